This design comes from an exercise in tuning for small area on the open sky130 flow, not from production work.
Where RTL was checked, it was by simulation tests only, not by an equivalence proof against the original.
The runs stand in the order in which they began. Some may have run side by side, so a run need not build on the results above it, and the first need not be the original design.
Some runs may be left out. An edit can pass the tests and still lose a function that they never use.
No functional check of the RTL was part of runs 2 to 6.

**flow/run.sh**
```bash
#!/bin/bash
# synth_recipe.tcl (not shown) runs the flow's synth.tcl, then flattens the netlist and writes it again
# the make line also repeats each setting of config.mk as NAME=value (left out here)
make -C /OpenROAD-flow-scripts/flow DESIGN_CONFIG=/design/flow/config.mk WORK_HOME=/design/flow/orfs CLKGATE_MAP_FILE= SYNTH_SCRIPT=/design/flow/synth_recipe.tcl finish
```
**flow/config.mk**
```make
export PLATFORM = sky130hd
export DESIGN_NAME = fp_adder_tree
export DESIGN_NICKNAME = fp_adder_tree
export VERILOG_FILES = /design/flow/design.v
export SDC_FILE = /design/flow/constraint.sdc
export NUM_CORES = 4
export LEC_CHECK = 0
export CAP_MARGIN = 20
export CORE_MARGIN = 2
export CORE_UTILIZATION = 40
export SLEW_MARGIN = 20
```
**flow/constraint.sdc**
```tcl
create_clock -name core_clock -period 8.5 [get_ports {clk}]
set_input_delay 1.7000 -clock core_clock [delete_from_list [all_inputs] [get_ports {clk}]]
set_output_delay 1.7000 -clock core_clock [all_outputs]
set_load 0.01 [all_outputs]
```
**flow/design.v**
```verilog
module first_set_bit64(
  input logic [63:0] x,
  output logic [5:0] q,
  output logic aOut
);
logic [4:0] z0,z1;
logic [1:0] a;
first_set_bit32 lzc0(x[31:0],z0,a[0]);
first_set_bit32 lzc1(x[63:32],z1,a[1]);
assign aOut = a[1] && a[0];
assign q = (a[1]) ? {1'b0,z0} : {1'b1,z1};
endmodule
module first_set_bit32(
  input logic [31:0] x,
  output logic [4:0] q,
  output logic aOut
);
logic [3:0] z0,z1;
logic [1:0] a;
first_set_bit16 lzc0(x[15:0],z0,a[0]);
first_set_bit16 lzc1(x[31:16],z1,a[1]);
assign aOut = a[1] && a[0];
assign q = (a[1]) ? {1'b0,z0} : {1'b1,z1};
endmodule
module first_set_bit16(
  input logic [15:0] x,
  output logic [3:0] q,
  output logic aOut
);
logic [2:0] z0,z1;
logic [1:0] a;
first_set_bit8 lzc0(x[7:0],z0,a[0]);
first_set_bit8 lzc1(x[15:8],z1,a[1]);
assign aOut = a[1] && a[0];
assign q = (a[1]) ? {1'b0,z0} : {1'b1,z1};
endmodule
module first_set_bit8(
  input logic [7:0] x,
  output logic [2:0] q,
  output logic aOut
);
logic [1:0] z0,z1;
logic [1:0] a;
first_set_bit4 lzc0(x[3:0],z0,a[0]);
first_set_bit4 lzc1(x[7:4],z1,a[1]);
assign aOut = a[1] && a[0];
assign q = (a[1]) ? {1'b0,z0} : {1'b1,z1};
endmodule
module first_set_bit4(
  input logic [3:0] x,
  output logic [1:0] q,
  output logic a
);
assign a = ~x[3] && ~x[2] && ~x[1] && ~x[0]; 
assign q = 2'b11 - {~(x[3] || x[2]),(~x[3] && x[2]) || (~x[3] && ~x[1])};
endmodule
module fp32_converter #(
    parameter int unsigned DATA_WIDTH = 51,        
    parameter int unsigned FIXED_POINT = 46        
) (
    input [DATA_WIDTH-1:0] in_fixed,
    input [7:0]            exp,
    output [31:0]          fp32
);
logic sign;
logic [DATA_WIDTH-1:0] abs_fixed;
logic [63:0] abs_fixed_64;
logic [5:0] first_set_bit;
logic [7:0] exp_out;
logic [DATA_WIDTH-1:0] shifted_fixed;
logic [5:0] shamt;
logic [22:0] mantissa;
assign sign = in_fixed[DATA_WIDTH-1];
assign abs_fixed = sign ? (~in_fixed)+1: in_fixed;
assign abs_fixed_64 = abs_fixed;
first_set_bit64 first_set_bit64_inst(
    .x (abs_fixed_64), 
    .q (first_set_bit),
    .aOut ()
);
assign exp_out = exp + first_set_bit - FIXED_POINT + 8'b01111111;
assign shamt = first_set_bit - 23;
assign shifted_fixed = abs_fixed >> shamt;
assign mantissa = shifted_fixed[22:0]; 
assign fp32 = {sign, exp_out, mantissa};
endmodule
module max_8 #(
  parameter int unsigned DATA_WIDTH=9
)(
    input clk,
    input [7:0][DATA_WIDTH-1:0] in,
    output logic signed [DATA_WIDTH-1:0] out
);
logic signed [DATA_WIDTH-1:0] max1;
logic signed [DATA_WIDTH-1:0] max2;
logic signed [DATA_WIDTH-1:0] max;
max_4 #(DATA_WIDTH) mx1(.in(in[3:0]), .out(max1));
max_4 #(DATA_WIDTH) mx2(.in(in[7:4]), .out(max2));
assign max = max1 > max2 ? max1 : max2;
always_ff @(posedge clk) begin
    out <= max;
end
endmodule
module max_4 #(
  parameter int unsigned DATA_WIDTH=9
)(
    input [3:0][DATA_WIDTH-1:0] in,
    output signed [DATA_WIDTH-1:0] out
);
logic signed [DATA_WIDTH-1:0] max;
always_comb begin
    max = $signed(in[0]);
    if ($signed(in[1]) > max)begin
        max = $signed(in[1]);
    end
    if ($signed(in[2]) > max)begin
        max = $signed(in[2]);
    end
    if ($signed(in[3]) > max)begin
        max = $signed(in[3]);
    end
end
assign out = max;
endmodule
module fixed_adder_arr #(
  parameter int unsigned ARRAY_IN_WIDTH=64,
  parameter int unsigned ARRAY_OUT_WIDTH=ARRAY_IN_WIDTH/2,
  parameter int unsigned DATA_WIDTH=32
)(
    input clk,
    input [ARRAY_IN_WIDTH-1:0][DATA_WIDTH-1:0] in,
    output logic [ARRAY_OUT_WIDTH-1:0][DATA_WIDTH:0] out
);
int i;
always_ff @(posedge clk) begin
    for (i=0; i<ARRAY_OUT_WIDTH; i=i+1) begin: add_arr
        out[i] <= $signed(in[2*i]) + $signed(in[2*i+1]);
    end
end
endmodule
module fixed_adder_arr_out_1d #(
  parameter int unsigned DATA_WIDTH=32
)(
    input clk,
    input [1:0][DATA_WIDTH-1:0] in,
    output logic signed [DATA_WIDTH:0] out
);
always_ff @(posedge clk) begin
    out <= $signed(in[0]) + $signed(in[1]);
end
endmodule
module normalizer #(
    parameter N = 8,
    parameter EXP_W = 8,
    parameter MANT_W = 23
) (
    input clk,
    input [N-1:0][EXP_W-1:0] exp_in,
    input [N-1:0][EXP_W-1:0] exp,
    input [N-1:0][MANT_W:0] mant,
    output logic signed [EXP_W-1:0] exp_max,
    output logic [N-1:0][2*MANT_W:0] out
);
logic unsigned [EXP_W-1:0] exp_diff[0:N-1];
max_8 #(.DATA_WIDTH (EXP_W)) max_inst (
    .clk (clk),
    .in (exp_in),
    .out (exp_max)
);
int j;
always_comb begin
    for(j=0;j<N;j=j+1) begin
        exp_diff[j] = exp_max - exp[j];
    end
end
int k;
always_comb begin
    for(k=0;k<N;k=k+1) begin
        out[k] = {mant[k], {MANT_W{1'b0}}} >>> exp_diff[k];
    end
end
endmodule
module fp_adder_tree #(
    parameter int unsigned N = 8
) (
    input clk,
    input rst_n,
    input            in_valid,
    input [32*N-1:0] fp_in,
    output           out_valid,
    output [31:0]    out
);
localparam EXP_W = 8;
localparam EXP_BIAS = 127;
localparam MANT_W = 23;
logic [N-1:0] in_sign;
logic [N-1:0][EXP_W-1:0] in_exp;
logic [N-1:0][MANT_W:0] in_mant_all;
logic [N-1:0] is_normal;
logic [N-1:0] in_sign_r;
logic [N-1:0][EXP_W-1:0] in_exp_r;
logic [N-1:0][MANT_W:0] in_mant_all_r;
logic signed [EXP_W-1:0] exp_max;
logic [N-1:0][2*MANT_W:0] mant_shift;
logic [N-1:0][2*MANT_W+1:0] mant_shift_sign;
logic [3:0][2*MANT_W+2:0] reduction_4;
logic [1:0][2*MANT_W+3:0] reduction_2;
logic signed [2*MANT_W+4:0] fixed_adder_out;
logic [EXP_W-1:0] exp_max_d2, exp_max_d3, exp_max_d4;
logic [31:0] fp32;
logic [31:0] out_r;
logic [4:0] valid_pipe;
int i;
always_comb begin
    for(i=0;i<N;i=i+1) begin
        in_sign[i] = fp_in[32*i+EXP_W+MANT_W];
        is_normal[i] = fp_in[32*i+MANT_W +: EXP_W] != {EXP_W{1'b0}};
        in_exp[i] = is_normal[i] ? {1'b0, fp_in[32*i+MANT_W +: EXP_W]}-EXP_BIAS: -EXP_BIAS+1;
        in_mant_all[i] = {is_normal[i], fp_in[32*i +: MANT_W]};  
    end
end
always_ff @(posedge clk) begin
    in_sign_r <= in_sign;
    in_exp_r <= in_exp;
    in_mant_all_r <= in_mant_all;
end
normalizer #(.N(N), .EXP_W(EXP_W), .MANT_W(MANT_W)) normalizer_inst (
    .clk (clk),
    .exp_in (in_exp),
    .exp (in_exp_r),
    .mant (in_mant_all_r),
    .exp_max (exp_max),
    .out (mant_shift)
);
int j;
always_comb begin
    for(j=0;j<N;j=j+1) begin
        if (in_sign_r[j]) begin
            mant_shift_sign[j] = ~{1'b0, mant_shift[j]}+1;
        end else begin
            mant_shift_sign[j] = {1'b0, mant_shift[j]};
        end
    end
end
fixed_adder_arr #(.ARRAY_IN_WIDTH(8), .DATA_WIDTH(2*MANT_W+2)) l1(
    clk, mant_shift_sign, reduction_4
);
fixed_adder_arr #(.ARRAY_IN_WIDTH(4), .DATA_WIDTH(2*MANT_W+3)) l2(
    clk, reduction_4, reduction_2
);
fixed_adder_arr_out_1d #(.DATA_WIDTH(2*MANT_W+4)) l3(
    clk, reduction_2, fixed_adder_out
);
always_ff @(posedge clk) begin
    exp_max_d2 <= exp_max;
    exp_max_d3 <= exp_max_d2;
    exp_max_d4 <= exp_max_d3;
end
fp32_converter #(
    .DATA_WIDTH (2*MANT_W+5),
    .FIXED_POINT (2*MANT_W)
) fp32_converter_inst (
    .in_fixed (fixed_adder_out),
    .exp (exp_max_d4),
    .fp32 (fp32)
);
always_ff @(posedge clk) begin
    out_r <= fp32;
end
always_ff @(posedge clk) begin
    if (!rst_n) begin
        valid_pipe <= '0;
    end else begin
        valid_pipe <= {valid_pipe[3:0], in_valid};
    end
end
assign out = out_r;
assign out_valid = valid_pipe[4];
endmodule
```
==> impl_metrics.toml, run 1 <==
[grt]
grt_pass1_vias = 64500
grt_pass1_wl_mm = 381
grt_max_degree = 61
grt-ovfl-total = 0
grt_antenna_before_repair = 11
grt_use_total = 0.288

[worst_setup_path]
critical_path_class = "input port to flip-flop"
critPathMaxStageDelay_ns = 0.35
cp_common_cell = "a21oi_2"
end_kind = "flip-flop"
crit_required_ns = 9.04
start_kind = "input port"
path_buf_inv = 8
critPathTopFamily = "compound AO/OA/AOI/OAI gates"
slowest_stage = "ha_1"
cp_max_fo = 10
arrival_ns = 8.82

[run]
maxCapViolations = 0

[logic_synthesis]
synth-seq-area-share = 0.209
synthArstFlopShare = 0
postSynthCellCount = 8517
synth_edf_count = 0
synth-main-ff-cell = "dfxtp_1"
syn_area_um2 = 65300
synthTopCellsByArea = "dfxtp_1 21%, ha_1 9.1%, xnor2_1 7.1%, a21oi_1 5.5%, mux2i_1 5.3%"
synth_seq_cells = 680
synth_cell_type_count = 126
avgSynthCellArea_um2 = 7.66
synth_top_area_share = 0.209
ys_warn_count = 8
yosysTopAreaCell = "dfxtp_1"

[final_layout]
ff_latch_area_um2 = 13600
fin_cells = 11800
final_net_count = 10300
multi_input_area_um2 = 50200
drive_gt1_frac = 0.167
syn_to_final_growth_pct = 25.1
n_fill_cell = 15900

[clock_network]
tritoncts = "built"
clk_pin_slew_ns = 0.06
numCtsBuffers = 81
cts_max_path_buffers = 3
clkSinkCount = 680
ctsHtreeMaxLevel = 3
insertion_delay_ns = 0.73
clockRootBuffer = "clkbuf_16"

[timing]
maxSlewHeadroom = 0.177
setup_tns_ns = 0
finalSetupViolCount = 0
whs_ns = 0.320
hold_violations = 0
finalClockSkew_ns = 0.0533
fin_crit_ns = 8.29
tightestPinTransition_ns = 1.22
slew_viol_final = 0
rsz0062_at_grt = "true"
fmax_ghz = 0.121
setup_slack_ns = 0.215
fin_crit_sh = 0.975

[route]
wire_per_inst_um = 21.4
drc = 0
routed-wl-met2_mm = 111
ant_nets = 0
wl_met1_mm = 115
vias = 68400
met3WireLength_mm = 16.4
first_pass_iters = 7
top_layer = "met4"
drtIter0Drc = 6699
wirelength_mm = 252
vias_per_cell = 5.80

[die]
dieArea_um2 = 166000
initial_core_util = 0.402
core_area_um2 = 162000
pin_count = 292
die-height_um = 408
rows = 148
die_w_um = 408

[placed_design]
place_ws_ns = -1.21
portBuffers = 291
hpwlAfterDp_mm = 208
dp_cells = 11600
place_congestion = 0.997

[hold_path]
hold_path.class = "flip-flop to flip-flop"

[run_status]
status = "timing/DRC/antenna clean"
metrics by stage:
step | util | area (µm²)
after floorplan | - | 65500
after global placement | 0.477 | 77500
after detailed placement | 0.477 | 77500
after CTS | 0.496 | 80600
after global routing | 0.503 | 81600
final | 0.503 | 81600
final timing paths:
path | slack (ns) | cells past startpoint | from | endpoint
max | 0.21 | 43 | fp_in[24] | normalizer_inst.max_inst.out[7]
min reg2reg | 0.32 | 0 | exp_max_d2[2] | exp_max_d3[2]
max reg2reg | 0.33 | 35 | normalizer_inst.max_inst.out[0] | l1.out[194]
min | 0.32 | 0 | exp_max_d2[2] | exp_max_d3[2]
synth_stat cells, types with 82 or more instances:
| cell | number |
|---|---|
| a21o_1 | 218 |
| xnor2_1 | 529 |
| a211oi_1 | 89 |
| xor2_1 | 280 |
| o21ai_0 | 623 |
| mux2_2 | 96 |
| clkbuf_1 | 254 |
| nand2_1 | 834 |
| o21a_1 | 123 |
| mux2i_1 | 345 |
| ha_1 | 474 |
| a21oi_1 | 721 |
| nand2b_1 | 115 |
| nand4_1 | 98 |
| o31ai_1 | 82 |
| nor3_1 | 176 |
| nor2b_1 | 90 |
| o22ai_1 | 83 |
| dfxtp_1 | 680 |
| nand3_1 | 204 |
| nor2_1 | 698 |
| a31oi_1 | 102 |
| inv_1 | 332 |
layout make-up:
class,count,share of cell area
antenna,3,0.0000920
clock buffer,99,0.0270
clock inverter,46,0.00861
inverter,336,0.0157
multi-input combinational,7156,0.615
sequential,680,0.167
tap,2175,0.0333
timing repair buffer,1295,0.133
timing repair inverter,1,0.0000613
worst reg2reg max path: cells and delay by family (launching register included):
| kind | cells | cell delay (ns) |
|---|---|---|
| buf+inv | 7 | 1.00 |
| compound gates | 14 | 2.63 |
| xor+xnor | 2 | 0.41 |
| flops | 1 | 0.34 |
| fa+ha+maj | 4 | 1.31 |
| mux | 2 | 0.68 |
| simple gates | 6 | 1.72 |
per-layer routing:
metal,vias to the layer above,track usage
li1,33300,-
met1,32300,0.398
met2,2393,0.461
met3,381,0.0346
met4,0,0.101
met5,-,0
registers in the layout, summed over array words and instances (netlist names):
register,cells
l1.out,196
in_mant_all_r,192
l2.out,100
in_exp_r,64
l3.out,51
out_r,32
exp_max_d2,8
exp_max_d3,8
exp_max_d4,8
in_sign_r,8
normalizer_inst.max_inst.out,8
valid_pipe,5
logic make-up (layout without fill, tap and decap cells):
logic type / after synthesis / in the layout / share of synthesized area
AOI/OAI and AO/OA: 2682 / 2684 / 0.264
and+or+nand+nor: 2681 / 2681 / 0.198
other: 0 / 3 / 0
xor gates and xnor gates: 814 / 814 / 0.110
buffers and inverters: 683 / 1777 / 0.0403
adders and majority gates: 496 / 496 / 0.0967
muxes: 481 / 481 / 0.0833
DFF: 680 / 680 / 0.209
cells in the final DEF (no fill, tap or decap), drive strengths merged, types with 73 or more instances in the layout:
cell / count
mux2i: 345
clkdlybuf4s50: 259
a21oi: 722
a21o: 219
xor2: 282
o211ai: 76
buf: 1006
mux2: 96
nor3: 177
nand2b: 116
o22ai: 84
a31oi: 103
o21ai: 652
xnor2: 532
nor2b: 90
dfxtp: 680
clkbuf: 101
nor2: 700
nor4: 76
o31ai: 88
and3: 73
nand2: 835
inv: 340
nand3: 205
a211oi: 91
o21a: 123
nand4: 100
ha: 474
repair_timing:
action / CTS / global route
hold buffers: 0 / 0
gates cloned: 1 / 2
endpoints found under the setup margin: 8 / 45
resized for setup: 34 / 190
buffers inserted: 7 / 22
pin swaps: 14 / 68
Power of run 1 is left out: the tool's default activity adds up to more than one toggle a clock period on the data nets, which glitch-free logic cannot reach.
==> inputs of run 2 (changes only) <==
==> flow/design.v (replaced) <==
module leading_zero_cnt (input [63:0] x, output logic [5:0] lz, output logic zero);
logic [15:0] z4; logic [15:0][1:0] c4;
logic [7:0] z8; logic [7:0][2:0] c8;
logic [3:0] z16; logic [3:0][3:0] c16;
logic [1:0] z32; logic [1:0][4:0] c32;
always_comb begin
    for (int i = 0; i < 16; i++) begin
        logic [3:0] n; n = x[4*i +: 4];
        z4[i] = ~|n;
        c4[i] = n[3] ? 2'd0 : n[2] ? 2'd1 : n[1] ? 2'd2 : 2'd3;
    end
    for (int i = 0; i < 8; i++) begin
        z8[i] = z4[2*i+1] & z4[2*i];
        c8[i] = z4[2*i+1] ? {1'b1, c4[2*i]} : {1'b0, c4[2*i+1]};
    end
    for (int i = 0; i < 4; i++) begin
        z16[i] = z8[2*i+1] & z8[2*i];
        c16[i] = z8[2*i+1] ? {1'b1, c8[2*i]} : {1'b0, c8[2*i+1]};
    end
    for (int i = 0; i < 2; i++) begin
        z32[i] = z16[2*i+1] & z16[2*i];
        c32[i] = z16[2*i+1] ? {1'b1, c16[2*i]} : {1'b0, c16[2*i+1]};
    end
    zero = z32[1] & z32[0];
    lz = z32[1] ? {1'b1, c32[0]} : {1'b0, c32[1]};
end
endmodule
module fp32_converter (
    input  [50:0] t,
    input  [7:0]  xmax,
    output [31:0] fp32
);
logic        sign;
logic [49:0] a;
logic [5:0]  lz;
logic        zero;
logic [48:0] norm;
logic [7:0]  exp_out;
logic [22:0] frac;
assign sign = ~t[50];
assign a    = sign ? -t[49:0] : t[49:0];
leading_zero_cnt lzc_inst (.x({a, 14'b0}), .lz(lz), .zero(zero));
assign norm    = a[48:0] << lz[4:0];
assign frac    = (lz > 6'd26) ? 23'd0 : norm[48:26];
assign exp_out = zero ? xmax - 8'd46 : xmax + 8'd3 - {2'b00, lz};
assign fp32 = {sign, exp_out, frac};
endmodule
module ge9 (
    input  [8:0] a,
    input  [8:0] b,
    output       ge
);
logic [8:0] g, p, c;
always_comb begin
    g = a & ~b;
    p = a | ~b;
    c[0] = p[0];
    for (int i = 1; i < 9; i++) c[i] = g[i] | (p[i] & c[i-1]);
end
assign ge = c[8];
endmodule
module exp_max (
    input  [7:0][7:0]   ex,
    output logic [7:0]  xmax
);
logic [7:0][8:0] k;
logic [3:0][8:0] q;
logic [3:0]      l1;
logic            ge01, ge02, ge03, ge12, ge13, ge23;
logic [3:0]      win;
always_comb
    for (int i = 0; i < 8; i++) k[i] = {~&ex[i], ex[i]};
for (genvar i = 0; i < 4; i++) begin : g_pair
    ge9 c (.a(k[2*i]), .b(k[2*i+1]), .ge(l1[i]));
    assign q[i] = l1[i] ? k[2*i] : k[2*i+1];
end
ge9 c01 (.a(q[0]), .b(q[1]), .ge(ge01));
ge9 c02 (.a(q[0]), .b(q[2]), .ge(ge02));
ge9 c03 (.a(q[0]), .b(q[3]), .ge(ge03));
ge9 c12 (.a(q[1]), .b(q[2]), .ge(ge12));
ge9 c13 (.a(q[1]), .b(q[3]), .ge(ge13));
ge9 c23 (.a(q[2]), .b(q[3]), .ge(ge23));
assign win[0] =  ge01 &  ge02 &  ge03;
assign win[1] = ~ge01 &  ge12 &  ge13;
assign win[2] = ~ge02 & ~ge12 &  ge23;
assign win[3] = ~ge03 & ~ge13 & ~ge23;
always_comb begin
    xmax = '0;
    for (int i = 0; i < 4; i++) xmax |= q[i][7:0] & {8{win[i]}};
end
endmodule
module csa_row #(
    parameter int unsigned W = 51
) (
    input  [W-1:0] a,
    input  [W-1:0] b,
    input  [W-1:0] c,
    output [W-1:0] sm,
    output [W-1:0] cy
);
logic [W-1:0] maj;
assign sm  = a ^ b ^ c;
assign maj = (a & b) | (a & c) | (b & c);
assign cy  = {maj[W-2:0], 1'b0};
endmodule
module align (
    input               s,
    input        [23:0] m,
    input        [5:0]  d,
    output logic [47:0] u
);
logic [46:0] v [0:6];
always_comb begin
    v[0] = {m, 23'b0};
    for (int k = 0; k < 6; k++) begin
        for (int j = 0; j < 47; j++)
            v[k+1][j] = d[k] ? ((j + (1 << k) < 47) ? v[k][j + (1 << k)] : 1'b0) : v[k][j];
    end
    u[46:0] = v[6] ^ {47{s}};
    u[47]   = ~s;
end
endmodule
module fp_adder_tree #(
    parameter int unsigned N = 8
) (
    input clk,
    input rst_n,
    input            in_valid,
    input [32*N-1:0] fp_in,
    output           out_valid,
    output [31:0]    out
);
localparam int W = 51;    
logic [N-1:0][7:0]  ex;      
logic [N-1:0][7:0]  d;       
logic [N-1:0]       s;
logic [N-1:0][23:0] m;
logic [7:0]         xmax;    
always_comb begin
    for (int i = 0; i < N; i++) begin
        s[i]  = fp_in[32*i+31];
        ex[i] = (fp_in[32*i+23 +: 8] == 8'd0) ? 8'd1 : fp_in[32*i+23 +: 8];
        m[i]  = {fp_in[32*i+23 +: 8] != 8'd0, fp_in[32*i +: 23]};
    end
end
exp_max exp_max_inst (.ex(ex), .xmax(xmax));
always_comb
    for (int i = 0; i < N; i++) d[i] = xmax - ex[i];
logic [N-1:0][23:0] m_r;
logic [N-1:0][5:0]  d_r;
logic [N-1:0]       s_r;
logic [7:0]         xmax_r;
logic               valid_r;
always_ff @(posedge clk) begin
    for (int i = 0; i < N; i++) begin
        m_r[i] <= (d[i] >= 8'd48) ? 24'd0 : m[i];
        d_r[i] <= d[i][5:0];
    end
    s_r    <= s;
    xmax_r <= xmax;
end
logic [N-1:0][47:0] u;       
logic [3:0]         nneg;    
for (genvar i = 0; i < N; i++) begin : g_align
    align align_inst (.s(s_r[i]), .m(m_r[i]), .d(d_r[i]), .u(u[i]));
end
always_comb begin
    nneg = '0;
    for (int i = 0; i < N; i++) nneg = nneg + s_r[i];
end
logic [8:0][W-1:0] r0;
logic [5:0][W-1:0] r1;
logic [3:0][W-1:0] r2;
logic [2:0][W-1:0] r3;
logic [1:0][W-1:0] r4;
always_comb begin
    for (int i = 0; i < N; i++) r0[i] = W'(u[i]);
    r0[8] = W'(nneg);
end
csa_row #(W) c10 (r0[0], r0[1], r0[2], r1[0], r1[1]);
csa_row #(W) c11 (r0[3], r0[4], r0[5], r1[2], r1[3]);
csa_row #(W) c12 (r0[6], r0[7], r0[8], r1[4], r1[5]);
csa_row #(W) c20 (r1[0], r1[1], r1[2], r2[0], r2[1]);
csa_row #(W) c21 (r1[3], r1[4], r1[5], r2[2], r2[3]);
csa_row #(W) c30 (r2[0], r2[1], r2[2], r3[0], r3[1]);
assign r3[2] = r2[3];
csa_row #(W) c40 (r3[0], r3[1], r3[2], r4[0], r4[1]);
logic [W-1:0] t_r;
logic [7:0]   xmax_r2;
logic         valid_r2;
always_ff @(posedge clk) begin
    t_r     <= r4[0] + r4[1];
    xmax_r2 <= xmax_r;
end
always_ff @(posedge clk) begin
    if (!rst_n) begin
        valid_r  <= 1'b0;
        valid_r2 <= 1'b0;
    end else begin
        valid_r  <= in_valid;
        valid_r2 <= valid_r;
    end
end
fp32_converter conv_inst (
    .t     (t_r),
    .xmax  (xmax_r2),
    .fp32  (out)
);
assign out_valid = valid_r2;
endmodule
==> run 2 against run 1 <==
Against the previous run:
- now fails the layout checks on negative setup slack
- first-iteration DRC count decreased by 40%
- critical path depth shrank 7
- largest cell class unchanged
- via count shrank 38%
- global-route usage increased by 0.45 points
- count of clock-buffer cells in the layout is 54 lower
- non-clock buffer count shrank 640
- sequential share of layout area down 4.8 points
- synthesized cell count is 32% lower
- critical path type is now flip-flop to flip-flop
- setup slack worse by 0.23 ns
==> impl_metrics.toml, run 2 <==
[route]
wire_per_inst_um = 23.0
vias = 42500
ant_nets = 0
first_pass_iters = 6
wirelength_mm = 175
drtIter0Drc = 4010
drc = 0
vias_per_cell = 5.56

[clock_network]
numCtsBuffers = 38
insertion_delay_ns = 0.61
clockRootBuffer = "clkbuf_16"
cts_hold_buf = 0
tritoncts = "built"
cts_max_path_buffers = 3
clkSinkCount = 317
ctsHtreeMaxLevel = 2
clk_pin_slew_ns = 0.06

[final_layout]
final_common_cell = "inv_1"
drive_gt1_frac = 0.135
largest_register = "m_r"
stdcell_area_um2 = 53500
layout_common_cells = "660 x inv_1, 567 x nor2_1, 455 x xnor2_1"
final_net_count = 6833
syn_to_final_growth_pct = 18.0
largest_register_ffs = 192
n_fill_cell = 11200
largestRegisters = "m_r: 192 flops, t_r: 51 flops, d_r: 48 flops"

[grt]
grt-ovfl-total = 0
grt_pass1_vias = 41100
grt_use_total = 0.293
grt_antenna_before_repair = 13
grt_pass1_wl_mm = 258
grt_max_degree = 52

[placed_design]
place_congestion = 1.03
hpwlAfterDp_mm = 150
place_area_um2 = 51700
portBuffers = 291

[timing]
maxSlewHeadroom = 0.382
finalClockSkew_ns = 0.0355
slew_viol_final = 0
finalSetupViolCount = 2
fmax_ghz = 0.117
fin_crit_ns = 8.52
fin_crit_sh = 1.00
setup_slack_ns = -0.0192
hold_violations = 0
tightestPinTransition_ns = 0.925
rsz0062_at_grt = "true"

[die]
pin_count = 292
initial_core_util = 0.403
rows = 123
core_area_um2 = 112000
die_w_um = 341
dieArea_um2 = 116000
die-height_um = 341

[logic_synthesis]
synth.top_cells.by_count = "666 x inv_1, 568 x nor2_1, 461 x xnor2_1"
synth_seq_cells = 317
ys_warn_count = 6
synth-main-ff-cell = "dfxtp_1"
synth_cell_type_count = 111
avgSynthCellArea_um2 = 7.89
synth_top_area_share = 0.140
syn_area_um2 = 45400
synthArstFlopShare = 0
synthTopCellsByArea = "dfxtp_1 14%, fa_1 13%, xnor2_1 8.9%, mux2i_1 6.8%, inv_1 5.5%"
synth_edf_count = 0
postSynthCellCount = 5756
yosysTopAreaCell = "dfxtp_1"
synth.most_common_cell = "inv_1"
synth-seq-area-share = 0.140

[worst_setup_path]
end_kind = "flip-flop"
slowest_stage = "fa_1"
arrival_ns = 8.98
start_kind = "flip-flop"
critical_path_class = "flip-flop to flip-flop"
cp_max_fo = 3
crit_required_ns = 8.96
cp_common_cell = "fa_1"
critPathMaxStageDelay_ns = 0.57

[hold_path]
hold_path.class = "flip-flop to flip-flop"

[run_status]
status = "finished with violations"
so.violations = "negative setup slack"

[run]
maxCapViolations = 0
## run 2: changes by cell type after synthesis, moves of 304 or more
cell	before	now
a21oi_1	721	329
dfxtp_1	680	317
ha_1	474	170
inv_1	332	666
nand2_1	834	428
o21ai_0	623	250
## run 2: logic make-up (layout without fill, tap and decap cells)
kind of cell	count (synthesis)	after routing	synth area share
AO/OA/AOI/OAI	1207	1207	0.173
XOR/XNOR	520	520	0.100
adder cells (fa/ha/maj)	470	470	0.179
buffers and inverters	1029	1406	0.0873
flip-flops	317	317	0.140
multiplexers	521	521	0.141
other	0	1	0
AND/OR/NAND/NOR	1692	1692	0.180
## run 2: layer usage
metal  vias up  global-route usage  routed length, µm
met5         -                   0                 94
met4        14               0.121               8170
met3       277              0.0485              11700
met2      1477               0.483              81300
met1     20400               0.379              74100
li1      20300                   -                  -
## run 2: worst paths after layout
kind         startpoint    endpoint  cells after the start  slack, ns
max              s_r[3]     t_r[50]                     36      -0.02
min           xmax_r[0]  xmax_r2[0]                      0       0.33
max reg2reg      s_r[3]     t_r[50]                     36      -0.02
min reg2reg   xmax_r[0]  xmax_r2[0]                      0       0.33
## run 2: repair_timing
| action | 4_1_cts | 5_1_grt |
|---|---|---|
| setup buffers | 27 | 15 |
| pin swaps | 12 | 41 |
| endpoints found under the setup margin | 13 | 41 |
| gates resized for setup | 19 | 61 |
## run 2: final cells by class
class / instances / area, µm² / share of cell area
timing repair buffer: 655 / 6040 / 0.113
multi-input combinational: 4410 / 35400 / 0.662
antenna: 1 / 2.50 / 0.0000467
tap: 1500 / 1880 / 0.0351
clock buffer: 45 / 1020 / 0.0190
clock inverter: 21 / 264 / 0.00493
inverter: 685 / 2570 / 0.0480
sequential: 317 / 6350 / 0.119
## run 2: critical path, delay by kind of cell, from the launching register on
family | cells | cell delay, ns
AO/OA/AOI/OAI | 14 | 2.33
buffers and inverters | 7 | 0.43
adder cells (fa/ha/maj) | 11 | 4.67
XOR/XNOR | 2 | 0.27
flip-flops | 1 | 0.33
AND/OR/NAND/NOR | 2 | 0.33
## run 2: per-stage QoR
stage | instances | TNS, ns | hold slack [ns] | setup slack (ns) | util
floorplan | 5756 | 0 | 0.310 | 0.0647 | -
global placement | 7530 | -0.591 | 0.317 | -0.177 | 0.460
detailed placement | 7530 | -1.77 | 0.321 | -0.293 | 0.460
CTS | 7623 | 0 | 0.334 | 0.00966 | 0.473
global route | 7633 | -1.62 | 0.338 | -0.241 | 0.476
finish | 7634 | -0.0352 | 0.329 | -0.0192 | 0.476
Power of run 2 is left out for the same reason.
==> inputs of run 3 (changes only) <==
--- a/flow/config.mk
+++ b/flow/config.mk
@@ -10,2 +10,3 @@
 export CORE_UTILIZATION = 40
+export GPL_TIMING_DRIVEN = 0
 export SLEW_MARGIN = 20
==> run 3 against run 2 <==
Against the previous run:
- via count up 2.0%
- highest routed layer is now met4
- routed wire length up 3.1%
- cell count up 0.30%
- largest cell class unchanged
- synthesized cell count unchanged
- fmax down 0.97%
- area after synthesis unchanged
- final area down 1.3%
- first-iteration DRC count up 1.2%
- the layout still fails its checks (negative setup slack)
- count of clock-buffer cells in the layout up 8
==> impl_metrics.toml, run 3 <==
[route]
first_pass_iters = 6
drtIter0Drc = 4060
vias = 43300
vias_per_cell = 5.66
wire_per_inst_um = 23.6
ant_nets = 0
wirelength_mm = 181
drc = 0

[final_layout]
largestRegisters = "m_r: 192 flops, t_r: 51 flops, d_r: 48 flops"
n_fill_cell = 11300
final_common_cell = "inv_1"
largest_register = "m_r"
largest_register_ffs = 192
final_net_count = 6856
syn_to_final_growth_pct = 16.4
drive_gt1_frac = 0.111
layout_common_cells = "661 x inv_1, 567 x nor2_1, 444 x xnor2_1"

[timing]
maxSlewHeadroom = 0.347
setup_slack_ns = -0.103
fmax_ghz = 0.116
finalClockSkew_ns = 0.0192
fin_crit_ns = 8.60
hold_violations = 0
finalSetupViolCount = 5
fin_crit_sh = 1.01
slew_viol_final = 0
tightestPinTransition_ns = 0.952
setup_tns_ns = -0.310
rsz0062_at_grt = "true"

[worst_setup_path]
critPathTopFamily = "adder cells"
end_kind = "flip-flop"
cp_max_fo = 3
arrival_ns = 9.10
start_kind = "flip-flop"
critPathMaxStageDelay_ns = 0.64
path_buf_inv = 6
timing.critical_path.from = "s_r[0]"
cp_common_cell = "fa_1"
worstReg2RegStart = "s_r[0]"
crit_required_ns = 9.00
slowest_stage = "fa_2"
critical_path_class = "flip-flop to flip-flop"

[logic_synthesis]
synth-seq-area-share = 0.140
synthArstFlopShare = 0
synthAdderAreaFrac = 0.179
synth-simple-area-share = 0.180
syn_area_um2 = 45400
synth-xor-area-share = 0.100
synth_mux_area_frac = 0.141
synth-main-ff-cell = "dfxtp_1"
avgSynthCellArea_um2 = 7.89
synthTopCellsByArea = "dfxtp_1 14%, fa_1 13%, xnor2_1 8.9%, mux2i_1 6.8%, inv_1 5.5%"
synth_seq_cells = 317
synth_cell_type_count = 111
yosysTopAreaCell = "dfxtp_1"
synth_edf_count = 0
synth-compound-area-share = 0.173
synth_top_area_share = 0.140
synth.most_common_cell = "inv_1"
postSynthCellCount = 5756
synth_top_family_by_area = "simple AND/OR/NAND/NOR gates"
ys_warn_count = 6
synth.top_cells.by_count = "666 x inv_1, 568 x nor2_1, 461 x xnor2_1"

[clock_network]
cts_max_path_buffers = 3
clockRootBuffer = "clkbuf_16"
clkSinkCount = 317
tritoncts = "built"
clk_pin_slew_ns = 0.06
insertion_delay_ns = 0.59
numCtsBuffers = 37
ctsHtreeMaxLevel = 2
cts_hold_buf = 0

[run_status]
so.violations = "negative setup slack"
status = "finished with violations"

[hold_path]
min-delay-start = "xmax_r[0]"
hold_path.class = "flip-flop to flip-flop"

[grt]
grt_use_total = 0.301
grt_pass1_vias = 41900
grt_antenna_before_repair = 6
grt_max_degree = 15
grt_pass1_wl_mm = 266
grt-ovfl-total = 0

[placed_design]
portBuffers = 285
place_congestion = 1.07
hpwlAfterDp_mm = 155

[die]
die-height_um = 341
core_area_um2 = 112000
dieArea_um2 = 116000
die_w_um = 341
pin_count = 292
initial_core_util = 0.403
rows = 123

[run]
maxCapViolations = 0
-- run 3: cell counts after synthesis --
Identical to the previous run, type by type.
-- run 3: stage by stage --
stage	hold WS [ns]	setup slack, ns	util	area (µm²)	instances
2_1_floorplan	0.310	0.0647	-	45400	5756
3_3_place_gp	0.317	-3.38	0.446	50100	7541
3_5_place_dp	0.318	-2.08	0.446	50200	7546
4_1_cts	0.331	-0.232	0.465	52300	7630
5_1_grt	0.343	-0.414	0.470	52900	7656
6_report	0.331	-0.103	0.470	52900	7657
-- run 3: final cells by class --
cell class	count	area (µm²)	area share
Multi-Input combinational cell	4410	36000	0.681
Buffer	320	1440	0.0272
Timing Repair Buffer	359	3440	0.0651
Clock inverter	11	119	0.00225
Antenna cell	2	5.00	0.0000947
Clock buffer	53	1070	0.0202
Sequential cell	317	6370	0.120
Inverter	685	2570	0.0486
Tap cell	1500	1880	0.0355
-- run 3: routing by layer --
| metal | global-route usage | part of all wire | wire [µm] | vias up |
|---|---|---|---|---|
| met1 | 0.396 | 0.43 | 77100 | 20800 |
| met2 | 0.486 | 0.45 | 81300 | 1803 |
| met3 | 0.0429 | 0.069 | 12400 | 354 |
| li1 | - | - | - | 20400 |
| met4 | 0.143 | 0.055 | 10000 | 0 |
| met5 | 0 | 0 | 0 | - |
-- run 3: repair_timing --
item,CTS,global route
buffers inserted,37,33
pin swaps,46,48
resized for setup,188,105
setup endpoints to repair,247,238
-- run 3: worst reg2reg max path: cells and delay by family, from the launching register on --
family / cells / cell delay [ns]
flops: 1 / 0.39
fa+ha+maj: 11 / 4.80
buf+inv: 6 / 0.30
compound gates: 14 / 2.42
xor+xnor: 2 / 0.34
simple gates: 2 / 0.28
-- run 3: path summary, 6_finish.rpt --
| kind | end | slack (ns) | cells after the start |
|---|---|---|---|
| max reg2reg | t_r[50] | -0.10 | 35 |
| min reg2reg | xmax_r2[0] | 0.33 | 0 |
| min | xmax_r2[0] | 0.33 | 0 |
| max | t_r[50] | -0.10 | 35 |
-- run 3: cells by family (layout without fill, tap and decap cells) --
| group | after synthesis | in the layout |
|---|---|---|
| XOR/XNOR | 520 | 520 |
| AO/OA/AOI/OAI | 1207 | 1207 |
| other | 0 | 2 |
| buffers and inverters | 1029 | 1428 |
| flip-flops | 317 | 317 |
| AND/OR/NAND/NOR | 1692 | 1692 |
| adder cells (fa/ha/maj) | 470 | 470 |
| multiplexers | 521 | 521 |
Power of run 3 is left out for the same reason.
==> inputs of run 4 (changes only) <==
==> flow/design.v (replaced) <==
module c_o22ai (input a1, input a2, input b1, input b2, output y);
assign y = ~((a1 | a2) & (b1 | b2));
endmodule
module c_a22oi (input a1, input a2, input b1, input b2, output y);
assign y = ~((a1 & a2) | (b1 & b2));
endmodule
module c_a222oi (input a1, input a2, input b1, input b2, input c1, input c2, output y);
assign y = ~((a1 & a2) | (b1 & b2) | (c1 & c2));
endmodule
module c_nand2 (input a, input b, output y);
assign y = ~(a & b);
endmodule
module c_nor2 (input a, input b, output y);
assign y = ~(a | b);
endmodule
module c_inv (input a, output y);
assign y = ~a;
endmodule
module c_xor2 (input a, input b, output y);
assign y = a ^ b;
endmodule
module c_xnor2 (input a, input b, output y);
assign y = ~(a ^ b);
endmodule
module c_fa (input a, input b, input ci, output s, output co);
assign s  = a ^ b ^ ci;
assign co = (a & b) | (a & ci) | (b & ci);
endmodule
module c_ha (input a, input b, output s, output co);
assign s  = a ^ b;
assign co = a & b;
endmodule
module leading_zero_cnt (
    input  [63:0]      x,
    output logic [5:0] lz,
    output logic       zero
);
logic [15:0]      z4;
logic [15:0][1:0] c4;
logic [7:0]       z8;
logic [7:0][2:0]  c8;
logic [3:0]       z16;
logic [3:0][3:0]  c16;
logic [1:0]       z32;
logic [1:0][4:0]  c32;
always_comb begin
    for (int i = 0; i < 16; i++) begin
        logic [3:0] n;
        n = x[4*i +: 4];
        z4[i] = ~|n;
        c4[i] = n[3] ? 2'd0 : n[2] ? 2'd1 : n[1] ? 2'd2 : 2'd3;
    end
    for (int i = 0; i < 8; i++) begin
        z8[i] = z4[2*i+1] & z4[2*i];
        c8[i] = z4[2*i+1] ? {1'b1, c4[2*i]} : {1'b0, c4[2*i+1]};
    end
    for (int i = 0; i < 4; i++) begin
        z16[i] = z8[2*i+1] & z8[2*i];
        c16[i] = z8[2*i+1] ? {1'b1, c8[2*i]} : {1'b0, c8[2*i+1]};
    end
    for (int i = 0; i < 2; i++) begin
        z32[i] = z16[2*i+1] & z16[2*i];
        c32[i] = z16[2*i+1] ? {1'b1, c16[2*i]} : {1'b0, c16[2*i+1]};
    end
    zero = z32[1] & z32[0];
    lz   = z32[1] ? {1'b1, c32[0]} : {1'b0, c32[1]};
end
endmodule
module fp32_converter (
    input  [50:0] t,
    input  [7:0]  xmax,
    output [31:0] fp32
);
logic        sign;
logic [49:0] nz;      
logic [49:0] a;       
logic [5:0]  lz;
logic        zero;
logic        big;
logic [7:0]  exp_out;
logic [22:0] frac;
assign sign = ~t[50];
logic [48:0] po;
always_comb begin
    po = t[48:0];
    for (int st = 1; st < 49; st = st * 2)
        for (int i = 2*st - 1; i < 49; i += 2*st) po[i] = po[i] | po[i-st];
    for (int st = 16; st >= 1; st = st / 2)
        for (int i = 3*st - 1; i < 49; i += 2*st) po[i] = po[i] | po[i-st];
    nz = {po, 1'b0};
end
assign a = t[49:0] ^ ({50{sign}} & nz);
leading_zero_cnt lzc_inst (.x({a, 14'b0}), .lz(lz), .zero(zero));
assign big = lz[5] | (lz[4] & lz[3] & (lz[2] | (lz[1] & lz[0])));
norm_shift norm_inst (.a(a[48:0]), .lz(lz[4:0]), .big(big), .f(frac));
assign exp_out = zero ? xmax - 8'd46 : xmax + 8'd3 - {2'b00, lz};
assign fp32 = {sign, exp_out, frac};
endmodule
module norm_shift (
    input  [48:0] a,
    input  [4:0]  lz,
    input         big,
    output [22:0] f
);
wire lzn0, lzn1, lzn2, lzn3, lzn4, n0_11, n0_12, n0_13, n0_14, n0_15, n0_16, n0_17, n0_18, n0_19, n0_20, n0_21, n0_22, n0_23, n0_24, n0_25, n0_26, n0_27, n0_28, n0_29, n0_30, n0_31, n0_32, n0_33, n0_34, n0_35, n0_36, n0_37, n0_38, n0_39, n0_40, n0_41, n0_42, n0_43, n0_44, n0_45, n0_46, n0_47, n0_48, n1_19, n1_20, n1_21, n1_22, n1_23, n1_24, n1_25, n1_26, n1_27, n1_28, n1_29, n1_30, n1_31, n1_32, n1_33, n1_34, n1_35, n1_36, n1_37, n1_38, n1_39, n1_40, n1_41, n1_42, n1_43, n1_44, n1_45, n1_46, n1_47, n1_48, n2_23, n2_24, n2_25, n2_26, n2_27, n2_28, n2_29, n2_30, n2_31, n2_32, n2_33, n2_34, n2_35, n2_36, n2_37, n2_38, n2_39, n2_40, n2_41, n2_42, n2_43, n2_44, n2_45, n2_46, n2_47, n2_48, n3_25, n3_26, n3_27, n3_28, n3_29, n3_30, n3_31, n3_32, n3_33, n3_34, n3_35, n3_36, n3_37, n3_38, n3_39, n3_40, n3_41, n3_42, n3_43, n3_44, n3_45, n3_46, n3_47, n3_48, n4_26, n4_27, n4_28, n4_29, n4_30, n4_31, n4_32, n4_33, n4_34, n4_35, n4_36, n4_37, n4_38, n4_39, n4_40, n4_41, n4_42, n4_43, n4_44, n4_45, n4_46, n4_47, n4_48;
c_inv i_lzn4 (.a(lz[4]), .y(lzn4));
c_nand2 u0_11 (.a(a[11]), .b(lzn4), .y(n0_11));
c_nand2 u0_12 (.a(a[12]), .b(lzn4), .y(n0_12));
c_nand2 u0_13 (.a(a[13]), .b(lzn4), .y(n0_13));
c_nand2 u0_14 (.a(a[14]), .b(lzn4), .y(n0_14));
c_nand2 u0_15 (.a(a[15]), .b(lzn4), .y(n0_15));
c_o22ai u0_16 (.a1(a[16]), .a2(lz[4]), .b1(a[0]), .b2(lzn4), .y(n0_16));
c_o22ai u0_17 (.a1(a[17]), .a2(lz[4]), .b1(a[1]), .b2(lzn4), .y(n0_17));
c_o22ai u0_18 (.a1(a[18]), .a2(lz[4]), .b1(a[2]), .b2(lzn4), .y(n0_18));
c_o22ai u0_19 (.a1(a[19]), .a2(lz[4]), .b1(a[3]), .b2(lzn4), .y(n0_19));
c_o22ai u0_20 (.a1(a[20]), .a2(lz[4]), .b1(a[4]), .b2(lzn4), .y(n0_20));
c_o22ai u0_21 (.a1(a[21]), .a2(lz[4]), .b1(a[5]), .b2(lzn4), .y(n0_21));
c_o22ai u0_22 (.a1(a[22]), .a2(lz[4]), .b1(a[6]), .b2(lzn4), .y(n0_22));
c_o22ai u0_23 (.a1(a[23]), .a2(lz[4]), .b1(a[7]), .b2(lzn4), .y(n0_23));
c_o22ai u0_24 (.a1(a[24]), .a2(lz[4]), .b1(a[8]), .b2(lzn4), .y(n0_24));
c_o22ai u0_25 (.a1(a[25]), .a2(lz[4]), .b1(a[9]), .b2(lzn4), .y(n0_25));
c_o22ai u0_26 (.a1(a[26]), .a2(lz[4]), .b1(a[10]), .b2(lzn4), .y(n0_26));
c_o22ai u0_27 (.a1(a[27]), .a2(lz[4]), .b1(a[11]), .b2(lzn4), .y(n0_27));
c_o22ai u0_28 (.a1(a[28]), .a2(lz[4]), .b1(a[12]), .b2(lzn4), .y(n0_28));
c_o22ai u0_29 (.a1(a[29]), .a2(lz[4]), .b1(a[13]), .b2(lzn4), .y(n0_29));
c_o22ai u0_30 (.a1(a[30]), .a2(lz[4]), .b1(a[14]), .b2(lzn4), .y(n0_30));
c_o22ai u0_31 (.a1(a[31]), .a2(lz[4]), .b1(a[15]), .b2(lzn4), .y(n0_31));
c_o22ai u0_32 (.a1(a[32]), .a2(lz[4]), .b1(a[16]), .b2(lzn4), .y(n0_32));
c_o22ai u0_33 (.a1(a[33]), .a2(lz[4]), .b1(a[17]), .b2(lzn4), .y(n0_33));
c_o22ai u0_34 (.a1(a[34]), .a2(lz[4]), .b1(a[18]), .b2(lzn4), .y(n0_34));
c_o22ai u0_35 (.a1(a[35]), .a2(lz[4]), .b1(a[19]), .b2(lzn4), .y(n0_35));
c_o22ai u0_36 (.a1(a[36]), .a2(lz[4]), .b1(a[20]), .b2(lzn4), .y(n0_36));
c_o22ai u0_37 (.a1(a[37]), .a2(lz[4]), .b1(a[21]), .b2(lzn4), .y(n0_37));
c_o22ai u0_38 (.a1(a[38]), .a2(lz[4]), .b1(a[22]), .b2(lzn4), .y(n0_38));
c_o22ai u0_39 (.a1(a[39]), .a2(lz[4]), .b1(a[23]), .b2(lzn4), .y(n0_39));
c_o22ai u0_40 (.a1(a[40]), .a2(lz[4]), .b1(a[24]), .b2(lzn4), .y(n0_40));
c_o22ai u0_41 (.a1(a[41]), .a2(lz[4]), .b1(a[25]), .b2(lzn4), .y(n0_41));
c_o22ai u0_42 (.a1(a[42]), .a2(lz[4]), .b1(a[26]), .b2(lzn4), .y(n0_42));
c_o22ai u0_43 (.a1(a[43]), .a2(lz[4]), .b1(a[27]), .b2(lzn4), .y(n0_43));
c_o22ai u0_44 (.a1(a[44]), .a2(lz[4]), .b1(a[28]), .b2(lzn4), .y(n0_44));
c_o22ai u0_45 (.a1(a[45]), .a2(lz[4]), .b1(a[29]), .b2(lzn4), .y(n0_45));
c_o22ai u0_46 (.a1(a[46]), .a2(lz[4]), .b1(a[30]), .b2(lzn4), .y(n0_46));
c_o22ai u0_47 (.a1(a[47]), .a2(lz[4]), .b1(a[31]), .b2(lzn4), .y(n0_47));
c_o22ai u0_48 (.a1(a[48]), .a2(lz[4]), .b1(a[32]), .b2(lzn4), .y(n0_48));
c_inv i_lzn3 (.a(lz[3]), .y(lzn3));
c_o22ai u1_19 (.a1(n0_19), .a2(lz[3]), .b1(n0_11), .b2(lzn3), .y(n1_19));
c_o22ai u1_20 (.a1(n0_20), .a2(lz[3]), .b1(n0_12), .b2(lzn3), .y(n1_20));
c_o22ai u1_21 (.a1(n0_21), .a2(lz[3]), .b1(n0_13), .b2(lzn3), .y(n1_21));
c_o22ai u1_22 (.a1(n0_22), .a2(lz[3]), .b1(n0_14), .b2(lzn3), .y(n1_22));
c_o22ai u1_23 (.a1(n0_23), .a2(lz[3]), .b1(n0_15), .b2(lzn3), .y(n1_23));
c_o22ai u1_24 (.a1(n0_24), .a2(lz[3]), .b1(n0_16), .b2(lzn3), .y(n1_24));
c_o22ai u1_25 (.a1(n0_25), .a2(lz[3]), .b1(n0_17), .b2(lzn3), .y(n1_25));
c_o22ai u1_26 (.a1(n0_26), .a2(lz[3]), .b1(n0_18), .b2(lzn3), .y(n1_26));
c_o22ai u1_27 (.a1(n0_27), .a2(lz[3]), .b1(n0_19), .b2(lzn3), .y(n1_27));
c_o22ai u1_28 (.a1(n0_28), .a2(lz[3]), .b1(n0_20), .b2(lzn3), .y(n1_28));
c_o22ai u1_29 (.a1(n0_29), .a2(lz[3]), .b1(n0_21), .b2(lzn3), .y(n1_29));
c_o22ai u1_30 (.a1(n0_30), .a2(lz[3]), .b1(n0_22), .b2(lzn3), .y(n1_30));
c_o22ai u1_31 (.a1(n0_31), .a2(lz[3]), .b1(n0_23), .b2(lzn3), .y(n1_31));
c_o22ai u1_32 (.a1(n0_32), .a2(lz[3]), .b1(n0_24), .b2(lzn3), .y(n1_32));
c_o22ai u1_33 (.a1(n0_33), .a2(lz[3]), .b1(n0_25), .b2(lzn3), .y(n1_33));
c_o22ai u1_34 (.a1(n0_34), .a2(lz[3]), .b1(n0_26), .b2(lzn3), .y(n1_34));
c_o22ai u1_35 (.a1(n0_35), .a2(lz[3]), .b1(n0_27), .b2(lzn3), .y(n1_35));
c_o22ai u1_36 (.a1(n0_36), .a2(lz[3]), .b1(n0_28), .b2(lzn3), .y(n1_36));
c_o22ai u1_37 (.a1(n0_37), .a2(lz[3]), .b1(n0_29), .b2(lzn3), .y(n1_37));
c_o22ai u1_38 (.a1(n0_38), .a2(lz[3]), .b1(n0_30), .b2(lzn3), .y(n1_38));
c_o22ai u1_39 (.a1(n0_39), .a2(lz[3]), .b1(n0_31), .b2(lzn3), .y(n1_39));
c_o22ai u1_40 (.a1(n0_40), .a2(lz[3]), .b1(n0_32), .b2(lzn3), .y(n1_40));
c_o22ai u1_41 (.a1(n0_41), .a2(lz[3]), .b1(n0_33), .b2(lzn3), .y(n1_41));
c_o22ai u1_42 (.a1(n0_42), .a2(lz[3]), .b1(n0_34), .b2(lzn3), .y(n1_42));
c_o22ai u1_43 (.a1(n0_43), .a2(lz[3]), .b1(n0_35), .b2(lzn3), .y(n1_43));
c_o22ai u1_44 (.a1(n0_44), .a2(lz[3]), .b1(n0_36), .b2(lzn3), .y(n1_44));
c_o22ai u1_45 (.a1(n0_45), .a2(lz[3]), .b1(n0_37), .b2(lzn3), .y(n1_45));
c_o22ai u1_46 (.a1(n0_46), .a2(lz[3]), .b1(n0_38), .b2(lzn3), .y(n1_46));
c_o22ai u1_47 (.a1(n0_47), .a2(lz[3]), .b1(n0_39), .b2(lzn3), .y(n1_47));
c_o22ai u1_48 (.a1(n0_48), .a2(lz[3]), .b1(n0_40), .b2(lzn3), .y(n1_48));
c_inv i_lzn2 (.a(lz[2]), .y(lzn2));
c_o22ai u2_23 (.a1(n1_23), .a2(lz[2]), .b1(n1_19), .b2(lzn2), .y(n2_23));
c_o22ai u2_24 (.a1(n1_24), .a2(lz[2]), .b1(n1_20), .b2(lzn2), .y(n2_24));
c_o22ai u2_25 (.a1(n1_25), .a2(lz[2]), .b1(n1_21), .b2(lzn2), .y(n2_25));
c_o22ai u2_26 (.a1(n1_26), .a2(lz[2]), .b1(n1_22), .b2(lzn2), .y(n2_26));
c_o22ai u2_27 (.a1(n1_27), .a2(lz[2]), .b1(n1_23), .b2(lzn2), .y(n2_27));
c_o22ai u2_28 (.a1(n1_28), .a2(lz[2]), .b1(n1_24), .b2(lzn2), .y(n2_28));
c_o22ai u2_29 (.a1(n1_29), .a2(lz[2]), .b1(n1_25), .b2(lzn2), .y(n2_29));
c_o22ai u2_30 (.a1(n1_30), .a2(lz[2]), .b1(n1_26), .b2(lzn2), .y(n2_30));
c_o22ai u2_31 (.a1(n1_31), .a2(lz[2]), .b1(n1_27), .b2(lzn2), .y(n2_31));
c_o22ai u2_32 (.a1(n1_32), .a2(lz[2]), .b1(n1_28), .b2(lzn2), .y(n2_32));
c_o22ai u2_33 (.a1(n1_33), .a2(lz[2]), .b1(n1_29), .b2(lzn2), .y(n2_33));
c_o22ai u2_34 (.a1(n1_34), .a2(lz[2]), .b1(n1_30), .b2(lzn2), .y(n2_34));
c_o22ai u2_35 (.a1(n1_35), .a2(lz[2]), .b1(n1_31), .b2(lzn2), .y(n2_35));
c_o22ai u2_36 (.a1(n1_36), .a2(lz[2]), .b1(n1_32), .b2(lzn2), .y(n2_36));
c_o22ai u2_37 (.a1(n1_37), .a2(lz[2]), .b1(n1_33), .b2(lzn2), .y(n2_37));
c_o22ai u2_38 (.a1(n1_38), .a2(lz[2]), .b1(n1_34), .b2(lzn2), .y(n2_38));
c_o22ai u2_39 (.a1(n1_39), .a2(lz[2]), .b1(n1_35), .b2(lzn2), .y(n2_39));
c_o22ai u2_40 (.a1(n1_40), .a2(lz[2]), .b1(n1_36), .b2(lzn2), .y(n2_40));
c_o22ai u2_41 (.a1(n1_41), .a2(lz[2]), .b1(n1_37), .b2(lzn2), .y(n2_41));
c_o22ai u2_42 (.a1(n1_42), .a2(lz[2]), .b1(n1_38), .b2(lzn2), .y(n2_42));
c_o22ai u2_43 (.a1(n1_43), .a2(lz[2]), .b1(n1_39), .b2(lzn2), .y(n2_43));
c_o22ai u2_44 (.a1(n1_44), .a2(lz[2]), .b1(n1_40), .b2(lzn2), .y(n2_44));
c_o22ai u2_45 (.a1(n1_45), .a2(lz[2]), .b1(n1_41), .b2(lzn2), .y(n2_45));
c_o22ai u2_46 (.a1(n1_46), .a2(lz[2]), .b1(n1_42), .b2(lzn2), .y(n2_46));
c_o22ai u2_47 (.a1(n1_47), .a2(lz[2]), .b1(n1_43), .b2(lzn2), .y(n2_47));
c_o22ai u2_48 (.a1(n1_48), .a2(lz[2]), .b1(n1_44), .b2(lzn2), .y(n2_48));
c_inv i_lzn1 (.a(lz[1]), .y(lzn1));
c_o22ai u3_25 (.a1(n2_25), .a2(lz[1]), .b1(n2_23), .b2(lzn1), .y(n3_25));
c_o22ai u3_26 (.a1(n2_26), .a2(lz[1]), .b1(n2_24), .b2(lzn1), .y(n3_26));
c_o22ai u3_27 (.a1(n2_27), .a2(lz[1]), .b1(n2_25), .b2(lzn1), .y(n3_27));
c_o22ai u3_28 (.a1(n2_28), .a2(lz[1]), .b1(n2_26), .b2(lzn1), .y(n3_28));
c_o22ai u3_29 (.a1(n2_29), .a2(lz[1]), .b1(n2_27), .b2(lzn1), .y(n3_29));
c_o22ai u3_30 (.a1(n2_30), .a2(lz[1]), .b1(n2_28), .b2(lzn1), .y(n3_30));
c_o22ai u3_31 (.a1(n2_31), .a2(lz[1]), .b1(n2_29), .b2(lzn1), .y(n3_31));
c_o22ai u3_32 (.a1(n2_32), .a2(lz[1]), .b1(n2_30), .b2(lzn1), .y(n3_32));
c_o22ai u3_33 (.a1(n2_33), .a2(lz[1]), .b1(n2_31), .b2(lzn1), .y(n3_33));
c_o22ai u3_34 (.a1(n2_34), .a2(lz[1]), .b1(n2_32), .b2(lzn1), .y(n3_34));
c_o22ai u3_35 (.a1(n2_35), .a2(lz[1]), .b1(n2_33), .b2(lzn1), .y(n3_35));
c_o22ai u3_36 (.a1(n2_36), .a2(lz[1]), .b1(n2_34), .b2(lzn1), .y(n3_36));
c_o22ai u3_37 (.a1(n2_37), .a2(lz[1]), .b1(n2_35), .b2(lzn1), .y(n3_37));
c_o22ai u3_38 (.a1(n2_38), .a2(lz[1]), .b1(n2_36), .b2(lzn1), .y(n3_38));
c_o22ai u3_39 (.a1(n2_39), .a2(lz[1]), .b1(n2_37), .b2(lzn1), .y(n3_39));
c_o22ai u3_40 (.a1(n2_40), .a2(lz[1]), .b1(n2_38), .b2(lzn1), .y(n3_40));
c_o22ai u3_41 (.a1(n2_41), .a2(lz[1]), .b1(n2_39), .b2(lzn1), .y(n3_41));
c_o22ai u3_42 (.a1(n2_42), .a2(lz[1]), .b1(n2_40), .b2(lzn1), .y(n3_42));
c_o22ai u3_43 (.a1(n2_43), .a2(lz[1]), .b1(n2_41), .b2(lzn1), .y(n3_43));
c_o22ai u3_44 (.a1(n2_44), .a2(lz[1]), .b1(n2_42), .b2(lzn1), .y(n3_44));
c_o22ai u3_45 (.a1(n2_45), .a2(lz[1]), .b1(n2_43), .b2(lzn1), .y(n3_45));
c_o22ai u3_46 (.a1(n2_46), .a2(lz[1]), .b1(n2_44), .b2(lzn1), .y(n3_46));
c_o22ai u3_47 (.a1(n2_47), .a2(lz[1]), .b1(n2_45), .b2(lzn1), .y(n3_47));
c_o22ai u3_48 (.a1(n2_48), .a2(lz[1]), .b1(n2_46), .b2(lzn1), .y(n3_48));
c_inv i_lzn0 (.a(lz[0]), .y(lzn0));
c_o22ai u4_26 (.a1(n3_26), .a2(lz[0]), .b1(n3_25), .b2(lzn0), .y(n4_26));
c_o22ai u4_27 (.a1(n3_27), .a2(lz[0]), .b1(n3_26), .b2(lzn0), .y(n4_27));
c_o22ai u4_28 (.a1(n3_28), .a2(lz[0]), .b1(n3_27), .b2(lzn0), .y(n4_28));
c_o22ai u4_29 (.a1(n3_29), .a2(lz[0]), .b1(n3_28), .b2(lzn0), .y(n4_29));
c_o22ai u4_30 (.a1(n3_30), .a2(lz[0]), .b1(n3_29), .b2(lzn0), .y(n4_30));
c_o22ai u4_31 (.a1(n3_31), .a2(lz[0]), .b1(n3_30), .b2(lzn0), .y(n4_31));
c_o22ai u4_32 (.a1(n3_32), .a2(lz[0]), .b1(n3_31), .b2(lzn0), .y(n4_32));
c_o22ai u4_33 (.a1(n3_33), .a2(lz[0]), .b1(n3_32), .b2(lzn0), .y(n4_33));
c_o22ai u4_34 (.a1(n3_34), .a2(lz[0]), .b1(n3_33), .b2(lzn0), .y(n4_34));
c_o22ai u4_35 (.a1(n3_35), .a2(lz[0]), .b1(n3_34), .b2(lzn0), .y(n4_35));
c_o22ai u4_36 (.a1(n3_36), .a2(lz[0]), .b1(n3_35), .b2(lzn0), .y(n4_36));
c_o22ai u4_37 (.a1(n3_37), .a2(lz[0]), .b1(n3_36), .b2(lzn0), .y(n4_37));
c_o22ai u4_38 (.a1(n3_38), .a2(lz[0]), .b1(n3_37), .b2(lzn0), .y(n4_38));
c_o22ai u4_39 (.a1(n3_39), .a2(lz[0]), .b1(n3_38), .b2(lzn0), .y(n4_39));
c_o22ai u4_40 (.a1(n3_40), .a2(lz[0]), .b1(n3_39), .b2(lzn0), .y(n4_40));
c_o22ai u4_41 (.a1(n3_41), .a2(lz[0]), .b1(n3_40), .b2(lzn0), .y(n4_41));
c_o22ai u4_42 (.a1(n3_42), .a2(lz[0]), .b1(n3_41), .b2(lzn0), .y(n4_42));
c_o22ai u4_43 (.a1(n3_43), .a2(lz[0]), .b1(n3_42), .b2(lzn0), .y(n4_43));
c_o22ai u4_44 (.a1(n3_44), .a2(lz[0]), .b1(n3_43), .b2(lzn0), .y(n4_44));
c_o22ai u4_45 (.a1(n3_45), .a2(lz[0]), .b1(n3_44), .b2(lzn0), .y(n4_45));
c_o22ai u4_46 (.a1(n3_46), .a2(lz[0]), .b1(n3_45), .b2(lzn0), .y(n4_46));
c_o22ai u4_47 (.a1(n3_47), .a2(lz[0]), .b1(n3_46), .b2(lzn0), .y(n4_47));
c_o22ai u4_48 (.a1(n3_48), .a2(lz[0]), .b1(n3_47), .b2(lzn0), .y(n4_48));
c_nor2 uf_26 (.a(n4_26), .b(big), .y(f[0]));
c_nor2 uf_27 (.a(n4_27), .b(big), .y(f[1]));
c_nor2 uf_28 (.a(n4_28), .b(big), .y(f[2]));
c_nor2 uf_29 (.a(n4_29), .b(big), .y(f[3]));
c_nor2 uf_30 (.a(n4_30), .b(big), .y(f[4]));
c_nor2 uf_31 (.a(n4_31), .b(big), .y(f[5]));
c_nor2 uf_32 (.a(n4_32), .b(big), .y(f[6]));
c_nor2 uf_33 (.a(n4_33), .b(big), .y(f[7]));
c_nor2 uf_34 (.a(n4_34), .b(big), .y(f[8]));
c_nor2 uf_35 (.a(n4_35), .b(big), .y(f[9]));
c_nor2 uf_36 (.a(n4_36), .b(big), .y(f[10]));
c_nor2 uf_37 (.a(n4_37), .b(big), .y(f[11]));
c_nor2 uf_38 (.a(n4_38), .b(big), .y(f[12]));
c_nor2 uf_39 (.a(n4_39), .b(big), .y(f[13]));
c_nor2 uf_40 (.a(n4_40), .b(big), .y(f[14]));
c_nor2 uf_41 (.a(n4_41), .b(big), .y(f[15]));
c_nor2 uf_42 (.a(n4_42), .b(big), .y(f[16]));
c_nor2 uf_43 (.a(n4_43), .b(big), .y(f[17]));
c_nor2 uf_44 (.a(n4_44), .b(big), .y(f[18]));
c_nor2 uf_45 (.a(n4_45), .b(big), .y(f[19]));
c_nor2 uf_46 (.a(n4_46), .b(big), .y(f[20]));
c_nor2 uf_47 (.a(n4_47), .b(big), .y(f[21]));
c_nor2 uf_48 (.a(n4_48), .b(big), .y(f[22]));
endmodule
module ge9 (
    input  [8:0] a,
    input  [8:0] b,
    output       ge
);
logic [8:0] g, e;
logic [2:0] gg, ee;
always_comb begin
    g = a & ~b;
    e = ~(a ^ b);
    for (int k = 0; k < 3; k++) begin
        gg[k] = g[3*k+2] | (e[3*k+2] & g[3*k+1]) | (e[3*k+2] & e[3*k+1] & g[3*k]);
        ee[k] = e[3*k+2] & e[3*k+1] & e[3*k];
    end
end
assign ge = gg[2] | (ee[2] & gg[1]) | (ee[2] & ee[1] & (gg[0] | ee[0]));
endmodule
module max9 (
    input  [8:0] a,
    input  [8:0] b,
    output [8:0] y
);
logic ge;
ge9 cmp (.a(a), .b(b), .ge(ge));
assign y = ge ? a : b;
endmodule
module shift_dist (
    input  [7:0] x,
    input  [7:0] y,
    output [5:0] dsat
);
logic [7:0] d;
logic [8:0] c;
always_comb begin
    c[0] = 1'b1;
    for (int i = 0; i < 8; i++) begin
        d[i]   = x[i] ^ ~y[i] ^ c[i];
        c[i+1] = (x[i] & ~y[i]) | (x[i] & c[i]) | (~y[i] & c[i]);
    end
end
assign dsat = d[5:0] | {6{d[7] | d[6] | (d[5] & d[4])}};
endmodule
module exp_max (
    input  [7:0][7:0]  e,
    output [7:0]       xmax,
    output [7:0][5:0]  dsat
);
logic [7:0][7:0] ex;
logic [8:0]      q [0:14];
always_comb begin
    for (int i = 0; i < 8; i++) begin
        ex[i] = {e[i][7:1], e[i][0] | ~|e[i][7:1]};
        q[i]  = {~&e[i], e[i]};
    end
end
for (genvar i = 0; i < 7; i++) begin : g_tree
    max9 m (.a(q[2*i]), .b(q[2*i+1]), .y(q[8+i]));
end
assign xmax = {q[14][7:1], q[14][0] | ~|q[14][7:1]};
for (genvar i = 0; i < 8; i++) begin : g_dist
    shift_dist dd (.x(xmax), .y(ex[i]), .dsat(dsat[i]));
end
endmodule
module csa_tree (
    input  [7:0][47:0] u,
    input  [3:0]       pc,
    output [50:0]      x,
    output [50:0]      y
);
wire w1, w2, w3, w4, w5, w6, w7, w8, w9, w10, w11, w12, w13, w14, w15, w16, w17, w18, w19, w20, w21, w22, w23, w24, w25, w26, w27, w28, w29, w30, w31, w32, w33, w34, w35, w36, w37, w38, w39, w40, w41, w42, w43, w44, w45, w46, w47, w48, w49, w50, w51, w52, w53, w54, w55, w56, w57, w58, w59, w60, w61, w62, w63, w64, w65, w66, w67, w68, w69, w70, w71, w72, w73, w74, w75, w76, w77, w78, w79, w80, w81, w82, w83, w84, w85, w86, w87, w88, w89, w90, w91, w92, w93, w94, w95, w96, w97, w98, w99, w100, w101, w102, w103, w104, w105, w106, w107, w108, w109, w110, w111, w112, w113, w114, w115, w116, w117, w118, w119, w120, w121, w122, w123, w124, w125, w126, w127, w128, w129, w130, w131, w132, w133, w134, w135, w136, w137, w138, w139, w140, w141, w142, w143, w144, w145, w146, w147, w148, w149, w150, w151, w152, w153, w154, w155, w156, w157, w158, w159, w160, w161, w162, w163, w164, w165, w166, w167, w168, w169, w170, w171, w172, w173, w174, w175, w176, w177, w178, w179, w180, w181, w182, w183, w184, w185, w186, w187, w188, w189, w190, w191, w192, w193, w194, w195, w196, w197, w198, w199, w200, w201, w202, w203, w204, w205, w206, w207, w208, w209, w210, w211, w212, w213, w214, w215, w216, w217, w218, w219, w220, w221, w222, w223, w224, w225, w226, w227, w228, w229, w230, w231, w232, w233, w234, w235, w236, w237, w238, w239, w240, w241, w242, w243, w244, w245, w246, w247, w248, w249, w250, w251, w252, w253, w254, w255, w256, w257, w258, w259, w260, w261, w262, w263, w264, w265, w266, w267, w268, w269, w270, w271, w272, w273, w274, w275, w276, w277, w278, w279, w280, w281, w282, w283, w284, w285, w286, w287, w288, w289, w290, w291, w292, w293, w294, w295, w296, w297, w298, w299, w300, w301, w302, w303, w304, w305, w306, w307, w308, w309, w310, w311, w312, w313, w314, w315, w316, w317, w318, w319, w320, w321, w322, w323, w324, w325, w326, w327, w328, w329, w330, w331, w332, w333, w334, w335, w336, w337, w338, w339, w340, w341, w342, w343, w344, w345, w346, w347, w348, w349, w350, w351, w352, w353, w354, w355, w356, w357, w358, w359, w360, w361, w362, w363, w364, w365, w366, w367, w368, w369, w370, w371, w372, w373, w374, w375, w376, w377, w378, w379, w380, w381, w382, w383, w384, w385, w386, w387, w388, w389, w390, w391, w392, w393, w394, w395, w396, w397, w398, w399, w400, w401, w402, w403, w404, w405, w406, w407, w408, w409, w410, w411, w412, w413, w414, w415, w416, w417, w418, w419, w420, w421, w422, w423, w424, w425, w426, w427, w428, w429, w430, w431, w432, w433, w434, w435, w436, w437, w438, w439, w440, w441, w442, w443, w444, w445, w446, w447, w448, w449, w450, w451, w452, w453, w454, w455, w456, w457, w458, w459, w460, w461, w462, w463, w464, w465, w466, w467, w468, w469, w470, w471, w472, w473, w474, w475, w476, w477, w478, w480, w481, w482, w483, w484, w485, w486, w487, w488, w489, w490, w491, w492, w493, w494, w495, w496, w497, w498, w499, w500, w501, w502, w503, w504, w505, w506, w507, w508, w509, w510, w511, w512, w513, w514, w515, w516, w517, w518, w519, w520, w521, w522, w523, w524, w525, w526, w527, w528, w529, w530, w531, w532, w533, w534, w535, w536, w537, w538, w539, w540, w541, w542, w543, w544, w545, w546, w547, w548, w549, w550, w551, w552, w553, w554, w555, w556, w557, w558, w559, w560, w561, w562, w563, w564, w565, w566, w567, w568, w569, w570, w571, w572, w573, w574, w575, w576;
c_fa f_w1 (.a(u[0][0]), .b(u[1][0]), .ci(u[2][0]), .s(w1), .co(w2));
c_ha h_w3 (.a(u[3][0]), .b(u[4][0]), .s(w3), .co(w4));
c_fa f_w5 (.a(u[0][1]), .b(u[1][1]), .ci(u[2][1]), .s(w5), .co(w6));
c_fa f_w7 (.a(u[3][1]), .b(u[4][1]), .ci(u[5][1]), .s(w7), .co(w8));
c_ha h_w9 (.a(u[6][1]), .b(u[7][1]), .s(w9), .co(w10));
c_fa f_w11 (.a(u[0][2]), .b(u[1][2]), .ci(u[2][2]), .s(w11), .co(w12));
c_fa f_w13 (.a(u[3][2]), .b(u[4][2]), .ci(u[5][2]), .s(w13), .co(w14));
c_fa f_w15 (.a(u[6][2]), .b(u[7][2]), .ci(pc[2]), .s(w15), .co(w16));
c_fa f_w17 (.a(u[0][3]), .b(u[1][3]), .ci(u[2][3]), .s(w17), .co(w18));
c_fa f_w19 (.a(u[3][3]), .b(u[4][3]), .ci(u[5][3]), .s(w19), .co(w20));
c_fa f_w21 (.a(u[6][3]), .b(u[7][3]), .ci(pc[3]), .s(w21), .co(w22));
c_fa f_w23 (.a(u[0][4]), .b(u[1][4]), .ci(u[2][4]), .s(w23), .co(w24));
c_fa f_w25 (.a(u[3][4]), .b(u[4][4]), .ci(u[5][4]), .s(w25), .co(w26));
c_ha h_w27 (.a(u[6][4]), .b(u[7][4]), .s(w27), .co(w28));
c_fa f_w29 (.a(u[0][5]), .b(u[1][5]), .ci(u[2][5]), .s(w29), .co(w30));
c_fa f_w31 (.a(u[3][5]), .b(u[4][5]), .ci(u[5][5]), .s(w31), .co(w32));
c_ha h_w33 (.a(u[6][5]), .b(u[7][5]), .s(w33), .co(w34));
c_fa f_w35 (.a(u[0][6]), .b(u[1][6]), .ci(u[2][6]), .s(w35), .co(w36));
c_fa f_w37 (.a(u[3][6]), .b(u[4][6]), .ci(u[5][6]), .s(w37), .co(w38));
c_ha h_w39 (.a(u[6][6]), .b(u[7][6]), .s(w39), .co(w40));
c_fa f_w41 (.a(u[0][7]), .b(u[1][7]), .ci(u[2][7]), .s(w41), .co(w42));
c_fa f_w43 (.a(u[3][7]), .b(u[4][7]), .ci(u[5][7]), .s(w43), .co(w44));
c_ha h_w45 (.a(u[6][7]), .b(u[7][7]), .s(w45), .co(w46));
c_fa f_w47 (.a(u[0][8]), .b(u[1][8]), .ci(u[2][8]), .s(w47), .co(w48));
c_fa f_w49 (.a(u[3][8]), .b(u[4][8]), .ci(u[5][8]), .s(w49), .co(w50));
c_ha h_w51 (.a(u[6][8]), .b(u[7][8]), .s(w51), .co(w52));
c_fa f_w53 (.a(u[0][9]), .b(u[1][9]), .ci(u[2][9]), .s(w53), .co(w54));
c_fa f_w55 (.a(u[3][9]), .b(u[4][9]), .ci(u[5][9]), .s(w55), .co(w56));
c_ha h_w57 (.a(u[6][9]), .b(u[7][9]), .s(w57), .co(w58));
c_fa f_w59 (.a(u[0][10]), .b(u[1][10]), .ci(u[2][10]), .s(w59), .co(w60));
c_fa f_w61 (.a(u[3][10]), .b(u[4][10]), .ci(u[5][10]), .s(w61), .co(w62));
c_ha h_w63 (.a(u[6][10]), .b(u[7][10]), .s(w63), .co(w64));
c_fa f_w65 (.a(u[0][11]), .b(u[1][11]), .ci(u[2][11]), .s(w65), .co(w66));
c_fa f_w67 (.a(u[3][11]), .b(u[4][11]), .ci(u[5][11]), .s(w67), .co(w68));
c_ha h_w69 (.a(u[6][11]), .b(u[7][11]), .s(w69), .co(w70));
c_fa f_w71 (.a(u[0][12]), .b(u[1][12]), .ci(u[2][12]), .s(w71), .co(w72));
c_fa f_w73 (.a(u[3][12]), .b(u[4][12]), .ci(u[5][12]), .s(w73), .co(w74));
c_ha h_w75 (.a(u[6][12]), .b(u[7][12]), .s(w75), .co(w76));
c_fa f_w77 (.a(u[0][13]), .b(u[1][13]), .ci(u[2][13]), .s(w77), .co(w78));
c_fa f_w79 (.a(u[3][13]), .b(u[4][13]), .ci(u[5][13]), .s(w79), .co(w80));
c_ha h_w81 (.a(u[6][13]), .b(u[7][13]), .s(w81), .co(w82));
c_fa f_w83 (.a(u[0][14]), .b(u[1][14]), .ci(u[2][14]), .s(w83), .co(w84));
c_fa f_w85 (.a(u[3][14]), .b(u[4][14]), .ci(u[5][14]), .s(w85), .co(w86));
c_ha h_w87 (.a(u[6][14]), .b(u[7][14]), .s(w87), .co(w88));
c_fa f_w89 (.a(u[0][15]), .b(u[1][15]), .ci(u[2][15]), .s(w89), .co(w90));
c_fa f_w91 (.a(u[3][15]), .b(u[4][15]), .ci(u[5][15]), .s(w91), .co(w92));
c_ha h_w93 (.a(u[6][15]), .b(u[7][15]), .s(w93), .co(w94));
c_fa f_w95 (.a(u[0][16]), .b(u[1][16]), .ci(u[2][16]), .s(w95), .co(w96));
c_fa f_w97 (.a(u[3][16]), .b(u[4][16]), .ci(u[5][16]), .s(w97), .co(w98));
c_ha h_w99 (.a(u[6][16]), .b(u[7][16]), .s(w99), .co(w100));
c_fa f_w101 (.a(u[0][17]), .b(u[1][17]), .ci(u[2][17]), .s(w101), .co(w102));
c_fa f_w103 (.a(u[3][17]), .b(u[4][17]), .ci(u[5][17]), .s(w103), .co(w104));
c_ha h_w105 (.a(u[6][17]), .b(u[7][17]), .s(w105), .co(w106));
c_fa f_w107 (.a(u[0][18]), .b(u[1][18]), .ci(u[2][18]), .s(w107), .co(w108));
c_fa f_w109 (.a(u[3][18]), .b(u[4][18]), .ci(u[5][18]), .s(w109), .co(w110));
c_ha h_w111 (.a(u[6][18]), .b(u[7][18]), .s(w111), .co(w112));
c_fa f_w113 (.a(u[0][19]), .b(u[1][19]), .ci(u[2][19]), .s(w113), .co(w114));
c_fa f_w115 (.a(u[3][19]), .b(u[4][19]), .ci(u[5][19]), .s(w115), .co(w116));
c_ha h_w117 (.a(u[6][19]), .b(u[7][19]), .s(w117), .co(w118));
c_fa f_w119 (.a(u[0][20]), .b(u[1][20]), .ci(u[2][20]), .s(w119), .co(w120));
c_fa f_w121 (.a(u[3][20]), .b(u[4][20]), .ci(u[5][20]), .s(w121), .co(w122));
c_ha h_w123 (.a(u[6][20]), .b(u[7][20]), .s(w123), .co(w124));
c_fa f_w125 (.a(u[0][21]), .b(u[1][21]), .ci(u[2][21]), .s(w125), .co(w126));
c_fa f_w127 (.a(u[3][21]), .b(u[4][21]), .ci(u[5][21]), .s(w127), .co(w128));
c_ha h_w129 (.a(u[6][21]), .b(u[7][21]), .s(w129), .co(w130));
c_fa f_w131 (.a(u[0][22]), .b(u[1][22]), .ci(u[2][22]), .s(w131), .co(w132));
c_fa f_w133 (.a(u[3][22]), .b(u[4][22]), .ci(u[5][22]), .s(w133), .co(w134));
c_ha h_w135 (.a(u[6][22]), .b(u[7][22]), .s(w135), .co(w136));
c_fa f_w137 (.a(u[0][23]), .b(u[1][23]), .ci(u[2][23]), .s(w137), .co(w138));
c_fa f_w139 (.a(u[3][23]), .b(u[4][23]), .ci(u[5][23]), .s(w139), .co(w140));
c_ha h_w141 (.a(u[6][23]), .b(u[7][23]), .s(w141), .co(w142));
c_fa f_w143 (.a(u[0][24]), .b(u[1][24]), .ci(u[2][24]), .s(w143), .co(w144));
c_fa f_w145 (.a(u[3][24]), .b(u[4][24]), .ci(u[5][24]), .s(w145), .co(w146));
c_ha h_w147 (.a(u[6][24]), .b(u[7][24]), .s(w147), .co(w148));
c_fa f_w149 (.a(u[0][25]), .b(u[1][25]), .ci(u[2][25]), .s(w149), .co(w150));
c_fa f_w151 (.a(u[3][25]), .b(u[4][25]), .ci(u[5][25]), .s(w151), .co(w152));
c_ha h_w153 (.a(u[6][25]), .b(u[7][25]), .s(w153), .co(w154));
c_fa f_w155 (.a(u[0][26]), .b(u[1][26]), .ci(u[2][26]), .s(w155), .co(w156));
c_fa f_w157 (.a(u[3][26]), .b(u[4][26]), .ci(u[5][26]), .s(w157), .co(w158));
c_ha h_w159 (.a(u[6][26]), .b(u[7][26]), .s(w159), .co(w160));
c_fa f_w161 (.a(u[0][27]), .b(u[1][27]), .ci(u[2][27]), .s(w161), .co(w162));
c_fa f_w163 (.a(u[3][27]), .b(u[4][27]), .ci(u[5][27]), .s(w163), .co(w164));
c_ha h_w165 (.a(u[6][27]), .b(u[7][27]), .s(w165), .co(w166));
c_fa f_w167 (.a(u[0][28]), .b(u[1][28]), .ci(u[2][28]), .s(w167), .co(w168));
c_fa f_w169 (.a(u[3][28]), .b(u[4][28]), .ci(u[5][28]), .s(w169), .co(w170));
c_ha h_w171 (.a(u[6][28]), .b(u[7][28]), .s(w171), .co(w172));
c_fa f_w173 (.a(u[0][29]), .b(u[1][29]), .ci(u[2][29]), .s(w173), .co(w174));
c_fa f_w175 (.a(u[3][29]), .b(u[4][29]), .ci(u[5][29]), .s(w175), .co(w176));
c_ha h_w177 (.a(u[6][29]), .b(u[7][29]), .s(w177), .co(w178));
c_fa f_w179 (.a(u[0][30]), .b(u[1][30]), .ci(u[2][30]), .s(w179), .co(w180));
c_fa f_w181 (.a(u[3][30]), .b(u[4][30]), .ci(u[5][30]), .s(w181), .co(w182));
c_ha h_w183 (.a(u[6][30]), .b(u[7][30]), .s(w183), .co(w184));
c_fa f_w185 (.a(u[0][31]), .b(u[1][31]), .ci(u[2][31]), .s(w185), .co(w186));
c_fa f_w187 (.a(u[3][31]), .b(u[4][31]), .ci(u[5][31]), .s(w187), .co(w188));
c_ha h_w189 (.a(u[6][31]), .b(u[7][31]), .s(w189), .co(w190));
c_fa f_w191 (.a(u[0][32]), .b(u[1][32]), .ci(u[2][32]), .s(w191), .co(w192));
c_fa f_w193 (.a(u[3][32]), .b(u[4][32]), .ci(u[5][32]), .s(w193), .co(w194));
c_ha h_w195 (.a(u[6][32]), .b(u[7][32]), .s(w195), .co(w196));
c_fa f_w197 (.a(u[0][33]), .b(u[1][33]), .ci(u[2][33]), .s(w197), .co(w198));
c_fa f_w199 (.a(u[3][33]), .b(u[4][33]), .ci(u[5][33]), .s(w199), .co(w200));
c_ha h_w201 (.a(u[6][33]), .b(u[7][33]), .s(w201), .co(w202));
c_fa f_w203 (.a(u[0][34]), .b(u[1][34]), .ci(u[2][34]), .s(w203), .co(w204));
c_fa f_w205 (.a(u[3][34]), .b(u[4][34]), .ci(u[5][34]), .s(w205), .co(w206));
c_ha h_w207 (.a(u[6][34]), .b(u[7][34]), .s(w207), .co(w208));
c_fa f_w209 (.a(u[0][35]), .b(u[1][35]), .ci(u[2][35]), .s(w209), .co(w210));
c_fa f_w211 (.a(u[3][35]), .b(u[4][35]), .ci(u[5][35]), .s(w211), .co(w212));
c_ha h_w213 (.a(u[6][35]), .b(u[7][35]), .s(w213), .co(w214));
c_fa f_w215 (.a(u[0][36]), .b(u[1][36]), .ci(u[2][36]), .s(w215), .co(w216));
c_fa f_w217 (.a(u[3][36]), .b(u[4][36]), .ci(u[5][36]), .s(w217), .co(w218));
c_ha h_w219 (.a(u[6][36]), .b(u[7][36]), .s(w219), .co(w220));
c_fa f_w221 (.a(u[0][37]), .b(u[1][37]), .ci(u[2][37]), .s(w221), .co(w222));
c_fa f_w223 (.a(u[3][37]), .b(u[4][37]), .ci(u[5][37]), .s(w223), .co(w224));
c_ha h_w225 (.a(u[6][37]), .b(u[7][37]), .s(w225), .co(w226));
c_fa f_w227 (.a(u[0][38]), .b(u[1][38]), .ci(u[2][38]), .s(w227), .co(w228));
c_fa f_w229 (.a(u[3][38]), .b(u[4][38]), .ci(u[5][38]), .s(w229), .co(w230));
c_ha h_w231 (.a(u[6][38]), .b(u[7][38]), .s(w231), .co(w232));
c_fa f_w233 (.a(u[0][39]), .b(u[1][39]), .ci(u[2][39]), .s(w233), .co(w234));
c_fa f_w235 (.a(u[3][39]), .b(u[4][39]), .ci(u[5][39]), .s(w235), .co(w236));
c_ha h_w237 (.a(u[6][39]), .b(u[7][39]), .s(w237), .co(w238));
c_fa f_w239 (.a(u[0][40]), .b(u[1][40]), .ci(u[2][40]), .s(w239), .co(w240));
c_fa f_w241 (.a(u[3][40]), .b(u[4][40]), .ci(u[5][40]), .s(w241), .co(w242));
c_ha h_w243 (.a(u[6][40]), .b(u[7][40]), .s(w243), .co(w244));
c_fa f_w245 (.a(u[0][41]), .b(u[1][41]), .ci(u[2][41]), .s(w245), .co(w246));
c_fa f_w247 (.a(u[3][41]), .b(u[4][41]), .ci(u[5][41]), .s(w247), .co(w248));
c_ha h_w249 (.a(u[6][41]), .b(u[7][41]), .s(w249), .co(w250));
c_fa f_w251 (.a(u[0][42]), .b(u[1][42]), .ci(u[2][42]), .s(w251), .co(w252));
c_fa f_w253 (.a(u[3][42]), .b(u[4][42]), .ci(u[5][42]), .s(w253), .co(w254));
c_ha h_w255 (.a(u[6][42]), .b(u[7][42]), .s(w255), .co(w256));
c_fa f_w257 (.a(u[0][43]), .b(u[1][43]), .ci(u[2][43]), .s(w257), .co(w258));
c_fa f_w259 (.a(u[3][43]), .b(u[4][43]), .ci(u[5][43]), .s(w259), .co(w260));
c_ha h_w261 (.a(u[6][43]), .b(u[7][43]), .s(w261), .co(w262));
c_fa f_w263 (.a(u[0][44]), .b(u[1][44]), .ci(u[2][44]), .s(w263), .co(w264));
c_fa f_w265 (.a(u[3][44]), .b(u[4][44]), .ci(u[5][44]), .s(w265), .co(w266));
c_ha h_w267 (.a(u[6][44]), .b(u[7][44]), .s(w267), .co(w268));
c_fa f_w269 (.a(u[0][45]), .b(u[1][45]), .ci(u[2][45]), .s(w269), .co(w270));
c_fa f_w271 (.a(u[3][45]), .b(u[4][45]), .ci(u[5][45]), .s(w271), .co(w272));
c_ha h_w273 (.a(u[6][45]), .b(u[7][45]), .s(w273), .co(w274));
c_fa f_w275 (.a(u[0][46]), .b(u[1][46]), .ci(u[2][46]), .s(w275), .co(w276));
c_fa f_w277 (.a(u[3][46]), .b(u[4][46]), .ci(u[5][46]), .s(w277), .co(w278));
c_ha h_w279 (.a(u[6][46]), .b(u[7][46]), .s(w279), .co(w280));
c_fa f_w281 (.a(u[0][47]), .b(u[1][47]), .ci(u[2][47]), .s(w281), .co(w282));
c_fa f_w283 (.a(u[3][47]), .b(u[4][47]), .ci(u[5][47]), .s(w283), .co(w284));
c_ha h_w285 (.a(u[6][47]), .b(u[7][47]), .s(w285), .co(w286));
c_fa f_w287 (.a(u[5][0]), .b(u[6][0]), .ci(u[7][0]), .s(w287), .co(w288));
c_fa f_w289 (.a(pc[1]), .b(w2), .ci(w4), .s(w289), .co(w290));
c_ha h_w291 (.a(w5), .b(w7), .s(w291), .co(w292));
c_fa f_w293 (.a(w6), .b(w8), .ci(w10), .s(w293), .co(w294));
c_fa f_w295 (.a(w11), .b(w13), .ci(w15), .s(w295), .co(w296));
c_fa f_w297 (.a(w12), .b(w14), .ci(w16), .s(w297), .co(w298));
c_fa f_w299 (.a(w17), .b(w19), .ci(w21), .s(w299), .co(w300));
c_fa f_w301 (.a(w18), .b(w20), .ci(w22), .s(w301), .co(w302));
c_fa f_w303 (.a(w23), .b(w25), .ci(w27), .s(w303), .co(w304));
c_fa f_w305 (.a(w24), .b(w26), .ci(w28), .s(w305), .co(w306));
c_fa f_w307 (.a(w29), .b(w31), .ci(w33), .s(w307), .co(w308));
c_fa f_w309 (.a(w30), .b(w32), .ci(w34), .s(w309), .co(w310));
c_fa f_w311 (.a(w35), .b(w37), .ci(w39), .s(w311), .co(w312));
c_fa f_w313 (.a(w36), .b(w38), .ci(w40), .s(w313), .co(w314));
c_fa f_w315 (.a(w41), .b(w43), .ci(w45), .s(w315), .co(w316));
c_fa f_w317 (.a(w42), .b(w44), .ci(w46), .s(w317), .co(w318));
c_fa f_w319 (.a(w47), .b(w49), .ci(w51), .s(w319), .co(w320));
c_fa f_w321 (.a(w48), .b(w50), .ci(w52), .s(w321), .co(w322));
c_fa f_w323 (.a(w53), .b(w55), .ci(w57), .s(w323), .co(w324));
c_fa f_w325 (.a(w54), .b(w56), .ci(w58), .s(w325), .co(w326));
c_fa f_w327 (.a(w59), .b(w61), .ci(w63), .s(w327), .co(w328));
c_fa f_w329 (.a(w60), .b(w62), .ci(w64), .s(w329), .co(w330));
c_fa f_w331 (.a(w65), .b(w67), .ci(w69), .s(w331), .co(w332));
c_fa f_w333 (.a(w66), .b(w68), .ci(w70), .s(w333), .co(w334));
c_fa f_w335 (.a(w71), .b(w73), .ci(w75), .s(w335), .co(w336));
c_fa f_w337 (.a(w72), .b(w74), .ci(w76), .s(w337), .co(w338));
c_fa f_w339 (.a(w77), .b(w79), .ci(w81), .s(w339), .co(w340));
c_fa f_w341 (.a(w78), .b(w80), .ci(w82), .s(w341), .co(w342));
c_fa f_w343 (.a(w83), .b(w85), .ci(w87), .s(w343), .co(w344));
c_fa f_w345 (.a(w84), .b(w86), .ci(w88), .s(w345), .co(w346));
c_fa f_w347 (.a(w89), .b(w91), .ci(w93), .s(w347), .co(w348));
c_fa f_w349 (.a(w90), .b(w92), .ci(w94), .s(w349), .co(w350));
c_fa f_w351 (.a(w95), .b(w97), .ci(w99), .s(w351), .co(w352));
c_fa f_w353 (.a(w96), .b(w98), .ci(w100), .s(w353), .co(w354));
c_fa f_w355 (.a(w101), .b(w103), .ci(w105), .s(w355), .co(w356));
c_fa f_w357 (.a(w102), .b(w104), .ci(w106), .s(w357), .co(w358));
c_fa f_w359 (.a(w107), .b(w109), .ci(w111), .s(w359), .co(w360));
c_fa f_w361 (.a(w108), .b(w110), .ci(w112), .s(w361), .co(w362));
c_fa f_w363 (.a(w113), .b(w115), .ci(w117), .s(w363), .co(w364));
c_fa f_w365 (.a(w114), .b(w116), .ci(w118), .s(w365), .co(w366));
c_fa f_w367 (.a(w119), .b(w121), .ci(w123), .s(w367), .co(w368));
c_fa f_w369 (.a(w120), .b(w122), .ci(w124), .s(w369), .co(w370));
c_fa f_w371 (.a(w125), .b(w127), .ci(w129), .s(w371), .co(w372));
c_fa f_w373 (.a(w126), .b(w128), .ci(w130), .s(w373), .co(w374));
c_fa f_w375 (.a(w131), .b(w133), .ci(w135), .s(w375), .co(w376));
c_fa f_w377 (.a(w132), .b(w134), .ci(w136), .s(w377), .co(w378));
c_fa f_w379 (.a(w137), .b(w139), .ci(w141), .s(w379), .co(w380));
c_fa f_w381 (.a(w138), .b(w140), .ci(w142), .s(w381), .co(w382));
c_fa f_w383 (.a(w143), .b(w145), .ci(w147), .s(w383), .co(w384));
c_fa f_w385 (.a(w144), .b(w146), .ci(w148), .s(w385), .co(w386));
c_fa f_w387 (.a(w149), .b(w151), .ci(w153), .s(w387), .co(w388));
c_fa f_w389 (.a(w150), .b(w152), .ci(w154), .s(w389), .co(w390));
c_fa f_w391 (.a(w155), .b(w157), .ci(w159), .s(w391), .co(w392));
c_fa f_w393 (.a(w156), .b(w158), .ci(w160), .s(w393), .co(w394));
c_fa f_w395 (.a(w161), .b(w163), .ci(w165), .s(w395), .co(w396));
c_fa f_w397 (.a(w162), .b(w164), .ci(w166), .s(w397), .co(w398));
c_fa f_w399 (.a(w167), .b(w169), .ci(w171), .s(w399), .co(w400));
c_fa f_w401 (.a(w168), .b(w170), .ci(w172), .s(w401), .co(w402));
c_fa f_w403 (.a(w173), .b(w175), .ci(w177), .s(w403), .co(w404));
c_fa f_w405 (.a(w174), .b(w176), .ci(w178), .s(w405), .co(w406));
c_fa f_w407 (.a(w179), .b(w181), .ci(w183), .s(w407), .co(w408));
c_fa f_w409 (.a(w180), .b(w182), .ci(w184), .s(w409), .co(w410));
c_fa f_w411 (.a(w185), .b(w187), .ci(w189), .s(w411), .co(w412));
c_fa f_w413 (.a(w186), .b(w188), .ci(w190), .s(w413), .co(w414));
c_fa f_w415 (.a(w191), .b(w193), .ci(w195), .s(w415), .co(w416));
c_fa f_w417 (.a(w192), .b(w194), .ci(w196), .s(w417), .co(w418));
c_fa f_w419 (.a(w197), .b(w199), .ci(w201), .s(w419), .co(w420));
c_fa f_w421 (.a(w198), .b(w200), .ci(w202), .s(w421), .co(w422));
c_fa f_w423 (.a(w203), .b(w205), .ci(w207), .s(w423), .co(w424));
c_fa f_w425 (.a(w204), .b(w206), .ci(w208), .s(w425), .co(w426));
c_fa f_w427 (.a(w209), .b(w211), .ci(w213), .s(w427), .co(w428));
c_fa f_w429 (.a(w210), .b(w212), .ci(w214), .s(w429), .co(w430));
c_fa f_w431 (.a(w215), .b(w217), .ci(w219), .s(w431), .co(w432));
c_fa f_w433 (.a(w216), .b(w218), .ci(w220), .s(w433), .co(w434));
c_fa f_w435 (.a(w221), .b(w223), .ci(w225), .s(w435), .co(w436));
c_fa f_w437 (.a(w222), .b(w224), .ci(w226), .s(w437), .co(w438));
c_fa f_w439 (.a(w227), .b(w229), .ci(w231), .s(w439), .co(w440));
c_fa f_w441 (.a(w228), .b(w230), .ci(w232), .s(w441), .co(w442));
c_fa f_w443 (.a(w233), .b(w235), .ci(w237), .s(w443), .co(w444));
c_fa f_w445 (.a(w234), .b(w236), .ci(w238), .s(w445), .co(w446));
c_fa f_w447 (.a(w239), .b(w241), .ci(w243), .s(w447), .co(w448));
c_fa f_w449 (.a(w240), .b(w242), .ci(w244), .s(w449), .co(w450));
c_fa f_w451 (.a(w245), .b(w247), .ci(w249), .s(w451), .co(w452));
c_fa f_w453 (.a(w246), .b(w248), .ci(w250), .s(w453), .co(w454));
c_fa f_w455 (.a(w251), .b(w253), .ci(w255), .s(w455), .co(w456));
c_fa f_w457 (.a(w252), .b(w254), .ci(w256), .s(w457), .co(w458));
c_fa f_w459 (.a(w257), .b(w259), .ci(w261), .s(w459), .co(w460));
c_fa f_w461 (.a(w258), .b(w260), .ci(w262), .s(w461), .co(w462));
c_fa f_w463 (.a(w263), .b(w265), .ci(w267), .s(w463), .co(w464));
c_fa f_w465 (.a(w264), .b(w266), .ci(w268), .s(w465), .co(w466));
c_fa f_w467 (.a(w269), .b(w271), .ci(w273), .s(w467), .co(w468));
c_fa f_w469 (.a(w270), .b(w272), .ci(w274), .s(w469), .co(w470));
c_fa f_w471 (.a(w275), .b(w277), .ci(w279), .s(w471), .co(w472));
c_fa f_w473 (.a(w276), .b(w278), .ci(w280), .s(w473), .co(w474));
c_fa f_w475 (.a(w281), .b(w283), .ci(w285), .s(w475), .co(w476));
c_ha h_w477 (.a(w282), .b(w284), .s(w477), .co(w478));
c_ha h_w479 (.a(pc[0]), .b(w1), .s(x[0]), .co(w480));
c_fa f_w481 (.a(w9), .b(w288), .ci(w289), .s(w481), .co(w482));
c_fa f_w483 (.a(w290), .b(w292), .ci(w293), .s(w483), .co(w484));
c_fa f_w485 (.a(w294), .b(w296), .ci(w297), .s(w485), .co(w486));
c_fa f_w487 (.a(w298), .b(w300), .ci(w301), .s(w487), .co(w488));
c_fa f_w489 (.a(w302), .b(w304), .ci(w305), .s(w489), .co(w490));
c_fa f_w491 (.a(w306), .b(w308), .ci(w309), .s(w491), .co(w492));
c_fa f_w493 (.a(w310), .b(w312), .ci(w313), .s(w493), .co(w494));
c_fa f_w495 (.a(w314), .b(w316), .ci(w317), .s(w495), .co(w496));
c_fa f_w497 (.a(w318), .b(w320), .ci(w321), .s(w497), .co(w498));
c_fa f_w499 (.a(w322), .b(w324), .ci(w325), .s(w499), .co(w500));
c_fa f_w501 (.a(w326), .b(w328), .ci(w329), .s(w501), .co(w502));
c_fa f_w503 (.a(w330), .b(w332), .ci(w333), .s(w503), .co(w504));
c_fa f_w505 (.a(w334), .b(w336), .ci(w337), .s(w505), .co(w506));
c_fa f_w507 (.a(w338), .b(w340), .ci(w341), .s(w507), .co(w508));
c_fa f_w509 (.a(w342), .b(w344), .ci(w345), .s(w509), .co(w510));
c_fa f_w511 (.a(w346), .b(w348), .ci(w349), .s(w511), .co(w512));
c_fa f_w513 (.a(w350), .b(w352), .ci(w353), .s(w513), .co(w514));
c_fa f_w515 (.a(w354), .b(w356), .ci(w357), .s(w515), .co(w516));
c_fa f_w517 (.a(w358), .b(w360), .ci(w361), .s(w517), .co(w518));
c_fa f_w519 (.a(w362), .b(w364), .ci(w365), .s(w519), .co(w520));
c_fa f_w521 (.a(w366), .b(w368), .ci(w369), .s(w521), .co(w522));
c_fa f_w523 (.a(w370), .b(w372), .ci(w373), .s(w523), .co(w524));
c_fa f_w525 (.a(w374), .b(w376), .ci(w377), .s(w525), .co(w526));
c_fa f_w527 (.a(w378), .b(w380), .ci(w381), .s(w527), .co(w528));
c_fa f_w529 (.a(w382), .b(w384), .ci(w385), .s(w529), .co(w530));
c_fa f_w531 (.a(w386), .b(w388), .ci(w389), .s(w531), .co(w532));
c_fa f_w533 (.a(w390), .b(w392), .ci(w393), .s(w533), .co(w534));
c_fa f_w535 (.a(w394), .b(w396), .ci(w397), .s(w535), .co(w536));
c_fa f_w537 (.a(w398), .b(w400), .ci(w401), .s(w537), .co(w538));
c_fa f_w539 (.a(w402), .b(w404), .ci(w405), .s(w539), .co(w540));
c_fa f_w541 (.a(w406), .b(w408), .ci(w409), .s(w541), .co(w542));
c_fa f_w543 (.a(w410), .b(w412), .ci(w413), .s(w543), .co(w544));
c_fa f_w545 (.a(w414), .b(w416), .ci(w417), .s(w545), .co(w546));
c_fa f_w547 (.a(w418), .b(w420), .ci(w421), .s(w547), .co(w548));
c_fa f_w549 (.a(w422), .b(w424), .ci(w425), .s(w549), .co(w550));
c_fa f_w551 (.a(w426), .b(w428), .ci(w429), .s(w551), .co(w552));
c_fa f_w553 (.a(w430), .b(w432), .ci(w433), .s(w553), .co(w554));
c_fa f_w555 (.a(w434), .b(w436), .ci(w437), .s(w555), .co(w556));
c_fa f_w557 (.a(w438), .b(w440), .ci(w441), .s(w557), .co(w558));
c_fa f_w559 (.a(w442), .b(w444), .ci(w445), .s(w559), .co(w560));
c_fa f_w561 (.a(w446), .b(w448), .ci(w449), .s(w561), .co(w562));
c_fa f_w563 (.a(w450), .b(w452), .ci(w453), .s(w563), .co(w564));
c_fa f_w565 (.a(w454), .b(w456), .ci(w457), .s(w565), .co(w566));
c_fa f_w567 (.a(w458), .b(w460), .ci(w461), .s(w567), .co(w568));
c_fa f_w569 (.a(w462), .b(w464), .ci(w465), .s(w569), .co(w570));
c_fa f_w571 (.a(w466), .b(w468), .ci(w469), .s(w571), .co(w572));
c_fa f_w573 (.a(w470), .b(w472), .ci(w473), .s(w573), .co(w574));
c_fa f_w575 (.a(w286), .b(w474), .ci(w476), .s(w575), .co(w576));
c_ha h_w577 (.a(w3), .b(w287), .s(y[0]), .co(x[1]));
c_fa f_w579 (.a(w291), .b(w480), .ci(w481), .s(y[1]), .co(x[2]));
c_fa f_w581 (.a(w295), .b(w482), .ci(w483), .s(y[2]), .co(x[3]));
c_fa f_w583 (.a(w299), .b(w484), .ci(w485), .s(y[3]), .co(x[4]));
c_fa f_w585 (.a(w303), .b(w486), .ci(w487), .s(y[4]), .co(x[5]));
c_fa f_w587 (.a(w307), .b(w488), .ci(w489), .s(y[5]), .co(x[6]));
c_fa f_w589 (.a(w311), .b(w490), .ci(w491), .s(y[6]), .co(x[7]));
c_fa f_w591 (.a(w315), .b(w492), .ci(w493), .s(y[7]), .co(x[8]));
c_fa f_w593 (.a(w319), .b(w494), .ci(w495), .s(y[8]), .co(x[9]));
c_fa f_w595 (.a(w323), .b(w496), .ci(w497), .s(y[9]), .co(x[10]));
c_fa f_w597 (.a(w327), .b(w498), .ci(w499), .s(y[10]), .co(x[11]));
c_fa f_w599 (.a(w331), .b(w500), .ci(w501), .s(y[11]), .co(x[12]));
c_fa f_w601 (.a(w335), .b(w502), .ci(w503), .s(y[12]), .co(x[13]));
c_fa f_w603 (.a(w339), .b(w504), .ci(w505), .s(y[13]), .co(x[14]));
c_fa f_w605 (.a(w343), .b(w506), .ci(w507), .s(y[14]), .co(x[15]));
c_fa f_w607 (.a(w347), .b(w508), .ci(w509), .s(y[15]), .co(x[16]));
c_fa f_w609 (.a(w351), .b(w510), .ci(w511), .s(y[16]), .co(x[17]));
c_fa f_w611 (.a(w355), .b(w512), .ci(w513), .s(y[17]), .co(x[18]));
c_fa f_w613 (.a(w359), .b(w514), .ci(w515), .s(y[18]), .co(x[19]));
c_fa f_w615 (.a(w363), .b(w516), .ci(w517), .s(y[19]), .co(x[20]));
c_fa f_w617 (.a(w367), .b(w518), .ci(w519), .s(y[20]), .co(x[21]));
c_fa f_w619 (.a(w371), .b(w520), .ci(w521), .s(y[21]), .co(x[22]));
c_fa f_w621 (.a(w375), .b(w522), .ci(w523), .s(y[22]), .co(x[23]));
c_fa f_w623 (.a(w379), .b(w524), .ci(w525), .s(y[23]), .co(x[24]));
c_fa f_w625 (.a(w383), .b(w526), .ci(w527), .s(y[24]), .co(x[25]));
c_fa f_w627 (.a(w387), .b(w528), .ci(w529), .s(y[25]), .co(x[26]));
c_fa f_w629 (.a(w391), .b(w530), .ci(w531), .s(y[26]), .co(x[27]));
c_fa f_w631 (.a(w395), .b(w532), .ci(w533), .s(y[27]), .co(x[28]));
c_fa f_w633 (.a(w399), .b(w534), .ci(w535), .s(y[28]), .co(x[29]));
c_fa f_w635 (.a(w403), .b(w536), .ci(w537), .s(y[29]), .co(x[30]));
c_fa f_w637 (.a(w407), .b(w538), .ci(w539), .s(y[30]), .co(x[31]));
c_fa f_w639 (.a(w411), .b(w540), .ci(w541), .s(y[31]), .co(x[32]));
c_fa f_w641 (.a(w415), .b(w542), .ci(w543), .s(y[32]), .co(x[33]));
c_fa f_w643 (.a(w419), .b(w544), .ci(w545), .s(y[33]), .co(x[34]));
c_fa f_w645 (.a(w423), .b(w546), .ci(w547), .s(y[34]), .co(x[35]));
c_fa f_w647 (.a(w427), .b(w548), .ci(w549), .s(y[35]), .co(x[36]));
c_fa f_w649 (.a(w431), .b(w550), .ci(w551), .s(y[36]), .co(x[37]));
c_fa f_w651 (.a(w435), .b(w552), .ci(w553), .s(y[37]), .co(x[38]));
c_fa f_w653 (.a(w439), .b(w554), .ci(w555), .s(y[38]), .co(x[39]));
c_fa f_w655 (.a(w443), .b(w556), .ci(w557), .s(y[39]), .co(x[40]));
c_fa f_w657 (.a(w447), .b(w558), .ci(w559), .s(y[40]), .co(x[41]));
c_fa f_w659 (.a(w451), .b(w560), .ci(w561), .s(y[41]), .co(x[42]));
c_fa f_w661 (.a(w455), .b(w562), .ci(w563), .s(y[42]), .co(x[43]));
c_fa f_w663 (.a(w459), .b(w564), .ci(w565), .s(y[43]), .co(x[44]));
c_fa f_w665 (.a(w463), .b(w566), .ci(w567), .s(y[44]), .co(x[45]));
c_fa f_w667 (.a(w467), .b(w568), .ci(w569), .s(y[45]), .co(x[46]));
c_fa f_w669 (.a(w471), .b(w570), .ci(w571), .s(y[46]), .co(x[47]));
c_fa f_w671 (.a(w475), .b(w572), .ci(w573), .s(y[47]), .co(x[48]));
c_fa f_w673 (.a(w477), .b(w574), .ci(w575), .s(y[48]), .co(x[49]));
c_ha h_w675 (.a(w478), .b(w576), .s(y[49]), .co(x[50]));
assign y[50] = 1'b0;
endmodule
module popcount8 (
    input  [7:0] s,
    output [3:0] pc
);
wire a0, a1, b0, b1, c0, c1, k, q1, q2, r2;
c_fa f0 (.a(s[0]), .b(s[1]), .ci(s[2]), .s(a0), .co(a1));
c_fa f1 (.a(s[3]), .b(s[4]), .ci(s[5]), .s(b0), .co(b1));
c_ha h0 (.a(s[6]), .b(s[7]), .s(c0), .co(c1));
c_fa f2 (.a(a0), .b(b0), .ci(c0), .s(pc[0]), .co(k));
c_fa f3 (.a(a1), .b(b1), .ci(c1), .s(q1), .co(q2));
c_ha h1 (.a(q1), .b(k), .s(pc[1]), .co(r2));
c_ha h2 (.a(q2), .b(r2), .s(pc[2]), .co(pc[3]));
endmodule
module cpa51 (
    input  [50:0]       a,
    input  [50:0]       b,
    output logic [50:0] s
);
localparam int W = 51;
logic [W-1:0] g, p, gg, pp;
always_comb begin
    g  = a & b;
    p  = a ^ b;
    gg = g;
    pp = p;
    for (int st = 1; st < W; st = st * 2)
        for (int i = 2*st - 1; i < W; i += 2*st) begin
            gg[i] = gg[i] | (pp[i] & gg[i-st]);
            pp[i] = pp[i] & pp[i-st];
        end
    for (int st = 16; st >= 1; st = st / 2)
        for (int i = 3*st - 1; i < W; i += 2*st) begin
            gg[i] = gg[i] | (pp[i] & gg[i-st]);
            pp[i] = pp[i] & pp[i-st];
        end
    s[0] = p[0];
    for (int i = 1; i < W; i++) s[i] = p[i] ^ gg[i-1];
end
endmodule
module align (
    input         s,
    input  [23:0] m,
    input  [5:0]  d,
    output [47:0] u
);
wire dn0, dn1, dn2, dn3, dn4, dn5, l0_22, l0_23, l0_24, l0_25, l0_26, l0_27, l0_28, l0_29, l0_30, l0_31, l0_32, l0_33, l0_34, l0_35, l0_36, l0_37, l0_38, l0_39, l0_40, l0_41, l0_42, l0_43, l0_44, l0_45, l0_46, l1_20, l1_21, l1_22, l1_23, l1_24, l1_25, l1_26, l1_27, l1_28, l1_29, l1_30, l1_31, l1_32, l1_33, l1_34, l1_35, l1_36, l1_37, l1_38, l1_39, l1_40, l1_41, l1_42, l1_43, l1_44, l1_45, l1_46, l2_16, l2_17, l2_18, l2_19, l2_20, l2_21, l2_22, l2_23, l2_24, l2_25, l2_26, l2_27, l2_28, l2_29, l2_30, l2_31, l2_32, l2_33, l2_34, l2_35, l2_36, l2_37, l2_38, l2_39, l2_40, l2_41, l2_42, l2_43, l2_44, l2_45, l2_46, l3_10, l3_11, l3_12, l3_13, l3_14, l3_15, l3_16, l3_17, l3_18, l3_19, l3_20, l3_21, l3_22, l3_23, l3_24, l3_25, l3_26, l3_27, l3_28, l3_29, l3_30, l3_31, l3_32, l3_33, l3_34, l3_35, l3_36, l3_37, l3_38, l3_39, l3_40, l3_41, l3_42, l3_43, l3_44, l3_45, l3_46, l3_8, l3_9, l4_0, l4_1, l4_10, l4_11, l4_12, l4_13, l4_14, l4_15, l4_16, l4_17, l4_18, l4_19, l4_2, l4_20, l4_21, l4_22, l4_23, l4_24, l4_25, l4_26, l4_27, l4_28, l4_29, l4_3, l4_30, l4_31, l4_32, l4_33, l4_34, l4_35, l4_36, l4_37, l4_38, l4_39, l4_4, l4_40, l4_41, l4_42, l4_43, l4_44, l4_45, l4_46, l4_5, l4_6, l4_7, l4_8, l4_9, l5_0, l5_1, l5_10, l5_11, l5_12, l5_13, l5_14, l5_15, l5_16, l5_17, l5_18, l5_19, l5_2, l5_20, l5_21, l5_22, l5_23, l5_24, l5_25, l5_26, l5_27, l5_28, l5_29, l5_3, l5_30, l5_31, l5_32, l5_33, l5_34, l5_35, l5_36, l5_37, l5_38, l5_39, l5_4, l5_40, l5_41, l5_42, l5_43, l5_44, l5_45, l5_46, l5_5, l5_6, l5_7, l5_8, l5_9;
c_inv i_dn0 (.a(d[0]), .y(dn0));
c_nand2 u0_22 (.a(m[0]), .b(d[0]), .y(l0_22));
c_o22ai u0_23 (.a1(m[0]), .a2(d[0]), .b1(m[1]), .b2(dn0), .y(l0_23));
c_o22ai u0_24 (.a1(m[1]), .a2(d[0]), .b1(m[2]), .b2(dn0), .y(l0_24));
c_o22ai u0_25 (.a1(m[2]), .a2(d[0]), .b1(m[3]), .b2(dn0), .y(l0_25));
c_o22ai u0_26 (.a1(m[3]), .a2(d[0]), .b1(m[4]), .b2(dn0), .y(l0_26));
c_o22ai u0_27 (.a1(m[4]), .a2(d[0]), .b1(m[5]), .b2(dn0), .y(l0_27));
c_o22ai u0_28 (.a1(m[5]), .a2(d[0]), .b1(m[6]), .b2(dn0), .y(l0_28));
c_o22ai u0_29 (.a1(m[6]), .a2(d[0]), .b1(m[7]), .b2(dn0), .y(l0_29));
c_o22ai u0_30 (.a1(m[7]), .a2(d[0]), .b1(m[8]), .b2(dn0), .y(l0_30));
c_o22ai u0_31 (.a1(m[8]), .a2(d[0]), .b1(m[9]), .b2(dn0), .y(l0_31));
c_o22ai u0_32 (.a1(m[9]), .a2(d[0]), .b1(m[10]), .b2(dn0), .y(l0_32));
c_o22ai u0_33 (.a1(m[10]), .a2(d[0]), .b1(m[11]), .b2(dn0), .y(l0_33));
c_o22ai u0_34 (.a1(m[11]), .a2(d[0]), .b1(m[12]), .b2(dn0), .y(l0_34));
c_o22ai u0_35 (.a1(m[12]), .a2(d[0]), .b1(m[13]), .b2(dn0), .y(l0_35));
c_o22ai u0_36 (.a1(m[13]), .a2(d[0]), .b1(m[14]), .b2(dn0), .y(l0_36));
c_o22ai u0_37 (.a1(m[14]), .a2(d[0]), .b1(m[15]), .b2(dn0), .y(l0_37));
c_o22ai u0_38 (.a1(m[15]), .a2(d[0]), .b1(m[16]), .b2(dn0), .y(l0_38));
c_o22ai u0_39 (.a1(m[16]), .a2(d[0]), .b1(m[17]), .b2(dn0), .y(l0_39));
c_o22ai u0_40 (.a1(m[17]), .a2(d[0]), .b1(m[18]), .b2(dn0), .y(l0_40));
c_o22ai u0_41 (.a1(m[18]), .a2(d[0]), .b1(m[19]), .b2(dn0), .y(l0_41));
c_o22ai u0_42 (.a1(m[19]), .a2(d[0]), .b1(m[20]), .b2(dn0), .y(l0_42));
c_o22ai u0_43 (.a1(m[20]), .a2(d[0]), .b1(m[21]), .b2(dn0), .y(l0_43));
c_o22ai u0_44 (.a1(m[21]), .a2(d[0]), .b1(m[22]), .b2(dn0), .y(l0_44));
c_o22ai u0_45 (.a1(m[22]), .a2(d[0]), .b1(m[23]), .b2(dn0), .y(l0_45));
c_nand2 u0_46 (.a(m[23]), .b(dn0), .y(l0_46));
c_inv i_dn1 (.a(d[1]), .y(dn1));
c_nor2 u1_20 (.a(l0_22), .b(dn1), .y(l1_20));
c_nor2 u1_21 (.a(l0_23), .b(dn1), .y(l1_21));
c_o22ai u1_22 (.a1(l0_22), .a2(d[1]), .b1(l0_24), .b2(dn1), .y(l1_22));
c_o22ai u1_23 (.a1(l0_23), .a2(d[1]), .b1(l0_25), .b2(dn1), .y(l1_23));
c_o22ai u1_24 (.a1(l0_24), .a2(d[1]), .b1(l0_26), .b2(dn1), .y(l1_24));
c_o22ai u1_25 (.a1(l0_25), .a2(d[1]), .b1(l0_27), .b2(dn1), .y(l1_25));
c_o22ai u1_26 (.a1(l0_26), .a2(d[1]), .b1(l0_28), .b2(dn1), .y(l1_26));
c_o22ai u1_27 (.a1(l0_27), .a2(d[1]), .b1(l0_29), .b2(dn1), .y(l1_27));
c_o22ai u1_28 (.a1(l0_28), .a2(d[1]), .b1(l0_30), .b2(dn1), .y(l1_28));
c_o22ai u1_29 (.a1(l0_29), .a2(d[1]), .b1(l0_31), .b2(dn1), .y(l1_29));
c_o22ai u1_30 (.a1(l0_30), .a2(d[1]), .b1(l0_32), .b2(dn1), .y(l1_30));
c_o22ai u1_31 (.a1(l0_31), .a2(d[1]), .b1(l0_33), .b2(dn1), .y(l1_31));
c_o22ai u1_32 (.a1(l0_32), .a2(d[1]), .b1(l0_34), .b2(dn1), .y(l1_32));
c_o22ai u1_33 (.a1(l0_33), .a2(d[1]), .b1(l0_35), .b2(dn1), .y(l1_33));
c_o22ai u1_34 (.a1(l0_34), .a2(d[1]), .b1(l0_36), .b2(dn1), .y(l1_34));
c_o22ai u1_35 (.a1(l0_35), .a2(d[1]), .b1(l0_37), .b2(dn1), .y(l1_35));
c_o22ai u1_36 (.a1(l0_36), .a2(d[1]), .b1(l0_38), .b2(dn1), .y(l1_36));
c_o22ai u1_37 (.a1(l0_37), .a2(d[1]), .b1(l0_39), .b2(dn1), .y(l1_37));
c_o22ai u1_38 (.a1(l0_38), .a2(d[1]), .b1(l0_40), .b2(dn1), .y(l1_38));
c_o22ai u1_39 (.a1(l0_39), .a2(d[1]), .b1(l0_41), .b2(dn1), .y(l1_39));
c_o22ai u1_40 (.a1(l0_40), .a2(d[1]), .b1(l0_42), .b2(dn1), .y(l1_40));
c_o22ai u1_41 (.a1(l0_41), .a2(d[1]), .b1(l0_43), .b2(dn1), .y(l1_41));
c_o22ai u1_42 (.a1(l0_42), .a2(d[1]), .b1(l0_44), .b2(dn1), .y(l1_42));
c_o22ai u1_43 (.a1(l0_43), .a2(d[1]), .b1(l0_45), .b2(dn1), .y(l1_43));
c_o22ai u1_44 (.a1(l0_44), .a2(d[1]), .b1(l0_46), .b2(dn1), .y(l1_44));
c_nor2 u1_45 (.a(l0_45), .b(d[1]), .y(l1_45));
c_nor2 u1_46 (.a(l0_46), .b(d[1]), .y(l1_46));
c_inv i_dn2 (.a(d[2]), .y(dn2));
c_nand2 u2_16 (.a(l1_20), .b(d[2]), .y(l2_16));
c_nand2 u2_17 (.a(l1_21), .b(d[2]), .y(l2_17));
c_nand2 u2_18 (.a(l1_22), .b(d[2]), .y(l2_18));
c_nand2 u2_19 (.a(l1_23), .b(d[2]), .y(l2_19));
c_o22ai u2_20 (.a1(l1_20), .a2(d[2]), .b1(l1_24), .b2(dn2), .y(l2_20));
c_o22ai u2_21 (.a1(l1_21), .a2(d[2]), .b1(l1_25), .b2(dn2), .y(l2_21));
c_o22ai u2_22 (.a1(l1_22), .a2(d[2]), .b1(l1_26), .b2(dn2), .y(l2_22));
c_o22ai u2_23 (.a1(l1_23), .a2(d[2]), .b1(l1_27), .b2(dn2), .y(l2_23));
c_o22ai u2_24 (.a1(l1_24), .a2(d[2]), .b1(l1_28), .b2(dn2), .y(l2_24));
c_o22ai u2_25 (.a1(l1_25), .a2(d[2]), .b1(l1_29), .b2(dn2), .y(l2_25));
c_o22ai u2_26 (.a1(l1_26), .a2(d[2]), .b1(l1_30), .b2(dn2), .y(l2_26));
c_o22ai u2_27 (.a1(l1_27), .a2(d[2]), .b1(l1_31), .b2(dn2), .y(l2_27));
c_o22ai u2_28 (.a1(l1_28), .a2(d[2]), .b1(l1_32), .b2(dn2), .y(l2_28));
c_o22ai u2_29 (.a1(l1_29), .a2(d[2]), .b1(l1_33), .b2(dn2), .y(l2_29));
c_o22ai u2_30 (.a1(l1_30), .a2(d[2]), .b1(l1_34), .b2(dn2), .y(l2_30));
c_o22ai u2_31 (.a1(l1_31), .a2(d[2]), .b1(l1_35), .b2(dn2), .y(l2_31));
c_o22ai u2_32 (.a1(l1_32), .a2(d[2]), .b1(l1_36), .b2(dn2), .y(l2_32));
c_o22ai u2_33 (.a1(l1_33), .a2(d[2]), .b1(l1_37), .b2(dn2), .y(l2_33));
c_o22ai u2_34 (.a1(l1_34), .a2(d[2]), .b1(l1_38), .b2(dn2), .y(l2_34));
c_o22ai u2_35 (.a1(l1_35), .a2(d[2]), .b1(l1_39), .b2(dn2), .y(l2_35));
c_o22ai u2_36 (.a1(l1_36), .a2(d[2]), .b1(l1_40), .b2(dn2), .y(l2_36));
c_o22ai u2_37 (.a1(l1_37), .a2(d[2]), .b1(l1_41), .b2(dn2), .y(l2_37));
c_o22ai u2_38 (.a1(l1_38), .a2(d[2]), .b1(l1_42), .b2(dn2), .y(l2_38));
c_o22ai u2_39 (.a1(l1_39), .a2(d[2]), .b1(l1_43), .b2(dn2), .y(l2_39));
c_o22ai u2_40 (.a1(l1_40), .a2(d[2]), .b1(l1_44), .b2(dn2), .y(l2_40));
c_o22ai u2_41 (.a1(l1_41), .a2(d[2]), .b1(l1_45), .b2(dn2), .y(l2_41));
c_o22ai u2_42 (.a1(l1_42), .a2(d[2]), .b1(l1_46), .b2(dn2), .y(l2_42));
c_nand2 u2_43 (.a(l1_43), .b(dn2), .y(l2_43));
c_nand2 u2_44 (.a(l1_44), .b(dn2), .y(l2_44));
c_nand2 u2_45 (.a(l1_45), .b(dn2), .y(l2_45));
c_nand2 u2_46 (.a(l1_46), .b(dn2), .y(l2_46));
c_inv i_dn3 (.a(d[3]), .y(dn3));
c_nor2 u3_8 (.a(l2_16), .b(dn3), .y(l3_8));
c_nor2 u3_9 (.a(l2_17), .b(dn3), .y(l3_9));
c_nor2 u3_10 (.a(l2_18), .b(dn3), .y(l3_10));
c_nor2 u3_11 (.a(l2_19), .b(dn3), .y(l3_11));
c_nor2 u3_12 (.a(l2_20), .b(dn3), .y(l3_12));
c_nor2 u3_13 (.a(l2_21), .b(dn3), .y(l3_13));
c_nor2 u3_14 (.a(l2_22), .b(dn3), .y(l3_14));
c_nor2 u3_15 (.a(l2_23), .b(dn3), .y(l3_15));
c_o22ai u3_16 (.a1(l2_16), .a2(d[3]), .b1(l2_24), .b2(dn3), .y(l3_16));
c_o22ai u3_17 (.a1(l2_17), .a2(d[3]), .b1(l2_25), .b2(dn3), .y(l3_17));
c_o22ai u3_18 (.a1(l2_18), .a2(d[3]), .b1(l2_26), .b2(dn3), .y(l3_18));
c_o22ai u3_19 (.a1(l2_19), .a2(d[3]), .b1(l2_27), .b2(dn3), .y(l3_19));
c_o22ai u3_20 (.a1(l2_20), .a2(d[3]), .b1(l2_28), .b2(dn3), .y(l3_20));
c_o22ai u3_21 (.a1(l2_21), .a2(d[3]), .b1(l2_29), .b2(dn3), .y(l3_21));
c_o22ai u3_22 (.a1(l2_22), .a2(d[3]), .b1(l2_30), .b2(dn3), .y(l3_22));
c_o22ai u3_23 (.a1(l2_23), .a2(d[3]), .b1(l2_31), .b2(dn3), .y(l3_23));
c_o22ai u3_24 (.a1(l2_24), .a2(d[3]), .b1(l2_32), .b2(dn3), .y(l3_24));
c_o22ai u3_25 (.a1(l2_25), .a2(d[3]), .b1(l2_33), .b2(dn3), .y(l3_25));
c_o22ai u3_26 (.a1(l2_26), .a2(d[3]), .b1(l2_34), .b2(dn3), .y(l3_26));
c_o22ai u3_27 (.a1(l2_27), .a2(d[3]), .b1(l2_35), .b2(dn3), .y(l3_27));
c_o22ai u3_28 (.a1(l2_28), .a2(d[3]), .b1(l2_36), .b2(dn3), .y(l3_28));
c_o22ai u3_29 (.a1(l2_29), .a2(d[3]), .b1(l2_37), .b2(dn3), .y(l3_29));
c_o22ai u3_30 (.a1(l2_30), .a2(d[3]), .b1(l2_38), .b2(dn3), .y(l3_30));
c_o22ai u3_31 (.a1(l2_31), .a2(d[3]), .b1(l2_39), .b2(dn3), .y(l3_31));
c_o22ai u3_32 (.a1(l2_32), .a2(d[3]), .b1(l2_40), .b2(dn3), .y(l3_32));
c_o22ai u3_33 (.a1(l2_33), .a2(d[3]), .b1(l2_41), .b2(dn3), .y(l3_33));
c_o22ai u3_34 (.a1(l2_34), .a2(d[3]), .b1(l2_42), .b2(dn3), .y(l3_34));
c_o22ai u3_35 (.a1(l2_35), .a2(d[3]), .b1(l2_43), .b2(dn3), .y(l3_35));
c_o22ai u3_36 (.a1(l2_36), .a2(d[3]), .b1(l2_44), .b2(dn3), .y(l3_36));
c_o22ai u3_37 (.a1(l2_37), .a2(d[3]), .b1(l2_45), .b2(dn3), .y(l3_37));
c_o22ai u3_38 (.a1(l2_38), .a2(d[3]), .b1(l2_46), .b2(dn3), .y(l3_38));
c_nor2 u3_39 (.a(l2_39), .b(d[3]), .y(l3_39));
c_nor2 u3_40 (.a(l2_40), .b(d[3]), .y(l3_40));
c_nor2 u3_41 (.a(l2_41), .b(d[3]), .y(l3_41));
c_nor2 u3_42 (.a(l2_42), .b(d[3]), .y(l3_42));
c_nor2 u3_43 (.a(l2_43), .b(d[3]), .y(l3_43));
c_nor2 u3_44 (.a(l2_44), .b(d[3]), .y(l3_44));
c_nor2 u3_45 (.a(l2_45), .b(d[3]), .y(l3_45));
c_nor2 u3_46 (.a(l2_46), .b(d[3]), .y(l3_46));
c_inv i_dn4 (.a(d[4]), .y(dn4));
c_nand2 u4_0 (.a(l3_16), .b(d[4]), .y(l4_0));
c_nand2 u4_1 (.a(l3_17), .b(d[4]), .y(l4_1));
c_nand2 u4_2 (.a(l3_18), .b(d[4]), .y(l4_2));
c_nand2 u4_3 (.a(l3_19), .b(d[4]), .y(l4_3));
c_nand2 u4_4 (.a(l3_20), .b(d[4]), .y(l4_4));
c_nand2 u4_5 (.a(l3_21), .b(d[4]), .y(l4_5));
c_nand2 u4_6 (.a(l3_22), .b(d[4]), .y(l4_6));
c_nand2 u4_7 (.a(l3_23), .b(d[4]), .y(l4_7));
c_o22ai u4_8 (.a1(l3_8), .a2(d[4]), .b1(l3_24), .b2(dn4), .y(l4_8));
c_o22ai u4_9 (.a1(l3_9), .a2(d[4]), .b1(l3_25), .b2(dn4), .y(l4_9));
c_o22ai u4_10 (.a1(l3_10), .a2(d[4]), .b1(l3_26), .b2(dn4), .y(l4_10));
c_o22ai u4_11 (.a1(l3_11), .a2(d[4]), .b1(l3_27), .b2(dn4), .y(l4_11));
c_o22ai u4_12 (.a1(l3_12), .a2(d[4]), .b1(l3_28), .b2(dn4), .y(l4_12));
c_o22ai u4_13 (.a1(l3_13), .a2(d[4]), .b1(l3_29), .b2(dn4), .y(l4_13));
c_o22ai u4_14 (.a1(l3_14), .a2(d[4]), .b1(l3_30), .b2(dn4), .y(l4_14));
c_o22ai u4_15 (.a1(l3_15), .a2(d[4]), .b1(l3_31), .b2(dn4), .y(l4_15));
c_o22ai u4_16 (.a1(l3_16), .a2(d[4]), .b1(l3_32), .b2(dn4), .y(l4_16));
c_o22ai u4_17 (.a1(l3_17), .a2(d[4]), .b1(l3_33), .b2(dn4), .y(l4_17));
c_o22ai u4_18 (.a1(l3_18), .a2(d[4]), .b1(l3_34), .b2(dn4), .y(l4_18));
c_o22ai u4_19 (.a1(l3_19), .a2(d[4]), .b1(l3_35), .b2(dn4), .y(l4_19));
c_o22ai u4_20 (.a1(l3_20), .a2(d[4]), .b1(l3_36), .b2(dn4), .y(l4_20));
c_o22ai u4_21 (.a1(l3_21), .a2(d[4]), .b1(l3_37), .b2(dn4), .y(l4_21));
c_o22ai u4_22 (.a1(l3_22), .a2(d[4]), .b1(l3_38), .b2(dn4), .y(l4_22));
c_o22ai u4_23 (.a1(l3_23), .a2(d[4]), .b1(l3_39), .b2(dn4), .y(l4_23));
c_o22ai u4_24 (.a1(l3_24), .a2(d[4]), .b1(l3_40), .b2(dn4), .y(l4_24));
c_o22ai u4_25 (.a1(l3_25), .a2(d[4]), .b1(l3_41), .b2(dn4), .y(l4_25));
c_o22ai u4_26 (.a1(l3_26), .a2(d[4]), .b1(l3_42), .b2(dn4), .y(l4_26));
c_o22ai u4_27 (.a1(l3_27), .a2(d[4]), .b1(l3_43), .b2(dn4), .y(l4_27));
c_o22ai u4_28 (.a1(l3_28), .a2(d[4]), .b1(l3_44), .b2(dn4), .y(l4_28));
c_o22ai u4_29 (.a1(l3_29), .a2(d[4]), .b1(l3_45), .b2(dn4), .y(l4_29));
c_o22ai u4_30 (.a1(l3_30), .a2(d[4]), .b1(l3_46), .b2(dn4), .y(l4_30));
c_nand2 u4_31 (.a(l3_31), .b(dn4), .y(l4_31));
c_nand2 u4_32 (.a(l3_32), .b(dn4), .y(l4_32));
c_nand2 u4_33 (.a(l3_33), .b(dn4), .y(l4_33));
c_nand2 u4_34 (.a(l3_34), .b(dn4), .y(l4_34));
c_nand2 u4_35 (.a(l3_35), .b(dn4), .y(l4_35));
c_nand2 u4_36 (.a(l3_36), .b(dn4), .y(l4_36));
c_nand2 u4_37 (.a(l3_37), .b(dn4), .y(l4_37));
c_nand2 u4_38 (.a(l3_38), .b(dn4), .y(l4_38));
c_nand2 u4_39 (.a(l3_39), .b(dn4), .y(l4_39));
c_nand2 u4_40 (.a(l3_40), .b(dn4), .y(l4_40));
c_nand2 u4_41 (.a(l3_41), .b(dn4), .y(l4_41));
c_nand2 u4_42 (.a(l3_42), .b(dn4), .y(l4_42));
c_nand2 u4_43 (.a(l3_43), .b(dn4), .y(l4_43));
c_nand2 u4_44 (.a(l3_44), .b(dn4), .y(l4_44));
c_nand2 u4_45 (.a(l3_45), .b(dn4), .y(l4_45));
c_nand2 u4_46 (.a(l3_46), .b(dn4), .y(l4_46));
c_inv i_dn5 (.a(d[5]), .y(dn5));
c_o22ai u5_0 (.a1(l4_0), .a2(d[5]), .b1(l4_32), .b2(dn5), .y(l5_0));
c_o22ai u5_1 (.a1(l4_1), .a2(d[5]), .b1(l4_33), .b2(dn5), .y(l5_1));
c_o22ai u5_2 (.a1(l4_2), .a2(d[5]), .b1(l4_34), .b2(dn5), .y(l5_2));
c_o22ai u5_3 (.a1(l4_3), .a2(d[5]), .b1(l4_35), .b2(dn5), .y(l5_3));
c_o22ai u5_4 (.a1(l4_4), .a2(d[5]), .b1(l4_36), .b2(dn5), .y(l5_4));
c_o22ai u5_5 (.a1(l4_5), .a2(d[5]), .b1(l4_37), .b2(dn5), .y(l5_5));
c_o22ai u5_6 (.a1(l4_6), .a2(d[5]), .b1(l4_38), .b2(dn5), .y(l5_6));
c_o22ai u5_7 (.a1(l4_7), .a2(d[5]), .b1(l4_39), .b2(dn5), .y(l5_7));
c_o22ai u5_8 (.a1(l4_8), .a2(d[5]), .b1(l4_40), .b2(dn5), .y(l5_8));
c_o22ai u5_9 (.a1(l4_9), .a2(d[5]), .b1(l4_41), .b2(dn5), .y(l5_9));
c_o22ai u5_10 (.a1(l4_10), .a2(d[5]), .b1(l4_42), .b2(dn5), .y(l5_10));
c_o22ai u5_11 (.a1(l4_11), .a2(d[5]), .b1(l4_43), .b2(dn5), .y(l5_11));
c_o22ai u5_12 (.a1(l4_12), .a2(d[5]), .b1(l4_44), .b2(dn5), .y(l5_12));
c_o22ai u5_13 (.a1(l4_13), .a2(d[5]), .b1(l4_45), .b2(dn5), .y(l5_13));
c_o22ai u5_14 (.a1(l4_14), .a2(d[5]), .b1(l4_46), .b2(dn5), .y(l5_14));
c_nor2 u5_15 (.a(l4_15), .b(d[5]), .y(l5_15));
c_nor2 u5_16 (.a(l4_16), .b(d[5]), .y(l5_16));
c_nor2 u5_17 (.a(l4_17), .b(d[5]), .y(l5_17));
c_nor2 u5_18 (.a(l4_18), .b(d[5]), .y(l5_18));
c_nor2 u5_19 (.a(l4_19), .b(d[5]), .y(l5_19));
c_nor2 u5_20 (.a(l4_20), .b(d[5]), .y(l5_20));
c_nor2 u5_21 (.a(l4_21), .b(d[5]), .y(l5_21));
c_nor2 u5_22 (.a(l4_22), .b(d[5]), .y(l5_22));
c_nor2 u5_23 (.a(l4_23), .b(d[5]), .y(l5_23));
c_nor2 u5_24 (.a(l4_24), .b(d[5]), .y(l5_24));
c_nor2 u5_25 (.a(l4_25), .b(d[5]), .y(l5_25));
c_nor2 u5_26 (.a(l4_26), .b(d[5]), .y(l5_26));
c_nor2 u5_27 (.a(l4_27), .b(d[5]), .y(l5_27));
c_nor2 u5_28 (.a(l4_28), .b(d[5]), .y(l5_28));
c_nor2 u5_29 (.a(l4_29), .b(d[5]), .y(l5_29));
c_nor2 u5_30 (.a(l4_30), .b(d[5]), .y(l5_30));
c_nor2 u5_31 (.a(l4_31), .b(d[5]), .y(l5_31));
c_nor2 u5_32 (.a(l4_32), .b(d[5]), .y(l5_32));
c_nor2 u5_33 (.a(l4_33), .b(d[5]), .y(l5_33));
c_nor2 u5_34 (.a(l4_34), .b(d[5]), .y(l5_34));
c_nor2 u5_35 (.a(l4_35), .b(d[5]), .y(l5_35));
c_nor2 u5_36 (.a(l4_36), .b(d[5]), .y(l5_36));
c_nor2 u5_37 (.a(l4_37), .b(d[5]), .y(l5_37));
c_nor2 u5_38 (.a(l4_38), .b(d[5]), .y(l5_38));
c_nor2 u5_39 (.a(l4_39), .b(d[5]), .y(l5_39));
c_nor2 u5_40 (.a(l4_40), .b(d[5]), .y(l5_40));
c_nor2 u5_41 (.a(l4_41), .b(d[5]), .y(l5_41));
c_nor2 u5_42 (.a(l4_42), .b(d[5]), .y(l5_42));
c_nor2 u5_43 (.a(l4_43), .b(d[5]), .y(l5_43));
c_nor2 u5_44 (.a(l4_44), .b(d[5]), .y(l5_44));
c_nor2 u5_45 (.a(l4_45), .b(d[5]), .y(l5_45));
c_nor2 u5_46 (.a(l4_46), .b(d[5]), .y(l5_46));
c_xor2 ux_0 (.a(l5_0), .b(s), .y(u[0]));
c_xor2 ux_1 (.a(l5_1), .b(s), .y(u[1]));
c_xor2 ux_2 (.a(l5_2), .b(s), .y(u[2]));
c_xor2 ux_3 (.a(l5_3), .b(s), .y(u[3]));
c_xor2 ux_4 (.a(l5_4), .b(s), .y(u[4]));
c_xor2 ux_5 (.a(l5_5), .b(s), .y(u[5]));
c_xor2 ux_6 (.a(l5_6), .b(s), .y(u[6]));
c_xor2 ux_7 (.a(l5_7), .b(s), .y(u[7]));
c_xor2 ux_8 (.a(l5_8), .b(s), .y(u[8]));
c_xor2 ux_9 (.a(l5_9), .b(s), .y(u[9]));
c_xor2 ux_10 (.a(l5_10), .b(s), .y(u[10]));
c_xor2 ux_11 (.a(l5_11), .b(s), .y(u[11]));
c_xor2 ux_12 (.a(l5_12), .b(s), .y(u[12]));
c_xor2 ux_13 (.a(l5_13), .b(s), .y(u[13]));
c_xor2 ux_14 (.a(l5_14), .b(s), .y(u[14]));
c_xor2 ux_15 (.a(l5_15), .b(s), .y(u[15]));
c_xor2 ux_16 (.a(l5_16), .b(s), .y(u[16]));
c_xor2 ux_17 (.a(l5_17), .b(s), .y(u[17]));
c_xor2 ux_18 (.a(l5_18), .b(s), .y(u[18]));
c_xor2 ux_19 (.a(l5_19), .b(s), .y(u[19]));
c_xor2 ux_20 (.a(l5_20), .b(s), .y(u[20]));
c_xor2 ux_21 (.a(l5_21), .b(s), .y(u[21]));
c_xor2 ux_22 (.a(l5_22), .b(s), .y(u[22]));
c_xor2 ux_23 (.a(l5_23), .b(s), .y(u[23]));
c_xor2 ux_24 (.a(l5_24), .b(s), .y(u[24]));
c_xor2 ux_25 (.a(l5_25), .b(s), .y(u[25]));
c_xor2 ux_26 (.a(l5_26), .b(s), .y(u[26]));
c_xor2 ux_27 (.a(l5_27), .b(s), .y(u[27]));
c_xor2 ux_28 (.a(l5_28), .b(s), .y(u[28]));
c_xor2 ux_29 (.a(l5_29), .b(s), .y(u[29]));
c_xor2 ux_30 (.a(l5_30), .b(s), .y(u[30]));
c_xor2 ux_31 (.a(l5_31), .b(s), .y(u[31]));
c_xor2 ux_32 (.a(l5_32), .b(s), .y(u[32]));
c_xor2 ux_33 (.a(l5_33), .b(s), .y(u[33]));
c_xor2 ux_34 (.a(l5_34), .b(s), .y(u[34]));
c_xor2 ux_35 (.a(l5_35), .b(s), .y(u[35]));
c_xor2 ux_36 (.a(l5_36), .b(s), .y(u[36]));
c_xor2 ux_37 (.a(l5_37), .b(s), .y(u[37]));
c_xor2 ux_38 (.a(l5_38), .b(s), .y(u[38]));
c_xor2 ux_39 (.a(l5_39), .b(s), .y(u[39]));
c_xor2 ux_40 (.a(l5_40), .b(s), .y(u[40]));
c_xor2 ux_41 (.a(l5_41), .b(s), .y(u[41]));
c_xor2 ux_42 (.a(l5_42), .b(s), .y(u[42]));
c_xor2 ux_43 (.a(l5_43), .b(s), .y(u[43]));
c_xor2 ux_44 (.a(l5_44), .b(s), .y(u[44]));
c_xor2 ux_45 (.a(l5_45), .b(s), .y(u[45]));
c_xor2 ux_46 (.a(l5_46), .b(s), .y(u[46]));
c_inv u_sgn (.a(s), .y(u[47]));
endmodule
module fp_adder_tree #(
    parameter int unsigned N = 8
) (
    input clk,
    input rst_n,
    input            in_valid,
    input [32*N-1:0] fp_in,
    output           out_valid,
    output [31:0]    out
);
logic [N-1:0][7:0]  e;
logic [N-1:0][5:0]  dsat;
logic [7:0]         xmax;
always_comb
    for (int i = 0; i < N; i++) e[i] = fp_in[32*i+23 +: 8];
exp_max exp_max_inst (.e(e), .xmax(xmax), .dsat(dsat));
logic [N-1:0][23:0] m_r;
logic [N-1:0][5:0]  d_r;
logic [N-1:0]       s_r;
logic [7:0]         xmax_r;
logic               valid_r;
always_ff @(posedge clk) begin
    for (int i = 0; i < N; i++) begin
        m_r[i] <= {e[i] != 8'd0, fp_in[32*i +: 23]};
        s_r[i] <= fp_in[32*i+31];
    end
    d_r    <= dsat;
    xmax_r <= xmax;
end
logic [N-1:0][47:0] u;
logic [3:0]         pc;
logic [50:0]        sum_x, sum_y, t;
for (genvar i = 0; i < N; i++) begin : g_align
    align align_inst (.s(s_r[i]), .m(m_r[i]), .d(d_r[i]), .u(u[i]));
end
popcount8 pc_inst (.s(s_r), .pc(pc));
csa_tree  csa_inst (.u(u), .pc(pc), .x(sum_x), .y(sum_y));
cpa51     cpa_inst (.a(sum_x), .b(sum_y), .s(t));
logic [50:0] t_r;
logic [7:0]  xmax_r2;
logic        valid_r2;
always_ff @(posedge clk) begin
    t_r     <= t;
    xmax_r2 <= xmax_r;
end
always_ff @(posedge clk) begin
    if (!rst_n) begin
        valid_r  <= 1'b0;
        valid_r2 <= 1'b0;
    end else begin
        valid_r  <= in_valid;
        valid_r2 <= valid_r;
    end
end
fp32_converter conv_inst (
    .t    (t_r),
    .xmax (xmax_r2),
    .fp32 (out)
);
assign out_valid = valid_r2;
endmodule
--- a/flow/config.mk
+++ b/flow/config.mk
@@ -10,3 +10,3 @@
 export CORE_UTILIZATION = 40
-export GPL_TIMING_DRIVEN = 0
 export SLEW_MARGIN = 20
+export SYNTH_HIERARCHICAL = 1
==> run 4 against run 3 <==
Against the previous run:
- the layout still fails its checks (negative setup slack)
- area after synthesis is 21% lower
- fmax shrank 0.12%
- routed wire length down 23%
- setup slack got worse by 0.010 ns
- non-clock buffer count fell by 145
- synthesized cell count shrank 28%
- utilization increased by 2.8 points
- final area down 16%
- critical endpoint is now d_r[1]
- register-to-register slack better by 1.0 ns
- via count down 19%
- sequential share of layout area rose by 2.3 points
==> impl_metrics.toml, run 4 <==
[run_status]
status = "finished with violations"
so.violations = "negative setup slack"

[timing]
fin_crit_ns = 8.61
rsz0062_at_grt = "true"
setup_slack_ns = -0.113
finalClockSkew_ns = 0.0393
finalSetupViolCount = 42
hold_violations = 0
fmax_ghz = 0.116
fin_crit_sh = 1.01
slew_viol_final = 0
maxSlewHeadroom = 0.417
tightestPinTransition_ns = 0.874

[die]
pin_count = 292
initial_core_util = 0.405
core_area_um2 = 88600
die-height_um = 304
dieArea_um2 = 92200
rows = 109
die_w_um = 304

[final_layout]
largestRegisters = "m_r: 192 flops, t_r: 51 flops, d_r: 48 flops"
final_common_cell = "o22ai_1"
largest_register_ffs = 192
drive_gt1_frac = 0.136
antenna_cells = 0
layout_common_cells = "1179 x o22ai_1, 495 x nor2_1, 420 x xor2_1"
syn_to_final_growth_pct = 23.0
largest_register = "m_r"
n_fill_cell = 8643
stdcell_area_um2 = 44200
final_net_count = 5537

[clock_network]
clkSinkCount = 317
cts_max_path_buffers = 3
clk_pin_slew_ns = 0.06
ctsHtreeMaxLevel = 2
cts_hold_buf = 0
tritoncts = "built"
insertion_delay_ns = 0.59
numCtsBuffers = 35
clockRootBuffer = "clkbuf_16"

[logic_synthesis]
syn_area_um2 = 35900
avgSynthCellArea_um2 = 8.68
postSynthCellCount = 4136
ys_warn_count = 22

[route]
first_pass_iters = 7
ant_nets = 0
drtIter0Drc = 3675
wirelength_mm = 140
vias = 35000
drc = 0
vias_per_cell = 5.92
wire_per_inst_um = 23.7

[worst_setup_path]
end_kind = "flip-flop"
critical_path_class = "input port to flip-flop"
critPathMaxStageDelay_ns = 0.35
crit_required_ns = 8.92
start_kind = "input port"
cp_max_fo = 6
cp_common_cell = "fa_2"
arrival_ns = 9.03
slowest_stage = "mux2_4"

[grt]
grt-ovfl-total = 0
grt_pass1_wl_mm = 205
grt_pass1_vias = 32800
grt_use_total = 0.297
grt_max_degree = 49
grt_antenna_before_repair = 1

[placed_design]
place_congestion = 1.07
hpwlAfterDp_mm = 117
place_area_um2 = 42200
portBuffers = 291

[run]
maxCapViolations = 0

[hold_path]
hold_path.class = "flip-flop to flip-flop"
## run 4: metal layers
metal,GRT usage,routed length [µm]
met5,0,0
met4,0.153,8230
met3,0.0388,9870
met2,0.469,62900
met1,0.399,59100
## run 4: what timing repair did
action / 4_1_cts / 5_1_grt
endpoints found under the setup margin: 49 / 72
resized for setup: 243 / 112
pin swaps: 48 / 40
cloned: 5 / 2
setup buffers: 15 / 13
## run 4: metrics by stage
stage	hold slack [ns]	setup slack, ns	std cells	TNS [ns]	utilization
global route	0.326	-0.379	5916	-15.03	0.498
CTS	0.325	-0.134	5902	-2.71	0.496
floorplan	0.310	-0.0810	4172	-3.43	-
detailed placement	0.314	-1.18	5820	-53.70	0.476
global placement	0.314	-1.04	5820	-48.57	0.476
finish	0.325	-0.113	5916	-2.30	0.498
## run 4: worst max-delay path, delay by kind of cell
family	cells	cell delay (ns)
AO/OA/AOI/OAI	9	1.55
XOR/XNOR	1	0.28
adder cells (fa/ha/maj)	10	2.68
buffers and inverters	9	1.02
multiplexers	3	0.99
AND/OR/NAND/NOR	4	0.79
## run 4: worst paths after layout
path	cells after the start	startpoint	slack (ns)	endpoint
setup / recovery	36	fp_in[91]	-0.11	d_r[1]
hold / removal	0	xmax_r[7]	0.32	xmax_r2[7]
hold reg to reg	0	xmax_r[7]	0.32	xmax_r2[7]
setup reg to reg	22	d_r[30]	0.90	t_r[48]
## run 4: final cells by class
cell class / instances / area [µm²] / share of cell area
sequential: 317 / 6360 / 0.144
timing repair inverter: 1 / 7.51 / 0.000170
tap: 1165 / 1460 / 0.0330
timing repair buffer: 534 / 4750 / 0.108
multi-input combinational: 3579 / 29500 / 0.667
inverter: 258 / 1000 / 0.0227
clock buffer: 48 / 965 / 0.0218
clock inverter: 14 / 171 / 0.00388
Power of run 4 is not shown: the default activity estimate is doubtful for this run.
==> inputs of run 5 (changes only) <==
--- a/flow/config.mk
+++ b/flow/config.mk
@@ -9,3 +9,3 @@
 export CORE_MARGIN = 2
-export CORE_UTILIZATION = 40
+export CORE_UTILIZATION = 60
 export SLEW_MARGIN = 20
==> run 5 against run 4 <==
Against the previous run:
- the layout still fails its checks (negative setup slack)
- final area is 1.1% lower
- cell count is 6.8% lower
- area after synthesis stayed put
- register-to-register slack worse by 0.28 ns
- setup slack worse by 0.25 ns
- via count is 6.0% higher
- utilization is 24 points higher
- critical endpoint unchanged
==> impl_metrics.toml, run 5 <==
[run_status]
status = "finished with violations"
so.violations = "negative setup slack"

[placed_design]
place_congestion = 1.18
portBuffers = 291
place_ws_ns = -1.21
hpwlAfterDp_mm = 113

[clock_network]
clk_pin_slew_ns = 0.07
clkSinkCount = 317
clockRootBuffer = "clkbuf_16"
insertion_delay_ns = 0.58
cts_max_path_buffers = 3
ctsHtreeMaxLevel = 2
tritoncts = "built"
numCtsBuffers = 34

[die]
core_area_um2 = 59100
dieArea_um2 = 61800
die-height_um = 249
rows = 89
initial_core_util = 0.607
die_w_um = 249
pin_count = 292

[logic_synthesis]
avgSynthCellArea_um2 = 8.68
ys_warn_count = 22
postSynthCellCount = 4136
syn_area_um2 = 35900

[worst_setup_path]
start_kind = "input port"
end_kind = "flip-flop"
crit_required_ns = 8.94
critPathMaxStageDelay_ns = 0.37
arrival_ns = 9.31
critical_path_class = "input port to flip-flop"
cp_common_cell = "fa_2"
cp_max_fo = 8
slowest_stage = "fa_2"

[final_layout]
largest_register = "m_r"
largest_register_ffs = 192
ff_latch_area_um2 = 6360
syn_to_final_growth_pct = 21.7
drive_gt1_frac = 0.135
n_fill_cell = 4382
multi_input_area_um2 = 29500
layout_common_cells = "1179 x o22ai_1, 495 x nor2_1, 423 x xor2_1"
final_net_count = 5524
largestRegisters = "m_r: 192 flops, t_r: 51 flops, d_r: 48 flops"
final_common_cell = "o22ai_1"

[route]
vias = 37100
drtIter0Drc = 5484
vias_per_cell = 6.73
ant_nets = 0
wire_per_inst_um = 25.7
drc = 0
wirelength_mm = 142
first_pass_iters = 9

[grt]
grt_use_total = 0.442
grt_pass1_vias = 34800
grt-ovfl-total = 0
grt_pass1_wl_mm = 208
grt_antenna_before_repair = 6
grt_max_degree = 49

[timing]
rsz0062_at_grt = "true"
fin_crit_ns = 8.87
fin_crit_sh = 1.04
finalSetupViolCount = 48
setup_slack_ns = -0.365
fmax_ghz = 0.113
tightestPinTransition_ns = 1.01
hold_violations = 0
slew_viol_final = 0
finalClockSkew_ns = 0.0243
maxSlewHeadroom = 0.324

[hold_path]
hold_path.class = "flip-flop to flip-flop"

[run]
maxCapViolations = 0
run 5: changes by cell type in the layout (fill, tap and decap cells not counted), moves of 4 or more:
cell / before / now
a21oi_2: 9 / 13
buf_16: 5 / 0
buf_2: 15 / 11
buf_4: 216 / 198
clkbuf_1: 9 / 1
dlygate4sd2_1: 2 / 13
ha_4: 32 / 36
inv_6: 6 / 2
run 5: stage by stage:
step | cells | hold slack, ns | setup TNS, ns | instance area [µm²] | utilization
after floorplan | 4172 | 0.310 | -3.43 | 36300 | -
after global placement | 5411 | 0.415 | -46.56 | 41600 | 0.703
after detailed placement | 5411 | 0.415 | -54.84 | 41600 | 0.703
after CTS | 5499 | 0.435 | -6.80 | 43500 | 0.735
after global routing | 5512 | 0.442 | -23.26 | 43700 | 0.739
final | 5514 | 0.438 | -13.33 | 43700 | 0.739
run 5: repair_timing:
action	4_1_cts	5_1_grt
gates resized for setup	245	91
cloned	2	1
setup endpoints to repair	49	67
pin swaps	50	42
hold buffers	0	0
buffers inserted	25	15
run 5: routing by layer:
| metal | GRT usage | vias up | part of all wire |
|---|---|---|---|
| li1 | - | 16700 | - |
| met3 | 0.0968 | 520 | 0.11 |
| met4 | 0.318 | 6 | 0.088 |
| met5 | 0 | - | 0.00026 |
| met1 | 0.558 | 17400 | 0.37 |
| met2 | 0.672 | 2431 | 0.43 |
run 5: path summary, 6_finish.rpt:
path,slack [ns],from,to,depth (start not counted)
setup reg to reg,0.62,d_r[37],t_r[48],21
setup / recovery,-0.37,fp_in[124],d_r[1],36
hold reg to reg,0.44,valid_r,valid_r2,1
hold / removal,0.44,valid_r,valid_r2,1
run 5: area by class of cell:
cell class | instances | area share
diodes | 2 | 0.000115
clock buffers | 41 | 0.0217
clock inverters | 21 | 0.00604
inverters | 258 | 0.0227
multi-input cells | 3579 | 0.675
flip-flops and latches | 317 | 0.146
well taps | 773 | 0.0221
repair buffers | 522 | 0.107
repair inverters | 1 | 0.000172
run 5: worst max-delay path: cells and delay by family:
kind	cells	cell delay, ns
fa+ha+maj	10	2.81
compound gates	9	1.78
buf+inv	10	1.17
mux	3	0.99
simple gates	3	0.50
xor+xnor	1	0.30
Power of run 5 is not shown: the default activity estimate is doubtful for this run.
==> inputs of run 6 (changes only) <==
--- a/flow/design.v
+++ b/flow/design.v
@@ -327,3 +327,3 @@
         ex[i] = {e[i][7:1], e[i][0] | ~|e[i][7:1]};
-        q[i]  = {~&e[i], e[i]};
+        q[i]  = {~&e[i], ex[i]};
     end
@@ -333,3 +333,3 @@
 end
-assign xmax = {q[14][7:1], q[14][0] | ~|q[14][7:1]};
+assign xmax = q[14][7:0];
 for (genvar i = 0; i < 8; i++) begin : g_dist
==> run 6 against run 5 <==
Against the previous run:
- the layout still fails its checks (negative setup slack)
- clock skew down 0.0079 ns
- critical path depth up 1
- first-iteration DRC count up 0.62%
- die area about the same
==> impl_metrics.toml, run 6 <==
[final_layout]
syn_to_final_growth_pct = 21.4
layout_common_cells = "1179 x o22ai_1, 494 x nor2_1, 422 x xor2_1"
largest_register_ffs = 192
final_common_cell = "o22ai_1"
fin_cells = 5519
n_fill_cell = 4366
largest_register = "m_r"
largestRegisters = "m_r: 192 flops, t_r: 51 flops, d_r: 48 flops"
final_net_count = 5527
drive_gt1_frac = 0.121
fin_util = 0.737
stdcell_area_um2 = 43600

[timing]
setup_slack_ns = -0.145
slew_viol_final = 0
maxSlewHeadroom = 0.365
fmax_ghz = 0.116
finalClockSkew_ns = 0.0165
fin_crit_ns = 8.64
fin_crit_sh = 1.02
hold_violations = 0
tightestPinTransition_ns = 0.945
finalSetupViolCount = 12
rsz0062_at_grt = "true"

[route]
vias_per_cell = 6.75
wirelength_mm = 143
vias = 37300
wire_per_inst_um = 25.9
ant_nets = 0
drtIter0Drc = 5518
drc = 0
first_pass_iters = 22

[worst_setup_path]
r2r_end = "t_r[48]"
start_kind = "input port"
cp_common_cell = "fa_2"
rr_worst_depth = 23
arrival_ns = 9.07
slowest_stage = "fa_2"
crit_required_ns = 8.92
critical_path_class = "input port to flip-flop"
end_kind = "flip-flop"
critPathMaxStageDelay_ns = 0.40
worstReg2RegStart = "d_r[6]"
reg2reg_slack_ns = 0.44
cp_max_fo = 6

[grt]
grt_use_total = 0.442
grt_antenna_before_repair = 6
grt_max_degree = 49
grt_pass1_vias = 34800
grt_pass1_wl_mm = 208
grt-ovfl-total = 0

[hold_path]
min-delay-start = "xmax_r[2]"
hold_path.class = "flip-flop to flip-flop"
holdPathStages = 0
worstHoldEndpoint = "xmax_r2[2]"

[clock_network]
cts_hold_buf = 0
ctsHtreeMaxLevel = 2
clk_pin_slew_ns = 0.06
cts_max_path_buffers = 3
clkSinkCount = 317
insertion_delay_ns = 0.58
clockRootBuffer = "clkbuf_16"
tritoncts = "built"
numCtsBuffers = 35

[run]
maxCapViolations = 0

[logic_synthesis]
avgSynthCellArea_um2 = 8.69
syn_area_um2 = 35900
postSynthCellCount = 4132
ys_warn_count = 22

[die]
die-height_um = 249
pin_count = 292
initial_core_util = 0.607
rows = 89
die_w_um = 249
core_area_um2 = 59100
dieArea_um2 = 61800

[placed_design]
dp_cells = 5408
portBuffers = 291
hpwlAfterDp_mm = 113
place_congestion = 1.15
place_area_um2 = 41300

[run_status]
status = "finished with violations"
so.violations = "negative setup slack"
[run 6: worst max-delay path, delay by kind of cell]
kind                     cells  cell delay (ns)
buffers and inverters       11             1.34
multiplexers                 3             0.72
adder cells (fa/ha/maj)     10             3.04
XOR/XNOR                     1             0.32
AND/OR/NAND/NOR              6             0.90
AO/OA/AOI/OAI                6             1.04
[run 6: how the worst max path moves through the flow]
stage | start | endpoint | slack, ns | cells after the start
after floorplan | fp_in[60] | d_r[0] | 0.02 | 33
after global placement | fp_in[188] | d_r[15] | -0.66 | 34
after detailed placement | fp_in[29] | d_r[12] | -0.91 | 32
after CTS | fp_in[183] | d_r[24] | 0.003 | 36
after global routing | fp_in[126] | d_r[13] | -0.32 | 37
final | fp_in[126] | d_r[13] | -0.14 | 37
[run 6: cell type report]
class                           instances  area, µm²  area share
Timing Repair Buffer                  527       4790       0.110
Antenna cell                            3       7.51    0.000172
Clock inverter                         18        270     0.00620
Tap cell                              773        967      0.0222
Sequential cell                       317       6360       0.146
Clock buffer                           46        977      0.0224
Inverter                              259        978      0.0225
Timing Repair inverter                  1       7.51    0.000172
Multi-Input combinational cell       3575      29200       0.671
[run 6: repair_timing]
item,in CTS,in global routing
endpoints found under the setup margin,49,68
cloned,4,1
resized for setup,88,186
setup buffers,18,23
pin swaps,34,68
[run 6: per-layer routing]
layer,track usage,vias to the layer above,part of all wire
met5,0,-,0.00019
met4,0.301,4,0.087
met3,0.0907,595,0.11
met2,0.675,2526,0.43
met1,0.566,17400,0.37
li1,-,16700,-
[run 6: per-stage QoR]
step           hold WS (ns)  TNS [ns]  worst slack (ns)
5_1_grt               0.344     -7.40            -0.316
3_5_place_dp          0.312    -41.11            -0.914
3_3_place_gp          0.313    -30.70            -0.661
2_1_floorplan         0.310         0            0.0227
6_report              0.326    -0.723            -0.145
4_1_cts               0.326         0           0.00264
Power of run 6 is not shown: the default activity estimate is doubtful for this run.
==> inputs of run 7 (changes only) <==
--- a/flow/design.v
+++ b/flow/design.v
@@ -292,26 +292,39 @@
 endmodule
-module max9 (
+module max9n (
     input  [8:0] a,
     input  [8:0] b,
+    input        ge,
     output [8:0] y
 );
-logic ge;
-ge9 cmp (.a(a), .b(b), .ge(ge));
-assign y = ge ? a : b;
+wire gen;
+c_inv i_gen (.a(ge), .y(gen));
+for (genvar i = 0; i < 9; i++) begin : g_mux
+    c_o22ai u (.a1(b[i]), .a2(ge), .b1(a[i]), .b2(gen), .y(y[i]));
+end
 endmodule
-module shift_dist (
-    input  [7:0] x,
-    input  [7:0] y,
-    output [5:0] dsat
+module dist_lo (
+    input  [5:0] nx,
+    input  [5:0] y,
+    output [5:0] r,
+    output       co
 );
-logic [7:0] d;
-logic [8:0] c;
-always_comb begin
-    c[0] = 1'b1;
-    for (int i = 0; i < 8; i++) begin
-        d[i]   = x[i] ^ ~y[i] ^ c[i];
-        c[i+1] = (x[i] & ~y[i]) | (x[i] & c[i]) | (~y[i] & c[i]);
-    end
+wire [5:0] c;
+c_ha h0 (.a(nx[0]), .b(y[0]), .s(r[0]), .co(c[0]));
+for (genvar i = 1; i < 6; i++) begin : g_fa
+    c_fa f (.a(nx[i]), .b(y[i]), .ci(c[i-1]), .s(r[i]), .co(c[i]));
 end
-assign dsat = d[5:0] | {6{d[7] | d[6] | (d[5] & d[4])}};
+assign co = c[5];
+endmodule
+module dist_sat (
+    input  [1:0] nx,
+    input  [1:0] y,
+    input        ci,
+    input  [1:0] r54,
+    output       keep
+);
+wire [1:0] r;       
+wire       c6, c7;
+c_fa f6 (.a(nx[0]), .b(y[0]), .ci(ci), .s(r[0]), .co(c6));
+c_fa f7 (.a(nx[1]), .b(y[1]), .ci(c6), .s(r[1]), .co(c7));
+assign keep = r[1] & r[0] & (r54[1] | r54[0]);
 endmodule
@@ -319,7 +332,14 @@
     input  [7:0][7:0]  e,
-    output [7:0]       xmax,
-    output [7:0][5:0]  dsat
+    output [7:0]       xn,
+    output [7:0][5:0]  rl,
+    output [7:0]       cl
 );
 logic [7:0][7:0] ex;
-logic [8:0]      q [0:14];
+logic [7:0][8:0] q;
+wire  [3:0][8:0] w1n;      
+wire  [1:0][8:0] w2;       
+wire  [8:0]      kn;       
+wire  [3:0]      ge1;
+wire  [1:0]      ge2;
+wire             ge3;
 always_comb begin
@@ -330,8 +350,15 @@
 end
-for (genvar i = 0; i < 7; i++) begin : g_tree
-    max9 m (.a(q[2*i]), .b(q[2*i+1]), .y(q[8+i]));
+for (genvar i = 0; i < 4; i++) begin : g_r1
+    ge9   c (.a(q[2*i]), .b(q[2*i+1]), .ge(ge1[i]));
+    max9n m (.a(q[2*i]), .b(q[2*i+1]), .ge(ge1[i]), .y(w1n[i]));
+end
+for (genvar i = 0; i < 2; i++) begin : g_r2
+    ge9   c (.a(w1n[2*i+1]), .b(w1n[2*i]), .ge(ge2[i]));
+    max9n m (.a(w1n[2*i]), .b(w1n[2*i+1]), .ge(ge2[i]), .y(w2[i]));
 end
-assign xmax = q[14][7:0];
+ge9   c3 (.a(w2[0]), .b(w2[1]), .ge(ge3));
+max9n m3 (.a(w2[0]), .b(w2[1]), .ge(ge3), .y(kn));
+assign xn = kn[7:0];
 for (genvar i = 0; i < 8; i++) begin : g_dist
-    shift_dist dd (.x(xmax), .y(ex[i]), .dsat(dsat[i]));
+    dist_lo dd (.nx(kn[5:0]), .y(ex[i][5:0]), .r(rl[i]), .co(cl[i]));
 end
@@ -727,228 +754,231 @@
     input  [23:0] m,
-    input  [5:0]  d,
+    input  [5:0]  rl,      
+    input         keep,    
     output [47:0] u
 );
-wire dn0, dn1, dn2, dn3, dn4, dn5, l0_22, l0_23, l0_24, l0_25, l0_26, l0_27, l0_28, l0_29, l0_30, l0_31, l0_32, l0_33, l0_34, l0_35, l0_36, l0_37, l0_38, l0_39, l0_40, l0_41, l0_42, l0_43, l0_44, l0_45, l0_46, l1_20, l1_21, l1_22, l1_23, l1_24, l1_25, l1_26, l1_27, l1_28, l1_29, l1_30, l1_31, l1_32, l1_33, l1_34, l1_35, l1_36, l1_37, l1_38, l1_39, l1_40, l1_41, l1_42, l1_43, l1_44, l1_45, l1_46, l2_16, l2_17, l2_18, l2_19, l2_20, l2_21, l2_22, l2_23, l2_24, l2_25, l2_26, l2_27, l2_28, l2_29, l2_30, l2_31, l2_32, l2_33, l2_34, l2_35, l2_36, l2_37, l2_38, l2_39, l2_40, l2_41, l2_42, l2_43, l2_44, l2_45, l2_46, l3_10, l3_11, l3_12, l3_13, l3_14, l3_15, l3_16, l3_17, l3_18, l3_19, l3_20, l3_21, l3_22, l3_23, l3_24, l3_25, l3_26, l3_27, l3_28, l3_29, l3_30, l3_31, l3_32, l3_33, l3_34, l3_35, l3_36, l3_37, l3_38, l3_39, l3_40, l3_41, l3_42, l3_43, l3_44, l3_45, l3_46, l3_8, l3_9, l4_0, l4_1, l4_10, l4_11, l4_12, l4_13, l4_14, l4_15, l4_16, l4_17, l4_18, l4_19, l4_2, l4_20, l4_21, l4_22, l4_23, l4_24, l4_25, l4_26, l4_27, l4_28, l4_29, l4_3, l4_30, l4_31, l4_32, l4_33, l4_34, l4_35, l4_36, l4_37, l4_38, l4_39, l4_4, l4_40, l4_41, l4_42, l4_43, l4_44, l4_45, l4_46, l4_5, l4_6, l4_7, l4_8, l4_9, l5_0, l5_1, l5_10, l5_11, l5_12, l5_13, l5_14, l5_15, l5_16, l5_17, l5_18, l5_19, l5_2, l5_20, l5_21, l5_22, l5_23, l5_24, l5_25, l5_26, l5_27, l5_28, l5_29, l5_3, l5_30, l5_31, l5_32, l5_33, l5_34, l5_35, l5_36, l5_37, l5_38, l5_39, l5_4, l5_40, l5_41, l5_42, l5_43, l5_44, l5_45, l5_46, l5_5, l5_6, l5_7, l5_8, l5_9;
-c_inv i_dn0 (.a(d[0]), .y(dn0));
-c_nand2 u0_22 (.a(m[0]), .b(d[0]), .y(l0_22));
-c_o22ai u0_23 (.a1(m[0]), .a2(d[0]), .b1(m[1]), .b2(dn0), .y(l0_23));
-c_o22ai u0_24 (.a1(m[1]), .a2(d[0]), .b1(m[2]), .b2(dn0), .y(l0_24));
-c_o22ai u0_25 (.a1(m[2]), .a2(d[0]), .b1(m[3]), .b2(dn0), .y(l0_25));
-c_o22ai u0_26 (.a1(m[3]), .a2(d[0]), .b1(m[4]), .b2(dn0), .y(l0_26));
-c_o22ai u0_27 (.a1(m[4]), .a2(d[0]), .b1(m[5]), .b2(dn0), .y(l0_27));
-c_o22ai u0_28 (.a1(m[5]), .a2(d[0]), .b1(m[6]), .b2(dn0), .y(l0_28));
-c_o22ai u0_29 (.a1(m[6]), .a2(d[0]), .b1(m[7]), .b2(dn0), .y(l0_29));
-c_o22ai u0_30 (.a1(m[7]), .a2(d[0]), .b1(m[8]), .b2(dn0), .y(l0_30));
-c_o22ai u0_31 (.a1(m[8]), .a2(d[0]), .b1(m[9]), .b2(dn0), .y(l0_31));
-c_o22ai u0_32 (.a1(m[9]), .a2(d[0]), .b1(m[10]), .b2(dn0), .y(l0_32));
-c_o22ai u0_33 (.a1(m[10]), .a2(d[0]), .b1(m[11]), .b2(dn0), .y(l0_33));
-c_o22ai u0_34 (.a1(m[11]), .a2(d[0]), .b1(m[12]), .b2(dn0), .y(l0_34));
-c_o22ai u0_35 (.a1(m[12]), .a2(d[0]), .b1(m[13]), .b2(dn0), .y(l0_35));
-c_o22ai u0_36 (.a1(m[13]), .a2(d[0]), .b1(m[14]), .b2(dn0), .y(l0_36));
-c_o22ai u0_37 (.a1(m[14]), .a2(d[0]), .b1(m[15]), .b2(dn0), .y(l0_37));
-c_o22ai u0_38 (.a1(m[15]), .a2(d[0]), .b1(m[16]), .b2(dn0), .y(l0_38));
-c_o22ai u0_39 (.a1(m[16]), .a2(d[0]), .b1(m[17]), .b2(dn0), .y(l0_39));
-c_o22ai u0_40 (.a1(m[17]), .a2(d[0]), .b1(m[18]), .b2(dn0), .y(l0_40));
-c_o22ai u0_41 (.a1(m[18]), .a2(d[0]), .b1(m[19]), .b2(dn0), .y(l0_41));
-c_o22ai u0_42 (.a1(m[19]), .a2(d[0]), .b1(m[20]), .b2(dn0), .y(l0_42));
-c_o22ai u0_43 (.a1(m[20]), .a2(d[0]), .b1(m[21]), .b2(dn0), .y(l0_43));
-c_o22ai u0_44 (.a1(m[21]), .a2(d[0]), .b1(m[22]), .b2(dn0), .y(l0_44));
-c_o22ai u0_45 (.a1(m[22]), .a2(d[0]), .b1(m[23]), .b2(dn0), .y(l0_45));
-c_nand2 u0_46 (.a(m[23]), .b(dn0), .y(l0_46));
-c_inv i_dn1 (.a(d[1]), .y(dn1));
-c_nor2 u1_20 (.a(l0_22), .b(dn1), .y(l1_20));
-c_nor2 u1_21 (.a(l0_23), .b(dn1), .y(l1_21));
-c_o22ai u1_22 (.a1(l0_22), .a2(d[1]), .b1(l0_24), .b2(dn1), .y(l1_22));
-c_o22ai u1_23 (.a1(l0_23), .a2(d[1]), .b1(l0_25), .b2(dn1), .y(l1_23));
-c_o22ai u1_24 (.a1(l0_24), .a2(d[1]), .b1(l0_26), .b2(dn1), .y(l1_24));
-c_o22ai u1_25 (.a1(l0_25), .a2(d[1]), .b1(l0_27), .b2(dn1), .y(l1_25));
-c_o22ai u1_26 (.a1(l0_26), .a2(d[1]), .b1(l0_28), .b2(dn1), .y(l1_26));
-c_o22ai u1_27 (.a1(l0_27), .a2(d[1]), .b1(l0_29), .b2(dn1), .y(l1_27));
-c_o22ai u1_28 (.a1(l0_28), .a2(d[1]), .b1(l0_30), .b2(dn1), .y(l1_28));
-c_o22ai u1_29 (.a1(l0_29), .a2(d[1]), .b1(l0_31), .b2(dn1), .y(l1_29));
-c_o22ai u1_30 (.a1(l0_30), .a2(d[1]), .b1(l0_32), .b2(dn1), .y(l1_30));
-c_o22ai u1_31 (.a1(l0_31), .a2(d[1]), .b1(l0_33), .b2(dn1), .y(l1_31));
-c_o22ai u1_32 (.a1(l0_32), .a2(d[1]), .b1(l0_34), .b2(dn1), .y(l1_32));
-c_o22ai u1_33 (.a1(l0_33), .a2(d[1]), .b1(l0_35), .b2(dn1), .y(l1_33));
-c_o22ai u1_34 (.a1(l0_34), .a2(d[1]), .b1(l0_36), .b2(dn1), .y(l1_34));
-c_o22ai u1_35 (.a1(l0_35), .a2(d[1]), .b1(l0_37), .b2(dn1), .y(l1_35));
-c_o22ai u1_36 (.a1(l0_36), .a2(d[1]), .b1(l0_38), .b2(dn1), .y(l1_36));
-c_o22ai u1_37 (.a1(l0_37), .a2(d[1]), .b1(l0_39), .b2(dn1), .y(l1_37));
-c_o22ai u1_38 (.a1(l0_38), .a2(d[1]), .b1(l0_40), .b2(dn1), .y(l1_38));
-c_o22ai u1_39 (.a1(l0_39), .a2(d[1]), .b1(l0_41), .b2(dn1), .y(l1_39));
-c_o22ai u1_40 (.a1(l0_40), .a2(d[1]), .b1(l0_42), .b2(dn1), .y(l1_40));
-c_o22ai u1_41 (.a1(l0_41), .a2(d[1]), .b1(l0_43), .b2(dn1), .y(l1_41));
-c_o22ai u1_42 (.a1(l0_42), .a2(d[1]), .b1(l0_44), .b2(dn1), .y(l1_42));
-c_o22ai u1_43 (.a1(l0_43), .a2(d[1]), .b1(l0_45), .b2(dn1), .y(l1_43));
-c_o22ai u1_44 (.a1(l0_44), .a2(d[1]), .b1(l0_46), .b2(dn1), .y(l1_44));
-c_nor2 u1_45 (.a(l0_45), .b(d[1]), .y(l1_45));
-c_nor2 u1_46 (.a(l0_46), .b(d[1]), .y(l1_46));
-c_inv i_dn2 (.a(d[2]), .y(dn2));
-c_nand2 u2_16 (.a(l1_20), .b(d[2]), .y(l2_16));
-c_nand2 u2_17 (.a(l1_21), .b(d[2]), .y(l2_17));
-c_nand2 u2_18 (.a(l1_22), .b(d[2]), .y(l2_18));
-c_nand2 u2_19 (.a(l1_23), .b(d[2]), .y(l2_19));
-c_o22ai u2_20 (.a1(l1_20), .a2(d[2]), .b1(l1_24), .b2(dn2), .y(l2_20));
-c_o22ai u2_21 (.a1(l1_21), .a2(d[2]), .b1(l1_25), .b2(dn2), .y(l2_21));
-c_o22ai u2_22 (.a1(l1_22), .a2(d[2]), .b1(l1_26), .b2(dn2), .y(l2_22));
-c_o22ai u2_23 (.a1(l1_23), .a2(d[2]), .b1(l1_27), .b2(dn2), .y(l2_23));
-c_o22ai u2_24 (.a1(l1_24), .a2(d[2]), .b1(l1_28), .b2(dn2), .y(l2_24));
-c_o22ai u2_25 (.a1(l1_25), .a2(d[2]), .b1(l1_29), .b2(dn2), .y(l2_25));
-c_o22ai u2_26 (.a1(l1_26), .a2(d[2]), .b1(l1_30), .b2(dn2), .y(l2_26));
-c_o22ai u2_27 (.a1(l1_27), .a2(d[2]), .b1(l1_31), .b2(dn2), .y(l2_27));
-c_o22ai u2_28 (.a1(l1_28), .a2(d[2]), .b1(l1_32), .b2(dn2), .y(l2_28));
-c_o22ai u2_29 (.a1(l1_29), .a2(d[2]), .b1(l1_33), .b2(dn2), .y(l2_29));
-c_o22ai u2_30 (.a1(l1_30), .a2(d[2]), .b1(l1_34), .b2(dn2), .y(l2_30));
-c_o22ai u2_31 (.a1(l1_31), .a2(d[2]), .b1(l1_35), .b2(dn2), .y(l2_31));
-c_o22ai u2_32 (.a1(l1_32), .a2(d[2]), .b1(l1_36), .b2(dn2), .y(l2_32));
-c_o22ai u2_33 (.a1(l1_33), .a2(d[2]), .b1(l1_37), .b2(dn2), .y(l2_33));
-c_o22ai u2_34 (.a1(l1_34), .a2(d[2]), .b1(l1_38), .b2(dn2), .y(l2_34));
-c_o22ai u2_35 (.a1(l1_35), .a2(d[2]), .b1(l1_39), .b2(dn2), .y(l2_35));
-c_o22ai u2_36 (.a1(l1_36), .a2(d[2]), .b1(l1_40), .b2(dn2), .y(l2_36));
-c_o22ai u2_37 (.a1(l1_37), .a2(d[2]), .b1(l1_41), .b2(dn2), .y(l2_37));
-c_o22ai u2_38 (.a1(l1_38), .a2(d[2]), .b1(l1_42), .b2(dn2), .y(l2_38));
-c_o22ai u2_39 (.a1(l1_39), .a2(d[2]), .b1(l1_43), .b2(dn2), .y(l2_39));
-c_o22ai u2_40 (.a1(l1_40), .a2(d[2]), .b1(l1_44), .b2(dn2), .y(l2_40));
-c_o22ai u2_41 (.a1(l1_41), .a2(d[2]), .b1(l1_45), .b2(dn2), .y(l2_41));
-c_o22ai u2_42 (.a1(l1_42), .a2(d[2]), .b1(l1_46), .b2(dn2), .y(l2_42));
-c_nand2 u2_43 (.a(l1_43), .b(dn2), .y(l2_43));
-c_nand2 u2_44 (.a(l1_44), .b(dn2), .y(l2_44));
-c_nand2 u2_45 (.a(l1_45), .b(dn2), .y(l2_45));
-c_nand2 u2_46 (.a(l1_46), .b(dn2), .y(l2_46));
-c_inv i_dn3 (.a(d[3]), .y(dn3));
-c_nor2 u3_8 (.a(l2_16), .b(dn3), .y(l3_8));
-c_nor2 u3_9 (.a(l2_17), .b(dn3), .y(l3_9));
-c_nor2 u3_10 (.a(l2_18), .b(dn3), .y(l3_10));
-c_nor2 u3_11 (.a(l2_19), .b(dn3), .y(l3_11));
-c_nor2 u3_12 (.a(l2_20), .b(dn3), .y(l3_12));
-c_nor2 u3_13 (.a(l2_21), .b(dn3), .y(l3_13));
-c_nor2 u3_14 (.a(l2_22), .b(dn3), .y(l3_14));
-c_nor2 u3_15 (.a(l2_23), .b(dn3), .y(l3_15));
-c_o22ai u3_16 (.a1(l2_16), .a2(d[3]), .b1(l2_24), .b2(dn3), .y(l3_16));
-c_o22ai u3_17 (.a1(l2_17), .a2(d[3]), .b1(l2_25), .b2(dn3), .y(l3_17));
-c_o22ai u3_18 (.a1(l2_18), .a2(d[3]), .b1(l2_26), .b2(dn3), .y(l3_18));
-c_o22ai u3_19 (.a1(l2_19), .a2(d[3]), .b1(l2_27), .b2(dn3), .y(l3_19));
-c_o22ai u3_20 (.a1(l2_20), .a2(d[3]), .b1(l2_28), .b2(dn3), .y(l3_20));
-c_o22ai u3_21 (.a1(l2_21), .a2(d[3]), .b1(l2_29), .b2(dn3), .y(l3_21));
-c_o22ai u3_22 (.a1(l2_22), .a2(d[3]), .b1(l2_30), .b2(dn3), .y(l3_22));
-c_o22ai u3_23 (.a1(l2_23), .a2(d[3]), .b1(l2_31), .b2(dn3), .y(l3_23));
-c_o22ai u3_24 (.a1(l2_24), .a2(d[3]), .b1(l2_32), .b2(dn3), .y(l3_24));
-c_o22ai u3_25 (.a1(l2_25), .a2(d[3]), .b1(l2_33), .b2(dn3), .y(l3_25));
-c_o22ai u3_26 (.a1(l2_26), .a2(d[3]), .b1(l2_34), .b2(dn3), .y(l3_26));
-c_o22ai u3_27 (.a1(l2_27), .a2(d[3]), .b1(l2_35), .b2(dn3), .y(l3_27));
-c_o22ai u3_28 (.a1(l2_28), .a2(d[3]), .b1(l2_36), .b2(dn3), .y(l3_28));
-c_o22ai u3_29 (.a1(l2_29), .a2(d[3]), .b1(l2_37), .b2(dn3), .y(l3_29));
-c_o22ai u3_30 (.a1(l2_30), .a2(d[3]), .b1(l2_38), .b2(dn3), .y(l3_30));
-c_o22ai u3_31 (.a1(l2_31), .a2(d[3]), .b1(l2_39), .b2(dn3), .y(l3_31));
-c_o22ai u3_32 (.a1(l2_32), .a2(d[3]), .b1(l2_40), .b2(dn3), .y(l3_32));
-c_o22ai u3_33 (.a1(l2_33), .a2(d[3]), .b1(l2_41), .b2(dn3), .y(l3_33));
-c_o22ai u3_34 (.a1(l2_34), .a2(d[3]), .b1(l2_42), .b2(dn3), .y(l3_34));
-c_o22ai u3_35 (.a1(l2_35), .a2(d[3]), .b1(l2_43), .b2(dn3), .y(l3_35));
-c_o22ai u3_36 (.a1(l2_36), .a2(d[3]), .b1(l2_44), .b2(dn3), .y(l3_36));
-c_o22ai u3_37 (.a1(l2_37), .a2(d[3]), .b1(l2_45), .b2(dn3), .y(l3_37));
-c_o22ai u3_38 (.a1(l2_38), .a2(d[3]), .b1(l2_46), .b2(dn3), .y(l3_38));
-c_nor2 u3_39 (.a(l2_39), .b(d[3]), .y(l3_39));
-c_nor2 u3_40 (.a(l2_40), .b(d[3]), .y(l3_40));
-c_nor2 u3_41 (.a(l2_41), .b(d[3]), .y(l3_41));
-c_nor2 u3_42 (.a(l2_42), .b(d[3]), .y(l3_42));
-c_nor2 u3_43 (.a(l2_43), .b(d[3]), .y(l3_43));
-c_nor2 u3_44 (.a(l2_44), .b(d[3]), .y(l3_44));
-c_nor2 u3_45 (.a(l2_45), .b(d[3]), .y(l3_45));
-c_nor2 u3_46 (.a(l2_46), .b(d[3]), .y(l3_46));
-c_inv i_dn4 (.a(d[4]), .y(dn4));
-c_nand2 u4_0 (.a(l3_16), .b(d[4]), .y(l4_0));
-c_nand2 u4_1 (.a(l3_17), .b(d[4]), .y(l4_1));
-c_nand2 u4_2 (.a(l3_18), .b(d[4]), .y(l4_2));
-c_nand2 u4_3 (.a(l3_19), .b(d[4]), .y(l4_3));
-c_nand2 u4_4 (.a(l3_20), .b(d[4]), .y(l4_4));
-c_nand2 u4_5 (.a(l3_21), .b(d[4]), .y(l4_5));
-c_nand2 u4_6 (.a(l3_22), .b(d[4]), .y(l4_6));
-c_nand2 u4_7 (.a(l3_23), .b(d[4]), .y(l4_7));
-c_o22ai u4_8 (.a1(l3_8), .a2(d[4]), .b1(l3_24), .b2(dn4), .y(l4_8));
-c_o22ai u4_9 (.a1(l3_9), .a2(d[4]), .b1(l3_25), .b2(dn4), .y(l4_9));
-c_o22ai u4_10 (.a1(l3_10), .a2(d[4]), .b1(l3_26), .b2(dn4), .y(l4_10));
-c_o22ai u4_11 (.a1(l3_11), .a2(d[4]), .b1(l3_27), .b2(dn4), .y(l4_11));
-c_o22ai u4_12 (.a1(l3_12), .a2(d[4]), .b1(l3_28), .b2(dn4), .y(l4_12));
-c_o22ai u4_13 (.a1(l3_13), .a2(d[4]), .b1(l3_29), .b2(dn4), .y(l4_13));
-c_o22ai u4_14 (.a1(l3_14), .a2(d[4]), .b1(l3_30), .b2(dn4), .y(l4_14));
-c_o22ai u4_15 (.a1(l3_15), .a2(d[4]), .b1(l3_31), .b2(dn4), .y(l4_15));
-c_o22ai u4_16 (.a1(l3_16), .a2(d[4]), .b1(l3_32), .b2(dn4), .y(l4_16));
-c_o22ai u4_17 (.a1(l3_17), .a2(d[4]), .b1(l3_33), .b2(dn4), .y(l4_17));
-c_o22ai u4_18 (.a1(l3_18), .a2(d[4]), .b1(l3_34), .b2(dn4), .y(l4_18));
-c_o22ai u4_19 (.a1(l3_19), .a2(d[4]), .b1(l3_35), .b2(dn4), .y(l4_19));
-c_o22ai u4_20 (.a1(l3_20), .a2(d[4]), .b1(l3_36), .b2(dn4), .y(l4_20));
-c_o22ai u4_21 (.a1(l3_21), .a2(d[4]), .b1(l3_37), .b2(dn4), .y(l4_21));
-c_o22ai u4_22 (.a1(l3_22), .a2(d[4]), .b1(l3_38), .b2(dn4), .y(l4_22));
-c_o22ai u4_23 (.a1(l3_23), .a2(d[4]), .b1(l3_39), .b2(dn4), .y(l4_23));
-c_o22ai u4_24 (.a1(l3_24), .a2(d[4]), .b1(l3_40), .b2(dn4), .y(l4_24));
-c_o22ai u4_25 (.a1(l3_25), .a2(d[4]), .b1(l3_41), .b2(dn4), .y(l4_25));
-c_o22ai u4_26 (.a1(l3_26), .a2(d[4]), .b1(l3_42), .b2(dn4), .y(l4_26));
-c_o22ai u4_27 (.a1(l3_27), .a2(d[4]), .b1(l3_43), .b2(dn4), .y(l4_27));
-c_o22ai u4_28 (.a1(l3_28), .a2(d[4]), .b1(l3_44), .b2(dn4), .y(l4_28));
-c_o22ai u4_29 (.a1(l3_29), .a2(d[4]), .b1(l3_45), .b2(dn4), .y(l4_29));
-c_o22ai u4_30 (.a1(l3_30), .a2(d[4]), .b1(l3_46), .b2(dn4), .y(l4_30));
-c_nand2 u4_31 (.a(l3_31), .b(dn4), .y(l4_31));
-c_nand2 u4_32 (.a(l3_32), .b(dn4), .y(l4_32));
-c_nand2 u4_33 (.a(l3_33), .b(dn4), .y(l4_33));
-c_nand2 u4_34 (.a(l3_34), .b(dn4), .y(l4_34));
-c_nand2 u4_35 (.a(l3_35), .b(dn4), .y(l4_35));
-c_nand2 u4_36 (.a(l3_36), .b(dn4), .y(l4_36));
-c_nand2 u4_37 (.a(l3_37), .b(dn4), .y(l4_37));
-c_nand2 u4_38 (.a(l3_38), .b(dn4), .y(l4_38));
-c_nand2 u4_39 (.a(l3_39), .b(dn4), .y(l4_39));
-c_nand2 u4_40 (.a(l3_40), .b(dn4), .y(l4_40));
-c_nand2 u4_41 (.a(l3_41), .b(dn4), .y(l4_41));
-c_nand2 u4_42 (.a(l3_42), .b(dn4), .y(l4_42));
-c_nand2 u4_43 (.a(l3_43), .b(dn4), .y(l4_43));
-c_nand2 u4_44 (.a(l3_44), .b(dn4), .y(l4_44));
-c_nand2 u4_45 (.a(l3_45), .b(dn4), .y(l4_45));
-c_nand2 u4_46 (.a(l3_46), .b(dn4), .y(l4_46));
-c_inv i_dn5 (.a(d[5]), .y(dn5));
-c_o22ai u5_0 (.a1(l4_0), .a2(d[5]), .b1(l4_32), .b2(dn5), .y(l5_0));
-c_o22ai u5_1 (.a1(l4_1), .a2(d[5]), .b1(l4_33), .b2(dn5), .y(l5_1));
-c_o22ai u5_2 (.a1(l4_2), .a2(d[5]), .b1(l4_34), .b2(dn5), .y(l5_2));
-c_o22ai u5_3 (.a1(l4_3), .a2(d[5]), .b1(l4_35), .b2(dn5), .y(l5_3));
-c_o22ai u5_4 (.a1(l4_4), .a2(d[5]), .b1(l4_36), .b2(dn5), .y(l5_4));
-c_o22ai u5_5 (.a1(l4_5), .a2(d[5]), .b1(l4_37), .b2(dn5), .y(l5_5));
-c_o22ai u5_6 (.a1(l4_6), .a2(d[5]), .b1(l4_38), .b2(dn5), .y(l5_6));
-c_o22ai u5_7 (.a1(l4_7), .a2(d[5]), .b1(l4_39), .b2(dn5), .y(l5_7));
-c_o22ai u5_8 (.a1(l4_8), .a2(d[5]), .b1(l4_40), .b2(dn5), .y(l5_8));
-c_o22ai u5_9 (.a1(l4_9), .a2(d[5]), .b1(l4_41), .b2(dn5), .y(l5_9));
-c_o22ai u5_10 (.a1(l4_10), .a2(d[5]), .b1(l4_42), .b2(dn5), .y(l5_10));
-c_o22ai u5_11 (.a1(l4_11), .a2(d[5]), .b1(l4_43), .b2(dn5), .y(l5_11));
-c_o22ai u5_12 (.a1(l4_12), .a2(d[5]), .b1(l4_44), .b2(dn5), .y(l5_12));
-c_o22ai u5_13 (.a1(l4_13), .a2(d[5]), .b1(l4_45), .b2(dn5), .y(l5_13));
-c_o22ai u5_14 (.a1(l4_14), .a2(d[5]), .b1(l4_46), .b2(dn5), .y(l5_14));
-c_nor2 u5_15 (.a(l4_15), .b(d[5]), .y(l5_15));
-c_nor2 u5_16 (.a(l4_16), .b(d[5]), .y(l5_16));
-c_nor2 u5_17 (.a(l4_17), .b(d[5]), .y(l5_17));
-c_nor2 u5_18 (.a(l4_18), .b(d[5]), .y(l5_18));
-c_nor2 u5_19 (.a(l4_19), .b(d[5]), .y(l5_19));
-c_nor2 u5_20 (.a(l4_20), .b(d[5]), .y(l5_20));
-c_nor2 u5_21 (.a(l4_21), .b(d[5]), .y(l5_21));
-c_nor2 u5_22 (.a(l4_22), .b(d[5]), .y(l5_22));
-c_nor2 u5_23 (.a(l4_23), .b(d[5]), .y(l5_23));
-c_nor2 u5_24 (.a(l4_24), .b(d[5]), .y(l5_24));
-c_nor2 u5_25 (.a(l4_25), .b(d[5]), .y(l5_25));
-c_nor2 u5_26 (.a(l4_26), .b(d[5]), .y(l5_26));
-c_nor2 u5_27 (.a(l4_27), .b(d[5]), .y(l5_27));
-c_nor2 u5_28 (.a(l4_28), .b(d[5]), .y(l5_28));
-c_nor2 u5_29 (.a(l4_29), .b(d[5]), .y(l5_29));
-c_nor2 u5_30 (.a(l4_30), .b(d[5]), .y(l5_30));
-c_nor2 u5_31 (.a(l4_31), .b(d[5]), .y(l5_31));
-c_nor2 u5_32 (.a(l4_32), .b(d[5]), .y(l5_32));
-c_nor2 u5_33 (.a(l4_33), .b(d[5]), .y(l5_33));
-c_nor2 u5_34 (.a(l4_34), .b(d[5]), .y(l5_34));
-c_nor2 u5_35 (.a(l4_35), .b(d[5]), .y(l5_35));
-c_nor2 u5_36 (.a(l4_36), .b(d[5]), .y(l5_36));
-c_nor2 u5_37 (.a(l4_37), .b(d[5]), .y(l5_37));
-c_nor2 u5_38 (.a(l4_38), .b(d[5]), .y(l5_38));
-c_nor2 u5_39 (.a(l4_39), .b(d[5]), .y(l5_39));
-c_nor2 u5_40 (.a(l4_40), .b(d[5]), .y(l5_40));
-c_nor2 u5_41 (.a(l4_41), .b(d[5]), .y(l5_41));
-c_nor2 u5_42 (.a(l4_42), .b(d[5]), .y(l5_42));
-c_nor2 u5_43 (.a(l4_43), .b(d[5]), .y(l5_43));
-c_nor2 u5_44 (.a(l4_44), .b(d[5]), .y(l5_44));
-c_nor2 u5_45 (.a(l4_45), .b(d[5]), .y(l5_45));
-c_nor2 u5_46 (.a(l4_46), .b(d[5]), .y(l5_46));
+wire dh4, dh5, dhn4, dhn5, dl0, dl1, dl2, dl3, l0_22, l0_23, l0_24, l0_25, l0_26, l0_27, l0_28, l0_29, l0_30, l0_31, l0_32, l0_33, l0_34, l0_35, l0_36, l0_37, l0_38, l0_39, l0_40, l0_41, l0_42, l0_43, l0_44, l0_45, l0_46, l1_20, l1_21, l1_22, l1_23, l1_24, l1_25, l1_26, l1_27, l1_28, l1_29, l1_30, l1_31, l1_32, l1_33, l1_34, l1_35, l1_36, l1_37, l1_38, l1_39, l1_40, l1_41, l1_42, l1_43, l1_44, l1_45, l1_46, l2_16, l2_17, l2_18, l2_19, l2_20, l2_21, l2_22, l2_23, l2_24, l2_25, l2_26, l2_27, l2_28, l2_29, l2_30, l2_31, l2_32, l2_33, l2_34, l2_35, l2_36, l2_37, l2_38, l2_39, l2_40, l2_41, l2_42, l2_43, l2_44, l2_45, l2_46, l3_10, l3_11, l3_12, l3_13, l3_14, l3_15, l3_16, l3_17, l3_18, l3_19, l3_20, l3_21, l3_22, l3_23, l3_24, l3_25, l3_26, l3_27, l3_28, l3_29, l3_30, l3_31, l3_32, l3_33, l3_34, l3_35, l3_36, l3_37, l3_38, l3_39, l3_40, l3_41, l3_42, l3_43, l3_44, l3_45, l3_46, l3_8, l3_9, l4_0, l4_1, l4_10, l4_11, l4_12, l4_13, l4_14, l4_15, l4_16, l4_17, l4_18, l4_19, l4_2, l4_20, l4_21, l4_22, l4_23, l4_24, l4_25, l4_26, l4_27, l4_28, l4_29, l4_3, l4_30, l4_31, l4_32, l4_33, l4_34, l4_35, l4_36, l4_37, l4_38, l4_39, l4_4, l4_40, l4_41, l4_42, l4_43, l4_44, l4_45, l4_46, l4_5, l4_6, l4_7, l4_8, l4_9, l5_0, l5_1, l5_10, l5_11, l5_12, l5_13, l5_14, l5_15, l5_16, l5_17, l5_18, l5_19, l5_2, l5_20, l5_21, l5_22, l5_23, l5_24, l5_25, l5_26, l5_27, l5_28, l5_29, l5_3, l5_30, l5_31, l5_32, l5_33, l5_34, l5_35, l5_36, l5_37, l5_38, l5_39, l5_4, l5_40, l5_41, l5_42, l5_43, l5_44, l5_45, l5_46, l5_5, l5_6, l5_7, l5_8, l5_9;
+c_inv i_dl0 (.a(rl[0]), .y(dl0));
+c_nand2 u0_22 (.a(m[0]), .b(dl0), .y(l0_22));
+c_o22ai u0_23 (.a1(m[0]), .a2(dl0), .b1(m[1]), .b2(rl[0]), .y(l0_23));
+c_o22ai u0_24 (.a1(m[1]), .a2(dl0), .b1(m[2]), .b2(rl[0]), .y(l0_24));
+c_o22ai u0_25 (.a1(m[2]), .a2(dl0), .b1(m[3]), .b2(rl[0]), .y(l0_25));
+c_o22ai u0_26 (.a1(m[3]), .a2(dl0), .b1(m[4]), .b2(rl[0]), .y(l0_26));
+c_o22ai u0_27 (.a1(m[4]), .a2(dl0), .b1(m[5]), .b2(rl[0]), .y(l0_27));
+c_o22ai u0_28 (.a1(m[5]), .a2(dl0), .b1(m[6]), .b2(rl[0]), .y(l0_28));
+c_o22ai u0_29 (.a1(m[6]), .a2(dl0), .b1(m[7]), .b2(rl[0]), .y(l0_29));
+c_o22ai u0_30 (.a1(m[7]), .a2(dl0), .b1(m[8]), .b2(rl[0]), .y(l0_30));
+c_o22ai u0_31 (.a1(m[8]), .a2(dl0), .b1(m[9]), .b2(rl[0]), .y(l0_31));
+c_o22ai u0_32 (.a1(m[9]), .a2(dl0), .b1(m[10]), .b2(rl[0]), .y(l0_32));
+c_o22ai u0_33 (.a1(m[10]), .a2(dl0), .b1(m[11]), .b2(rl[0]), .y(l0_33));
+c_o22ai u0_34 (.a1(m[11]), .a2(dl0), .b1(m[12]), .b2(rl[0]), .y(l0_34));
+c_o22ai u0_35 (.a1(m[12]), .a2(dl0), .b1(m[13]), .b2(rl[0]), .y(l0_35));
+c_o22ai u0_36 (.a1(m[13]), .a2(dl0), .b1(m[14]), .b2(rl[0]), .y(l0_36));
+c_o22ai u0_37 (.a1(m[14]), .a2(dl0), .b1(m[15]), .b2(rl[0]), .y(l0_37));
+c_o22ai u0_38 (.a1(m[15]), .a2(dl0), .b1(m[16]), .b2(rl[0]), .y(l0_38));
+c_o22ai u0_39 (.a1(m[16]), .a2(dl0), .b1(m[17]), .b2(rl[0]), .y(l0_39));
+c_o22ai u0_40 (.a1(m[17]), .a2(dl0), .b1(m[18]), .b2(rl[0]), .y(l0_40));
+c_o22ai u0_41 (.a1(m[18]), .a2(dl0), .b1(m[19]), .b2(rl[0]), .y(l0_41));
+c_o22ai u0_42 (.a1(m[19]), .a2(dl0), .b1(m[20]), .b2(rl[0]), .y(l0_42));
+c_o22ai u0_43 (.a1(m[20]), .a2(dl0), .b1(m[21]), .b2(rl[0]), .y(l0_43));
+c_o22ai u0_44 (.a1(m[21]), .a2(dl0), .b1(m[22]), .b2(rl[0]), .y(l0_44));
+c_o22ai u0_45 (.a1(m[22]), .a2(dl0), .b1(m[23]), .b2(rl[0]), .y(l0_45));
+c_nand2 u0_46 (.a(m[23]), .b(rl[0]), .y(l0_46));
+c_inv i_dl1 (.a(rl[1]), .y(dl1));
+c_nor2 u1_20 (.a(l0_22), .b(rl[1]), .y(l1_20));
+c_nor2 u1_21 (.a(l0_23), .b(rl[1]), .y(l1_21));
+c_o22ai u1_22 (.a1(l0_22), .a2(dl1), .b1(l0_24), .b2(rl[1]), .y(l1_22));
+c_o22ai u1_23 (.a1(l0_23), .a2(dl1), .b1(l0_25), .b2(rl[1]), .y(l1_23));
+c_o22ai u1_24 (.a1(l0_24), .a2(dl1), .b1(l0_26), .b2(rl[1]), .y(l1_24));
+c_o22ai u1_25 (.a1(l0_25), .a2(dl1), .b1(l0_27), .b2(rl[1]), .y(l1_25));
+c_o22ai u1_26 (.a1(l0_26), .a2(dl1), .b1(l0_28), .b2(rl[1]), .y(l1_26));
+c_o22ai u1_27 (.a1(l0_27), .a2(dl1), .b1(l0_29), .b2(rl[1]), .y(l1_27));
+c_o22ai u1_28 (.a1(l0_28), .a2(dl1), .b1(l0_30), .b2(rl[1]), .y(l1_28));
+c_o22ai u1_29 (.a1(l0_29), .a2(dl1), .b1(l0_31), .b2(rl[1]), .y(l1_29));
+c_o22ai u1_30 (.a1(l0_30), .a2(dl1), .b1(l0_32), .b2(rl[1]), .y(l1_30));
+c_o22ai u1_31 (.a1(l0_31), .a2(dl1), .b1(l0_33), .b2(rl[1]), .y(l1_31));
+c_o22ai u1_32 (.a1(l0_32), .a2(dl1), .b1(l0_34), .b2(rl[1]), .y(l1_32));
+c_o22ai u1_33 (.a1(l0_33), .a2(dl1), .b1(l0_35), .b2(rl[1]), .y(l1_33));
+c_o22ai u1_34 (.a1(l0_34), .a2(dl1), .b1(l0_36), .b2(rl[1]), .y(l1_34));
+c_o22ai u1_35 (.a1(l0_35), .a2(dl1), .b1(l0_37), .b2(rl[1]), .y(l1_35));
+c_o22ai u1_36 (.a1(l0_36), .a2(dl1), .b1(l0_38), .b2(rl[1]), .y(l1_36));
+c_o22ai u1_37 (.a1(l0_37), .a2(dl1), .b1(l0_39), .b2(rl[1]), .y(l1_37));
+c_o22ai u1_38 (.a1(l0_38), .a2(dl1), .b1(l0_40), .b2(rl[1]), .y(l1_38));
+c_o22ai u1_39 (.a1(l0_39), .a2(dl1), .b1(l0_41), .b2(rl[1]), .y(l1_39));
+c_o22ai u1_40 (.a1(l0_40), .a2(dl1), .b1(l0_42), .b2(rl[1]), .y(l1_40));
+c_o22ai u1_41 (.a1(l0_41), .a2(dl1), .b1(l0_43), .b2(rl[1]), .y(l1_41));
+c_o22ai u1_42 (.a1(l0_42), .a2(dl1), .b1(l0_44), .b2(rl[1]), .y(l1_42));
+c_o22ai u1_43 (.a1(l0_43), .a2(dl1), .b1(l0_45), .b2(rl[1]), .y(l1_43));
+c_o22ai u1_44 (.a1(l0_44), .a2(dl1), .b1(l0_46), .b2(rl[1]), .y(l1_44));
+c_nor2 u1_45 (.a(l0_45), .b(dl1), .y(l1_45));
+c_nor2 u1_46 (.a(l0_46), .b(dl1), .y(l1_46));
+c_inv i_dl2 (.a(rl[2]), .y(dl2));
+c_nand2 u2_16 (.a(l1_20), .b(dl2), .y(l2_16));
+c_nand2 u2_17 (.a(l1_21), .b(dl2), .y(l2_17));
+c_nand2 u2_18 (.a(l1_22), .b(dl2), .y(l2_18));
+c_nand2 u2_19 (.a(l1_23), .b(dl2), .y(l2_19));
+c_o22ai u2_20 (.a1(l1_20), .a2(dl2), .b1(l1_24), .b2(rl[2]), .y(l2_20));
+c_o22ai u2_21 (.a1(l1_21), .a2(dl2), .b1(l1_25), .b2(rl[2]), .y(l2_21));
+c_o22ai u2_22 (.a1(l1_22), .a2(dl2), .b1(l1_26), .b2(rl[2]), .y(l2_22));
+c_o22ai u2_23 (.a1(l1_23), .a2(dl2), .b1(l1_27), .b2(rl[2]), .y(l2_23));
+c_o22ai u2_24 (.a1(l1_24), .a2(dl2), .b1(l1_28), .b2(rl[2]), .y(l2_24));
+c_o22ai u2_25 (.a1(l1_25), .a2(dl2), .b1(l1_29), .b2(rl[2]), .y(l2_25));
+c_o22ai u2_26 (.a1(l1_26), .a2(dl2), .b1(l1_30), .b2(rl[2]), .y(l2_26));
+c_o22ai u2_27 (.a1(l1_27), .a2(dl2), .b1(l1_31), .b2(rl[2]), .y(l2_27));
+c_o22ai u2_28 (.a1(l1_28), .a2(dl2), .b1(l1_32), .b2(rl[2]), .y(l2_28));
+c_o22ai u2_29 (.a1(l1_29), .a2(dl2), .b1(l1_33), .b2(rl[2]), .y(l2_29));
+c_o22ai u2_30 (.a1(l1_30), .a2(dl2), .b1(l1_34), .b2(rl[2]), .y(l2_30));
+c_o22ai u2_31 (.a1(l1_31), .a2(dl2), .b1(l1_35), .b2(rl[2]), .y(l2_31));
+c_o22ai u2_32 (.a1(l1_32), .a2(dl2), .b1(l1_36), .b2(rl[2]), .y(l2_32));
+c_o22ai u2_33 (.a1(l1_33), .a2(dl2), .b1(l1_37), .b2(rl[2]), .y(l2_33));
+c_o22ai u2_34 (.a1(l1_34), .a2(dl2), .b1(l1_38), .b2(rl[2]), .y(l2_34));
+c_o22ai u2_35 (.a1(l1_35), .a2(dl2), .b1(l1_39), .b2(rl[2]), .y(l2_35));
+c_o22ai u2_36 (.a1(l1_36), .a2(dl2), .b1(l1_40), .b2(rl[2]), .y(l2_36));
+c_o22ai u2_37 (.a1(l1_37), .a2(dl2), .b1(l1_41), .b2(rl[2]), .y(l2_37));
+c_o22ai u2_38 (.a1(l1_38), .a2(dl2), .b1(l1_42), .b2(rl[2]), .y(l2_38));
+c_o22ai u2_39 (.a1(l1_39), .a2(dl2), .b1(l1_43), .b2(rl[2]), .y(l2_39));
+c_o22ai u2_40 (.a1(l1_40), .a2(dl2), .b1(l1_44), .b2(rl[2]), .y(l2_40));
+c_o22ai u2_41 (.a1(l1_41), .a2(dl2), .b1(l1_45), .b2(rl[2]), .y(l2_41));
+c_o22ai u2_42 (.a1(l1_42), .a2(dl2), .b1(l1_46), .b2(rl[2]), .y(l2_42));
+c_nand2 u2_43 (.a(l1_43), .b(rl[2]), .y(l2_43));
+c_nand2 u2_44 (.a(l1_44), .b(rl[2]), .y(l2_44));
+c_nand2 u2_45 (.a(l1_45), .b(rl[2]), .y(l2_45));
+c_nand2 u2_46 (.a(l1_46), .b(rl[2]), .y(l2_46));
+c_inv i_dl3 (.a(rl[3]), .y(dl3));
+c_nor2 u3_8 (.a(l2_16), .b(rl[3]), .y(l3_8));
+c_nor2 u3_9 (.a(l2_17), .b(rl[3]), .y(l3_9));
+c_nor2 u3_10 (.a(l2_18), .b(rl[3]), .y(l3_10));
+c_nor2 u3_11 (.a(l2_19), .b(rl[3]), .y(l3_11));
+c_nor2 u3_12 (.a(l2_20), .b(rl[3]), .y(l3_12));
+c_nor2 u3_13 (.a(l2_21), .b(rl[3]), .y(l3_13));
+c_nor2 u3_14 (.a(l2_22), .b(rl[3]), .y(l3_14));
+c_nor2 u3_15 (.a(l2_23), .b(rl[3]), .y(l3_15));
+c_o22ai u3_16 (.a1(l2_16), .a2(dl3), .b1(l2_24), .b2(rl[3]), .y(l3_16));
+c_o22ai u3_17 (.a1(l2_17), .a2(dl3), .b1(l2_25), .b2(rl[3]), .y(l3_17));
+c_o22ai u3_18 (.a1(l2_18), .a2(dl3), .b1(l2_26), .b2(rl[3]), .y(l3_18));
+c_o22ai u3_19 (.a1(l2_19), .a2(dl3), .b1(l2_27), .b2(rl[3]), .y(l3_19));
+c_o22ai u3_20 (.a1(l2_20), .a2(dl3), .b1(l2_28), .b2(rl[3]), .y(l3_20));
+c_o22ai u3_21 (.a1(l2_21), .a2(dl3), .b1(l2_29), .b2(rl[3]), .y(l3_21));
+c_o22ai u3_22 (.a1(l2_22), .a2(dl3), .b1(l2_30), .b2(rl[3]), .y(l3_22));
+c_o22ai u3_23 (.a1(l2_23), .a2(dl3), .b1(l2_31), .b2(rl[3]), .y(l3_23));
+c_o22ai u3_24 (.a1(l2_24), .a2(dl3), .b1(l2_32), .b2(rl[3]), .y(l3_24));
+c_o22ai u3_25 (.a1(l2_25), .a2(dl3), .b1(l2_33), .b2(rl[3]), .y(l3_25));
+c_o22ai u3_26 (.a1(l2_26), .a2(dl3), .b1(l2_34), .b2(rl[3]), .y(l3_26));
+c_o22ai u3_27 (.a1(l2_27), .a2(dl3), .b1(l2_35), .b2(rl[3]), .y(l3_27));
+c_o22ai u3_28 (.a1(l2_28), .a2(dl3), .b1(l2_36), .b2(rl[3]), .y(l3_28));
+c_o22ai u3_29 (.a1(l2_29), .a2(dl3), .b1(l2_37), .b2(rl[3]), .y(l3_29));
+c_o22ai u3_30 (.a1(l2_30), .a2(dl3), .b1(l2_38), .b2(rl[3]), .y(l3_30));
+c_o22ai u3_31 (.a1(l2_31), .a2(dl3), .b1(l2_39), .b2(rl[3]), .y(l3_31));
+c_o22ai u3_32 (.a1(l2_32), .a2(dl3), .b1(l2_40), .b2(rl[3]), .y(l3_32));
+c_o22ai u3_33 (.a1(l2_33), .a2(dl3), .b1(l2_41), .b2(rl[3]), .y(l3_33));
+c_o22ai u3_34 (.a1(l2_34), .a2(dl3), .b1(l2_42), .b2(rl[3]), .y(l3_34));
+c_o22ai u3_35 (.a1(l2_35), .a2(dl3), .b1(l2_43), .b2(rl[3]), .y(l3_35));
+c_o22ai u3_36 (.a1(l2_36), .a2(dl3), .b1(l2_44), .b2(rl[3]), .y(l3_36));
+c_o22ai u3_37 (.a1(l2_37), .a2(dl3), .b1(l2_45), .b2(rl[3]), .y(l3_37));
+c_o22ai u3_38 (.a1(l2_38), .a2(dl3), .b1(l2_46), .b2(rl[3]), .y(l3_38));
+c_nor2 u3_39 (.a(l2_39), .b(dl3), .y(l3_39));
+c_nor2 u3_40 (.a(l2_40), .b(dl3), .y(l3_40));
+c_nor2 u3_41 (.a(l2_41), .b(dl3), .y(l3_41));
+c_nor2 u3_42 (.a(l2_42), .b(dl3), .y(l3_42));
+c_nor2 u3_43 (.a(l2_43), .b(dl3), .y(l3_43));
+c_nor2 u3_44 (.a(l2_44), .b(dl3), .y(l3_44));
+c_nor2 u3_45 (.a(l2_45), .b(dl3), .y(l3_45));
+c_nor2 u3_46 (.a(l2_46), .b(dl3), .y(l3_46));
+c_nand2 i_dh4 (.a(rl[4]), .b(keep), .y(dh4));
+c_inv i_dhn4 (.a(dh4), .y(dhn4));
+c_nand2 u4_0 (.a(l3_16), .b(dh4), .y(l4_0));
+c_nand2 u4_1 (.a(l3_17), .b(dh4), .y(l4_1));
+c_nand2 u4_2 (.a(l3_18), .b(dh4), .y(l4_2));
+c_nand2 u4_3 (.a(l3_19), .b(dh4), .y(l4_3));
+c_nand2 u4_4 (.a(l3_20), .b(dh4), .y(l4_4));
+c_nand2 u4_5 (.a(l3_21), .b(dh4), .y(l4_5));
+c_nand2 u4_6 (.a(l3_22), .b(dh4), .y(l4_6));
+c_nand2 u4_7 (.a(l3_23), .b(dh4), .y(l4_7));
+c_o22ai u4_8 (.a1(l3_8), .a2(dh4), .b1(l3_24), .b2(dhn4), .y(l4_8));
+c_o22ai u4_9 (.a1(l3_9), .a2(dh4), .b1(l3_25), .b2(dhn4), .y(l4_9));
+c_o22ai u4_10 (.a1(l3_10), .a2(dh4), .b1(l3_26), .b2(dhn4), .y(l4_10));
+c_o22ai u4_11 (.a1(l3_11), .a2(dh4), .b1(l3_27), .b2(dhn4), .y(l4_11));
+c_o22ai u4_12 (.a1(l3_12), .a2(dh4), .b1(l3_28), .b2(dhn4), .y(l4_12));
+c_o22ai u4_13 (.a1(l3_13), .a2(dh4), .b1(l3_29), .b2(dhn4), .y(l4_13));
+c_o22ai u4_14 (.a1(l3_14), .a2(dh4), .b1(l3_30), .b2(dhn4), .y(l4_14));
+c_o22ai u4_15 (.a1(l3_15), .a2(dh4), .b1(l3_31), .b2(dhn4), .y(l4_15));
+c_o22ai u4_16 (.a1(l3_16), .a2(dh4), .b1(l3_32), .b2(dhn4), .y(l4_16));
+c_o22ai u4_17 (.a1(l3_17), .a2(dh4), .b1(l3_33), .b2(dhn4), .y(l4_17));
+c_o22ai u4_18 (.a1(l3_18), .a2(dh4), .b1(l3_34), .b2(dhn4), .y(l4_18));
+c_o22ai u4_19 (.a1(l3_19), .a2(dh4), .b1(l3_35), .b2(dhn4), .y(l4_19));
+c_o22ai u4_20 (.a1(l3_20), .a2(dh4), .b1(l3_36), .b2(dhn4), .y(l4_20));
+c_o22ai u4_21 (.a1(l3_21), .a2(dh4), .b1(l3_37), .b2(dhn4), .y(l4_21));
+c_o22ai u4_22 (.a1(l3_22), .a2(dh4), .b1(l3_38), .b2(dhn4), .y(l4_22));
+c_o22ai u4_23 (.a1(l3_23), .a2(dh4), .b1(l3_39), .b2(dhn4), .y(l4_23));
+c_o22ai u4_24 (.a1(l3_24), .a2(dh4), .b1(l3_40), .b2(dhn4), .y(l4_24));
+c_o22ai u4_25 (.a1(l3_25), .a2(dh4), .b1(l3_41), .b2(dhn4), .y(l4_25));
+c_o22ai u4_26 (.a1(l3_26), .a2(dh4), .b1(l3_42), .b2(dhn4), .y(l4_26));
+c_o22ai u4_27 (.a1(l3_27), .a2(dh4), .b1(l3_43), .b2(dhn4), .y(l4_27));
+c_o22ai u4_28 (.a1(l3_28), .a2(dh4), .b1(l3_44), .b2(dhn4), .y(l4_28));
+c_o22ai u4_29 (.a1(l3_29), .a2(dh4), .b1(l3_45), .b2(dhn4), .y(l4_29));
+c_o22ai u4_30 (.a1(l3_30), .a2(dh4), .b1(l3_46), .b2(dhn4), .y(l4_30));
+c_nand2 u4_31 (.a(l3_31), .b(dhn4), .y(l4_31));
+c_nand2 u4_32 (.a(l3_32), .b(dhn4), .y(l4_32));
+c_nand2 u4_33 (.a(l3_33), .b(dhn4), .y(l4_33));
+c_nand2 u4_34 (.a(l3_34), .b(dhn4), .y(l4_34));
+c_nand2 u4_35 (.a(l3_35), .b(dhn4), .y(l4_35));
+c_nand2 u4_36 (.a(l3_36), .b(dhn4), .y(l4_36));
+c_nand2 u4_37 (.a(l3_37), .b(dhn4), .y(l4_37));
+c_nand2 u4_38 (.a(l3_38), .b(dhn4), .y(l4_38));
+c_nand2 u4_39 (.a(l3_39), .b(dhn4), .y(l4_39));
+c_nand2 u4_40 (.a(l3_40), .b(dhn4), .y(l4_40));
+c_nand2 u4_41 (.a(l3_41), .b(dhn4), .y(l4_41));
+c_nand2 u4_42 (.a(l3_42), .b(dhn4), .y(l4_42));
+c_nand2 u4_43 (.a(l3_43), .b(dhn4), .y(l4_43));
+c_nand2 u4_44 (.a(l3_44), .b(dhn4), .y(l4_44));
+c_nand2 u4_45 (.a(l3_45), .b(dhn4), .y(l4_45));
+c_nand2 u4_46 (.a(l3_46), .b(dhn4), .y(l4_46));
+c_nand2 i_dh5 (.a(rl[5]), .b(keep), .y(dh5));
+c_inv i_dhn5 (.a(dh5), .y(dhn5));
+c_o22ai u5_0 (.a1(l4_0), .a2(dh5), .b1(l4_32), .b2(dhn5), .y(l5_0));
+c_o22ai u5_1 (.a1(l4_1), .a2(dh5), .b1(l4_33), .b2(dhn5), .y(l5_1));
+c_o22ai u5_2 (.a1(l4_2), .a2(dh5), .b1(l4_34), .b2(dhn5), .y(l5_2));
+c_o22ai u5_3 (.a1(l4_3), .a2(dh5), .b1(l4_35), .b2(dhn5), .y(l5_3));
+c_o22ai u5_4 (.a1(l4_4), .a2(dh5), .b1(l4_36), .b2(dhn5), .y(l5_4));
+c_o22ai u5_5 (.a1(l4_5), .a2(dh5), .b1(l4_37), .b2(dhn5), .y(l5_5));
+c_o22ai u5_6 (.a1(l4_6), .a2(dh5), .b1(l4_38), .b2(dhn5), .y(l5_6));
+c_o22ai u5_7 (.a1(l4_7), .a2(dh5), .b1(l4_39), .b2(dhn5), .y(l5_7));
+c_o22ai u5_8 (.a1(l4_8), .a2(dh5), .b1(l4_40), .b2(dhn5), .y(l5_8));
+c_o22ai u5_9 (.a1(l4_9), .a2(dh5), .b1(l4_41), .b2(dhn5), .y(l5_9));
+c_o22ai u5_10 (.a1(l4_10), .a2(dh5), .b1(l4_42), .b2(dhn5), .y(l5_10));
+c_o22ai u5_11 (.a1(l4_11), .a2(dh5), .b1(l4_43), .b2(dhn5), .y(l5_11));
+c_o22ai u5_12 (.a1(l4_12), .a2(dh5), .b1(l4_44), .b2(dhn5), .y(l5_12));
+c_o22ai u5_13 (.a1(l4_13), .a2(dh5), .b1(l4_45), .b2(dhn5), .y(l5_13));
+c_o22ai u5_14 (.a1(l4_14), .a2(dh5), .b1(l4_46), .b2(dhn5), .y(l5_14));
+c_nor2 u5_15 (.a(l4_15), .b(dh5), .y(l5_15));
+c_nor2 u5_16 (.a(l4_16), .b(dh5), .y(l5_16));
+c_nor2 u5_17 (.a(l4_17), .b(dh5), .y(l5_17));
+c_nor2 u5_18 (.a(l4_18), .b(dh5), .y(l5_18));
+c_nor2 u5_19 (.a(l4_19), .b(dh5), .y(l5_19));
+c_nor2 u5_20 (.a(l4_20), .b(dh5), .y(l5_20));
+c_nor2 u5_21 (.a(l4_21), .b(dh5), .y(l5_21));
+c_nor2 u5_22 (.a(l4_22), .b(dh5), .y(l5_22));
+c_nor2 u5_23 (.a(l4_23), .b(dh5), .y(l5_23));
+c_nor2 u5_24 (.a(l4_24), .b(dh5), .y(l5_24));
+c_nor2 u5_25 (.a(l4_25), .b(dh5), .y(l5_25));
+c_nor2 u5_26 (.a(l4_26), .b(dh5), .y(l5_26));
+c_nor2 u5_27 (.a(l4_27), .b(dh5), .y(l5_27));
+c_nor2 u5_28 (.a(l4_28), .b(dh5), .y(l5_28));
+c_nor2 u5_29 (.a(l4_29), .b(dh5), .y(l5_29));
+c_nor2 u5_30 (.a(l4_30), .b(dh5), .y(l5_30));
+c_nor2 u5_31 (.a(l4_31), .b(dh5), .y(l5_31));
+c_nor2 u5_32 (.a(l4_32), .b(dh5), .y(l5_32));
+c_nor2 u5_33 (.a(l4_33), .b(dh5), .y(l5_33));
+c_nor2 u5_34 (.a(l4_34), .b(dh5), .y(l5_34));
+c_nor2 u5_35 (.a(l4_35), .b(dh5), .y(l5_35));
+c_nor2 u5_36 (.a(l4_36), .b(dh5), .y(l5_36));
+c_nor2 u5_37 (.a(l4_37), .b(dh5), .y(l5_37));
+c_nor2 u5_38 (.a(l4_38), .b(dh5), .y(l5_38));
+c_nor2 u5_39 (.a(l4_39), .b(dh5), .y(l5_39));
+c_nor2 u5_40 (.a(l4_40), .b(dh5), .y(l5_40));
+c_nor2 u5_41 (.a(l4_41), .b(dh5), .y(l5_41));
+c_nor2 u5_42 (.a(l4_42), .b(dh5), .y(l5_42));
+c_nor2 u5_43 (.a(l4_43), .b(dh5), .y(l5_43));
+c_nor2 u5_44 (.a(l4_44), .b(dh5), .y(l5_44));
+c_nor2 u5_45 (.a(l4_45), .b(dh5), .y(l5_45));
+c_nor2 u5_46 (.a(l4_46), .b(dh5), .y(l5_46));
 c_xor2 ux_0 (.a(l5_0), .b(s), .y(u[0]));
@@ -1013,11 +1043,14 @@
 logic [N-1:0][7:0]  e;
-logic [N-1:0][5:0]  dsat;
-logic [7:0]         xmax;
+logic [N-1:0][5:0]  rl;
+logic [N-1:0]       cl;
+logic [7:0]         xn;
 always_comb
     for (int i = 0; i < N; i++) e[i] = fp_in[32*i+23 +: 8];
-exp_max exp_max_inst (.e(e), .xmax(xmax), .dsat(dsat));
+exp_max exp_max_inst (.e(e), .xn(xn), .rl(rl), .cl(cl));
 logic [N-1:0][23:0] m_r;
-logic [N-1:0][5:0]  d_r;
 logic [N-1:0]       s_r;
-logic [7:0]         xmax_r;
+logic [N-1:0][5:0]  rl_r;
+logic [N-1:0]       cl_r;
+logic [N-1:0][1:0]  eh_r;
+logic [7:0]         xn_r;
 logic               valid_r;
@@ -1025,8 +1058,11 @@
     for (int i = 0; i < N; i++) begin
-        m_r[i] <= {e[i] != 8'd0, fp_in[32*i +: 23]};
-        s_r[i] <= fp_in[32*i+31];
+        m_r[i]  <= {e[i] != 8'd0, fp_in[32*i +: 23]};
+        s_r[i]  <= fp_in[32*i+31];
+        eh_r[i] <= e[i][7:6];
     end
-    d_r    <= dsat;
-    xmax_r <= xmax;
+    rl_r <= rl;
+    cl_r <= cl;
+    xn_r <= xn;
 end
+logic [N-1:0]       keep;
 logic [N-1:0][47:0] u;
@@ -1035,3 +1071,4 @@
 for (genvar i = 0; i < N; i++) begin : g_align
-    align align_inst (.s(s_r[i]), .m(m_r[i]), .d(d_r[i]), .u(u[i]));
+    dist_sat dist_inst (.nx(xn_r[7:6]), .y(eh_r[i]), .ci(cl_r[i]), .r54(rl_r[i][5:4]), .keep(keep[i]));
+    align align_inst (.s(s_r[i]), .m(m_r[i]), .rl(rl_r[i]), .keep(keep[i]), .u(u[i]));
 end
@@ -1045,3 +1082,3 @@
     t_r     <= t;
-    xmax_r2 <= xmax_r;
+    xmax_r2 <= ~xn_r;
 end
==> flow/flow/run.sh (new file) <==
#!/bin/bash
# Standard layout, with two changes: the port buffers are buf_1 cells, and
# after global routing the cells on paths with slack are downsized
# (ORFS's power recovery step), which also takes back area.
set -euo pipefail
export BUFFER_PORTS_ARGS="-buffer_cell sky130_fd_sc_hd__buf_1"
export RECOVER_POWER=100
bash standard.sh > standard.log 2>&1
==> flow/standard.sh (new file) <==
#!/bin/bash
# synth_recipe.tcl (not shown) runs the flow's synth.tcl, then flattens the netlist and writes it again
# the make line also repeats each setting of config.mk as NAME=value (left out here)
make -C /OpenROAD-flow-scripts/flow DESIGN_CONFIG=/design/flow/config.mk WORK_HOME=/design/flow/orfs CLKGATE_MAP_FILE= SYNTH_SCRIPT=/design/flow/synth_recipe.tcl "${@:-finish}"
--- a/flow/config.mk
+++ b/flow/config.mk
@@ -9,3 +9,3 @@
 export CORE_MARGIN = 2
-export CORE_UTILIZATION = 60
+export CORE_UTILIZATION = 40
 export SLEW_MARGIN = 20
removed: flow/run.sh
==> run 7 against run 6 <==
Against the previous run:
- the layout fails its checks (max-capacitance violations, max-slew violations)
- via count decreased by 8.8%
- routed wire length decreased by 4.5%
- flip-flop and latch count increased by 24
- synthesized cell count decreased by 1.8%
- register-to-register slack improved by 0.08 ns
- critical path type is now flip-flop to output pin
- largest cell class unchanged
==> impl_metrics.toml, run 7 <==
[route]
vias_per_cell = 5.90
wire_per_inst_um = 23.8
drtIter0Drc = 3366
wirelength_mm = 137
first_pass_iters = 6
ant_nets = 0
drc = 0
vias = 34000

[final_layout]
largestRegisters = "m_r: 192 flops, t_r: 51 flops, rl_r: 48 flops"
layout_common_cells = "1240 x o22ai_1, 498 x nor2_1, 429 x xor2_1"
n_fill_cell = 8891
syn_to_final_growth_pct = 14.2
final_common_cell = "o22ai_1"
final_net_count = 5392
drive_gt1_frac = 0.0565
ff_latch_area_um2 = 6840
largest_register_ffs = 192
largest_register = "m_r"
multi_input_area_um2 = 27800

[placed_design]
place_congestion = 1.03
place_ws_ns = -0.0426
portBuffers = 291
hpwlAfterDp_mm = 116

[grt]
grt-ovfl-total = 0
grt_antenna_before_repair = 5
grt_max_degree = 49
grt_pass1_vias = 31700
grt_pass1_wl_mm = 200
grt_use_total = 0.295

[clock_network]
cts_hold_buf = 0
numCtsBuffers = 37
clkSinkCount = 341
ctsHtreeMaxLevel = 2
tritoncts = "built"
insertion_delay_ns = 0.59
clk_pin_slew_ns = 0.06
cts_max_path_buffers = 3
clockRootBuffer = "clkbuf_16"

[worst_setup_path]
crit_cells = 21
end_kind = "output pin"
crit_required_ns = 6.80
path_buf_inv = 3
slowest_stage = "or4_4"
arrival_ns = 6.42
cp_max_fo = 14
start_kind = "flip-flop"
rr_worst_depth = 24
critical_path_class = "flip-flop to output pin"
critPathMaxStageDelay_ns = 0.56
cp_cell_sequence = "or4_4 -> or4_4 -> nor3_4 -> buf_12 -> a31oi_1 -> xor2_1 -> nor4_4 -> nand2_1 -> nor2_1 -> o2111ai_1 -> a22oi_1 -> inv_1 -> ha_1 -> ha_1 -> fa_1 -> a211oi_1 -> o21bai_1 -> a31o_2 -> o22ai_1 -> xor2_1 -> buf_1"
critPathTopFamily = "simple AND/OR/NAND/NOR gates"

[die]
initial_core_util = 0.405
dieArea_um2 = 90700
rows = 108
pin_count = 292
die_w_um = 301
die-height_um = 301
core_area_um2 = 87200

[logic_synthesis]
syn_area_um2 = 35300
avgSynthCellArea_um2 = 8.70
ys_warn_count = 12
postSynthCellCount = 4059

[timing]
tightestPinTransition_ns = 1.86
setup_slack_ns = 0.378
slew_viol_final = 20
hold_violations = 0
fmax_ghz = 0.123
fin_crit_ns = 8.12
finalClockSkew_ns = 0.0273
maxSlewHeadroom = -0.237
finalSetupViolCount = 0
rsz0062_at_grt = "false"
fin_crit_sh = 0.956

[run_status]
so.violations = "max-capacitance violations, max-slew violations"
status = "finished with violations"

[hold_path]
holdPathStages = 1
hold_path.class = "flip-flop to flip-flop"

[run]
maxCapViolations = 2
==> run 7: timing repair <==
action	in CTS	in global routing
resized for setup	0	1
setup endpoints to repair	0	2
setup buffers	0	5
==> run 7: worst paths after layout <==
check                from  slack, ns        to
setup / recovery  t_r[14]       0.38   out[30]
setup reg to reg  xn_r[6]       0.52   t_r[49]
hold reg to reg   valid_r       0.43  valid_r2
hold / removal    valid_r       0.43  valid_r2
==> run 7: per-layer routing <==
metal / track usage / up-vias / wire (µm) / part of all wire
met2: 0.459 / 1285 / 60500 / 0.44
met5: 0 / - / 13 / 0.000095
met4: 0.142 / 2 / 7450 / 0.054
met3: 0.0371 / 218 / 8900 / 0.065
li1: - / 16400 / - / -
met1: 0.406 / 16100 / 59900 / 0.44
==> run 7: worst reg2reg max path: stages (launching register included) <==
cell and delay (ns):
dfxtp_1 0.57, fa_1 0.55, fa_1 0.49, o211a_1 0.16, nand2_1 0.21, inv_1 0.45, buf_4 0.35, o22ai_1 0.14
o22ai_1 0.19, xor2_1 0.52, ha_1 0.37, fa_1 0.41, fa_1 0.56, fa_1 0.49, ha_1 0.33, nand4_1 0.12
nor2_1 0.07, o211a_1 0.14, o311ai_4 0.31, o211a_4 0.26, o21ai_4 0.08, a2111oi_2 0.35, nor2_1 0.15, fa_1 0.39
xor2_1 0.17
==> run 7: layout make-up <==
type / count / share of cell area
Multi-Input combinational cell: 3544 / 0.689
Sequential cell: 341 / 0.169
Timing Repair Buffer: 450 / 0.0556
Tap cell: 1155 / 0.0358
Clock buffer: 48 / 0.0252
Inverter: 199 / 0.0185
Clock inverter: 19 / 0.00586
Antenna cell: 2 / 0.000124
==> run 7: per-stage QoR <==
| stage | area, µm² | instances | utilization | hold WS (ns) | TNS [ns] |
|---|---|---|---|---|---|
| final | 40300 | 5758 | 0.463 | 0.431 | 0 |
| after global routing | 40300 | 5758 | 0.463 | 0.463 | 0 |
| after detailed placement | 39200 | 5684 | 0.449 | 0.419 | -0.136 |
| after global placement | 39200 | 5684 | 0.449 | 0.414 | -0.00754 |
| after floorplan | 35400 | 4095 | - | 0.338 | 0 |
| after CTS | 40400 | 5751 | 0.464 | 0.437 | 0 |
Power of run 7 is not shown: default switching activity piles up to over one toggle a cycle in this logic, so the estimate is an artifact.
==> inputs of run 8 (changes only) <==
==> flow/run.sh (new file) <==
#!/bin/bash
# synth_recipe.tcl (not shown) runs the flow's synth.tcl, then flattens the netlist and writes it again
# the make line also repeats each setting of config.mk as NAME=value (left out here)
make -C /OpenROAD-flow-scripts/flow DESIGN_CONFIG=/design/flow/config.mk WORK_HOME=/design/flow/orfs CLKGATE_MAP_FILE= SYNTH_SCRIPT=/design/flow/synth_recipe.tcl finish
removed: flow/flow/run.sh
removed: flow/standard.sh
==> run 8 against run 7 <==
Against the previous run:
- now clean on timing, DRC and antenna
- cell count grew 0.54%
- count of clock-buffer cells in the layout grew 5
- critical path depth grew 1
- clock skew shrank 0.013 ns
- first-iteration DRC count grew 6.0%
==> impl_metrics.toml, run 8 <==
[worst_setup_path]
crit_required_ns = 6.80
rr_worst_depth = 24
critPathMaxStageDelay_ns = 0.58
start_kind = "flip-flop"
end_kind = "output pin"
reg2reg_slack_ns = 0.62
cp_cell_sequence = "or4_4 -> or4_4 -> nor3_4 -> buf_12 -> a31oi_1 -> xor2_2 -> nor4_4 -> buf_4 -> nand4_2 -> o311ai_1 -> buf_4 -> a22oi_2 -> inv_1 -> ha_1 -> ha_1 -> fa_1 -> a211oi_2 -> o21bai_1 -> a31o_2 -> o22ai_1 -> xor2_1 -> clkdlybuf4s50_1"
arrival_ns = 6.53
slowest_stage = "clkdlybuf4s50_1"
worstReg2RegStart = "xn_r[6]"
r2r_end = "t_r[49]"
cp_max_fo = 14
timing.critical_path.from = "t_r[14]"
critical_path_class = "flip-flop to output pin"

[timing]
tightestPinTransition_ns = 0.863
setup_slack_ns = 0.268
finalSetupViolCount = 0
fmax_ghz = 0.121
maxSlewHeadroom = 0.424
finalClockSkew_ns = 0.0145
fin_crit_sh = 0.969
fin_crit_ns = 8.23
hold_violations = 0
slew_viol_final = 0
setup_tns_ns = 0

[grt]
grt_antenna_before_repair = 5
grt_use_total = 0.289
grt-ovfl-total = 0
grt_max_degree = 49
grt_pass1_vias = 32200
grt_pass1_wl_mm = 198

[final_layout]
stdcell_area_um2 = 42600
largestRegisters = "m_r: 192 flops, t_r: 51 flops, rl_r: 48 flops"
final_common_cell = "o22ai_1"
n_fill_cell = 8567
drive_gt1_frac = 0.0730
syn_to_final_growth_pct = 20.8
final_net_count = 5422
layout_common_cells = "1236 x o22ai_1, 496 x nor2_1, 424 x xor2_1"
largest_register_ffs = 192
largest_register = "m_r"
multi_input_area_um2 = 27900
ff_latch_area_um2 = 6840

[clock_network]
clkSinkCount = 341
insertion_delay_ns = 0.58
cts_max_path_buffers = 3
clk_pin_slew_ns = 0.06
ctsHtreeMaxLevel = 2
clockRootBuffer = "clkbuf_16"
cts_hold_buf = 0
numCtsBuffers = 38
tritoncts = "built"

[placed_design]
place_congestion = 1.08
hpwlAfterDp_mm = 114
place_area_um2 = 41200
place_ws_ns = -0.109
portBuffers = 291

[die]
rows = 108
die-height_um = 301
pin_count = 292
initial_core_util = 0.405
core_area_um2 = 87200
dieArea_um2 = 90700
die_w_um = 301

[hold_path]
min-delay-start = "valid_r"
hold_path.class = "flip-flop to flip-flop"
holdPathStages = 1
worstHoldEndpoint = "valid_r2"

[route]
drc = 0
wire_per_inst_um = 23.4
first_pass_iters = 6
ant_nets = 0
vias = 34500
vias_per_cell = 5.97
wirelength_mm = 135
drtIter0Drc = 3569

[logic_synthesis]
avgSynthCellArea_um2 = 8.70
syn_area_um2 = 35300
postSynthCellCount = 4059
ys_warn_count = 12

[run]
maxCapViolations = 0

[run_status]
status = "timing/DRC/antenna clean"
==> run 8: cell type report <==
cell class / instances / area share
inverters: 199 / 0.0175
repair buffers: 479 / 0.102
flip-flops and latches: 341 / 0.160
multi-input cells: 3544 / 0.655
well taps: 1155 / 0.0339
clock buffers: 53 / 0.0262
clock inverters: 16 / 0.00411
diodes: 2 / 0.000117
==> run 8: through the flow <==
step,hold WS [ns],cells,util
4_1_cts,0.448,5784,0.488
3_5_place_dp,0.431,5710,0.472
6_report,0.442,5789,0.489
3_3_place_gp,0.416,5710,0.472
2_1_floorplan,0.338,4095,-
5_1_grt,0.463,5787,0.489
==> run 8: critical path, delay by kind of cell, from the launching register on <==
kind,cells,cell delay [ns]
compound gates,7,1.17
xor+xnor,2,0.40
fa+ha+maj,3,0.94
buf+inv,5,1.19
flops,1,0.34
simple gates,5,1.91
==> run 8: how the worst max path moves through the flow <==
stage                     endpoint  slack [ns]  depth (start not counted)
after floorplan           rl_r[11]        0.29                         28
after global placement    rl_r[29]         0.1                         29
after detailed placement  rl_r[23]       -0.11                         29
after CTS                  out[30]       0.008                         21
after global routing       out[30]       -0.01                         22
final                      out[30]        0.27                         22
==> run 8: routing by layer <==
layer | up-vias | global-route usage | wire length (µm)
li1 | 16400 | - | -
met1 | 16500 | 0.388 | 57300
met5 | - | 0 | 13
met3 | 234 | 0.0454 | 10300
met2 | 1403 | 0.450 | 59400
met4 | 2 | 0.153 | 8410
==> run 8: timing repair <==
action | CTS | global route
pin swaps | 2 | 2
setup buffers | 5 | 2
resized for setup | 1 | 15
endpoints found under the setup margin | 1 | 3
Power of run 8 is left out for the same reason.
==> inputs of run 9 (changes only) <==
--- a/flow/config.mk
+++ b/flow/config.mk
@@ -10,2 +10,3 @@
 export CORE_UTILIZATION = 40
+export GPL_TIMING_DRIVEN = 0
 export SLEW_MARGIN = 20
==> run 9 against run 8 <==
Against the previous run:
- still clean on timing, DRC and antenna
- first-iteration DRC count increased by 0.78%
- via count is 1.3% lower
- setup slack lost 0.096 ns
- critical path depth is 6 higher
- sequential share of layout area hardly changed
- final area increased by 0.32%
- utilization increased by 0.16 points
- synthesized cell count did not move
- non-clock buffer count decreased by 109
- global-route usage grew 0.17 points
- register-to-register slack worse by 0.19 ns
- critical path type is now input port to flip-flop
==> impl_metrics.toml, run 9 <==
[timing]
finalSetupViolCount = 0
fmax_ghz = 0.120
slew_viol_final = 0
finalClockSkew_ns = 0.0322
fin_crit_ns = 8.33
fin_crit_sh = 0.980
setup_slack_ns = 0.172
hold_violations = 0
maxSlewHeadroom = 0.308
tightestPinTransition_ns = 1.04

[worst_setup_path]
end_kind = "flip-flop"
critPathMaxStageDelay_ns = 0.61
start_kind = "input port"
path_buf_inv = 5
critical_path_class = "input port to flip-flop"
crit_required_ns = 8.95
slowest_stage = "clkdlybuf4s50_1"
cp_max_fo = 9
arrival_ns = 8.77
cp_common_cell = "fa_1"
critPathTopFamily = "adder cells"

[grt]
grt_antenna_before_repair = 6
grt_max_degree = 50
grt_pass1_wl_mm = 198
grt-ovfl-total = 0
grt_pass1_vias = 31700
grt_use_total = 0.291

[final_layout]
drive_gt1_frac = 0.0675
largest_register = "m_r"
syn_to_final_growth_pct = 21.2
final_common_cell = "o22ai_1"
layout_common_cells = "1213 x o22ai_1, 496 x nor2_1, 426 x xor2_1"
largest_register_ffs = 192
final_net_count = 5326
largestRegisters = "m_r: 192 flops, t_r: 51 flops, rl_r: 48 flops"

[clock_network]
numCtsBuffers = 38
cts_hold_buf = 0
clkSinkCount = 341
clk_pin_slew_ns = 0.06
ctsHtreeMaxLevel = 2
insertion_delay_ns = 0.60
cts_max_path_buffers = 3
clockRootBuffer = "clkbuf_16"
tritoncts = "built"

[die]
core_area_um2 = 87200
die_w_um = 301
pin_count = 292
rows = 108
initial_core_util = 0.405
dieArea_um2 = 90700
die-height_um = 301

[logic_synthesis]
syn_area_um2 = 35300
avgSynthCellArea_um2 = 8.70
postSynthCellCount = 4059
ys_warn_count = 12

[hold_path]
hold_path.class = "flip-flop to flip-flop"

[placed_design]
place_ws_ns = -1.54
portBuffers = 291
place_congestion = 1.08
hpwlAfterDp_mm = 111

[run]
maxCapViolations = 0

[route]
drtIter0Drc = 3597
first_pass_iters = 6
wire_per_inst_um = 23.8
vias_per_cell = 5.98
wirelength_mm = 135
ant_nets = 0
drc = 0
vias = 34100

[run_status]
status = "timing/DRC/antenna clean"
run 9: repair_timing:
action	4_1_cts	5_1_grt
gates cloned	10	3
endpoints found under the setup margin	68	65
pin swaps	17	15
setup buffers	27	18
gates resized for setup	77	81
run 9: cell type report:
| class | instances | area (µm²) |
|---|---|---|
| fillers | 8479 | 44400 |
| multi-input cells | 3546 | 28400 |
| flip-flops and latches | 341 | 6860 |
| repair buffers | 359 | 3790 |
| well taps | 1155 | 1450 |
| clock buffers | 49 | 1050 |
| inverters | 199 | 797 |
| clock inverters | 19 | 294 |
| repair inverters | 11 | 80.1 |
| plain buffers | 11 | 67.6 |
| diodes | 5 | 12.5 |
run 9: metrics by stage:
stage	setup TNS, ns	util	instances	instance area, µm²	hold WS, ns
after floorplan	0	-	4095	35400	0.338
after global placement	-95.22	0.457	5541	39800	0.415
after detailed placement	-56.19	0.464	5564	40400	0.427
after CTS	0	0.486	5669	42400	0.441
after global routing	-0.0601	0.491	5695	42800	0.465
final	0	0.491	5695	42800	0.437
run 9: layer usage:
layer  vias up  share of wire  global-route usage
li1      16300              -                   -
met1     16200           0.43               0.396
met2      1398           0.44               0.450
met3       241          0.071              0.0376
met4         2          0.062               0.155
met5         -       0.000089                   0
run 9: worst paths after layout:
path	startpoint	endpoint	slack [ns]	depth (start not counted)
setup / recovery	fp_in[122]	rl_r[23]	0.17	28
hold / removal	valid_r	valid_r2	0.44	1
setup reg to reg	xn_r[6]	t_r[38]	0.43	21
hold reg to reg	valid_r	valid_r2	0.44	1
run 9: worst reg2reg max path: stages, from the launching register on:
cell	delay (ns)
dfxtp_2	0.45
fa_1	0.48
fa_1	0.45
o211a_1	0.16
nand2_2	0.32
buf_8	0.24
clkinvlp_4	0.52
o22ai_1	0.32
nor2_1	0.08
xor2_1	0.44
fa_1	0.59
fa_1	0.49
fa_1	0.60
fa_1	0.49
ha_1	0.32
nand4_1	0.13
or4_1	0.54
o211a_4	0.31
o21ai_0	0.30
a21o_1	0.17
a21o_1	0.12
fa_1	0.43
Power of run 9 is left out for the same reason.
==> inputs of run 10 (changes only) <==
==> flow/flow/run.sh (new file) <==
#!/bin/bash
# Standard layout, with one change: the port buffers that the standard flow
# puts on every input and output are buf_1 cells instead of the default.
set -euo pipefail
export BUFFER_PORTS_ARGS="-buffer_cell sky130_fd_sc_hd__buf_1"
bash standard.sh > standard.log 2>&1
==> flow/standard.sh (new file) <==
#!/bin/bash
# synth_recipe.tcl (not shown) runs the flow's synth.tcl, then flattens the netlist and writes it again
# the make line also repeats each setting of config.mk as NAME=value (left out here)
make -C /OpenROAD-flow-scripts/flow DESIGN_CONFIG=/design/flow/config.mk WORK_HOME=/design/flow/orfs CLKGATE_MAP_FILE= SYNTH_SCRIPT=/design/flow/synth_recipe.tcl "${@:-finish}"
--- a/flow/config.mk
+++ b/flow/config.mk
@@ -10,3 +10,2 @@
 export CORE_UTILIZATION = 40
-export GPL_TIMING_DRIVEN = 0
 export SLEW_MARGIN = 20
removed: flow/run.sh
==> run 10 against run 9 <==
Against the previous run:
- utilization fell by 2.6 points
- clock skew is 0.0039 ns lower
- synthesized cell count unchanged
- sequential share of layout area rose by 0.85 points
- final area decreased by 5.4%
- first-iteration DRC count down 8.2%
- critical endpoint is now out[30]
- area after synthesis stayed put
- setup slack gained 0.17 ns
- count of clock-buffer cells in the layout fell by 1
==> impl_metrics.toml, run 10 <==
[run_status]
status = "timing/DRC/antenna clean"

[timing]
finalClockSkew_ns = 0.0283
fin_crit_sh = 0.960
maxSlewHeadroom = 0.276
setup_slack_ns = 0.342
whs_ns = 0.429
slew_viol_final = 0
fin_crit_ns = 8.16
fmax_ghz = 0.123
finalSetupViolCount = 0
tightestPinTransition_ns = 1.08
rsz0062_at_grt = "false"
hold_violations = 0

[placed_design]
dp_cells = 5684
portBuffers = 291
place_congestion = 1.03
hpwlAfterDp_mm = 116
place_ws_ns = -0.0426

[die]
core_area_um2 = 87200
initial_core_util = 0.405
die_w_um = 301
dieArea_um2 = 90700
pin_count = 292
rows = 108
die-height_um = 301

[route]
drtIter0Drc = 3301
wirelength_mm = 137
wire_per_inst_um = 23.8
vias = 34000
vias_per_cell = 5.90
first_pass_iters = 6
drc = 0
ant_nets = 0

[worst_setup_path]
cp_max_fo = 14
start_kind = "flip-flop"
rr_worst_depth = 24
crit_required_ns = 6.80
arrival_ns = 6.46
r2r_end = "t_r[49]"
end_kind = "output pin"
critical_path_class = "flip-flop to output pin"
timing.critical_path.from = "t_r[14]"
reg2reg_slack_ns = 0.55
worstReg2RegStart = "xn_r[6]"
crit_end = "out[30]"

[logic_synthesis]
postSynthCellCount = 4059
ys_warn_count = 12
syn_area_um2 = 35300
avgSynthCellArea_um2 = 8.70

[grt]
grt-busiest-layer = "met2"
grt-ovfl-total = 0
grt_antenna_before_repair = 5
gr-usage-met3 = 0.0371
grt_use_total = 0.295
grt_pass1_wl_mm = 200
grt.met2_usage = 0.459
grt_pass1_vias = 31700
grt_max_degree = 49
grt_use_met1 = 0.406

[clock_network]
cts_max_path_buffers = 3
clockRootBuffer = "clkbuf_16"
ctsHtreeMaxLevel = 2
numCtsBuffers = 37
tritoncts = "built"
clk_pin_slew_ns = 0.06
insertion_delay_ns = 0.59
clkSinkCount = 341

[final_layout]
layout_common_cells = "1236 x o22ai_1, 497 x nor2_1, 429 x xor2_1"
final_common_cell = "o22ai_1"
fin_cells = 5758
largestRegisters = "m_r: 192 flops, t_r: 51 flops, rl_r: 48 flops"
largest_register_ffs = 192
final_net_count = 5392
largest_register = "m_r"
drive_gt1_frac = 0.0635
syn_to_final_growth_pct = 14.7

[hold_path]
hold_path.class = "flip-flop to flip-flop"
min-delay-start = "valid_r"

[run]
maxCapViolations = 0
[run 10: worst min path at each step]
stage / end / slack [ns] / cells after the start
after floorplan: xmax_r2[0] / 0.34 / 1
after global placement: valid_r2 / 0.41 / 1
after detailed placement: valid_r2 / 0.42 / 1
after CTS: valid_r2 / 0.44 / 1
after global routing: valid_r2 / 0.46 / 1
final: valid_r2 / 0.43 / 1
[run 10: worst max-delay path, stage by stage (launching register included)]
cell and delay, ns:
dfxtp_1 0.34, or4_4 0.54, or4_4 0.57, nor3_4 0.25
buf_12 0.16, a31oi_1 0.09, xor2_1 0.25, nor4_4 0.37
nand2_1 0.17, nor2_1 0.23, o2111ai_1 0.22, a22oi_1 0.35
inv_1 0.08, ha_1 0.28, ha_1 0.21, fa_1 0.47
a211oi_1 0.31, o21bai_1 0.15, a31o_2 0.26, o22ai_1 0.18
xor2_1 0.20, buf_1 0.17
[run 10: final cells by class]
cell class	instances	area [µm²]
clock buffers	48	1020
fillers	8849	46700
inverters	199	747
well taps	1155	1450
repair buffers	450	2320
diodes	2	5.00
flip-flops and latches	341	6840
clock inverters	19	236
multi-input cells	3544	27900
[run 10: what timing repair did]
action	4_1_cts	5_1_grt
setup endpoints to repair	0	2
buffers inserted	0	5
gates resized for setup	0	1
hold buffers	0	0
endpoints found under the hold margin	0	0
[run 10: through the flow]
stage	cell area (µm²)	TNS [ns]	util
3_3_place_gp	39200	-0.00754	0.449
4_1_cts	40400	0	0.464
5_1_grt	40500	0	0.464
3_5_place_dp	39200	-0.136	0.449
6_report	40500	0	0.464
2_1_floorplan	35400	0	-
[run 10: routing by layer]
layer | vias to the layer above | part of all wire
li1 | 16400 | -
met1 | 16100 | 0.43
met2 | 1293 | 0.44
met3 | 214 | 0.068
met4 | 2 | 0.055
met5 | - | 0.000095
Power of run 10 is left out for the same reason.
==> inputs of run 11 (changes only) <==
--- a/flow/design.v
+++ b/flow/design.v
@@ -33,3 +33,3 @@
 module leading_zero_cnt (
-    input  [63:0]      x,
+    input  [49:0]      x,
     output logic [5:0] lz,
@@ -37,2 +37,3 @@
 );
+logic [63:0]      xp;
 logic [15:0]      z4;
@@ -46,5 +47,6 @@
 always_comb begin
+    xp = {x, 14'b0};
     for (int i = 0; i < 16; i++) begin
         logic [3:0] n;
-        n = x[4*i +: 4];
+        n = xp[4*i +: 4];
         z4[i] = ~|n;
@@ -70,3 +72,3 @@
     input  [50:0] t,
-    input  [7:0]  xmax,
+    input  [7:0]  xn,
     output [31:0] fp32
@@ -92,6 +94,6 @@
 assign a = t[49:0] ^ ({50{sign}} & nz);
-leading_zero_cnt lzc_inst (.x({a, 14'b0}), .lz(lz), .zero(zero));
+leading_zero_cnt lzc_inst (.x(a), .lz(lz), .zero(zero));
 assign big = lz[5] | (lz[4] & lz[3] & (lz[2] | (lz[1] & lz[0])));
 norm_shift norm_inst (.a(a[48:0]), .lz(lz[4:0]), .big(big), .f(frac));
-assign exp_out = zero ? xmax - 8'd46 : xmax + 8'd3 - {2'b00, lz};
+assign exp_out = zero ? ~xn - 8'd46 : ~xn + 8'd3 - {2'b00, lz};
 assign fp32 = {sign, exp_out, frac};
@@ -334,3 +336,4 @@
     output [7:0][5:0]  rl,
-    output [7:0]       cl
+    output [7:0]       cl,
+    output logic [7:0] hid      
 );
@@ -346,3 +349,4 @@
     for (int i = 0; i < 8; i++) begin
-        ex[i] = {e[i][7:1], e[i][0] | ~|e[i][7:1]};
+        ex[i]  = {e[i][7:1], e[i][0] | ~|e[i][7:1]};
+        hid[i] = e[i][0] | |e[i][7:1];
         q[i]  = {~&e[i], ex[i]};
@@ -727,3 +731,3 @@
     input  [50:0]       a,
-    input  [50:0]       b,
+    input  [49:0]       b,
     output logic [50:0] s
@@ -733,4 +737,4 @@
 always_comb begin
-    g  = a & b;
-    p  = a ^ b;
+    g  = a & {1'b0, b};
+    p  = a ^ {1'b0, b};
     gg = g;
@@ -1048,3 +1052,4 @@
     for (int i = 0; i < N; i++) e[i] = fp_in[32*i+23 +: 8];
-exp_max exp_max_inst (.e(e), .xn(xn), .rl(rl), .cl(cl));
+logic [N-1:0]       hid;
+exp_max exp_max_inst (.e(e), .xn(xn), .rl(rl), .cl(cl), .hid(hid));
 logic [N-1:0][23:0] m_r;
@@ -1058,3 +1063,3 @@
     for (int i = 0; i < N; i++) begin
-        m_r[i]  <= {e[i] != 8'd0, fp_in[32*i +: 23]};
+        m_r[i]  <= {hid[i], fp_in[32*i +: 23]};
         s_r[i]  <= fp_in[32*i+31];
@@ -1076,5 +1081,5 @@
 csa_tree  csa_inst (.u(u), .pc(pc), .x(sum_x), .y(sum_y));
-cpa51     cpa_inst (.a(sum_x), .b(sum_y), .s(t));
+cpa51     cpa_inst (.a(sum_x), .b(sum_y[49:0]), .s(t));
 logic [50:0] t_r;
-logic [7:0]  xmax_r2;
+logic [7:0]  xn_r2;
 logic        valid_r2;
@@ -1082,3 +1087,3 @@
     t_r     <= t;
-    xmax_r2 <= ~xn_r;
+    xn_r2   <= xn_r;
 end
@@ -1095,3 +1100,3 @@
     .t    (t_r),
-    .xmax (xmax_r2),
+    .xn   (xn_r2),
     .fp32 (out)
--- a/flow/config.mk
+++ b/flow/config.mk
@@ -10,2 +10,3 @@
 export CORE_UTILIZATION = 40
+export CTS_BUF_LIST = sky130_fd_sc_hd__clkbuf_4 sky130_fd_sc_hd__clkbuf_8
 export SLEW_MARGIN = 20
==> run 11 against run 10 <==
Against the previous run:
- final area barely moved
- setup slack better by 0.074 ns
- synthesized cell count is 1.0% lower
- via count is 0.29% higher
- non-clock buffer count increased by 10
- fmax is 0.91% higher
- clock skew is 0.0068 ns higher
- global-route usage grew 0.53 points
- count of clock-buffer cells in the layout rose by 38
- die area decreased by 0.69%
- largest cell class unchanged
==> impl_metrics.toml, run 11 <==
[run_status]
status = "timing/DRC/antenna clean"

[grt]
grt_pass1_vias = 32000
grt-ovfl-total = 0
grt_pass1_wl_mm = 203
grt_max_degree = 49
grt_use_total = 0.300
grt_antenna_before_repair = 10

[route]
ant_nets = 0
vias_per_cell = 5.94
wire_per_inst_um = 24.2
first_pass_iters = 6
wirelength_mm = 139
vias = 34100
drtIter0Drc = 3358
drc = 0

[clock_network]
cts_hold_buf = 0
clk_pin_slew_ns = 0.07
insertion_delay_ns = 0.73
tritoncts = "built"
ctsHtreeMaxLevel = 2
cts_max_path_buffers = 3
clockRootBuffer = "clkbuf_8"
clkSinkCount = 341
numCtsBuffers = 59

[placed_design]
place_ws_ns = 0.00175
place_congestion = 1.04
dp_cells = 5620
place_area_um2 = 38900
portBuffers = 291
hpwlAfterDp_mm = 117

[logic_synthesis]
syn_area_um2 = 35100
postSynthCellCount = 4017
ys_warn_count = 12
avgSynthCellArea_um2 = 8.73

[hold_path]
hold_path.class = "flip-flop to flip-flop"
holdPathStages = 1
worstHoldEndpoint = "valid_r2"
min-delay-start = "valid_r"

[worst_setup_path]
cp_max_fo = 11
arrival_ns = 6.38
end_kind = "output pin"
start_kind = "flip-flop"
worstReg2RegStart = "xn_r[6]"
critical_path_class = "flip-flop to output pin"
r2r_end = "t_r[31]"
crit_required_ns = 6.80
rr_worst_depth = 26
reg2reg_slack_ns = 0.47
timing.critical_path.from = "t_r[16]"

[timing]
setup_tns_ns = 0
hold_violations = 0
fin_crit_ns = 8.08
fin_crit_sh = 0.951
tightestPinTransition_ns = 1.06
slew_viol_final = 0
fmax_ghz = 0.124
finalSetupViolCount = 0
finalClockSkew_ns = 0.0350
maxSlewHeadroom = 0.294
setup_slack_ns = 0.416

[final_layout]
largest_register_ffs = 192
layout_common_cells = "1233 x o22ai_1, 491 x nor2_1, 421 x xor2_1"
drive_gt1_frac = 0.0824
final_common_cell = "o22ai_1"
fin_cells = 5737
final_net_count = 5346
largestRegisters = "m_r: 192 flops, t_r: 51 flops, rl_r: 48 flops"
largest_register = "m_r"
syn_to_final_growth_pct = 15.5
stdcell_area_um2 = 40500

[run]
maxCapViolations = 0

[die]
initial_core_util = 0.404
pin_count = 292
rows = 108
dieArea_um2 = 90000
die_w_um = 300
core_area_um2 = 86800
die-height_um = 300
-- run 11: routing by layer --
metal,up-vias,share of wire,track usage
met2,1254,0.46,0.484
li1,16300,-,-
met5,-,0.000094,0
met4,2,0.040,0.113
met1,16400,0.44,0.409
met3,188,0.065,0.0412
-- run 11: layout make-up --
class                           instances  area (µm²)
Antenna cell                            4        10.0
Clock buffer                           86        1110
Clock inverter                         26         330
Fill cell                            8756       46200
Inverter                              198         743
Multi-Input combinational cell       3467       27600
Sequential cell                       341        6840
Tap cell                             1155        1450
Timing Repair Buffer                  460        2410
-- run 11: repair_timing --
| item | in CTS | in global routing |
|---|---|---|
| gates resized for setup | 0 | 21 |
| buffers inserted | 0 | 1 |
| setup endpoints to repair | 0 | 1 |
-- run 11: worst max-delay path, cell delays in order (launching register included) --
cell and delay [ns]:
dfxtp_1 0.34, nor4_2 0.35, nand3_2 0.21, nor4_1 0.64, a21oi_1 0.18, xor2_1 0.57, inv_1 0.09, a21oi_1 0.15
a21oi_1 0.10, a2111oi_2 0.46, a2bb2oi_2 0.17, buf_4 0.18, inv_1 0.06, ha_1 0.18, ha_1 0.23, fa_1 0.48
a211oi_1 0.23, nor2_1 0.10, o31ai_1 0.23, mux2_2 0.37, xnor2_1 0.16, buf_1 0.18
-- run 11: worst max path at each step --
stage | to | slack (ns) | depth (start not counted)
floorplan | rl_r[11] | 0.24 | 28
global placement | rl_r[23] | 0.06 | 28
detailed placement | rl_r[47] | 0.002 | 28
CTS | out[30] | 0.09 | 21
global route | out[30] | -0.009 | 21
finish | out[30] | 0.42 | 21
-- run 11: stage by stage --
step | util | hold slack [ns]
after floorplan | - | 0.310
after global routing | 0.467 | 0.458
after detailed placement | 0.449 | 0.422
after global placement | 0.449 | 0.414
final | 0.467 | 0.434
after CTS | 0.465 | 0.438
Power of run 11 is left out for the same reason.
==> inputs of run 12 (changes only) <==
--- a/flow/config.mk
+++ b/flow/config.mk
@@ -10,3 +10,2 @@
 export CORE_UTILIZATION = 40
-export CTS_BUF_LIST = sky130_fd_sc_hd__clkbuf_4 sky130_fd_sc_hd__clkbuf_8
 export SLEW_MARGIN = 20
==> run 12 against run 11 <==
Against the previous run:
- critical path depth is the same
- hold slack lost 0.0016 ns
- synthesized cell count is the same
- routed wire length is essentially flat
- register-to-register slack gained 0.03 ns
- critical path type unchanged
- largest cell class unchanged
==> impl_metrics.toml, run 12 <==
[run_status]
status = "timing/DRC/antenna clean"

[timing]
finalSetupViolCount = 0
tightestPinTransition_ns = 1.06
fin_crit_ns = 8.19
fin_crit_sh = 0.963
slew_viol_final = 0
fmax_ghz = 0.122
maxSlewHeadroom = 0.293
setup_tns_ns = 0
hold_violations = 0
finalClockSkew_ns = 0.0310
rsz0062_at_grt = "false"

[die]
core_area_um2 = 86800
die_w_um = 300
rows = 108
die-height_um = 300
dieArea_um2 = 90000
pin_count = 292
initial_core_util = 0.404

[route]
vias = 33900
drtIter0Drc = 3232
drc = 0
ant_nets = 0
first_pass_iters = 6
wirelength_mm = 138
wire_per_inst_um = 24.3
vias_per_cell = 5.95

[worst_setup_path]
start_kind = "flip-flop"
r2r_end = "t_r[39]"
crit_required_ns = 6.80
reg2reg_slack_ns = 0.50
rr_worst_depth = 23
end_kind = "output pin"
cp_max_fo = 22
slowest_stage = "nor4_2"
worstReg2RegStart = "xn_r[6]"
cp_cell_sequence = "nor4_2 -> nand2_4 -> nor4_4 -> buf_4 -> a21oi_1 -> xor2_1 -> nor4_1 -> nand2_1 -> nor4_1 -> o311ai_0 -> a31oi_2 -> inv_1 -> ha_1 -> ha_1 -> fa_1 -> a211oi_1 -> nor2_1 -> o31ai_1 -> mux2_2 -> xnor2_1 -> buf_1"
timing.critical_path.from = "t_r[6]"
critical_path_class = "flip-flop to output pin"
critPathMaxStageDelay_ns = 0.49
arrival_ns = 6.49

[grt]
grt_antenna_before_repair = 8
grt_use_total = 0.299
grt_pass1_vias = 32000
grt_max_degree = 49
grt-ovfl-total = 0
grt_pass1_wl_mm = 202

[final_layout]
drive_gt1_frac = 0.0713
final_net_count = 5328
largestRegisters = "m_r: 192 flops, t_r: 51 flops, rl_r: 48 flops"
final_common_cell = "o22ai_1"
largest_register_ffs = 192
n_fill_cell = 8755
largest_register = "m_r"
syn_to_final_growth_pct = 15.1
layout_common_cells = "1233 x o22ai_1, 491 x nor2_1, 430 x xor2_1"

[logic_synthesis]
postSynthCellCount = 4017
avgSynthCellArea_um2 = 8.73
ys_warn_count = 12
syn_area_um2 = 35100

[clock_network]
tritoncts = "built"
cts_max_path_buffers = 3
clockRootBuffer = "clkbuf_16"
clkSinkCount = 341
insertion_delay_ns = 0.61
cts_hold_buf = 0
clk_pin_slew_ns = 0.06
numCtsBuffers = 41
ctsHtreeMaxLevel = 2

[placed_design]
hpwlAfterDp_mm = 117
place_congestion = 1.04
portBuffers = 291

[hold_path]
worstHoldEndpoint = "valid_r2"
holdPathStages = 1
hold_path.class = "flip-flop to flip-flop"
min-delay-start = "valid_r"

[run]
maxCapViolations = 0
run 12: routing by layer:
metal / track usage / routed length [µm] / up-vias
li1: - / - / 16200
met1: 0.405 / 60500 / 16200
met2: 0.481 / 62800 / 1246
met3: 0.0425 / 9150 / 192
met4: 0.117 / 6020 / 2
met5: 0 / 13 / -
run 12: worst max-delay path, delay by kind of cell (launching register included):
kind | cells | cell delay, ns
AOI/OAI and AO/OA | 5 | 1.25
xor gates and xnor gates | 2 | 0.41
adders and majority gates | 3 | 0.98
buffers and inverters | 3 | 0.56
DFF | 1 | 0.33
muxes | 1 | 0.37
and+or+nand+nor | 7 | 2.00
run 12: worst max path at each step:
stage,end,slack (ns),cells past startpoint
floorplan,rl_r[11],0.24,28
CTS,out[30],0.26,21
global placement,rl_r[23],0.06,28
finish,out[30],0.31,21
detailed placement,rl_r[47],0.002,28
global route,out[30],0.01,21
run 12: cell type report:
class | instances | area, µm² | area share
clock inverters | 25 | 248 | 0.00614
flip-flops and latches | 341 | 6840 | 0.169
inverters | 198 | 743 | 0.0184
repair buffers | 460 | 2410 | 0.0598
well taps | 1155 | 1450 | 0.0358
clock buffers | 51 | 1140 | 0.0284
multi-input cells | 3467 | 27500 | 0.682
diodes | 1 | 2.50 | 0.0000620
run 12: timing repair:
action / CTS / global route
setup buffers: 0 / 1
endpoints found under the setup margin: 0 / 1
resized for setup: 0 / 4
run 12: metrics by stage:
| step | worst slack [ns] | cell area, µm² | cells | utilization | hold WS, ns |
|---|---|---|---|---|---|
| after detailed placement | 0.00175 | 38900 | 5620 | 0.449 | 0.422 |
| after global placement | 0.0582 | 38900 | 5620 | 0.449 | 0.414 |
| after global routing | 0.00956 | 40300 | 5697 | 0.465 | 0.457 |
| after CTS | 0.257 | 40300 | 5696 | 0.465 | 0.436 |
| final | 0.311 | 40300 | 5698 | 0.465 | 0.433 |
| after floorplan | 0.242 | 35100 | 4017 | - | 0.310 |
Power of run 12 is left out for the same reason.
==> inputs of run 13 (changes only) <==
--- a/flow/config.mk
+++ b/flow/config.mk
@@ -10,2 +10,4 @@
 export CORE_UTILIZATION = 40
+export CTS_CLUSTER_DIAMETER = 100
+export CTS_CLUSTER_SIZE = 30
 export SLEW_MARGIN = 20
==> run 13 against run 12 <==
Against the previous run:
- synthesized cell count is the same
- first-iteration DRC count shrank 1.1%
- setup slack gained 0.15 ns
- critical endpoint is now t_r[31]
==> impl_metrics.toml, run 13 <==
[timing]
fin_crit_sh = 0.946
fin_crit_ns = 8.04
finalClockSkew_ns = 0.0252
setup_slack_ns = 0.458
tightestPinTransition_ns = 1.07
slew_viol_final = 0
maxSlewHeadroom = 0.286
fmax_ghz = 0.124
finalSetupViolCount = 0
hold_violations = 0

[placed_design]
portBuffers = 291
hpwlAfterDp_mm = 117
place_ws_ns = 0.00175
place_congestion = 1.04

[route]
ant_nets = 0
vias = 33700
wirelength_mm = 138
drc = 0
first_pass_iters = 6
vias_per_cell = 5.96
wire_per_inst_um = 24.4
drtIter0Drc = 3198

[die]
core_area_um2 = 86800
die_w_um = 300
die-height_um = 300
initial_core_util = 0.404
dieArea_um2 = 90000
rows = 108
pin_count = 292

[worst_setup_path]
crit_required_ns = 8.98
slowest_stage = "fa_1"
arrival_ns = 8.52
reg2reg_slack_ns = 0.46
crit_end = "t_r[31]"
critical_path_class = "flip-flop to flip-flop"
timing.critical_path.from = "xn_r[6]"
r2r_end = "t_r[31]"
critPathMaxStageDelay_ns = 0.57
start_kind = "flip-flop"
cp_max_fo = 19
end_kind = "flip-flop"
cp_common_cell = "fa_1"
rr_worst_depth = 26
worstReg2RegStart = "xn_r[6]"

[final_layout]
drive_gt1_frac = 0.0644
syn_to_final_growth_pct = 13.4
layout_common_cells = "1233 x o22ai_1, 491 x nor2_1, 429 x xor2_1"
largest_register = "m_r"
largest_register_ffs = 192
largestRegisters = "m_r: 192 flops, t_r: 51 flops, rl_r: 48 flops"
final_common_cell = "o22ai_1"
final_net_count = 5308
fin_util = 0.458

[clock_network]
ctsHtreeMaxLevel = 1
cts_max_path_buffers = 3
insertion_delay_ns = 0.62
clkSinkCount = 341
clk_pin_slew_ns = 0.11
tritoncts = "built"
numCtsBuffers = 21
clockRootBuffer = "clkbuf_16"
cts_hold_buf = 0

[run_status]
status = "timing/DRC/antenna clean"

[logic_synthesis]
ys_warn_count = 12
postSynthCellCount = 4017
avgSynthCellArea_um2 = 8.73
syn_area_um2 = 35100

[grt]
grt_antenna_before_repair = 7
grt_pass1_vias = 31600
grt_use_total = 0.297
grt_pass1_wl_mm = 201
grt_max_degree = 49
grt-ovfl-total = 0

[run]
maxCapViolations = 0

[hold_path]
hold_path.class = "flip-flop to flip-flop"
-- run 13: cell count changes in the layout (fill, tap and decap cells not counted), sizes merged --
cell      previous run  this run
clkinvlp             4         1
bufinv               2         0
clkinv              12         6
clkbuf              51        21
-- run 13: worst min path at each step --
stage | from | endpoint | slack, ns | depth (start not counted)
after detailed placement | valid_r | valid_r2 | 0.42 | 1
after floorplan | xn_r[0] | xn_r2[0] | 0.31 | 0
after global routing | valid_r | valid_r2 | 0.47 | 1
final | valid_r | valid_r2 | 0.44 | 1
after CTS | valid_r | valid_r2 | 0.45 | 1
after global placement | valid_r | valid_r2 | 0.41 | 1
-- run 13: layout make-up --
type	count	area (µm²)
clock buffer	21	526
timing repair buffer	460	2410
sequential	341	6840
inverter	198	743
fill	8797	47000
multi-input combinational	3467	27500
tap	1155	1450
clock inverter	14	255
antenna	1	2.50
-- run 13: critical path: cells and delay by family, from the launching register on --
family,cells,cell delay [ns]
AND/OR/NAND/NOR,3,0.44
AO/OA/AOI/OAI,10,1.70
flip-flops,1,0.53
adder cells (fa/ha/maj),8,3.80
buffers and inverters,3,0.69
XOR/XNOR,2,0.72
-- run 13: layer usage --
metal  wire length (µm)  up-vias  track usage
li1                   -    16100            -
met5                 13        -            0
met4               5210        2        0.100
met2              63100     1274        0.483
met3               9370      145       0.0346
met1              60000    16200        0.408
-- run 13: timing repair --
action,4_1_cts,5_1_grt
setup endpoints to repair,0,1
resized for setup,0,10
setup buffers,0,1
hold endpoints to repair,0,0
-- run 13: per-stage QoR --
step	hold slack [ns]	cell area [µm²]	instances	setup TNS, ns
3_5_place_dp	0.422	38900	5620	0
5_1_grt	0.470	39800	5656	-0.0281
6_report	0.444	39800	5657	0
3_3_place_gp	0.414	38900	5620	0
4_1_cts	0.448	39700	5655	0
2_1_floorplan	0.310	35100	4017	0
Power of run 13 is left out for the same reason.
==> inputs of run 14 (changes only) <==
--- a/flow/config.mk
+++ b/flow/config.mk
@@ -10,4 +10,3 @@
 export CORE_UTILIZATION = 40
-export CTS_CLUSTER_DIAMETER = 100
-export CTS_CLUSTER_SIZE = 30
+export CTS_BUF_LIST = sky130_fd_sc_hd__clkbuf_4
 export SLEW_MARGIN = 20
==> run 14 against run 13 <==
Against the previous run:
- clock skew up 0.025 ns
- synthesized cell count unchanged
- critical path depth down 4
- via count up 1.5%
- utilization up 0.61 points
- cell count up 2.3%
- non-clock buffer count up 6
- global-route usage up 0.37 points
- hold slack worse by 0.011 ns
- count of clock-buffer cells in the layout up 95
- flip-flop and latch count unchanged
- still clean on timing, DRC and antenna
- critical path type is now flip-flop to output pin
==> impl_metrics.toml, run 14 <==
[route]
vias_per_cell = 5.91
first_pass_iters = 8
wirelength_mm = 139
vias = 34200
drtIter0Drc = 3268
ant_nets = 0
drc = 0
wire_per_inst_um = 24.0

[worst_setup_path]
cp_max_fo = 22
crit_end = "out[30]"
timing.critical_path.from = "t_r[2]"
crit_required_ns = 6.80
critical_path_class = "flip-flop to output pin"
start_kind = "flip-flop"
r2r_end = "t_r[31]"
reg2reg_slack_ns = 0.56
end_kind = "output pin"
worstReg2RegStart = "xn_r[6]"
rr_worst_depth = 26
arrival_ns = 6.49

[clock_network]
clockRootBuffer = "clkbuf_4"
clkSinkCount = 341
clk_pin_slew_ns = 0.06
numCtsBuffers = 90
ctsHtreeMaxLevel = 3
insertion_delay_ns = 0.91
cts_hold_buf = 0
tritoncts = "built"
cts_max_path_buffers = 3

[timing]
setup_tns_ns = 0
hold_violations = 0
fmax_ghz = 0.122
fin_crit_sh = 0.963
setup_slack_ns = 0.314
finalSetupViolCount = 0
slew_viol_final = 0
fin_crit_ns = 8.19
finalClockSkew_ns = 0.0505
tightestPinTransition_ns = 1.06
maxSlewHeadroom = 0.289

[placed_design]
portBuffers = 291
place_ws_ns = 0.00175
place_congestion = 1.04
hpwlAfterDp_mm = 117

[logic_synthesis]
postSynthCellCount = 4017
syn_area_um2 = 35100
ys_warn_count = 12
avgSynthCellArea_um2 = 8.73

[final_layout]
n_fill_cell = 8813
fin_util = 0.464
largestRegisters = "m_r: 192 flops, t_r: 51 flops, rl_r: 48 flops"
syn_to_final_growth_pct = 14.9
layout_common_cells = "1233 x o22ai_1, 491 x nor2_1, 418 x xor2_1"
largest_register = "m_r"
final_common_cell = "o22ai_1"
final_net_count = 5383
drive_gt1_frac = 0.0886
largest_register_ffs = 192

[run_status]
status = "timing/DRC/antenna clean"

[run]
maxCapViolations = 0

[die]
initial_core_util = 0.404
dieArea_um2 = 90000
die-height_um = 300
die_w_um = 300
rows = 108
pin_count = 292
core_area_um2 = 86800

[hold_path]
hold_path.class = "flip-flop to flip-flop"

[grt]
grt_pass1_vias = 32300
grt_max_degree = 49
grt_use_total = 0.300
grt_antenna_before_repair = 12
grt_pass1_wl_mm = 203
grt-ovfl-total = 0
run 14: how the worst min path moves through the flow:
stage | start | endpoint | depth (start not counted)
4_1_cts | valid_r | valid_r2 | 1
3_3_place_gp | valid_r | valid_r2 | 1
6_report | valid_r | valid_r2 | 1
3_5_place_dp | valid_r | valid_r2 | 1
5_1_grt | valid_r | valid_r2 | 1
2_1_floorplan | xn_r[0] | xn_r2[0] | 0
run 14: critical path: stages, from the launching register on:
cell and delay, ns:
dfxtp_1 0.35, nor4_4 0.28, buf_4 0.19, nand2_4 0.10, nor4_4 0.29, buf_6 0.24
a21oi_1 0.10, xor2_1 0.25, nor4_2 0.39, nand2_1 0.16, nor4_1 0.31, o311ai_1 0.25
a31oi_2 0.28, inv_1 0.09, ha_1 0.28, ha_1 0.22, fa_1 0.48, a211oi_1 0.23
nor2_1 0.10, o31ai_1 0.24, mux2_2 0.38, xnor2_1 0.16, buf_1 0.18
run 14: repair_timing:
item	4_1_cts	5_1_grt
endpoints found under the setup margin	1	25
resized for setup	3	30
setup buffers	0	7
pin swaps	0	8
run 14: stage by stage:
step	instances	cell area [µm²]	hold slack, ns
after floorplan	4017	35100	0.310
after global placement	5620	38900	0.414
after detailed placement	5620	38900	0.422
after CTS	5773	40000	0.436
after global routing	5785	40300	0.457
final	5788	40300	0.434
run 14: area by class of cell:
cell class | count | area, µm² | share of cell area
multi-input cells | 3467 | 27700 | 0.687
flip-flops and latches | 341 | 6840 | 0.170
well taps | 1155 | 1450 | 0.0359
diodes | 8 | 20.0 | 0.000497
clock inverters | 37 | 220 | 0.00546
repair buffers | 466 | 2460 | 0.0610
clock buffers | 116 | 871 | 0.0216
inverters | 198 | 743 | 0.0184
run 14: routing by layer:
metal  share of wire  vias to the layer above  global-route usage
met5        0.000094                        -                   0
met3           0.068                      193              0.0463
met1            0.43                    16400               0.405
met4           0.044                        2               0.125
met2            0.46                     1301               0.480
li1                -                    16400                   -
Power of run 14 is left out for the same reason.
==> inputs of run 15 (changes only) <==
--- a/flow/config.mk
+++ b/flow/config.mk
@@ -7,7 +7,8 @@
 export LEC_CHECK = 0
-export CAP_MARGIN = 20
+export CAP_MARGIN = 5
 export CORE_MARGIN = 2
 export CORE_UTILIZATION = 40
-export CTS_BUF_LIST = sky130_fd_sc_hd__clkbuf_4
-export SLEW_MARGIN = 20
+export CTS_CLUSTER_DIAMETER = 100
+export CTS_CLUSTER_SIZE = 30
+export SLEW_MARGIN = 5
 export SYNTH_HIERARCHICAL = 1
==> run 15 against run 14 <==
Against the previous run:
- final area decreased by 1.3%
- global-route usage down 0.37 points
- setup slack improved by 0.14 ns
- area after synthesis is the same
- flip-flop and latch count unchanged
==> impl_metrics.toml, run 15 <==
[worst_setup_path]
cp_common_cell = "fa_1"
critPathTopFamily = "adder cells"
path_buf_inv = 3
critPathMaxStageDelay_ns = 0.57
arrival_ns = 8.52
critical_path_class = "flip-flop to flip-flop"
slowest_stage = "fa_1"
crit_required_ns = 8.98
cp_max_fo = 19
end_kind = "flip-flop"
start_kind = "flip-flop"

[final_layout]
drive_gt1_frac = 0.0644
layout_common_cells = "1233 x o22ai_1, 491 x nor2_1, 429 x xor2_1"
largest_register_ffs = 192
fin_cells = 5657
final_common_cell = "o22ai_1"
largestRegisters = "m_r: 192 flops, t_r: 51 flops, rl_r: 48 flops"
largest_register = "m_r"
final_net_count = 5308
n_fill_cell = 8797
syn_to_final_growth_pct = 13.4

[placed_design]
portBuffers = 291
dp_cells = 5620
place_ws_ns = 0.00175
hpwlAfterDp_mm = 117
place_congestion = 1.04

[die]
pin_count = 292
dieArea_um2 = 90000
initial_core_util = 0.404
core_area_um2 = 86800
rows = 108
die-height_um = 300
die_w_um = 300

[clock_network]
ctsHtreeMaxLevel = 1
clk_pin_slew_ns = 0.11
insertion_delay_ns = 0.62
numCtsBuffers = 21
tritoncts = "built"
cts_hold_buf = 0
cts_max_path_buffers = 3
clockRootBuffer = "clkbuf_16"
clkSinkCount = 341

[route]
wire_per_inst_um = 24.4
wirelength_mm = 138
vias = 33700
ant_nets = 0
drc = 0
drtIter0Drc = 3198
vias_per_cell = 5.96
first_pass_iters = 6

[logic_synthesis]
ys_warn_count = 12
avgSynthCellArea_um2 = 8.73
postSynthCellCount = 4017
syn_area_um2 = 35100

[run]
maxCapViolations = 0

[timing]
fmax_ghz = 0.124
whs_ns = 0.444
setup_slack_ns = 0.458
hold_violations = 0
tightestPinTransition_ns = 1.07
slew_viol_final = 0
fin_crit_sh = 0.946
fin_crit_ns = 8.04
finalClockSkew_ns = 0.0252
finalSetupViolCount = 0
maxSlewHeadroom = 0.286

[grt]
grt_max_degree = 49
grt_pass1_wl_mm = 201
grt_antenna_before_repair = 7
grt-ovfl-total = 0
grt_use_total = 0.297
grt_pass1_vias = 31600

[hold_path]
hold_path.class = "flip-flop to flip-flop"

[run_status]
status = "timing/DRC/antenna clean"
run 15: path summary, 6_finish.rpt:
kind | start | to | slack (ns) | depth (start not counted)
setup reg to reg | xn_r[6] | t_r[31] | 0.46 | 26
hold reg to reg | valid_r | valid_r2 | 0.44 | 1
hold / removal | valid_r | valid_r2 | 0.44 | 1
setup / recovery | xn_r[6] | t_r[31] | 0.46 | 26
run 15: per-stage QoR:
stage	TNS [ns]	utilization	instance area, µm²
5_1_grt	-0.0281	0.458	39800
2_1_floorplan	0	-	35100
4_1_cts	0	0.458	39700
6_report	0	0.458	39800
3_3_place_gp	0	0.449	38900
3_5_place_dp	0	0.449	38900
run 15: timing repair:
item                       CTS  global route
resized for setup            0            10
buffers inserted             0             1
setup endpoints to repair    0             1
run 15: layout make-up:
type	instances	area, µm²	area share
well taps	1155	1450	0.0363
repair buffers	460	2410	0.0606
clock buffers	21	526	0.0132
multi-input cells	3467	27500	0.693
flip-flops and latches	341	6840	0.172
diodes	1	2.50	0.0000629
inverters	198	743	0.0187
clock inverters	14	255	0.00642
run 15: routing by layer:
layer  GRT usage  vias to the layer above  wire length (µm)
li1            -                    16100                 -
met1       0.408                    16200             60000
met2       0.483                     1274             63100
met3      0.0346                      145              9370
met4       0.100                        2              5210
met5           0                        -                13
Power of run 15 is left out for the same reason.
==> inputs of run 16 (changes only) <==
--- a/flow/design.v
+++ b/flow/design.v
@@ -306,9 +306,11 @@
 endmodule
-module dist_lo (
-    input  [5:0] nx,
-    input  [5:0] y,
+module shift_dist (
+    input  [7:0] nx,
+    input  [7:0] y,
     output [5:0] r,
-    output       co
+    output       keep
 );
 wire [5:0] c;
+wire [1:0] p;       
+wire       hi_ones;
 c_ha h0 (.a(nx[0]), .b(y[0]), .s(r[0]), .co(c[0]));
@@ -317,16 +319,5 @@
 end
-assign co = c[5];
-endmodule
-module dist_sat (
-    input  [1:0] nx,
-    input  [1:0] y,
-    input        ci,
-    input  [1:0] r54,
-    output       keep
-);
-wire [1:0] r;       
-wire       c6, c7;
-c_fa f6 (.a(nx[0]), .b(y[0]), .ci(ci), .s(r[0]), .co(c6));
-c_fa f7 (.a(nx[1]), .b(y[1]), .ci(c6), .s(r[1]), .co(c7));
-assign keep = r[1] & r[0] & (r54[1] | r54[0]);
+assign p       = nx[7:6] + y[7:6];
+assign hi_ones = c[5] ? (p == 2'd2) : (p == 2'd3);
+assign keep    = hi_ones & (r[5] | r[4]);
 endmodule
@@ -336,3 +327,3 @@
     output [7:0][5:0]  rl,
-    output [7:0]       cl,
+    output [7:0]       keep,
     output logic [7:0] hid      
@@ -366,3 +357,3 @@
 for (genvar i = 0; i < 8; i++) begin : g_dist
-    dist_lo dd (.nx(kn[5:0]), .y(ex[i][5:0]), .r(rl[i]), .co(cl[i]));
+    shift_dist dd (.nx(kn[7:0]), .y(ex[i]), .r(rl[i]), .keep(keep[i]));
 end
@@ -1048,3 +1039,3 @@
 logic [N-1:0][5:0]  rl;
-logic [N-1:0]       cl;
+logic [N-1:0]       keep;
 logic [7:0]         xn;
@@ -1053,3 +1044,3 @@
 logic [N-1:0]       hid;
-exp_max exp_max_inst (.e(e), .xn(xn), .rl(rl), .cl(cl), .hid(hid));
+exp_max exp_max_inst (.e(e), .xn(xn), .rl(rl), .keep(keep), .hid(hid));
 logic [N-1:0][23:0] m_r;
@@ -1057,4 +1048,3 @@
 logic [N-1:0][5:0]  rl_r;
-logic [N-1:0]       cl_r;
-logic [N-1:0][1:0]  eh_r;
+logic [N-1:0]       keep_r;
 logic [7:0]         xn_r;
@@ -1065,9 +1055,7 @@
         s_r[i]  <= fp_in[32*i+31];
-        eh_r[i] <= e[i][7:6];
     end
     rl_r <= rl;
-    cl_r <= cl;
+    keep_r <= keep;
     xn_r <= xn;
 end
-logic [N-1:0]       keep;
 logic [N-1:0][47:0] u;
@@ -1076,4 +1064,3 @@
 for (genvar i = 0; i < N; i++) begin : g_align
-    dist_sat dist_inst (.nx(xn_r[7:6]), .y(eh_r[i]), .ci(cl_r[i]), .r54(rl_r[i][5:4]), .keep(keep[i]));
-    align align_inst (.s(s_r[i]), .m(m_r[i]), .rl(rl_r[i]), .keep(keep[i]), .u(u[i]));
+    align align_inst (.s(s_r[i]), .m(m_r[i]), .rl(rl_r[i]), .keep(keep_r[i]), .u(u[i]));
 end
--- a/flow/config.mk
+++ b/flow/config.mk
@@ -7,3 +7,3 @@
 export LEC_CHECK = 0
-export CAP_MARGIN = 5
+export CAP_MARGIN = 20
 export CORE_MARGIN = 2
@@ -12,3 +12,3 @@
 export CTS_CLUSTER_SIZE = 30
-export SLEW_MARGIN = 5
+export SLEW_MARGIN = 20
 export SYNTH_HIERARCHICAL = 1
==> run 16 against run 15 <==
Against the previous run:
- still clean
- highest routed layer is now met4
- via count is 0.26% lower
- area after synthesis is 0.82% lower
- flip-flop and latch count shrank 16
- utilization down 0.25 points
- final area shrank 0.85%
==> impl_metrics.toml, run 16 <==
[die]
dieArea_um2 = 89300
core_area_um2 = 86500
initial_core_util = 0.402
die-height_um = 299
rows = 108
pin_count = 292
die_w_um = 299

[final_layout]
final_common_cell = "o22ai_1"
syn_to_final_growth_pct = 13.4
layout_common_cells = "1233 x o22ai_1, 493 x nor2_1, 430 x xor2_1"
largest_register = "m_r"
largestRegisters = "m_r: 192 flops, t_r: 51 flops, rl_r: 48 flops"
largest_register_ffs = 192
n_fill_cell = 8782
antenna_cells = 0
final_net_count = 5310
drive_gt1_frac = 0.0688

[worst_setup_path]
critical_path_class = "input port to flip-flop"
reg2reg_slack_ns = 0.95
crit_end = "keep_r[7]"
worstReg2RegStart = "rl_r[0]"
critPathMaxStageDelay_ns = 0.50
arrival_ns = 8.54
start_kind = "input port"
rr_worst_depth = 22
cp_max_fo = 9
timing.critical_path.from = "fp_in[124]"
slowest_stage = "fa_1"
cp_common_cell = "fa_1"
crit_required_ns = 9.02
r2r_end = "t_r[48]"
end_kind = "flip-flop"

[clock_network]
cts_max_path_buffers = 3
insertion_delay_ns = 0.60
ctsHtreeMaxLevel = 1
clk_pin_slew_ns = 0.10
numCtsBuffers = 18
tritoncts = "built"
cts_hold_buf = 0
clockRootBuffer = "clkbuf_16"
clkSinkCount = 325

[timing]
tightestPinTransition_ns = 1.07
slew_viol_final = 0
finalSetupViolCount = 0
maxSlewHeadroom = 0.284
fmax_ghz = 0.125
hold_violations = 0
fin_crit_sh = 0.943
whs_ns = 0.348
finalClockSkew_ns = 0.0201
fin_crit_ns = 8.02
rsz0062_at_grt = "false"

[route]
drtIter0Drc = 3448
vias_per_cell = 5.94
ant_nets = 0
first_pass_iters = 6
wire_per_inst_um = 23.6
wirelength_mm = 134
vias = 33600
drc = 0

[placed_design]
place_congestion = 1.05
portBuffers = 291
hpwlAfterDp_mm = 113

[grt]
grt_use_total = 0.290
grt_antenna_before_repair = 2
grt_max_degree = 49
grt_pass1_wl_mm = 197
grt_pass1_vias = 31500
grt-ovfl-total = 0

[hold_path]
hold_path.class = "flip-flop to flip-flop"

[logic_synthesis]
syn_area_um2 = 34800
avgSynthCellArea_um2 = 8.68
postSynthCellCount = 4007
ys_warn_count = 12

[run_status]
status = "timing/DRC/antenna clean"

[run]
maxCapViolations = 0
-- run 16: worst min path at each step --
| stage | start | end | slack (ns) | cells past startpoint |
|---|---|---|---|---|
| after floorplan | xn_r[0] | xn_r2[0] | 0.31 | 0 |
| after global placement | xn_r[2] | xn_r2[2] | 0.31 | 0 |
| after detailed placement | xn_r[2] | xn_r2[2] | 0.33 | 0 |
| after CTS | xn_r[2] | xn_r2[2] | 0.35 | 0 |
| after global routing | xn_r[2] | xn_r2[2] | 0.36 | 0 |
| final | xn_r[2] | xn_r2[2] | 0.35 | 0 |
-- run 16: cell type report --
class | instances | area (µm²) | share of cell area
tap | 1155 | 1450 | 0.0367
timing repair buffer | 483 | 2550 | 0.0646
sequential | 325 | 6520 | 0.165
multi-input combinational | 3474 | 27600 | 0.699
inverter | 197 | 739 | 0.0188
clock buffer | 19 | 454 | 0.0115
clock inverter | 10 | 163 | 0.00413
-- run 16: worst max-delay path, delay by kind of cell --
kind | cells | cell delay [ns]
simple gates | 3 | 0.67
compound gates | 13 | 2.11
buf+inv | 6 | 0.88
fa+ha+maj | 9 | 3.18
-- run 16: what timing repair did --
action	in CTS	in global routing
setup buffers	0	3
endpoints found under the setup margin	0	19
resized for setup	0	7
-- run 16: per-layer routing --
metal / routed length [µm] / part of all wire / up-vias / global-route usage
li1: - / - / 16200 / -
met1: 56300 / 0.42 / 15900 / 0.387
met2: 58500 / 0.44 / 1326 / 0.448
met3: 10300 / 0.077 / 234 / 0.0467
met4: 8670 / 0.065 / 0 / 0.163
met5: 0 / 0 / - / 0
-- run 16: metrics by stage --
step,instance area (µm²),setup slack [ns],util,instances,setup TNS (ns)
3_3_place_gp,38800,0.0394,0.448,5631,0
2_1_floorplan,34800,0.0320,-,4007,0
3_5_place_dp,38800,-0.142,0.448,5631,-0.848
5_1_grt,39400,0.0608,0.456,5663,0
4_1_cts,39400,0.312,0.455,5660,0
6_report,39400,0.483,0.456,5663,0
Power of run 16 is left out for the same reason.
==> run 17: too many edits to list; what changed since run 16 <==
flow/design.v: 1092 -> 1053 lines; modules unchanged: 17
  fp32_converter: edited, 30 -> 31 lines
  csa_tree: edited, 347 -> 297 lines
  popcount7: new, 13 lines
  cpa51: edited, 26 -> 29 lines
  fp_adder_tree: edited, 65 -> 72 lines
  removed: popcount8
==> module fp32_converter, changes in run 17 <==
@@ -3,2 +3,3 @@
     input  [7:0]  xn,
+    input         allneg,
     output [31:0] fp32
@@ -28,3 +29,3 @@
 assign exp_out = zero ? ~xn - 8'd46 : ~xn + 8'd3 - {2'b00, lz};
-assign fp32 = {sign, exp_out, frac};
+assign fp32 = {allneg ? ~zero : sign, exp_out, frac};
 endmodule
==> module csa_tree as of run 17 <==
module csa_tree (
    input  [7:0][47:0] u,
    input  [2:0]       pc,
    output [50:0]      x,
    output [50:0]      y
);
wire w1, w2, w3, w4, w5, w6, w7, w8, w9, w10, w11, w12, w13, w14, w15, w16, w17, w18, w19, w20, w21, w22, w23, w24, w25, w26, w27, w28, w29, w30, w31, w32, w33, w34, w35, w36, w37, w38, w39, w40, w41, w42, w43, w44, w45, w46, w47, w48, w49, w50, w51, w52, w53, w54, w55, w56, w57, w58, w59, w60, w61, w62, w63, w64, w65, w66, w67, w68, w69, w70, w71, w72, w73, w74, w75, w76, w77, w78, w79, w80, w81, w82, w83, w84, w85, w86, w87, w88, w89, w90, w91, w92, w93, w94, w95, w96, w97, w98, w99, w100, w101, w102, w103, w104, w105, w106, w107, w108, w109, w110, w111, w112, w113, w114, w115, w116, w117, w118, w119, w120, w121, w122, w123, w124, w125, w126, w127, w128, w129, w130, w131, w132, w133, w134, w135, w136, w137, w138, w139, w140, w141, w142, w143, w144, w145, w146, w147, w148, w149, w150, w151, w152, w153, w154, w155, w156, w157, w158, w159, w160, w161, w162, w163, w164, w165, w166, w167, w168, w169, w170, w171, w172, w173, w174, w175, w176, w177, w178, w179, w180, w181, w182, w183, w184, w185, w186, w187, w188, w189, w190, w192, w193, w194, w195, w196, w197, w198, w199, w200, w201, w202, w203, w204, w205, w206, w207, w208, w209, w210, w211, w212, w213, w214, w215, w216, w217, w218, w219, w220, w221, w222, w223, w224, w225, w226, w227, w228, w229, w230, w231, w232, w233, w234, w235, w236, w237, w238, w239, w240, w241, w242, w243, w244, w245, w246, w247, w248, w249, w250, w251, w252, w253, w254, w255, w256, w257, w258, w259, w260, w261, w262, w263, w264, w265, w266, w267, w268, w269, w270, w271, w272, w273, w274, w275, w276, w277, w278, w279, w280, w281, w282, w283, w284, w285, w286, w287, w288, w289, w290, w291, w292, w293, w294, w295, w296, w297, w298, w299, w300, w301, w302, w303, w304, w305, w306, w307, w308, w309, w310, w311, w312, w313, w314, w315, w316, w317, w318, w319, w320, w321, w322, w323, w324, w325, w326, w327, w328, w329, w330, w331, w332, w333, w334, w335, w336, w337, w338, w339, w340, w341, w342, w343, w344, w345, w346, w347, w348, w349, w350, w351, w352, w353, w354, w355, w356, w357, w358, w359, w360, w361, w362, w363, w364, w365, w366, w367, w368, w369, w370, w371, w372, w373, w374, w375, w376, w377, w378, w379, w380, w384, w385, w386, w387, w388, w389, w390, w391, w392, w393, w394, w395, w396, w397, w398, w399, w400, w401, w402, w403, w404, w405, w406, w407, w408, w409, w410, w411, w412, w413, w414, w415, w416, w417, w418, w419, w420, w421, w422, w423, w424, w425, w426, w427, w428, w429, w430, w431, w432, w433, w434, w435, w436, w437, w438, w439, w440, w441, w442, w443, w444, w445, w446, w447, w448, w449, w450, w451, w452, w453, w454, w455, w456, w457, w458, w459, w460, w461, w462, w463, w464, w465, w466, w467, w468, w469, w470, w471, w472, w473, w474, w475, w476, w477;
c_fa f_w1 (.a(u[0][0]), .b(u[1][0]), .ci(u[2][0]), .s(w1), .co(w2));
c_fa f_w3 (.a(u[0][1]), .b(u[1][1]), .ci(u[2][1]), .s(w3), .co(w4));
c_fa f_w5 (.a(u[3][1]), .b(u[4][1]), .ci(u[5][1]), .s(w5), .co(w6));
c_fa f_w7 (.a(u[0][2]), .b(u[1][2]), .ci(u[2][2]), .s(w7), .co(w8));
c_fa f_w9 (.a(u[3][2]), .b(u[4][2]), .ci(u[5][2]), .s(w9), .co(w10));
c_fa f_w11 (.a(u[0][3]), .b(u[1][3]), .ci(u[2][3]), .s(w11), .co(w12));
c_fa f_w13 (.a(u[3][3]), .b(u[4][3]), .ci(u[5][3]), .s(w13), .co(w14));
c_fa f_w15 (.a(u[0][4]), .b(u[1][4]), .ci(u[2][4]), .s(w15), .co(w16));
c_fa f_w17 (.a(u[3][4]), .b(u[4][4]), .ci(u[5][4]), .s(w17), .co(w18));
c_fa f_w19 (.a(u[0][5]), .b(u[1][5]), .ci(u[2][5]), .s(w19), .co(w20));
c_fa f_w21 (.a(u[3][5]), .b(u[4][5]), .ci(u[5][5]), .s(w21), .co(w22));
c_fa f_w23 (.a(u[0][6]), .b(u[1][6]), .ci(u[2][6]), .s(w23), .co(w24));
c_fa f_w25 (.a(u[3][6]), .b(u[4][6]), .ci(u[5][6]), .s(w25), .co(w26));
c_fa f_w27 (.a(u[0][7]), .b(u[1][7]), .ci(u[2][7]), .s(w27), .co(w28));
c_fa f_w29 (.a(u[3][7]), .b(u[4][7]), .ci(u[5][7]), .s(w29), .co(w30));
c_fa f_w31 (.a(u[0][8]), .b(u[1][8]), .ci(u[2][8]), .s(w31), .co(w32));
c_fa f_w33 (.a(u[3][8]), .b(u[4][8]), .ci(u[5][8]), .s(w33), .co(w34));
c_fa f_w35 (.a(u[0][9]), .b(u[1][9]), .ci(u[2][9]), .s(w35), .co(w36));
c_fa f_w37 (.a(u[3][9]), .b(u[4][9]), .ci(u[5][9]), .s(w37), .co(w38));
c_fa f_w39 (.a(u[0][10]), .b(u[1][10]), .ci(u[2][10]), .s(w39), .co(w40));
c_fa f_w41 (.a(u[3][10]), .b(u[4][10]), .ci(u[5][10]), .s(w41), .co(w42));
c_fa f_w43 (.a(u[0][11]), .b(u[1][11]), .ci(u[2][11]), .s(w43), .co(w44));
c_fa f_w45 (.a(u[3][11]), .b(u[4][11]), .ci(u[5][11]), .s(w45), .co(w46));
c_fa f_w47 (.a(u[0][12]), .b(u[1][12]), .ci(u[2][12]), .s(w47), .co(w48));
c_fa f_w49 (.a(u[3][12]), .b(u[4][12]), .ci(u[5][12]), .s(w49), .co(w50));
c_fa f_w51 (.a(u[0][13]), .b(u[1][13]), .ci(u[2][13]), .s(w51), .co(w52));
c_fa f_w53 (.a(u[3][13]), .b(u[4][13]), .ci(u[5][13]), .s(w53), .co(w54));
c_fa f_w55 (.a(u[0][14]), .b(u[1][14]), .ci(u[2][14]), .s(w55), .co(w56));
c_fa f_w57 (.a(u[3][14]), .b(u[4][14]), .ci(u[5][14]), .s(w57), .co(w58));
c_fa f_w59 (.a(u[0][15]), .b(u[1][15]), .ci(u[2][15]), .s(w59), .co(w60));
c_fa f_w61 (.a(u[3][15]), .b(u[4][15]), .ci(u[5][15]), .s(w61), .co(w62));
c_fa f_w63 (.a(u[0][16]), .b(u[1][16]), .ci(u[2][16]), .s(w63), .co(w64));
c_fa f_w65 (.a(u[3][16]), .b(u[4][16]), .ci(u[5][16]), .s(w65), .co(w66));
c_fa f_w67 (.a(u[0][17]), .b(u[1][17]), .ci(u[2][17]), .s(w67), .co(w68));
c_fa f_w69 (.a(u[3][17]), .b(u[4][17]), .ci(u[5][17]), .s(w69), .co(w70));
c_fa f_w71 (.a(u[0][18]), .b(u[1][18]), .ci(u[2][18]), .s(w71), .co(w72));
c_fa f_w73 (.a(u[3][18]), .b(u[4][18]), .ci(u[5][18]), .s(w73), .co(w74));
c_fa f_w75 (.a(u[0][19]), .b(u[1][19]), .ci(u[2][19]), .s(w75), .co(w76));
c_fa f_w77 (.a(u[3][19]), .b(u[4][19]), .ci(u[5][19]), .s(w77), .co(w78));
c_fa f_w79 (.a(u[0][20]), .b(u[1][20]), .ci(u[2][20]), .s(w79), .co(w80));
c_fa f_w81 (.a(u[3][20]), .b(u[4][20]), .ci(u[5][20]), .s(w81), .co(w82));
c_fa f_w83 (.a(u[0][21]), .b(u[1][21]), .ci(u[2][21]), .s(w83), .co(w84));
c_fa f_w85 (.a(u[3][21]), .b(u[4][21]), .ci(u[5][21]), .s(w85), .co(w86));
c_fa f_w87 (.a(u[0][22]), .b(u[1][22]), .ci(u[2][22]), .s(w87), .co(w88));
c_fa f_w89 (.a(u[3][22]), .b(u[4][22]), .ci(u[5][22]), .s(w89), .co(w90));
c_fa f_w91 (.a(u[0][23]), .b(u[1][23]), .ci(u[2][23]), .s(w91), .co(w92));
c_fa f_w93 (.a(u[3][23]), .b(u[4][23]), .ci(u[5][23]), .s(w93), .co(w94));
c_fa f_w95 (.a(u[0][24]), .b(u[1][24]), .ci(u[2][24]), .s(w95), .co(w96));
c_fa f_w97 (.a(u[3][24]), .b(u[4][24]), .ci(u[5][24]), .s(w97), .co(w98));
c_fa f_w99 (.a(u[0][25]), .b(u[1][25]), .ci(u[2][25]), .s(w99), .co(w100));
c_fa f_w101 (.a(u[3][25]), .b(u[4][25]), .ci(u[5][25]), .s(w101), .co(w102));
c_fa f_w103 (.a(u[0][26]), .b(u[1][26]), .ci(u[2][26]), .s(w103), .co(w104));
c_fa f_w105 (.a(u[3][26]), .b(u[4][26]), .ci(u[5][26]), .s(w105), .co(w106));
c_fa f_w107 (.a(u[0][27]), .b(u[1][27]), .ci(u[2][27]), .s(w107), .co(w108));
c_fa f_w109 (.a(u[3][27]), .b(u[4][27]), .ci(u[5][27]), .s(w109), .co(w110));
c_fa f_w111 (.a(u[0][28]), .b(u[1][28]), .ci(u[2][28]), .s(w111), .co(w112));
c_fa f_w113 (.a(u[3][28]), .b(u[4][28]), .ci(u[5][28]), .s(w113), .co(w114));
c_fa f_w115 (.a(u[0][29]), .b(u[1][29]), .ci(u[2][29]), .s(w115), .co(w116));
c_fa f_w117 (.a(u[3][29]), .b(u[4][29]), .ci(u[5][29]), .s(w117), .co(w118));
c_fa f_w119 (.a(u[0][30]), .b(u[1][30]), .ci(u[2][30]), .s(w119), .co(w120));
c_fa f_w121 (.a(u[3][30]), .b(u[4][30]), .ci(u[5][30]), .s(w121), .co(w122));
c_fa f_w123 (.a(u[0][31]), .b(u[1][31]), .ci(u[2][31]), .s(w123), .co(w124));
c_fa f_w125 (.a(u[3][31]), .b(u[4][31]), .ci(u[5][31]), .s(w125), .co(w126));
c_fa f_w127 (.a(u[0][32]), .b(u[1][32]), .ci(u[2][32]), .s(w127), .co(w128));
c_fa f_w129 (.a(u[3][32]), .b(u[4][32]), .ci(u[5][32]), .s(w129), .co(w130));
c_fa f_w131 (.a(u[0][33]), .b(u[1][33]), .ci(u[2][33]), .s(w131), .co(w132));
c_fa f_w133 (.a(u[3][33]), .b(u[4][33]), .ci(u[5][33]), .s(w133), .co(w134));
c_fa f_w135 (.a(u[0][34]), .b(u[1][34]), .ci(u[2][34]), .s(w135), .co(w136));
c_fa f_w137 (.a(u[3][34]), .b(u[4][34]), .ci(u[5][34]), .s(w137), .co(w138));
c_fa f_w139 (.a(u[0][35]), .b(u[1][35]), .ci(u[2][35]), .s(w139), .co(w140));
c_fa f_w141 (.a(u[3][35]), .b(u[4][35]), .ci(u[5][35]), .s(w141), .co(w142));
c_fa f_w143 (.a(u[0][36]), .b(u[1][36]), .ci(u[2][36]), .s(w143), .co(w144));
c_fa f_w145 (.a(u[3][36]), .b(u[4][36]), .ci(u[5][36]), .s(w145), .co(w146));
c_fa f_w147 (.a(u[0][37]), .b(u[1][37]), .ci(u[2][37]), .s(w147), .co(w148));
c_fa f_w149 (.a(u[3][37]), .b(u[4][37]), .ci(u[5][37]), .s(w149), .co(w150));
c_fa f_w151 (.a(u[0][38]), .b(u[1][38]), .ci(u[2][38]), .s(w151), .co(w152));
c_fa f_w153 (.a(u[3][38]), .b(u[4][38]), .ci(u[5][38]), .s(w153), .co(w154));
c_fa f_w155 (.a(u[0][39]), .b(u[1][39]), .ci(u[2][39]), .s(w155), .co(w156));
c_fa f_w157 (.a(u[3][39]), .b(u[4][39]), .ci(u[5][39]), .s(w157), .co(w158));
c_fa f_w159 (.a(u[0][40]), .b(u[1][40]), .ci(u[2][40]), .s(w159), .co(w160));
c_fa f_w161 (.a(u[3][40]), .b(u[4][40]), .ci(u[5][40]), .s(w161), .co(w162));
c_fa f_w163 (.a(u[0][41]), .b(u[1][41]), .ci(u[2][41]), .s(w163), .co(w164));
c_fa f_w165 (.a(u[3][41]), .b(u[4][41]), .ci(u[5][41]), .s(w165), .co(w166));
c_fa f_w167 (.a(u[0][42]), .b(u[1][42]), .ci(u[2][42]), .s(w167), .co(w168));
c_fa f_w169 (.a(u[3][42]), .b(u[4][42]), .ci(u[5][42]), .s(w169), .co(w170));
c_fa f_w171 (.a(u[0][43]), .b(u[1][43]), .ci(u[2][43]), .s(w171), .co(w172));
c_fa f_w173 (.a(u[3][43]), .b(u[4][43]), .ci(u[5][43]), .s(w173), .co(w174));
c_fa f_w175 (.a(u[0][44]), .b(u[1][44]), .ci(u[2][44]), .s(w175), .co(w176));
c_fa f_w177 (.a(u[3][44]), .b(u[4][44]), .ci(u[5][44]), .s(w177), .co(w178));
c_fa f_w179 (.a(u[0][45]), .b(u[1][45]), .ci(u[2][45]), .s(w179), .co(w180));
c_fa f_w181 (.a(u[3][45]), .b(u[4][45]), .ci(u[5][45]), .s(w181), .co(w182));
c_fa f_w183 (.a(u[0][46]), .b(u[1][46]), .ci(u[2][46]), .s(w183), .co(w184));
c_fa f_w185 (.a(u[3][46]), .b(u[4][46]), .ci(u[5][46]), .s(w185), .co(w186));
c_fa f_w187 (.a(u[0][47]), .b(u[1][47]), .ci(u[2][47]), .s(w187), .co(w188));
c_fa f_w189 (.a(u[3][47]), .b(u[4][47]), .ci(u[5][47]), .s(w189), .co(w190));
c_fa f_w191 (.a(u[3][0]), .b(u[4][0]), .ci(u[5][0]), .s(x[0]), .co(w192));
c_fa f_w193 (.a(u[6][1]), .b(u[7][1]), .ci(pc[1]), .s(w193), .co(w194));
c_fa f_w195 (.a(w2), .b(w3), .ci(w5), .s(w195), .co(w196));
c_fa f_w197 (.a(u[6][2]), .b(u[7][2]), .ci(w4), .s(w197), .co(w198));
c_fa f_w199 (.a(w6), .b(w7), .ci(w9), .s(w199), .co(w200));
c_fa f_w201 (.a(u[6][3]), .b(u[7][3]), .ci(w8), .s(w201), .co(w202));
c_fa f_w203 (.a(w10), .b(w11), .ci(w13), .s(w203), .co(w204));
c_fa f_w205 (.a(u[6][4]), .b(u[7][4]), .ci(w12), .s(w205), .co(w206));
c_fa f_w207 (.a(w14), .b(w15), .ci(w17), .s(w207), .co(w208));
c_fa f_w209 (.a(u[6][5]), .b(u[7][5]), .ci(w16), .s(w209), .co(w210));
c_fa f_w211 (.a(w18), .b(w19), .ci(w21), .s(w211), .co(w212));
c_fa f_w213 (.a(u[6][6]), .b(u[7][6]), .ci(w20), .s(w213), .co(w214));
c_fa f_w215 (.a(w22), .b(w23), .ci(w25), .s(w215), .co(w216));
c_fa f_w217 (.a(u[6][7]), .b(u[7][7]), .ci(w24), .s(w217), .co(w218));
c_fa f_w219 (.a(w26), .b(w27), .ci(w29), .s(w219), .co(w220));
c_fa f_w221 (.a(u[6][8]), .b(u[7][8]), .ci(w28), .s(w221), .co(w222));
c_fa f_w223 (.a(w30), .b(w31), .ci(w33), .s(w223), .co(w224));
c_fa f_w225 (.a(u[6][9]), .b(u[7][9]), .ci(w32), .s(w225), .co(w226));
c_fa f_w227 (.a(w34), .b(w35), .ci(w37), .s(w227), .co(w228));
c_fa f_w229 (.a(u[6][10]), .b(u[7][10]), .ci(w36), .s(w229), .co(w230));
c_fa f_w231 (.a(w38), .b(w39), .ci(w41), .s(w231), .co(w232));
c_fa f_w233 (.a(u[6][11]), .b(u[7][11]), .ci(w40), .s(w233), .co(w234));
c_fa f_w235 (.a(w42), .b(w43), .ci(w45), .s(w235), .co(w236));
c_fa f_w237 (.a(u[6][12]), .b(u[7][12]), .ci(w44), .s(w237), .co(w238));
c_fa f_w239 (.a(w46), .b(w47), .ci(w49), .s(w239), .co(w240));
c_fa f_w241 (.a(u[6][13]), .b(u[7][13]), .ci(w48), .s(w241), .co(w242));
c_fa f_w243 (.a(w50), .b(w51), .ci(w53), .s(w243), .co(w244));
c_fa f_w245 (.a(u[6][14]), .b(u[7][14]), .ci(w52), .s(w245), .co(w246));
c_fa f_w247 (.a(w54), .b(w55), .ci(w57), .s(w247), .co(w248));
c_fa f_w249 (.a(u[6][15]), .b(u[7][15]), .ci(w56), .s(w249), .co(w250));
c_fa f_w251 (.a(w58), .b(w59), .ci(w61), .s(w251), .co(w252));
c_fa f_w253 (.a(u[6][16]), .b(u[7][16]), .ci(w60), .s(w253), .co(w254));
c_fa f_w255 (.a(w62), .b(w63), .ci(w65), .s(w255), .co(w256));
c_fa f_w257 (.a(u[6][17]), .b(u[7][17]), .ci(w64), .s(w257), .co(w258));
c_fa f_w259 (.a(w66), .b(w67), .ci(w69), .s(w259), .co(w260));
c_fa f_w261 (.a(u[6][18]), .b(u[7][18]), .ci(w68), .s(w261), .co(w262));
c_fa f_w263 (.a(w70), .b(w71), .ci(w73), .s(w263), .co(w264));
c_fa f_w265 (.a(u[6][19]), .b(u[7][19]), .ci(w72), .s(w265), .co(w266));
c_fa f_w267 (.a(w74), .b(w75), .ci(w77), .s(w267), .co(w268));
c_fa f_w269 (.a(u[6][20]), .b(u[7][20]), .ci(w76), .s(w269), .co(w270));
c_fa f_w271 (.a(w78), .b(w79), .ci(w81), .s(w271), .co(w272));
c_fa f_w273 (.a(u[6][21]), .b(u[7][21]), .ci(w80), .s(w273), .co(w274));
c_fa f_w275 (.a(w82), .b(w83), .ci(w85), .s(w275), .co(w276));
c_fa f_w277 (.a(u[6][22]), .b(u[7][22]), .ci(w84), .s(w277), .co(w278));
c_fa f_w279 (.a(w86), .b(w87), .ci(w89), .s(w279), .co(w280));
c_fa f_w281 (.a(u[6][23]), .b(u[7][23]), .ci(w88), .s(w281), .co(w282));
c_fa f_w283 (.a(w90), .b(w91), .ci(w93), .s(w283), .co(w284));
c_fa f_w285 (.a(u[6][24]), .b(u[7][24]), .ci(w92), .s(w285), .co(w286));
c_fa f_w287 (.a(w94), .b(w95), .ci(w97), .s(w287), .co(w288));
c_fa f_w289 (.a(u[6][25]), .b(u[7][25]), .ci(w96), .s(w289), .co(w290));
c_fa f_w291 (.a(w98), .b(w99), .ci(w101), .s(w291), .co(w292));
c_fa f_w293 (.a(u[6][26]), .b(u[7][26]), .ci(w100), .s(w293), .co(w294));
c_fa f_w295 (.a(w102), .b(w103), .ci(w105), .s(w295), .co(w296));
c_fa f_w297 (.a(u[6][27]), .b(u[7][27]), .ci(w104), .s(w297), .co(w298));
c_fa f_w299 (.a(w106), .b(w107), .ci(w109), .s(w299), .co(w300));
c_fa f_w301 (.a(u[6][28]), .b(u[7][28]), .ci(w108), .s(w301), .co(w302));
c_fa f_w303 (.a(w110), .b(w111), .ci(w113), .s(w303), .co(w304));
c_fa f_w305 (.a(u[6][29]), .b(u[7][29]), .ci(w112), .s(w305), .co(w306));
c_fa f_w307 (.a(w114), .b(w115), .ci(w117), .s(w307), .co(w308));
c_fa f_w309 (.a(u[6][30]), .b(u[7][30]), .ci(w116), .s(w309), .co(w310));
c_fa f_w311 (.a(w118), .b(w119), .ci(w121), .s(w311), .co(w312));
c_fa f_w313 (.a(u[6][31]), .b(u[7][31]), .ci(w120), .s(w313), .co(w314));
c_fa f_w315 (.a(w122), .b(w123), .ci(w125), .s(w315), .co(w316));
c_fa f_w317 (.a(u[6][32]), .b(u[7][32]), .ci(w124), .s(w317), .co(w318));
c_fa f_w319 (.a(w126), .b(w127), .ci(w129), .s(w319), .co(w320));
c_fa f_w321 (.a(u[6][33]), .b(u[7][33]), .ci(w128), .s(w321), .co(w322));
c_fa f_w323 (.a(w130), .b(w131), .ci(w133), .s(w323), .co(w324));
c_fa f_w325 (.a(u[6][34]), .b(u[7][34]), .ci(w132), .s(w325), .co(w326));
c_fa f_w327 (.a(w134), .b(w135), .ci(w137), .s(w327), .co(w328));
c_fa f_w329 (.a(u[6][35]), .b(u[7][35]), .ci(w136), .s(w329), .co(w330));
c_fa f_w331 (.a(w138), .b(w139), .ci(w141), .s(w331), .co(w332));
c_fa f_w333 (.a(u[6][36]), .b(u[7][36]), .ci(w140), .s(w333), .co(w334));
c_fa f_w335 (.a(w142), .b(w143), .ci(w145), .s(w335), .co(w336));
c_fa f_w337 (.a(u[6][37]), .b(u[7][37]), .ci(w144), .s(w337), .co(w338));
c_fa f_w339 (.a(w146), .b(w147), .ci(w149), .s(w339), .co(w340));
c_fa f_w341 (.a(u[6][38]), .b(u[7][38]), .ci(w148), .s(w341), .co(w342));
c_fa f_w343 (.a(w150), .b(w151), .ci(w153), .s(w343), .co(w344));
c_fa f_w345 (.a(u[6][39]), .b(u[7][39]), .ci(w152), .s(w345), .co(w346));
c_fa f_w347 (.a(w154), .b(w155), .ci(w157), .s(w347), .co(w348));
c_fa f_w349 (.a(u[6][40]), .b(u[7][40]), .ci(w156), .s(w349), .co(w350));
c_fa f_w351 (.a(w158), .b(w159), .ci(w161), .s(w351), .co(w352));
c_fa f_w353 (.a(u[6][41]), .b(u[7][41]), .ci(w160), .s(w353), .co(w354));
c_fa f_w355 (.a(w162), .b(w163), .ci(w165), .s(w355), .co(w356));
c_fa f_w357 (.a(u[6][42]), .b(u[7][42]), .ci(w164), .s(w357), .co(w358));
c_fa f_w359 (.a(w166), .b(w167), .ci(w169), .s(w359), .co(w360));
c_fa f_w361 (.a(u[6][43]), .b(u[7][43]), .ci(w168), .s(w361), .co(w362));
c_fa f_w363 (.a(w170), .b(w171), .ci(w173), .s(w363), .co(w364));
c_fa f_w365 (.a(u[6][44]), .b(u[7][44]), .ci(w172), .s(w365), .co(w366));
c_fa f_w367 (.a(w174), .b(w175), .ci(w177), .s(w367), .co(w368));
c_fa f_w369 (.a(u[6][45]), .b(u[7][45]), .ci(w176), .s(w369), .co(w370));
c_fa f_w371 (.a(w178), .b(w179), .ci(w181), .s(w371), .co(w372));
c_fa f_w373 (.a(u[6][46]), .b(u[7][46]), .ci(w180), .s(w373), .co(w374));
c_fa f_w375 (.a(w182), .b(w183), .ci(w185), .s(w375), .co(w376));
c_fa f_w377 (.a(u[6][47]), .b(u[7][47]), .ci(w184), .s(w377), .co(w378));
c_fa f_w379 (.a(w186), .b(w187), .ci(w189), .s(w379), .co(w380));
c_fa f_w381 (.a(u[6][0]), .b(u[7][0]), .ci(w1), .s(y[0]), .co(x[1]));
c_fa f_w383 (.a(w192), .b(w193), .ci(w195), .s(y[1]), .co(w384));
c_fa f_w385 (.a(w194), .b(w196), .ci(w197), .s(w385), .co(w386));
c_fa f_w387 (.a(w198), .b(w200), .ci(w201), .s(w387), .co(w388));
c_fa f_w389 (.a(w202), .b(w204), .ci(w205), .s(w389), .co(w390));
c_fa f_w391 (.a(w206), .b(w208), .ci(w209), .s(w391), .co(w392));
c_fa f_w393 (.a(w210), .b(w212), .ci(w213), .s(w393), .co(w394));
c_fa f_w395 (.a(w214), .b(w216), .ci(w217), .s(w395), .co(w396));
c_fa f_w397 (.a(w218), .b(w220), .ci(w221), .s(w397), .co(w398));
c_fa f_w399 (.a(w222), .b(w224), .ci(w225), .s(w399), .co(w400));
c_fa f_w401 (.a(w226), .b(w228), .ci(w229), .s(w401), .co(w402));
c_fa f_w403 (.a(w230), .b(w232), .ci(w233), .s(w403), .co(w404));
c_fa f_w405 (.a(w234), .b(w236), .ci(w237), .s(w405), .co(w406));
c_fa f_w407 (.a(w238), .b(w240), .ci(w241), .s(w407), .co(w408));
c_fa f_w409 (.a(w242), .b(w244), .ci(w245), .s(w409), .co(w410));
c_fa f_w411 (.a(w246), .b(w248), .ci(w249), .s(w411), .co(w412));
c_fa f_w413 (.a(w250), .b(w252), .ci(w253), .s(w413), .co(w414));
c_fa f_w415 (.a(w254), .b(w256), .ci(w257), .s(w415), .co(w416));
c_fa f_w417 (.a(w258), .b(w260), .ci(w261), .s(w417), .co(w418));
c_fa f_w419 (.a(w262), .b(w264), .ci(w265), .s(w419), .co(w420));
c_fa f_w421 (.a(w266), .b(w268), .ci(w269), .s(w421), .co(w422));
c_fa f_w423 (.a(w270), .b(w272), .ci(w273), .s(w423), .co(w424));
c_fa f_w425 (.a(w274), .b(w276), .ci(w277), .s(w425), .co(w426));
c_fa f_w427 (.a(w278), .b(w280), .ci(w281), .s(w427), .co(w428));
c_fa f_w429 (.a(w282), .b(w284), .ci(w285), .s(w429), .co(w430));
c_fa f_w431 (.a(w286), .b(w288), .ci(w289), .s(w431), .co(w432));
c_fa f_w433 (.a(w290), .b(w292), .ci(w293), .s(w433), .co(w434));
c_fa f_w435 (.a(w294), .b(w296), .ci(w297), .s(w435), .co(w436));
c_fa f_w437 (.a(w298), .b(w300), .ci(w301), .s(w437), .co(w438));
c_fa f_w439 (.a(w302), .b(w304), .ci(w305), .s(w439), .co(w440));
c_fa f_w441 (.a(w306), .b(w308), .ci(w309), .s(w441), .co(w442));
c_fa f_w443 (.a(w310), .b(w312), .ci(w313), .s(w443), .co(w444));
c_fa f_w445 (.a(w314), .b(w316), .ci(w317), .s(w445), .co(w446));
c_fa f_w447 (.a(w318), .b(w320), .ci(w321), .s(w447), .co(w448));
c_fa f_w449 (.a(w322), .b(w324), .ci(w325), .s(w449), .co(w450));
c_fa f_w451 (.a(w326), .b(w328), .ci(w329), .s(w451), .co(w452));
c_fa f_w453 (.a(w330), .b(w332), .ci(w333), .s(w453), .co(w454));
c_fa f_w455 (.a(w334), .b(w336), .ci(w337), .s(w455), .co(w456));
c_fa f_w457 (.a(w338), .b(w340), .ci(w341), .s(w457), .co(w458));
c_fa f_w459 (.a(w342), .b(w344), .ci(w345), .s(w459), .co(w460));
c_fa f_w461 (.a(w346), .b(w348), .ci(w349), .s(w461), .co(w462));
c_fa f_w463 (.a(w350), .b(w352), .ci(w353), .s(w463), .co(w464));
c_fa f_w465 (.a(w354), .b(w356), .ci(w357), .s(w465), .co(w466));
c_fa f_w467 (.a(w358), .b(w360), .ci(w361), .s(w467), .co(w468));
c_fa f_w469 (.a(w362), .b(w364), .ci(w365), .s(w469), .co(w470));
c_fa f_w471 (.a(w366), .b(w368), .ci(w369), .s(w471), .co(w472));
c_fa f_w473 (.a(w370), .b(w372), .ci(w373), .s(w473), .co(w474));
c_fa f_w475 (.a(w374), .b(w376), .ci(w377), .s(w475), .co(w476));
c_fa f_w477 (.a(w188), .b(w190), .ci(w378), .s(w477), .co(x[49]));
c_fa f_w479 (.a(w199), .b(w384), .ci(w385), .s(x[2]), .co(x[3]));
c_fa f_w481 (.a(w203), .b(w386), .ci(w387), .s(y[3]), .co(x[4]));
c_fa f_w483 (.a(w207), .b(w388), .ci(w389), .s(y[4]), .co(x[5]));
c_fa f_w485 (.a(w211), .b(w390), .ci(w391), .s(y[5]), .co(x[6]));
c_fa f_w487 (.a(w215), .b(w392), .ci(w393), .s(y[6]), .co(x[7]));
c_fa f_w489 (.a(w219), .b(w394), .ci(w395), .s(y[7]), .co(x[8]));
c_fa f_w491 (.a(w223), .b(w396), .ci(w397), .s(y[8]), .co(x[9]));
c_fa f_w493 (.a(w227), .b(w398), .ci(w399), .s(y[9]), .co(x[10]));
c_fa f_w495 (.a(w231), .b(w400), .ci(w401), .s(y[10]), .co(x[11]));
c_fa f_w497 (.a(w235), .b(w402), .ci(w403), .s(y[11]), .co(x[12]));
c_fa f_w499 (.a(w239), .b(w404), .ci(w405), .s(y[12]), .co(x[13]));
c_fa f_w501 (.a(w243), .b(w406), .ci(w407), .s(y[13]), .co(x[14]));
c_fa f_w503 (.a(w247), .b(w408), .ci(w409), .s(y[14]), .co(x[15]));
c_fa f_w505 (.a(w251), .b(w410), .ci(w411), .s(y[15]), .co(x[16]));
c_fa f_w507 (.a(w255), .b(w412), .ci(w413), .s(y[16]), .co(x[17]));
c_fa f_w509 (.a(w259), .b(w414), .ci(w415), .s(y[17]), .co(x[18]));
c_fa f_w511 (.a(w263), .b(w416), .ci(w417), .s(y[18]), .co(x[19]));
c_fa f_w513 (.a(w267), .b(w418), .ci(w419), .s(y[19]), .co(x[20]));
c_fa f_w515 (.a(w271), .b(w420), .ci(w421), .s(y[20]), .co(x[21]));
c_fa f_w517 (.a(w275), .b(w422), .ci(w423), .s(y[21]), .co(x[22]));
c_fa f_w519 (.a(w279), .b(w424), .ci(w425), .s(y[22]), .co(x[23]));
c_fa f_w521 (.a(w283), .b(w426), .ci(w427), .s(y[23]), .co(x[24]));
c_fa f_w523 (.a(w287), .b(w428), .ci(w429), .s(y[24]), .co(x[25]));
c_fa f_w525 (.a(w291), .b(w430), .ci(w431), .s(y[25]), .co(x[26]));
c_fa f_w527 (.a(w295), .b(w432), .ci(w433), .s(y[26]), .co(x[27]));
c_fa f_w529 (.a(w299), .b(w434), .ci(w435), .s(y[27]), .co(x[28]));
c_fa f_w531 (.a(w303), .b(w436), .ci(w437), .s(y[28]), .co(x[29]));
c_fa f_w533 (.a(w307), .b(w438), .ci(w439), .s(y[29]), .co(x[30]));
c_fa f_w535 (.a(w311), .b(w440), .ci(w441), .s(y[30]), .co(x[31]));
c_fa f_w537 (.a(w315), .b(w442), .ci(w443), .s(y[31]), .co(x[32]));
c_fa f_w539 (.a(w319), .b(w444), .ci(w445), .s(y[32]), .co(x[33]));
c_fa f_w541 (.a(w323), .b(w446), .ci(w447), .s(y[33]), .co(x[34]));
c_fa f_w543 (.a(w327), .b(w448), .ci(w449), .s(y[34]), .co(x[35]));
c_fa f_w545 (.a(w331), .b(w450), .ci(w451), .s(y[35]), .co(x[36]));
c_fa f_w547 (.a(w335), .b(w452), .ci(w453), .s(y[36]), .co(x[37]));
c_fa f_w549 (.a(w339), .b(w454), .ci(w455), .s(y[37]), .co(x[38]));
c_fa f_w551 (.a(w343), .b(w456), .ci(w457), .s(y[38]), .co(x[39]));
c_fa f_w553 (.a(w347), .b(w458), .ci(w459), .s(y[39]), .co(x[40]));
c_fa f_w555 (.a(w351), .b(w460), .ci(w461), .s(y[40]), .co(x[41]));
c_fa f_w557 (.a(w355), .b(w462), .ci(w463), .s(y[41]), .co(x[42]));
c_fa f_w559 (.a(w359), .b(w464), .ci(w465), .s(y[42]), .co(x[43]));
c_fa f_w561 (.a(w363), .b(w466), .ci(w467), .s(y[43]), .co(x[44]));
c_fa f_w563 (.a(w367), .b(w468), .ci(w469), .s(y[44]), .co(x[45]));
c_fa f_w565 (.a(w371), .b(w470), .ci(w471), .s(y[45]), .co(x[46]));
c_fa f_w567 (.a(w375), .b(w472), .ci(w473), .s(y[46]), .co(x[47]));
c_fa f_w569 (.a(w379), .b(w474), .ci(w475), .s(y[47]), .co(x[48]));
c_fa f_w571 (.a(w380), .b(w476), .ci(w477), .s(y[48]), .co(y[49]));
assign y[2] = pc[2];
assign x[50] = 1'b0;
assign y[50] = 1'b0;
endmodule
==> module popcount7 as of run 17 <==
module popcount7 (
    input  [7:0] s,
    output [2:0] pc
);
wire a0, a1, b0, b1, c0, c1, k, q1, q2, r2;
c_fa f0 (.a(s[0]), .b(s[1]), .ci(s[2]), .s(a0), .co(a1));
c_fa f1 (.a(s[3]), .b(s[4]), .ci(s[5]), .s(b0), .co(b1));
c_ha h0 (.a(s[6]), .b(s[7]), .s(c0), .co(c1));
c_fa f2 (.a(a0), .b(b0), .ci(c0), .s(pc[0]), .co(k));
c_fa f3 (.a(a1), .b(b1), .ci(c1), .s(q1), .co(q2));
c_ha h1 (.a(q1), .b(k), .s(pc[1]), .co(r2));
assign pc[2] = q2 | r2;      
endmodule
==> module cpa51 as of run 17 <==
module cpa51 (
    input  [49:0]       a,
    input  [49:0]       b,
    input               ci,
    output logic [50:0] s
);
localparam int W = 50;
logic [W-1:0] g, p, gg, pp;
always_comb begin
    g  = a & b;
    p  = a ^ b;
    gg = g;
    gg[0] = g[0] | (p[0] & ci);
    pp = p;
    for (int st = 1; st < W; st = st * 2)
        for (int i = 2*st - 1; i < W; i += 2*st) begin
            gg[i] = gg[i] | (pp[i] & gg[i-st]);
            pp[i] = pp[i] & pp[i-st];
        end
    for (int st = 16; st >= 1; st = st / 2)
        for (int i = 3*st - 1; i < W; i += 2*st) begin
            gg[i] = gg[i] | (pp[i] & gg[i-st]);
            pp[i] = pp[i] & pp[i-st];
        end
    s[0] = p[0] ^ ci;
    for (int i = 1; i < W; i++) s[i] = p[i] ^ gg[i-1];
    s[W] = gg[W-1];
end
endmodule
==> module fp_adder_tree, changes in run 17 <==
@@ -33,17 +33,23 @@
 end
+logic               allneg;
+logic [N-1:0]       sp;
 logic [N-1:0][47:0] u;
-logic [3:0]         pc;
+logic [2:0]         pc;
 logic [50:0]        sum_x, sum_y, t;
+assign allneg = &s_r;
+assign sp     = s_r & ~{N{allneg}};
 for (genvar i = 0; i < N; i++) begin : g_align
-    align align_inst (.s(s_r[i]), .m(m_r[i]), .rl(rl_r[i]), .keep(keep_r[i]), .u(u[i]));
+    align align_inst (.s(sp[i]), .m(m_r[i]), .rl(rl_r[i]), .keep(keep_r[i]), .u(u[i]));
 end
-popcount8 pc_inst (.s(s_r), .pc(pc));
+popcount7 pc_inst (.s(sp), .pc(pc));
 csa_tree  csa_inst (.u(u), .pc(pc), .x(sum_x), .y(sum_y));
-cpa51     cpa_inst (.a(sum_x), .b(sum_y[49:0]), .s(t));
+cpa51     cpa_inst (.a(sum_x[49:0]), .b(sum_y[49:0]), .ci(pc[0]), .s(t));
 logic [50:0] t_r;
 logic [7:0]  xn_r2;
+logic        allneg_r2;
 logic        valid_r2;
 always_ff @(posedge clk) begin
-    t_r     <= t;
-    xn_r2   <= xn_r;
+    t_r       <= t;
+    xn_r2     <= xn_r;
+    allneg_r2 <= allneg;
 end
@@ -59,5 +65,6 @@
 fp32_converter conv_inst (
-    .t    (t_r),
-    .xn   (xn_r2),
-    .fp32 (out)
+    .t      (t_r),
+    .xn     (xn_r2),
+    .allneg (allneg_r2),
+    .fp32   (out)
 );
==> run 17 against run 16 <==
Against the previous run:
- hold slack lost 0.025 ns
- synthesized cell count fell by 0.35%
- critical path depth fell by 12
- routed wire length is 2.9% lower
==> impl_metrics.toml, run 17 <==
[run_status]
status = "timing/DRC/antenna clean"

[final_layout]
antenna_cells = 0
multi_input_area_um2 = 27100
largest_register = "m_r"
fin_util = 0.461
final_net_count = 5256
drive_gt1_frac = 0.0714
layout_common_cells = "1233 x o22ai_1, 499 x nor2_1, 424 x xor2_1"
final_common_cell = "o22ai_1"
syn_to_final_growth_pct = 14.2
n_fill_cell = 8563
largest_register_ffs = 192
ff_latch_area_um2 = 6530
largestRegisters = "m_r: 192 flops, t_r: 51 flops, rl_r: 48 flops"

[worst_setup_path]
crit_required_ns = 6.80
critical_path_class = "flip-flop to output pin"
critPathMaxStageDelay_ns = 0.80
slowest_stage = "a2111oi_1"
arrival_ns = 6.32
cp_max_fo = 17
cp_cell_sequence = "nor4_1 -> nand4_1 -> nor3_4 -> a31oi_1 -> xor2_1 -> nor4_4 -> nand2_1 -> a21oi_1 -> a2111oi_1 -> a2bb2oi_2 -> inv_1 -> ha_1 -> ha_1 -> fa_1 -> a21o_1 -> a211oi_1 -> a211oi_1 -> nor3_1 -> buf_1"
start_kind = "flip-flop"
end_kind = "output pin"

[placed_design]
portBuffers = 291
place_ws_ns = -0.0488
place_congestion = 1.02
hpwlAfterDp_mm = 111

[timing]
setup_tns_ns = 0
hold_violations = 0
tightestPinTransition_ns = 1.09
maxSlewHeadroom = 0.275
finalClockSkew_ns = 0.0433
setup_slack_ns = 0.476
fin_crit_ns = 8.02
slew_viol_final = 0
rsz0062_at_grt = "false"
whs_ns = 0.324
fmax_ghz = 0.125
fin_crit_sh = 0.944
finalSetupViolCount = 0

[clock_network]
insertion_delay_ns = 0.59
cts_resized = 0
ctsHtreeMaxLevel = 1
cts_setup_buffers = 0
cts_hold_buf = 0
numCtsBuffers = 19
clkSinkCount = 326
clockRootBuffer = "clkbuf_16"
clk_pin_slew_ns = 0.10
cts_max_path_buffers = 3
tritoncts = "built"

[grt]
grt-ovfl-total = 0
grt_pass1_vias = 31100
grt_antenna_before_repair = 0
grt_max_degree = 50
grt_pass1_wl_mm = 191
grt_use_total = 0.283

[die]
pin_count = 292
die-height_um = 297
core_area_um2 = 85100
dieArea_um2 = 88200
initial_core_util = 0.403
die_w_um = 297
rows = 107

[route]
drtIter0Drc = 3256
drc = 0
wire_per_inst_um = 23.0
vias_per_cell = 5.90
ant_nets = 0
vias = 33400
first_pass_iters = 6
wirelength_mm = 130

[logic_synthesis]
postSynthCellCount = 3993
avgSynthCellArea_um2 = 8.60
syn_area_um2 = 34400
ys_warn_count = 12

[run]
maxCapViolations = 0

[hold_path]
hold_path.class = "flip-flop to flip-flop"
## run 17: area by class of cell
class | instances | area share
Multi-Input combinational cell | 3445 | 0.690
Sequential cell | 326 | 0.166
Timing Repair Buffer | 497 | 0.0688
Tap cell | 1144 | 0.0365
Inverter | 209 | 0.0200
Clock buffer | 22 | 0.0124
Clock inverter | 10 | 0.00590
## run 17: routing by layer
metal	part of all wire	vias up	global-route usage
li1	-	16100	-
met1	0.43	15700	0.383
met2	0.45	1302	0.447
met3	0.074	184	0.0402
met4	0.052	0	0.133
met5	0	-	0
## run 17: metrics by stage
stage | cells | area (µm²)
finish | 5653 | 39200
global route | 5653 | 39200
CTS | 5653 | 39200
detailed placement | 5621 | 38500
global placement | 5621 | 38500
floorplan | 3993 | 34400
## run 17: worst paths after layout
path	cells after the start	startpoint	end	slack [ns]
worst max-delay path	19	t_r[22]	out[30]	0.48
worst min-delay path	0	xn_r[0]	xn_r2[0]	0.32
worst max register to register	24	rl_r[6]	t_r[49]	0.60
worst min register to register	0	xn_r[0]	xn_r2[0]	0.32
## run 17: critical path, delay by kind of cell (launching register included)
family / cells / cell delay [ns]
XOR/XNOR: 1 / 0.51
buffers and inverters: 2 / 0.25
flip-flops: 1 / 0.35
adder cells (fa/ha/maj): 3 / 0.88
AND/OR/NAND/NOR: 6 / 1.76
AO/OA/AOI/OAI: 7 / 2.00
Power of run 17 is left out for the same reason.
==> inputs of run 18 (changes only) <==
--- a/flow/design.v
+++ b/flow/design.v
@@ -85,10 +85,10 @@
 assign sign = ~t[50];
-logic [48:0] po;
+logic [49:0] po;
 always_comb begin
-    po = t[48:0];
-    for (int st = 1; st < 49; st = st * 2)
-        for (int i = 2*st - 1; i < 49; i += 2*st) po[i] = po[i] | po[i-st];
+    po = {t[48:0], allneg};
+    for (int st = 1; st < 50; st = st * 2)
+        for (int i = 2*st - 1; i < 50; i += 2*st) po[i] = po[i] | po[i-st];
     for (int st = 16; st >= 1; st = st / 2)
-        for (int i = 3*st - 1; i < 49; i += 2*st) po[i] = po[i] | po[i-st];
-    nz = {po, 1'b0};
+        for (int i = 3*st - 1; i < 50; i += 2*st) po[i] = po[i] | po[i-st];
+    nz = po;
 end
@@ -1020,5 +1020,5 @@
 assign allneg = &s_r;
-assign sp     = s_r & ~{N{allneg}};
+assign sp     = {s_r[N-1] & ~allneg, s_r[N-2:0]};
 for (genvar i = 0; i < N; i++) begin : g_align
-    align align_inst (.s(sp[i]), .m(m_r[i]), .rl(rl_r[i]), .keep(keep_r[i]), .u(u[i]));
+    align align_inst (.s(s_r[i]), .m(m_r[i]), .rl(rl_r[i]), .keep(keep_r[i]), .u(u[i]));
 end
==> run 18 against run 17 <==
Against the previous run:
- critical path depth up 12
- via count rose by 0.64%
- cell count down 0.12%
- fmax up 0.36%
- non-clock buffer count decreased by 2
==> impl_metrics.toml, run 18 <==
[die]
pin_count = 292
die-height_um = 297
die_w_um = 297
dieArea_um2 = 88000
initial_core_util = 0.403
rows = 107
core_area_um2 = 85000

[timing]
rsz0062_at_grt = "false"
hold_violations = 0
finalClockSkew_ns = 0.0284
fin_crit_ns = 8.00
maxSlewHeadroom = 0.295
fin_crit_sh = 0.941
finalSetupViolCount = 0
setup_slack_ns = 0.505
slew_viol_final = 0
tightestPinTransition_ns = 1.06
fmax_ghz = 0.125

[worst_setup_path]
r2r_end = "t_r[49]"
crit_cells = 31
critPathTopFamily = "adder cells"
slowest_stage = "fa_1"
crit_end = "keep_r[2]"
cp_max_fo = 9
rr_worst_depth = 24
arrival_ns = 8.52
start_kind = "input port"
end_kind = "flip-flop"
worstReg2RegStart = "rl_r[6]"
crit_required_ns = 9.03
critPathMaxStageDelay_ns = 0.52
timing.critical_path.from = "fp_in[123]"
path_buf_inv = 6
reg2reg_slack_ns = 0.71
critical_path_class = "input port to flip-flop"
cp_common_cell = "fa_1"

[route]
drc = 0
drtIter0Drc = 3401
vias_per_cell = 5.94
vias = 33600
first_pass_iters = 6
wire_per_inst_um = 22.6
ant_nets = 0
wirelength_mm = 128

[clock_network]
clockRootBuffer = "clkbuf_16"
clkSinkCount = 326
cts_hold_buf = 0
tritoncts = "built"
clk_pin_slew_ns = 0.10
cts_max_path_buffers = 3
ctsHtreeMaxLevel = 1
cts_setup_buffers = 0
insertion_delay_ns = 0.59
numCtsBuffers = 17

[grt]
grt-busiest-layer = "met2"
grt_antenna_before_repair = 3
grt.met2_usage = 0.438
grt_max_degree = 49
gr-usage-met3 = 0.0451
grt_use_met1 = 0.381
grt_use_total = 0.282
grt_pass1_wl_mm = 186
grt_pass1_vias = 30800
grt-ovfl-total = 0

[placed_design]
hpwlAfterDp_mm = 108
place_congestion = 1.07
portBuffers = 291
dp_cells = 5618
place_ws_ns = -0.0575

[final_layout]
fin_cells = 5646
final_common_cell = "o22ai_1"
largest_register_ffs = 192
final_net_count = 5253
syn_to_final_growth_pct = 13.7
largest_register = "m_r"
drive_gt1_frac = 0.0700
layout_common_cells = "1233 x o22ai_1, 502 x nor2_1, 428 x xor2_1"
largestRegisters = "m_r: 192 flops, t_r: 51 flops, rl_r: 48 flops"

[logic_synthesis]
avgSynthCellArea_um2 = 8.58
syn_area_um2 = 34300
ys_warn_count = 12
postSynthCellCount = 3993

[hold_path]
hold_path.class = "flip-flop to flip-flop"

[run_status]
status = "timing/DRC/antenna clean"

[run]
maxCapViolations = 0
-- run 18: area by class of cell --
| type | instances | area (µm²) |
|---|---|---|
| Timing Repair inverter | 1 | 7.51 |
| Clock buffer | 18 | 439 |
| Timing Repair Buffer | 495 | 2660 |
| Antenna cell | 1 | 2.50 |
| Fill cell | 8611 | 46100 |
| Tap cell | 1144 | 1430 |
| Clock inverter | 7 | 123 |
| Inverter | 210 | 792 |
| Sequential cell | 326 | 6540 |
| Multi-Input combinational cell | 3444 | 26900 |
-- run 18: what timing repair did --
action	in CTS	in global routing
setup endpoints to repair	0	24
gates resized for setup	0	3
endpoints found under the hold margin	0	0
-- run 18: per-layer routing --
metal	up-vias	routed length, µm
li1	16100	-
met1	15900	54300
met2	1345	56100
met3	203	10200
met4	0	7010
met5	-	0
-- run 18: how the worst min path moves through the flow --
stage	start	endpoint	slack [ns]	cells past startpoint
CTS	xn_r[2]	xn_r2[2]	0.34	0
finish	xn_r[2]	xn_r2[2]	0.34	0
global placement	xn_r[2]	xn_r2[2]	0.32	0
detailed placement	xn_r[2]	xn_r2[2]	0.32	0
floorplan	xn_r[0]	xn_r2[0]	0.31	0
global route	xn_r[2]	xn_r2[2]	0.36	0
-- run 18: through the flow --
step | setup TNS (ns) | util | hold slack, ns | cell area [µm²]
3_5_place_dp | -0.207 | 0.451 | 0.318 | 38300
4_1_cts | 0 | 0.458 | 0.343 | 38900
2_1_floorplan | 0 | - | 0.310 | 34300
5_1_grt | 0 | 0.458 | 0.359 | 38900
3_3_place_gp | 0 | 0.451 | 0.319 | 38300
6_report | 0 | 0.458 | 0.341 | 38900
-- run 18: worst reg2reg max path, delay by kind of cell, from the launching register on --
kind | cells | cell delay (ns)
flip-flops | 1 | 0.42
adder cells (fa/ha/maj) | 6 | 2.86
AND/OR/NAND/NOR | 3 | 0.81
buffers and inverters | 2 | 0.70
XOR/XNOR | 2 | 0.60
AO/OA/AOI/OAI | 11 | 2.29
Power of run 18 is left out for the same reason.
==> inputs of run 19 (changes only) <==
--- a/flow/config.mk
+++ b/flow/config.mk
@@ -12,2 +12,3 @@
 export CTS_CLUSTER_SIZE = 30
+export PLACE_DENSITY = 0.72
 export SLEW_MARGIN = 20
==> run 19 against run 18 <==
Against the previous run:
- sequential share of layout area barely moved
- global-route usage fell by 0.37 points
- die area did not move
- still clean
- critical path depth fell by 1
- flip-flop and latch count did not move
- routed wire length fell by 1.2%
==> impl_metrics.toml, run 19 <==
[clock_network]
tritoncts = "built"
clk_pin_slew_ns = 0.10
insertion_delay_ns = 0.57
ctsHtreeMaxLevel = 1
cts_max_path_buffers = 3
numCtsBuffers = 16
cts_hold_buf = 0
cts_resized = 0
cts_setup_buffers = 0
clkSinkCount = 326
clockRootBuffer = "clkbuf_16"

[route]
ant_nets = 0
drc = 0
drtIter0Drc = 4025
vias = 33700
vias_per_cell = 5.98
wirelength_mm = 126
first_pass_iters = 8
wire_per_inst_um = 22.4

[die]
dieArea_um2 = 88000
pin_count = 292
core_area_um2 = 85000
die_w_um = 297
initial_core_util = 0.403
rows = 107
die-height_um = 297

[worst_setup_path]
cp_max_fo = 9
slowest_stage = "fa_1"
reg2reg_slack_ns = 0.62
crit_required_ns = 8.99
cp_common_cell = "fa_1"
critPathMaxStageDelay_ns = 0.52
critical_path_class = "input port to flip-flop"
rr_worst_depth = 23
arrival_ns = 8.49
start_kind = "input port"
end_kind = "flip-flop"
worstReg2RegStart = "rl_r[12]"
r2r_end = "t_r[49]"

[timing]
setup_tns_ns = 0
fin_crit_sh = 0.940
setup_slack_ns = 0.507
fmax_ghz = 0.125
slew_viol_final = 0
maxSlewHeadroom = 0.251
whs_ns = 0.386
finalSetupViolCount = 0
tightestPinTransition_ns = 1.12
finalClockSkew_ns = 0.0173
hold_violations = 0
fin_crit_ns = 7.99

[grt]
grt-ovfl-total = 0
grt_use_total = 0.278
grt_pass1_wl_mm = 185
grt_max_degree = 52
grt_pass1_vias = 31000
grt_antenna_before_repair = 1

[final_layout]
drive_gt1_frac = 0.0698
final_common_cell = "o22ai_1"
largest_register = "m_r"
antenna_cells = 0
multi_input_area_um2 = 27000
layout_common_cells = "1233 x o22ai_1, 501 x nor2_1, 427 x xor2_1"
largest_register_ffs = 192
largestRegisters = "m_r: 192 flops, t_r: 51 flops, rl_r: 48 flops"
stdcell_area_um2 = 38900
n_fill_cell = 8469
syn_to_final_growth_pct = 13.5
ff_latch_area_um2 = 6540
final_net_count = 5248

[logic_synthesis]
syn_area_um2 = 34300
postSynthCellCount = 3993
ys_warn_count = 12
avgSynthCellArea_um2 = 8.58

[hold_path]
worstHoldEndpoint = "xn_r2[0]"
min-delay-start = "xn_r[0]"
holdPathStages = 0
hold_path.class = "flip-flop to flip-flop"

[placed_design]
hpwlAfterDp_mm = 106
place_congestion = 1.04
place_area_um2 = 38300
portBuffers = 291
place_ws_ns = -0.125

[run_status]
status = "timing/DRC/antenna clean"

[run]
maxCapViolations = 0
run 19: cell count changes in the layout (fill, tap and decap cells not counted), sizes merged:
| cell | previous run | this run |
|---|---|---|
| buf | 495 | 492 |
| inv | 212 | 215 |
| clkinvlp | 2 | 0 |
| clkinv | 4 | 2 |
| diode | 1 | 0 |
run 19: cell type report:
type	instances	share of cell area
multi-input combinational	3444	0.694
sequential	326	0.168
timing repair buffer	492	0.0679
tap	1144	0.0368
inverter	210	0.0203
clock buffer	18	0.0110
clock inverter	7	0.00200
run 19: how the worst max path moves through the flow:
stage / start / endpoint / slack [ns]
floorplan: fp_in[188] / keep_r[0] / 0.03
global placement: fp_in[188] / keep_r[1] / 0.06
detailed placement: fp_in[188] / keep_r[5] / -0.13
CTS: t_r[13] / out[30] / 0.36
global route: t_r[1] / out[30] / -0.007
finish: fp_in[92] / keep_r[1] / 0.51
run 19: through the flow:
step / utilization / std cells
after floorplan: - / 3993
after global placement: 0.451 / 5616
after detailed placement: 0.451 / 5616
after CTS: 0.457 / 5641
after global routing: 0.457 / 5641
final: 0.457 / 5641
run 19: worst max-delay path, delay by kind of cell:
family | cells | cell delay, ns
adders and majority gates | 9 | 3.21
AOI/OAI and AO/OA | 13 | 2.29
and+or+nand+nor | 3 | 0.55
buffers and inverters | 5 | 0.75
run 19: metal layers:
metal,vias to the layer above,part of all wire,routed length [µm],track usage
met2,1528,0.44,56100,0.440
met5,-,0.00010,13,0
met3,261,0.085,10700,0.0439
li1,16100,-,-,-
met4,2,0.060,7620,0.146
met1,15800,0.41,51700,0.366
Power of run 19 is left out for the same reason.
==> inputs of run 20 (changes only) <==
--- a/flow/design.v
+++ b/flow/design.v
@@ -362,4 +362,5 @@
 module csa_tree (
-    input  [7:0][47:0] u,
+    input  [7:0][46:0] u,
     input  [2:0]       pc,
+    input              allneg,
     output [50:0]      x,
@@ -367,3 +368,8 @@
 );
-wire w1, w2, w3, w4, w5, w6, w7, w8, w9, w10, w11, w12, w13, w14, w15, w16, w17, w18, w19, w20, w21, w22, w23, w24, w25, w26, w27, w28, w29, w30, w31, w32, w33, w34, w35, w36, w37, w38, w39, w40, w41, w42, w43, w44, w45, w46, w47, w48, w49, w50, w51, w52, w53, w54, w55, w56, w57, w58, w59, w60, w61, w62, w63, w64, w65, w66, w67, w68, w69, w70, w71, w72, w73, w74, w75, w76, w77, w78, w79, w80, w81, w82, w83, w84, w85, w86, w87, w88, w89, w90, w91, w92, w93, w94, w95, w96, w97, w98, w99, w100, w101, w102, w103, w104, w105, w106, w107, w108, w109, w110, w111, w112, w113, w114, w115, w116, w117, w118, w119, w120, w121, w122, w123, w124, w125, w126, w127, w128, w129, w130, w131, w132, w133, w134, w135, w136, w137, w138, w139, w140, w141, w142, w143, w144, w145, w146, w147, w148, w149, w150, w151, w152, w153, w154, w155, w156, w157, w158, w159, w160, w161, w162, w163, w164, w165, w166, w167, w168, w169, w170, w171, w172, w173, w174, w175, w176, w177, w178, w179, w180, w181, w182, w183, w184, w185, w186, w187, w188, w189, w190, w192, w193, w194, w195, w196, w197, w198, w199, w200, w201, w202, w203, w204, w205, w206, w207, w208, w209, w210, w211, w212, w213, w214, w215, w216, w217, w218, w219, w220, w221, w222, w223, w224, w225, w226, w227, w228, w229, w230, w231, w232, w233, w234, w235, w236, w237, w238, w239, w240, w241, w242, w243, w244, w245, w246, w247, w248, w249, w250, w251, w252, w253, w254, w255, w256, w257, w258, w259, w260, w261, w262, w263, w264, w265, w266, w267, w268, w269, w270, w271, w272, w273, w274, w275, w276, w277, w278, w279, w280, w281, w282, w283, w284, w285, w286, w287, w288, w289, w290, w291, w292, w293, w294, w295, w296, w297, w298, w299, w300, w301, w302, w303, w304, w305, w306, w307, w308, w309, w310, w311, w312, w313, w314, w315, w316, w317, w318, w319, w320, w321, w322, w323, w324, w325, w326, w327, w328, w329, w330, w331, w332, w333, w334, w335, w336, w337, w338, w339, w340, w341, w342, w343, w344, w345, w346, w347, w348, w349, w350, w351, w352, w353, w354, w355, w356, w357, w358, w359, w360, w361, w362, w363, w364, w365, w366, w367, w368, w369, w370, w371, w372, w373, w374, w375, w376, w377, w378, w379, w380, w384, w385, w386, w387, w388, w389, w390, w391, w392, w393, w394, w395, w396, w397, w398, w399, w400, w401, w402, w403, w404, w405, w406, w407, w408, w409, w410, w411, w412, w413, w414, w415, w416, w417, w418, w419, w420, w421, w422, w423, w424, w425, w426, w427, w428, w429, w430, w431, w432, w433, w434, w435, w436, w437, w438, w439, w440, w441, w442, w443, w444, w445, w446, w447, w448, w449, w450, w451, w452, w453, w454, w455, w456, w457, w458, w459, w460, w461, w462, w463, w464, w465, w466, w467, w468, w469, w470, w471, w472, w473, w474, w475, w476, w477;
+wire w1, w2, w3, w4, w5, w6, w7, w8, w9, w10, w11, w12, w13, w14, w15, w16, w17, w18, w19, w20, w21, w22, w23, w24, w25, w26, w27, w28, w29, w30, w31, w32, w33, w34, w35, w36, w37, w38, w39, w40, w41, w42, w43, w44, w45, w46, w47, w48, w49, w50, w51, w52, w53, w54, w55, w56, w57, w58, w59, w60, w61, w62, w63, w64, w65, w66, w67, w68, w69, w70, w71, w72, w73, w74, w75, w76, w77, w78, w79, w80, w81, w82, w83, w84, w85, w86, w87, w88, w89, w90, w91, w92, w93, w94, w95, w96, w97, w98, w99, w100, w101, w102, w103, w104, w105, w106, w107, w108, w109, w110, w111, w112, w113, w114, w115, w116, w117, w118, w119, w120, w121, w122, w123, w124, w125, w126, w127, w128, w129, w130, w131, w132, w133, w134, w135, w136, w137, w138, w139, w140, w141, w142, w143, w144, w145, w146, w147, w148, w149, w150, w151, w152, w153, w154, w155, w156, w157, w158, w159, w160, w161, w162, w163, w164, w165, w166, w167, w168, w169, w170, w171, w172, w173, w174, w175, w176, w177, w178, w179, w180, w181, w182, w183, w184, w185, w186, w188, w189, w190, w191, w192, w193, w194, w195, w196, w197, w198, w199, w200, w201, w202, w203, w204, w205, w206, w207, w208, w209, w210, w211, w212, w213, w214, w215, w216, w217, w218, w219, w220, w221, w222, w223, w224, w225, w226, w227, w228, w229, w230, w231, w232, w233, w234, w235, w236, w237, w238, w239, w240, w241, w242, w243, w244, w245, w246, w247, w248, w249, w250, w251, w252, w253, w254, w255, w256, w257, w258, w259, w260, w261, w262, w263, w264, w265, w266, w267, w268, w269, w270, w271, w272, w273, w274, w275, w276, w277, w278, w279, w280, w281, w282, w283, w284, w285, w286, w287, w288, w289, w290, w291, w292, w293, w294, w295, w296, w297, w298, w299, w300, w301, w302, w303, w304, w305, w306, w307, w308, w309, w310, w311, w312, w313, w314, w315, w316, w317, w318, w319, w320, w321, w322, w323, w324, w325, w326, w327, w328, w329, w330, w331, w332, w333, w334, w335, w336, w337, w338, w339, w340, w341, w342, w343, w344, w345, w346, w347, w348, w349, w350, w351, w352, w353, w354, w355, w356, w357, w358, w359, w360, w361, w362, w363, w364, w365, w366, w367, w368, w369, w370, w371, w372, w373, w374, w378, w379, w380, w381, w382, w383, w384, w385, w386, w387, w388, w389, w390, w391, w392, w393, w394, w395, w396, w397, w398, w399, w400, w401, w402, w403, w404, w405, w406, w407, w408, w409, w410, w411, w412, w413, w414, w415, w416, w417, w418, w419, w420, w421, w422, w423, w424, w425, w426, w427, w428, w429, w430, w431, w432, w433, w434, w435, w436, w437, w438, w439, w440, w441, w442, w443, w444, w445, w446, w447, w448, w449, w450, w451, w452, w453, w454, w455, w456, w457, w458, w459, w460, w461, w462, w463, w464, w465, w466, w467, w468, w469, w470;
+wire nall, npc0, npc1;
+c_inv i_npc0 (.a(pc[0]), .y(npc0));
+c_inv i_npc1 (.a(pc[1]), .y(npc1));
+c_inv i_npc2 (.a(pc[2]), .y(x[49]));
+c_inv i_nall (.a(allneg), .y(nall));
 c_fa f_w1 (.a(u[0][0]), .b(u[1][0]), .ci(u[2][0]), .s(w1), .co(w2));
@@ -461,195 +467,191 @@
 c_fa f_w185 (.a(u[3][46]), .b(u[4][46]), .ci(u[5][46]), .s(w185), .co(w186));
-c_fa f_w187 (.a(u[0][47]), .b(u[1][47]), .ci(u[2][47]), .s(w187), .co(w188));
-c_fa f_w189 (.a(u[3][47]), .b(u[4][47]), .ci(u[5][47]), .s(w189), .co(w190));
-c_fa f_w191 (.a(u[3][0]), .b(u[4][0]), .ci(u[5][0]), .s(x[0]), .co(w192));
-c_fa f_w193 (.a(u[6][1]), .b(u[7][1]), .ci(pc[1]), .s(w193), .co(w194));
-c_fa f_w195 (.a(w2), .b(w3), .ci(w5), .s(w195), .co(w196));
-c_fa f_w197 (.a(u[6][2]), .b(u[7][2]), .ci(w4), .s(w197), .co(w198));
-c_fa f_w199 (.a(w6), .b(w7), .ci(w9), .s(w199), .co(w200));
-c_fa f_w201 (.a(u[6][3]), .b(u[7][3]), .ci(w8), .s(w201), .co(w202));
-c_fa f_w203 (.a(w10), .b(w11), .ci(w13), .s(w203), .co(w204));
-c_fa f_w205 (.a(u[6][4]), .b(u[7][4]), .ci(w12), .s(w205), .co(w206));
-c_fa f_w207 (.a(w14), .b(w15), .ci(w17), .s(w207), .co(w208));
-c_fa f_w209 (.a(u[6][5]), .b(u[7][5]), .ci(w16), .s(w209), .co(w210));
-c_fa f_w211 (.a(w18), .b(w19), .ci(w21), .s(w211), .co(w212));
-c_fa f_w213 (.a(u[6][6]), .b(u[7][6]), .ci(w20), .s(w213), .co(w214));
-c_fa f_w215 (.a(w22), .b(w23), .ci(w25), .s(w215), .co(w216));
-c_fa f_w217 (.a(u[6][7]), .b(u[7][7]), .ci(w24), .s(w217), .co(w218));
-c_fa f_w219 (.a(w26), .b(w27), .ci(w29), .s(w219), .co(w220));
-c_fa f_w221 (.a(u[6][8]), .b(u[7][8]), .ci(w28), .s(w221), .co(w222));
-c_fa f_w223 (.a(w30), .b(w31), .ci(w33), .s(w223), .co(w224));
-c_fa f_w225 (.a(u[6][9]), .b(u[7][9]), .ci(w32), .s(w225), .co(w226));
-c_fa f_w227 (.a(w34), .b(w35), .ci(w37), .s(w227), .co(w228));
-c_fa f_w229 (.a(u[6][10]), .b(u[7][10]), .ci(w36), .s(w229), .co(w230));
-c_fa f_w231 (.a(w38), .b(w39), .ci(w41), .s(w231), .co(w232));
-c_fa f_w233 (.a(u[6][11]), .b(u[7][11]), .ci(w40), .s(w233), .co(w234));
-c_fa f_w235 (.a(w42), .b(w43), .ci(w45), .s(w235), .co(w236));
-c_fa f_w237 (.a(u[6][12]), .b(u[7][12]), .ci(w44), .s(w237), .co(w238));
-c_fa f_w239 (.a(w46), .b(w47), .ci(w49), .s(w239), .co(w240));
-c_fa f_w241 (.a(u[6][13]), .b(u[7][13]), .ci(w48), .s(w241), .co(w242));
-c_fa f_w243 (.a(w50), .b(w51), .ci(w53), .s(w243), .co(w244));
-c_fa f_w245 (.a(u[6][14]), .b(u[7][14]), .ci(w52), .s(w245), .co(w246));
-c_fa f_w247 (.a(w54), .b(w55), .ci(w57), .s(w247), .co(w248));
-c_fa f_w249 (.a(u[6][15]), .b(u[7][15]), .ci(w56), .s(w249), .co(w250));
-c_fa f_w251 (.a(w58), .b(w59), .ci(w61), .s(w251), .co(w252));
-c_fa f_w253 (.a(u[6][16]), .b(u[7][16]), .ci(w60), .s(w253), .co(w254));
-c_fa f_w255 (.a(w62), .b(w63), .ci(w65), .s(w255), .co(w256));
-c_fa f_w257 (.a(u[6][17]), .b(u[7][17]), .ci(w64), .s(w257), .co(w258));
-c_fa f_w259 (.a(w66), .b(w67), .ci(w69), .s(w259), .co(w260));
-c_fa f_w261 (.a(u[6][18]), .b(u[7][18]), .ci(w68), .s(w261), .co(w262));
-c_fa f_w263 (.a(w70), .b(w71), .ci(w73), .s(w263), .co(w264));
-c_fa f_w265 (.a(u[6][19]), .b(u[7][19]), .ci(w72), .s(w265), .co(w266));
-c_fa f_w267 (.a(w74), .b(w75), .ci(w77), .s(w267), .co(w268));
-c_fa f_w269 (.a(u[6][20]), .b(u[7][20]), .ci(w76), .s(w269), .co(w270));
-c_fa f_w271 (.a(w78), .b(w79), .ci(w81), .s(w271), .co(w272));
-c_fa f_w273 (.a(u[6][21]), .b(u[7][21]), .ci(w80), .s(w273), .co(w274));
-c_fa f_w275 (.a(w82), .b(w83), .ci(w85), .s(w275), .co(w276));
-c_fa f_w277 (.a(u[6][22]), .b(u[7][22]), .ci(w84), .s(w277), .co(w278));
-c_fa f_w279 (.a(w86), .b(w87), .ci(w89), .s(w279), .co(w280));
-c_fa f_w281 (.a(u[6][23]), .b(u[7][23]), .ci(w88), .s(w281), .co(w282));
-c_fa f_w283 (.a(w90), .b(w91), .ci(w93), .s(w283), .co(w284));
-c_fa f_w285 (.a(u[6][24]), .b(u[7][24]), .ci(w92), .s(w285), .co(w286));
-c_fa f_w287 (.a(w94), .b(w95), .ci(w97), .s(w287), .co(w288));
-c_fa f_w289 (.a(u[6][25]), .b(u[7][25]), .ci(w96), .s(w289), .co(w290));
-c_fa f_w291 (.a(w98), .b(w99), .ci(w101), .s(w291), .co(w292));
-c_fa f_w293 (.a(u[6][26]), .b(u[7][26]), .ci(w100), .s(w293), .co(w294));
-c_fa f_w295 (.a(w102), .b(w103), .ci(w105), .s(w295), .co(w296));
-c_fa f_w297 (.a(u[6][27]), .b(u[7][27]), .ci(w104), .s(w297), .co(w298));
-c_fa f_w299 (.a(w106), .b(w107), .ci(w109), .s(w299), .co(w300));
-c_fa f_w301 (.a(u[6][28]), .b(u[7][28]), .ci(w108), .s(w301), .co(w302));
-c_fa f_w303 (.a(w110), .b(w111), .ci(w113), .s(w303), .co(w304));
-c_fa f_w305 (.a(u[6][29]), .b(u[7][29]), .ci(w112), .s(w305), .co(w306));
-c_fa f_w307 (.a(w114), .b(w115), .ci(w117), .s(w307), .co(w308));
-c_fa f_w309 (.a(u[6][30]), .b(u[7][30]), .ci(w116), .s(w309), .co(w310));
-c_fa f_w311 (.a(w118), .b(w119), .ci(w121), .s(w311), .co(w312));
-c_fa f_w313 (.a(u[6][31]), .b(u[7][31]), .ci(w120), .s(w313), .co(w314));
-c_fa f_w315 (.a(w122), .b(w123), .ci(w125), .s(w315), .co(w316));
-c_fa f_w317 (.a(u[6][32]), .b(u[7][32]), .ci(w124), .s(w317), .co(w318));
-c_fa f_w319 (.a(w126), .b(w127), .ci(w129), .s(w319), .co(w320));
-c_fa f_w321 (.a(u[6][33]), .b(u[7][33]), .ci(w128), .s(w321), .co(w322));
-c_fa f_w323 (.a(w130), .b(w131), .ci(w133), .s(w323), .co(w324));
-c_fa f_w325 (.a(u[6][34]), .b(u[7][34]), .ci(w132), .s(w325), .co(w326));
-c_fa f_w327 (.a(w134), .b(w135), .ci(w137), .s(w327), .co(w328));
-c_fa f_w329 (.a(u[6][35]), .b(u[7][35]), .ci(w136), .s(w329), .co(w330));
-c_fa f_w331 (.a(w138), .b(w139), .ci(w141), .s(w331), .co(w332));
-c_fa f_w333 (.a(u[6][36]), .b(u[7][36]), .ci(w140), .s(w333), .co(w334));
-c_fa f_w335 (.a(w142), .b(w143), .ci(w145), .s(w335), .co(w336));
-c_fa f_w337 (.a(u[6][37]), .b(u[7][37]), .ci(w144), .s(w337), .co(w338));
-c_fa f_w339 (.a(w146), .b(w147), .ci(w149), .s(w339), .co(w340));
-c_fa f_w341 (.a(u[6][38]), .b(u[7][38]), .ci(w148), .s(w341), .co(w342));
-c_fa f_w343 (.a(w150), .b(w151), .ci(w153), .s(w343), .co(w344));
-c_fa f_w345 (.a(u[6][39]), .b(u[7][39]), .ci(w152), .s(w345), .co(w346));
-c_fa f_w347 (.a(w154), .b(w155), .ci(w157), .s(w347), .co(w348));
-c_fa f_w349 (.a(u[6][40]), .b(u[7][40]), .ci(w156), .s(w349), .co(w350));
-c_fa f_w351 (.a(w158), .b(w159), .ci(w161), .s(w351), .co(w352));
-c_fa f_w353 (.a(u[6][41]), .b(u[7][41]), .ci(w160), .s(w353), .co(w354));
-c_fa f_w355 (.a(w162), .b(w163), .ci(w165), .s(w355), .co(w356));
-c_fa f_w357 (.a(u[6][42]), .b(u[7][42]), .ci(w164), .s(w357), .co(w358));
-c_fa f_w359 (.a(w166), .b(w167), .ci(w169), .s(w359), .co(w360));
-c_fa f_w361 (.a(u[6][43]), .b(u[7][43]), .ci(w168), .s(w361), .co(w362));
-c_fa f_w363 (.a(w170), .b(w171), .ci(w173), .s(w363), .co(w364));
-c_fa f_w365 (.a(u[6][44]), .b(u[7][44]), .ci(w172), .s(w365), .co(w366));
-c_fa f_w367 (.a(w174), .b(w175), .ci(w177), .s(w367), .co(w368));
-c_fa f_w369 (.a(u[6][45]), .b(u[7][45]), .ci(w176), .s(w369), .co(w370));
-c_fa f_w371 (.a(w178), .b(w179), .ci(w181), .s(w371), .co(w372));
-c_fa f_w373 (.a(u[6][46]), .b(u[7][46]), .ci(w180), .s(w373), .co(w374));
-c_fa f_w375 (.a(w182), .b(w183), .ci(w185), .s(w375), .co(w376));
-c_fa f_w377 (.a(u[6][47]), .b(u[7][47]), .ci(w184), .s(w377), .co(w378));
-c_fa f_w379 (.a(w186), .b(w187), .ci(w189), .s(w379), .co(w380));
-c_fa f_w381 (.a(u[6][0]), .b(u[7][0]), .ci(w1), .s(y[0]), .co(x[1]));
-c_fa f_w383 (.a(w192), .b(w193), .ci(w195), .s(y[1]), .co(w384));
-c_fa f_w385 (.a(w194), .b(w196), .ci(w197), .s(w385), .co(w386));
-c_fa f_w387 (.a(w198), .b(w200), .ci(w201), .s(w387), .co(w388));
-c_fa f_w389 (.a(w202), .b(w204), .ci(w205), .s(w389), .co(w390));
-c_fa f_w391 (.a(w206), .b(w208), .ci(w209), .s(w391), .co(w392));
-c_fa f_w393 (.a(w210), .b(w212), .ci(w213), .s(w393), .co(w394));
-c_fa f_w395 (.a(w214), .b(w216), .ci(w217), .s(w395), .co(w396));
-c_fa f_w397 (.a(w218), .b(w220), .ci(w221), .s(w397), .co(w398));
-c_fa f_w399 (.a(w222), .b(w224), .ci(w225), .s(w399), .co(w400));
-c_fa f_w401 (.a(w226), .b(w228), .ci(w229), .s(w401), .co(w402));
-c_fa f_w403 (.a(w230), .b(w232), .ci(w233), .s(w403), .co(w404));
-c_fa f_w405 (.a(w234), .b(w236), .ci(w237), .s(w405), .co(w406));
-c_fa f_w407 (.a(w238), .b(w240), .ci(w241), .s(w407), .co(w408));
-c_fa f_w409 (.a(w242), .b(w244), .ci(w245), .s(w409), .co(w410));
-c_fa f_w411 (.a(w246), .b(w248), .ci(w249), .s(w411), .co(w412));
-c_fa f_w413 (.a(w250), .b(w252), .ci(w253), .s(w413), .co(w414));
-c_fa f_w415 (.a(w254), .b(w256), .ci(w257), .s(w415), .co(w416));
-c_fa f_w417 (.a(w258), .b(w260), .ci(w261), .s(w417), .co(w418));
-c_fa f_w419 (.a(w262), .b(w264), .ci(w265), .s(w419), .co(w420));
-c_fa f_w421 (.a(w266), .b(w268), .ci(w269), .s(w421), .co(w422));
-c_fa f_w423 (.a(w270), .b(w272), .ci(w273), .s(w423), .co(w424));
-c_fa f_w425 (.a(w274), .b(w276), .ci(w277), .s(w425), .co(w426));
-c_fa f_w427 (.a(w278), .b(w280), .ci(w281), .s(w427), .co(w428));
-c_fa f_w429 (.a(w282), .b(w284), .ci(w285), .s(w429), .co(w430));
-c_fa f_w431 (.a(w286), .b(w288), .ci(w289), .s(w431), .co(w432));
-c_fa f_w433 (.a(w290), .b(w292), .ci(w293), .s(w433), .co(w434));
-c_fa f_w435 (.a(w294), .b(w296), .ci(w297), .s(w435), .co(w436));
-c_fa f_w437 (.a(w298), .b(w300), .ci(w301), .s(w437), .co(w438));
-c_fa f_w439 (.a(w302), .b(w304), .ci(w305), .s(w439), .co(w440));
-c_fa f_w441 (.a(w306), .b(w308), .ci(w309), .s(w441), .co(w442));
-c_fa f_w443 (.a(w310), .b(w312), .ci(w313), .s(w443), .co(w444));
-c_fa f_w445 (.a(w314), .b(w316), .ci(w317), .s(w445), .co(w446));
-c_fa f_w447 (.a(w318), .b(w320), .ci(w321), .s(w447), .co(w448));
-c_fa f_w449 (.a(w322), .b(w324), .ci(w325), .s(w449), .co(w450));
-c_fa f_w451 (.a(w326), .b(w328), .ci(w329), .s(w451), .co(w452));
-c_fa f_w453 (.a(w330), .b(w332), .ci(w333), .s(w453), .co(w454));
-c_fa f_w455 (.a(w334), .b(w336), .ci(w337), .s(w455), .co(w456));
-c_fa f_w457 (.a(w338), .b(w340), .ci(w341), .s(w457), .co(w458));
-c_fa f_w459 (.a(w342), .b(w344), .ci(w345), .s(w459), .co(w460));
-c_fa f_w461 (.a(w346), .b(w348), .ci(w349), .s(w461), .co(w462));
-c_fa f_w463 (.a(w350), .b(w352), .ci(w353), .s(w463), .co(w464));
-c_fa f_w465 (.a(w354), .b(w356), .ci(w357), .s(w465), .co(w466));
-c_fa f_w467 (.a(w358), .b(w360), .ci(w361), .s(w467), .co(w468));
-c_fa f_w469 (.a(w362), .b(w364), .ci(w365), .s(w469), .co(w470));
-c_fa f_w471 (.a(w366), .b(w368), .ci(w369), .s(w471), .co(w472));
-c_fa f_w473 (.a(w370), .b(w372), .ci(w373), .s(w473), .co(w474));
-c_fa f_w475 (.a(w374), .b(w376), .ci(w377), .s(w475), .co(w476));
-c_fa f_w477 (.a(w188), .b(w190), .ci(w378), .s(w477), .co(x[49]));
-c_fa f_w479 (.a(w199), .b(w384), .ci(w385), .s(x[2]), .co(x[3]));
-c_fa f_w481 (.a(w203), .b(w386), .ci(w387), .s(y[3]), .co(x[4]));
-c_fa f_w483 (.a(w207), .b(w388), .ci(w389), .s(y[4]), .co(x[5]));
-c_fa f_w485 (.a(w211), .b(w390), .ci(w391), .s(y[5]), .co(x[6]));
-c_fa f_w487 (.a(w215), .b(w392), .ci(w393), .s(y[6]), .co(x[7]));
-c_fa f_w489 (.a(w219), .b(w394), .ci(w395), .s(y[7]), .co(x[8]));
-c_fa f_w491 (.a(w223), .b(w396), .ci(w397), .s(y[8]), .co(x[9]));
-c_fa f_w493 (.a(w227), .b(w398), .ci(w399), .s(y[9]), .co(x[10]));
-c_fa f_w495 (.a(w231), .b(w400), .ci(w401), .s(y[10]), .co(x[11]));
-c_fa f_w497 (.a(w235), .b(w402), .ci(w403), .s(y[11]), .co(x[12]));
-c_fa f_w499 (.a(w239), .b(w404), .ci(w405), .s(y[12]), .co(x[13]));
-c_fa f_w501 (.a(w243), .b(w406), .ci(w407), .s(y[13]), .co(x[14]));
-c_fa f_w503 (.a(w247), .b(w408), .ci(w409), .s(y[14]), .co(x[15]));
-c_fa f_w505 (.a(w251), .b(w410), .ci(w411), .s(y[15]), .co(x[16]));
-c_fa f_w507 (.a(w255), .b(w412), .ci(w413), .s(y[16]), .co(x[17]));
-c_fa f_w509 (.a(w259), .b(w414), .ci(w415), .s(y[17]), .co(x[18]));
-c_fa f_w511 (.a(w263), .b(w416), .ci(w417), .s(y[18]), .co(x[19]));
-c_fa f_w513 (.a(w267), .b(w418), .ci(w419), .s(y[19]), .co(x[20]));
-c_fa f_w515 (.a(w271), .b(w420), .ci(w421), .s(y[20]), .co(x[21]));
-c_fa f_w517 (.a(w275), .b(w422), .ci(w423), .s(y[21]), .co(x[22]));
-c_fa f_w519 (.a(w279), .b(w424), .ci(w425), .s(y[22]), .co(x[23]));
-c_fa f_w521 (.a(w283), .b(w426), .ci(w427), .s(y[23]), .co(x[24]));
-c_fa f_w523 (.a(w287), .b(w428), .ci(w429), .s(y[24]), .co(x[25]));
-c_fa f_w525 (.a(w291), .b(w430), .ci(w431), .s(y[25]), .co(x[26]));
-c_fa f_w527 (.a(w295), .b(w432), .ci(w433), .s(y[26]), .co(x[27]));
-c_fa f_w529 (.a(w299), .b(w434), .ci(w435), .s(y[27]), .co(x[28]));
-c_fa f_w531 (.a(w303), .b(w436), .ci(w437), .s(y[28]), .co(x[29]));
-c_fa f_w533 (.a(w307), .b(w438), .ci(w439), .s(y[29]), .co(x[30]));
-c_fa f_w535 (.a(w311), .b(w440), .ci(w441), .s(y[30]), .co(x[31]));
-c_fa f_w537 (.a(w315), .b(w442), .ci(w443), .s(y[31]), .co(x[32]));
-c_fa f_w539 (.a(w319), .b(w444), .ci(w445), .s(y[32]), .co(x[33]));
-c_fa f_w541 (.a(w323), .b(w446), .ci(w447), .s(y[33]), .co(x[34]));
-c_fa f_w543 (.a(w327), .b(w448), .ci(w449), .s(y[34]), .co(x[35]));
-c_fa f_w545 (.a(w331), .b(w450), .ci(w451), .s(y[35]), .co(x[36]));
-c_fa f_w547 (.a(w335), .b(w452), .ci(w453), .s(y[36]), .co(x[37]));
-c_fa f_w549 (.a(w339), .b(w454), .ci(w455), .s(y[37]), .co(x[38]));
-c_fa f_w551 (.a(w343), .b(w456), .ci(w457), .s(y[38]), .co(x[39]));
-c_fa f_w553 (.a(w347), .b(w458), .ci(w459), .s(y[39]), .co(x[40]));
-c_fa f_w555 (.a(w351), .b(w460), .ci(w461), .s(y[40]), .co(x[41]));
-c_fa f_w557 (.a(w355), .b(w462), .ci(w463), .s(y[41]), .co(x[42]));
-c_fa f_w559 (.a(w359), .b(w464), .ci(w465), .s(y[42]), .co(x[43]));
-c_fa f_w561 (.a(w363), .b(w466), .ci(w467), .s(y[43]), .co(x[44]));
-c_fa f_w563 (.a(w367), .b(w468), .ci(w469), .s(y[44]), .co(x[45]));
-c_fa f_w565 (.a(w371), .b(w470), .ci(w471), .s(y[45]), .co(x[46]));
-c_fa f_w567 (.a(w375), .b(w472), .ci(w473), .s(y[46]), .co(x[47]));
-c_fa f_w569 (.a(w379), .b(w474), .ci(w475), .s(y[47]), .co(x[48]));
-c_fa f_w571 (.a(w380), .b(w476), .ci(w477), .s(y[48]), .co(y[49]));
+c_fa f_w187 (.a(u[3][0]), .b(u[4][0]), .ci(u[5][0]), .s(x[0]), .co(w188));
+c_fa f_w189 (.a(u[6][1]), .b(u[7][1]), .ci(pc[1]), .s(w189), .co(w190));
+c_fa f_w191 (.a(w2), .b(w3), .ci(w5), .s(w191), .co(w192));
+c_fa f_w193 (.a(u[6][2]), .b(u[7][2]), .ci(w4), .s(w193), .co(w194));
+c_fa f_w195 (.a(w6), .b(w7), .ci(w9), .s(w195), .co(w196));
+c_fa f_w197 (.a(u[6][3]), .b(u[7][3]), .ci(w8), .s(w197), .co(w198));
+c_fa f_w199 (.a(w10), .b(w11), .ci(w13), .s(w199), .co(w200));
+c_fa f_w201 (.a(u[6][4]), .b(u[7][4]), .ci(w12), .s(w201), .co(w202));
+c_fa f_w203 (.a(w14), .b(w15), .ci(w17), .s(w203), .co(w204));
+c_fa f_w205 (.a(u[6][5]), .b(u[7][5]), .ci(w16), .s(w205), .co(w206));
+c_fa f_w207 (.a(w18), .b(w19), .ci(w21), .s(w207), .co(w208));
+c_fa f_w209 (.a(u[6][6]), .b(u[7][6]), .ci(w20), .s(w209), .co(w210));
+c_fa f_w211 (.a(w22), .b(w23), .ci(w25), .s(w211), .co(w212));
+c_fa f_w213 (.a(u[6][7]), .b(u[7][7]), .ci(w24), .s(w213), .co(w214));
+c_fa f_w215 (.a(w26), .b(w27), .ci(w29), .s(w215), .co(w216));
+c_fa f_w217 (.a(u[6][8]), .b(u[7][8]), .ci(w28), .s(w217), .co(w218));
+c_fa f_w219 (.a(w30), .b(w31), .ci(w33), .s(w219), .co(w220));
+c_fa f_w221 (.a(u[6][9]), .b(u[7][9]), .ci(w32), .s(w221), .co(w222));
+c_fa f_w223 (.a(w34), .b(w35), .ci(w37), .s(w223), .co(w224));
+c_fa f_w225 (.a(u[6][10]), .b(u[7][10]), .ci(w36), .s(w225), .co(w226));
+c_fa f_w227 (.a(w38), .b(w39), .ci(w41), .s(w227), .co(w228));
+c_fa f_w229 (.a(u[6][11]), .b(u[7][11]), .ci(w40), .s(w229), .co(w230));
+c_fa f_w231 (.a(w42), .b(w43), .ci(w45), .s(w231), .co(w232));
+c_fa f_w233 (.a(u[6][12]), .b(u[7][12]), .ci(w44), .s(w233), .co(w234));
+c_fa f_w235 (.a(w46), .b(w47), .ci(w49), .s(w235), .co(w236));
+c_fa f_w237 (.a(u[6][13]), .b(u[7][13]), .ci(w48), .s(w237), .co(w238));
+c_fa f_w239 (.a(w50), .b(w51), .ci(w53), .s(w239), .co(w240));
+c_fa f_w241 (.a(u[6][14]), .b(u[7][14]), .ci(w52), .s(w241), .co(w242));
+c_fa f_w243 (.a(w54), .b(w55), .ci(w57), .s(w243), .co(w244));
+c_fa f_w245 (.a(u[6][15]), .b(u[7][15]), .ci(w56), .s(w245), .co(w246));
+c_fa f_w247 (.a(w58), .b(w59), .ci(w61), .s(w247), .co(w248));
+c_fa f_w249 (.a(u[6][16]), .b(u[7][16]), .ci(w60), .s(w249), .co(w250));
+c_fa f_w251 (.a(w62), .b(w63), .ci(w65), .s(w251), .co(w252));
+c_fa f_w253 (.a(u[6][17]), .b(u[7][17]), .ci(w64), .s(w253), .co(w254));
+c_fa f_w255 (.a(w66), .b(w67), .ci(w69), .s(w255), .co(w256));
+c_fa f_w257 (.a(u[6][18]), .b(u[7][18]), .ci(w68), .s(w257), .co(w258));
+c_fa f_w259 (.a(w70), .b(w71), .ci(w73), .s(w259), .co(w260));
+c_fa f_w261 (.a(u[6][19]), .b(u[7][19]), .ci(w72), .s(w261), .co(w262));
+c_fa f_w263 (.a(w74), .b(w75), .ci(w77), .s(w263), .co(w264));
+c_fa f_w265 (.a(u[6][20]), .b(u[7][20]), .ci(w76), .s(w265), .co(w266));
+c_fa f_w267 (.a(w78), .b(w79), .ci(w81), .s(w267), .co(w268));
+c_fa f_w269 (.a(u[6][21]), .b(u[7][21]), .ci(w80), .s(w269), .co(w270));
+c_fa f_w271 (.a(w82), .b(w83), .ci(w85), .s(w271), .co(w272));
+c_fa f_w273 (.a(u[6][22]), .b(u[7][22]), .ci(w84), .s(w273), .co(w274));
+c_fa f_w275 (.a(w86), .b(w87), .ci(w89), .s(w275), .co(w276));
+c_fa f_w277 (.a(u[6][23]), .b(u[7][23]), .ci(w88), .s(w277), .co(w278));
+c_fa f_w279 (.a(w90), .b(w91), .ci(w93), .s(w279), .co(w280));
+c_fa f_w281 (.a(u[6][24]), .b(u[7][24]), .ci(w92), .s(w281), .co(w282));
+c_fa f_w283 (.a(w94), .b(w95), .ci(w97), .s(w283), .co(w284));
+c_fa f_w285 (.a(u[6][25]), .b(u[7][25]), .ci(w96), .s(w285), .co(w286));
+c_fa f_w287 (.a(w98), .b(w99), .ci(w101), .s(w287), .co(w288));
+c_fa f_w289 (.a(u[6][26]), .b(u[7][26]), .ci(w100), .s(w289), .co(w290));
+c_fa f_w291 (.a(w102), .b(w103), .ci(w105), .s(w291), .co(w292));
+c_fa f_w293 (.a(u[6][27]), .b(u[7][27]), .ci(w104), .s(w293), .co(w294));
+c_fa f_w295 (.a(w106), .b(w107), .ci(w109), .s(w295), .co(w296));
+c_fa f_w297 (.a(u[6][28]), .b(u[7][28]), .ci(w108), .s(w297), .co(w298));
+c_fa f_w299 (.a(w110), .b(w111), .ci(w113), .s(w299), .co(w300));
+c_fa f_w301 (.a(u[6][29]), .b(u[7][29]), .ci(w112), .s(w301), .co(w302));
+c_fa f_w303 (.a(w114), .b(w115), .ci(w117), .s(w303), .co(w304));
+c_fa f_w305 (.a(u[6][30]), .b(u[7][30]), .ci(w116), .s(w305), .co(w306));
+c_fa f_w307 (.a(w118), .b(w119), .ci(w121), .s(w307), .co(w308));
+c_fa f_w309 (.a(u[6][31]), .b(u[7][31]), .ci(w120), .s(w309), .co(w310));
+c_fa f_w311 (.a(w122), .b(w123), .ci(w125), .s(w311), .co(w312));
+c_fa f_w313 (.a(u[6][32]), .b(u[7][32]), .ci(w124), .s(w313), .co(w314));
+c_fa f_w315 (.a(w126), .b(w127), .ci(w129), .s(w315), .co(w316));
+c_fa f_w317 (.a(u[6][33]), .b(u[7][33]), .ci(w128), .s(w317), .co(w318));
+c_fa f_w319 (.a(w130), .b(w131), .ci(w133), .s(w319), .co(w320));
+c_fa f_w321 (.a(u[6][34]), .b(u[7][34]), .ci(w132), .s(w321), .co(w322));
+c_fa f_w323 (.a(w134), .b(w135), .ci(w137), .s(w323), .co(w324));
+c_fa f_w325 (.a(u[6][35]), .b(u[7][35]), .ci(w136), .s(w325), .co(w326));
+c_fa f_w327 (.a(w138), .b(w139), .ci(w141), .s(w327), .co(w328));
+c_fa f_w329 (.a(u[6][36]), .b(u[7][36]), .ci(w140), .s(w329), .co(w330));
+c_fa f_w331 (.a(w142), .b(w143), .ci(w145), .s(w331), .co(w332));
+c_fa f_w333 (.a(u[6][37]), .b(u[7][37]), .ci(w144), .s(w333), .co(w334));
+c_fa f_w335 (.a(w146), .b(w147), .ci(w149), .s(w335), .co(w336));
+c_fa f_w337 (.a(u[6][38]), .b(u[7][38]), .ci(w148), .s(w337), .co(w338));
+c_fa f_w339 (.a(w150), .b(w151), .ci(w153), .s(w339), .co(w340));
+c_fa f_w341 (.a(u[6][39]), .b(u[7][39]), .ci(w152), .s(w341), .co(w342));
+c_fa f_w343 (.a(w154), .b(w155), .ci(w157), .s(w343), .co(w344));
+c_fa f_w345 (.a(u[6][40]), .b(u[7][40]), .ci(w156), .s(w345), .co(w346));
+c_fa f_w347 (.a(w158), .b(w159), .ci(w161), .s(w347), .co(w348));
+c_fa f_w349 (.a(u[6][41]), .b(u[7][41]), .ci(w160), .s(w349), .co(w350));
+c_fa f_w351 (.a(w162), .b(w163), .ci(w165), .s(w351), .co(w352));
+c_fa f_w353 (.a(u[6][42]), .b(u[7][42]), .ci(w164), .s(w353), .co(w354));
+c_fa f_w355 (.a(w166), .b(w167), .ci(w169), .s(w355), .co(w356));
+c_fa f_w357 (.a(u[6][43]), .b(u[7][43]), .ci(w168), .s(w357), .co(w358));
+c_fa f_w359 (.a(w170), .b(w171), .ci(w173), .s(w359), .co(w360));
+c_fa f_w361 (.a(u[6][44]), .b(u[7][44]), .ci(w172), .s(w361), .co(w362));
+c_fa f_w363 (.a(w174), .b(w175), .ci(w177), .s(w363), .co(w364));
+c_fa f_w365 (.a(u[6][45]), .b(u[7][45]), .ci(w176), .s(w365), .co(w366));
+c_fa f_w367 (.a(w178), .b(w179), .ci(w181), .s(w367), .co(w368));
+c_fa f_w369 (.a(u[6][46]), .b(u[7][46]), .ci(w180), .s(w369), .co(w370));
+c_fa f_w371 (.a(w182), .b(w183), .ci(w185), .s(w371), .co(w372));
+c_fa f_w373 (.a(npc0), .b(nall), .ci(w184), .s(w373), .co(w374));
+c_fa f_w375 (.a(u[6][0]), .b(u[7][0]), .ci(w1), .s(y[0]), .co(x[1]));
+c_fa f_w377 (.a(w188), .b(w189), .ci(w191), .s(y[1]), .co(w378));
+c_fa f_w379 (.a(w190), .b(w192), .ci(w193), .s(w379), .co(w380));
+c_fa f_w381 (.a(w194), .b(w196), .ci(w197), .s(w381), .co(w382));
+c_fa f_w383 (.a(w198), .b(w200), .ci(w201), .s(w383), .co(w384));
+c_fa f_w385 (.a(w202), .b(w204), .ci(w205), .s(w385), .co(w386));
+c_fa f_w387 (.a(w206), .b(w208), .ci(w209), .s(w387), .co(w388));
+c_fa f_w389 (.a(w210), .b(w212), .ci(w213), .s(w389), .co(w390));
+c_fa f_w391 (.a(w214), .b(w216), .ci(w217), .s(w391), .co(w392));
+c_fa f_w393 (.a(w218), .b(w220), .ci(w221), .s(w393), .co(w394));
+c_fa f_w395 (.a(w222), .b(w224), .ci(w225), .s(w395), .co(w396));
+c_fa f_w397 (.a(w226), .b(w228), .ci(w229), .s(w397), .co(w398));
+c_fa f_w399 (.a(w230), .b(w232), .ci(w233), .s(w399), .co(w400));
+c_fa f_w401 (.a(w234), .b(w236), .ci(w237), .s(w401), .co(w402));
+c_fa f_w403 (.a(w238), .b(w240), .ci(w241), .s(w403), .co(w404));
+c_fa f_w405 (.a(w242), .b(w244), .ci(w245), .s(w405), .co(w406));
+c_fa f_w407 (.a(w246), .b(w248), .ci(w249), .s(w407), .co(w408));
+c_fa f_w409 (.a(w250), .b(w252), .ci(w253), .s(w409), .co(w410));
+c_fa f_w411 (.a(w254), .b(w256), .ci(w257), .s(w411), .co(w412));
+c_fa f_w413 (.a(w258), .b(w260), .ci(w261), .s(w413), .co(w414));
+c_fa f_w415 (.a(w262), .b(w264), .ci(w265), .s(w415), .co(w416));
+c_fa f_w417 (.a(w266), .b(w268), .ci(w269), .s(w417), .co(w418));
+c_fa f_w419 (.a(w270), .b(w272), .ci(w273), .s(w419), .co(w420));
+c_fa f_w421 (.a(w274), .b(w276), .ci(w277), .s(w421), .co(w422));
+c_fa f_w423 (.a(w278), .b(w280), .ci(w281), .s(w423), .co(w424));
+c_fa f_w425 (.a(w282), .b(w284), .ci(w285), .s(w425), .co(w426));
+c_fa f_w427 (.a(w286), .b(w288), .ci(w289), .s(w427), .co(w428));
+c_fa f_w429 (.a(w290), .b(w292), .ci(w293), .s(w429), .co(w430));
+c_fa f_w431 (.a(w294), .b(w296), .ci(w297), .s(w431), .co(w432));
+c_fa f_w433 (.a(w298), .b(w300), .ci(w301), .s(w433), .co(w434));
+c_fa f_w435 (.a(w302), .b(w304), .ci(w305), .s(w435), .co(w436));
+c_fa f_w437 (.a(w306), .b(w308), .ci(w309), .s(w437), .co(w438));
+c_fa f_w439 (.a(w310), .b(w312), .ci(w313), .s(w439), .co(w440));
+c_fa f_w441 (.a(w314), .b(w316), .ci(w317), .s(w441), .co(w442));
+c_fa f_w443 (.a(w318), .b(w320), .ci(w321), .s(w443), .co(w444));
+c_fa f_w445 (.a(w322), .b(w324), .ci(w325), .s(w445), .co(w446));
+c_fa f_w447 (.a(w326), .b(w328), .ci(w329), .s(w447), .co(w448));
+c_fa f_w449 (.a(w330), .b(w332), .ci(w333), .s(w449), .co(w450));
+c_fa f_w451 (.a(w334), .b(w336), .ci(w337), .s(w451), .co(w452));
+c_fa f_w453 (.a(w338), .b(w340), .ci(w341), .s(w453), .co(w454));
+c_fa f_w455 (.a(w342), .b(w344), .ci(w345), .s(w455), .co(w456));
+c_fa f_w457 (.a(w346), .b(w348), .ci(w349), .s(w457), .co(w458));
+c_fa f_w459 (.a(w350), .b(w352), .ci(w353), .s(w459), .co(w460));
+c_fa f_w461 (.a(w354), .b(w356), .ci(w357), .s(w461), .co(w462));
+c_fa f_w463 (.a(w358), .b(w360), .ci(w361), .s(w463), .co(w464));
+c_fa f_w465 (.a(w362), .b(w364), .ci(w365), .s(w465), .co(w466));
+c_fa f_w467 (.a(w366), .b(w368), .ci(w369), .s(w467), .co(w468));
+c_fa f_w469 (.a(w186), .b(w370), .ci(w372), .s(w469), .co(w470));
+c_fa f_w471 (.a(w195), .b(w378), .ci(w379), .s(x[2]), .co(x[3]));
+c_fa f_w473 (.a(w199), .b(w380), .ci(w381), .s(y[3]), .co(x[4]));
+c_fa f_w475 (.a(w203), .b(w382), .ci(w383), .s(y[4]), .co(x[5]));
+c_fa f_w477 (.a(w207), .b(w384), .ci(w385), .s(y[5]), .co(x[6]));
+c_fa f_w479 (.a(w211), .b(w386), .ci(w387), .s(y[6]), .co(x[7]));
+c_fa f_w481 (.a(w215), .b(w388), .ci(w389), .s(y[7]), .co(x[8]));
+c_fa f_w483 (.a(w219), .b(w390), .ci(w391), .s(y[8]), .co(x[9]));
+c_fa f_w485 (.a(w223), .b(w392), .ci(w393), .s(y[9]), .co(x[10]));
+c_fa f_w487 (.a(w227), .b(w394), .ci(w395), .s(y[10]), .co(x[11]));
+c_fa f_w489 (.a(w231), .b(w396), .ci(w397), .s(y[11]), .co(x[12]));
+c_fa f_w491 (.a(w235), .b(w398), .ci(w399), .s(y[12]), .co(x[13]));
+c_fa f_w493 (.a(w239), .b(w400), .ci(w401), .s(y[13]), .co(x[14]));
+c_fa f_w495 (.a(w243), .b(w402), .ci(w403), .s(y[14]), .co(x[15]));
+c_fa f_w497 (.a(w247), .b(w404), .ci(w405), .s(y[15]), .co(x[16]));
+c_fa f_w499 (.a(w251), .b(w406), .ci(w407), .s(y[16]), .co(x[17]));
+c_fa f_w501 (.a(w255), .b(w408), .ci(w409), .s(y[17]), .co(x[18]));
+c_fa f_w503 (.a(w259), .b(w410), .ci(w411), .s(y[18]), .co(x[19]));
+c_fa f_w505 (.a(w263), .b(w412), .ci(w413), .s(y[19]), .co(x[20]));
+c_fa f_w507 (.a(w267), .b(w414), .ci(w415), .s(y[20]), .co(x[21]));
+c_fa f_w509 (.a(w271), .b(w416), .ci(w417), .s(y[21]), .co(x[22]));
+c_fa f_w511 (.a(w275), .b(w418), .ci(w419), .s(y[22]), .co(x[23]));
+c_fa f_w513 (.a(w279), .b(w420), .ci(w421), .s(y[23]), .co(x[24]));
+c_fa f_w515 (.a(w283), .b(w422), .ci(w423), .s(y[24]), .co(x[25]));
+c_fa f_w517 (.a(w287), .b(w424), .ci(w425), .s(y[25]), .co(x[26]));
+c_fa f_w519 (.a(w291), .b(w426), .ci(w427), .s(y[26]), .co(x[27]));
+c_fa f_w521 (.a(w295), .b(w428), .ci(w429), .s(y[27]), .co(x[28]));
+c_fa f_w523 (.a(w299), .b(w430), .ci(w431), .s(y[28]), .co(x[29]));
+c_fa f_w525 (.a(w303), .b(w432), .ci(w433), .s(y[29]), .co(x[30]));
+c_fa f_w527 (.a(w307), .b(w434), .ci(w435), .s(y[30]), .co(x[31]));
+c_fa f_w529 (.a(w311), .b(w436), .ci(w437), .s(y[31]), .co(x[32]));
+c_fa f_w531 (.a(w315), .b(w438), .ci(w439), .s(y[32]), .co(x[33]));
+c_fa f_w533 (.a(w319), .b(w440), .ci(w441), .s(y[33]), .co(x[34]));
+c_fa f_w535 (.a(w323), .b(w442), .ci(w443), .s(y[34]), .co(x[35]));
+c_fa f_w537 (.a(w327), .b(w444), .ci(w445), .s(y[35]), .co(x[36]));
+c_fa f_w539 (.a(w331), .b(w446), .ci(w447), .s(y[36]), .co(x[37]));
+c_fa f_w541 (.a(w335), .b(w448), .ci(w449), .s(y[37]), .co(x[38]));
+c_fa f_w543 (.a(w339), .b(w450), .ci(w451), .s(y[38]), .co(x[39]));
+c_fa f_w545 (.a(w343), .b(w452), .ci(w453), .s(y[39]), .co(x[40]));
+c_fa f_w547 (.a(w347), .b(w454), .ci(w455), .s(y[40]), .co(x[41]));
+c_fa f_w549 (.a(w351), .b(w456), .ci(w457), .s(y[41]), .co(x[42]));
+c_fa f_w551 (.a(w355), .b(w458), .ci(w459), .s(y[42]), .co(x[43]));
+c_fa f_w553 (.a(w359), .b(w460), .ci(w461), .s(y[43]), .co(x[44]));
+c_fa f_w555 (.a(w363), .b(w462), .ci(w463), .s(y[44]), .co(x[45]));
+c_fa f_w557 (.a(w367), .b(w464), .ci(w465), .s(y[45]), .co(x[46]));
+c_fa f_w559 (.a(w371), .b(w466), .ci(w467), .s(y[46]), .co(x[47]));
+c_fa f_w561 (.a(w373), .b(w468), .ci(w469), .s(y[47]), .co(x[48]));
+c_fa f_w563 (.a(npc1), .b(w374), .ci(w470), .s(y[48]), .co(y[49]));
 assign y[2] = pc[2];
@@ -678,22 +680,36 @@
 localparam int W = 50;
-logic [W-1:0] g, p, gg, pp;
+localparam int NG = 13;
+logic [W-1:0]  g, p;
+logic [NG-1:0] gg, pg, ggs, pgs;
+logic [W:0]    c;
 always_comb begin
-    g  = a & b;
-    p  = a ^ b;
-    gg = g;
-    gg[0] = g[0] | (p[0] & ci);
-    pp = p;
-    for (int st = 1; st < W; st = st * 2)
-        for (int i = 2*st - 1; i < W; i += 2*st) begin
-            gg[i] = gg[i] | (pp[i] & gg[i-st]);
-            pp[i] = pp[i] & pp[i-st];
+    g = a & b;
+    p = a ^ b;
+    for (int k = 0; k < NG; k++) begin
+        gg[k] = 1'b0;
+        pg[k] = 1'b1;
+        for (int i = 4*k; i < 4*k + 4 && i < W; i++) begin
+            gg[k] = g[i] | (p[i] & gg[k]);
+            pg[k] = pg[k] & p[i];
         end
-    for (int st = 16; st >= 1; st = st / 2)
-        for (int i = 3*st - 1; i < W; i += 2*st) begin
-            gg[i] = gg[i] | (pp[i] & gg[i-st]);
-            pp[i] = pp[i] & pp[i-st];
+    end
+    gg[0] = gg[0] | (pg[0] & ci);
+    ggs = gg;
+    pgs = pg;
+    for (int st = 1; st < NG; st = st * 2)
+        for (int i = 2*st - 1; i < NG; i += 2*st) begin
+            ggs[i] = ggs[i] | (pgs[i] & ggs[i-st]);
+            pgs[i] = pgs[i] & pgs[i-st];
+        end
+    for (int st = 4; st >= 1; st = st / 2)
+        for (int i = 3*st - 1; i < NG; i += 2*st) begin
+            ggs[i] = ggs[i] | (pgs[i] & ggs[i-st]);
+            pgs[i] = pgs[i] & pgs[i-st];
         end
-    s[0] = p[0] ^ ci;
-    for (int i = 1; i < W; i++) s[i] = p[i] ^ gg[i-1];
-    s[W] = gg[W-1];
+    for (int k = 0; k < NG; k++) begin
+        c[4*k] = (k == 0) ? ci : ggs[k-1];
+        for (int i = 4*k; i < 4*k + 4 && i < W; i++) c[i+1] = g[i] | (p[i] & c[i]);
+    end
+    for (int i = 0; i < W; i++) s[i] = p[i] ^ c[i];
+    s[W] = ggs[NG-1];
 end
@@ -705,3 +721,3 @@
     input         keep,    
-    output [47:0] u
+    output [46:0] u
 );
@@ -979,3 +995,2 @@
 c_xor2 ux_46 (.a(l5_46), .b(s), .y(u[46]));
-c_inv u_sgn (.a(s), .y(u[47]));
 endmodule
@@ -1016,3 +1031,3 @@
 logic [N-1:0]       sp;
-logic [N-1:0][47:0] u;
+logic [N-1:0][46:0] u;
 logic [2:0]         pc;
@@ -1025,3 +1040,3 @@
 popcount7 pc_inst (.s(sp), .pc(pc));
-csa_tree  csa_inst (.u(u), .pc(pc), .x(sum_x), .y(sum_y));
+csa_tree  csa_inst (.u(u), .pc(pc), .allneg(allneg), .x(sum_x), .y(sum_y));
 cpa51     cpa_inst (.a(sum_x[49:0]), .b(sum_y[49:0]), .ci(pc[0]), .s(t));
--- a/flow/config.mk
+++ b/flow/config.mk
@@ -12,3 +12,2 @@
 export CTS_CLUSTER_SIZE = 30
-export PLACE_DENSITY = 0.72
 export SLEW_MARGIN = 20
==> run 20 against run 19 <==
Against the previous run:
- highest routed layer is now met4
- register-to-register slack worse by 0.18 ns
- setup slack got worse by 0.069 ns
- routed wire length is 2.2% higher
- final area decreased by 0.17%
- first-iteration DRC count fell by 20%
- synthesized cell count shrank 1.5%
- fmax fell by 0.85%
==> impl_metrics.toml, run 20 <==
[placed_design]
dp_cells = 5548
portBuffers = 291
place_ws_ns = -0.103
hpwlAfterDp_mm = 109
place_congestion = 1.06

[run]
maxCapViolations = 0

[timing]
slew_viol_final = 0
tightestPinTransition_ns = 1.04
hold_violations = 0
fin_crit_ns = 8.06
maxSlewHeadroom = 0.309
setup_slack_ns = 0.438
fmax_ghz = 0.124
whs_ns = 0.342
fin_crit_sh = 0.948
finalClockSkew_ns = 0.0255
finalSetupViolCount = 0
rsz0062_at_grt = "false"

[clock_network]
clockRootBuffer = "clkbuf_16"
tritoncts = "built"
clkSinkCount = 326
cts_max_path_buffers = 3
numCtsBuffers = 19
ctsHtreeMaxLevel = 1
insertion_delay_ns = 0.59
cts_setup_buffers = 0
clk_pin_slew_ns = 0.10

[route]
first_pass_iters = 6
drtIter0Drc = 3236
vias_per_cell = 5.91
drc = 0
vias = 33000
wire_per_inst_um = 23.1
wirelength_mm = 129
ant_nets = 0

[final_layout]
largest_register_ffs = 192
final_net_count = 5192
largest_register = "m_r"
largestRegisters = "m_r: 192 flops, t_r: 51 flops, rl_r: 48 flops"
final_common_cell = "o22ai_1"
drive_gt1_frac = 0.0697
layout_common_cells = "1233 x o22ai_1, 501 x nor2_1, 426 x xor2_1"
syn_to_final_growth_pct = 13.9
fin_cells = 5583

[grt]
grt_antenna_before_repair = 5
grt_pass1_vias = 30200
grt_max_degree = 52
grt_use_total = 0.286
grt_pass1_wl_mm = 188
grt-ovfl-total = 0

[die]
pin_count = 292
core_area_um2 = 84700
dieArea_um2 = 87600
die_w_um = 296
initial_core_util = 0.402
rows = 107
die-height_um = 296

[logic_synthesis]
ys_warn_count = 12
avgSynthCellArea_um2 = 8.67
postSynthCellCount = 3933
syn_area_um2 = 34100

[run_status]
status = "timing/DRC/antenna clean"

[worst_setup_path]
crit_required_ns = 8.98
arrival_ns = 8.54
critical_path_class = "flip-flop to flip-flop"
cp_max_fo = 24
end_kind = "flip-flop"
start_kind = "flip-flop"

[hold_path]
hold_path.class = "flip-flop to flip-flop"
## run 20: cell types whose count changed in the layout (fill, tap and decap cells not counted), sizes merged, moves of 3 or more
cell | previous run | this run
buf | 492 | 484
nand4 | 24 | 29
inv | 215 | 185
o21ai | 25 | 22
nand2 | 316 | 310
clkinv | 2 | 6
fa | 357 | 364
a21oi | 76 | 68
nand3 | 35 | 30
diode | 0 | 3
a211oi | 9 | 4
xnor2 | 34 | 25
## run 20: final cells by class
class / count / area [µm²]
Clock buffer: 20 / 489
Fill cell: 8533 / 45900
Multi-Input combinational cell: 3414 / 26900
Inverter: 180 / 676
Timing Repair Buffer: 484 / 2580
Sequential cell: 326 / 6540
Antenna cell: 3 / 7.51
Clock inverter: 12 / 210
Tap cell: 1144 / 1430
## run 20: through the flow
step	TNS [ns]	area [µm²]	utilization
2_1_floorplan	0	34100	-
3_3_place_gp	0	38100	0.450
3_5_place_dp	-0.635	38100	0.450
4_1_cts	0	38800	0.458
5_1_grt	0	38800	0.458
6_report	0	38800	0.458
## run 20: path summary, 6_finish.rpt
check                           startpoint  endpoint  slack, ns  cells after the start
worst max-delay path               rl_r[6]   t_r[35]       0.44                     24
worst min-delay path               xn_r[3]  xn_r2[3]       0.34                      0
worst max register to register     rl_r[6]   t_r[35]       0.44                     24
worst min register to register     xn_r[3]  xn_r2[3]       0.34                      0
## run 20: what timing repair did
| action | CTS | global route |
|---|---|---|
| gates resized for setup | 0 | 1 |
| hold buffers | 0 | 0 |
| endpoints found under the hold margin | 0 | 0 |
| setup endpoints to repair | 0 | 2 |
## run 20: routing by layer
metal / global-route usage / wire, µm / vias to the layer above
met5: 0 / 0 / -
met4: 0.130 / 6440 / 0
met3: 0.0447 / 9160 / 188
met2: 0.449 / 57500 / 1218
met1: 0.388 / 55800 / 15600
li1: - / - / 15900
## run 20: critical path, stage by stage, from the launching register on
cell and delay [ns]:
dfxtp_1 0.42, inv_1 0.51, o22ai_1 0.23, o22ai_1 0.25, o22ai_1 0.14, o22ai_1 0.28, o22ai_1 0.14, o22ai_1 0.19
xor2_1 0.50, fa_1 0.64, fa_1 0.46, fa_1 0.48, fa_1 0.67, ha_1 0.31, nand4_1 0.16, inv_1 0.06
a221o_1 0.34, a22oi_2 0.28, a21oi_1 0.14, a21oi_1 0.23, inv_1 0.08, fa_1 0.38, fa_1 0.39, fa_1 0.38
xor2_1 0.28
Power of run 20 is left out for the same reason.
==> inputs of run 21 (changes only) <==
==> flow/flow/run.sh (replaced) <==
#!/bin/bash
# Standard layout, with two changes: the port buffers that the standard flow
# puts on every input and output are buf_1 cells instead of the default, and
# timing-driven global placement does not keep the buffers its timing
# estimate inserts (timing is repaired after clock tree synthesis instead).
set -euo pipefail
export BUFFER_PORTS_ARGS="-buffer_cell sky130_fd_sc_hd__buf_1"
export GPL_KEEP_OVERFLOW=0
bash standard.sh > standard.log 2>&1
==> run 21 against run 20 <==
Against the previous run:
- area after synthesis unchanged
- synthesized cell count unchanged
- global-route usage decreased by 0.094 points
- still clean on timing, DRC and antenna
- highest routed layer unchanged
- flip-flop and latch count unchanged
- fmax decreased by 2.7%
- cell count decreased by 2.0%
- first-iteration DRC count increased by 8.8%
- clock skew increased by 0.0075 ns
==> impl_metrics.toml, run 21 <==
[final_layout]
n_fill_cell = 8426
largest_register_ffs = 192
largestRegisters = "m_r: 192 flops, t_r: 51 flops, rl_r: 48 flops"
final_common_cell = "o22ai_1"
drive_gt1_frac = 0.0784
largest_register = "m_r"
fin_cells = 5474
syn_to_final_growth_pct = 14.9
final_net_count = 5081
layout_common_cells = "1180 x o22ai_1, 501 x nor2_1, 426 x xor2_1"

[timing]
fin_crit_ns = 8.28
fin_crit_sh = 0.974
hold_violations = 0
fmax_ghz = 0.121
tightestPinTransition_ns = 1.12
finalSetupViolCount = 0
setup_slack_ns = 0.218
maxSlewHeadroom = 0.245
slew_viol_final = 0
finalClockSkew_ns = 0.0330

[worst_setup_path]
arrival_ns = 8.79
cp_common_cell = "fa_1"
critical_path_class = "input port to flip-flop"
slowest_stage = "fa_1"
critPathMaxStageDelay_ns = 0.50
reg2reg_slack_ns = 0.36
cp_max_fo = 7
crit_required_ns = 9.01
end_kind = "flip-flop"
start_kind = "input port"

[die]
rows = 107
pin_count = 292
dieArea_um2 = 87600
die_w_um = 296
die-height_um = 296
core_area_um2 = 84700
initial_core_util = 0.402

[grt]
grt.met2_usage = 0.447
grt_antenna_before_repair = 8
grt_pass1_vias = 30100
grt_max_degree = 50
grt-busiest-layer = "met2"
grt-ovfl-total = 0
gr-usage-met3 = 0.0474
grt_use_met1 = 0.386
grt_use_total = 0.285
grt_pass1_wl_mm = 187

[logic_synthesis]
syn_area_um2 = 34100
postSynthCellCount = 3933
avgSynthCellArea_um2 = 8.67
ys_warn_count = 12

[route]
vias_per_cell = 6.03
wire_per_inst_um = 23.7
first_pass_iters = 6
drtIter0Drc = 3520
wirelength_mm = 130
vias = 33000
drc = 0
ant_nets = 0

[placed_design]
dp_cells = 5381
place_ws_ns = -1.58
place_congestion = 1.02
hpwlAfterDp_mm = 106
portBuffers = 291

[hold_path]
hold_path.class = "flip-flop to flip-flop"

[run]
maxCapViolations = 0

[clock_network]
clkSinkCount = 326
ctsHtreeMaxLevel = 1
clk_pin_slew_ns = 0.10
clockRootBuffer = "clkbuf_16"
insertion_delay_ns = 0.58
cts_hold_buf = 0
numCtsBuffers = 18
cts_max_path_buffers = 3
tritoncts = "built"

[run_status]
status = "timing/DRC/antenna clean"
## run 21: per-stage QoR
stage	hold slack [ns]	cell area [µm²]	TNS, ns	utilization
2_1_floorplan	0.310	34100	0	-
3_3_place_gp	0.312	36500	-72.75	0.431
3_5_place_dp	0.312	37200	-38.87	0.439
4_1_cts	0.336	38200	0	0.451
5_1_grt	0.344	39200	-0.252	0.462
6_report	0.335	39200	0	0.462
## run 21: worst paths after layout
path / start / endpoint / cells past startpoint
worst min-delay path: xn_r[0] / xn_r2[0] / 0
worst min register to register: xn_r[0] / xn_r2[0] / 0
worst max-delay path: fp_in[91] / keep_r[0] / 30
worst max register to register: rl_r[15] / t_r[39] / 21
## run 21: area by class of cell
type / count / area [µm²] / share of cell area
Antenna cell: 4 / 10.0 / 0.000256
Clock buffer: 24 / 524 / 0.0134
Clock inverter: 8 / 135 / 0.00345
Inverter: 180 / 704 / 0.0180
Multi-Input combinational cell: 3417 / 27700 / 0.708
Sequential cell: 326 / 6580 / 0.168
Tap cell: 1144 / 1430 / 0.0366
Timing Repair Buffer: 369 / 2050 / 0.0524
Timing Repair inverter: 2 / 15.0 / 0.000383
## run 21: per-layer routing
layer  share of wire  vias to the layer above
met3           0.083                      191
met2            0.44                     1302
met4           0.052                        0
met5               0                        -
li1                -                    15700
met1            0.42                    15800
## run 21: worst max-delay path, delay by kind of cell
family	cells	cell delay, ns
buffers and inverters	5	0.94
adder cells (fa/ha/maj)	9	3.19
AND/OR/NAND/NOR	6	0.98
AO/OA/AOI/OAI	10	1.95
## run 21: what timing repair did
item	CTS	global route
cloned	1	4
buffers inserted	11	38
endpoints found under the setup margin	30	55
pin swaps	6	37
endpoints found under the hold margin	0	0
resized for setup	42	134
Power of run 21 is left out for the same reason.
==> inputs of run 22 (changes only) <==
==> flow/flow/run.sh (replaced) <==
#!/bin/bash
# Standard layout, with two changes: the port buffers that the standard flow
# puts on every input and output are buf_1 cells instead of the default, and
# clock tree synthesis adds no dummy loads at the leaves of the clock tree.
set -euo pipefail
export BUFFER_PORTS_ARGS="-buffer_cell sky130_fd_sc_hd__buf_1"
export CTS_ARGS="-sink_clustering_enable -repair_clock_nets -sink_clustering_size 30 -sink_clustering_max_diameter 100 -dont_use_dummy_load"
bash standard.sh > standard.log 2>&1
==> run 22 against run 21 <==
Against the previous run:
- still clean
- clock skew is 0.015 ns higher
- cell count is 1.8% higher
- register-to-register slack better by 0.08 ns
- first-iteration DRC count is 8.7% lower
- die area stayed put
- area after synthesis stayed put
- critical path type is now flip-flop to flip-flop
- critical endpoint is now t_r[35]
==> impl_metrics.toml, run 22 <==
[route]
first_pass_iters = 8
ant_nets = 0
wire_per_inst_um = 23.1
vias = 32900
drtIter0Drc = 3214
wirelength_mm = 129
drc = 0
vias_per_cell = 5.91

[worst_setup_path]
reg2reg_slack_ns = 0.44
start_kind = "flip-flop"
r2r_end = "t_r[35]"
end_kind = "flip-flop"
arrival_ns = 8.53
crit_end = "t_r[35]"
cp_max_fo = 24
crit_required_ns = 8.97
critical_path_class = "flip-flop to flip-flop"
timing.critical_path.from = "rl_r[6]"
rr_worst_depth = 24
worstReg2RegStart = "rl_r[6]"

[clock_network]
cts_setup_buffers = 0
numCtsBuffers = 19
tritoncts = "built"
clkSinkCount = 326
ctsHtreeMaxLevel = 1
insertion_delay_ns = 0.58
cts_max_path_buffers = 3
clockRootBuffer = "clkbuf_16"
clk_pin_slew_ns = 0.10

[final_layout]
layout_common_cells = "1233 x o22ai_1, 501 x nor2_1, 426 x xor2_1"
largest_register = "m_r"
final_net_count = 5192
final_common_cell = "o22ai_1"
largest_register_ffs = 192
drive_gt1_frac = 0.0669
largestRegisters = "m_r: 192 flops, t_r: 51 flops, rl_r: 48 flops"
syn_to_final_growth_pct = 13.2
fin_cells = 5571

[die]
initial_core_util = 0.402
pin_count = 292
die_w_um = 296
die-height_um = 296
core_area_um2 = 84700
rows = 107
dieArea_um2 = 87600

[timing]
maxSlewHeadroom = 0.311
slew_viol_final = 0
fin_crit_ns = 8.06
setup_slack_ns = 0.441
finalSetupViolCount = 0
fin_crit_sh = 0.948
hold_violations = 0
rsz0062_at_grt = "false"
tightestPinTransition_ns = 1.03
fmax_ghz = 0.124
finalClockSkew_ns = 0.0477
whs_ns = 0.342

[grt]
grt-ovfl-total = 0
grt_use_total = 0.286
grt_max_degree = 52
grt_pass1_wl_mm = 187
grt_pass1_vias = 30100
grt_antenna_before_repair = 5

[placed_design]
portBuffers = 291
dp_cells = 5548
hpwlAfterDp_mm = 109
place_congestion = 1.06
place_ws_ns = -0.103

[hold_path]
hold_path.class = "flip-flop to flip-flop"

[logic_synthesis]
avgSynthCellArea_um2 = 8.67
ys_warn_count = 12
postSynthCellCount = 3933
syn_area_um2 = 34100

[run]
maxCapViolations = 0

[run_status]
status = "timing/DRC/antenna clean"
-- run 22: changes by cell type in the layout (fill, tap and decap cells not counted), moves of 11 or more --
| cell | previous run | this run |
|---|---|---|
| nand2_1 | 297 | 310 |
| dfxtp_1 | 299 | 318 |
| buf_4 | 46 | 190 |
| inv_1 | 163 | 179 |
| nand2_2 | 13 | 0 |
| buf_1 | 265 | 291 |
| o22ai_2 | 29 | 5 |
| buf_6 | 12 | 0 |
| clkbuf_2 | 21 | 0 |
| o22ai_1 | 1180 | 1233 |
| o22ai_4 | 30 | 0 |
| dfxtp_2 | 19 | 8 |
-- run 22: layer usage --
layer | share of wire | vias up | wire (µm) | GRT usage
met4 | 0.051 | 0 | 6560 | 0.134
met2 | 0.44 | 1257 | 57200 | 0.446
li1 | - | 15900 | - | -
met3 | 0.075 | 172 | 9660 | 0.0438
met1 | 0.43 | 15600 | 55200 | 0.389
met5 | 0 | - | 0 | 0
-- run 22: final cells by class --
type                       instances  area (µm²)
antenna                            4        10.0
fill                            8550       46100
clock buffer                      19         475
sequential                       326        6540
multi-input combinational       3414       26900
inverter                         180         676
tap                             1144        1430
timing repair buffer             484        2580
-- run 22: repair_timing --
action,CTS,global route
hold buffers,0,0
setup endpoints to repair,0,1
resized for setup,0,1
-- run 22: worst min path at each step --
stage	start	end	slack, ns	cells past startpoint
2_1_floorplan	xn_r[0]	xn_r2[0]	0.31	0
3_3_place_gp	xn_r[3]	xn_r2[3]	0.31	0
3_5_place_dp	xn_r[3]	xn_r2[3]	0.32	0
4_1_cts	xn_r[3]	xn_r2[3]	0.34	0
5_1_grt	xn_r[3]	xn_r2[3]	0.36	0
6_report	xn_r[3]	xn_r2[3]	0.34	0
-- run 22: per-stage QoR --
stage,setup TNS (ns),area [µm²],util
2_1_floorplan,0,34100,-
3_3_place_gp,0,38100,0.450
3_5_place_dp,-0.635,38100,0.450
4_1_cts,0,38600,0.455
5_1_grt,0,38600,0.455
6_report,0,38600,0.455
-- run 22: critical path, cell delays in order, from the launching register on --
cell	delay, ns
dfxtp_1	0.41
inv_1	0.50
o22ai_1	0.25
o22ai_1	0.25
o22ai_1	0.16
o22ai_1	0.25
o22ai_1	0.11
o22ai_1	0.21
xor2_1	0.48
fa_1	0.63
fa_1	0.46
fa_1	0.64
fa_1	0.50
ha_1	0.33
nand4_1	0.16
inv_1	0.06
a221o_1	0.34
a22oi_2	0.27
a21oi_1	0.14
a21oi_1	0.23
inv_1	0.08
fa_1	0.38
fa_1	0.40
fa_1	0.39
xor2_1	0.29
Power of run 22 is left out for the same reason.
==> inputs of run 23 (changes only) <==
--- a/flow/flow/run.sh
+++ b/flow/flow/run.sh
@@ -6,3 +6,3 @@
 export BUFFER_PORTS_ARGS="-buffer_cell sky130_fd_sc_hd__buf_1"
-export CTS_ARGS="-sink_clustering_enable -repair_clock_nets -sink_clustering_size 30 -sink_clustering_max_diameter 100 -dont_use_dummy_load"
+export CTS_ARGS="-sink_clustering_enable -repair_clock_nets -sink_clustering_size 20 -sink_clustering_max_diameter 80 -sink_clustering_buffer sky130_fd_sc_hd__clkbuf_8 -dont_use_dummy_load"
 bash standard.sh > standard.log 2>&1
==> run 23 against run 22 <==
Against the previous run:
- critical path depth fell by 4
- hold slack got worse by 0.0017 ns
- still clean
- utilization fell by 0.14 points
==> impl_metrics.toml, run 23 <==
[run_status]
status = "timing/DRC/antenna clean"

[logic_synthesis]
postSynthCellCount = 3933
ys_warn_count = 12
avgSynthCellArea_um2 = 8.67
syn_area_um2 = 34100

[worst_setup_path]
crit_required_ns = 6.80
slowest_stage = "o311ai_0"
end_kind = "output pin"
cp_cell_sequence = "nor3_1 -> nand3_2 -> nor4b_2 -> a21oi_1 -> xor2_1 -> nor4_1 -> nand2_1 -> nor4_1 -> o311ai_0 -> a31oi_2 -> buf_4 -> inv_1 -> ha_1 -> ha_1 -> fa_1 -> a21o_1 -> a211oi_1 -> a211oi_1 -> nor3_1 -> buf_1"
worstReg2RegStart = "rl_r[6]"
critical_path_class = "flip-flop to output pin"
arrival_ns = 6.36
path_buf_inv = 3
critPathTopFamily = "simple AND/OR/NAND/NOR gates"
timing.critical_path.from = "t_r[5]"
cp_max_fo = 27
critPathMaxStageDelay_ns = 0.79
start_kind = "flip-flop"

[die]
die_w_um = 296
die-height_um = 296
core_area_um2 = 84700
initial_core_util = 0.402
rows = 107
dieArea_um2 = 87600
pin_count = 292

[clock_network]
ctsHtreeMaxLevel = 1
cts_max_path_buffers = 3
insertion_delay_ns = 0.56
numCtsBuffers = 24
clkSinkCount = 326
cts_resized = 0
tritoncts = "built"
clockRootBuffer = "clkbuf_16"
cts_setup_buffers = 0
clk_pin_slew_ns = 0.10
cts_hold_buf = 0

[final_layout]
largest_register = "m_r"
largestRegisters = "m_r: 192 flops, t_r: 51 flops, rl_r: 48 flops"
n_fill_cell = 8568
largest_register_ffs = 192
ff_latch_area_um2 = 6540
drive_gt1_frac = 0.0680
fin_cells = 5574
final_common_cell = "o22ai_1"
layout_common_cells = "1233 x o22ai_1, 501 x nor2_1, 426 x xor2_1"
syn_to_final_growth_pct = 12.9
final_net_count = 5197
multi_input_area_um2 = 26900

[timing]
slew_viol_final = 0
maxSlewHeadroom = 0.296
finalClockSkew_ns = 0.0626
tightestPinTransition_ns = 1.06
hold_violations = 0
fin_crit_ns = 8.06
rsz0062_at_grt = "false"
fmax_ghz = 0.124
whs_ns = 0.340
fin_crit_sh = 0.948
finalSetupViolCount = 0
setup_tns_ns = 0
setup_slack_ns = 0.443

[route]
vias = 33100
ant_nets = 0
wl_met1_mm = 55.6
first_pass_iters = 8
wirelength_mm = 129
drc = 0
routed-wl-met2_mm = 57.1
wire_per_inst_um = 23.1
drtIter0Drc = 3377
vias_per_cell = 5.93
met3WireLength_mm = 9.17
top_layer = "met4"

[run]
maxCapViolations = 0

[grt]
grt_max_degree = 52
grt_pass1_wl_mm = 188
grt_pass1_vias = 30200
grt_use_total = 0.286
grt-ovfl-total = 0
grt_antenna_before_repair = 5

[placed_design]
portBuffers = 291
hpwlAfterDp_mm = 109
dp_cells = 5548
place_congestion = 1.06
place_ws_ns = -0.103

[hold_path]
hold_path.class = "flip-flop to flip-flop"
min-delay-start = "xn_r[3]"
run 23: metal layers:
metal | vias up | GRT usage
met3 | 199 | 0.0424
met4 | 0 | 0.141
met5 | - | 0
li1 | 15900 | -
met1 | 15700 | 0.388
met2 | 1259 | 0.446
run 23: stage by stage:
| stage | instance area, µm² | utilization |
|---|---|---|
| 2_1_floorplan | 34100 | - |
| 3_3_place_gp | 38100 | 0.450 |
| 3_5_place_dp | 38100 | 0.450 |
| 4_1_cts | 38500 | 0.454 |
| 5_1_grt | 38500 | 0.454 |
| 6_report | 38500 | 0.454 |
run 23: layout make-up:
type                    instances  area share
well taps                    1144      0.0372
inverters                     180      0.0176
flip-flops and latches        326       0.170
repair buffers                484      0.0670
clock buffers                  24     0.00946
diodes                          2    0.000130
multi-input cells            3414       0.699
run 23: worst paths after layout:
path              endpoint  slack [ns]  cells after the start
hold reg to reg   xn_r2[3]        0.34                      0
hold / removal    xn_r2[3]        0.34                      0
setup / recovery   out[30]        0.44                     20
setup reg to reg   t_r[35]        0.49                     24
Power of run 23 is left out for the same reason.
==> inputs of run 24 (changes only) <==
--- a/flow/flow/run.sh
+++ b/flow/flow/run.sh
@@ -6,3 +6,3 @@
 export BUFFER_PORTS_ARGS="-buffer_cell sky130_fd_sc_hd__buf_1"
-export CTS_ARGS="-sink_clustering_enable -repair_clock_nets -sink_clustering_size 20 -sink_clustering_max_diameter 80 -sink_clustering_buffer sky130_fd_sc_hd__clkbuf_8 -dont_use_dummy_load"
+export CTS_ARGS="-sink_clustering_enable -repair_clock_nets -sink_clustering_size 30 -sink_clustering_max_diameter 100 -dont_use_dummy_load"
 bash standard.sh > standard.log 2>&1
--- a/flow/config.mk
+++ b/flow/config.mk
@@ -9,3 +9,3 @@
 export CORE_MARGIN = 2
-export CORE_UTILIZATION = 40
+export CORE_UTILIZATION = 50
 export CTS_CLUSTER_DIAMETER = 100
==> run 24 against run 23 <==
Against the previous run:
- critical endpoint is now keep_r[2]
- sequential share of layout area grew 0.17 points
- flip-flop and latch count unchanged
- fmax is 0.64% higher
- still clean
- critical path depth up 12
- hold slack improved by 0.0022 ns
- first-iteration DRC count is 19% higher
==> impl_metrics.toml, run 24 <==
[run_status]
status = "timing/DRC/antenna clean"

[timing]
whs_ns = 0.342
finalClockSkew_ns = 0.0659
fmax_ghz = 0.125
slew_viol_final = 0
hold_violations = 0
finalSetupViolCount = 0
maxSlewHeadroom = 0.307
fin_crit_ns = 8.01
tightestPinTransition_ns = 1.04
rsz0062_at_grt = "false"
fin_crit_sh = 0.942

[die]
rows = 95
die-height_um = 265
pin_count = 292
dieArea_um2 = 70300
initial_core_util = 0.507
die_w_um = 265
core_area_um2 = 67300

[grt]
grt_use_total = 0.355
grt_max_degree = 52
grt-ovfl-total = 0
grt_pass1_vias = 31100
grt_pass1_wl_mm = 189
grt_antenna_before_repair = 4

[route]
top_layer = "met5"
drtIter0Drc = 4029
routed-wl-met2_mm = 57.0
first_pass_iters = 6
vias = 33300
wirelength_mm = 127
drc = 0
vias_per_cell = 6.30
met3WireLength_mm = 11.0
ant_nets = 0
wire_per_inst_um = 24.0
wl_met1_mm = 53.7

[final_layout]
multi_input_area_um2 = 26900
fin_util = 0.566
ff_latch_area_um2 = 6540
largestRegisters = "m_r: 192 flops, t_r: 51 flops, rl_r: 48 flops"
largest_register = "m_r"
fin_cells = 5284
stdcell_area_um2 = 38100
final_common_cell = "o22ai_1"
final_net_count = 5179
syn_to_final_growth_pct = 11.8
n_fill_cell = 6458
layout_common_cells = "1233 x o22ai_1, 501 x nor2_1, 426 x xor2_1"
largest_register_ffs = 192
drive_gt1_frac = 0.0642

[worst_setup_path]
critPathMaxStageDelay_ns = 0.51
r2r_end = "t_r[39]"
start_kind = "input port"
critical_path_class = "input port to flip-flop"
crit_required_ns = 8.97
worstReg2RegStart = "rl_r[12]"
rr_worst_depth = 25
cp_max_fo = 9
slowest_stage = "fa_1"
arrival_ns = 8.47
end_kind = "flip-flop"
reg2reg_slack_ns = 0.55

[clock_network]
clkSinkCount = 326
cts_setup_buffers = 0
clk_pin_slew_ns = 0.08
insertion_delay_ns = 0.56
cts_hold_buf = 0
tritoncts = "built"
ctsHtreeMaxLevel = 1
numCtsBuffers = 18
cts_max_path_buffers = 3
clockRootBuffer = "clkbuf_16"

[hold_path]
hold_path.class = "flip-flop to flip-flop"
min-delay-start = "xn_r[2]"
holdPathStages = 0
worstHoldEndpoint = "xn_r2[2]"

[placed_design]
place_area_um2 = 37600
hpwlAfterDp_mm = 108
portBuffers = 291
dp_cells = 5265
place_congestion = 1.08

[run]
maxCapViolations = 0

[logic_synthesis]
postSynthCellCount = 3933
syn_area_um2 = 34100
avgSynthCellArea_um2 = 8.67
ys_warn_count = 12
-- run 24: cell count changes in the layout (fill, tap and decap cells not counted), sizes merged --
cell and delta:
diode -1, buf -12, clkbuf -6
-- run 24: timing repair --
item,4_1_cts,5_1_grt
endpoints found under the setup margin,0,4
gates resized for setup,0,1
endpoints found under the hold margin,0,0
-- run 24: critical path, delay by kind of cell --
family / cells / cell delay (ns)
fa+ha+maj: 9 / 3.18
simple gates: 3 / 0.51
compound gates: 13 / 2.10
buf+inv: 7 / 0.95
-- run 24: how the worst max path moves through the flow --
stage | from | end | cells past startpoint
2_1_floorplan | fp_in[188] | keep_r[0] | 30
5_1_grt | fp_in[62] | keep_r[6] | 32
6_report | fp_in[62] | keep_r[2] | 32
4_1_cts | rl_r[13] | t_r[39] | 23
3_3_place_gp | fp_in[60] | keep_r[2] | 32
3_5_place_dp | fp_in[60] | keep_r[6] | 32
-- run 24: metal layers --
metal	up-vias	GRT usage
met4	2	0.123
met5	-	0
met2	1486	0.565
met1	15800	0.489
met3	176	0.0605
li1	15900	-
-- run 24: through the flow --
step | TNS [ns] | setup WS [ns]
CTS | 0 | 0.455
detailed placement | -0.110 | -0.0362
global placement | 0 | 0.109
floorplan | 0 | 0.0320
finish | 0 | 0.495
global route | 0 | 0.0794
-- run 24: area by class of cell --
type	count	area share
clock buffers	18	0.0118
well taps	873	0.0287
flip-flops and latches	326	0.172
diodes	1	0.0000657
multi-input cells	3414	0.706
inverters	180	0.0177
repair buffers	472	0.0646
Power of run 24 is left out for the same reason.
==> inputs of run 25 (changes only) <==
--- a/flow/flow/run.sh
+++ b/flow/flow/run.sh
@@ -6,3 +6,3 @@
 export BUFFER_PORTS_ARGS="-buffer_cell sky130_fd_sc_hd__buf_1"
-export CTS_ARGS="-sink_clustering_enable -repair_clock_nets -sink_clustering_size 30 -sink_clustering_max_diameter 100 -dont_use_dummy_load"
+export CTS_ARGS="-sink_clustering_enable -repair_clock_nets -sink_clustering_size 20 -sink_clustering_max_diameter 80 -sink_clustering_buffer sky130_fd_sc_hd__clkbuf_8 -dont_use_dummy_load"
 bash standard.sh > standard.log 2>&1
==> run 25 against run 24 <==
Against the previous run:
- global-route usage increased by 0.068 points
- via count rose by 0.19%
- non-clock buffer count did not move
- count of clock-buffer cells in the layout increased by 8
==> impl_metrics.toml, run 25 <==
[run_status]
status = "timing/DRC/antenna clean"

[grt]
grt_antenna_before_repair = 6
grt-ovfl-total = 0
grt_pass1_vias = 31200
grt_max_degree = 52
grt_use_total = 0.355
grt_pass1_wl_mm = 190

[final_layout]
stdcell_area_um2 = 38100
drive_gt1_frac = 0.0659
final_common_cell = "o22ai_1"
final_net_count = 5187
largest_register = "m_r"
largest_register_ffs = 192
largestRegisters = "m_r: 192 flops, t_r: 51 flops, rl_r: 48 flops"
ff_latch_area_um2 = 6540
multi_input_area_um2 = 26900
syn_to_final_growth_pct = 11.7
n_fill_cell = 6468
layout_common_cells = "1233 x o22ai_1, 501 x nor2_1, 426 x xor2_1"

[route]
vias_per_cell = 6.31
first_pass_iters = 6
ant_nets = 0
wire_per_inst_um = 24.1
drtIter0Drc = 3972
wirelength_mm = 127
vias = 33400
drc = 0

[worst_setup_path]
path_buf_inv = 7
worstReg2RegStart = "rl_r[12]"
critical_path_class = "input port to flip-flop"
arrival_ns = 8.50
rr_worst_depth = 25
start_kind = "input port"
critPathMaxStageDelay_ns = 0.51
crit_required_ns = 8.98
crit_cells = 32
critPathTopFamily = "adder cells"
cp_max_fo = 9
end_kind = "flip-flop"
timing.critical_path.from = "fp_in[62]"
slowest_stage = "fa_1"

[clock_network]
clk_pin_slew_ns = 0.08
clkSinkCount = 326
cts_hold_buf = 0
cts_resized = 0
tritoncts = "built"
cts_setup_buffers = 0
ctsHtreeMaxLevel = 1
insertion_delay_ns = 0.59
numCtsBuffers = 26
cts_max_path_buffers = 3
clockRootBuffer = "clkbuf_16"

[timing]
hold_violations = 0
slew_viol_final = 0
finalSetupViolCount = 0
tightestPinTransition_ns = 1.03
fmax_ghz = 0.125
maxSlewHeadroom = 0.310
finalClockSkew_ns = 0.119
fin_crit_sh = 0.944
fin_crit_ns = 8.02
rsz0062_at_grt = "false"

[die]
pin_count = 292
core_area_um2 = 67300
dieArea_um2 = 70300
die-height_um = 265
initial_core_util = 0.507
die_w_um = 265
rows = 95

[placed_design]
hpwlAfterDp_mm = 108
place_congestion = 1.08
place_area_um2 = 37600
portBuffers = 291

[hold_path]
holdPathStages = 0
hold_path.class = "flip-flop to flip-flop"
min-delay-start = "xn_r[2]"

[logic_synthesis]
ys_warn_count = 12
syn_area_um2 = 34100
avgSynthCellArea_um2 = 8.67
postSynthCellCount = 3933

[run]
maxCapViolations = 0
run 25: worst paths after layout:
check / end / slack (ns)
worst max-delay path: keep_r[7] / 0.48
worst min-delay path: xn_r2[2] / 0.34
worst max register to register: t_r[39] / 0.55
worst min register to register: xn_r2[2] / 0.34
run 25: cell type report:
type | instances | share of cell area
multi-input cells | 3414 | 0.707
flip-flops and latches | 326 | 0.172
repair buffers | 472 | 0.0647
well taps | 873 | 0.0287
inverters | 180 | 0.0178
clock buffers | 26 | 0.0103
diodes | 1 | 0.0000658
run 25: layer usage:
| layer | vias to the layer above | share of wire | track usage |
|---|---|---|---|
| met5 | - | 0.000086 | 0 |
| met4 | 2 | 0.045 | 0.133 |
| met3 | 208 | 0.087 | 0.0669 |
| met2 | 1442 | 0.44 | 0.563 |
| met1 | 15800 | 0.42 | 0.484 |
| li1 | 15900 | - | - |
run 25: stage by stage:
stage / std cells / util / hold WS (ns) / setup TNS, ns / setup slack, ns
floorplan: 3933 / - / 0.310 / 0 / 0.0320
global placement: 5265 / 0.560 / 0.317 / 0 / 0.109
detailed placement: 5265 / 0.560 / 0.325 / -0.110 / -0.0362
CTS: 5291 / 0.565 / 0.344 / 0 / 0.447
global route: 5292 / 0.566 / 0.343 / 0 / 0.123
finish: 5292 / 0.566 / 0.342 / 0 / 0.477
Power of run 25 is left out for the same reason.
==> inputs of run 26 (changes only) <==
--- a/flow/flow/run.sh
+++ b/flow/flow/run.sh
@@ -3,3 +3,4 @@
 # puts on every input and output are buf_1 cells instead of the default, and
-# clock tree synthesis adds no dummy loads at the leaves of the clock tree.
+# clock tree synthesis clusters up to 20 sinks on a clkbuf_8 and adds no
+# dummy loads at the leaves of the clock tree.
 set -euo pipefail
==> run 26 against run 25 <==
Against the previous run:
- critical endpoint unchanged
- register-to-register slack is essentially flat
- utilization stayed put
- largest cell class unchanged
- synthesized cell count is the same
==> impl_metrics.toml, run 26 <==
[worst_setup_path]
reg2reg_slack_ns = 0.55
worstReg2RegStart = "rl_r[12]"
crit_end = "keep_r[7]"
timing.critical_path.from = "fp_in[62]"
rr_worst_depth = 25
end_kind = "flip-flop"
critical_path_class = "input port to flip-flop"
critPathMaxStageDelay_ns = 0.51
r2r_end = "t_r[39]"
cp_max_fo = 9
crit_required_ns = 8.98
start_kind = "input port"
arrival_ns = 8.50
slowest_stage = "fa_1"

[logic_synthesis]
postSynthCellCount = 3933
ys_warn_count = 12
syn_area_um2 = 34100
avgSynthCellArea_um2 = 8.67

[placed_design]
hpwlAfterDp_mm = 108
place_area_um2 = 37600
portBuffers = 291
place_congestion = 1.08

[run]
maxCapViolations = 0

[clock_network]
clkSinkCount = 326
clockRootBuffer = "clkbuf_16"
numCtsBuffers = 26
cts_hold_buf = 0
ctsHtreeMaxLevel = 1
tritoncts = "built"
cts_setup_buffers = 0
insertion_delay_ns = 0.59
cts_max_path_buffers = 3
clk_pin_slew_ns = 0.08

[route]
first_pass_iters = 6
wire_per_inst_um = 24.1
wirelength_mm = 127
vias = 33400
vias_per_cell = 6.31
drc = 0
ant_nets = 0
drtIter0Drc = 3972

[timing]
maxSlewHeadroom = 0.310
finalClockSkew_ns = 0.119
fmax_ghz = 0.125
slew_viol_final = 0
finalSetupViolCount = 0
whs_ns = 0.342
fin_crit_sh = 0.944
fin_crit_ns = 8.02
rsz0062_at_grt = "false"
hold_violations = 0
tightestPinTransition_ns = 1.03
setup_tns_ns = 0

[hold_path]
hold_path.class = "flip-flop to flip-flop"
holdPathStages = 0

[final_layout]
final_common_cell = "o22ai_1"
final_net_count = 5187
fin_util = 0.566
largest_register_ffs = 192
syn_to_final_growth_pct = 11.7
n_fill_cell = 6468
stdcell_area_um2 = 38100
drive_gt1_frac = 0.0659
largestRegisters = "m_r: 192 flops, t_r: 51 flops, rl_r: 48 flops"
layout_common_cells = "1233 x o22ai_1, 501 x nor2_1, 426 x xor2_1"
largest_register = "m_r"

[grt]
grt_antenna_before_repair = 6
grt_use_total = 0.355
grt_max_degree = 52
grt_pass1_wl_mm = 190
grt-ovfl-total = 0
grt_pass1_vias = 31200

[die]
pin_count = 292
die_w_um = 265
initial_core_util = 0.507
die-height_um = 265
dieArea_um2 = 70300
core_area_um2 = 67300
rows = 95

[run_status]
status = "timing/DRC/antenna clean"
run 26: worst max-delay path: cells and delay by family:
family / cells / cell delay (ns)
buffers and inverters: 7 / 0.97
AOI/OAI and AO/OA: 13 / 2.11
and+or+nand+nor: 3 / 0.51
adders and majority gates: 9 / 3.19
run 26: cell type report:
| cell class | count | area [µm²] | area share |
|---|---|---|---|
| well taps | 873 | 1090 | 0.0287 |
| clock buffers | 26 | 392 | 0.0103 |
| multi-input cells | 3414 | 26900 | 0.707 |
| diodes | 1 | 2.50 | 0.0000658 |
| inverters | 180 | 676 | 0.0178 |
| flip-flops and latches | 326 | 6540 | 0.172 |
| repair buffers | 472 | 2460 | 0.0647 |
run 26: worst min-delay path by stage:
stage	start	endpoint	slack (ns)
after floorplan	xn_r[0]	xn_r2[0]	0.31
after global placement	xn_r[2]	xn_r2[2]	0.32
after detailed placement	xn_r[2]	xn_r2[2]	0.33
after CTS	xn_r[2]	xn_r2[2]	0.34
after global routing	xn_r[2]	xn_r2[2]	0.34
final	xn_r[2]	xn_r2[2]	0.34
run 26: metal layers:
layer / vias to the layer above / global-route usage / wire length [µm]
met2: 1442 / 0.563 / 56600
li1: 15900 / - / -
met1: 15800 / 0.484 / 53900
met3: 208 / 0.0669 / 11100
met5: - / 0 / 11
met4: 2 / 0.133 / 5750
run 26: stage by stage:
step	std cells	setup WS (ns)
2_1_floorplan	3933	0.0320
5_1_grt	5292	0.123
3_5_place_dp	5265	-0.0362
3_3_place_gp	5265	0.109
6_report	5292	0.477
4_1_cts	5291	0.447
run 26: what timing repair did:
action | 4_1_cts | 5_1_grt
endpoints found under the setup margin | 0 | 4
resized for setup | 0 | 1
hold endpoints to repair | 0 | 0
Power of run 26 is left out for the same reason.
==> inputs of run 27 (changes only) <==
--- a/flow/design.v
+++ b/flow/design.v
@@ -33,5 +33,4 @@
 module leading_zero_cnt (
-    input  [49:0]      x,
-    output logic [5:0] lz,
-    output logic       zero
+    input  [49:1]      x,
+    output logic [5:0] lz
 );
@@ -47,3 +46,3 @@
 always_comb begin
-    xp = {x, 14'b0};
+    xp = {x, 1'b1, 14'b0};
     for (int i = 0; i < 16; i++) begin
@@ -66,4 +65,3 @@
     end
-    zero = z32[1] & z32[0];
-    lz   = z32[1] ? {1'b1, c32[0]} : {1'b0, c32[1]};
+    lz = z32[1] ? {1'b1, c32[0]} : {1'b0, c32[1]};
 end
@@ -95,6 +93,7 @@
 assign a = t[49:0] ^ ({50{sign}} & nz);
-leading_zero_cnt lzc_inst (.x(a), .lz(lz), .zero(zero));
+leading_zero_cnt lzc_inst (.x(a[49:1]), .lz(lz));
+assign zero = (lz == 6'd49) & ~a[0];
 assign big = lz[5] | (lz[4] & lz[3] & (lz[2] | (lz[1] & lz[0])));
 norm_shift norm_inst (.a(a[48:0]), .lz(lz[4:0]), .big(big), .f(frac));
-assign exp_out = zero ? ~xn - 8'd46 : ~xn + 8'd3 - {2'b00, lz};
+assign exp_out = ~xn + 8'd3 - {2'b00, lz};
 assign fp32 = {allneg ? ~zero : sign, exp_out, frac};
==> flow/flow/run.sh (replaced) <==
#!/bin/bash
# Standard layout, with two changes: the port buffers that the standard flow
# puts on every input and output are buf_1 cells instead of the default, and
# clock tree synthesis adds no dummy loads at the leaves of the clock tree.
set -euo pipefail
export BUFFER_PORTS_ARGS="-buffer_cell sky130_fd_sc_hd__buf_1"
export CTS_ARGS="-sink_clustering_enable -repair_clock_nets -sink_clustering_size 30 -sink_clustering_max_diameter 100 -dont_use_dummy_load"
bash standard.sh > standard.log 2>&1
==> run 27 against run 26 <==
Against the previous run:
- die area decreased by 0.82%
- cell count decreased by 0.96%
- critical endpoint is now out[30]
- fmax decreased by 0.79%
- critical path depth decreased by 13
- highest routed layer unchanged
- critical path type is now flip-flop to output pin
==> impl_metrics.toml, run 27 <==
[run_status]
status = "timing/DRC/antenna clean"

[route]
ant_nets = 0
drtIter0Drc = 3694
drc = 0
vias = 33300
wire_per_inst_um = 24.2
first_pass_iters = 6
vias_per_cell = 6.35
wirelength_mm = 127

[grt]
grt_antenna_before_repair = 10
grt_max_degree = 49
grt_pass1_wl_mm = 188
grt-ovfl-total = 0
grt_pass1_vias = 31000
grt_use_total = 0.355

[timing]
maxSlewHeadroom = 0.300
slew_viol_final = 0
fin_crit_sh = 0.951
hold_violations = 0
fmax_ghz = 0.124
fin_crit_ns = 8.09
setup_slack_ns = 0.414
tightestPinTransition_ns = 1.05
finalSetupViolCount = 0
finalClockSkew_ns = 0.0442

[die]
pin_count = 292
initial_core_util = 0.504
dieArea_um2 = 69700
die_w_um = 264
die-height_um = 264
core_area_um2 = 67000
rows = 95

[worst_setup_path]
start_kind = "flip-flop"
cp_max_fo = 5
critPathMaxStageDelay_ns = 0.61
crit_required_ns = 6.80
path_buf_inv = 2
worstReg2RegStart = "rl_r[43]"
timing.critical_path.from = "t_r[13]"
end_kind = "output pin"
critical_path_class = "flip-flop to output pin"
critPathTopFamily = "compound AO/OA/AOI/OAI gates"
cp_cell_sequence = "nor4_1 -> nand3_1 -> nor3_1 -> nor2_1 -> xnor2_1 -> nor4_1 -> a2111oi_0 -> nor3_1 -> a211oi_2 -> inv_1 -> ha_1 -> ha_1 -> fa_1 -> a21o_1 -> a21oi_1 -> o21bai_1 -> a21oi_1 -> xnor2_1 -> buf_1"
arrival_ns = 6.39
slowest_stage = "a2111oi_0"

[final_layout]
ff_latch_area_um2 = 6540
n_fill_cell = 6528
final_net_count = 5131
largest_register_ffs = 192
largestRegisters = "m_r: 192 flops, t_r: 51 flops, rl_r: 48 flops"
layout_common_cells = "1233 x o22ai_1, 498 x nor2_1, 425 x xor2_1"
largest_register = "m_r"
multi_input_area_um2 = 26700
syn_to_final_growth_pct = 11.8
final_common_cell = "o22ai_1"
drive_gt1_frac = 0.0621

[clock_network]
cts_hold_buf = 0
insertion_delay_ns = 0.56
cts_max_path_buffers = 3
clkSinkCount = 326
ctsHtreeMaxLevel = 1
tritoncts = "built"
numCtsBuffers = 18
clockRootBuffer = "clkbuf_16"
clk_pin_slew_ns = 0.09

[placed_design]
portBuffers = 291
place_congestion = 1.08
place_ws_ns = 0.00339
hpwlAfterDp_mm = 108

[logic_synthesis]
postSynthCellCount = 3893
avgSynthCellArea_um2 = 8.68
ys_warn_count = 12
syn_area_um2 = 33800

[hold_path]
min-delay-start = "xn_r[6]"
hold_path.class = "flip-flop to flip-flop"

[run]
maxCapViolations = 0
[run 27: final cells by class]
type                    count  share of cell area
flip-flops and latches    326               0.173
well taps                 873              0.0289
inverters                 173              0.0172
multi-input cells        3385               0.706
clock buffers              18              0.0119
repair buffers            461              0.0630
diodes                      5            0.000331
[run 27: path summary, 6_finish.rpt]
kind	end	slack [ns]	cells past startpoint
worst max-delay path	out[30]	0.41	19
worst min-delay path	xn_r2[6]	0.31	0
worst max register to register	t_r[31]	0.60	22
worst min register to register	xn_r2[6]	0.31	0
[run 27: per-layer routing]
| metal | vias up | wire [µm] | global-route usage |
|---|---|---|---|
| met5 | - | 22 | 0 |
| met1 | 15800 | 52300 | 0.474 |
| met2 | 1490 | 56500 | 0.559 |
| li1 | 15700 | - | - |
| met4 | 4 | 6550 | 0.157 |
| met3 | 246 | 11600 | 0.0724 |
[run 27: repair_timing]
| action | CTS | global route |
|---|---|---|
| setup endpoints to repair | 0 | 4 |
| setup buffers | 0 | 0 |
| gates resized for setup | 0 | 3 |
[run 27: per-stage QoR]
stage / utilization / hold slack, ns / instance area [µm²] / instances / setup TNS (ns)
5_1_grt: 0.564 / 0.318 / 37800 / 5240 / -0.00920
3_3_place_gp: 0.556 / 0.310 / 37300 / 5218 / 0
6_report: 0.564 / 0.311 / 37800 / 5241 / 0
3_5_place_dp: 0.556 / 0.318 / 37300 / 5218 / 0
2_1_floorplan: - / 0.310 / 33800 / 3893 / 0
4_1_cts: 0.563 / 0.310 / 37800 / 5236 / 0
Power of run 27 is left out for the same reason.
==> inputs of run 28 (changes only) <==
==> flow/flow/run.sh (replaced) <==
#!/bin/bash
# Standard layout, with two changes: the port buffers that the standard flow
# puts on every input and output are buf_1 cells instead of the default, and
# clock tree synthesis clusters up to 20 sinks on a clkbuf_8 and adds no
# dummy loads at the leaves of the clock tree.
set -euo pipefail
export BUFFER_PORTS_ARGS="-buffer_cell sky130_fd_sc_hd__buf_1"
export CTS_ARGS="-sink_clustering_enable -repair_clock_nets -sink_clustering_size 20 -sink_clustering_max_diameter 80 -sink_clustering_buffer sky130_fd_sc_hd__clkbuf_8 -dont_use_dummy_load"
bash standard.sh > standard.log 2>&1
==> run 28 against run 27 <==
Against the previous run:
- still clean
- final area shrank 0.22%
- first-iteration DRC count increased by 0.65%
- synthesized cell count stayed put
- utilization fell by 0.12 points
- critical path depth did not move
- register-to-register slack worse by 0.06 ns
- hold slack gained 0.031 ns
- fmax down 0.20%
- critical path type unchanged
- highest routed layer unchanged
==> impl_metrics.toml, run 28 <==
[timing]
fin_crit_ns = 8.10
maxSlewHeadroom = 0.299
slew_viol_final = 0
setup_slack_ns = 0.397
fin_crit_sh = 0.953
tightestPinTransition_ns = 1.05
finalClockSkew_ns = 0.0716
finalSetupViolCount = 0
setup_tns_ns = 0
fmax_ghz = 0.123
hold_violations = 0
rsz0062_at_grt = "false"

[die]
dieArea_um2 = 69700
initial_core_util = 0.504
die-height_um = 264
pin_count = 292
core_area_um2 = 67000
rows = 95
die_w_um = 264

[final_layout]
syn_to_final_growth_pct = 11.5
stdcell_area_um2 = 37700
largestRegisters = "m_r: 192 flops, t_r: 51 flops, rl_r: 48 flops"
drive_gt1_frac = 0.0634
largest_register_ffs = 192
layout_common_cells = "1233 x o22ai_1, 498 x nor2_1, 425 x xor2_1"
final_common_cell = "o22ai_1"
final_net_count = 5137
largest_register = "m_r"

[grt]
grt_max_degree = 49
grt_pass1_vias = 31000
grt_antenna_before_repair = 11
grt_use_total = 0.356
grt-ovfl-total = 0
grt_pass1_wl_mm = 188

[clock_network]
tritoncts = "built"
cts_hold_buf = 0
numCtsBuffers = 24
ctsHtreeMaxLevel = 1
clk_pin_slew_ns = 0.12
cts_max_path_buffers = 3
clkSinkCount = 326
clockRootBuffer = "clkbuf_16"
insertion_delay_ns = 0.57

[route]
wire_per_inst_um = 24.3
drtIter0Drc = 3718
vias_per_cell = 6.35
first_pass_iters = 6
wirelength_mm = 127
ant_nets = 0
drc = 0
vias = 33300

[worst_setup_path]
arrival_ns = 6.40
crit_required_ns = 6.80
slowest_stage = "a2111oi_0"
end_kind = "output pin"
cp_max_fo = 5
path_buf_inv = 2
start_kind = "flip-flop"
critPathMaxStageDelay_ns = 0.62
cp_cell_sequence = "nor4_1 -> nand3_1 -> nor3_1 -> nor2_1 -> xnor2_1 -> nor4_1 -> a2111oi_0 -> nor3_1 -> a211oi_2 -> inv_1 -> ha_1 -> ha_1 -> fa_1 -> a21o_1 -> a21oi_1 -> o21bai_1 -> a21oi_1 -> xnor2_1 -> buf_1"
critPathTopFamily = "compound AO/OA/AOI/OAI gates"
critical_path_class = "flip-flop to output pin"

[placed_design]
place_ws_ns = 0.00339
place_area_um2 = 37300
portBuffers = 291
hpwlAfterDp_mm = 108
place_congestion = 1.08

[logic_synthesis]
postSynthCellCount = 3893
syn_area_um2 = 33800
avgSynthCellArea_um2 = 8.68
ys_warn_count = 12

[run]
maxCapViolations = 0

[hold_path]
hold_path.class = "flip-flop to flip-flop"

[run_status]
status = "timing/DRC/antenna clean"
-- run 28: path summary, 6_finish.rpt --
kind	from	endpoint	slack (ns)	depth (start not counted)
max	t_r[9]	out[30]	0.40	19
min	xn_r[4]	xn_r2[4]	0.34	0
max reg2reg	rl_r[43]	t_r[27]	0.54	22
min reg2reg	xn_r[4]	xn_r2[4]	0.34	0
-- run 28: routing by layer --
| layer | GRT usage | share of wire |
|---|---|---|
| met4 | 0.160 | 0.054 |
| met5 | 0 | 0.000063 |
| met2 | 0.557 | 0.44 |
| met3 | 0.0713 | 0.084 |
| met1 | 0.478 | 0.42 |
-- run 28: layout make-up --
type                       instances  area (µm²)
timing repair buffer             461        2380
multi-input combinational       3385       26700
inverter                         173         649
antenna                            6        15.0
clock buffer                      24         364
tap                              873        1090
sequential                       326        6540
fill                            6551       29300
-- run 28: timing repair --
| item | 4_1_cts | 5_1_grt |
|---|---|---|
| buffers inserted | 0 | 0 |
| setup endpoints to repair | 0 | 4 |
| resized for setup | 0 | 3 |
-- run 28: metrics by stage --
step / utilization / instances / hold WS (ns)
after floorplan: - / 3893 / 0.310
after global placement: 0.556 / 5218 / 0.310
after detailed placement: 0.556 / 5218 / 0.318
after CTS: 0.562 / 5242 / 0.345
after global routing: 0.562 / 5246 / 0.349
final: 0.562 / 5248 / 0.342
-- run 28: worst reg2reg max path: stages, from the launching register on --
cell      delay (ns)
dfxtp_1         0.86
inv_1           0.56
o22ai_1         0.38
o22ai_1         0.15
o22ai_1         0.30
nand2_1         0.12
o22ai_1         0.54
xor2_1          0.32
fa_1            0.49
fa_1            0.43
fa_1            0.53
ha_1            0.34
a21oi_1         0.15
nor2b_1         0.08
o31ai_2         0.28
nand3b_1        0.18
a21o_1          0.24
a21oi_1         0.35
o21bai_1        0.15
fa_1            0.39
fa_1            0.39
fa_1            0.38
xor2_1          0.26
Power of run 28 is left out for the same reason.

[static timing again, ports no longer ideal]
Ports are ideal in the flow. The routed layouts listed here were re-timed in OpenROAD. Step 1 sets driving cells, clkbuf_16 on the clock port and buf_2 on the other inputs (assumed; they add their load-dependent delay and slew). Step 2, shift: input delay + t, output delay - t, t = (earliest + latest rising clock arrival at the registers) / 2. This alone moves slack from input paths to output paths. a / b / c = ideal / step 1 / step 2; a / b = the first two.
| run | t, ns | slack for setup (ns) | latest minus earliest clock arrival (ns) | slew at the worst register clock pin (ns) |
|---|---|---|---|---|
| run 1 | 0.783 | 0.215 / 0.273 / -0.510 | 0.056 / 0.056 | 0.07 / 0.07 |
| run 2 | 0.656 | -0.019 / -0.019 / -0.114 | 0.035 / 0.036 | 0.07 / 0.07 |
| run 3 | 0.653 | -0.103 / -0.103 / -0.532 | 0.020 / 0.019 | 0.06 / 0.06 |
| run 4 | 0.632 | -0.113 / -0.080 / -0.712 | 0.047 / 0.048 | 0.07 / 0.07 |
| run 5 | 0.629 | -0.365 / -0.334 / -0.963 | 0.024 / 0.025 | 0.07 / 0.07 |
| run 6 | 0.637 | -0.145 / -0.100 / -0.737 | 0.018 / 0.018 | 0.07 / 0.07 |
| run 7 | 0.639 | 0.378 / 0.316 / -0.059 | 0.029 / 0.029 | 0.07 / 0.07 |
| run 8 | 0.640 | 0.268 / 0.203 / -0.143 | 0.016 / 0.016 | 0.06 / 0.06 |
| run 9 | 0.646 | 0.172 / 0.150 / -0.427 | 0.040 / 0.040 | 0.07 / 0.07 |
| run 10 | 0.641 | 0.342 / 0.279 / -0.056 | 0.031 / 0.030 | 0.07 / 0.07 |
| run 11 | 0.780 | 0.416 / 0.351 / -0.052 | 0.035 / 0.035 | 0.07 / 0.07 |
| run 12 | 0.661 | 0.311 / 0.242 / -0.022 | 0.032 / 0.033 | 0.07 / 0.07 |
| run 13 | 0.679 | 0.458 / 0.426 / -0.024 | 0.025 / 0.026 | 0.11 / 0.11 |
| run 14 | 0.947 | 0.314 / 0.251 / -0.056 | 0.051 / 0.051 | 0.07 / 0.07 |
| run 15 | 0.679 | 0.458 / 0.426 / -0.024 | 0.025 / 0.026 | 0.11 / 0.11 |
| run 16 | 0.655 | 0.483 / 0.502 / -0.133 | 0.020 / 0.020 | 0.10 / 0.10 |
| run 17 | 0.632 | 0.476 / 0.411 / -0.042 | 0.046 / 0.046 | 0.11 / 0.11 |
| run 18 | 0.646 | 0.505 / 0.507 / -0.094 | 0.032 / 0.032 | 0.11 / 0.11 |
| run 19 | 0.629 | 0.507 / 0.514 / -0.082 | 0.022 / 0.022 | 0.11 / 0.11 |
| run 20 | 0.648 | 0.438 / 0.411 / -0.021 | 0.032 / 0.032 | 0.11 / 0.11 |
| run 21 | 0.631 | 0.218 / 0.261 / -0.371 | 0.033 / 0.033 | 0.11 / 0.11 |
| run 22 | 0.625 | 0.441 / 0.386 / -0.013 | 0.062 / 0.062 | 0.11 / 0.11 |
| run 23 | 0.603 | 0.443 / 0.374 / -0.073 | 0.074 / 0.073 | 0.12 / 0.12 |
| run 24 | 0.596 | 0.495 / 0.543 / -0.053 | 0.066 / 0.066 | 0.11 / 0.11 |
| run 25 | 0.592 | 0.477 / 0.522 / -0.070 | 0.118 / 0.119 | 0.11 / 0.11 |
| run 26 | 0.592 | 0.477 / 0.522 / -0.070 | 0.118 / 0.119 | 0.11 / 0.11 |
| run 27 | 0.609 | 0.414 / 0.346 / -0.021 | 0.049 / 0.049 | 0.10 / 0.10 |
| run 28 | 0.598 | 0.397 / 0.331 / -0.053 | 0.072 / 0.072 | 0.12 / 0.12 |
For run 1, which loses most, drivers alone change the setup slack by +0.058 ns; drivers and shift together by -0.725 ns.
